Source: an optimization exercise on an open RTL-to-GDS flow (aim: small area). Production flows keep margins and buffers that such runs may drop.
At most, simulation tests tie the RTL to the original design; equivalence was not proved.
Runs are listed by start time; runs that overlapped did not see each other's results, and the first one shown may already differ from the original design.
The series may have gaps, and a smaller design here may also do less where the tests do not look.
The RTL of runs 5 and 6 was laid out without a check of its function.
Power is estimated from default activity; no workload was simulated.

[design/flow/run.sh]
#!/bin/bash
# synth_recipe.tcl (not shown) runs the flow's synth.tcl, then flattens the netlist and writes it again
# the make line also repeats each setting of config.mk as NAME=value (left out here)
make -C /OpenROAD-flow-scripts/flow DESIGN_CONFIG=/design/flow/config.mk WORK_HOME=/design/flow/orfs CLKGATE_MAP_FILE= SYNTH_SCRIPT=/design/flow/synth_recipe.tcl finish
[design/flow/config.mk]
export PLATFORM = sky130hd
export DESIGN_NAME = uart
export DESIGN_NICKNAME = uart
export VERILOG_FILES = /design/flow/design.v
export SDC_FILE = /design/flow/constraint.sdc
export NUM_CORES = 4
export LEC_CHECK = 0
export CAP_MARGIN = 20
export CORE_MARGIN = 2
export CORE_UTILIZATION = 40
export PLACE_DENSITY = 0.6
export SLEW_MARGIN = 20
[design/flow/constraint.sdc]
create_clock -name core_clock -period 10.0 [get_ports {clk}]
set_input_delay 2.0000 -clock core_clock [delete_from_list [all_inputs] [get_ports {clk}]]
set_output_delay 2.0000 -clock core_clock [all_outputs]
set_load 0.01 [all_outputs]
[design/flow/design.v]
module Divide_By_N_Counter (clk, enable, reset, OUT, COUNT);
    parameter N = 16;
    input clk, enable, reset;
    output reg [3:0] COUNT;
    output reg OUT;
    always @ (posedge clk or posedge reset) begin
        if (reset)
        begin
            COUNT <= 4'b0;
            OUT   <= 1'b0;
        end
        else if (enable)
        begin
            if (COUNT == N-2) begin
                OUT <= 1'b1;
                COUNT <= N-1;
            end
            else if (COUNT == N-1) begin
                OUT <= 1'b0;
                COUNT <= 4'b0;
            end
            else begin
                OUT <= 1'b0;
                COUNT <= COUNT + 1'b1;
            end
        end
    end
endmodule
module ClockGenNM(clock, enable, reset, N, Nout);
    input clock, enable, reset;
    input [31:0] N;
    output reg Nout;
    reg [31:0] count;
    reg [31:0] target;
    always @ (posedge clock, posedge reset)
    begin
        if (reset)
        begin
            Nout   <= 1'b0;
            count  <= 32'b0;
            target <= 32'b0;
        end
        else if (enable)
        begin
            count <= count + 8'b10000000;
            if (count[31:7] == target[31:7])
            begin
                target <= target + N;
                Nout <= ~Nout;
            end
        end
    end
endmodule
module BAUD_GEN(clk, enable, BRD, reset, Nout);
    input clk, reset, enable;
    input [31:0] BRD;
    output Nout;
    ClockGenNM baudGen
    (
        .clock  (clk),
        .enable (enable),
        .reset  (reset),
        .N      (BRD),
        .Nout   (Nout)
    );
endmodule
module FIFO(
        output reg [8:0] DataOut,
        output     [8:0] Head,
        input      [8:0] DataIn,
        input            read, write, clk, reset, ClearOV,
        output     [2:0] states
        );
        reg [3:0] ReadPtr, WritePtr;
        reg [4:0] PtrDiff;            
        reg       OV;
        reg [8:0] Stack [15:0];       
        wire Empty = (PtrDiff == 5'd0);
        wire Full  = (PtrDiff == 5'd16);
        assign states = {Empty, Full, OV};
        assign Head = Stack[ReadPtr];
        wire do_read  = read && !Empty;
        wire do_write = write && !Full;
        always @ (posedge clk)
        begin
            if (do_write)
                Stack[WritePtr] <= DataIn;
        end
        always @ (posedge clk, posedge reset)
        begin
            if (reset) begin
                DataOut  <= 9'b0;
                ReadPtr  <= 4'b0;
                WritePtr <= 4'b0;
                PtrDiff  <= 5'b0;
                OV       <= 1'b0;
            end
            else begin
                if (do_read) begin
                    DataOut <= Stack[ReadPtr];
                    ReadPtr <= ReadPtr + 1'b1;
                end
                if (do_write)
                    WritePtr <= WritePtr + 1'b1;
                if (do_read && !do_write)
                    PtrDiff <= PtrDiff - 1'b1;
                else if (do_write && !do_read)
                    PtrDiff <= PtrDiff + 1'b1;
                if (write && Full)
                    OV <= 1'b1;
                else if (ClearOV)
                    OV <= 1'b0;
            end
        end
endmodule
module transmitter (
    input       clk,
    input       reset,
    input       tx_clk_enable,     
    input       tx_request,        
    input [8:0] tx_data,           
    input [1:0] parityMode,        
    input       wordSize,          
    output reg  tx_Ack,            
    output reg  tx_out             
    );
    parameter START = 4'd0,    
              A     = 4'd1,    
              B     = 4'd2,    
              C     = 4'd3,    
              D     = 4'd4,    
              E     = 4'd5,    
              F     = 4'd6,    
              G     = 4'd7,    
              H     = 4'd8,    
              I     = 4'd9,    
              J     = 4'd10,   
              IDLE  = 4'd11;   
    reg [3:0] state;
    reg [3:0] nextstate;
    reg [8:0] latch_data;
    reg tx_enable_perBRD;
    wire clk_enableDiv16In;
    wire clk_enable;
    always @ (posedge clk or posedge reset)
    begin
        if (reset)
            tx_enable_perBRD <= 1'b0;
        else
            tx_enable_perBRD <= tx_clk_enable;
    end
    assign clk_enableDiv16In = tx_clk_enable & !tx_enable_perBRD;
    Divide_By_N_Counter div16
    (
        .clk    (clk),
        .enable (clk_enableDiv16In),
        .reset  (reset),
        .OUT    (clk_enable),
        .COUNT  ()
    );
    always @ (posedge clk or posedge reset)
    begin
        if (reset)
        begin
            state      <= IDLE;
            nextstate  <= IDLE;
            latch_data <= 9'b0;
            tx_Ack     <= 1'b0;
            tx_out     <= 1'b1;
        end
        else if (clk_enable)
        begin
            state <= nextstate;
        end
        else
        begin
            case (state)
                IDLE:
                begin
                    if (!tx_request)
                    begin
                        nextstate <= START;
                        tx_Ack <= 1'b1;
                    end
                end
                START:
                begin
                    tx_out <= 1'b0;
                    latch_data <= tx_data;                                   
                    nextstate <= A;
                end
                A: begin tx_out <= latch_data[0]; nextstate <= B; end       
                B: begin tx_out <= latch_data[1]; nextstate <= C; end       
                C: begin tx_out <= latch_data[2]; nextstate <= D; end       
                D: begin tx_out <= latch_data[3]; nextstate <= E; end       
                E: begin tx_out <= latch_data[4]; nextstate <= F; end       
                F: begin tx_out <= latch_data[5]; nextstate <= G; end       
                G: begin
                    tx_out <= latch_data[6];                                 
                    if (wordSize)                                           
                        nextstate <= H;
                    else if (parityMode != 2'b0)
                        nextstate <= I;                                      
                    else
                        nextstate <= J;                                      
                end
                H:
                begin
                    tx_out <= latch_data[7];                                 
                    if (parityMode != 2'b0)
                        nextstate <= I;                                      
                    else
                        nextstate <= J;                                      
                end
                I: begin tx_out <= latch_data[8]; nextstate <= J; end       
                J: begin tx_out <= 1'b1; nextstate <= IDLE; tx_Ack <= 1'b0; end  
                default: nextstate <= IDLE;
            endcase
        end
    end
endmodule
module reciever (
    input       clk,
    input       reset,
    input       rx_clk_enable,     
    input [1:0] parityMode,        
    input       wordSize,          
    output      PE,                
    output reg  FE,                
    input       clearPE,
    input       clearFE,
    input       rxIn_pin,          
    output reg  rxwr_request,      
    output reg [8:0] rx_data       
    );
    parameter FINDFALLINGEDGE  = 4'd0,          
                 VERIFYSTART         = 4'd1,          
                 B0                   = 4'd2,          
                 B1                    = 4'd3,          
                 B2                    = 4'd4,         
                 B3                    = 4'd5,          
                 B4                    = 4'd6,          
                 B5                    = 4'd7,          
                 B6                    = 4'd8,          
                 B7                    = 4'd9,          
                 BP                    = 4'd10,      
                 STOP                 = 4'd11,      
                 IDLE                    = 4'd12;         
    reg [3:0] state;
    reg [3:0] nextstate;
    assign PE = 1'b0;
    reg rx_enable_perBRD;
    wire clk_enable;
    always @ (posedge clk or posedge reset)
    begin
        if (reset)
            rx_enable_perBRD <= 1'b0;
        else
            rx_enable_perBRD <= rx_clk_enable;
    end
    assign clk_enable = rx_clk_enable & !rx_enable_perBRD;
    reg [3:0] phase;
    reg bit7;
    reg bit8;
    reg bit9;
    reg FE_set;
    always @ (posedge clk or posedge reset)
    begin
        if (reset)
            FE <= 1'b0;
        else if (clk_enable && FE_set)
            FE <= 1'b1;
        else if (clearFE)
            FE <= 1'b0;
    end
    always @ (*)
    begin
        FE_set = 1'b0;
        if (state == STOP && phase == 4'd15 && !((bit7 & bit8) | (bit8 & bit9) | (bit9 & bit7)))
            FE_set = 1'b1;
    end
    always @ (posedge clk or posedge reset)
    begin
        if (reset)
        begin
            state        <= IDLE;
            nextstate    <= IDLE;
            phase        <= 4'b0;
            rx_data      <= 9'b0;
            rxwr_request <= 1'b0;
            bit7         <= 1'b0;
            bit8         <= 1'b0;
            bit9         <= 1'b0;
        end
        else if (clk_enable)
        begin
            state <= nextstate;
            case(state)
                IDLE:
                begin
                    if(rxIn_pin)
                        phase <= phase + 1'b1;
                    else
                        phase <= 1'b0;
                    if(phase >= 4'd8)
                        nextstate <= FINDFALLINGEDGE;
                end
                FINDFALLINGEDGE:
                begin
                    rxwr_request <= 1'b0;
                    if(rxIn_pin == 0)
                    begin
                        nextstate <= VERIFYSTART;
                        phase <= 1'b0;
                    end
                end
                VERIFYSTART: 
                begin 
                    phase <= phase + 1'b1;
                    if(phase == 4'd7)
                        bit7 <= rxIn_pin;
                    if(phase == 4'd8)
                        bit8 <= rxIn_pin;
                    if(phase == 4'd9)
                        bit9 <= rxIn_pin;
                    if(phase == 4'd15)
                    begin
                        if( !((bit7 & bit8) | (bit8 & bit9) | (bit9 & bit7)))
                        begin
                            nextstate <= B0;                                       
                            phase <= 4'd0;
                        end
                        else
                            nextstate <= IDLE;                                     
                    end
                end 
                B0:    
                begin    
                    phase <= phase + 1'b1;
                    if(phase == 4'd7)
                        bit7 <= rxIn_pin;
                    if(phase == 4'd8)
                        bit8 <= rxIn_pin;
                    if(phase == 4'd9)
                        bit9 <= rxIn_pin;                    
                    if(phase == 4'd15)
                    begin
                        if( ((bit7 & bit8) | (bit8 & bit9) | (bit9 & bit7)))
                            rx_data[0] <= 1'b1;                           
                        else
                            rx_data[0] <= 1'b0;                           
                        nextstate <= B1;    
                        phase <= 4'd0;
                    end
                end
                B1: 
                begin    
                    phase <= phase + 1'b1;
                    if(phase == 4'd7)
                        bit7 <= rxIn_pin;
                    if(phase == 4'd8)
                        bit8 <= rxIn_pin;
                    if(phase == 4'd9)
                        bit9 <= rxIn_pin;                    
                    if(phase == 4'd15)
                    begin
                        if( ((bit7 & bit8) | (bit8 & bit9) | (bit9 & bit7)))
                            rx_data[1] <= 1'b1;                           
                        else
                            rx_data[1] <= 1'b0;                           
                        nextstate <= B2;    
                        phase <= 4'd0;
                    end
                end
                B2: 
                begin    
                    phase <= phase + 1'b1;
                    if(phase == 4'd7)
                        bit7 <= rxIn_pin;
                    if(phase == 4'd8)
                        bit8 <= rxIn_pin;
                    if(phase == 4'd9)
                        bit9 <= rxIn_pin;                    
                    if(phase == 4'd15)
                    begin
                        if( ((bit7 & bit8) | (bit8 & bit9) | (bit9 & bit7)))
                            rx_data[2] <= 1'b1;                           
                        else
                            rx_data[2] <= 1'b0;                           
                        nextstate <= B3;    
                        phase <= 4'd0;
                    end
                end
                B3:  
                begin    
                    phase <= phase + 1'b1;
                    if(phase == 4'd7)
                        bit7 <= rxIn_pin;
                    if(phase == 4'd8)
                        bit8 <= rxIn_pin;
                    if(phase == 4'd9)
                        bit9 <= rxIn_pin;                    
                    if(phase == 4'd15)
                    begin
                        if( ((bit7 & bit8) | (bit8 & bit9) | (bit9 & bit7)))
                            rx_data[3] <= 1'b1;                           
                        else
                            rx_data[3] <= 1'b0;                           
                        nextstate <= B4;    
                        phase <= 4'd0;
                    end
                end
                B4:  
                begin    
                    phase <= phase + 1'b1;
                    if(phase == 4'd7)
                        bit7 <= rxIn_pin;
                    if(phase == 4'd8)
                        bit8 <= rxIn_pin;
                    if(phase == 4'd9)
                        bit9 <= rxIn_pin;                    
                    if(phase == 4'd15)
                    begin
                        if( ((bit7 & bit8) | (bit8 & bit9) | (bit9 & bit7)))
                            rx_data[4] <= 1'b1;                           
                        else
                            rx_data[4] <= 1'b0;                           
                        nextstate <= B5;    
                        phase <= 4'd0;
                    end
                end
                B5: 
                begin    
                    phase <= phase + 1'b1;
                    if(phase == 4'd7)
                        bit7 <= rxIn_pin;
                    if(phase == 4'd8)
                        bit8 <= rxIn_pin;
                    if(phase == 4'd9)
                        bit9 <= rxIn_pin;                    
                    if(phase == 4'd15)
                    begin
                        if( ((bit7 & bit8) | (bit8 & bit9) | (bit9 & bit7)))
                            rx_data[5] <= 1'b1;                           
                        else
                            rx_data[5] <= 1'b0;                           
                        nextstate <= B6;    
                        phase <= 4'd0;
                    end
                end
                B6:  
                begin    
                    phase <= phase + 1'b1;
                    if(phase == 4'd7)
                        bit7 <= rxIn_pin;
                    if(phase == 4'd8)
                        bit8 <= rxIn_pin;
                    if(phase == 4'd9)
                        bit9 <= rxIn_pin;    
                    if(phase == 4'd15)
                    begin
                        if( ((bit7 & bit8) | (bit8 & bit9) | (bit9 & bit7)))
                        begin
                            rx_data[6] <= 1'b1;                           
                        end
                        else
                        begin
                            rx_data[6] <= 1'b0;                           
                        end
                        phase <= 4'd0;
                        if((wordSize  == 0) && (parityMode == 0))   
                        begin 
                            rx_data[7] <= 1'b0;                             
                            rx_data[8] <= 1'b0;                             
                            nextstate <= STOP;                                 
                        end
                        else if(wordSize)
                        begin
                            nextstate <= B7; 
                        end
                        else if(parityMode)
                        begin
                            nextstate <= BP; 
                        end
                    end
                end
                B7:  
                begin    
                    phase <= phase + 1'b1;
                    if(phase == 4'd7)
                        bit7 <= rxIn_pin;
                    if(phase == 4'd8)
                        bit8 <= rxIn_pin;
                    if(phase == 4'd9)
                        bit9 <= rxIn_pin;                    
                    if(phase == 4'd15)
                    begin
                        if( ((bit7 & bit8) | (bit8 & bit9) | (bit9 & bit7)))
                        begin
                            rx_data[7] <= 1'b1;                              
                            phase <= 4'd0;
                            if(parityMode) 
                            begin
                                nextstate <= BP;                               
                            end
                            else
                            begin
                                rx_data[8] <= 1'b0;                           
                                nextstate <= STOP;                                
                            end    
                        end
                        else
                        begin
                            rx_data[7] <= 1'b0;                              
                            phase <= 4'd0;    
                            if(parityMode) 
                            begin
                                nextstate <= BP;                               
                            end
                            else
                            begin
                                rx_data[8] <= 1'b0;                           
                                nextstate <= STOP;                                
                            end
                        end                    
                    end
                end             
                BP:  
                begin    
                    phase <= phase + 1'b1;
                    if(phase == 4'd7)
                        bit7 <= rxIn_pin;
                    if(phase == 4'd8)
                        bit8 <= rxIn_pin;
                    if(phase == 4'd9)
                        bit9 <= rxIn_pin;                    
                    if(phase == 4'd15)
                    begin
                        if( ((bit7 & bit8) | (bit8 & bit9) | (bit9 & bit7)))
                            rx_data[8] <= 1'b1;                           
                        else
                            rx_data[8] <= 1'b0;                           
                        nextstate <= STOP;    
                        phase <= 4'd0;
                    end
                end                
                STOP:   
                begin    
                    phase <= phase + 1'b1;
                    if(phase == 4'd7)
                        bit7 <= rxIn_pin;
                    if(phase == 4'd8)
                        bit8 <= rxIn_pin;
                    if(phase == 4'd9)
                        bit9 <= rxIn_pin;                    
                    if(phase == 4'd15)
                    begin
                        nextstate <= IDLE;    
                        phase <= 4'd0;
                        rxwr_request <= 1'b1;                     
                    end
                end        
                default: nextstate <= IDLE;
            endcase
        end
    end
endmodule
module uart (
    clk,
    reset,
    address,
    chipselect,
    writedata,
    readdata,
    write,
    read,
    uart_clk_out,
    uart_rx,
    uart_tx
);
    input   clk, reset;
    input            read, write, chipselect;
    input [2:0]      address;
    input [31:0]     writedata;
    output reg [31:0] readdata;
    input        uart_rx;
    output       uart_clk_out;
    output       uart_tx;
    reg [31:0] latch_data;
    reg [7:0]  STATUS;
    reg [7:0]  RXFO_TXFO_FE_PE_clear_request;
    reg [31:0] CONTROL;
    reg [31:0] BRD;
    wire [8:0] transmitter_data;
    wire       clk_enable;
    reg last_write;
    reg last_read;
    reg wrFIFO;
    reg rdFIFO;
    wire [8:0] rx_head;
    wire [2:0] states_txfifo;
    wire [2:0] states_rxfifo;
    parameter DATA_REG    = 3'b000;
    parameter STATUS_REG  = 3'b001;
    parameter CONTROL_REG = 3'b010;
    parameter BRD_REG     = 3'b011;
    always @ (posedge clk or posedge reset)
    begin
        if (reset)
        begin
            last_write <= 1'b0;
            last_read  <= 1'b0;
        end
        else
        begin
            last_write <= write;
            last_read  <= read;
        end
    end
    always @ (posedge clk or posedge reset)
    begin
        if (reset)
        begin
            readdata <= 32'b0;
            rdFIFO   <= 1'b0;
        end
        else
        begin
            if (read && chipselect && (address == DATA_REG) && (!last_read))
            begin
                rdFIFO <= 1'b1;
            end
            else if (rdFIFO == 1'b1)
            begin
                readdata <= states_rxfifo[2] ? 32'b0 : {23'b0, rx_head};
                rdFIFO   <= 1'b0;
            end
            if (read && chipselect && (address == STATUS_REG))
                readdata <= {24'b0, STATUS};
            if (read && chipselect && (address == CONTROL_REG))
                readdata <= CONTROL;
            if (read && chipselect && (address == BRD_REG))
                readdata <= BRD;
        end
    end
    wire PE;
    wire FE;
    always @ (posedge clk or posedge reset)
    begin
        if (reset)
            STATUS <= 8'b0010_0100;
        else if (RXFO_TXFO_FE_PE_clear_request != 8'b0)
            STATUS <= STATUS & ~RXFO_TXFO_FE_PE_clear_request;
        else
            STATUS <= {PE, FE, states_txfifo, states_rxfifo};
    end
    reg W1C_STROBE;
    always @ (posedge clk or posedge reset)
    begin
        if (reset)
        begin
            latch_data <= 32'b0;
            wrFIFO     <= 1'b0;
            CONTROL    <= 32'd0;
            BRD        <= 32'b0;
            RXFO_TXFO_FE_PE_clear_request <= 8'b0;
            W1C_STROBE <= 1'b0;
        end
        else
        begin
            if (write && chipselect && (address == DATA_REG) && (!last_write))    
            begin
                latch_data <= writedata;
                wrFIFO <= 1'b1;
            end
            else
                wrFIFO <= 1'b0;
            if (write && chipselect && (address == STATUS_REG) && (!W1C_STROBE))  
            begin
                if (writedata[0] || writedata[3] || writedata[6] || writedata[7])
                begin
                    RXFO_TXFO_FE_PE_clear_request <= writedata[7:0] & 8'b1100_1001;
                    W1C_STROBE <= 1'b1;
                end
            end
            else
            begin
                RXFO_TXFO_FE_PE_clear_request <= 8'b0;
                W1C_STROBE <= 1'b0;
            end
            if (write && chipselect && (address == CONTROL_REG))                  
                CONTROL <= writedata;
            else
                CONTROL[4] <= uart_clk_out;
            if (write && chipselect && (address == BRD_REG))                      
                BRD <= writedata;
        end
    end
    BAUD_GEN baudGen
    (
        .clk    (clk),
        .enable (CONTROL[3]),
        .reset  (reset),
        .BRD    (BRD),
        .Nout   (clk_enable)
    );
    assign uart_clk_out = clk_enable;
    wire tx_read_Ack;        
    reg  rd_tx_fifo;         
    reg  last_tx_read_Ack;   
    always @ (posedge clk or posedge reset)
    begin
        if (reset)
        begin
            last_tx_read_Ack <= 1'b0;
            rd_tx_fifo       <= 1'b0;
        end
        else
        begin
            last_tx_read_Ack <= tx_read_Ack;
            rd_tx_fifo       <= tx_read_Ack & !last_tx_read_Ack;
        end
    end
    wire rx_write_Ack;       
    reg  rd_rx_fifo;         
    reg  last_rx_write_Ack;  
    always @ (posedge clk or posedge reset)
    begin
        if (reset)
        begin
            last_rx_write_Ack <= 1'b0;
            rd_rx_fifo        <= 1'b0;
        end
        else
        begin
            last_rx_write_Ack <= rx_write_Ack;
            rd_rx_fifo        <= rx_write_Ack & !last_rx_write_Ack;
        end
    end
    transmitter tx
    (
        .clk           (clk),
        .reset         (reset),
        .tx_clk_enable (clk_enable),
        .tx_request    (STATUS[5]),
        .tx_data       (transmitter_data),
        .parityMode    (CONTROL[2:1]),
        .wordSize      (CONTROL[0]),
        .tx_Ack        (tx_read_Ack),
        .tx_out        (uart_tx)
    );
    FIFO txfifo
    (
        .DataIn   (latch_data[8:0]),
        .DataOut  (transmitter_data),
        .Head     (),
        .write    (wrFIFO),
        .read     (rd_tx_fifo),
        .clk      (clk),
        .reset    (reset),
        .states   (states_txfifo),
        .ClearOV  (RXFO_TXFO_FE_PE_clear_request[3])
    );
    wire [8:0] received;
    reciever rx
    (
        .clk           (clk),
        .reset         (reset),
        .rx_clk_enable (clk_enable),
        .parityMode    (CONTROL[2:1]),
        .wordSize      (CONTROL[0]),
        .PE            (PE),
        .FE            (FE),
        .clearFE       (RXFO_TXFO_FE_PE_clear_request[6]),
        .clearPE       (RXFO_TXFO_FE_PE_clear_request[7]),
        .rxIn_pin      (uart_rx),
        .rxwr_request  (rx_write_Ack),
        .rx_data       (received)
    );
    FIFO rxfifo
    (
        .DataIn   (received),        
        .DataOut  (),
        .Head     (rx_head),         
        .write    (rd_rx_fifo),      
        .read     (rdFIFO),          
        .clk      (clk),
        .reset    (reset),
        .states   (states_rxfifo),
        .ClearOV  (RXFO_TXFO_FE_PE_clear_request[0])
    );
endmodule
==> results of run 1 <==
==> state kept, by name (all words and copies together) (netlist names), 5 cells and up <==
| name | cells |
|---|---|
| BRD | 32 |
| CONTROL | 32 |
| STATUS | 8 |
| baudGen.baudGen.count | 25 |
| baudGen.baudGen.target | 32 |
| latch_data | 9 |
| readdata | 32 |
| rx.rx_data | 9 |
| rxfifo.PtrDiff | 5 |
| rxfifo.Stack | 144 |
| tx.latch_data | 9 |
| txfifo.DataOut | 9 |
| txfifo.PtrDiff | 5 |
| txfifo.Stack | 144 |
==> cell type report <==
| type | count | area, sq um | area share |
|---|---|---|---|
| clock inverters | 32 | 357.8 | 0.01268 |
| flip-flops and latches | 560 | 15470 | 0.5483 |
| diodes | 1 | 2.502 | 0.00008867 |
| repair buffers | 88 | 853.3 | 0.03024 |
| multi-input cells | 1090 | 8748 | 0.3100 |
| clock buffers | 79 | 1643 | 0.05821 |
| inverters | 39 | 153.9 | 0.005453 |
| well taps | 790 | 988.4 | 0.03503 |
==> metrics by stage <==
step | utilization | worst slack, ps
finish | 0.4598 | 6200
floorplan | - | 526.1
global route | 0.4598 | 6099
global placement | 0.4271 | 5480
CTS | 0.4597 | 6009
detailed placement | 0.4271 | 5343
==> report_power, final <==
| group | internal (mW) | switching [mW] |
|---|---|---|
| Combinational | 0.424 | 0.491 |
| Sequential | 2.65 | 0.263 |
| Clock | 1.31 | 0.914 |
==> logic make-up (layout without fill, tap and decap cells) <==
kind of cell | after synthesis | count (layout) | synth area share
xor+xnor | 105 | 105 | 0.03731
buf+inv | 123 | 238 | 0.01914
fa+ha+maj | 57 | 57 | 0.02913
mux | 212 | 212 | 0.1360
other cells | 0 | 1 | 0
simple gates | 440 | 440 | 0.08248
flops | 560 | 560 | 0.6276
compound gates | 276 | 276 | 0.06837
==> worst min path at each step <==
stage / startpoint / to / slack, ps / depth (start not counted)
2_1_floorplan: tx.tx_Ack / last_tx_read_Ack / 370 / 0
3_3_place_gp: last_tx_read_Ack / rd_tx_fifo / 390 / 1
3_5_place_dp: last_rx_write_Ack / rd_rx_fifo / 390 / 1
4_1_cts: last_rx_write_Ack / rd_rx_fifo / 400 / 1
5_1_grt: last_rx_write_Ack / rd_rx_fifo / 400 / 1
6_report: last_rx_write_Ack / rd_rx_fifo / 390 / 1
==> layer usage <==
metal	global-route usage	vias to the layer above	wire, um	part of all wire
met5	0	-	35	0.00063
met4	0.05224	6	1426	0.026
met3	0.03018	96	2620	0.047
met2	0.2791	310	25770	0.46
met1	0.2541	7331	25640	0.46
li1	-	6726	-	-
==> layout by cell type (no fill, tap or decap), types with 60 or more instances in the layout <==
cell,instances
mux4_2,89
clkbuf_16,60
nand2_1,219
o21ai_0,110
a21oi_1,61
edfxtp_1,288
clkdlybuf4s50_1,73
dfrtp_1,257
nor2_1,71
mux2_2,93
==> impl_metrics.json, run 1 <==
{
  "cp.depth": 1,
  "max_slew.worst_pin.slew_ps": 1076,
  "cts.reportedPaths.clkPinSlew_ps": 60,
  "ctsLongestPathBuffers": 3,
  "rr_startpoint": "txfifo.PtrDiff[1]",
  "synth-edff-count": 288,
  "worstSetupEndpoint": "uart_clk_out",
  "fill_cells": 5351,
  "hp-class": "reg2reg",
  "ir_drop_uv": 169.4,
  "r2r-end": "txfifo.PtrDiff[4]",
  "cts_buffers": 59,
  "p_leak_nw": 10.90,
  "pwr_density_cell_nw_per_um2": 214.4,
  "numPortBuffers": 74,
  "vias": 14470,
  "slew_violations": 0,
  "wl_per_cell_um": 20.71,
  "syn_inst": 1773,
  "yosys-top-cells-count": "edfxtp_1, dfrtp_1, nand2_1",
  "ys_types": 64,
  "period_share": 0.3800,
  "num_rows": 91,
  "max_stage_delay_ps": 620,
  "ys_seq_area_frac": 0.6276,
  "ys_ff_latch": 560,
  "post_dp_cell_area_sq_um": 26210,
  "antenna_found_initial": 4,
  "yosysTopAreaCell": "edfxtp_1",
  "holdWs_ps": 393.6,
  "cp.required_ps": 8000,
  "r2r_cells": 13,
  "yosysMostFrequentCell": "edfxtp_1",
  "path_class": "reg2out",
  "total_power_mw": 6.049,
  "synth_nets": 1870,
  "hold_viol_final": 0,
  "drive_above_1_share": 0.1711,
  "tritoncts": "built",
  "clk_latency_ps": 620,
  "path_cells": "clkdlybuf4s50_1",
  "setup_viol": 0,
  "synth.area.top_cells": "edfxtp_1, dfrtp_1, mux4_2",
  "grt_first_pass_wirelength_um": 86820,
  "status": "no timing/DRC/antenna violations",
  "drc": 0,
  "cts_root_buf": "clkbuf_16",
  "relSlewSlack": 0.2798,
  "dieArea_sq_um": 63630,
  "setup_tns_ps": 0,
  "slowest_stage": "clkdlybuf4s50_1",
  "cp_top_family": "buffers and inverters",
  "ys_warn_count": 6,
  "gp_congestion": 0.8722,
  "syn_area_per_cell_sq_um": 13.90,
  "grt_setup_unrepaired": "false",
  "dpl.hpwl_um": 37490,
  "cts_setup_buffers": 0,
  "core_area_sq_um": 61370,
  "worst_ep_arrival_time_ps": 1800,
  "cts_resized": 0,
  "path_buf_inv": 1,
  "die_w_um": 252.3,
  "grt.total_usage": 0.1775,
  "wl_um": 55490,
  "layoutNonFillerInstCount": 2679,
  "cap_violations": 0,
  "first_pass_iters": 5,
  "post-route-cell-area_sq_um": 28220,
  "htreeDepth": 2,
  "crit_start": "baudGen.baudGen.Nout",
  "async_reset_ff_frac": 0.4857,
  "end_kind": "primary output",
  "area_growth_pct": 14.48,
  "fmax_mhz": 263.1,
  "detail-route-antenna-nets": 0,
  "fin_nets": 1935,
  "dr.first_iter.drc_count": 1188,
  "synth_top_area_share": 0.3508,
  "die_h_um": 252.3,
  "crit_fanout": 6,
  "finClkSkew_ps": 23.96,
  "numClockSinks": 560,
  "viasPerCell": 5.401,
  "dp.cells": 2567,
  "grt_max_degree": 176,
  "netlist_area_sq_um": 24650,
  "reg2reg_slack_ps": 6520,
  "synth_flop_cell": "edfxtp_1",
  "grt_pass1_vias": 14560,
  "initial_core_util": 0.4017,
  "start_kind": "register",
  "fin_crit_ps": 3800,
  "overflow": 0,
  "io_pins": 75,
  "hold_buffers": 0
}
==> run 2, diff against run 1 <==
==> design/flow/design.v (replaced) <==
module Divide_By_N_Counter (clk, enable, reset, OUT, COUNT);
    input clk, enable, reset;
    output reg [3:0] COUNT;
    output OUT;
    assign OUT = &COUNT;
    always @ (posedge clk or posedge reset) begin
        if (reset)
            COUNT <= 4'b0;
        else if (enable)
            COUNT <= COUNT + 1'b1;
    end
endmodule
module ClockGenNM(clock, enable, reset, N, Nout);
    input clock, enable, reset;
    input [31:0] N;
    output reg Nout;
    reg [31:0] d;
    wire hit = (d[31:7] == 25'd0);
    wire [31:0] base = hit ? N + {25'd0, d[6:0]} : d;
    always @ (posedge clock, posedge reset)
    begin
        if (reset)
        begin
            Nout <= 1'b0;
            d    <= 32'b0;
        end
        else if (enable)
        begin
            d <= {base[31:7] - 1'b1, base[6:0]};
            if (hit)
                Nout <= ~Nout;
        end
    end
endmodule
module BAUD_GEN(clk, enable, BRD, reset, Nout);
    input clk, reset, enable;
    input [31:0] BRD;
    output Nout;
    ClockGenNM baudGen
    (
        .clock  (clk),
        .enable (enable),
        .reset  (reset),
        .N      (BRD),
        .Nout   (Nout)
    );
endmodule
module FIFO(
        output reg [8:0] DataOut,
        output     [8:0] Head,
        input      [8:0] DataIn,
        input            read, write, clk, reset, ClearOV,
        output     [2:0] states
        );
        reg [4:0] top;
        reg       OV;
        reg [143:0] Stack;            
        wire Empty = top[4];
        wire Full  = (top == 5'd15);
        assign states = {Empty, Full, OV};
        assign Head = Stack[9*top[3:0] +: 9];
        wire do_read  = read && !Empty;
        wire do_write = write && !Full;
        always @ (posedge clk)
        begin
            if (do_write)
                Stack <= {Stack[134:0], DataIn};
        end
        always @ (posedge clk, posedge reset)
        begin
            if (reset) begin
                DataOut <= 9'b0;
                top     <= 5'b11111;
                OV      <= 1'b0;
            end
            else begin
                if (do_read)
                    DataOut <= Head;
                if (do_read && !do_write)
                    top <= top - 1'b1;
                else if (do_write && !do_read)
                    top <= top + 1'b1;
                if (write && Full)
                    OV <= 1'b1;
                else if (ClearOV)
                    OV <= 1'b0;
            end
        end
endmodule
module transmitter (
    input       clk,
    input       reset,
    input       tx_tick,           
    input       tx_request,        
    input [8:0] tx_data,           
    input [1:0] parityMode,        
    input       wordSize,          
    output      tx_Ack,            
    output reg  tx_out             
    );
    parameter START = 4'd0,    
              A     = 4'd1,    
              B     = 4'd2,    
              C     = 4'd3,    
              D     = 4'd4,    
              E     = 4'd5,    
              F     = 4'd6,    
              G     = 4'd7,    
              H     = 4'd8,    
              I     = 4'd9,    
              J     = 4'd10,   
              IDLE  = 4'd11;   
    reg [3:0] state;
    reg [3:0] nextstate;
    wire clk_enable;
    assign tx_Ack = (nextstate != IDLE);
    Divide_By_N_Counter div16
    (
        .clk    (clk),
        .enable (tx_tick),
        .reset  (reset),
        .OUT    (clk_enable),
        .COUNT  ()
    );
    always @ (posedge clk or posedge reset)
    begin
        if (reset)
        begin
            state      <= IDLE;
            nextstate  <= IDLE;
            tx_out     <= 1'b1;
        end
        else if (clk_enable)
        begin
            state <= nextstate;
        end
        else
        begin
            case (state)
                IDLE: if (!tx_request) nextstate <= START;
                START: begin tx_out <= 1'b0; nextstate <= A; end
                A: begin tx_out <= tx_data[0]; nextstate <= B; end
                B: begin tx_out <= tx_data[1]; nextstate <= C; end
                C: begin tx_out <= tx_data[2]; nextstate <= D; end
                D: begin tx_out <= tx_data[3]; nextstate <= E; end
                E: begin tx_out <= tx_data[4]; nextstate <= F; end
                F: begin tx_out <= tx_data[5]; nextstate <= G; end
                G: begin
                    tx_out <= tx_data[6];
                    if (wordSize)
                        nextstate <= H;
                    else if (parityMode != 2'b0)
                        nextstate <= I;
                    else
                        nextstate <= J;
                end
                H:
                begin
                    tx_out <= tx_data[7];
                    if (parityMode != 2'b0)
                        nextstate <= I;
                    else
                        nextstate <= J;
                end
                I: begin tx_out <= tx_data[8]; nextstate <= J; end
                J: begin tx_out <= 1'b1; nextstate <= IDLE; end
                default: nextstate <= IDLE;
            endcase
        end
    end
endmodule
module reciever (
    input       clk,
    input       reset,
    input       rx_tick,           
    input [1:0] parityMode,        
    input       wordSize,          
    output reg  FE,                
    input       clearFE,
    input       rxIn_pin,          
    output      rx_done,           
    output reg [8:0] rx_data       
    );
    parameter FINDFALLINGEDGE = 4'd0,
              VERIFYSTART     = 4'd1,
              B0              = 4'd2,
              B6              = 4'd8,
              B7              = 4'd9,
              BP              = 4'd10,
              STOP            = 4'd11,
              IDLE            = 4'd12;
    reg [3:0] state;
    reg [3:0] nextstate;
    reg [3:0] phase;
    reg bit7, bit8, bit9;
    wire maj = (bit7 & bit8) | (bit8 & bit9) | (bit9 & bit7);
    wire last_phase = (phase == 4'd15);
    wire in_bit = (state >= VERIFYSTART) && (state <= STOP);
    assign rx_done = rx_tick && (state == STOP) && last_phase;
    always @ (posedge clk or posedge reset)
    begin
        if (reset)
            FE <= 1'b0;
        else if (rx_done && !maj)
            FE <= 1'b1;
        else if (clearFE)
            FE <= 1'b0;
    end
    always @ (posedge clk or posedge reset)
    begin
        if (reset)
        begin
            state     <= IDLE;
            nextstate <= IDLE;
            phase     <= 4'b0;
            rx_data   <= 9'b0;
            bit7      <= 1'b0;
            bit8      <= 1'b0;
            bit9      <= 1'b0;
        end
        else if (rx_tick)
        begin
            state <= nextstate;
            if (state == IDLE)
            begin
                if (rxIn_pin)
                    phase <= phase + 1'b1;
                else
                    phase <= 4'd0;
                if (phase >= 4'd8)
                    nextstate <= FINDFALLINGEDGE;
            end
            else if (state == FINDFALLINGEDGE)
            begin
                if (!rxIn_pin)
                begin
                    nextstate <= VERIFYSTART;
                    phase <= 4'd0;
                end
            end
            else if (in_bit)
            begin
                phase <= phase + 1'b1;
                if (phase == 4'd7)
                    bit7 <= rxIn_pin;
                if (phase == 4'd8)
                    bit8 <= rxIn_pin;
                if (phase == 4'd9)
                    bit9 <= rxIn_pin;
                if (last_phase)
                begin
                    if (state == VERIFYSTART)
                        nextstate <= maj ? IDLE : B0;
                    else if (state < B6)
                    begin
                        rx_data[state - B0] <= maj;
                        nextstate <= state + 1'b1;
                    end
                    else if (state == B6)
                    begin
                        rx_data[6] <= maj;
                        if (!wordSize && parityMode == 2'b0)
                        begin
                            rx_data[8:7] <= 2'b00;
                            nextstate <= STOP;
                        end
                        else if (wordSize)
                            nextstate <= B7;
                        else
                            nextstate <= BP;
                    end
                    else if (state == B7)
                    begin
                        rx_data[7] <= maj;
                        if (parityMode != 2'b0)
                            nextstate <= BP;
                        else
                        begin
                            rx_data[8] <= 1'b0;
                            nextstate <= STOP;
                        end
                    end
                    else if (state == BP)
                    begin
                        rx_data[8] <= maj;
                        nextstate <= STOP;
                    end
                    else
                        nextstate <= IDLE;
                end
            end
            else
                nextstate <= IDLE;
        end
    end
endmodule
module uart (
    clk,
    reset,
    address,
    chipselect,
    writedata,
    readdata,
    write,
    read,
    uart_clk_out,
    uart_rx,
    uart_tx
);
    input   clk, reset;
    input            read, write, chipselect;
    input [2:0]      address;
    input [31:0]     writedata;
    output reg [31:0] readdata;
    input        uart_rx;
    output       uart_clk_out;
    output       uart_tx;
    reg [8:0]  latch_data;
    reg [6:0]  STATUS;
    reg [31:0] CONTROL;
    reg [31:0] BRD;
    reg last_write;
    reg last_read;
    reg wrFIFO;
    reg rdFIFO;
    reg W1C_STROBE;
    reg clr_rxo, clr_txo, clr_fe;
    wire [8:0] rx_head;
    wire [8:0] tx_word;
    wire [2:0] states_txfifo;
    wire [2:0] states_rxfifo;
    wire       FE;
    wire sel = chipselect;
    wire wr_data = write && sel && (address == 3'd0) && !last_write;
    wire wr_stat = write && sel && (address == 3'd1) && !W1C_STROBE;
    wire wr_ctrl = write && sel && (address == 3'd2);
    wire wr_brd  = write && sel && (address == 3'd3);
    wire rd_data = read && sel && (address == 3'd0) && !last_read;
    always @ (posedge clk or posedge reset)
    begin
        if (reset)
        begin
            last_write <= 1'b0;
            last_read  <= 1'b0;
        end
        else
        begin
            last_write <= write;
            last_read  <= read;
        end
    end
    always @ (posedge clk or posedge reset)
    begin
        if (reset)
        begin
            readdata <= 32'b0;
            rdFIFO   <= 1'b0;
        end
        else
        begin
            rdFIFO <= rd_data;
            if (read && sel && (address == 3'd1))
                readdata <= {25'b0, STATUS};
            else if (read && sel && (address == 3'd2))
                readdata <= CONTROL;
            else if (read && sel && (address == 3'd3))
                readdata <= BRD;
            else if (rdFIFO)
                readdata <= {23'b0, states_rxfifo[2] ? 9'b0 : rx_head};
        end
    end
    always @ (posedge clk or posedge reset)
    begin
        if (reset)
            STATUS <= 7'b010_0100;
        else if (W1C_STROBE)
            STATUS <= STATUS & ~{clr_fe, 2'b00, clr_txo, 2'b00, clr_rxo};
        else
            STATUS <= {FE, states_txfifo, states_rxfifo};
    end
    always @ (posedge clk or posedge reset)
    begin
        if (reset)
        begin
            latch_data <= 9'b0;
            wrFIFO     <= 1'b0;
            CONTROL    <= 32'd0;
            BRD        <= 32'b0;
            W1C_STROBE <= 1'b0;
            clr_rxo    <= 1'b0;
            clr_txo    <= 1'b0;
            clr_fe     <= 1'b0;
        end
        else
        begin
            if (wr_data)
                latch_data <= writedata[8:0];
            wrFIFO <= wr_data;
            W1C_STROBE <= wr_stat && (writedata[0] || writedata[3] || writedata[6] || writedata[7]);
            clr_rxo    <= wr_stat && writedata[0];
            clr_txo    <= wr_stat && writedata[3];
            clr_fe     <= wr_stat && writedata[6];
            if (wr_ctrl)
                CONTROL <= writedata;
            else
                CONTROL[4] <= uart_clk_out;
            if (wr_brd)
                BRD <= writedata;
        end
    end
    wire baud;
    reg  baud_q;
    BAUD_GEN baudGen
    (
        .clk    (clk),
        .enable (CONTROL[3]),
        .reset  (reset),
        .BRD    (BRD),
        .Nout   (baud)
    );
    assign uart_clk_out = baud;
    always @ (posedge clk or posedge reset)
    begin
        if (reset)
            baud_q <= 1'b0;
        else
            baud_q <= baud;
    end
    wire tick = baud && !baud_q;
    wire tx_Ack;
    reg  last_tx_Ack;
    reg  rd_tx_fifo;
    wire rx_done;
    reg  rx_done_q;
    reg  wr_rx_fifo;
    always @ (posedge clk or posedge reset)
    begin
        if (reset)
        begin
            last_tx_Ack <= 1'b0;
            rd_tx_fifo  <= 1'b0;
            rx_done_q   <= 1'b0;
            wr_rx_fifo  <= 1'b0;
        end
        else
        begin
            last_tx_Ack <= tx_Ack;
            rd_tx_fifo  <= tx_Ack & !last_tx_Ack;
            rx_done_q   <= rx_done;
            wr_rx_fifo  <= rx_done_q;
        end
    end
    transmitter tx
    (
        .clk        (clk),
        .reset      (reset),
        .tx_tick    (tick),
        .tx_request (STATUS[5]),
        .tx_data    (tx_word),
        .parityMode (CONTROL[2:1]),
        .wordSize   (CONTROL[0]),
        .tx_Ack     (tx_Ack),
        .tx_out     (uart_tx)
    );
    FIFO txfifo
    (
        .DataIn   (latch_data),
        .DataOut  (tx_word),
        .Head     (),
        .write    (wrFIFO),
        .read     (rd_tx_fifo),
        .clk      (clk),
        .reset    (reset),
        .states   (states_txfifo),
        .ClearOV  (clr_txo)
    );
    wire [8:0] received;
    reciever rx
    (
        .clk        (clk),
        .reset      (reset),
        .rx_tick    (tick),
        .parityMode (CONTROL[2:1]),
        .wordSize   (CONTROL[0]),
        .FE         (FE),
        .clearFE    (clr_fe),
        .rxIn_pin   (uart_rx),
        .rx_done    (rx_done),
        .rx_data    (received)
    );
    FIFO rxfifo
    (
        .DataIn   (received),
        .DataOut  (),
        .Head     (rx_head),
        .write    (wr_rx_fifo),
        .read     (rdFIFO),
        .clk      (clk),
        .reset    (reset),
        .states   (states_rxfifo),
        .ClearOV  (clr_rxo)
    );
endmodule
==> impl_metrics.json, run 2 <==
{
  "status": "no timing/DRC/antenna violations",
  "end_kind": "register",
  "tritoncts": "built",
  "cap_violations": 0,
  "cts_setup_buffers": 0,
  "grt_max_degree": 141,
  "clk_latency_ps": 610,
  "first_pass_iters": 6,
  "grt.total_usage": 0.1699,
  "detail-route-antenna-nets": 0,
  "ys_types": 77,
  "register_area_sq_um": 14110,
  "start_kind": "register",
  "gp_congestion": 0.8786,
  "overflow": 0,
  "setup_tns_ps": 0,
  "p_leak_nw": 9.311,
  "dpl.hpwl_um": 30270,
  "initial_core_util": 0.4025,
  "hp-class": "reg2reg",
  "fill_cells": 4771,
  "ctsLongestPathBuffers": 3,
  "viasPerCell": 5.723,
  "crit_start": "BRD[0]",
  "wl_per_cell_um": 20.80,
  "wl_um": 48150,
  "core_area_sq_um": 54880,
  "ys_warn_count": 6,
  "area_growth_pct": 14.91,
  "die_w_um": 239,
  "netlist_area_sq_um": 22090,
  "numPortBuffers": 74,
  "yosysMostFrequentCell": "edfxtp_1",
  "fmax_mhz": 220.7,
  "synth-edff-count": 288,
  "multiInputGateArea_sq_um": 7465,
  "cts_resized": 0,
  "vias": 13250,
  "synth_top_area_share": 0.3915,
  "ir_drop_uv": 126.1,
  "fin_nets": 1639,
  "antenna_cells": 0,
  "hold_viol_final": 0,
  "yosysTopAreaCell": "edfxtp_1",
  "ys_ff_latch": 505,
  "worst_ep_arrival_time_ps": 5070,
  "min_from": "rx_done_q",
  "setup_viol": 0,
  "timing.final.ws_setup_ps": 5468,
  "crit_fanout": 8,
  "synth_flop_cell": "edfxtp_1",
  "path_class": "reg2reg",
  "finClkSkew_ps": 28.72,
  "antenna_found_initial": 2,
  "async_reset_ff_frac": 0.4297,
  "dieArea_sq_um": 57120,
  "largestRegisters": "rxfifo.Stack (144), txfifo.Stack (144)",
  "num_rows": 86,
  "slew_violations": 0,
  "syn_area_per_cell_sq_um": 14.72,
  "grt_first_pass_wirelength_um": 75920,
  "drc": 0,
  "rr_startpoint": "BRD[0]",
  "grt_setup_unrepaired": "false",
  "die_h_um": 239,
  "synth.area.top_cells": "edfxtp_1, dfrtp_1, mux4_2",
  "drive_above_1_share": 0.2067,
  "syn_inst": 1501,
  "cts_buffers": 52,
  "max_slew.worst_pin.slew_ps": 1087,
  "dp_slack_ps": 5236,
  "synth_nets": 1573,
  "htreeDepth": 2,
  "relSlewSlack": 0.2752,
  "yosys-top-cells-count": "edfxtp_1, dfrtp_1, mux2_2",
  "grt_pass1_vias": 13060,
  "holdWs_ps": 348.5,
  "fin_crit_ps": 4532,
  "cts_root_buf": "clkbuf_16",
  "io_pins": 75,
  "ys_seq_area_frac": 0.6386,
  "cp.required_ps": 10530,
  "hold_buffers": 0,
  "cts.reportedPaths.clkPinSlew_ps": 60,
  "dr.first_iter.drc_count": 1180,
  "pwr_density_cell_nw_per_um2": 239.4,
  "layout_commonest_cell": "edfxtp_1",
  "numClockSinks": 505,
  "final_cell_mix": "edfxtp_1, dfrtp_1, mux2_2",
  "period_share": 0.4532
}
-- run 2: cell families after synthesis --
group                    Yosys count  synth area share
adder cells (fa/ha/maj)           32           0.01903
flip-flops                       505            0.6386
multiplexers                     196            0.1458
XOR/XNOR                          39           0.01546
buffers and inverters            147           0.02577
AO/OA/AOI/OAI                    270           0.08270
AND/OR/NAND/NOR                  312           0.07261
-- run 2: report_power, final --
part / switching, mW / internal, mW
sequential: 0.283 / 2.42
clock: 0.834 / 1.15
combinational: 0.679 / 0.708
-- run 2: final timing paths --
check	endpoint	slack, ps	cells after the start
worst max-delay path	baudGen.baudGen.d[31]	5470	18
worst min-delay path	wr_rx_fifo	350	0
worst max register to register	baudGen.baudGen.d[31]	5470	18
worst min register to register	wr_rx_fifo	350	0
max in group asynchronous	rx.state[2]	6630	5
min in group asynchronous	baudGen.baudGen.d[29]	1830	2
-- run 2: critical path, stage by stage, from the launching register on --
cell	delay [ps]
dfrtp_1	360
ha_1	220
inv_1	70
fa_1	400
nand2b_1	180
a21o_1	270
mux2i_1	170
nor3_1	230
nor2_1	90
nor2_1	160
ha_1	250
nand3b_1	100
a211oi_1	220
a211oi_1	130
nor4_2	370
o2111ai_1	340
nor3_1	550
and3_1	260
xnor2_1	110
-- run 2: cell type report --
cell class / instances / area share
repair buffers: 90 / 0.03598
inverters: 69 / 0.01070
clock inverters: 25 / 0.01129
flip-flops and latches: 505 / 0.5557
well taps: 704 / 0.03470
clock buffers: 73 / 0.05752
multi-input cells: 849 / 0.2941
-- run 2: metrics by stage --
| step | util | power (mW) | area [sq um] | std cells |
|---|---|---|---|---|
| floorplan | - | 3.681 | 22090 | 1501 |
| global placement | 0.4289 | 4.109 | 23540 | 2214 |
| detailed placement | 0.4295 | 4.125 | 23570 | 2215 |
| CTS | 0.4614 | 6.146 | 25320 | 2313 |
| global route | 0.4626 | 6.393 | 25380 | 2315 |
| finish | 0.4626 | 6.077 | 25380 | 2315 |
-- run 2: metal layers --
| metal | up-vias | global-route usage | part of all wire |
|---|---|---|---|
| li1 | 5945 | - | - |
| met1 | 6880 | 0.2561 | 0.48 |
| met2 | 349 | 0.2535 | 0.45 |
| met3 | 74 | 0.02517 | 0.049 |
| met4 | 0 | 0.05379 | 0.023 |
| met5 | - | 0 | 0 |
==> run 3, diff against run 2 <==
--- a/design/flow/config.mk
+++ b/design/flow/config.mk
@@ -6,7 +6,8 @@
 export NUM_CORES = 4
 export LEC_CHECK = 0
+export ABC_AREA = 1
 export CAP_MARGIN = 20
 export CORE_MARGIN = 2
-export CORE_UTILIZATION = 40
-export PLACE_DENSITY = 0.6
+export CORE_UTILIZATION = 65
+export PLACE_DENSITY = 0.75
 export SLEW_MARGIN = 20
==> impl_metrics.json, run 3 <==
{
  "pwr_density_cell_nw_per_um2": 239.2,
  "numClockSinks": 505,
  "vias": 17310,
  "numPortBuffers": 74,
  "status": "no timing/DRC/antenna violations",
  "slew_violations": 0,
  "cts.reportedPaths.clkPinSlew_ps": 60,
  "grt_max_degree": 143,
  "area_growth_pct": 12.28,
  "fill_cells": 2400,
  "ys_ff_latch": 505,
  "hp-class": "reg2reg",
  "cap_violations": 0,
  "grt_pass1_vias": 16710,
  "synth-edff-count": 288,
  "wl_per_cell_um": 18.90,
  "gp_congestion": 0.9249,
  "min_from": "rx_done_q",
  "dieArea_sq_um": 37010,
  "dpl.hpwl_um": 36110,
  "path_class": "in2reg",
  "p_leak_nw": 10.53,
  "crit_fanout": 22,
  "setup_tns_ps": 0,
  "synth_flop_cell": "edfxtp_1",
  "synth_nets": 2426,
  "synth_top_area_share": 0.3750,
  "wl_um": 54800,
  "final_cell_mix": "nand2_1, o21ai_0, edfxtp_1",
  "tritoncts": "built",
  "ctsLongestPathBuffers": 3,
  "die_w_um": 192.4,
  "initial_core_util": 0.6644,
  "layout_commonest_cell": "nand2_1",
  "synth.area.top_cells": "edfxtp_1, dfrtp_1, nand2_1",
  "ys_types": 55,
  "max_slew.worst_pin.slew_ps": 1063,
  "grt_setup_unrepaired": "false",
  "ir_drop_uv": 186.7,
  "relSlewSlack": 0.2916,
  "worst_ep_arrival_time_ps": 4960,
  "viasPerCell": 5.970,
  "clk_latency_ps": 590,
  "ys_warn_count": 6,
  "drive_above_1_share": 0.08429,
  "num_rows": 68,
  "core_area_sq_um": 34710,
  "setup_viol": 0,
  "fin_crit_ps": 4426,
  "die_h_um": 192.4,
  "multiInputGateArea_sq_um": 7774,
  "ys_seq_area_frac": 0.6116,
  "period_share": 0.4426,
  "dr.first_iter.drc_count": 1740,
  "detail-route-antenna-nets": 0,
  "overflow": 0,
  "final_util": 0.7460,
  "largestRegisters": "rxfifo.Stack (144), txfifo.Stack (144)",
  "htreeDepth": 2,
  "antenna_found_initial": 0,
  "crit_start": "address[1]",
  "end_kind": "register",
  "fmax_mhz": 226.0,
  "yosys-top-cells-count": "nand2_1, o21ai_0, edfxtp_1",
  "io_pins": 75,
  "hold_viol_final": 0,
  "cts_resized": 0,
  "fin_nets": 2477,
  "start_kind": "input pin",
  "rr_startpoint": "txfifo.top[1]",
  "first_pass_iters": 6,
  "cts_buffers": 50,
  "yosysMostFrequentCell": "nand2_1",
  "syn_area_per_cell_sq_um": 9.798,
  "syn_inst": 2354,
  "async_reset_ff_frac": 0.4297,
  "drc": 0,
  "finClkSkew_ps": 13.27,
  "grt.total_usage": 0.3035,
  "yosysTopAreaCell": "edfxtp_1",
  "cts_setup_buffers": 0,
  "hold_buffers": 0,
  "grt_first_pass_wirelength_um": 87350,
  "cts_root_buf": "clkbuf_16",
  "cp.required_ps": 10530,
  "register_area_sq_um": 14110,
  "antenna_cells": 0,
  "netlist_area_sq_um": 23060
}
-- run 3: changes by cell type after synthesis, sizes merged, moves of 25 or more --
cell / delta
o22ai: +32
inv: +144
mux2: -95
mux4: -91
nand2: +418
o21ai: +243
nor2: +238
nand3: +113
clkbuf: +25
o221ai: +38
a21oi: -27
-- run 3: final timing paths --
check                                        end  slack (ps)  cells past startpoint
min in group asynchronous      tx.div16.COUNT[1]        1950                      2
max in group asynchronous  baudGen.baudGen.d[28]        6370                      3
min reg2reg                           wr_rx_fifo         350                      0
max                                  readdata[8]        5570                     11
max reg2reg                        txfifo.top[4]        5610                     15
min                                   wr_rx_fifo         350                      0
-- run 3: layer usage --
layer  part of all wire  wire (um)  vias up  GRT usage
li1                   -          -     8147          -
met1               0.43      23550     8305     0.4358
met2               0.47      25590      739     0.4779
met3              0.075       4088      115    0.04746
met4              0.029       1576        0     0.1036
met5                  0          0        -          0
-- run 3: area by class of cell --
cell class,instances,share of cell area
Clock buffer,63,0.05136
Clock inverter,28,0.01459
Inverter,221,0.03232
Multi-Input combinational cell,1536,0.3002
Sequential cell,505,0.5448
Tap cell,455,0.02198
Timing Repair Buffer,91,0.03479
-- run 3: logic make-up (layout without fill, tap and decap cells) --
logic type      after synthesis  in the layout  share of synthesized area
mux                           2              2                  0.0009222
flops                       505            505                     0.6116
buf+inv                     313            403                    0.05257
simple gates                995            995                     0.1881
compound gates              483            483                     0.1195
xor+xnor                     25             25                   0.009493
fa+ha+maj                    31             31                    0.01779
-- run 3: per-stage QoR --
stage	power (mW)	instance area, sq um	hold WS, ps	worst slack, ps	std cells
final	6.194	25900	345.5	5574	2899
after global routing	6.516	25900	348.1	5224	2899
after CTS	6.213	25880	345.3	5658	2898
after detailed placement	4.243	24170	336.4	5038	2807
after global placement	4.180	24140	333.6	5158	2806
after floorplan	3.716	23060	331.2	1119	2354
-- run 3: worst max-delay path, cell delays in order --
cell and delay (ps):
clkdlybuf4s50_1 540, inv_1 70, nor3_1 270, nand2_1 600, inv_1 600, nor4_2 90
nor2_1 120, clkinv_1 250, a31oi_1 220, o21ai_0 100, nand2_1 70
-- run 3: power by group --
part           total [mW]  switching (mW)  leakage (nW)  internal, mW
clock                1.96           0.802         0.827          1.15
sequential           2.64           0.237          5.29          2.41
combinational        1.59            1.06          4.41         0.534
total                6.19            2.10          10.5          4.09
==> run 4, diff against run 3 <==
--- a/design/flow/config.mk
+++ b/design/flow/config.mk
@@ -9,5 +9,5 @@
 export CAP_MARGIN = 20
 export CORE_MARGIN = 2
-export CORE_UTILIZATION = 65
-export PLACE_DENSITY = 0.75
+export CORE_UTILIZATION = 40
+export PLACE_DENSITY = 0.6
 export SLEW_MARGIN = 20
==> impl_metrics.json, run 4 <==
{
  "status": "no timing/DRC/antenna violations",
  "ys_seq_area_frac": 0.6116,
  "worst_ep_arrival_time_ps": 5130,
  "grt_first_pass_wirelength_um": 92170,
  "num_rows": 88,
  "clk_latency_ps": 600,
  "syn_area_per_cell_sq_um": 9.798,
  "wl_um": 57080,
  "grt_max_degree": 136,
  "final_cell_mix": "nand2_1, o21ai_0, edfxtp_1",
  "initial_core_util": 0.4021,
  "pwr_density_cell_nw_per_um2": 238.9,
  "gp_congestion": 0.8714,
  "ys_types": 55,
  "cts_resized": 0,
  "grt.total_usage": 0.1939,
  "ys_warn_count": 6,
  "dpl.hpwl_um": 37910,
  "fin_crit_ps": 4608,
  "setup_viol": 0,
  "setup_tns_ps": 0,
  "end_kind": "register",
  "drive_above_1_share": 0.08883,
  "period_share": 0.4608,
  "antenna_found_initial": 2,
  "tritoncts": "built",
  "final_util": 0.4602,
  "overflow": 0,
  "slew_violations": 0,
  "dieArea_sq_um": 59600,
  "io_pins": 75,
  "start_kind": "input pin",
  "fin_nets": 2483,
  "total_power_mw": 6.306,
  "detail-route-antenna-nets": 0,
  "synth.area.top_cells": "edfxtp_1, dfrtp_1, nand2_1",
  "drc": 0,
  "relSlewSlack": 0.3083,
  "max_slew.worst_pin.slew_ps": 1038,
  "ir_drop_uv": 139.8,
  "vias": 16920,
  "synth_nets": 2426,
  "ys_ff_latch": 505,
  "yosysTopAreaCell": "edfxtp_1",
  "yosysMostFrequentCell": "nand2_1",
  "crit_fanout": 22,
  "cts_root_buf": "clkbuf_16",
  "yosys-top-cells-count": "nand2_1, o21ai_0, edfxtp_1",
  "path_class": "in2reg",
  "die_h_um": 244.1,
  "finClkSkew_ps": 19.45,
  "area_growth_pct": 14.46,
  "cap_violations": 0,
  "hold_viol_final": 0,
  "cts_setup_buffers": 0,
  "hp-class": "reg2reg",
  "synth_flop_cell": "edfxtp_1",
  "netlist_area_sq_um": 23060,
  "synth-edff-count": 288,
  "numPortBuffers": 74,
  "post-route-cell-area_sq_um": 26400,
  "layout_commonest_cell": "nand2_1",
  "htreeDepth": 2,
  "viasPerCell": 5.256,
  "antenna_cells": 0,
  "p_leak_nw": 10.61,
  "largestRegisters": "rxfifo.Stack (144), txfifo.Stack (144)",
  "cts.reportedPaths.clkPinSlew_ps": 60,
  "async_reset_ff_frac": 0.4297,
  "numClockSinks": 505,
  "die_w_um": 244.1,
  "cp.required_ps": 10530,
  "synth_top_area_share": 0.3750,
  "grt_setup_unrepaired": "false",
  "post_dp_cell_area_sq_um": 24560,
  "cts_buffers": 54,
  "fmax_mhz": 217.0,
  "ctsLongestPathBuffers": 3,
  "hold_buffers": 0,
  "first_pass_iters": 5,
  "syn_inst": 2354,
  "grt_pass1_vias": 16610,
  "wl_per_cell_um": 17.73,
  "dr.first_iter.drc_count": 1477,
  "core_area_sq_um": 57370
}
run 4: cell counts after synthesis:
Identical to the previous run, type by type.
run 4: layout make-up:
| class | instances | area [sq um] |
|---|---|---|
| Fill cell | 5326 | 30970 |
| Tap cell | 765 | 957.2 |
| Timing Repair Buffer | 93 | 887.1 |
| Sequential cell | 505 | 14110 |
| Multi-Input combinational cell | 1536 | 7781 |
| Inverter | 221 | 837.1 |
| Clock inverter | 29 | 336.6 |
| Clock buffer | 70 | 1493 |
run 4: critical path: stages:
cell	delay [ps]
clkdlybuf4s50_1	550
inv_1	80
nor3_1	350
nand2_1	660
inv_1	630
nor4_2	80
nor2_1	110
clkinv_1	260
a31oi_1	210
o21ai_0	100
nand2_1	80
run 4: final timing paths:
path / depth (start not counted) / end / slack, ps / start
max: 11 / readdata[8] / 5390 / address[1]
min: 0 / wr_rx_fifo / 350 / rx_done_q
max reg2reg: 14 / txfifo.top[4] / 6190 / txfifo.top[0]
min reg2reg: 0 / wr_rx_fifo / 350 / rx_done_q
max in group asynchronous: 3 / CONTROL[28] / 6580 / reset
min in group asynchronous: 2 / rx.state[0] / 1970 / reset
run 4: cells by family (layout without fill, tap and decap cells):
kind of cell / Yosys count / count (layout) / synth area share
AOI/OAI and AO/OA: 483 / 483 / 0.1195
xor gates and xnor gates: 25 / 25 / 0.009493
adders and majority gates: 31 / 31 / 0.01779
buffers and inverters: 313 / 413 / 0.05257
DFF: 505 / 505 / 0.6116
muxes: 2 / 2 / 0.0009222
and+or+nand+nor: 995 / 995 / 0.1881
run 4: report_power, final:
part / switching, mW / internal, mW
clock network: 0.832 / 1.23
registers: 0.220 / 2.41
logic: 1.08 / 0.536
run 4: stage by stage:
| stage | hold WS, ps | std cells | worst slack (ps) |
|---|---|---|---|
| CTS | 354.6 | 3219 | 5589 |
| detailed placement | 341.8 | 3120 | 4961 |
| global placement | 336.5 | 3120 | 5023 |
| finish | 349.9 | 3219 | 5392 |
| global route | 364.9 | 3219 | 5142 |
| floorplan | 331.2 | 2354 | 1119 |
run 4: layer usage:
| metal | vias up | GRT usage | part of all wire |
|---|---|---|---|
| met5 | - | 0 | 0 |
| li1 | 8161 | - | - |
| met1 | 8190 | 0.2739 | 0.47 |
| met4 | 0 | 0.06923 | 0.035 |
| met3 | 103 | 0.03830 | 0.056 |
| met2 | 464 | 0.2975 | 0.44 |
==> run 5, diff against run 4 <==
--- a/design/flow/design.v
+++ b/design/flow/design.v
@@ -88,4 +88,50 @@
         end
 endmodule
+module TXFIFO(
+        output reg [8:0] DataOut,
+        input      [8:0] DataIn,
+        input            read, wreq, clk, reset, ClearOV,
+        output     [2:0] states
+        );
+        reg [4:0] top;                
+        reg       pend;
+        reg       ovset;
+        reg       OV;
+        reg [143:0] Stack;            
+        wire Empty = pend ? (top == 5'd0) : top[4];
+        wire Full  = !pend && (top == 5'd15);
+        assign states = {Empty, Full, OV};
+        wire do_read = read && !Empty;
+        wire shift   = wreq && !((top == 5'd15) && !do_read);
+        always @ (posedge clk)
+        begin
+            if (shift)
+                Stack <= {Stack[134:0], DataIn};
+        end
+        always @ (posedge clk, posedge reset)
+        begin
+            if (reset) begin
+                DataOut <= 9'b0;
+                top     <= 5'b11111;
+                pend    <= 1'b0;
+                ovset   <= 1'b0;
+                OV      <= 1'b0;
+            end
+            else begin
+                pend  <= shift;
+                ovset <= wreq && !shift;
+                if (do_read)
+                    DataOut <= Stack[9*top[3:0] +: 9];
+                if (do_read && !shift)
+                    top <= top - 1'b1;
+                else if (shift && !do_read)
+                    top <= top + 1'b1;
+                if (ovset)
+                    OV <= 1'b1;
+                else if (ClearOV)
+                    OV <= 1'b0;
+            end
+        end
+endmodule
 module transmitter (
     input       clk,
@@ -316,5 +362,4 @@
     output       uart_clk_out;
     output       uart_tx;
-    reg [8:0]  latch_data;
     reg [6:0]  STATUS;
     reg [31:0] CONTROL;
@@ -322,5 +367,4 @@
     reg last_write;
     reg last_read;
-    reg wrFIFO;
     reg rdFIFO;
     reg W1C_STROBE;
@@ -383,6 +427,4 @@
         if (reset)
         begin
-            latch_data <= 9'b0;
-            wrFIFO     <= 1'b0;
             CONTROL    <= 32'd0;
             BRD        <= 32'b0;
@@ -394,7 +436,4 @@
         else
         begin
-            if (wr_data)
-                latch_data <= writedata[8:0];
-            wrFIFO <= wr_data;
             W1C_STROBE <= wr_stat && (writedata[0] || writedata[3] || writedata[6] || writedata[7]);
             clr_rxo    <= wr_stat && writedata[0];
@@ -463,10 +502,9 @@
         .tx_out     (uart_tx)
     );
-    FIFO txfifo
+    TXFIFO txfifo
     (
-        .DataIn   (latch_data),
+        .DataIn   (writedata[8:0]),
         .DataOut  (tx_word),
-        .Head     (),
-        .write    (wrFIFO),
+        .wreq     (wr_data),
         .read     (rd_tx_fifo),
         .clk      (clk),
--- a/design/flow/config.mk
+++ b/design/flow/config.mk
@@ -6,8 +6,8 @@
 export NUM_CORES = 4
 export LEC_CHECK = 0
-export ABC_AREA = 1
 export CAP_MARGIN = 20
 export CORE_MARGIN = 2
-export CORE_UTILIZATION = 40
-export PLACE_DENSITY = 0.6
+export CORE_UTILIZATION = 65
+export CTS_BUF_LIST = sky130_fd_sc_hd__clkbuf_4
+export PLACE_DENSITY = 0.75
 export SLEW_MARGIN = 20
==> impl_metrics.json, run 5 <==
{
  "status": "no timing/DRC/antenna violations",
  "highest_layer": "met5",
  "slew_violations": 0,
  "pwr_density_cell_nw_per_um2": 228.5,
  "final_cell_mix": "edfxtp_1, clkbuf_4, dfrtp_1",
  "vias": 13550,
  "fmax_mhz": 208.1,
  "area_growth_pct": 12.39,
  "intPower_mw": 3.944,
  "end_kind": "register",
  "wl_met2_um": 20790,
  "ys_ff_latch": 497,
  "initial_core_util": 0.6593,
  "yosysTopAreaCell": "edfxtp_1",
  "drive_above_1_share": 0.2600,
  "p_leak_nw": 9.174,
  "synth-edff-count": 288,
  "synth.area.top_cells": "edfxtp_1, dfrtp_1, mux4_2",
  "grt_setup_unrepaired": "false",
  "netlist_area_sq_um": 22050,
  "async_reset_ff_frac": 0.4205,
  "numClockSinks": 497,
  "worst_ep_arrival_time_ps": 5490,
  "die_h_um": 188.2,
  "ys_warn_count": 7,
  "drc": 0,
  "worstSetupEndpoint": "baudGen.baudGen.d[31]",
  "synth_nets": 1576,
  "dieArea_sq_um": 35420,
  "synth_flop_cell": "edfxtp_1",
  "die_w_um": 188.2,
  "p_switching_mw": 1.719,
  "holdWs_ps": 353.4,
  "r2r_cells": 16,
  "numPortBuffers": 74,
  "grt_max_degree": 105,
  "ir_drop_uv": 165.1,
  "relSlewSlack": 0.3005,
  "viasPerCell": 6.184,
  "yosysMostFrequentCell": "edfxtp_1",
  "hp-class": "reg2reg",
  "netSwitchingFraction": 0.3036,
  "cts_root_buf": "clkbuf_4",
  "tritoncts": "built",
  "period_share": 0.4804,
  "gp_congestion": 0.8689,
  "cts.reportedPaths.clkPinSlew_ps": 70,
  "grt.total_usage": 0.2706,
  "cts_setup_buffers": 0,
  "ys_seq_area_frac": 0.6306,
  "clkPwrFrac": 0.305,
  "first_pass_iters": 6,
  "layout_commonest_cell": "edfxtp_1",
  "cts_resized": 0,
  "r2r-end": "baudGen.baudGen.d[31]",
  "clk_latency_ps": 840,
  "grt_first_pass_wirelength_um": 74380,
  "cp.required_ps": 10690,
  "max_slew.worst_pin.slew_ps": 1049,
  "cts_buffers": 121,
  "wl_met1_um": 20280,
  "dr.first_iter.drc_count": 1195,
  "num_rows": 67,
  "synth_top_area_share": 0.3922,
  "antenna_found_initial": 4,
  "wl_um": 45210,
  "cap_violations": 0,
  "detail-route-antenna-nets": 0,
  "hold_viol_final": 0,
  "crit_fanout": 11,
  "reg2reg_slack_ps": 5200,
  "ctsLongestPathBuffers": 3,
  "wl_per_cell_um": 20.64,
  "setup_viol": 0,
  "core_area_sq_um": 33450,
  "setup_tns_ps": 0,
  "fill_cells": 2115,
  "ys_types": 82,
  "fin_crit_ps": 4804,
  "syn_inst": 1504,
  "crit_start": "BRD[0]",
  "largestRegisters": "rxfifo.Stack (144), txfifo.Stack (144)",
  "wl_met3_um": 3269,
  "path_class": "reg2reg",
  "syn_area_per_cell_sq_um": 14.66,
  "p_comb_frac": 0.232,
  "p_seq_frac": 0.463,
  "finClkSkew_ps": 42.39,
  "grt_pass1_vias": 13460,
  "hold_buffers": 0,
  "yosys-top-cells-count": "edfxtp_1, dfrtp_1, nand2_1",
  "rr_startpoint": "BRD[0]",
  "fin_nets": 1708,
  "start_kind": "register",
  "htreeDepth": 3,
  "dpl.hpwl_um": 28770,
  "overflow": 0,
  "io_pins": 75
}
==> run 5: cell count changes in the layout (fill, tap and decap cells not counted), moves of 96 or more <==
cell,change
o21ai_0,-224
inv_1,-156
nand3_1,-101
mux2_2,+96
nand2_1,-377
nor2_1,-205
clkbuf_4,+189
==> run 5: critical path: stages, from the launching register on <==
cell	delay, ps
dfrtp_1	390
ha_1	250
fa_1	470
a211o_1	350
a21boi_2	430
nor2_1	250
nand2_1	150
xnor2_1	70
a21oi_1	180
ha_1	200
nor2b_1	230
nand3_1	120
a211oi_2	330
nand3_1	340
nor3_1	540
nand4_1	180
xor2_1	180
==> run 5: per-stage QoR <==
| stage | std cells | setup slack (ps) | cell area, sq um | util | power [mW] |
|---|---|---|---|---|---|
| 2_1_floorplan | 1504 | 2329 | 22050 | - | 3.579 |
| 3_3_place_gp | 1961 | 4976 | 23140 | 0.6917 | 3.940 |
| 3_5_place_dp | 1961 | 4882 | 23140 | 0.6917 | 3.973 |
| 4_1_cts | 2190 | 5335 | 24780 | 0.7408 | 5.721 |
| 5_1_grt | 2191 | 4774 | 24790 | 0.7410 | 5.990 |
| 6_report | 2191 | 5196 | 24790 | 0.7410 | 5.662 |
==> run 5: kinds of logic after synthesis <==
group	share of synthesized area
xor+xnor	0.01906
buf+inv	0.02304
flops	0.6306
simple gates	0.07750
mux	0.1597
compound gates	0.07098
fa+ha+maj	0.01906
==> run 5: metal layers <==
metal	track usage	up-vias
li1	-	6119
met1	0.4068	6851
met2	0.3968	495
met3	0.06947	79
met4	0.08056	6
met5	0	-
==> run 5: worst min-delay path by stage <==
stage | slack (ps) | end | cells past startpoint | startpoint
2_1_floorplan | 330 | wr_rx_fifo | 0 | rx_done_q
3_3_place_gp | 330 | wr_rx_fifo | 0 | rx_done_q
3_5_place_dp | 340 | wr_rx_fifo | 0 | rx_done_q
4_1_cts | 350 | wr_rx_fifo | 0 | rx_done_q
5_1_grt | 380 | wr_rx_fifo | 0 | rx_done_q
6_report | 350 | wr_rx_fifo | 0 | rx_done_q
==> run 5: area by class of cell <==
| cell class | instances | area (sq um) | area share |
|---|---|---|---|
| diodes | 1 | 2.502 | 0.0001010 |
| clock buffers | 189 | 1419 | 0.05725 |
| clock inverters | 40 | 224.0 | 0.009036 |
| inverters | 44 | 177.7 | 0.007168 |
| multi-input cells | 883 | 7642 | 0.3083 |
| flip-flops and latches | 497 | 13910 | 0.5611 |
| well taps | 448 | 560.5 | 0.02262 |
| repair buffers | 89 | 852.1 | 0.03438 |
==> run 5: power by group through the flow <==
stage	Sequential [mW]	Clock [mW]	Combinational (mW)
2_1_floorplan	2.52	0	1.06
3_3_place_gp	2.65	0	1.29
3_5_place_dp	2.66	0	1.31
4_1_cts	2.62	1.78	1.32
5_1_grt	2.66	1.88	1.45
6_report	2.62	1.73	1.31
==> run 6, diff against run 5 <==
--- a/design/flow/config.mk
+++ b/design/flow/config.mk
@@ -9,5 +9,6 @@
 export CORE_MARGIN = 2
 export CORE_UTILIZATION = 65
-export CTS_BUF_LIST = sky130_fd_sc_hd__clkbuf_4
+export CTS_BUF_LIST = sky130_fd_sc_hd__clkbuf_2
+export CTS_CLUSTER_SIZE = 10
 export PLACE_DENSITY = 0.75
 export SLEW_MARGIN = 20
==> impl_metrics.json, run 6 <==
{
  "status": "no timing/DRC/antenna violations",
  "drive_above_1_share": 0.2556,
  "antenna_found_initial": 4,
  "drc": 0,
  "dr.first_iter.drc_count": 1269,
  "ys_ff_latch": 497,
  "wl_met1_um": 20110,
  "grt_first_pass_wirelength_um": 73270,
  "layout_commonest_cell": "edfxtp_1",
  "largestRegisters": "rxfifo.Stack (144), txfifo.Stack (144)",
  "htreeDepth": 3,
  "synth_nets": 1576,
  "core_area_sq_um": 33450,
  "p_leak_nw": 9.047,
  "period_share": 0.4767,
  "worst_ep_arrival_time_ps": 5680,
  "timing.final.ws_setup_ps": 5233,
  "cap_violations": 0,
  "path_class": "reg2reg",
  "yosys-top-cells-count": "edfxtp_1, dfrtp_1, nand2_1",
  "fin_crit_ps": 4767,
  "detail-route-antenna-nets": 0,
  "highest_layer": "met5",
  "async_reset_ff_frac": 0.4205,
  "fin_nets": 1706,
  "final_cell_mix": "edfxtp_1, dfrtp_1, clkbuf_2",
  "fill_cells": 2206,
  "grt.total_usage": 0.2656,
  "dieArea_sq_um": 35420,
  "syn_inst": 1504,
  "finClkSkew_ps": 45.85,
  "start_kind": "register",
  "crit_fanout": 11,
  "yosysMostFrequentCell": "edfxtp_1",
  "die_h_um": 188.2,
  "fmax_mhz": 209.8,
  "numClockSinks": 497,
  "num_rows": 67,
  "initial_core_util": 0.6593,
  "synth_flop_cell": "edfxtp_1",
  "cp.required_ps": 10910,
  "netlist_area_sq_um": 22050,
  "synth-edff-count": 288,
  "cts.reportedPaths.clkPinSlew_ps": 120,
  "grt_max_degree": 105,
  "syn_area_per_cell_sq_um": 14.66,
  "wl_met2_um": 20570,
  "synth.area.top_cells": "edfxtp_1, dfrtp_1, mux4_2",
  "overflow": 0,
  "hp-class": "reg2reg",
  "clk_latency_ps": 1040,
  "ys_seq_area_frac": 0.6306,
  "numPortBuffers": 74,
  "ys_types": 82,
  "dpl.hpwl_um": 28770,
  "dp_slack_ps": 4882,
  "cts_setup_buffers": 0,
  "area_growth_pct": 9.980,
  "ctsLongestPathBuffers": 3,
  "cts_resized": 0,
  "io_pins": 75,
  "total_power_mw": 5.241,
  "die_w_um": 188.2,
  "wl_um": 44670,
  "cts_buffers": 119,
  "gp_congestion": 0.8689,
  "viasPerCell": 6.137,
  "relSlewSlack": 0.3184,
  "first_pass_iters": 5,
  "pwr_density_cell_nw_per_um2": 216.1,
  "grt_setup_unrepaired": "false",
  "hold_buffers": 0,
  "synth_top_area_share": 0.3922,
  "max_slew.worst_pin.slew_ps": 1022,
  "slew_violations": 0,
  "setup_viol": 0,
  "vias": 13420,
  "cts_root_buf": "clkbuf_2",
  "ys_warn_count": 7,
  "tritoncts": "built",
  "end_kind": "register",
  "wl_per_cell_um": 20.43,
  "hold_viol_final": 0,
  "grt_pass1_vias": 13400,
  "yosysTopAreaCell": "edfxtp_1",
  "setup_tns_ps": 0,
  "ir_drop_uv": 133.7,
  "wl_met3_um": 3193
}
==> run 6: where the power goes <==
| part | switching (mW) | internal [mW] |
|---|---|---|
| Sequential | 0.268 | 2.35 |
| Clock | 0.798 | 0.513 |
| Combinational | 0.636 | 0.674 |
==> run 6: cell families after synthesis <==
| family | synth area share |
|---|---|
| XOR/XNOR | 0.01906 |
| buffers and inverters | 0.02304 |
| flip-flops | 0.6306 |
| multiplexers | 0.1597 |
| AND/OR/NAND/NOR | 0.07750 |
| adder cells (fa/ha/maj) | 0.01906 |
| AO/OA/AOI/OAI | 0.07098 |
==> run 6: worst paths after layout <==
kind / to / slack (ps) / cells past startpoint / start
setup / recovery: baudGen.baudGen.d[31] / 5230 / 16 / BRD[0]
hold / removal: wr_rx_fifo / 360 / 0 / rx_done_q
setup reg to reg: baudGen.baudGen.d[31] / 5230 / 16 / BRD[0]
hold reg to reg: wr_rx_fifo / 360 / 0 / rx_done_q
max in group asynchronous: BRD[8] / 6640 / 4 / reset
min in group asynchronous: rx.rx_data[6] / 1480 / 2 / reset
==> run 6: cell type report <==
cell class                 instances  area [sq um]  area share
clock buffer                     181         905.9     0.03735
clock inverter                    43         205.2    0.008461
multi-input combinational        883          7642      0.3151
sequential                       497         13910      0.5734
timing repair buffer              89         852.1     0.03513
tap                              448         560.5     0.02311
antenna                            1         2.502   0.0001032
inverter                          44         177.7    0.007326
==> run 6: per-layer routing <==
layer  global-route usage  vias up
met4              0.07238        6
met3              0.07152       68
li1                     -     6113
met2               0.3920      440
met5                    0        -
met1               0.3975     6788
==> run 6: metrics by stage <==
step / cell area [sq um] / hold slack, ps / instances / utilization
after CTS: 24250 / 362.2 / 2185 / 0.7249
after global placement: 23140 / 331.2 / 1961 / 0.6917
final: 24250 / 363.6 / 2186 / 0.7251
after floorplan: 22050 / 331.2 / 1504 / -
after detailed placement: 23140 / 339.7 / 1961 / 0.6917
after global routing: 24250 / 390.9 / 2186 / 0.7251
==> run 6: critical path, stage by stage (launching register included) <==
cell	delay, ps
dfrtp_1	410
ha_1	250
fa_1	480
a211o_1	350
a21boi_2	440
nor2_1	250
nand2_1	150
xnor2_1	70
a21oi_1	180
ha_1	190
nor2b_1	220
nand3_1	110
a211oi_2	340
nand3_1	350
nor3_1	500
nand4_1	180
xor2_1	170
==> run 7, diff against run 6 <==
--- a/design/flow/design.v
+++ b/design/flow/design.v
@@ -16,6 +16,9 @@
     output reg Nout;
     reg [31:0] d;
-    wire hit = (d[31:7] == 25'd0);
-    wire [31:0] base = hit ? N + {25'd0, d[6:0]} : d;
+    wire        hit  = ~|d[31:7];
+    wire [7:0]  slo  = {1'b0, N[6:0]} + {1'b0, d[6:0]};
+    wire [24:0] hi   = hit ? N[31:7] : d[31:7];
+    wire [24:0] hi_n = (hit && slo[7]) ? N[31:7] : hi - 1'b1;
+    wire [6:0]  lo_n = hit ? slo[6:0] : d[6:0];
     always @ (posedge clock, posedge reset)
     begin
@@ -27,5 +30,5 @@
         else if (enable)
         begin
-            d <= {base[31:7] - 1'b1, base[6:0]};
+            d <= {hi_n, lo_n};
             if (hit)
                 Nout <= ~Nout;
--- a/design/flow/config.mk
+++ b/design/flow/config.mk
@@ -9,6 +9,5 @@
 export CORE_MARGIN = 2
 export CORE_UTILIZATION = 65
-export CTS_BUF_LIST = sky130_fd_sc_hd__clkbuf_2
-export CTS_CLUSTER_SIZE = 10
+export CTS_BUF_LIST = sky130_fd_sc_hd__clkbuf_4
 export PLACE_DENSITY = 0.75
 export SLEW_MARGIN = 20
==> impl_metrics.json, run 7 <==
{
  "cts_root_buf": "clkbuf_4",
  "die_w_um": 187.5,
  "numClockSinks": 497,
  "cts_resized": 0,
  "slew_violations": 0,
  "hp-class": "reg2reg",
  "numPortBuffers": 74,
  "dpl.hpwl_um": 28310,
  "max_stage_delay_ps": 890,
  "dp.cells": 1951,
  "tritoncts": "built",
  "ys_ff_latch": 497,
  "core_area_sq_um": 33360,
  "grt_setup_unrepaired": "false",
  "grt_max_degree": 136,
  "setup_tns_ps": 0,
  "period_share": 0.4912,
  "fin_nets": 1700,
  "grt_pass1_vias": 13770,
  "detail-route-antenna-nets": 0,
  "synth-edff-count": 288,
  "overflow": 0,
  "path_cells": "clkdlybuf4s50_1 -> nor2b_1 -> nand2_1 -> or4_1 -> nand2b_1 -> inv_4 -> buf_4",
  "ir_drop_uv": 153.7,
  "multiInputGateArea_sq_um": 7523,
  "initial_core_util": 0.6562,
  "dr.first_iter.drc_count": 1108,
  "slowest_stage": "buf_4",
  "max_slew.worst_pin.slew_ps": 1011,
  "first_pass_iters": 8,
  "drive_above_1_share": 0.2612,
  "syn_inst": 1488,
  "ys_warn_count": 7,
  "hold_buffers": 0,
  "io_pins": 75,
  "setup_viol": 0,
  "register_area_sq_um": 13910,
  "netlist_area_sq_um": 21890,
  "area_growth_pct": 12.77,
  "reg2reg_slack_ps": 5820,
  "final_cell_mix": "edfxtp_1, clkbuf_4, dfrtp_1",
  "path_class": "in2reg",
  "finClkSkew_ps": 37.57,
  "min_to": "wr_rx_fifo",
  "cts.reportedPaths.clkPinSlew_ps": 70,
  "cts_setup_buffers": 0,
  "ctsLongestPathBuffers": 3,
  "wl_um": 45080,
  "num_rows": 67,
  "hold_depth": 0,
  "min_from": "rx_done_q",
  "layout_commonest_cell": "edfxtp_1",
  "status": "no timing/DRC/antenna violations",
  "fmax_mhz": 203.6,
  "largestRegisters": "rxfifo.Stack (144), txfifo.Stack (144)",
  "synth_top_area_share": 0.3950,
  "yosys-top-cells-count": "edfxtp_1, dfrtp_1, nand2_1",
  "start_kind": "input pin",
  "pwr_density_cell_nw_per_um2": 221.7,
  "ys_seq_area_frac": 0.6353,
  "cts_buffers": 121,
  "cap_violations": 0,
  "viasPerCell": 6.185,
  "drc": 0,
  "async_reset_ff_frac": 0.4205,
  "r2r-end": "txfifo.Stack[125]",
  "ys_types": 88,
  "hold_viol_final": 0,
  "worst_ep_arrival_time_ps": 5310,
  "final_util": 0.7399,
  "htreeDepth": 3,
  "fill_cells": 2205,
  "layoutNonFillerInstCount": 2184,
  "die_h_um": 187.5,
  "rr_startpoint": "txfifo.top[1]",
  "grt.total_usage": 0.2648,
  "grt_first_pass_wirelength_um": 72770,
  "end_kind": "register",
  "synth_nets": 1560,
  "crit_fanout": 82,
  "clk_latency_ps": 800,
  "r2r_cells": 7,
  "syn_area_per_cell_sq_um": 14.71,
  "yosysMostFrequentCell": "edfxtp_1",
  "synth_flop_cell": "edfxtp_1",
  "synth.area.top_cells": "edfxtp_1, dfrtp_1, mux4_2",
  "gp_congestion": 0.8891,
  "p_leak_nw": 8.848,
  "dieArea_sq_um": 35160,
  "yosysTopAreaCell": "edfxtp_1",
  "fin_crit_ps": 4912,
  "cp.required_ps": 10400,
  "relSlewSlack": 0.3258,
  "antenna_found_initial": 2,
  "wl_per_cell_um": 20.64,
  "vias": 13510
}
==> run 7: cells by family after synthesis <==
logic type	synth area share
DFF	0.6353
AOI/OAI and AO/OA	0.08396
and+or+nand+nor	0.07573
xor gates and xnor gates	0.009602
adders and majority gates	0.01875
muxes	0.1547
buffers and inverters	0.02200
==> run 7: critical path, delay by kind of cell <==
kind                   cells  cell delay, ps
and+or+nand+nor            4            1340
buffers and inverters      3            1910
==> run 7: worst max-delay path by stage <==
stage                     from           endpoint  slack (ps)
CTS                 chipselect   txfifo.Stack[99]        5210
detailed placement  chipselect   txfifo.Stack[17]        4310
floorplan                reset             BRD[0]        2330
global placement    chipselect  txfifo.Stack[116]        4390
finish              chipselect  txfifo.Stack[125]        5090
global route        chipselect   txfifo.Stack[88]        4910
==> run 7: where the power goes <==
group / internal [mW] / total (mW) / switching, mW
Sequential: 2.34 / 2.60 / 0.266
Clock: 0.943 / 1.74 / 0.798
Combinational: 0.587 / 1.13 / 0.540
Total: 3.87 / 5.47 / 1.60
==> run 7: layout make-up <==
type / count / share of cell area
Sequential cell: 497 / 0.5633
Multi-Input combinational cell: 883 / 0.3047
Clock buffer: 191 / 0.05808
Timing Repair Buffer: 88 / 0.03568
Tap cell: 448 / 0.02271
Clock inverter: 38 / 0.009123
Inverter: 37 / 0.006132
Antenna cell: 2 / 0.0002027
==> run 7: per-stage QoR <==
| step | setup WS [ps] | hold slack (ps) | total power, mW | area (sq um) |
|---|---|---|---|---|
| floorplan | 2329 | 331.2 | 3.429 | 21890 |
| global placement | 4390 | 336.3 | 3.739 | 22970 |
| detailed placement | 4313 | 353.0 | 3.772 | 22970 |
| CTS | 5212 | 403.8 | 5.529 | 24630 |
| global route | 4910 | 405.0 | 5.777 | 24690 |
| finish | 5088 | 385.9 | 5.474 | 24690 |
==> run 7: routing by layer <==
| layer | global-route usage | share of wire |
|---|---|---|
| met5 | 0 | 0 |
| met3 | 0.05970 | 0.064 |
| met1 | 0.3887 | 0.45 |
| met2 | 0.3900 | 0.46 |
| met4 | 0.1124 | 0.028 |
==> run 8, diff against run 7 <==
--- a/design/flow/config.mk
+++ b/design/flow/config.mk
@@ -9,5 +9,7 @@
 export CORE_MARGIN = 2
 export CORE_UTILIZATION = 65
-export CTS_BUF_LIST = sky130_fd_sc_hd__clkbuf_4
+export CTS_BUF_LIST = sky130_fd_sc_hd__clkbuf_8
+export CTS_CLUSTER_DIAMETER = 50
+export CTS_CLUSTER_SIZE = 14
 export PLACE_DENSITY = 0.75
 export SLEW_MARGIN = 20
==> impl_metrics.json, run 8 <==
{
  "finClkSkew_ps": 27.83,
  "async_reset_ff_frac": 0.4205,
  "drive_above_1_share": 0.2028,
  "ys_seq_area_frac": 0.6353,
  "grt_setup_unrepaired": "false",
  "dr.first_iter.drc_count": 1203,
  "syn_area_per_cell_sq_um": 14.71,
  "die_w_um": 187.5,
  "post-route-cell-area_sq_um": 24070,
  "grt_max_degree": 136,
  "total_power_mw": 5.074,
  "io_pins": 75,
  "slew_violations": 0,
  "min_from": "rx_done_q",
  "clk_latency_ps": 630,
  "vias": 13020,
  "min_to": "wr_rx_fifo",
  "pwr_density_cell_nw_per_um2": 210.8,
  "yosysTopAreaCell": "edfxtp_1",
  "ir_drop_uv": 176.4,
  "wl_per_cell_um": 21.66,
  "area_growth_pct": 9.939,
  "setup_viol": 0,
  "rr_startpoint": "txfifo.top[1]",
  "numPortBuffers": 74,
  "cts_buffers": 47,
  "start_kind": "input pin",
  "post_dp_cell_area_sq_um": 22970,
  "end_kind": "register",
  "synth.area.top_cells": "edfxtp_1, dfrtp_1, mux4_2",
  "cts_resized": 0,
  "worst_ep_arrival_time_ps": 5350,
  "slowest_stage": "buf_4",
  "antenna_cells": 0,
  "hold_buffers": 0,
  "core_area_sq_um": 33360,
  "numClockSinks": 497,
  "htreeDepth": 2,
  "max_slew.worst_pin.slew_ps": 1049,
  "synth-edff-count": 288,
  "cts.reportedPaths.clkPinSlew_ps": 90,
  "cap_violations": 0,
  "num_rows": 67,
  "netlist_area_sq_um": 21890,
  "fin_nets": 1626,
  "grt_first_pass_wirelength_um": 71210,
  "cts_root_buf": "clkbuf_8",
  "dieArea_sq_um": 35160,
  "fill_cells": 2221,
  "dpl.hpwl_um": 28310,
  "largestRegisters": "rxfifo.Stack (144), txfifo.Stack (144)",
  "layout_commonest_cell": "edfxtp_1",
  "syn_inst": 1488,
  "final_cell_mix": "edfxtp_1, dfrtp_1, nand2_1",
  "yosys-top-cells-count": "edfxtp_1, dfrtp_1, nand2_1",
  "antenna_found_initial": 0,
  "cp_top_family": "buffers and inverters",
  "crit_fanout": 82,
  "hold_viol_final": 0,
  "drc": 0,
  "r2r_cells": 7,
  "cts_setup_buffers": 0,
  "ys_warn_count": 7,
  "r2r-end": "txfifo.Stack[43]",
  "tritoncts": "built",
  "yosysMostFrequentCell": "edfxtp_1",
  "ys_types": 88,
  "hp-class": "reg2reg",
  "setup_tns_ps": 0,
  "first_pass_iters": 6,
  "p_leak_nw": 8.452,
  "ys_ff_latch": 497,
  "status": "no timing/DRC/antenna violations",
  "detail-route-antenna-nets": 0,
  "path_buf_inv": 3,
  "synth_top_area_share": 0.3950,
  "cp.required_ps": 10240,
  "synth_flop_cell": "edfxtp_1",
  "die_h_um": 187.5,
  "timing.final.ws_setup_ps": 4884,
  "grt.total_usage": 0.2577,
  "gp_congestion": 0.8891,
  "initial_core_util": 0.6562,
  "fmax_mhz": 195.5,
  "reg2reg_slack_ps": 5760,
  "period_share": 0.5116,
  "ctsLongestPathBuffers": 3,
  "path_class": "in2reg",
  "dp_slack_ps": 4313,
  "overflow": 0,
  "max_stage_delay_ps": 870,
  "viasPerCell": 6.380,
  "wl_um": 44210,
  "relSlewSlack": 0.3009,
  "grt_pass1_vias": 12990,
  "synth_nets": 1560,
  "holdWs_ps": 371.7,
  "fin_crit_ps": 5116,
  "path_cells": "clkdlybuf4s50_1 -> nor2b_1 -> nand2_1 -> or4_1 -> nand2b_1 -> inv_4 -> buf_4",
  "hold_depth": 0
}
## run 8: cell count changes in the layout (fill, tap and decap cells not counted), sizes merged
cell	before	now
bufinv	3	6
clkbuf	191	51
diode	2	0
clkinvlp	0	2
clkinv	33	8
inv	39	58
## run 8: logic make-up (layout without fill, tap and decap cells)
kind of cell,Yosys count,count (layout),synth area share
adder cells (fa/ha/maj),31,31,0.01875
AO/OA/AOI/OAI,286,286,0.08396
multiplexers,214,214,0.1547
XOR/XNOR,24,24,0.009602
flip-flops,497,497,0.6353
AND/OR/NAND/NOR,328,328,0.07573
buffers and inverters,108,213,0.02200
## run 8: area by class of cell
cell class / count / area, sq um / area share
clock buffer: 51 / 701.9 / 0.02916
clock inverter: 37 / 342.8 / 0.01424
inverter: 37 / 151.4 / 0.006290
multi-input combinational: 883 / 7523 / 0.3126
sequential: 497 / 13910 / 0.5778
tap: 448 / 560.5 / 0.02329
timing repair buffer: 88 / 880.8 / 0.03660
## run 8: how the worst max path moves through the flow
stage / startpoint / to / slack [ps] / cells after the start
2_1_floorplan: reset / BRD[0] / 2330 / 1
3_3_place_gp: chipselect / txfifo.Stack[116] / 4390 / 7
3_5_place_dp: chipselect / txfifo.Stack[17] / 4310 / 7
4_1_cts: chipselect / txfifo.Stack[125] / 5000 / 7
5_1_grt: chipselect / txfifo.Stack[89] / 4710 / 7
6_report: chipselect / txfifo.Stack[43] / 4880 / 7
## run 8: stage by stage
step           instances    util
2_1_floorplan       1488       -
3_3_place_gp        1951  0.6884
3_5_place_dp        1951  0.6884
4_1_cts             2039  0.7197
5_1_grt             2041  0.7214
6_report            2041  0.7214
## run 8: where the power goes
group | leakage [nW] | switching [mW] | internal, mW
registers | 4.82 | 0.266 | 2.34
logic | 3.03 | 0.541 | 0.588
clock network | 0.595 | 0.703 | 0.641
total | 8.45 | 1.51 | 3.56
## run 8: metal layers
metal  track usage  up-vias  routed length (um)
li1              -     5864                   -
met1        0.3971     6614               19720
met2        0.3890      460               20500
met3       0.03706       83                2863
met4       0.08056        0                1135
met5             0        -                   0
==> run 9, diff against run 8 <==
--- a/design/flow/design.v
+++ b/design/flow/design.v
@@ -145,75 +145,60 @@
     input [1:0] parityMode,        
     input       wordSize,          
-    output      tx_Ack,            
+    output      tx_take,           
     output reg  tx_out             
     );
-    parameter START = 4'd0,    
-              A     = 4'd1,    
-              B     = 4'd2,    
-              C     = 4'd3,    
-              D     = 4'd4,    
-              E     = 4'd5,    
-              F     = 4'd6,    
-              G     = 4'd7,    
-              H     = 4'd8,    
-              I     = 4'd9,    
-              J     = 4'd10,   
-              IDLE  = 4'd11;   
+    parameter START    = 4'd0,    
+              A        = 4'd1,    
+              G        = 4'd7,    
+              H        = 4'd8,    
+              I        = 4'd9,    
+              J        = 4'd10,   
+              IDLE     = 4'd11,   
+              IDLE_REQ = 4'd12;   
     reg [3:0] state;
-    reg [3:0] nextstate;
-    wire clk_enable;
-    assign tx_Ack = (nextstate != IDLE);
-    Divide_By_N_Counter div16
-    (
-        .clk    (clk),
-        .enable (tx_tick),
-        .reset  (reset),
-        .OUT    (clk_enable),
-        .COUNT  ()
-    );
+    reg [3:0] COUNT;
+    wire pulse  = &COUNT;                        
+    wire commit = tx_tick && (COUNT == 4'd14);   
+    wire parity = (parityMode != 2'b0);
+    assign tx_take = !pulse && (state == IDLE) && !tx_request;
+    always @ (posedge clk or posedge reset)
+    begin
+        if (reset)
+            COUNT <= 4'b0;
+        else if (tx_tick)
+            COUNT <= COUNT + 1'b1;
+    end
     always @ (posedge clk or posedge reset)
     begin
         if (reset)
         begin
-            state      <= IDLE;
-            nextstate  <= IDLE;
-            tx_out     <= 1'b1;
-        end
-        else if (clk_enable)
-        begin
-            state <= nextstate;
+            state  <= IDLE;
+            tx_out <= 1'b1;
         end
-        else
+        else if (!pulse)
         begin
-            case (state)
-                IDLE: if (!tx_request) nextstate <= START;
-                START: begin tx_out <= 1'b0; nextstate <= A; end
-                A: begin tx_out <= tx_data[0]; nextstate <= B; end
-                B: begin tx_out <= tx_data[1]; nextstate <= C; end
-                C: begin tx_out <= tx_data[2]; nextstate <= D; end
-                D: begin tx_out <= tx_data[3]; nextstate <= E; end
-                E: begin tx_out <= tx_data[4]; nextstate <= F; end
-                F: begin tx_out <= tx_data[5]; nextstate <= G; end
-                G: begin
-                    tx_out <= tx_data[6];
-                    if (wordSize)
-                        nextstate <= H;
-                    else if (parityMode != 2'b0)
-                        nextstate <= I;
-                    else
-                        nextstate <= J;
-                end
-                H:
-                begin
-                    tx_out <= tx_data[7];
-                    if (parityMode != 2'b0)
-                        nextstate <= I;
-                    else
-                        nextstate <= J;
-                end
-                I: begin tx_out <= tx_data[8]; nextstate <= J; end
-                J: begin tx_out <= 1'b1; nextstate <= IDLE; end
-                default: nextstate <= IDLE;
-            endcase
+            if (state == START)
+                tx_out <= 1'b0;
+            else if (state == J)
+                tx_out <= 1'b1;
+            else if (state <= I)
+                tx_out <= tx_data[state - A];
+            if (commit)
+            begin
+                if (state == IDLE)
+                    state <= tx_request ? IDLE : START;
+                else if (state == IDLE_REQ)
+                    state <= START;
+                else if (state == G)
+                    state <= wordSize ? H : (parity ? I : J);
+                else if (state == H)
+                    state <= parity ? I : J;
+                else if (state == J)
+                    state <= IDLE;
+                else
+                    state <= state + 1'b1;
+            end
+            else if (tx_take)
+                state <= IDLE_REQ;
         end
     end
@@ -240,11 +225,12 @@
               IDLE            = 4'd12;
     reg [3:0] state;
-    reg [3:0] nextstate;
+    reg       lag;
     reg [3:0] phase;
-    reg bit7, bit8, bit9;
-    wire maj = (bit7 & bit8) | (bit8 & bit9) | (bit9 & bit7);
+    reg       maj;         
+    reg       same;        
     wire last_phase = (phase == 4'd15);
-    wire in_bit = (state >= VERIFYSTART) && (state <= STOP);
-    assign rx_done = rx_tick && (state == STOP) && last_phase;
+    wire decide = rx_tick && !lag && last_phase &&
+                  (state != IDLE) && (state != FINDFALLINGEDGE);
+    assign rx_done = decide && (state == STOP);
     always @ (posedge clk or posedge reset)
     begin
@@ -260,23 +246,27 @@
         if (reset)
         begin
-            state     <= IDLE;
-            nextstate <= IDLE;
-            phase     <= 4'b0;
-            rx_data   <= 9'b0;
-            bit7      <= 1'b0;
-            bit8      <= 1'b0;
-            bit9      <= 1'b0;
+            state   <= IDLE;
+            lag     <= 1'b0;
+            phase   <= 4'b0;
+            rx_data <= 9'b0;
+            maj     <= 1'b0;
+            same    <= 1'b0;
         end
         else if (rx_tick)
         begin
-            state <= nextstate;
-            if (state == IDLE)
+            if (lag)
             begin
-                if (rxIn_pin)
+                lag <= 1'b0;
+                if (state != VERIFYSTART)
                     phase <= phase + 1'b1;
-                else
-                    phase <= 4'd0;
+            end
+            else if (state == IDLE)
+            begin
+                phase <= rxIn_pin ? phase + 1'b1 : 4'd0;
                 if (phase >= 4'd8)
-                    nextstate <= FINDFALLINGEDGE;
+                begin
+                    state <= FINDFALLINGEDGE;
+                    lag   <= 1'b1;
+                end
             end
             else if (state == FINDFALLINGEDGE)
@@ -284,25 +274,27 @@
                 if (!rxIn_pin)
                 begin
-                    nextstate <= VERIFYSTART;
+                    state <= VERIFYSTART;
+                    lag   <= 1'b1;
                     phase <= 4'd0;
                 end
             end
-            else if (in_bit)
+            else
             begin
                 phase <= phase + 1'b1;
                 if (phase == 4'd7)
-                    bit7 <= rxIn_pin;
+                    maj <= rxIn_pin;
                 if (phase == 4'd8)
-                    bit8 <= rxIn_pin;
-                if (phase == 4'd9)
-                    bit9 <= rxIn_pin;
+                    same <= (rxIn_pin == maj);
+                if (phase == 4'd9 && !same)
+                    maj <= rxIn_pin;
                 if (last_phase)
                 begin
+                    lag <= 1'b1;
                     if (state == VERIFYSTART)
-                        nextstate <= maj ? IDLE : B0;
+                        state <= maj ? IDLE : B0;
                     else if (state < B6)
                     begin
                         rx_data[state - B0] <= maj;
-                        nextstate <= state + 1'b1;
+                        state <= state + 1'b1;
                     end
                     else if (state == B6)
@@ -312,10 +304,10 @@
                         begin
                             rx_data[8:7] <= 2'b00;
-                            nextstate <= STOP;
+                            state <= STOP;
                         end
                         else if (wordSize)
-                            nextstate <= B7;
+                            state <= B7;
                         else
-                            nextstate <= BP;
+                            state <= BP;
                     end
                     else if (state == B7)
@@ -323,9 +315,9 @@
                         rx_data[7] <= maj;
                         if (parityMode != 2'b0)
-                            nextstate <= BP;
+                            state <= BP;
                         else
                         begin
                             rx_data[8] <= 1'b0;
-                            nextstate <= STOP;
+                            state <= STOP;
                         end
                     end
@@ -333,12 +325,10 @@
                     begin
                         rx_data[8] <= maj;
-                        nextstate <= STOP;
+                        state <= STOP;
                     end
                     else
-                        nextstate <= IDLE;
+                        state <= IDLE;
                 end
             end
-            else
-                nextstate <= IDLE;
         end
     end
@@ -470,6 +460,6 @@
     end
     wire tick = baud && !baud_q;
-    wire tx_Ack;
-    reg  last_tx_Ack;
+    wire tx_take;
+    reg  tx_take_q;
     reg  rd_tx_fifo;
     wire rx_done;
@@ -480,5 +470,5 @@
         if (reset)
         begin
-            last_tx_Ack <= 1'b0;
+            tx_take_q   <= 1'b0;
             rd_tx_fifo  <= 1'b0;
             rx_done_q   <= 1'b0;
@@ -487,6 +477,6 @@
         else
         begin
-            last_tx_Ack <= tx_Ack;
-            rd_tx_fifo  <= tx_Ack & !last_tx_Ack;
+            tx_take_q   <= tx_take;
+            rd_tx_fifo  <= tx_take_q;
             rx_done_q   <= rx_done;
             wr_rx_fifo  <= rx_done_q;
@@ -502,5 +492,5 @@
         .parityMode (CONTROL[2:1]),
         .wordSize   (CONTROL[0]),
-        .tx_Ack     (tx_Ack),
+        .tx_take    (tx_take),
         .tx_out     (uart_tx)
     );
==> impl_metrics.json, run 9 <==
{
  "status": "no timing/DRC/antenna violations",
  "numPortBuffers": 74,
  "crit_start": "txfifo.top[1]",
  "ctsLongestPathBuffers": 3,
  "r2r_cells": 7,
  "viasPerCell": 6.466,
  "max_slew.worst_pin.slew_ps": 1157,
  "cp_top_family": "buffers and inverters",
  "max_stage_delay_ps": 1230,
  "async_reset_ff_frac": 0.4110,
  "synth_top_area_share": 0.3966,
  "synth_flop_cell": "edfxtp_1",
  "hp-class": "reg2reg",
  "reg2reg_slack_ps": 5230,
  "slowest_stage": "dfstp_2",
  "ys_warn_count": 6,
  "path_class": "reg2reg",
  "path_buf_inv": 2,
  "worst_ep_arrival_time_ps": 5000,
  "fill_cells": 2218,
  "total_power_mw": 4.478,
  "cp.depth": 7,
  "initial_core_util": 0.6552,
  "grt.total_usage": 0.2634,
  "numClockSinks": 489,
  "crit_fanout": 86,
  "hold_buffers": 0,
  "cap_violations": 0,
  "p_comb_frac": 0.181,
  "cts_buffers": 46,
  "drive_above_1_share": 0.1912,
  "setup_viol": 0,
  "dpl.hpwl_um": 28990,
  "p_leak_nw": 8.296,
  "post_dp_cell_area_sq_um": 22840,
  "die_h_um": 187.2,
  "timing.final.ws_setup_ps": 5231,
  "dp.cells": 1950,
  "cts_root_buf": "clkbuf_8",
  "intPower_mw": 3.242,
  "hold_viol_final": 0,
  "period_share": 0.4769,
  "wl_per_cell_um": 22.01,
  "worstSetupEndpoint": "txfifo.Stack[22]",
  "io_pins": 75,
  "synth.area.top_cells": "edfxtp_1, dfrtp_1, mux4_2",
  "antenna_found_initial": 1,
  "cts_setup_buffers": 0,
  "gp_congestion": 0.8911,
  "area_growth_pct": 8.968,
  "cpMostUsedCell": "nand2_1",
  "cts_resized": 0,
  "fin_nets": 1628,
  "p_seq_frac": 0.547,
  "first_pass_iters": 6,
  "tritoncts": "built",
  "cp.required_ps": 10230,
  "largestRegisters": "rxfifo.Stack (144), txfifo.Stack (144)",
  "p_switching_mw": 1.236,
  "dr.first_iter.drc_count": 1307,
  "slew_violations": 0,
  "yosysMostFrequentCell": "edfxtp_1",
  "netlist_area_sq_um": 21810,
  "final_cell_mix": "edfxtp_1, dfrtp_1, o21ai_0",
  "finClkSkew_ps": 22.14,
  "synth-edff-count": 288,
  "htreeDepth": 2,
  "netSwitchingFraction": 0.2761,
  "clk_latency_ps": 610,
  "syn_area_per_cell_sq_um": 14.55,
  "syn_inst": 1499,
  "start_kind": "register",
  "dp_slack_ps": 4729,
  "wl_um": 44770,
  "holdWs_ps": 354.1,
  "ys_ff_latch": 489,
  "pwr_density_cell_nw_per_um2": 188.5,
  "post-route-cell-area_sq_um": 23760,
  "grt_pass1_vias": 12890,
  "vias": 13150,
  "fin_crit_ps": 4769,
  "core_area_sq_um": 33280,
  "grt_setup_unrepaired": "false",
  "r2r-end": "txfifo.Stack[22]",
  "final_util": 0.7140,
  "layoutNonFillerInstCount": 2034,
  "dieArea_sq_um": 35030,
  "overflow": 0,
  "cts.reportedPaths.clkPinSlew_ps": 90,
  "rr_startpoint": "txfifo.top[1]",
  "grt_first_pass_wirelength_um": 72550,
  "layout_commonest_cell": "edfxtp_1",
  "yosys-top-cells-count": "edfxtp_1, dfrtp_1, o21ai_0",
  "relSlewSlack": 0.2268,
  "setup_tns_ps": 0,
  "num_rows": 67,
  "ys_types": 89,
  "drc": 0,
  "grt_max_degree": 126,
  "fmax_mhz": 209.7,
  "ys_seq_area_frac": 0.6283,
  "yosysTopAreaCell": "edfxtp_1",
  "detail-route-antenna-nets": 0,
  "die_w_um": 187.2,
  "clkPwrFrac": 0.272,
  "ir_drop_uv": 131.2,
  "synth_nets": 1577,
  "path_cells": "nor4_1 -> a31oi_1 -> nand2_1 -> nand2_1 -> nand3_1 -> inv_4 -> buf_4",
  "end_kind": "register"
}
## run 9: changes by cell type in the layout (fill, tap and decap cells not counted), sizes merged, moves of 8 or more
| cell | previous run | this run |
|---|---|---|
| nand2 | 122 | 106 |
| a21o | 19 | 8 |
| nor2b | 9 | 19 |
| a211oi | 6 | 15 |
| nor3 | 31 | 22 |
| o21ai | 99 | 108 |
| o31ai | 12 | 3 |
| a21oi | 54 | 46 |
| nand2b | 14 | 6 |
## run 9: cell type report
type | count | area, sq um | area share
Multi-Input combinational cell | 890 | 7606 | 0.3201
Timing Repair Buffer | 85 | 818.3 | 0.03444
Sequential cell | 489 | 13700 | 0.5766
Inverter | 38 | 155.1 | 0.006529
Tap cell | 448 | 560.5 | 0.02359
Clock buffer | 48 | 660.6 | 0.02780
Antenna cell | 1 | 2.502 | 0.0001053
Clock inverter | 35 | 257.7 | 0.01085
## run 9: how the worst min path moves through the flow
stage                     startpoint          to  cells past startpoint
after floorplan            tx_take_q  rd_tx_fifo                      0
after global placement     rx_done_q  wr_rx_fifo                      0
after detailed placement   rx_done_q  wr_rx_fifo                      0
after CTS                  rx_done_q  wr_rx_fifo                      0
after global routing       rx_done_q  wr_rx_fifo                      0
final                      rx_done_q  wr_rx_fifo                      0
## run 9: power groups by stage
stage | Clock [mW] | Combinational [mW] | Sequential, mW
2_1_floorplan | 0 | 0.622 | 2.41
3_3_place_gp | 0 | 0.799 | 2.49
3_5_place_dp | 0 | 0.819 | 2.49
4_1_cts | 1.25 | 0.824 | 2.45
5_1_grt | 1.32 | 0.893 | 2.47
6_report | 1.22 | 0.812 | 2.45
## run 9: cells by family (layout without fill, tap and decap cells)
| kind of cell | count (synthesis) | count (layout) | share of synthesized area |
|---|---|---|---|
| DFF | 489 | 489 | 0.6283 |
| and+or+nand+nor | 336 | 336 | 0.07798 |
| AOI/OAI and AO/OA | 281 | 281 | 0.08263 |
| muxes | 208 | 208 | 0.1529 |
| buffers and inverters | 120 | 206 | 0.02404 |
| adders and majority gates | 37 | 37 | 0.02226 |
| xor gates and xnor gates | 28 | 28 | 0.01188 |
| other | 0 | 1 | 0 |
## run 9: per-layer routing
| layer | wire [um] | track usage | vias to the layer above | part of all wire |
|---|---|---|---|---|
| li1 | - | - | 5842 | - |
| met1 | 20680 | 0.4218 | 6734 | 0.46 |
| met2 | 19940 | 0.3782 | 508 | 0.45 |
| met3 | 3178 | 0.04765 | 67 | 0.071 |
| met4 | 965 | 0.07112 | 0 | 0.022 |
| met5 | 0 | 0 | - | 0 |
## run 9: worst register-to-register path, stage by stage, from the launching register on
cell     delay [ps]
dfstp_2        1230
nor4_1          150
a31oi_1         290
nand2_1         370
nand2_1         370
nand3_1         360
inv_4           640
buf_4           910
==> run 10, diff against run 9 <==
--- a/design/flow/config.mk
+++ b/design/flow/config.mk
@@ -10,6 +10,6 @@
 export CORE_UTILIZATION = 65
 export CTS_BUF_LIST = sky130_fd_sc_hd__clkbuf_8
-export CTS_CLUSTER_DIAMETER = 50
-export CTS_CLUSTER_SIZE = 14
+export CTS_CLUSTER_DIAMETER = 55
+export CTS_CLUSTER_SIZE = 17
 export PLACE_DENSITY = 0.75
 export SLEW_MARGIN = 20
==> impl_metrics.json, run 10 <==
{
  "status": "no timing/DRC/antenna violations",
  "cts_resized": 0,
  "path_class": "in2reg",
  "netSwitchingFraction": 0.2773,
  "ctsLongestPathBuffers": 3,
  "dpl.hpwl_um": 28990,
  "area_growth_pct": 8.469,
  "hold_viol_final": 0,
  "fin_nets": 1622,
  "synth.area.top_cells": "edfxtp_1, dfrtp_1, mux4_2",
  "hold_buffers": 0,
  "hold_depth": 0,
  "slew_violations": 0,
  "ys_types": 89,
  "syn_inst": 1499,
  "htreeDepth": 2,
  "layout_commonest_cell": "edfxtp_1",
  "period_share": 0.4691,
  "yosysMostFrequentCell": "edfxtp_1",
  "relSlewSlack": 0.2429,
  "drc": 0,
  "cp.required_ps": 10180,
  "numPortBuffers": 74,
  "dieArea_sq_um": 35030,
  "worst_ep_arrival_time_ps": 4870,
  "synth_flop_cell": "edfxtp_1",
  "cts.reportedPaths.clkPinSlew_ps": 100,
  "overflow": 0,
  "grt_max_degree": 126,
  "max_slew.worst_pin.slew_ps": 1133,
  "total_power_mw": 4.392,
  "start_kind": "input pin",
  "drive_above_1_share": 0.1896,
  "yosys-top-cells-count": "edfxtp_1, dfrtp_1, o21ai_0",
  "wl_um": 44420,
  "dr.first_iter.drc_count": 1329,
  "first_pass_iters": 5,
  "r2r_cells": 7,
  "antenna_cells": 0,
  "io_pins": 75,
  "intPower_mw": 3.174,
  "viasPerCell": 6.463,
  "cts_setup_buffers": 0,
  "syn_area_per_cell_sq_um": 14.55,
  "p_leak_nw": 8.211,
  "clk_latency_ps": 580,
  "crit_fanout": 86,
  "die_h_um": 187.2,
  "grt_first_pass_wirelength_um": 72300,
  "gp_congestion": 0.8911,
  "ys_ff_latch": 489,
  "min_from": "rx_done_q",
  "fin_crit_ps": 4691,
  "grt.total_usage": 0.2612,
  "async_reset_ff_frac": 0.4110,
  "antenna_found_initial": 0,
  "reg2reg_slack_ps": 5320,
  "r2r-end": "txfifo.Stack[128]",
  "largestRegisters": "rxfifo.Stack (144), txfifo.Stack (144)",
  "grt_pass1_vias": 12850,
  "core_area_sq_um": 33280,
  "fmax_mhz": 213.2,
  "yosysTopAreaCell": "edfxtp_1",
  "ir_drop_uv": 128.3,
  "p_comb_frac": 0.185,
  "die_w_um": 187.2,
  "synth_top_area_share": 0.3966,
  "setup_viol": 0,
  "cts_root_buf": "clkbuf_8",
  "register_area_sq_um": 13700,
  "ys_seq_area_frac": 0.6283,
  "end_kind": "register",
  "synth-edff-count": 288,
  "pwr_density_cell_nw_per_um2": 185.7,
  "final_util": 0.7107,
  "fill_cells": 2216,
  "initial_core_util": 0.6552,
  "ys_warn_count": 6,
  "final_cell_mix": "edfxtp_1, dfrtp_1, o21ai_0",
  "wl_per_cell_um": 21.99,
  "netlist_area_sq_um": 21810,
  "setup_tns_ps": 0,
  "finClkSkew_ps": 27.45,
  "rr_startpoint": "txfifo.top[1]",
  "synth_nets": 1577,
  "num_rows": 67,
  "cts_buffers": 40,
  "tritoncts": "built",
  "hp-class": "reg2reg",
  "cap_violations": 0,
  "grt_setup_unrepaired": "false",
  "clkPwrFrac": 0.257,
  "multiInputGateArea_sq_um": 7606,
  "min_to": "wr_rx_fifo",
  "numClockSinks": 489,
  "p_seq_frac": 0.558,
  "p_switching_mw": 1.218,
  "detail-route-antenna-nets": 0,
  "vias": 13060
}
==> run 10: layout make-up <==
| cell class | count | share of cell area |
|---|---|---|
| tap | 448 | 0.02370 |
| timing repair buffer | 85 | 0.03460 |
| multi-input combinational | 890 | 0.3216 |
| inverter | 38 | 0.006559 |
| sequential | 489 | 0.5792 |
| clock inverter | 27 | 0.009310 |
| clock buffer | 43 | 0.02502 |
==> run 10: logic make-up after synthesis <==
kind of cell,synth area share
buffers and inverters,0.02404
xor gates and xnor gates,0.01188
AOI/OAI and AO/OA,0.08263
adders and majority gates,0.02226
muxes,0.1529
and+or+nand+nor,0.07798
DFF,0.6283
==> run 10: worst max-delay path by stage <==
stage / depth (start not counted) / slack (ps) / start / endpoint
3_3_place_gp: 6 / 4850 / chipselect / txfifo.Stack[1]
3_5_place_dp: 6 / 4730 / chipselect / txfifo.Stack[73]
5_1_grt: 7 / 4990 / txfifo.top[1] / txfifo.Stack[91]
6_report: 6 / 5310 / chipselect / txfifo.Stack[128]
4_1_cts: 6 / 5380 / chipselect / txfifo.Stack[109]
2_1_floorplan: 1 / 2550 / reset / BRD[0]
==> run 10: routing by layer <==
layer / up-vias / global-route usage / wire (um)
li1: 5837 / - / -
met1: 6656 / 0.4210 / 20410
met2: 497 / 0.3775 / 19880
met3: 66 / 0.04296 / 3231
met4: 0 / 0.06624 / 896
met5: - / 0 / 0
==> run 10: worst max-delay path: stages <==
cell,delay [ps]
clkdlybuf4s50_1,440
nor2b_1,250
and2_1,250
nand3_1,300
inv_4,630
buf_4,900
==> run 10: per-stage QoR <==
stage | setup slack, ps | instance area, sq um | hold slack, ps | cells
2_1_floorplan | 2547 | 21810 | 331.2 | 1499
4_1_cts | 5379 | 23650 | 366.8 | 2020
6_report | 5309 | 23650 | 359.3 | 2020
3_5_place_dp | 4729 | 22840 | 341.8 | 1950
5_1_grt | 4989 | 23650 | 373.0 | 2020
3_3_place_gp | 4846 | 22840 | 335.1 | 1950
==> run 10: power by group through the flow <==
stage	clock network, mW	logic, mW	registers, mW
5_1_grt	1.23	0.893	2.47
3_5_place_dp	0	0.819	2.49
6_report	1.13	0.812	2.45
3_3_place_gp	0	0.799	2.49
4_1_cts	1.17	0.824	2.45
2_1_floorplan	0	0.622	2.41
==> run 11, diff against run 10 <==
--- a/design/flow/design.v
+++ b/design/flow/design.v
@@ -16,9 +16,8 @@
     output reg Nout;
     reg [31:0] d;
-    wire        hit  = ~|d[31:7];
-    wire [7:0]  slo  = {1'b0, N[6:0]} + {1'b0, d[6:0]};
-    wire [24:0] hi   = hit ? N[31:7] : d[31:7];
-    wire [24:0] hi_n = (hit && slo[7]) ? N[31:7] : hi - 1'b1;
-    wire [6:0]  lo_n = hit ? slo[6:0] : d[6:0];
+    wire        hit    = enable && ~|d[31:7];
+    wire [7:0]  slo    = {1'b0, N[6:0]} + {1'b0, d[6:0]};
+    wire [24:0] hi     = hit ? N[31:7] : d[31:7];
+    wire        borrow = enable && !(hit && slo[7]);
     always @ (posedge clock, posedge reset)
     begin
@@ -28,9 +27,12 @@
             d    <= 32'b0;
         end
-        else if (enable)
+        else
         begin
-            d <= {hi_n, lo_n};
+            d[31:7] <= hi - borrow;
             if (hit)
-                Nout <= ~Nout;
+            begin
+                d[6:0] <= slo[6:0];
+                Nout   <= ~Nout;
+            end
         end
     end
==> design/flow/flow/run.sh (new file) <==
#!/bin/bash
# Own layout flow: the standard ORFS flow (standard.sh, unchanged
# synthesis) with two placement/CTS arguments changed:
#  - port buffers use the smallest buffer (buf_1) instead of clkdlybuf4s50_1;
#  - clock tree: clkbuf_8 leaf buffers, 14-sink clusters, no dummy loads.
set -euo pipefail
export BUFFER_PORTS_ARGS="-buffer_cell sky130_fd_sc_hd__buf_1"
export CTS_ARGS="-sink_clustering_enable -repair_clock_nets -dont_use_dummy_load -buf_list sky130_fd_sc_hd__clkbuf_8 -sink_clustering_size 14 -sink_clustering_max_diameter 50"
bash standard.sh > standard_flow.log 2>&1
==> design/flow/standard.sh (new file) <==
#!/bin/bash
# synth_recipe.tcl (not shown) runs the flow's synth.tcl, then flattens the netlist and writes it again
# the make line also repeats each setting of config.mk as NAME=value (left out here)
make -C /OpenROAD-flow-scripts/flow DESIGN_CONFIG=/design/flow/config.mk WORK_HOME=/design/flow/orfs CLKGATE_MAP_FILE= SYNTH_SCRIPT=/design/flow/synth_recipe.tcl "${@:-finish}"
--- a/design/flow/config.mk
+++ b/design/flow/config.mk
@@ -9,7 +9,4 @@
 export CORE_MARGIN = 2
 export CORE_UTILIZATION = 65
-export CTS_BUF_LIST = sky130_fd_sc_hd__clkbuf_8
-export CTS_CLUSTER_DIAMETER = 55
-export CTS_CLUSTER_SIZE = 17
 export PLACE_DENSITY = 0.75
 export SLEW_MARGIN = 20
removed: design/flow/run.sh
==> impl_metrics.json, run 11 <==
{
  "status": "no timing/DRC/antenna violations",
  "area_growth_pct": 6.343,
  "dp_slack_ps": 5106,
  "dpl.hpwl_um": 26100,
  "ys_seq_area_frac": 0.6485,
  "crit_start": "address[0]",
  "async_reset_ff_frac": 0.4110,
  "ys_warn_count": 6,
  "cp_top_family": "buffers and inverters",
  "fin_crit_ps": 4313,
  "cts_resized": 0,
  "r2r_cells": 7,
  "grt_pass1_vias": 12000,
  "overflow": 0,
  "vias": 11930,
  "slowest_stage": "buf_4",
  "detail-route-antenna-nets": 0,
  "yosysTopAreaCell": "edfxtp_1",
  "slew_violations": 0,
  "worst_ep_arrival_time_ps": 4510,
  "crit_fanout": 75,
  "pwr_density_cell_nw_per_um2": 197.7,
  "antenna_found_initial": 1,
  "syn_inst": 1393,
  "numClockSinks": 489,
  "dieArea_sq_um": 33960,
  "gp_congestion": 0.9052,
  "grt_setup_unrepaired": "false",
  "drc": 0,
  "final_cell_mix": "edfxtp_1, dfrtp_1, nand2_1",
  "max_stage_delay_ps": 810,
  "cts_setup_buffers": 0,
  "core_area_sq_um": 32290,
  "cp.required_ps": 10190,
  "ctsLongestPathBuffers": 3,
  "fill_cells": 2222,
  "setup_tns_ps": 0,
  "cts.reportedPaths.clkPinSlew_ps": 90,
  "max_slew.worst_pin.slew_ps": 1079,
  "hold_buffers": 0,
  "largestRegisters": "rxfifo.Stack (144), txfifo.Stack (144)",
  "cts_buffers": 44,
  "path_buf_inv": 4,
  "r2r-end": "txfifo.Stack[86]",
  "ys_ff_latch": 489,
  "finClkSkew_ps": 59.97,
  "io_pins": 75,
  "die_w_um": 184.3,
  "htreeDepth": 2,
  "path_class": "in2reg",
  "clk_latency_ps": 610,
  "netlist_area_sq_um": 21130,
  "hold_viol_final": 0,
  "numPortBuffers": 74,
  "dr.first_iter.drc_count": 943,
  "reg2reg_slack_ps": 5750,
  "antenna_cells": 0,
  "setup_viol": 0,
  "synth.area.top_cells": "edfxtp_1, dfrtp_1, mux4_2",
  "cpMostUsedCell": "buf_4",
  "ys_types": 73,
  "synth_nets": 1472,
  "relSlewSlack": 0.2788,
  "viasPerCell": 6.255,
  "wl_um": 40330,
  "fin_nets": 1546,
  "layout_commonest_cell": "edfxtp_1",
  "ir_drop_uv": 137.8,
  "rr_startpoint": "txfifo.top[1]",
  "post_dp_cell_area_sq_um": 21860,
  "holdWs_ps": 332.4,
  "worstSetupEndpoint": "txfifo.Stack[86]",
  "synth-edff-count": 288,
  "post-route-cell-area_sq_um": 22470,
  "path_cells": "clkbuf_2 -> buf_4 -> nor3_1 -> nand3_1 -> inv_4 -> buf_4",
  "wl_per_cell_um": 21.15,
  "end_kind": "register",
  "yosysMostFrequentCell": "edfxtp_1",
  "cts_root_buf": "clkbuf_8",
  "first_pass_iters": 7,
  "die_h_um": 184.3,
  "synth_top_area_share": 0.4093,
  "p_leak_nw": 7.998,
  "grt_first_pass_wirelength_um": 65070,
  "tritoncts": "built",
  "cp.depth": 6,
  "fmax_mhz": 231.9,
  "synth_flop_cell": "edfxtp_1",
  "syn_area_per_cell_sq_um": 15.17,
  "timing.final.ws_setup_ps": 5687,
  "yosys-top-cells-count": "edfxtp_1, dfrtp_1, nand2_1",
  "initial_core_util": 0.6543,
  "start_kind": "input pin",
  "num_rows": 66,
  "grt.total_usage": 0.2464,
  "drive_above_1_share": 0.1843,
  "cap_violations": 0,
  "hp-class": "reg2reg",
  "period_share": 0.4313,
  "grt_max_degree": 132
}
## run 11: cell count changes after synthesis, sizes merged, moves of 7 or more
| cell | delta |
|---|---|
| clkbuf | -17 |
| a21o | +7 |
| o21ai | -31 |
| a21oi | -8 |
| nand2 | -7 |
| nor3 | +7 |
| a211oi | -10 |
| a31oi | -7 |
| a221oi | +8 |
| nor2 | -10 |
| a22oi | -7 |
## run 11: final cells by class
type	count	area (sq um)	area share
Sequential cell	489	13700	0.6098
Timing Repair Buffer	87	376.6	0.01676
Tap cell	442	553.0	0.02461
Clock buffer	44	605.6	0.02695
Inverter	45	181.4	0.008075
Multi-Input combinational cell	800	7051	0.3138
## run 11: report_power, final
| group | leakage (nW) | internal (mW) | switching [mW] |
|---|---|---|---|
| Clock | 0.316 | 0.393 | 0.604 |
| Combinational | 2.79 | 0.473 | 0.446 |
| Sequential | 4.89 | 2.30 | 0.224 |
## run 11: cell families after synthesis
group | synth area share
mux | 0.1593
flops | 0.6485
fa+ha+maj | 0.02357
compound gates | 0.06201
buf+inv | 0.01854
simple gates | 0.07255
xor+xnor | 0.01557
## run 11: how the worst min path moves through the flow
stage	from	endpoint	slack (ps)	cells past startpoint
global placement	rx_done_q	wr_rx_fifo	330	0
floorplan	tx_take_q	rd_tx_fifo	330	0
global route	rx_done_q	wr_rx_fifo	340	0
CTS	rx_done_q	wr_rx_fifo	340	0
detailed placement	rx_done_q	wr_rx_fifo	340	0
finish	rx_done_q	wr_rx_fifo	330	0
## run 11: metrics by stage
step	total power [mW]	utilization	std cells
2_1_floorplan	3.219	-	1393
3_3_place_gp	3.456	0.6770	1863
3_5_place_dp	3.490	0.6770	1863
4_1_cts	4.485	0.6958	1907
5_1_grt	4.669	0.6958	1907
6_report	4.442	0.6958	1907
## run 11: routing by layer
metal / global-route usage / wire, um
met1: 0.3678 / 18300
met2: 0.3754 / 18590
met3: 0.04762 / 2401
met4: 0.07552 / 1016
met5: 0 / 13
## run 11: worst register-to-register path, cell delays in order (launching register included)
cell,delay [ps]
dfstp_2,1210
nor4_1,130
a31oi_1,240
nand2_1,350
nand2_1,210
nand3_1,170
inv_4,690
buf_4,850
==> run 12, diff against run 11 <==
==> design/flow/flow/run.sh (replaced) <==
#!/bin/bash
# Own layout flow: the standard ORFS flow (standard.sh, the standard flow's synthesis
# script) with these changes:
#  - Yosys's ABC step maps for area (flow/abc_area.script in place of ORFS's
#    abc_speed.script; the registers are mapped before ABC and do not change);
#  - port buffers use the smallest buffer (buf_1) instead of clkdlybuf4s50_1;
#  - clock tree: clkbuf_8 leaf buffers, 14-sink clusters, no dummy loads.
set -euo pipefail
here=$(pwd)
rm -rf "$here/scripts"
cp -r "$FLOW_HOME/scripts" "$here/scripts"
cp "$here/flow/abc_area.script" "$here/scripts/abc_speed.script"
export SCRIPTS_DIR="$here/scripts"
export BUFFER_PORTS_ARGS="-buffer_cell sky130_fd_sc_hd__buf_1"
export CTS_ARGS="-sink_clustering_enable -repair_clock_nets -dont_use_dummy_load -buf_list sky130_fd_sc_hd__clkbuf_8 -sink_clustering_size 14 -sink_clustering_max_diameter 50"
bash standard.sh > standard_flow.log 2>&1
==> design/flow/flow/abc_area.script (new file) <==
&get -n
&st
&dch
&nf -R 1000
&put
==> impl_metrics.json, run 12 <==
{
  "status": "no timing/DRC/antenna violations",
  "viasPerCell": 6.287,
  "dpl.hpwl_um": 23820,
  "async_reset_ff_frac": 0.4110,
  "end_kind": "register",
  "grt.total_usage": 0.2356,
  "dp.cells": 1757,
  "finClkSkew_ps": 31.07,
  "synth-edff-count": 288,
  "cp.required_ps": 10180,
  "grt_pass1_vias": 11410,
  "worst_ep_arrival_time_ps": 4620,
  "r2r_cells": 8,
  "htreeDepth": 2,
  "fin_nets": 1487,
  "pwr_density_cell_nw_per_um2": 209.2,
  "ctsLongestPathBuffers": 3,
  "ys_types": 52,
  "cap_violations": 0,
  "p_leak_nw": 7.852,
  "min_to": "wr_rx_fifo",
  "numPortBuffers": 74,
  "setup_viol": 0,
  "yosysMostFrequentCell": "edfxtp_1",
  "crit_fanout": 96,
  "die_h_um": 179.5,
  "hold_viol_final": 0,
  "die_w_um": 179.5,
  "antenna_found_initial": 0,
  "synth_nets": 1352,
  "overflow": 0,
  "ys_seq_area_frac": 0.6843,
  "relSlewSlack": 0.2521,
  "max_stage_delay_ps": 800,
  "syn_area_per_cell_sq_um": 15.73,
  "vias": 11330,
  "area_growth_pct": 7.724,
  "rr_startpoint": "txfifo.top[2]",
  "cts.reportedPaths.clkPinSlew_ps": 90,
  "final_cell_mix": "edfxtp_1, dfrtp_1, nand2_1",
  "netlist_area_sq_um": 20020,
  "total_power_mw": 4.512,
  "layout_commonest_cell": "edfxtp_1",
  "post_dp_cell_area_sq_um": 20940,
  "cts_resized": 0,
  "hold_buffers": 0,
  "layoutNonFillerInstCount": 1802,
  "yosysTopAreaCell": "edfxtp_1",
  "max_slew.worst_pin.slew_ps": 1119,
  "wl_per_cell_um": 20.77,
  "period_share": 0.4449,
  "slew_violations": 0,
  "detail-route-antenna-nets": 0,
  "synth.area.top_cells": "edfxtp_1, dfrtp_1, mux4_2",
  "ys_ff_latch": 489,
  "grt_first_pass_wirelength_um": 60980,
  "numClockSinks": 489,
  "path_cells": "nor2_1 -> buf_4 -> a41oi_1 -> and2_0 -> nor2_1 -> or4_1 -> inv_4 -> buf_6",
  "dieArea_sq_um": 32220,
  "dr.first_iter.drc_count": 946,
  "fmax_mhz": 224.8,
  "num_rows": 64,
  "r2r-end": "txfifo.Stack[37]",
  "hold_depth": 0,
  "synth_top_area_share": 0.4319,
  "holdWs_ps": 345.7,
  "clk_latency_ps": 570,
  "largestRegisters": "rxfifo.Stack (144), txfifo.Stack (144)",
  "setup_tns_ps": 0,
  "initial_core_util": 0.6580,
  "syn_inst": 1273,
  "tritoncts": "built",
  "post-route-cell-area_sq_um": 21570,
  "io_pins": 75,
  "antenna_cells": 0,
  "drive_above_1_share": 0.1138,
  "cpMostUsedCell": "nor2_1",
  "first_pass_iters": 6,
  "fin_crit_ps": 4449,
  "reg2reg_slack_ps": 5550,
  "slowest_stage": "dfstp_2",
  "core_area_sq_um": 30430,
  "synth_flop_cell": "edfxtp_1",
  "grt_setup_unrepaired": "false",
  "wl_um": 37420,
  "yosys-top-cells-count": "edfxtp_1, dfrtp_1, nand2_1",
  "path_class": "reg2reg",
  "cts_setup_buffers": 0,
  "ir_drop_uv": 178.1,
  "hp-class": "reg2reg",
  "grt_max_degree": 122,
  "drc": 0,
  "gp_congestion": 0.8754,
  "start_kind": "register",
  "ys_warn_count": 6,
  "cts_root_buf": "clkbuf_8",
  "min_from": "rx_done_q",
  "cts_buffers": 45
}
-- run 12: stage by stage --
stage / setup slack [ps] / utilization
after floorplan: 3755 / -
after global placement: 5046 / 0.6882
after detailed placement: 4959 / 0.6882
after CTS: 5259 / 0.7086
after global routing: 5245 / 0.7088
final: 5551 / 0.7088
-- run 12: final cells by class --
type	count	area, sq um
clock buffer	45	619.3
fill	2026	8861
inverter	57	226.5
multi-input combinational	727	6136
sequential	489	13700
tap	396	495.5
timing repair buffer	88	390.4
-- run 12: worst max path at each step --
stage	start	end	slack [ps]
after floorplan	write	txfifo.Stack[0]	3760
after global placement	address[0]	txfifo.Stack[137]	5050
after detailed placement	address[0]	txfifo.Stack[119]	4960
after CTS	txfifo.top[2]	txfifo.Stack[65]	5260
after global routing	txfifo.top[2]	txfifo.Stack[37]	5240
final	txfifo.top[2]	txfifo.Stack[37]	5550
-- run 12: logic make-up (layout without fill, tap and decap cells) --
logic type	after synthesis	in the layout	synth area share
AO/OA/AOI/OAI	222	222	0.07205
adder cells (fa/ha/maj)	38	38	0.02487
flip-flops	489	489	0.6843
multiplexers	150	150	0.1260
buffers and inverters	57	190	0.01069
AND/OR/NAND/NOR	269	269	0.06112
XOR/XNOR	48	48	0.02100
-- run 12: power by group --
part | switching, mW | internal (mW) | total (mW)
sequential | 0.155 | 2.32 | 2.47
combinational | 0.558 | 0.485 | 1.04
clock | 0.593 | 0.402 | 0.995
-- run 12: worst max-delay path, delay by kind of cell (launching register included) --
family,cells,cell delay [ps]
flip-flops,1,800
AO/OA/AOI/OAI,1,250
buffers and inverters,3,1390
AND/OR/NAND/NOR,4,1530
-- run 12: routing by layer --
layer,share of wire,vias to the layer above,GRT usage
met2,0.48,321,0.3710
met1,0.45,5780,0.3542
met5,0,-,0
met3,0.050,57,0.03100
li1,-,5171,-
met4,0.023,0,0.06829
==> run 13, diff against run 12 <==
==> design/flow/flow/abc_area.script (replaced) <==
&get -n
&st
&dch
&nf -R 1000
&put
buffer -c
topo
stime -c
dnsize -c
==> impl_metrics.json, run 13 <==
{
  "synth.area.mux_share": 0.1246,
  "fin_crit_ps": 4312,
  "core_area_sq_um": 30590,
  "largestRegisters": "rxfifo.Stack (144), txfifo.Stack (144)",
  "setup_viol": 0,
  "ys_seq_area_frac": 0.6770,
  "initial_core_util": 0.6616,
  "synth-simple-area-share": 0.06046,
  "tritoncts": "built",
  "synth_top_area_share": 0.4273,
  "wl_met2_um": 17940,
  "cp.required_ps": 10180,
  "async_reset_ff_frac": 0.4110,
  "hold_viol_final": 0,
  "cts_root_buf": "clkbuf_8",
  "yosysMostFrequentCell": "edfxtp_1",
  "antenna_found_initial": 0,
  "numPortBuffers": 74,
  "yosys-top-cells-count": "edfxtp_1, dfrtp_1, nand2_1",
  "wl_met1_um": 16800,
  "hp-class": "reg2reg",
  "cts.reportedPaths.clkPinSlew_ps": 100,
  "intPower_mw": 3.212,
  "start_kind": "register",
  "synth-edff-count": 288,
  "end_kind": "register",
  "highest_layer": "met4",
  "synth_flop_cell": "edfxtp_1",
  "htreeDepth": 2,
  "drc": 0,
  "die_w_um": 180.5,
  "grt_max_degree": 123,
  "antenna_cells": 0,
  "num_rows": 64,
  "total_power_mw": 4.518,
  "fin_nets": 1484,
  "p_switching_mw": 1.306,
  "setup_tns_ps": 0,
  "pwr_density_cell_nw_per_um2": 209.9,
  "clkPwrFrac": 0.219,
  "synthAdderAreaFrac": 0.02461,
  "gp_congestion": 0.8594,
  "fmax_mhz": 231.9,
  "slew_violations": 0,
  "grt.total_usage": 0.2337,
  "max_slew.worst_pin.slew_ps": 1060,
  "grt_pass1_vias": 11310,
  "final_cell_mix": "edfxtp_1, dfrtp_1, nand2_1",
  "wl_met3_um": 1856,
  "numClockSinks": 489,
  "ctsLongestPathBuffers": 3,
  "p_comb_frac": 0.233,
  "io_pins": 75,
  "crit_fanout": 97,
  "fill_cells": 2070,
  "cts_resized": 0,
  "synthXorXnorAreaFrac": 0.02077,
  "finClkSkew_ps": 45.16,
  "syn_area_per_cell_sq_um": 15.23,
  "dpl.hpwl_um": 23880,
  "clk_latency_ps": 570,
  "p_leak_nw": 8.015,
  "syn_inst": 1329,
  "ys_types": 57,
  "layout_commonest_cell": "edfxtp_1",
  "synth_compound_area_frac": 0.07128,
  "grt_first_pass_wirelength_um": 60920,
  "grt_setup_unrepaired": "false",
  "p_seq_frac": 0.548,
  "ys_warn_count": 6,
  "dp.cells": 1755,
  "viasPerCell": 6.305,
  "hold_buffers": 0,
  "area_growth_pct": 6.386,
  "drive_above_1_share": 0.1682,
  "yosysTopAreaCell": "edfxtp_1",
  "period_share": 0.4312,
  "wl_per_cell_um": 20.76,
  "vias": 11340,
  "post_dp_cell_area_sq_um": 20920,
  "wl_um": 37340,
  "die_h_um": 180.5,
  "worst_ep_arrival_time_ps": 4490,
  "cts_setup_buffers": 0,
  "ir_drop_uv": 130.2,
  "netSwitchingFraction": 0.2891,
  "relSlewSlack": 0.2918,
  "first_pass_iters": 6,
  "status": "no timing/DRC/antenna violations",
  "post-route-cell-area_sq_um": 21530,
  "netlist_area_sq_um": 20240,
  "ys_ff_latch": 489,
  "cap_violations": 0,
  "dieArea_sq_um": 32560,
  "layoutNonFillerInstCount": 1799,
  "synth.area.top_cells": "edfxtp_1, dfrtp_1, mux4_2",
  "overflow": 0,
  "path_class": "reg2reg",
  "detail-route-antenna-nets": 0,
  "dr.first_iter.drc_count": 1026,
  "synth_top_family_by_area": "multiplexers",
  "synth_nets": 1408,
  "cts_buffers": 44
}
## run 13: changes by cell type in the layout (fill, tap and decap cells not counted), sizes merged
cell    delta
buf        -2
clkbuf     -1
clkinv    -53
inv       +53
## run 13: cell type report
class | instances | area [sq um] | share of cell area
clock buffers | 44 | 605.6 | 0.02813
well taps | 396 | 495.5 | 0.02301
repair buffers | 86 | 371.6 | 0.01726
inverters | 57 | 226.5 | 0.01052
multi-input cells | 727 | 6131 | 0.2848
flip-flops and latches | 489 | 13700 | 0.6363
## run 13: worst max-delay path, stage by stage (launching register included)
cell and delay (ps):
dfstp_2 790, nor2_1 280, a41oi_1 290, and2_1 640, nor2_1 120, or4_1 500
inv_4 480, buf_6 710
## run 13: routing by layer
| metal | global-route usage | up-vias |
|---|---|---|
| li1 | - | 5162 |
| met1 | 0.3525 | 5803 |
| met3 | 0.03537 | 61 |
| met4 | 0.05935 | 0 |
| met2 | 0.3667 | 316 |
| met5 | 0 | - |
## run 13: path summary, 6_finish.rpt
path | start | end | slack [ps] | cells after the start
max reg2reg | txfifo.top[2] | txfifo.Stack[9] | 5690 | 7
min reg2reg | rx_done_q | wr_rx_fifo | 360 | 0
max in group asynchronous | reset | rx.rx_data[0] | 6850 | 3
max | txfifo.top[2] | txfifo.Stack[9] | 5690 | 7
min in group asynchronous | reset | last_write | 1600 | 2
min | rx_done_q | wr_rx_fifo | 360 | 0
## run 13: stage by stage
step           utilization  setup WS (ps)  hold slack, ps
3_3_place_gp        0.6839           5066           338.9
6_report            0.7039           5688           363.1
4_1_cts             0.7037           5405           367.0
5_1_grt             0.7039           5316           386.3
2_1_floorplan            -           2547           331.2
3_5_place_dp        0.6839           4971           344.9
## run 13: power groups by stage
stage	combinational, mW	clock, mW	sequential, mW
floorplan	0.822	0	2.48
global placement	1.05	0	2.51
detailed placement	1.07	0	2.52
CTS	1.07	1.02	2.47
global route	1.18	1.09	2.50
finish	1.05	0.988	2.48
## run 13: logic make-up after synthesis
kind of cell / Yosys count
buffers and inverters: 113
AO/OA/AOI/OAI: 222
adder cells (fa/ha/maj): 38
XOR/XNOR: 48
flip-flops: 489
multiplexers: 150
AND/OR/NAND/NOR: 269
==> run 14, diff against run 13 <==
--- a/design/flow/flow/run.sh
+++ b/design/flow/flow/run.sh
@@ -13,4 +13,4 @@
 export SCRIPTS_DIR="$here/scripts"
 export BUFFER_PORTS_ARGS="-buffer_cell sky130_fd_sc_hd__buf_1"
-export CTS_ARGS="-sink_clustering_enable -repair_clock_nets -dont_use_dummy_load -buf_list sky130_fd_sc_hd__clkbuf_8 -sink_clustering_size 14 -sink_clustering_max_diameter 50"
+export CTS_ARGS="-sink_clustering_enable -repair_clock_nets -dont_use_dummy_load -buf_list sky130_fd_sc_hd__clkbuf_8 -sink_clustering_size 18 -sink_clustering_max_diameter 60"
 bash standard.sh > standard_flow.log 2>&1
==> design/flow/flow/abc_area.script (replaced) <==
&get -n
&st
&dch
&nf -R 1000
&put
==> impl_metrics.json, run 14 <==
{
  "status": "no timing/DRC/antenna violations",
  "numPortBuffers": 74,
  "core_area_sq_um": 30430,
  "hold_buffers": 0,
  "worst_ep_arrival_time_ps": 4610,
  "dr.first_iter.drc_count": 1076,
  "ir_drop_uv": 133.0,
  "viasPerCell": 6.289,
  "setup_viol": 0,
  "start_kind": "register",
  "io_pins": 75,
  "relSlewSlack": 0.2885,
  "dpl.hpwl_um": 23820,
  "layout_commonest_cell": "edfxtp_1",
  "p_leak_nw": 7.791,
  "numClockSinks": 489,
  "wl_per_cell_um": 20.73,
  "grt_setup_unrepaired": "false",
  "grt.total_usage": 0.2345,
  "cts.reportedPaths.clkPinSlew_ps": 100,
  "max_slew.worst_pin.slew_ps": 1065,
  "clk_latency_ps": 580,
  "path_cells": "nor2_1 -> buf_4 -> a41oi_1 -> and2_0 -> nor2_1 -> or4_1 -> inv_4 -> buf_6",
  "die_h_um": 179.5,
  "largestRegisters": "rxfifo.Stack (144), txfifo.Stack (144)",
  "cts_root_buf": "clkbuf_8",
  "gp_congestion": 0.8754,
  "crit_fanout": 96,
  "yosysMostFrequentCell": "edfxtp_1",
  "ctsLongestPathBuffers": 3,
  "area_growth_pct": 7.174,
  "fill_cells": 2043,
  "end_kind": "register",
  "hp-class": "reg2reg",
  "cts_buffers": 35,
  "synth_top_area_share": 0.4319,
  "wl_um": 37160,
  "netSwitchingFraction": 0.2913,
  "synth_nets": 1352,
  "die_w_um": 179.5,
  "num_rows": 64,
  "setup_tns_ps": 0,
  "p_comb_frac": 0.236,
  "yosys-top-cells-count": "edfxtp_1, dfrtp_1, nand2_1",
  "path_class": "reg2reg",
  "drc": 0,
  "max_stage_delay_ps": 810,
  "p_switching_mw": 1.283,
  "syn_area_per_cell_sq_um": 15.73,
  "dieArea_sq_um": 32220,
  "htreeDepth": 2,
  "drive_above_1_share": 0.1081,
  "grt_first_pass_wirelength_um": 60670,
  "yosysTopAreaCell": "edfxtp_1",
  "cp.required_ps": 10170,
  "post-route-cell-area_sq_um": 21460,
  "pwr_density_cell_nw_per_um2": 205.2,
  "slowest_stage": "and2_0",
  "slew_violations": 0,
  "clkPwrFrac": 0.202,
  "ys_seq_area_frac": 0.6843,
  "total_power_mw": 4.404,
  "cts_setup_buffers": 0,
  "ys_types": 52,
  "grt_pass1_vias": 11270,
  "synth.area.top_cells": "edfxtp_1, dfrtp_1, mux4_2",
  "fin_crit_ps": 4439,
  "cpMostUsedCell": "nor2_1",
  "ys_ff_latch": 489,
  "intPower_mw": 3.121,
  "hold_viol_final": 0,
  "synth_flop_cell": "edfxtp_1",
  "initial_core_util": 0.6580,
  "final_cell_mix": "edfxtp_1, dfrtp_1, nand2_1",
  "detail-route-antenna-nets": 0,
  "async_reset_ff_frac": 0.4110,
  "grt_max_degree": 122,
  "fmax_mhz": 225.3,
  "vias": 11280,
  "cap_violations": 0,
  "antenna_cells": 0,
  "timing.final.ws_setup_ps": 5561,
  "ys_warn_count": 6,
  "antenna_found_initial": 0,
  "p_seq_frac": 0.561,
  "synth-edff-count": 288,
  "finClkSkew_ps": 46.00,
  "fin_nets": 1478,
  "dp_slack_ps": 4959,
  "cts_resized": 0,
  "netlist_area_sq_um": 20020,
  "syn_inst": 1273,
  "post_dp_cell_area_sq_um": 20940,
  "overflow": 0,
  "first_pass_iters": 6,
  "period_share": 0.4439,
  "tritoncts": "built"
}
run 14: cell types whose count changed in the layout (fill, tap and decap cells not counted), moves of 9 or more:
cell      change
clkbuf_8      -9
and2_0        +9
mux2_2       -76
and2_1        -9
inv_1        -53
clkinv_1     +53
mux2_1       +76
run 14: cells by family after synthesis:
kind of cell	Yosys count	synth area share
simple gates	269	0.06112
flops	489	0.6843
mux	150	0.1260
buf+inv	57	0.01069
xor+xnor	48	0.02100
compound gates	222	0.07205
fa+ha+maj	38	0.02487
run 14: power groups by stage:
stage                     combinational, mW  sequential (mW)  clock (mW)
after floorplan                       0.700             2.58           0
after global placement                 1.04             2.51           0
after detailed placement               1.06             2.52           0
after CTS                              1.06             2.47       0.918
after global routing                   1.16             2.50       0.989
final                                  1.04             2.47       0.890
run 14: path summary, 6_finish.rpt:
path / to / slack [ps] / cells after the start / startpoint
max in group asynchronous: BRD[1] / 7160 / 3 / reset
setup / recovery: txfifo.Stack[142] / 5560 / 8 / txfifo.top[2]
min in group asynchronous: CONTROL[17] / 1570 / 2 / reset
hold / removal: rd_tx_fifo / 370 / 0 / tx_take_q
hold reg to reg: rd_tx_fifo / 370 / 0 / tx_take_q
setup reg to reg: txfifo.Stack[142] / 5560 / 8 / txfifo.top[2]
run 14: critical path, delay by kind of cell (launching register included):
kind / cells / cell delay, ps
AOI/OAI and AO/OA: 1 / 250
buffers and inverters: 3 / 1380
and+or+nand+nor: 4 / 1540
DFF: 1 / 800
run 14: cell type report:
cell class              instances  area, sq um  area share
well taps                     396        495.5     0.02309
multi-input cells             727         6136      0.2859
repair buffers                 89        417.9     0.01948
clock buffers                  35        481.7     0.02245
inverters                      57        226.5     0.01055
flip-flops and latches        489        13700      0.6385
run 14: routing by layer:
layer / share of wire / track usage / vias to the layer above
li1: - / - / 5146
met1: 0.45 / 0.3540 / 5772
met2: 0.48 / 0.3690 / 300
met3: 0.048 / 0.03424 / 58
met4: 0.024 / 0.05984 / 0
met5: 0 / 0 / -
run 14: per-stage QoR:
stage / std cells / util / hold WS (ps)
floorplan: 1273 / - / 331.2
global placement: 1757 / 0.6882 / 338.9
detailed placement: 1757 / 0.6882 / 350.9
CTS: 1792 / 0.7040 / 376.4
global route: 1793 / 0.7052 / 380.1
finish: 1793 / 0.7052 / 369.8
==> run 15, diff against run 14 <==
--- a/design/flow/flow/run.sh
+++ b/design/flow/flow/run.sh
@@ -13,4 +13,4 @@
 export SCRIPTS_DIR="$here/scripts"
 export BUFFER_PORTS_ARGS="-buffer_cell sky130_fd_sc_hd__buf_1"
-export CTS_ARGS="-sink_clustering_enable -repair_clock_nets -dont_use_dummy_load -buf_list sky130_fd_sc_hd__clkbuf_8 -sink_clustering_size 18 -sink_clustering_max_diameter 60"
+export CTS_ARGS="-sink_clustering_enable -repair_clock_nets -dont_use_dummy_load -buf_list sky130_fd_sc_hd__clkbuf_8 -sink_clustering_size 14 -sink_clustering_max_diameter 50"
 bash standard.sh > standard_flow.log 2>&1
==> design/flow/flow/abc_area.script (replaced) <==
strash
dch -f
amap
==> impl_metrics.json, run 15 <==
{
  "crit_start": "baudGen.baudGen.d[9]",
  "yosysTopAreaCell": "edfxtp_1",
  "dp.cells": 1992,
  "cpMostUsedCell": "or4_1",
  "layoutNonFillerInstCount": 2038,
  "synth_top_family_by_area": "compound AO/OA/AOI/OAI gates",
  "wl_um": 42130,
  "start_kind": "register",
  "synth_top_area_share": 0.4342,
  "hold_buffers": 0,
  "fill_cells": 2095,
  "numClockSinks": 489,
  "syn_inst": 1502,
  "area_growth_pct": 7.946,
  "detail-route-antenna-nets": 0,
  "synthXorXnorAreaFrac": 0,
  "setup_tns_ps": 0,
  "clk_latency_ps": 570,
  "viasPerCell": 6.571,
  "grt_max_degree": 138,
  "ys_warn_count": 6,
  "drc": 0,
  "fin_nets": 1722,
  "numPortBuffers": 74,
  "htreeDepth": 2,
  "core_area_sq_um": 30350,
  "grt_first_pass_wirelength_um": 68120,
  "max_stage_delay_ps": 550,
  "rr_startpoint": "baudGen.baudGen.d[9]",
  "hold_viol_final": 0,
  "die_h_um": 179.1,
  "synth_compound_area_frac": 0.1996,
  "antenna_found_initial": 1,
  "path_cells": "or4_1 -> or4_1 -> nor4_2 -> clkinv_1 -> o22ai_1 -> ha_1 -> nand3_1 -> nor3_1 -> clkinv_1 -> or4_1 -> or4_1 -> nor2_1 -> clkinv_1 -> nor3_1 -> nor2_1 -> a21oi_1",
  "async_reset_ff_frac": 0.4110,
  "wl_per_cell_um": 20.67,
  "end_kind": "register",
  "hp-class": "reg2reg",
  "synth-simple-area-share": 0.06024,
  "cts_setup_buffers": 0,
  "synth_nets": 1581,
  "grt.total_usage": 0.2692,
  "fin_crit_ps": 4985,
  "cts.reportedPaths.clkPinSlew_ps": 90,
  "gr-usage-met3": 0.03499,
  "fmax_mhz": 200.6,
  "gr-usage-met1": 0.4157,
  "initial_core_util": 0.6563,
  "pwr_density_cell_nw_per_um2": 225.7,
  "crit_fanout": 18,
  "min_from": "rx_done_q",
  "grt_pass1_vias": 12880,
  "ys_ff_latch": 489,
  "period_share": 0.4985,
  "largestRegisters": "rxfifo.Stack (144), txfifo.Stack (144)",
  "final_cell_mix": "edfxtp_1, dfrtp_1, clkinv_1",
  "gp_congestion": 0.8912,
  "relSlewSlack": 0.3050,
  "path_class": "reg2reg",
  "ctsLongestPathBuffers": 3,
  "layout_commonest_cell": "edfxtp_1",
  "cts_root_buf": "clkbuf_8",
  "cts_buffers": 45,
  "drive_above_1_share": 0.05606,
  "slowest_stage": "or4_1",
  "io_pins": 75,
  "finClkSkew_ps": 49.89,
  "syn_area_per_cell_sq_um": 13.26,
  "overflow": 0,
  "synthAdderAreaFrac": 0.02500,
  "top_usage_layer": "met1",
  "first_pass_iters": 5,
  "synth_flop_cell": "edfxtp_1",
  "ys_types": 41,
  "cap_violations": 0,
  "ys_seq_area_frac": 0.6879,
  "synth.area.mux_share": 0,
  "slew_violations": 0,
  "cp.required_ps": 10490,
  "post-route-cell-area_sq_um": 21500,
  "yosysMostFrequentCell": "edfxtp_1",
  "yosys-top-cells-count": "edfxtp_1, dfrtp_1, clkinv_1",
  "grtUsageMet2": 0.4079,
  "status": "no timing/DRC/antenna violations",
  "max_slew.worst_pin.slew_ps": 1036,
  "ir_drop_uv": 213.1,
  "dieArea_sq_um": 32060,
  "worst_ep_arrival_time_ps": 5480,
  "grt_setup_unrepaired": "false",
  "p_leak_nw": 7.526,
  "post_dp_cell_area_sq_um": 20880,
  "die_w_um": 179.1,
  "cts_resized": 0,
  "dpl.hpwl_um": 26480,
  "vias": 13390,
  "synth.area.top_cells": "edfxtp_1, dfrtp_1, a22oi_1",
  "setup_viol": 0,
  "dr.first_iter.drc_count": 1408,
  "tritoncts": "built",
  "num_rows": 64,
  "synth-edff-count": 288,
  "netlist_area_sq_um": 19920
}
## run 15: cell count changes in the layout (fill, tap and decap cells not counted), sizes merged, moves of 32 or more
cell    delta
a22oi     +85
o22a      +59
mux4      -74
o22ai     +74
o21ai     +49
nand2     -32
clkinv    +88
mux2      -76
## run 15: final cells by class
| cell class | instances | area, sq um | area share |
|---|---|---|---|
| flip-flops and latches | 489 | 13700 | 0.6372 |
| multi-input cells | 868 | 5700 | 0.2651 |
| clock buffers | 45 | 619.3 | 0.02881 |
| well taps | 396 | 495.5 | 0.02304 |
| diodes | 1 | 2.502 | 0.0001164 |
| repair buffers | 94 | 427.9 | 0.01990 |
| inverters | 145 | 554.3 | 0.02578 |
## run 15: metal layers
layer	up-vias	part of all wire
met5	-	0
met4	0	0.023
met3	74	0.061
met2	470	0.46
met1	6627	0.45
li1	6220	-
## run 15: worst paths after layout
| path | end | slack (ps) | cells past startpoint |
|---|---|---|---|
| hold / removal | wr_rx_fifo | 340 | 0 |
| hold reg to reg | wr_rx_fifo | 340 | 0 |
| setup reg to reg | baudGen.baudGen.d[24] | 5010 | 16 |
| min in group asynchronous | tx.COUNT[1] | 1680 | 2 |
| setup / recovery | baudGen.baudGen.d[24] | 5010 | 16 |
| max in group asynchronous | BRD[4] | 6900 | 3 |
## run 15: cell families after synthesis
logic type | count (synthesis)
buffers and inverters | 145
adder cells (fa/ha/maj) | 38
flip-flops | 489
AND/OR/NAND/NOR | 266
AO/OA/AOI/OAI | 564
## run 15: worst max-delay path: cells and delay by family, from the launching register on
family | cells | cell delay [ps]
compound gates | 2 | 410
fa+ha+maj | 1 | 210
simple gates | 10 | 3100
flops | 1 | 390
buf+inv | 3 | 810
## run 15: metrics by stage
stage / utilization / power (mW) / setup slack, ps / hold WS [ps]
after CTS: 0.7084 / 4.870 / 5039 / 349.5
after global routing: 0.7084 / 5.139 / 4518 / 365.7
final: 0.7084 / 4.852 / 5015 / 344.8
after floorplan: - / 3.445 / 458.3 / 331.2
after global placement: 0.6880 / 3.841 / 4531 / 333.7
after detailed placement: 0.6880 / 3.879 / 4442 / 339.6
## run 15: power by group
group | switching, mW | total, mW | internal (mW)
clock network | 0.600 | 1.00 | 0.402
registers | 0.204 | 2.55 | 2.35
logic | 0.810 | 1.30 | 0.487
total | 1.61 | 4.85 | 3.24
==> run 16, diff against run 15 <==
--- a/design/flow/design.v
+++ b/design/flow/design.v
@@ -293,14 +293,12 @@
                 begin
                     lag <= 1'b1;
+                    if (state >= B0 && state <= B6)
+                        rx_data[6:0] <= {maj, rx_data[6:1]};
                     if (state == VERIFYSTART)
                         state <= maj ? IDLE : B0;
                     else if (state < B6)
-                    begin
-                        rx_data[state - B0] <= maj;
                         state <= state + 1'b1;
-                    end
                     else if (state == B6)
                     begin
-                        rx_data[6] <= maj;
                         if (!wordSize && parityMode == 2'b0)
                         begin
==> design/flow/flow/run.sh (replaced) <==
#!/bin/bash
# Own layout flow: the standard ORFS flow (standard.sh, the standard flow's synthesis
# script) with these changes:
#  - Yosys's ABC step maps for area (flow/abc_area.script in place of ORFS's
#    abc_speed.script; the registers are mapped before ABC and do not change);
#  - port buffers use the smallest buffer (buf_1) instead of clkdlybuf4s50_1;
#  - clock tree: clkbuf_8 leaf buffers, 18-sink clusters, no dummy loads.
set -euo pipefail
here=$(pwd)
rm -rf "$here/scripts"
cp -r "$FLOW_HOME/scripts" "$here/scripts"
cp "$here/flow/abc_area.script" "$here/scripts/abc_speed.script"
export SCRIPTS_DIR="$here/scripts"
export BUFFER_PORTS_ARGS="-buffer_cell sky130_fd_sc_hd__buf_1"
export CTS_ARGS="-sink_clustering_enable -repair_clock_nets -dont_use_dummy_load -buf_list sky130_fd_sc_hd__clkbuf_8 -sink_clustering_size 18 -sink_clustering_max_diameter 60"
bash standard.sh > standard_flow.log 2>&1
==> impl_metrics.json, run 16 <==
{
  "antenna_cells": 0,
  "clk_latency_ps": 570,
  "max_slew.worst_pin.slew_ps": 951.9,
  "final_cell_mix": "edfxtp_1, dfrtp_1, clkinv_1",
  "post_dp_cell_area_sq_um": 20570,
  "gp_congestion": 0.8999,
  "num_rows": 63,
  "viasPerCell": 6.778,
  "p_leak_nw": 7.205,
  "wl_um": 41340,
  "holdWs_ps": 354.2,
  "yosysTopAreaCell": "edfxtp_1",
  "crit_fanout": 34,
  "hold_buffers": 0,
  "grt_max_degree": 134,
  "cts_setup_buffers": 0,
  "cpMostUsedCell": "clkinv_1",
  "antenna_found_initial": 0,
  "yosys-top-cells-count": "edfxtp_1, dfrtp_1, clkinv_1",
  "period_share": 0.5823,
  "hold_depth": 0,
  "ys_types": 43,
  "layout_commonest_cell": "edfxtp_1",
  "tritoncts": "built",
  "path_cells": "clkinv_1 -> or4_1 -> or4b_1 -> or4b_1 -> nor4_2 -> clkinv_1 -> o22ai_1 -> ha_1 -> ha_1 -> and3_1 -> nand3_1 -> or2_0 -> or3_1 -> nor4b_1 -> clkinv_1 -> nor3_1 -> nor2_1 -> a21oi_1",
  "cp_top_family": "simple AND/OR/NAND/NOR gates",
  "cts_root_buf": "clkbuf_8",
  "ys_warn_count": 6,
  "area_growth_pct": 7.626,
  "htreeDepth": 2,
  "fill_cells": 2065,
  "hold_viol_final": 0,
  "setup_viol": 0,
  "r2r_cells": 18,
  "slowest_stage": "clkinv_1",
  "initial_core_util": 0.6615,
  "cts.reportedPaths.clkPinSlew_ps": 100,
  "finClkSkew_ps": 54.27,
  "wl_per_cell_um": 21.44,
  "fin_crit_ps": 5823,
  "syn_inst": 1406,
  "worst_ep_arrival_time_ps": 6320,
  "die_w_um": 177.7,
  "rr_startpoint": "CONTROL[3]",
  "post-route-cell-area_sq_um": 21100,
  "vias": 13070,
  "timing.final.ws_setup_ps": 4177,
  "detail-route-antenna-nets": 0,
  "crit_start": "CONTROL[3]",
  "synth_top_area_share": 0.4411,
  "async_reset_ff_frac": 0.4110,
  "netlist_area_sq_um": 19610,
  "path_class": "reg2reg",
  "grt_setup_unrepaired": "false",
  "slew_violations": 0,
  "min_from": "rx_done_q",
  "synth.area.top_cells": "edfxtp_1, dfrtp_1, o22a_1",
  "max_stage_delay_ps": 800,
  "dp_slack_ps": 4211,
  "die_h_um": 177.7,
  "cp.depth": 18,
  "yosysMostFrequentCell": "edfxtp_1",
  "cts_buffers": 35,
  "end_kind": "register",
  "largestRegisters": "rxfifo.Stack (144), txfifo.Stack (144)",
  "status": "no timing/DRC/antenna violations",
  "ys_ff_latch": 489,
  "cp.required_ps": 10500,
  "drive_above_1_share": 0.05592,
  "synth_nets": 1481,
  "final_util": 0.7119,
  "path_buf_inv": 3,
  "numPortBuffers": 74,
  "pwr_density_cell_nw_per_um2": 201.5,
  "relSlewSlack": 0.3654,
  "first_pass_iters": 5,
  "io_pins": 75,
  "fin_nets": 1615,
  "drc": 0,
  "start_kind": "register",
  "fmax_mhz": 171.7,
  "dr.first_iter.drc_count": 1611,
  "cts_resized": 0,
  "numClockSinks": 489,
  "cap_violations": 0,
  "dpl.hpwl_um": 25700,
  "overflow": 0,
  "syn_area_per_cell_sq_um": 13.94,
  "hp-class": "reg2reg",
  "setup_tns_ps": 0,
  "synth-edff-count": 288,
  "dieArea_sq_um": 31570,
  "ctsLongestPathBuffers": 3,
  "synth_flop_cell": "edfxtp_1",
  "grt.total_usage": 0.2660,
  "core_area_sq_um": 29640,
  "grt_pass1_vias": 12520,
  "ys_seq_area_frac": 0.6988,
  "grt_first_pass_wirelength_um": 66360,
  "ir_drop_uv": 141.3
}
## run 16: changes by cell type after synthesis, moves of 5 or more
cell,before,now
a21oi_1,68,48
o22a_1,60,85
o21ai_0,109,79
clkinv_1,145,108
nor2_1,115,86
o22ai_1,80,93
nor3_1,28,22
a211oi_1,16,11
## run 16: through the flow
step / cells / total power, mW
final: 1928 / 4.252
after global routing: 1928 / 4.458
after CTS: 1926 / 4.274
after detailed placement: 1891 / 3.393
after global placement: 1891 / 3.362
after floorplan: 1406 / 3.076
## run 16: worst paths after layout
kind / endpoint / slack, ps
max: baudGen.baudGen.d[31] / 4180
min: wr_rx_fifo / 350
max reg2reg: baudGen.baudGen.d[31] / 4180
min reg2reg: wr_rx_fifo / 350
max in group asynchronous: BRD[28] / 6910
min in group asynchronous: rx.phase[0] / 1580
## run 16: cell type report
type / instances / area (sq um) / area share
multi-input combinational: 809 / 5529 / 0.2620
sequential: 489 / 13700 / 0.6493
inverter: 108 / 415.4 / 0.01969
clock buffer: 35 / 481.7 / 0.02283
timing repair buffer: 97 / 485.5 / 0.02301
tap: 390 / 488.0 / 0.02313
## run 16: per-layer routing
metal,track usage,share of wire,vias to the layer above
li1,-,-,5951
met1,0.4027,0.45,6562
met2,0.3994,0.46,482
met3,0.04520,0.066,73
met4,0.08607,0.028,0
met5,0,0,-
## run 16: where the power goes
part           leakage, nW  switching [mW]  internal, mW
Clock                0.252           0.575         0.317
Sequential            4.92           0.162          2.30
Combinational         2.03           0.543         0.359
Total                 7.21            1.28          2.97
## run 16: cell families (layout without fill, tap and decap cells)
family          count (synthesis)  after routing  synth area share
simple gates                  226            226           0.05348
xor+xnor                        4              4          0.001787
flops                         489            489            0.6988
buf+inv                       108            240           0.02068
fa+ha+maj                      34             34           0.02285
compound gates                545            545            0.2024
==> run 17, diff against run 16 <==
--- a/design/flow/design.v
+++ b/design/flow/design.v
@@ -113,9 +113,10 @@
             if (shift)
                 Stack <= {Stack[134:0], DataIn};
+            if (do_read)
+                DataOut <= Stack[9*top[3:0] +: 9];
         end
         always @ (posedge clk, posedge reset)
         begin
             if (reset) begin
-                DataOut <= 9'b0;
                 top     <= 5'b11111;
                 pend    <= 1'b0;
@@ -126,6 +127,4 @@
                 pend  <= shift;
                 ovset <= wreq && !shift;
-                if (do_read)
-                    DataOut <= Stack[9*top[3:0] +: 9];
                 if (do_read && !shift)
                     top <= top - 1'b1;
@@ -150,10 +149,10 @@
     output reg  tx_out             
     );
-    parameter START    = 4'd0,    
-              A        = 4'd1,    
-              G        = 4'd7,    
-              H        = 4'd8,    
-              I        = 4'd9,    
-              J        = 4'd10,   
+    parameter A        = 4'd0,    
+              G        = 4'd6,    
+              H        = 4'd7,    
+              I        = 4'd8,    
+              J        = 4'd9,    
+              START    = 4'd10,   
               IDLE     = 4'd11,   
               IDLE_REQ = 4'd12;   
@@ -185,5 +184,5 @@
                 tx_out <= 1'b1;
             else if (state <= I)
-                tx_out <= tx_data[state - A];
+                tx_out <= tx_data[state];
             if (commit)
             begin
@@ -198,4 +197,6 @@
                 else if (state == J)
                     state <= IDLE;
+                else if (state == START)
+                    state <= A;
                 else
                     state <= state + 1'b1;
@@ -232,6 +233,8 @@
     reg       same;        
     wire last_phase = (phase == 4'd15);
-    wire decide = rx_tick && !lag && last_phase &&
+    wire in_bit = rx_tick && !lag &&
                   (state != IDLE) && (state != FINDFALLINGEDGE);
+    wire decide = in_bit && last_phase;
+    wire parity = (parityMode != 2'b0);
     assign rx_done = decide && (state == STOP);
     always @ (posedge clk or posedge reset)
@@ -244,4 +247,38 @@
             FE <= 1'b0;
     end
+    always @ (posedge clk)
+    begin
+        if (in_bit)
+        begin
+            if (phase == 4'd7)
+                maj <= rxIn_pin;
+            if (phase == 4'd8)
+                same <= (rxIn_pin == maj);
+            if (phase == 4'd9 && !same)
+                maj <= rxIn_pin;
+        end
+        if (decide)
+        begin
+            if (state >= B0 && state <= B6)
+                rx_data[6:0] <= {maj, rx_data[6:1]};
+            if ((state == B6 && !wordSize && !parity) ||
+                (state == B7 && !parity))
+                rx_data[8] <= 1'b0;
+            if (state == BP)
+                rx_data[8] <= maj;
+        end
+    end
+    always @ (posedge clk or posedge reset)
+    begin
+        if (reset)
+            rx_data[7] <= 1'b0;
+        else if (decide)
+        begin
+            if (state == B6 && !wordSize && !parity)
+                rx_data[7] <= 1'b0;
+            if (state == B7)
+                rx_data[7] <= maj;
+        end
+    end
     always @ (posedge clk or posedge reset)
     begin
@@ -251,7 +288,4 @@
             lag     <= 1'b0;
             phase   <= 4'b0;
-            rx_data <= 9'b0;
-            maj     <= 1'b0;
-            same    <= 1'b0;
         end
         else if (rx_tick)
@@ -284,15 +318,7 @@
             begin
                 phase <= phase + 1'b1;
-                if (phase == 4'd7)
-                    maj <= rxIn_pin;
-                if (phase == 4'd8)
-                    same <= (rxIn_pin == maj);
-                if (phase == 4'd9 && !same)
-                    maj <= rxIn_pin;
                 if (last_phase)
                 begin
                     lag <= 1'b1;
-                    if (state >= B0 && state <= B6)
-                        rx_data[6:0] <= {maj, rx_data[6:1]};
                     if (state == VERIFYSTART)
                         state <= maj ? IDLE : B0;
@@ -300,31 +326,10 @@
                         state <= state + 1'b1;
                     else if (state == B6)
-                    begin
-                        if (!wordSize && parityMode == 2'b0)
-                        begin
-                            rx_data[8:7] <= 2'b00;
-                            state <= STOP;
-                        end
-                        else if (wordSize)
-                            state <= B7;
-                        else
-                            state <= BP;
-                    end
+                        state <= (!wordSize && !parity) ? STOP :
+                                 (wordSize ? B7 : BP);
                     else if (state == B7)
-                    begin
-                        rx_data[7] <= maj;
-                        if (parityMode != 2'b0)
-                            state <= BP;
-                        else
-                        begin
-                            rx_data[8] <= 1'b0;
-                            state <= STOP;
-                        end
-                    end
+                        state <= parity ? BP : STOP;
                     else if (state == BP)
-                    begin
-                        rx_data[8] <= maj;
                         state <= STOP;
-                    end
                     else
                         state <= IDLE;
--- a/design/flow/config.mk
+++ b/design/flow/config.mk
@@ -6,7 +6,7 @@
 export NUM_CORES = 4
 export LEC_CHECK = 0
-export CAP_MARGIN = 20
+export CAP_MARGIN = 0
 export CORE_MARGIN = 2
 export CORE_UTILIZATION = 65
 export PLACE_DENSITY = 0.75
-export SLEW_MARGIN = 20
+export SLEW_MARGIN = 0
==> impl_metrics.json, run 17 <==
{
  "max_stage_delay_ps": 1170,
  "antenna_found_initial": 4,
  "register_area_sq_um": 13800,
  "synth_flop_cell": "edfxtp_1",
  "yosysTopAreaCell": "edfxtp_1",
  "post_dp_cell_area_sq_um": 20370,
  "syn_area_per_cell_sq_um": 13.95,
  "layout_commonest_cell": "edfxtp_1",
  "gp_congestion": 0.8600,
  "cts_buffers": 36,
  "dr.first_iter.drc_count": 1413,
  "synth_top_family_by_area": "compound AO/OA/AOI/OAI gates",
  "wl_um": 40710,
  "path_class": "reg2reg",
  "largestRegisters": "rxfifo.Stack (144), txfifo.Stack (144)",
  "fmax_mhz": 197.2,
  "end_kind": "register",
  "grt_max_degree": 117,
  "die_w_um": 176.9,
  "detail-route-antenna-nets": 0,
  "fin_nets": 1592,
  "grt.total_usage": 0.2629,
  "cts_resized": 0,
  "timing.final.ws_setup_ps": 4929,
  "synth_compound_area_frac": 0.1940,
  "crit_fanout": 51,
  "layoutNonFillerInstCount": 1913,
  "hp-class": "reg2reg",
  "start_kind": "register",
  "slew_violations": 0,
  "synth_top_area_share": 0.4743,
  "yosys-top-cells-count": "edfxtp_1, dfrtp_1, clkinv_1",
  "tritoncts": "built",
  "cp.required_ps": 10490,
  "io_pins": 75,
  "ys_types": 45,
  "area_growth_pct": 7.377,
  "final_cell_mix": "edfxtp_1, dfrtp_1, clkinv_1",
  "synthXorXnorAreaFrac": 0.0009012,
  "pwr_density_cell_nw_per_um2": 201.3,
  "fin_crit_ps": 5072,
  "worst_ep_arrival_time_ps": 5560,
  "gr-usage-met1": 0.3920,
  "dpl.hpwl_um": 25650,
  "first_pass_iters": 6,
  "core_area_sq_um": 29560,
  "cts.reportedPaths.clkPinSlew_ps": 100,
  "drc": 0,
  "status": "no timing/DRC/antenna violations",
  "drive_above_1_share": 0.05329,
  "hold_viol_final": 0,
  "cts_root_buf": "clkbuf_8",
  "ctsLongestPathBuffers": 3,
  "p_leak_nw": 7.024,
  "dieArea_sq_um": 31300,
  "path_cells": "clkinv_1 -> a41oi_1 -> a21oi_1 -> nor2b_1 -> nor2_1 -> nor2_4 -> buf_4 -> clkinv_1 -> ha_1 -> fa_1 -> nand2_1 -> nand2b_1 -> a21oi_1 -> a21oi_1 -> o21ai_0 -> nand2_1 -> o21ai_0",
  "vias": 12750,
  "numClockSinks": 489,
  "ys_seq_area_frac": 0.7098,
  "cts_setup_buffers": 0,
  "max_slew.worst_pin.slew_ps": 1148,
  "num_rows": 63,
  "ys_ff_latch": 489,
  "relSlewSlack": 0.2347,
  "ys_warn_count": 6,
  "die_h_um": 176.9,
  "synth_nets": 1463,
  "fill_cells": 2074,
  "ir_drop_uv": 118.5,
  "viasPerCell": 6.664,
  "grt_pass1_vias": 12200,
  "wl_per_cell_um": 21.28,
  "initial_core_util": 0.6576,
  "hold_buffers": 0,
  "grt_first_pass_wirelength_um": 65180,
  "cpMostUsedCell": "a21oi_1",
  "post-route-cell-area_sq_um": 20870,
  "slowest_stage": "dfstp_2",
  "dp.cells": 1874,
  "setup_tns_ps": 0,
  "clk_latency_ps": 570,
  "async_reset_ff_frac": 0.3722,
  "cap_violations": 0,
  "period_share": 0.5072,
  "htreeDepth": 2,
  "finClkSkew_ps": 39.81,
  "synth.area.top_cells": "edfxtp_1, dfrtp_1, o22a_1",
  "setup_viol": 0,
  "numPortBuffers": 74,
  "synth-edff-count": 307,
  "gr-usage-met3": 0.04489,
  "multiInputGateArea_sq_um": 5184,
  "top_usage_layer": "met2",
  "grtUsageMet2": 0.4056,
  "synth-simple-area-share": 0.05040,
  "synth.area.mux_share": 0,
  "synthAdderAreaFrac": 0.01983,
  "yosysMostFrequentCell": "edfxtp_1",
  "syn_inst": 1393,
  "overflow": 0,
  "grt_setup_unrepaired": "false",
  "netlist_area_sq_um": 19440,
  "dp_slack_ps": 4601
}
-- run 17: changes by cell type in the layout (fill, tap and decap cells not counted), sizes merged, moves of 6 or more --
| cell | previous run | this run |
|---|---|---|
| o32a | 9 | 1 |
| clkinv | 105 | 127 |
| buf | 97 | 91 |
| nand2 | 52 | 60 |
| a21oi | 48 | 68 |
| edfxtp | 288 | 307 |
| o22ai | 93 | 71 |
| a22oi | 95 | 82 |
| a221o | 0 | 7 |
| dfrtp | 183 | 164 |
| o221a | 10 | 0 |
| nor4 | 6 | 14 |
-- run 17: final timing paths --
check | to | from | slack (ps) | depth (start not counted)
setup / recovery | txfifo.top[4] | txfifo.top[1] | 4930 | 17
hold / removal | wr_rx_fifo | rx_done_q | 330 | 0
setup reg to reg | txfifo.top[4] | txfifo.top[1] | 4930 | 17
hold reg to reg | wr_rx_fifo | rx_done_q | 330 | 0
max in group asynchronous | CONTROL[2] | reset | 6870 | 3
min in group asynchronous | readdata[9] | reset | 1690 | 2
-- run 17: per-layer routing --
| metal | up-vias | part of all wire | wire length [um] |
|---|---|---|---|
| li1 | 5817 | - | - |
| met1 | 6450 | 0.44 | 17890 |
| met2 | 413 | 0.48 | 19360 |
| met3 | 67 | 0.061 | 2493 |
| met4 | 2 | 0.023 | 954 |
| met5 | - | 0.00032 | 13 |
-- run 17: worst max-delay path, delay by kind of cell (launching register included) --
family                     cells  cell delay (ps)
and+or+nand+nor                6             1340
DFF                            1             1170
buffers and inverters          3              900
AOI/OAI and AO/OA              6              790
adders and majority gates      2              770
-- run 17: area by class of cell --
class / count / area share
multi-input cells: 774 / 0.2484
diodes: 3 / 0.0003597
well taps: 390 / 0.02338
clock buffers: 36 / 0.02374
flip-flops and latches: 489 / 0.6610
inverters: 130 / 0.02374
repair buffers: 91 / 0.01942
-- run 17: power breakdown --
| part | switching (mW) | internal [mW] |
|---|---|---|
| logic | 0.499 | 0.326 |
| registers | 0.173 | 2.30 |
| clock network | 0.577 | 0.326 |
-- run 17: logic make-up after synthesis --
kind of cell,after synthesis
AO/OA/AOI/OAI,525
XOR/XNOR,2
adder cells (fa/ha/maj),29
buffers and inverters,130
flip-flops,489
AND/OR/NAND/NOR,218
-- run 17: per-stage QoR --
step                power (mW)  utilization  hold WS [ps]
floorplan                3.028            -         331.2
global placement         3.309       0.6891         334.0
detailed placement       3.337       0.6891         334.7
CTS                      4.224       0.7058         336.0
global route             4.405       0.7059         351.9
finish                   4.201       0.7061         334.7
==> run 18, diff against run 17 <==
--- a/design/flow/config.mk
+++ b/design/flow/config.mk
@@ -6,7 +6,7 @@
 export NUM_CORES = 4
 export LEC_CHECK = 0
-export CAP_MARGIN = 0
+export CAP_MARGIN = 20
 export CORE_MARGIN = 2
 export CORE_UTILIZATION = 65
 export PLACE_DENSITY = 0.75
-export SLEW_MARGIN = 0
+export SLEW_MARGIN = 20
==> impl_metrics.json, run 18 <==
{
  "synth-edff-count": 307,
  "path_class": "reg2reg",
  "async_reset_ff_frac": 0.3722,
  "area_growth_pct": 7.550,
  "p_switching_mw": 1.249,
  "start_kind": "register",
  "fmax_mhz": 197.3,
  "overflow": 0,
  "hold_depth": 0,
  "largestRegisters": "rxfifo.Stack (144), txfifo.Stack (144)",
  "netlist_area_sq_um": 19440,
  "relSlewSlack": 0.3435,
  "layoutNonFillerInstCount": 1914,
  "die_w_um": 176.9,
  "pwr_density_cell_nw_per_um2": 201.0,
  "io_pins": 75,
  "finClkSkew_ps": 41.31,
  "dpl.hpwl_um": 25650,
  "p_comb_frac": 0.196,
  "synth_flop_cell": "edfxtp_1",
  "p_seq_frac": 0.588,
  "ctsLongestPathBuffers": 3,
  "cap_violations": 0,
  "dr.first_iter.drc_count": 1576,
  "numPortBuffers": 74,
  "wl_per_cell_um": 21.25,
  "vias": 12770,
  "synth_nets": 1463,
  "dp.cells": 1874,
  "worst_ep_arrival_time_ps": 5550,
  "rr_startpoint": "txfifo.top[1]",
  "final_cell_mix": "edfxtp_1, dfrtp_1, clkinv_1",
  "hold_buffers": 0,
  "intPower_mw": 2.952,
  "r2r_cells": 17,
  "synth_compound_area_frac": 0.1940,
  "grt_setup_unrepaired": "false",
  "grtUsageMet2": 0.4056,
  "antenna_found_initial": 4,
  "cp.required_ps": 10480,
  "drc": 0,
  "wl_um": 40680,
  "cts.reportedPaths.clkPinSlew_ps": 100,
  "hp-class": "reg2reg",
  "r2r-end": "txfifo.top[4]",
  "ys_ff_latch": 489,
  "core_area_sq_um": 29560,
  "setup_tns_ps": 0,
  "cts_resized": 0,
  "ir_drop_uv": 119.0,
  "top_usage_layer": "met2",
  "numClockSinks": 489,
  "gr-usage-met3": 0.04489,
  "cts_root_buf": "clkbuf_8",
  "synth-simple-area-share": 0.05040,
  "synthAdderAreaFrac": 0.01983,
  "end_kind": "register",
  "max_slew.worst_pin.slew_ps": 982.7,
  "netSwitchingFraction": 0.2972,
  "grt_pass1_vias": 12200,
  "yosysTopAreaCell": "edfxtp_1",
  "crit_fanout": 51,
  "slew_violations": 0,
  "tritoncts": "built",
  "cts_buffers": 36,
  "ys_types": 45,
  "clkPwrFrac": 0.215,
  "syn_inst": 1393,
  "drive_above_1_share": 0.05391,
  "period_share": 0.5069,
  "cts_setup_buffers": 0,
  "p_leak_nw": 7.040,
  "layout_commonest_cell": "edfxtp_1",
  "htreeDepth": 2,
  "synthXorXnorAreaFrac": 0.0009012,
  "clk_latency_ps": 570,
  "grt_first_pass_wirelength_um": 65180,
  "gr-usage-met1": 0.3920,
  "reg2reg_slack_ps": 4930,
  "fin_crit_ps": 5069,
  "setup_viol": 0,
  "synth_top_family_by_area": "compound AO/OA/AOI/OAI gates",
  "synth.area.top_cells": "edfxtp_1, dfrtp_1, o22a_1",
  "gp_congestion": 0.8600,
  "fin_nets": 1593,
  "detail-route-antenna-nets": 0,
  "min_from": "rx_done_q",
  "first_pass_iters": 6,
  "initial_core_util": 0.6576,
  "status": "no timing/DRC/antenna violations",
  "synth.area.mux_share": 0,
  "fill_cells": 2068,
  "ys_seq_area_frac": 0.7098,
  "grt_max_degree": 117,
  "synth_top_area_share": 0.4743,
  "ys_warn_count": 6,
  "dieArea_sq_um": 31300,
  "viasPerCell": 6.669,
  "hold_viol_final": 0,
  "num_rows": 63,
  "yosysMostFrequentCell": "edfxtp_1",
  "syn_area_per_cell_sq_um": 13.95,
  "grt.total_usage": 0.2629,
  "min_to": "wr_rx_fifo",
  "die_h_um": 176.9,
  "crit_start": "txfifo.top[1]",
  "yosys-top-cells-count": "edfxtp_1, dfrtp_1, clkinv_1"
}
[run 18: how the worst max path moves through the flow]
stage	slack, ps	end
after floorplan	800	txfifo.top[4]
after global placement	4790	txfifo.top[4]
after detailed placement	4600	txfifo.top[4]
after CTS	4980	txfifo.top[4]
after global routing	4510	txfifo.top[4]
final	4930	txfifo.top[4]
[run 18: critical path: stages, from the launching register on]
cell,delay (ps)
dfstp_2,1150
clkinv_1,220
a41oi_1,230
a21oi_1,80
nor2b_1,770
nor2_1,180
nor2_4,110
buf_4,520
clkinv_1,170
ha_1,320
fa_1,450
nand2_1,100
nand2b_1,70
a21oi_1,180
a21oi_1,80
o21ai_0,130
nand2_1,120
o21ai_0,90
[run 18: power by group through the flow]
stage | Sequential (mW) | Combinational, mW | Clock [mW]
after detailed placement | 2.51 | 0.827 | 0
after CTS | 2.47 | 0.829 | 0.927
after floorplan | 2.49 | 0.533 | 0
after global placement | 2.51 | 0.804 | 0
final | 2.47 | 0.825 | 0.904
after global routing | 2.49 | 0.915 | 0.997
[run 18: per-layer routing]
metal,vias to the layer above,wire [um]
met1,6423,17760
met5,-,13
met2,452,19330
met4,2,1000
met3,70,2566
li1,5818,-
[run 18: stage by stage]
step                instance area [sq um]  utilization  power (mW)  hold WS, ps  worst slack, ps
floorplan                           19440            -       3.028        331.2            797.5
global placement                    20370       0.6891       3.309        334.0             4790
detailed placement                  20370       0.6891       3.337        334.7             4601
CTS                                 20860       0.7058       4.224        336.0             4976
global route                        20900       0.7070       4.406        351.9             4505
finish                              20910       0.7072       4.201        334.8             4931
[run 18: cells by family (layout without fill, tap and decap cells)]
kind of cell	Yosys count	in the layout
simple gates	218	218
buf+inv	130	258
flops	489	489
xor+xnor	2	2
fa+ha+maj	29	29
compound gates	525	525
other cells	0	3
[run 18: final cells by class]
type                       count  area, sq um  area share
sequential                   489        13800      0.6599
tap                          390        488.0     0.02334
antenna                        3        7.507   0.0003591
inverter                     130        498.0     0.02382
timing repair buffer          92        436.7     0.02089
clock buffer                  36        495.5     0.02370
multi-input combinational    774         5184      0.2480
==> run 19, diff against run 18 <==
--- a/design/flow/config.mk
+++ b/design/flow/config.mk
@@ -8,5 +8,5 @@
 export CAP_MARGIN = 20
 export CORE_MARGIN = 2
-export CORE_UTILIZATION = 65
-export PLACE_DENSITY = 0.75
+export CORE_UTILIZATION = 80
+export PLACE_DENSITY = 0.88
 export SLEW_MARGIN = 20
==> impl_metrics.json, run 19 <==
{
  "io_pins": 75,
  "synth.area.top_cells": "edfxtp_1, dfrtp_1, o22a_1",
  "period_share": 0.4848,
  "status": "no timing/DRC/antenna violations",
  "first_pass_iters": 7,
  "grt_first_pass_wirelength_um": 68220,
  "yosysMostFrequentCell": "edfxtp_1",
  "tritoncts": "built",
  "die_h_um": 159.9,
  "synth-edff-count": 307,
  "finClkSkew_ps": 41.10,
  "post-route-cell-area_sq_um": 20780,
  "viasPerCell": 7.215,
  "crit_fanout": 75,
  "synth-simple-area-share": 0.05040,
  "synth_compound_area_frac": 0.1940,
  "synth_top_area_share": 0.4743,
  "vias": 13310,
  "drc": 0,
  "post_dp_cell_area_sq_um": 20290,
  "synthXorXnorAreaFrac": 0.0009012,
  "synth_flop_cell": "edfxtp_1",
  "ir_drop_uv": 170.2,
  "dpl.hpwl_um": 27310,
  "largestRegisters": "rxfifo.Stack (144), txfifo.Stack (144)",
  "dr.first_iter.drc_count": 1935,
  "grt_max_degree": 98,
  "num_rows": 57,
  "slew_violations": 0,
  "core_area_sq_um": 24110,
  "dieArea_sq_um": 25560,
  "gp_congestion": 0.9232,
  "syn_inst": 1393,
  "die_w_um": 159.9,
  "final_cell_mix": "edfxtp_1, dfrtp_1, clkinv_1",
  "ys_types": 45,
  "end_kind": "register",
  "ys_ff_latch": 489,
  "max_slew.worst_pin.slew_ps": 1030,
  "fill_cells": 1134,
  "syn_area_per_cell_sq_um": 13.95,
  "fin_nets": 1591,
  "cts_resized": 0,
  "ctsLongestPathBuffers": 3,
  "async_reset_ff_frac": 0.3722,
  "setup_tns_ps": 0,
  "pwr_density_cell_nw_per_um2": 203.5,
  "hold_buffers": 0,
  "netlist_area_sq_um": 19440,
  "numPortBuffers": 74,
  "slowest_stage": "dfstp_2",
  "synthAdderAreaFrac": 0.01983,
  "max_stage_delay_ps": 1140,
  "relSlewSlack": 0.3093,
  "area_growth_pct": 6.888,
  "ys_warn_count": 6,
  "detail-route-antenna-nets": 0,
  "grt_setup_unrepaired": "false",
  "path_cells": "clkinv_1 -> a41oi_1 -> a21oi_1 -> nor2b_1 -> nor2_1 -> nor2_4 -> buf_4 -> buf_4",
  "synth_nets": 1463,
  "cap_violations": 0,
  "ys_seq_area_frac": 0.7098,
  "hold_viol_final": 0,
  "yosysTopAreaCell": "edfxtp_1",
  "numClockSinks": 489,
  "cts_setup_buffers": 0,
  "drive_above_1_share": 0.05267,
  "p_leak_nw": 7.018,
  "cts_root_buf": "clkbuf_8",
  "synth.area.mux_share": 0,
  "cts.reportedPaths.clkPinSlew_ps": 100,
  "clk_latency_ps": 570,
  "antenna_found_initial": 3,
  "htreeDepth": 2,
  "grt_pass1_vias": 12860,
  "cpMostUsedCell": "buf_4",
  "fmax_mhz": 206.3,
  "worst_ep_arrival_time_ps": 5040,
  "wl_per_cell_um": 23.16,
  "hp-class": "reg2reg",
  "overflow": 0,
  "fin_crit_ps": 4848,
  "yosys-top-cells-count": "edfxtp_1, dfrtp_1, clkinv_1",
  "wl_um": 42730,
  "start_kind": "register",
  "path_class": "reg2reg",
  "grt.total_usage": 0.3386,
  "initial_core_util": 0.8063,
  "setup_viol": 0,
  "layout_commonest_cell": "edfxtp_1",
  "synth_top_family_by_area": "compound AO/OA/AOI/OAI gates",
  "cp.required_ps": 10190,
  "cts_buffers": 35
}
run 19: power by group:
group          internal (mW)  total, mW  switching (mW)  leakage (nW)
registers               2.30       2.48           0.179          4.88
logic                  0.328      0.852           0.524          1.89
clock network          0.317      0.896           0.579         0.252
run 19: worst paths after layout:
path | slack (ps) | endpoint | depth (start not counted) | startpoint
worst min register to register | 350 | rd_tx_fifo | 0 | tx_take_q
worst min-delay path | 350 | rd_tx_fifo | 0 | tx_take_q
min in group asynchronous | 1580 | readdata[10] | 2 | reset
worst max-delay path | 5150 | txfifo.Stack[141] | 8 | txfifo.top[1]
worst max register to register | 5150 | txfifo.Stack[141] | 8 | txfifo.top[1]
max in group asynchronous | 7120 | readdata[0] | 3 | reset
run 19: cells by family (layout without fill, tap and decap cells):
| logic type | Yosys count | count (layout) |
|---|---|---|
| AND/OR/NAND/NOR | 218 | 218 |
| AO/OA/AOI/OAI | 525 | 525 |
| XOR/XNOR | 2 | 2 |
| flip-flops | 489 | 489 |
| other | 0 | 2 |
| buffers and inverters | 130 | 256 |
| adder cells (fa/ha/maj) | 29 | 29 |
run 19: metal layers:
metal | share of wire | track usage | wire length (um) | up-vias
met5 | 0.00035 | 0 | 15 | -
met4 | 0.039 | 0.1314 | 1647 | 2
met3 | 0.086 | 0.04935 | 3663 | 118
met2 | 0.49 | 0.5431 | 20860 | 790
met1 | 0.39 | 0.4865 | 16550 | 6567
li1 | - | - | - | 5835
run 19: final cells by class:
| type | count | area, sq um | area share |
|---|---|---|---|
| sequential | 489 | 13800 | 0.6640 |
| tap | 324 | 405.4 | 0.01951 |
| timing repair buffer | 91 | 409.1 | 0.01969 |
| inverter | 130 | 495.5 | 0.02385 |
| antenna | 2 | 5.005 | 0.0002409 |
| clock buffer | 35 | 481.7 | 0.02319 |
| multi-input combinational | 774 | 5184 | 0.2495 |
run 19: metrics by stage:
step	cells	util	hold WS [ps]	power (mW)	worst slack, ps
floorplan	1393	-	331.2	3.028	797.5
global placement	1808	0.8415	336.3	3.298	5016
detailed placement	1808	0.8415	334.7	3.348	4917
CTS	1843	0.8615	354.7	4.211	5165
global route	1844	0.8618	365.9	4.399	4786
finish	1845	0.8619	352.0	4.227	5152
run 19: worst max-delay path, delay by kind of cell, from the launching register on:
kind                   cells  cell delay, ps
AOI/OAI and AO/OA          2             320
buffers and inverters      3            1780
DFF                        1            1140
and+or+nand+nor            3            1190
==> run 20, diff against run 19 <==
--- a/design/flow/design.v
+++ b/design/flow/design.v
@@ -138,4 +138,61 @@
         end
 endmodule
+module RXFIFO(
+        output     [8:0] Head,
+        input      [8:0] DataIn,
+        input            read, write, clk, reset, ClearOV,
+        output     [2:0] states
+        );
+        reg [143:0] Ring;             
+        reg [3:0] hp;                 
+        reg [4:0] count;              
+        reg       pend;               
+        reg [3:0] wp;                 
+        reg       OV;
+        wire Empty = (count == 5'd0);
+        wire Full  = count[4];
+        assign states = {Empty, Full, OV};
+        wire do_read  = read && !Empty;
+        wire do_write = write && !Full;
+        wire [3:0] tail = hp + count[3:0];       
+        wire put = do_write ? (tail == 4'd15) : (pend && wp == 4'd15);
+        assign Head = (pend && wp == hp) ? DataIn : Ring[9*hp +: 9];
+        always @ (posedge clk)
+        begin
+            Ring <= {Ring[134:0], put ? DataIn : Ring[143:135]};
+        end
+        always @ (posedge clk, posedge reset)
+        begin
+            if (reset) begin
+                hp    <= 4'd0;
+                count <= 5'd0;
+                pend  <= 1'b0;
+                wp    <= 4'd0;
+                OV    <= 1'b0;
+            end
+            else begin
+                hp <= hp + 1'b1 + do_read;
+                if (do_read && !do_write)
+                    count <= count - 1'b1;
+                else if (do_write && !do_read)
+                    count <= count + 1'b1;
+                if (do_write)
+                begin
+                    pend <= (tail != 4'd15);
+                    wp   <= tail + 1'b1;
+                end
+                else
+                begin
+                    if (wp == 4'd15)
+                        pend <= 1'b0;
+                    wp <= wp + 1'b1;
+                end
+                if (write && Full)
+                    OV <= 1'b1;
+                else if (ClearOV)
+                    OV <= 1'b0;
+            end
+        end
+endmodule
 module transmitter (
     input       clk,
@@ -525,8 +582,7 @@
         .rx_data    (received)
     );
-    FIFO rxfifo
+    RXFIFO rxfifo
     (
         .DataIn   (received),
-        .DataOut  (),
         .Head     (rx_head),
         .write    (wr_rx_fifo),
--- a/design/flow/config.mk
+++ b/design/flow/config.mk
@@ -8,5 +8,5 @@
 export CAP_MARGIN = 20
 export CORE_MARGIN = 2
-export CORE_UTILIZATION = 80
-export PLACE_DENSITY = 0.88
+export CORE_UTILIZATION = 65
+export PLACE_DENSITY = 0.75
 export SLEW_MARGIN = 20
==> impl_metrics.json, run 20 <==
{
  "grt_first_pass_wirelength_um": 65450,
  "grt_setup_unrepaired": "false",
  "first_pass_iters": 6,
  "ir_drop_uv": 171.0,
  "dpl.hpwl_um": 25310,
  "ys_warn_count": 6,
  "holdWs_ps": 334.1,
  "netlist_area_sq_um": 18720,
  "cp.required_ps": 10480,
  "hold_viol_final": 0,
  "htreeDepth": 2,
  "num_rows": 62,
  "cts_buffers": 36,
  "antenna_cells": 0,
  "grt.total_usage": 0.2666,
  "ys_seq_area_frac": 0.6718,
  "ys_types": 48,
  "path_class": "in2reg",
  "wl_um": 40330,
  "async_reset_ff_frac": 0.3835,
  "synth_top_area_share": 0.2615,
  "final_util": 0.7060,
  "syn_area_per_cell_sq_um": 12.85,
  "tritoncts": "built",
  "drc": 0,
  "vias": 12880,
  "fmax_mhz": 192.0,
  "relSlewSlack": 0.3299,
  "area_growth_pct": 7.688,
  "p_leak_nw": 7.220,
  "numClockSinks": 498,
  "ctsLongestPathBuffers": 3,
  "slowest_stage": "buf_4",
  "yosysMostFrequentCell": "dfrtp_1",
  "core_area_sq_um": 28550,
  "cts_setup_buffers": 0,
  "worst_ep_arrival_time_ps": 5690,
  "grt_pass1_vias": 12600,
  "detail-route-antenna-nets": 0,
  "max_stage_delay_ps": 650,
  "hold_buffers": 0,
  "fin_nets": 1664,
  "cts_resized": 0,
  "initial_core_util": 0.6556,
  "cts_root_buf": "clkbuf_8",
  "period_share": 0.5210,
  "fin_crit_ps": 5210,
  "slew_violations": 0,
  "synth-edff-count": 163,
  "crit_start": "address[0]",
  "path_cells": "buf_1 -> or3_1 -> or3_1 -> nor2_4 -> buf_4 -> clkinv_1 -> ha_1 -> fa_1 -> nor2b_1 -> o21a_1 -> o21a_1 -> nor3_1 -> nor2_1 -> a21oi_1",
  "min_from": "rxfifo.Ring[79]",
  "wl_per_cell_um": 20.48,
  "finClkSkew_ps": 42.07,
  "numPortBuffers": 74,
  "max_slew.worst_pin.slew_ps": 998.9,
  "dr.first_iter.drc_count": 1339,
  "dp_slack_ps": 4233,
  "viasPerCell": 6.542,
  "crit_fanout": 67,
  "yosys-top-cells-count": "dfrtp_1, edfxtp_1, dfxtp_1",
  "final_cell_mix": "dfrtp_1, edfxtp_1, dfxtp_1",
  "largestRegisters": "rxfifo.Ring (144), txfifo.Stack (144)",
  "drive_above_1_share": 0.04984,
  "synth.area.top_cells": "edfxtp_1, dfrtp_1, dfxtp_1",
  "hp-class": "reg2reg",
  "cap_violations": 0,
  "total_power_mw": 4.036,
  "die_w_um": 173.7,
  "status": "no timing/DRC/antenna violations",
  "grt_max_degree": 113,
  "setup_tns_ps": 0,
  "start_kind": "input pin",
  "timing.final.ws_setup_ps": 4790,
  "pwr_density_cell_nw_per_um2": 200.3,
  "die_h_um": 173.7,
  "cts.reportedPaths.clkPinSlew_ps": 100,
  "end_kind": "register",
  "syn_inst": 1456,
  "ys_ff_latch": 498,
  "dieArea_sq_um": 30170,
  "rr_startpoint": "baudGen.baudGen.d[30]",
  "gp_congestion": 0.8634,
  "clk_latency_ps": 570,
  "io_pins": 75,
  "yosysTopAreaCell": "edfxtp_1",
  "setup_viol": 0,
  "overflow": 0,
  "antenna_found_initial": 0,
  "synth_nets": 1533,
  "synth_flop_cell": "dfrtp_1",
  "layout_commonest_cell": "dfrtp_1"
}
[run 20: cell count changes after synthesis, sizes merged, moves of 14 or more]
| cell | change |
|---|---|
| a221oi | -18 |
| o21ai | -30 |
| dfxtp | +144 |
| o22a | +27 |
| nor2 | +23 |
| nand2 | -17 |
| edfxtp | -144 |
| dfrtp | +14 |
[run 20: cell families (layout without fill, tap and decap cells)]
family / Yosys count / in the layout / synth area share
compound gates: 547 / 547 / 0.2157
fa+ha+maj: 36 / 36 / 0.02567
flops: 498 / 498 / 0.6718
xor+xnor: 4 / 4 / 0.001872
buf+inv: 131 / 260 / 0.02627
simple gates: 240 / 240 / 0.05870
[run 20: path summary, 6_finish.rpt]
| check | endpoint | slack, ps | depth (start not counted) |
|---|---|---|---|
| worst max-delay path | txfifo.top[4] | 4790 | 14 |
| worst min-delay path | rxfifo.Ring[88] | 330 | 0 |
| worst max register to register | baudGen.baudGen.d[30] | 4980 | 16 |
| worst min register to register | rxfifo.Ring[88] | 330 | 0 |
| max in group asynchronous | rx.lag | 7200 | 3 |
| min in group asynchronous | rxfifo.hp[1] | 1560 | 2 |
[run 20: where the power goes]
group          switching, mW  internal, mW  total [mW]  leakage [nW]
logic                  0.419         0.296       0.715          2.01
registers              0.154          2.26        2.41          4.95
clock network          0.584         0.326       0.909         0.259
[run 20: layer usage]
layer / track usage / routed length, um / vias up
met2: 0.4080 / 18270 / 452
met3: 0.04298 / 2659 / 64
li1: - / - / 5988
met4: 0.07248 / 907 / 0
met5: 0 / 0 / -
met1: 0.4030 / 18490 / 6377
[run 20: metrics by stage]
step / area (sq um) / cells
after global routing: 20150 / 1969
after CTS: 20150 / 1969
final: 20150 / 1969
after detailed placement: 19660 / 1933
after floorplan: 18720 / 1456
after global placement: 19660 / 1933
[run 20: worst max-delay path: cells and delay by family]
kind | cells | cell delay [ps]
buf+inv | 3 | 960
compound gates | 3 | 490
simple gates | 6 | 1430
fa+ha+maj | 2 | 800
[run 20: final cells by class]
type,instances,area (sq um)
Tap cell,384,480.5
Fill cell,2085,8393
Timing Repair Buffer,93,424.2
Clock buffer,36,495.5
Inverter,131,499.2
Multi-Input combinational cell,827,5680
Sequential cell,498,12570
==> run 21, diff against run 20 <==
--- a/design/flow/design.v
+++ b/design/flow/design.v
@@ -148,5 +148,4 @@
         reg [4:0] count;              
         reg       pend;               
-        reg [3:0] wp;                 
         reg       OV;
         wire Empty = (count == 5'd0);
@@ -155,7 +154,7 @@
         wire do_read  = read && !Empty;
         wire do_write = write && !Full;
-        wire [3:0] tail = hp + count[3:0];       
-        wire put = do_write ? (tail == 4'd15) : (pend && wp == 4'd15);
-        assign Head = (pend && wp == hp) ? DataIn : Ring[9*hp +: 9];
+        wire [3:0] tail = hp + count[3:0];
+        wire put = do_write ? (tail == 4'd15) : (pend && tail == 4'd0);
+        assign Head = (pend && count == 5'd1) ? DataIn : Ring[9*hp +: 9];
         always @ (posedge clk)
         begin
@@ -168,5 +167,4 @@
                 count <= 5'd0;
                 pend  <= 1'b0;
-                wp    <= 4'd0;
                 OV    <= 1'b0;
             end
@@ -178,14 +176,7 @@
                     count <= count + 1'b1;
                 if (do_write)
-                begin
                     pend <= (tail != 4'd15);
-                    wp   <= tail + 1'b1;
-                end
-                else
-                begin
-                    if (wp == 4'd15)
-                        pend <= 1'b0;
-                    wp <= wp + 1'b1;
-                end
+                else if (tail == 4'd0)
+                    pend <= 1'b0;
                 if (write && Full)
                     OV <= 1'b1;
==> impl_metrics.json, run 21 <==
{
  "wl_met3_um": 2492,
  "reg2reg_slack_ps": 5340,
  "slowest_stage": "buf_4",
  "synth.area.top_cells": "edfxtp_1, dfrtp_1, dfxtp_1",
  "die_w_um": 172.2,
  "yosysTopAreaCell": "edfxtp_1",
  "vias": 12680,
  "max_stage_delay_ps": 550,
  "area_growth_pct": 8.050,
  "io_pins": 75,
  "dp.cells": 1900,
  "grt_pass1_vias": 12400,
  "ctsLongestPathBuffers": 3,
  "ys_seq_area_frac": 0.6783,
  "multiInputGateArea_sq_um": 5520,
  "drc": 0,
  "setup_tns_ps": 0,
  "drive_above_1_share": 0.05192,
  "ys_types": 41,
  "max_slew.worst_pin.slew_ps": 989.5,
  "ys_warn_count": 6,
  "post_dp_cell_area_sq_um": 19330,
  "ys_ff_latch": 494,
  "relSlewSlack": 0.3403,
  "p_leak_nw": 7.095,
  "num_rows": 61,
  "grt_first_pass_wirelength_um": 64780,
  "syn_inst": 1428,
  "fin_crit_ps": 5057,
  "path_cells": "buf_1 -> or3_1 -> or3_1 -> nor2_4 -> buf_4 -> clkinv_1 -> ha_1 -> fa_1 -> nor2b_1 -> o21a_1 -> o21a_1 -> nor3_1 -> nor2_1 -> a21oi_1",
  "synth-edff-count": 163,
  "syn_area_per_cell_sq_um": 12.88,
  "wl_um": 40500,
  "wl_met2_um": 18870,
  "cts_root_buf": "clkbuf_8",
  "htreeDepth": 2,
  "clk_latency_ps": 580,
  "viasPerCell": 6.544,
  "overflow": 0,
  "register_area_sq_um": 12470,
  "finClkSkew_ps": 58.30,
  "crit_fanout": 55,
  "wl_met1_um": 17960,
  "yosys-top-cells-count": "dfrtp_1, edfxtp_1, dfxtp_1",
  "antenna_found_initial": 0,
  "initial_core_util": 0.6619,
  "post-route-cell-area_sq_um": 19870,
  "final_util": 0.7151,
  "cp.required_ps": 10460,
  "tritoncts": "built",
  "cap_violations": 0,
  "numClockSinks": 494,
  "dpl.hpwl_um": 25270,
  "end_kind": "register",
  "worst_ep_arrival_time_ps": 5520,
  "fmax_mhz": 197.8,
  "hp-class": "reg2reg",
  "pwr_density_cell_nw_per_um2": 205.7,
  "gp_congestion": 0.9022,
  "fin_nets": 1637,
  "wl_per_cell_um": 20.90,
  "synth_flop_cell": "dfrtp_1",
  "cts_buffers": 37,
  "start_kind": "input pin",
  "path_class": "in2reg",
  "async_reset_ff_frac": 0.3785,
  "numPortBuffers": 74,
  "slew_violations": 0,
  "netlist_area_sq_um": 18390,
  "cts_resized": 0,
  "first_pass_iters": 5,
  "hold_viol_final": 0,
  "synth_nets": 1503,
  "final_cell_mix": "dfrtp_1, edfxtp_1, dfxtp_1",
  "dieArea_sq_um": 29650,
  "status": "no timing/DRC/antenna violations",
  "layout_commonest_cell": "dfrtp_1",
  "r2r_cells": 15,
  "hold_buffers": 0,
  "die_h_um": 172.2,
  "hold_depth": 0,
  "grt_max_degree": 122,
  "setup_viol": 0,
  "yosysMostFrequentCell": "dfrtp_1",
  "grt.total_usage": 0.2779,
  "antenna_cells": 0,
  "period_share": 0.5057,
  "largestRegisters": "rxfifo.Ring (144), txfifo.Stack (144)",
  "cts_setup_buffers": 0,
  "core_area_sq_um": 27780,
  "layoutNonFillerInstCount": 1938,
  "detail-route-antenna-nets": 0,
  "grt_setup_unrepaired": "false",
  "synth_top_area_share": 0.2662,
  "ir_drop_uv": 136.0,
  "cts.reportedPaths.clkPinSlew_ps": 110,
  "highest_layer": "met4",
  "fill_cells": 2009,
  "dr.first_iter.drc_count": 1337
}
## run 21: stage by stage
stage	power [mW]	worst slack [ps]	hold slack, ps
6_report	4.087	4943	333.8
5_1_grt	4.288	4645	347.8
4_1_cts	4.105	4947	334.8
3_5_place_dp	3.216	4377	337.0
3_3_place_gp	3.192	4514	332.2
2_1_floorplan	2.953	796.7	331.0
## run 21: routing by layer
metal,vias to the layer above,track usage
met5,-,0
met1,6280,0.3983
met2,434,0.4412
met4,0,0.09390
met3,71,0.04211
li1,5898,-
## run 21: worst max-delay path: cells and delay by family
kind                     cells  cell delay [ps]
AND/OR/NAND/NOR              6             1430
buffers and inverters        3              810
adder cells (fa/ha/maj)      2              790
AO/OA/AOI/OAI                3              480
## run 21: final timing paths
kind,startpoint,end
worst max register to register,baudGen.baudGen.d[30],baudGen.baudGen.d[29]
worst min register to register,rxfifo.Ring[30],rxfifo.Ring[39]
worst min-delay path,rxfifo.Ring[30],rxfifo.Ring[39]
min in group asynchronous,reset,BRD[30]
max in group asynchronous,reset,CONTROL[13]
worst max-delay path,address[0],txfifo.top[4]
## run 21: where the power goes
part / leakage [nW] / internal, mW / switching (mW)
logic: 1.94 / 0.315 / 0.440
clock network: 0.266 / 0.334 / 0.575
registers: 4.89 / 2.25 / 0.174
## run 21: layout make-up
| class | count | area share |
|---|---|---|
| Clock buffer | 37 | 0.02563 |
| Inverter | 113 | 0.02173 |
| Multi-Input combinational cell | 821 | 0.2779 |
| Sequential cell | 494 | 0.6279 |
| Tap cell | 378 | 0.02381 |
| Timing Repair Buffer | 95 | 0.02311 |
## run 21: cells by family (layout without fill, tap and decap cells)
group                    count (synthesis)  in the layout  synth area share
adder cells (fa/ha/maj)                 34             34           0.02436
buffers and inverters                  113            245           0.02307
flip-flops                             494            494            0.6783
AO/OA/AOI/OAI                          529            529            0.2099
AND/OR/NAND/NOR                        256            256           0.06342
XOR/XNOR                                 2              2         0.0009528
==> run 22, diff against run 21 <==
--- a/design/flow/design.v
+++ b/design/flow/design.v
@@ -186,4 +186,64 @@
         end
 endmodule
+module TXRING(
+        output reg [8:0] DataOut,
+        input      [8:0] DataIn,
+        input            read, wreq, clk, reset, ClearOV,
+        output     [2:0] states
+        );
+        reg [143:0] Ring;             
+        reg [8:0] held;               
+        reg [3:0] hp;                 
+        reg [4:0] count;              
+        reg       inc;                
+        reg       late;               
+        reg       ovset;
+        reg       OV;
+        wire Empty = (count == 5'd0);
+        wire Full  = count[4];
+        assign states = {Empty, Full, OV};
+        wire do_read = read && !Empty;
+        wire take    = wreq && !(Full && !do_read);
+        wire [3:0] tail = hp + count[3:0];
+        wire       put  = (take && tail[0]) || late;
+        wire [8:0] word = late ? held : DataIn;
+        wire [2:0] pq   = tail[3:1] + 1'b1;       
+        integer q;
+        always @ (posedge clk)
+        begin
+            held <= DataIn;
+            Ring <= {Ring[134:0], Ring[143:135]};
+            for (q = 0; q < 8; q = q + 1)
+                if (put && pq == q)
+                    Ring[18*q +: 9] <= word;
+            if (do_read)
+                DataOut <= Ring[9*hp +: 9];
+        end
+        always @ (posedge clk, posedge reset)
+        begin
+            if (reset) begin
+                hp    <= 4'd0;
+                count <= 5'd0;
+                inc   <= 1'b0;
+                late  <= 1'b0;
+                ovset <= 1'b0;
+                OV    <= 1'b0;
+            end
+            else begin
+                inc   <= take;
+                late  <= take && !tail[0];
+                ovset <= wreq && !take;
+                hp    <= hp + 1'b1 + do_read;
+                if (do_read && !inc)
+                    count <= count - 1'b1;
+                else if (inc && !do_read)
+                    count <= count + 1'b1;
+                if (ovset)
+                    OV <= 1'b1;
+                else if (ClearOV)
+                    OV <= 1'b0;
+            end
+        end
+endmodule
 module transmitter (
     input       clk,
@@ -548,5 +608,5 @@
         .tx_out     (uart_tx)
     );
-    TXFIFO txfifo
+    TXRING txfifo
     (
         .DataIn   (writedata[8:0]),
==> impl_metrics.json, run 22 <==
{
  "status": "no timing/DRC/antenna violations",
  "dr.first_iter.drc_count": 1520,
  "dp_slack_ps": 4686,
  "min_from": "rx_done_q",
  "yosysMostFrequentCell": "dfxtp_1",
  "first_pass_iters": 6,
  "syn_area_per_cell_sq_um": 11.53,
  "async_reset_ff_frac": 0.3780,
  "pwr_density_cell_nw_per_um2": 199.6,
  "multiInputGateArea_sq_um": 6332,
  "yosysTopAreaCell": "dfxtp_1",
  "ys_seq_area_frac": 0.6219,
  "start_kind": "register",
  "core_area_sq_um": 27710,
  "fin_nets": 1798,
  "numClockSinks": 508,
  "ctsLongestPathBuffers": 3,
  "die_w_um": 171.4,
  "die_h_um": 171.4,
  "ir_drop_uv": 134.9,
  "crit_fanout": 33,
  "path_class": "reg2reg",
  "clkPwrFrac": 0.237,
  "tritoncts": "built",
  "rr_startpoint": "baudGen.baudGen.d[18]",
  "dpl.hpwl_um": 28830,
  "yosys-top-cells-count": "dfxtp_1, dfrtp_1, clkinv_1",
  "cap_violations": 0,
  "grt.total_usage": 0.2989,
  "layout_commonest_cell": "dfxtp_1",
  "cts_setup_buffers": 0,
  "synth_top_area_share": 0.3264,
  "synth.area.top_cells": "dfxtp_1, dfrtp_1, o22a_1",
  "num_rows": 61,
  "fill_cells": 2082,
  "ys_ff_latch": 508,
  "synth-edff-count": 19,
  "drive_above_1_share": 0.04606,
  "dieArea_sq_um": 29380,
  "viasPerCell": 6.628,
  "ys_warn_count": 6,
  "numPortBuffers": 74,
  "intPower_mw": 2.854,
  "cts.reportedPaths.clkPinSlew_ps": 110,
  "post_dp_cell_area_sq_um": 19200,
  "hold_buffers": 0,
  "antenna_found_initial": 0,
  "netlist_area_sq_um": 18220,
  "crit_start": "baudGen.baudGen.d[18]",
  "r2r-end": "baudGen.baudGen.d[31]",
  "grt_max_degree": 131,
  "p_seq_frac": 0.612,
  "synth_flop_cell": "dfxtp_1",
  "largestRegisters": "rxfifo.Ring (144), txfifo.Ring (144)",
  "wl_per_cell_um": 21.22,
  "grt_pass1_vias": 13050,
  "worstSetupEndpoint": "baudGen.baudGen.d[31]",
  "clk_latency_ps": 580,
  "p_comb_frac": 0.151,
  "fin_crit_ps": 5435,
  "final_cell_mix": "dfxtp_1, dfrtp_1, clkinv_1",
  "cts_root_buf": "clkbuf_8",
  "final_util": 0.7121,
  "wl_um": 44440,
  "reg2reg_slack_ps": 4560,
  "max_slew.worst_pin.slew_ps": 1211,
  "period_share": 0.5435,
  "netSwitchingFraction": 0.2752,
  "io_pins": 75,
  "setup_viol": 0,
  "setup_tns_ps": 0,
  "post-route-cell-area_sq_um": 19730,
  "syn_inst": 1580,
  "vias": 13880,
  "register_area_sq_um": 11330,
  "htreeDepth": 2,
  "end_kind": "register",
  "grt_first_pass_wirelength_um": 69060,
  "relSlewSlack": 0.1928,
  "detail-route-antenna-nets": 0,
  "hold_viol_final": 0,
  "hold_depth": 0,
  "cts_resized": 0,
  "p_switching_mw": 1.083,
  "synth_nets": 1661,
  "overflow": 0,
  "finClkSkew_ps": 62.71,
  "fmax_mhz": 184.0,
  "drc": 0,
  "grt_setup_unrepaired": "false",
  "worst_ep_arrival_time_ps": 5900,
  "cts_buffers": 36,
  "ys_types": 44,
  "cp.required_ps": 10470,
  "area_growth_pct": 8.283,
  "r2r_cells": 21,
  "hp-class": "reg2reg",
  "p_leak_nw": 7.491,
  "timing.final.ws_setup_ps": 4565,
  "gp_congestion": 0.8934,
  "slew_violations": 0,
  "initial_core_util": 0.6576
}
run 22: cell count changes after synthesis, moves of 17 or more:
cell,previous run,this run
dfxtp_1,144,297
edfxtp_1,163,19
o22a_1,89,142
a22oi_1,70,25
clkinv_1,113,155
a221oi_1,7,40
o21ai_0,65,82
run 22: area by class of cell:
cell class                 instances  area share
antenna                            1   0.0001268
clock buffer                      36     0.02512
inverter                         155     0.02987
multi-input combinational        917      0.3210
sequential                       508      0.5744
tap                              378     0.02397
timing repair buffer              99     0.02550
run 22: how the worst min path moves through the flow:
stage,endpoint,slack (ps)
after floorplan,txfifo.Ring[83],330
after CTS,wr_rx_fifo,290
final,wr_rx_fifo,300
after detailed placement,rxfifo.Ring[47],340
after global placement,txfifo.Ring[17],330
after global routing,wr_rx_fifo,310
run 22: cells by family (layout without fill, tap and decap cells):
group,Yosys count,after routing,share of synthesized area
buffers and inverters,155,290,0.03193
and+or+nand+nor,261,261,0.06517
other,0,1,0
DFF,508,508,0.6219
xor gates and xnor gates,5,5,0.002404
adders and majority gates,40,40,0.02912
AOI/OAI and AO/OA,611,611,0.2494
run 22: power groups by stage:
stage / Clock (mW) / Combinational, mW / Sequential (mW)
finish: 0.932 / 0.596 / 2.41
CTS: 0.946 / 0.598 / 2.41
floorplan: 0 / 0.441 / 2.42
global placement: 0 / 0.574 / 2.44
global route: 1.01 / 0.675 / 2.43
detailed placement: 0 / 0.595 / 2.45
run 22: metal layers:
layer / up-vias / wire (um) / track usage
li1: 6385 / - / -
met1: 6869 / 19510 / 0.4269
met2: 537 / 20510 / 0.4709
met3: 88 / 3133 / 0.04648
met4: 0 / 1283 / 0.09838
met5: - / 0 / 0
run 22: stage by stage:
stage          total power, mW  instances  hold slack [ps]
6_report                 3.937       2094            295.9
5_1_grt                  4.117       2093            309.7
3_3_place_gp             3.014       2055            333.2
3_5_place_dp             3.044       2056            336.6
4_1_cts                  3.950       2092            294.7
2_1_floorplan            2.857       1580            330.8
run 22: critical path, cell delays in order, from the launching register on:
cell and delay (ps):
dfrtp_1 390, or4_1 540, nor4_1 190, nand4_1 140, nor4_2 220, clkinv_1 820
o22ai_1 400, ha_1 220, ha_1 190, nand3_1 110, clkinv_1 90, nand3_1 90
clkinv_1 90, nand3_1 110, nor2_1 250, clkinv_1 120, nor4_1 350, nand3_1 200
nor4_1 320, clkinv_1 140, nor3_1 190, xor2_1 160
==> run 23, diff against run 22 <==
--- a/design/flow/flow/run.sh
+++ b/design/flow/flow/run.sh
@@ -13,4 +13,4 @@
 export SCRIPTS_DIR="$here/scripts"
 export BUFFER_PORTS_ARGS="-buffer_cell sky130_fd_sc_hd__buf_1"
-export CTS_ARGS="-sink_clustering_enable -repair_clock_nets -dont_use_dummy_load -buf_list sky130_fd_sc_hd__clkbuf_8 -sink_clustering_size 18 -sink_clustering_max_diameter 60"
+export CTS_ARGS="-sink_clustering_enable -repair_clock_nets -dont_use_dummy_load -buf_list sky130_fd_sc_hd__clkbuf_8 -sink_clustering_size 20 -sink_clustering_max_diameter 50"
 bash standard.sh > standard_flow.log 2>&1
==> impl_metrics.json, run 23 <==
{
  "status": "no timing/DRC/antenna violations",
  "overflow": 0,
  "drive_above_1_share": 0.04718,
  "final_cell_mix": "dfxtp_1, dfrtp_1, clkinv_1",
  "grt_max_degree": 131,
  "area_growth_pct": 8.434,
  "rr_startpoint": "baudGen.baudGen.d[18]",
  "cts_root_buf": "clkbuf_8",
  "first_pass_iters": 6,
  "cap_violations": 0,
  "numPortBuffers": 74,
  "hold_depth": 0,
  "min_to": "rxfifo.Ring[74]",
  "ys_ff_latch": 508,
  "largestRegisters": "rxfifo.Ring (144), txfifo.Ring (144)",
  "num_rows": 61,
  "r2r_cells": 21,
  "antenna_found_initial": 0,
  "dpl.hpwl_um": 28830,
  "max_slew.worst_pin.slew_ps": 1200,
  "start_kind": "register",
  "ctsLongestPathBuffers": 3,
  "cts_resized": 0,
  "cts_setup_buffers": 0,
  "tritoncts": "built",
  "worst_ep_arrival_time_ps": 5870,
  "dp_slack_ps": 4686,
  "cts_buffers": 38,
  "wl_met2_um": 20630,
  "setup_tns_ps": 0,
  "hold_viol_final": 0,
  "synth-edff-count": 19,
  "synth_flop_cell": "dfxtp_1",
  "timing.final.ws_setup_ps": 4609,
  "clk_latency_ps": 590,
  "gp_congestion": 0.8934,
  "yosys-top-cells-count": "dfxtp_1, dfrtp_1, clkinv_1",
  "r2r-end": "baudGen.baudGen.d[31]",
  "cp.required_ps": 10480,
  "finClkSkew_ps": 66.78,
  "viasPerCell": 6.665,
  "vias": 13970,
  "ys_seq_area_frac": 0.6219,
  "register_area_sq_um": 11330,
  "synth_nets": 1661,
  "ys_types": 44,
  "die_h_um": 171.4,
  "syn_inst": 1580,
  "yosysMostFrequentCell": "dfxtp_1",
  "crit_fanout": 33,
  "initial_core_util": 0.6576,
  "hold_buffers": 0,
  "wl_met3_um": 3176,
  "cts.reportedPaths.clkPinSlew_ps": 120,
  "path_class": "reg2reg",
  "highest_layer": "met4",
  "p_leak_nw": 7.505,
  "reg2reg_slack_ps": 4610,
  "fin_crit_ps": 5391,
  "wl_per_cell_um": 21.33,
  "synth.area.top_cells": "dfxtp_1, dfrtp_1, o22a_1",
  "setup_viol": 0,
  "ys_warn_count": 6,
  "multiInputGateArea_sq_um": 6332,
  "async_reset_ff_frac": 0.3780,
  "core_area_sq_um": 27710,
  "synth_top_area_share": 0.3264,
  "wl_um": 44710,
  "yosysTopAreaCell": "dfxtp_1",
  "dr.first_iter.drc_count": 1430,
  "wl_met1_um": 19600,
  "grt.total_usage": 0.2994,
  "min_from": "rxfifo.Ring[65]",
  "grt_setup_unrepaired": "false",
  "pwr_density_cell_nw_per_um2": 200.4,
  "grt_pass1_vias": 13120,
  "hp-class": "reg2reg",
  "ir_drop_uv": 129.6,
  "relSlewSlack": 0.2003,
  "slew_violations": 0,
  "fmax_mhz": 185.5,
  "fill_cells": 2083,
  "end_kind": "register",
  "detail-route-antenna-nets": 0,
  "fin_nets": 1800,
  "syn_area_per_cell_sq_um": 11.53,
  "dieArea_sq_um": 29380,
  "layout_commonest_cell": "dfxtp_1",
  "period_share": 0.5391,
  "io_pins": 75,
  "htreeDepth": 2,
  "netlist_area_sq_um": 18220,
  "drc": 0,
  "numClockSinks": 508,
  "grt_first_pass_wirelength_um": 69150,
  "die_w_um": 171.4
}
run 23: cell counts after synthesis:
Identical to the previous run, type by type.
run 23: worst max-delay path, stage by stage, from the launching register on:
cell and delay [ps]:
dfrtp_1 390, or4_1 540, nor4_1 180, nand4_1 140, nor4_2 220, clkinv_1 810, o22ai_1 390, ha_1 220
ha_1 190, nand3_1 110, clkinv_1 90, nand3_1 90, clkinv_1 90, nand3_1 110, nor2_1 250, clkinv_1 120
nor4_1 350, nand3_1 200, nor4_1 320, clkinv_1 140, nor3_1 190, xor2_1 160
run 23: area by class of cell:
type                    count  area share
inverters                 155     0.02983
flip-flops and latches    508      0.5736
diodes                      1   0.0001267
multi-input cells         917      0.3205
well taps                 378     0.02394
clock buffers              38     0.02647
repair buffers             99     0.02546
run 23: cell families after synthesis:
family	share of synthesized area
adder cells (fa/ha/maj)	0.02912
flip-flops	0.6219
buffers and inverters	0.03193
AO/OA/AOI/OAI	0.2494
XOR/XNOR	0.002404
AND/OR/NAND/NOR	0.06517
run 23: worst max-delay path by stage:
stage	to	slack, ps	startpoint
finish	baudGen.baudGen.d[31]	4610	baudGen.baudGen.d[18]
global route	baudGen.baudGen.d[31]	3900	baudGen.baudGen.d[18]
CTS	baudGen.baudGen.d[31]	4650	baudGen.baudGen.d[18]
detailed placement	baudGen.baudGen.d[31]	4690	baudGen.baudGen.d[18]
global placement	txfifo.Ring[129]	4850	address[0]
floorplan	baudGen.baudGen.d[31]	2110	baudGen.baudGen.d[18]
run 23: report_power, final:
group | internal [mW] | switching, mW
logic | 0.268 | 0.328
registers | 2.26 | 0.150
clock network | 0.343 | 0.609
run 23: metal layers:
layer	vias to the layer above	global-route usage
li1	6380	-
met1	6914	0.4284
met3	94	0.04556
met5	-	0
met2	581	0.4669
met4	0	0.1087
run 23: through the flow:
stage | hold slack [ps] | area (sq um) | cells | utilization | power (mW)
floorplan | 330.8 | 18220 | 1580 | - | 2.857
global placement | 333.2 | 19170 | 2055 | 0.6920 | 3.014
detailed placement | 336.6 | 19200 | 2056 | 0.6930 | 3.044
CTS | 305.7 | 19720 | 2094 | 0.7119 | 3.975
global route | 301.0 | 19750 | 2095 | 0.7130 | 4.141
finish | 311.9 | 19760 | 2096 | 0.7130 | 3.958
==> run 24, diff against run 23 <==
--- a/design/flow/design.v
+++ b/design/flow/design.v
@@ -246,4 +246,72 @@
         end
 endmodule
+module TXRING17(
+        output reg [8:0] DataOut,
+        input      [8:0] DataIn,
+        input            read, wreq, clk, reset, ClearOV,
+        output     [2:0] states
+        );
+        reg [152:0] Ring;             
+        reg [8:0] held;               
+        reg [4:0] hp;                 
+        reg [4:0] count;              
+        reg       inc;                
+        reg       late;               
+        reg       ovset;
+        reg       cp;                 
+        reg       OV;
+        wire Empty = (count == 5'd0);
+        wire Full  = count[4];
+        assign states = {Empty, Full, OV};
+        wire do_read = read && !Empty;
+        wire take    = wreq && !(Full && !do_read);
+        wire [5:0] tsum = hp + count;
+        wire [4:0] tail = (tsum >= 6'd17) ? tsum - 6'd17 : tsum[4:0];
+        wire       odd  = tail[0] || (tail == 5'd16);
+        wire       put  = (take && odd) || late;
+        wire [8:0] word = late ? held : DataIn;
+        wire [4:0] pq   = (tail == 5'd16) ? 5'd0 : tail + 1'b1;
+        wire [5:0] hsum = hp + 1'b1 + do_read;
+        wire [4:0] hp_n = (hsum >= 6'd17) ? hsum - 6'd17 : hsum[4:0];
+        wire grab = (do_read && hp == 5'd16) || (cp && hp == 5'd0);
+        integer q;
+        always @ (posedge clk)
+        begin
+            held <= DataIn;
+            Ring <= {Ring[143:0], Ring[152:144]};
+            for (q = 0; q <= 16; q = q + 2)
+                if (put && pq == q)
+                    Ring[9*q +: 9] <= word;
+            if (grab)
+                DataOut <= Ring[152:144];
+        end
+        always @ (posedge clk, posedge reset)
+        begin
+            if (reset) begin
+                hp    <= 5'd0;
+                count <= 5'd0;
+                inc   <= 1'b0;
+                late  <= 1'b0;
+                ovset <= 1'b0;
+                cp    <= 1'b0;
+                OV    <= 1'b0;
+            end
+            else begin
+                inc   <= take;
+                late  <= take && !odd;
+                ovset <= wreq && !take;
+                hp    <= hp_n;
+                cp    <= (do_read && hp != 5'd16) || (cp && hp != 5'd0);
+                if (do_read && !inc)
+                    count <= count - 1'b1;
+                else if (inc && !do_read)
+                    count <= count + 1'b1;
+                if (ovset)
+                    OV <= 1'b1;
+                else if (ClearOV)
+                    OV <= 1'b0;
+            end
+        end
+endmodule
 module transmitter (
     input       clk,
@@ -608,5 +676,5 @@
         .tx_out     (uart_tx)
     );
-    TXRING txfifo
+    TXRING17 txfifo
     (
         .DataIn   (writedata[8:0]),
--- a/design/flow/flow/run.sh
+++ b/design/flow/flow/run.sh
@@ -13,4 +13,4 @@
 export SCRIPTS_DIR="$here/scripts"
 export BUFFER_PORTS_ARGS="-buffer_cell sky130_fd_sc_hd__buf_1"
-export CTS_ARGS="-sink_clustering_enable -repair_clock_nets -dont_use_dummy_load -buf_list sky130_fd_sc_hd__clkbuf_8 -sink_clustering_size 20 -sink_clustering_max_diameter 50"
+export CTS_ARGS="-sink_clustering_enable -repair_clock_nets -dont_use_dummy_load -buf_list sky130_fd_sc_hd__clkbuf_8 -sink_clustering_size 18 -sink_clustering_max_diameter 60"
 bash standard.sh > standard_flow.log 2>&1
==> impl_metrics.json, run 24 <==
{
  "first_pass_iters": 5,
  "drc": 0,
  "dieArea_sq_um": 28990,
  "detail-route-antenna-nets": 0,
  "synth_top_area_share": 0.3409,
  "min_from": "rxfifo.Ring[51]",
  "tritoncts": "built",
  "core_area_sq_um": 27030,
  "layout_commonest_cell": "dfxtp_1",
  "dp_slack_ps": 4225,
  "num_rows": 60,
  "worst_ep_arrival_time_ps": 6340,
  "grt_first_pass_wirelength_um": 62770,
  "rr_startpoint": "baudGen.baudGen.d[26]",
  "cp.required_ps": 10460,
  "cts_setup_buffers": 0,
  "holdWs_ps": 321.5,
  "ys_seq_area_frac": 0.6434,
  "antenna_found_initial": 2,
  "fin_nets": 1761,
  "drive_above_1_share": 0.04246,
  "setup_viol": 0,
  "initial_core_util": 0.6649,
  "max_slew.worst_pin.slew_ps": 1109,
  "grt_max_degree": 115,
  "io_pins": 75,
  "crit_start": "baudGen.baudGen.d[26]",
  "vias": 12750,
  "relSlewSlack": 0.2608,
  "dr.first_iter.drc_count": 1040,
  "finClkSkew_ps": 74.34,
  "netlist_area_sq_um": 17970,
  "path_class": "reg2reg",
  "area_growth_pct": 7.785,
  "wl_per_cell_um": 19.40,
  "p_leak_nw": 7.419,
  "hp-class": "reg2reg",
  "largest_reg_flops": 153,
  "setup_tns_ps": 0,
  "yosys-top-cells-count": "dfxtp_1, dfrtp_1, o22a_1",
  "gp_congestion": 0.8646,
  "largestRegisters": "txfifo.Ring (153), rxfifo.Ring (144)",
  "syn_inst": 1545,
  "final_cell_mix": "dfxtp_1, dfrtp_1, o22a_1",
  "pwr_density_cell_nw_per_um2": 196.8,
  "htreeDepth": 2,
  "synth_flop_cell": "dfxtp_1",
  "status": "no timing/DRC/antenna violations",
  "viasPerCell": 6.331,
  "cts_root_buf": "clkbuf_8",
  "start_kind": "register",
  "die_w_um": 170.3,
  "wl_um": 39080,
  "ys_ff_latch": 519,
  "synth_nets": 1632,
  "slew_violations": 0,
  "synth-edff-count": 19,
  "grt.total_usage": 0.2720,
  "grt_setup_unrepaired": "false",
  "cts_buffers": 38,
  "numPortBuffers": 74,
  "cts.reportedPaths.clkPinSlew_ps": 110,
  "hold_buffers": 0,
  "cap_violations": 0,
  "regMostFlops": "txfifo.Ring",
  "fin_crit_ps": 5880,
  "total_power_mw": 3.812,
  "grt_pass1_vias": 12210,
  "period_share": 0.5880,
  "syn_area_per_cell_sq_um": 11.63,
  "ys_warn_count": 6,
  "synth.area.top_cells": "dfxtp_1, dfrtp_1, o22a_1",
  "overflow": 0,
  "crit_fanout": 33,
  "end_kind": "register",
  "cts_resized": 0,
  "post-route-cell-area_sq_um": 19370,
  "numClockSinks": 519,
  "ys_types": 47,
  "clk_latency_ps": 580,
  "hold_viol_final": 0,
  "ir_drop_uv": 138.9,
  "timing.final.ws_setup_ps": 4120,
  "async_reset_ff_frac": 0.3738,
  "ctsLongestPathBuffers": 3,
  "yosysMostFrequentCell": "dfxtp_1",
  "dpl.hpwl_um": 25630,
  "post_dp_cell_area_sq_um": 18810,
  "fmax_mhz": 170.1,
  "die_h_um": 170.3,
  "yosysTopAreaCell": "dfxtp_1"
}
[run 24: cell families after synthesis]
| group | Yosys count | synth area share |
|---|---|---|
| xor gates and xnor gates | 5 | 0.002437 |
| AOI/OAI and AO/OA | 512 | 0.2106 |
| adders and majority gates | 46 | 0.03370 |
| DFF | 519 | 0.6434 |
| buffers and inverters | 154 | 0.03217 |
| and+or+nand+nor | 309 | 0.07771 |
[run 24: final cells by class]
cell class	count	area (sq um)
well taps	341	426.7
inverters	154	585.6
clock buffers	38	523.0
multi-input cells	872	5857
repair buffers	89	410.4
diodes	1	2.502
fillers	1971	7659
flip-flops and latches	519	11560
[run 24: per-layer routing]
layer  routed length [um]  part of all wire  vias up  track usage
met4                  805             0.021        2      0.07098
met3                 2184             0.056       74      0.03860
met1                17810              0.46     6270       0.3858
met2                18270              0.47      379       0.4443
met5                   13           0.00033        -            0
li1                     -                 -     6026            -
[run 24: metrics by stage]
step,cells,util
after floorplan,1545,-
after global placement,1973,0.6957
after detailed placement,1974,0.6960
after CTS,2012,0.7153
after global routing,2014,0.7166
final,2014,0.7166
[run 24: final timing paths]
check,to,depth (start not counted),slack (ps)
worst max register to register,baudGen.baudGen.d[31],21,4120
max in group asynchronous,baudGen.baudGen.d[29],3,6860
worst min-delay path,rxfifo.Ring[60],0,320
worst min register to register,rxfifo.Ring[60],0,320
worst max-delay path,baudGen.baudGen.d[31],21,4120
min in group asynchronous,CONTROL[24],2,1570
[run 24: worst max-delay path, stage by stage, from the launching register on]
cell      delay (ps)
dfrtp_1          390
or4_1            500
or4_1            390
or4_1            420
nor4_2           210
clkinv_1         790
o22ai_1          390
ha_1             230
ha_1             160
nand2_1           60
nor2_1           130
nand2_1          110
nor3_1           230
clkinv_1         130
nor2_1           160
clkinv_1         130
nor3_1           240
nand3_1          170
nor2_1           220
nand3_1          150
nor4b_1          430
xor2_1           180
[run 24: report_power, final]
| part | internal [mW] | total, mW | switching (mW) |
|---|---|---|---|
| Combinational | 0.205 | 0.476 | 0.271 |
| Sequential | 2.27 | 2.39 | 0.119 |
| Clock | 0.343 | 0.946 | 0.603 |
==> run 25, diff against run 24 <==
--- a/design/flow/config.mk
+++ b/design/flow/config.mk
@@ -6,7 +6,7 @@
 export NUM_CORES = 4
 export LEC_CHECK = 0
-export CAP_MARGIN = 20
+export CAP_MARGIN = 0
 export CORE_MARGIN = 2
 export CORE_UTILIZATION = 65
 export PLACE_DENSITY = 0.75
-export SLEW_MARGIN = 20
+export SLEW_MARGIN = 0
==> impl_metrics.json, run 25 <==
{
  "status": "no timing/DRC/antenna violations",
  "synth.area.mux_share": 0,
  "hold_viol_final": 0,
  "synth-simple-area-share": 0.07771,
  "ys_types": 47,
  "crit_fanout": 33,
  "cts.reportedPaths.clkPinSlew_ps": 110,
  "clk_latency_ps": 570,
  "register_area_sq_um": 11560,
  "vias": 12700,
  "detail-route-antenna-nets": 0,
  "setup_tns_ps": 0,
  "fill_cells": 1982,
  "multiInputGateArea_sq_um": 5852,
  "total_power_mw": 3.787,
  "final_cell_mix": "dfxtp_1, dfrtp_1, o22a_1",
  "hold_buffers": 0,
  "grt_pass1_vias": 12140,
  "drc": 0,
  "tritoncts": "built",
  "syn_inst": 1545,
  "initial_core_util": 0.6649,
  "finClkSkew_ps": 56.82,
  "worst_ep_arrival_time_ps": 6330,
  "dieArea_sq_um": 28990,
  "end_kind": "register",
  "post-route-cell-area_sq_um": 19300,
  "slew_violations": 0,
  "fin_crit_ps": 5864,
  "viasPerCell": 6.320,
  "die_h_um": 170.3,
  "cts_setup_buffers": 0,
  "yosysTopAreaCell": "dfxtp_1",
  "synth_compound_area_frac": 0.2106,
  "first_pass_iters": 6,
  "dr.first_iter.drc_count": 1020,
  "async_reset_ff_frac": 0.3738,
  "post_dp_cell_area_sq_um": 18800,
  "numClockSinks": 519,
  "area_growth_pct": 7.409,
  "drive_above_1_share": 0.03957,
  "fin_nets": 1757,
  "num_rows": 60,
  "dpl.hpwl_um": 25510,
  "synthXorXnorAreaFrac": 0.002437,
  "yosysMostFrequentCell": "dfxtp_1",
  "overflow": 0,
  "cts_root_buf": "clkbuf_8",
  "pwr_density_cell_nw_per_um2": 196.2,
  "gp_congestion": 0.8646,
  "cts_buffers": 36,
  "ctsLongestPathBuffers": 3,
  "synth-edff-count": 19,
  "cts_resized": 0,
  "layoutNonFillerInstCount": 2010,
  "largestRegisters": "txfifo.Ring (153), rxfifo.Ring (144)",
  "path_class": "reg2reg",
  "io_pins": 75,
  "yosys-top-cells-count": "dfxtp_1, dfrtp_1, o22a_1",
  "synthAdderAreaFrac": 0.03370,
  "grt.total_usage": 0.2728,
  "dp.cells": 1973,
  "reg2reg_slack_ps": 4140,
  "wl_um": 38740,
  "setup_viol": 0,
  "htreeDepth": 2,
  "slowest_stage": "clkinv_1",
  "synth_top_family_by_area": "compound AO/OA/AOI/OAI gates",
  "layout_commonest_cell": "dfxtp_1",
  "synth_top_area_share": 0.3409,
  "relSlewSlack": 0.1979,
  "antenna_found_initial": 2,
  "wl_per_cell_um": 19.28,
  "syn_area_per_cell_sq_um": 11.63,
  "hp-class": "reg2reg",
  "synth_nets": 1632,
  "core_area_sq_um": 27030,
  "netlist_area_sq_um": 17970,
  "ys_warn_count": 6,
  "numPortBuffers": 74,
  "max_stage_delay_ps": 800,
  "cp.required_ps": 10470,
  "path_cells": "or4_1 -> or4_1 -> or4_1 -> nor4_2 -> clkinv_1 -> o22ai_1 -> ha_1 -> ha_1 -> nand2_1 -> nor2_1 -> nand2_1 -> nor3_1 -> clkinv_1 -> nor2_1 -> clkinv_1 -> nor3_1 -> nand3_1 -> nor2_1 -> nand3_1 -> nor4b_1 -> xor2_1",
  "period_share": 0.5864,
  "p_leak_nw": 7.386,
  "synth_flop_cell": "dfxtp_1",
  "ir_drop_uv": 139.0,
  "grt_first_pass_wirelength_um": 63030,
  "grt_setup_unrepaired": "false",
  "synth.area.top_cells": "dfxtp_1, dfrtp_1, o22a_1",
  "fmax_mhz": 170.5,
  "start_kind": "register",
  "regMostFlops": "txfifo.Ring",
  "die_w_um": 170.3,
  "cap_violations": 0,
  "ys_ff_latch": 519,
  "grt_max_degree": 115,
  "ys_seq_area_frac": 0.6434,
  "largest_reg_flops": 153,
  "holdWs_ps": 314.3,
  "max_slew.worst_pin.slew_ps": 1203
}
## run 25: changes by cell type in the layout (fill, tap and decap cells not counted)
cell	delta
buf_16	-1
buf_4	-1
clkbuf_8	-2
nor3_1	+1
nor3_2	-1
## run 25: per-stage QoR
stage,util,setup WS (ps)
3_5_place_dp,0.6957,4254
3_3_place_gp,0.6957,4333
2_1_floorplan,-,1570
6_report,0.7141,4136
4_1_cts,0.7140,4198
5_1_grt,0.7141,3565
## run 25: cell families (layout without fill, tap and decap cells)
family,after synthesis,in the layout
other cells,0,1
compound gates,512,512
simple gates,309,309
buf+inv,154,277
flops,519,519
fa+ha+maj,46,46
xor+xnor,5,5
## run 25: per-layer routing
| metal | track usage | share of wire | up-vias |
|---|---|---|---|
| li1 | - | - | 6021 |
| met1 | 0.3911 | 0.46 | 6259 |
| met2 | 0.4415 | 0.47 | 363 |
| met3 | 0.03953 | 0.055 | 59 |
| met4 | 0.06912 | 0.020 | 2 |
| met5 | 0 | 0.00031 | - |
## run 25: critical path, delay by kind of cell (launching register included)
kind	cells	cell delay (ps)
compound gates	1	400
xor+xnor	1	170
fa+ha+maj	2	390
buf+inv	3	1040
flops	1	390
simple gates	14	3410
## run 25: final cells by class
class | count | area share
flip-flops and latches | 519 | 0.5991
multi-input cells | 872 | 0.3032
inverters | 154 | 0.03034
clock buffers | 36 | 0.02567
well taps | 341 | 0.02211
repair buffers | 87 | 0.01945
diodes | 1 | 0.0001297
## run 25: path summary, 6_finish.rpt
check                                           start               endpoint  cells after the start
worst max-delay path            baudGen.baudGen.d[26]  baudGen.baudGen.d[31]                     21
worst min-delay path                  rxfifo.Ring[59]        rxfifo.Ring[68]                      0
worst max register to register  baudGen.baudGen.d[26]  baudGen.baudGen.d[31]                     21
worst min register to register        rxfifo.Ring[59]        rxfifo.Ring[68]                      0
max in group asynchronous                       reset                BRD[18]                      3
min in group asynchronous                       reset           readdata[24]                      2
## run 25: power by group
part	internal, mW	total (mW)	leakage (nW)	switching (mW)
sequential	2.27	2.39	5.02	0.119
clock	0.326	0.924	0.259	0.598
combinational	0.204	0.473	2.11	0.269
==> run 26, diff against run 25 <==
==> design/flow/config.mk (replaced) <==
export PLATFORM = sky130hd
export DESIGN_NAME = uart
export DESIGN_NICKNAME = uart
export VERILOG_FILES = /design/flow/design.v
export SDC_FILE = /design/flow/constraint.sdc
export NUM_CORES = 4
export LEC_CHECK = 0
export CAP_MARGIN = 20
export CORE_MARGIN = 2
export CORE_UTILIZATION = 72
export PLACE_DENSITY = 0.8
export SLEW_MARGIN = 20
==> impl_metrics.json, run 26 <==
{
  "ys_types": 47,
  "viasPerCell": 6.450,
  "slew_violations": 0,
  "grt_first_pass_wirelength_um": 63890,
  "grt_pass1_vias": 12500,
  "wl_per_cell_um": 19.84,
  "numPortBuffers": 74,
  "syn_inst": 1545,
  "clkPwrFrac": 0.244,
  "num_rows": 57,
  "start_kind": "register",
  "multiInputGateArea_sq_um": 5856,
  "syn_area_per_cell_sq_um": 11.63,
  "core_area_sq_um": 24390,
  "synth_compound_area_frac": 0.2106,
  "synthXorXnorAreaFrac": 0.002437,
  "synth-simple-area-share": 0.07771,
  "hp-class": "reg2reg",
  "synthAdderAreaFrac": 0.03370,
  "yosysTopAreaCell": "dfxtp_1",
  "antenna_found_initial": 0,
  "grt.total_usage": 0.3035,
  "fin_crit_ps": 6003,
  "worst_ep_arrival_time_ps": 6460,
  "register_area_sq_um": 11560,
  "yosysMostFrequentCell": "dfxtp_1",
  "htreeDepth": 2,
  "async_reset_ff_frac": 0.3738,
  "final_cell_mix": "dfxtp_1, dfrtp_1, o22a_1",
  "setup_viol": 0,
  "hold_buffers": 0,
  "regMostFlops": "txfifo.Ring",
  "synth-edff-count": 19,
  "relSlewSlack": 0.2870,
  "cp.required_ps": 10460,
  "grt_setup_unrepaired": "false",
  "setup_tns_ps": 0,
  "synth_top_area_share": 0.3409,
  "yosys-top-cells-count": "dfxtp_1, dfrtp_1, o22a_1",
  "netlist_area_sq_um": 17970,
  "fill_cells": 1593,
  "first_pass_iters": 5,
  "dieArea_sq_um": 26240,
  "die_w_um": 162.0,
  "cp_top_family": "simple AND/OR/NAND/NOR gates",
  "io_pins": 75,
  "timing.final.ws_setup_ps": 3997,
  "fmax_mhz": 166.6,
  "max_slew.worst_pin.slew_ps": 1063,
  "post_dp_cell_area_sq_um": 18790,
  "dr.first_iter.drc_count": 1247,
  "clk_latency_ps": 570,
  "status": "no timing/DRC/antenna violations",
  "crit_fanout": 33,
  "slowest_stage": "clkinv_1",
  "largestRegisters": "txfifo.Ring (153), rxfifo.Ring (144)",
  "dp_slack_ps": 4124,
  "numClockSinks": 519,
  "drc": 0,
  "max_stage_delay_ps": 810,
  "synth.area.mux_share": 0,
  "intPower_mw": 2.803,
  "cts_setup_buffers": 0,
  "hold_viol_final": 0,
  "cts_buffers": 36,
  "drive_above_1_share": 0.04074,
  "synth_nets": 1632,
  "cts_resized": 0,
  "p_comb_frac": 0.126,
  "p_leak_nw": 7.392,
  "netSwitchingFraction": 0.2633,
  "cts_root_buf": "clkbuf_8",
  "wl_um": 39550,
  "cts.reportedPaths.clkPinSlew_ps": 100,
  "ctsLongestPathBuffers": 3,
  "fin_nets": 1758,
  "path_class": "reg2reg",
  "ys_ff_latch": 519,
  "path_buf_inv": 3,
  "area_growth_pct": 7.339,
  "finClkSkew_ps": 42.09,
  "pwr_density_cell_nw_per_um2": 197.3,
  "ys_warn_count": 6,
  "grt_max_degree": 133,
  "ys_seq_area_frac": 0.6434,
  "detail-route-antenna-nets": 0,
  "end_kind": "register",
  "dpl.hpwl_um": 25790,
  "gp_congestion": 0.8964,
  "synth_top_family_by_area": "compound AO/OA/AOI/OAI gates",
  "layout_commonest_cell": "dfxtp_1",
  "synth.area.top_cells": "dfxtp_1, dfrtp_1, o22a_1",
  "period_share": 0.6003,
  "initial_core_util": 0.7367,
  "vias": 12860,
  "antenna_cells": 0,
  "total_power_mw": 3.805,
  "largest_reg_flops": 153,
  "p_seq_frac": 0.630,
  "path_cells": "or4_1 -> or4_1 -> or4_1 -> nor4_2 -> clkinv_1 -> o22ai_1 -> ha_1 -> ha_1 -> nand2_1 -> nor2_1 -> nand2_1 -> nor3_1 -> clkinv_1 -> nor2_1 -> clkinv_1 -> nor3_1 -> nand3_1 -> nor2_1 -> nand3_1 -> nor4b_1 -> xor2_1",
  "ir_drop_uv": 170.2,
  "post-route-cell-area_sq_um": 19290,
  "p_switching_mw": 1.002,
  "tritoncts": "built",
  "synth_flop_cell": "dfxtp_1",
  "cap_violations": 0,
  "die_h_um": 162.0,
  "overflow": 0
}
run 26: cell count changes in the layout (fill, tap and decap cells not counted):
cell     change
buf_4        +1
a21oi_2      +1
a21oi_1      -1
diode_2      -1
run 26: metal layers:
metal / up-vias / wire, um / global-route usage
met5: - / 0 / 0
met4: 0 / 990 / 0.09212
met3: 70 / 2424 / 0.04111
met2: 458 / 18510 / 0.4882
met1: 6300 / 17630 / 0.4374
li1: 6027 / - / -
run 26: final timing paths:
check | startpoint | endpoint | slack [ps] | cells past startpoint
min reg2reg | txfifo.Ring[127] | txfifo.Ring[136] | 320 | 0
max reg2reg | baudGen.baudGen.d[26] | baudGen.baudGen.d[31] | 4000 | 21
min | txfifo.Ring[127] | txfifo.Ring[136] | 320 | 0
max in group asynchronous | reset | rxfifo.count[3] | 6970 | 3
max | baudGen.baudGen.d[26] | baudGen.baudGen.d[31] | 4000 | 21
min in group asynchronous | reset | CONTROL[25] | 1620 | 2
run 26: power groups by stage:
| stage | Sequential, mW | Clock, mW | Combinational [mW] |
|---|---|---|---|
| 2_1_floorplan | 2.40 | 0 | 0.349 |
| 3_3_place_gp | 2.43 | 0 | 0.452 |
| 3_5_place_dp | 2.44 | 0 | 0.478 |
| 4_1_cts | 2.39 | 0.939 | 0.481 |
| 5_1_grt | 2.41 | 1.01 | 0.544 |
| 6_report | 2.40 | 0.928 | 0.481 |
run 26: kinds of logic after synthesis:
group | after synthesis
fa+ha+maj | 46
compound gates | 512
flops | 519
xor+xnor | 5
simple gates | 309
buf+inv | 154
run 26: cell type report:
cell class	instances	area share
Tap cell	324	0.02102
Sequential cell	519	0.5995
Inverter	154	0.03036
Clock buffer	36	0.02569
Timing Repair Buffer	88	0.01985
Multi-Input combinational cell	872	0.3036
run 26: metrics by stage:
step           hold slack (ps)  utilization  cells
6_report                 323.9       0.7908   1993
5_1_grt                  332.6       0.7908   1993
4_1_cts                  320.3       0.7906   1993
3_5_place_dp             312.1       0.7703   1957
3_3_place_gp             310.1       0.7703   1957
2_1_floorplan            309.6            -   1545
==> run 27, diff against run 26 <==
--- a/design/flow/config.mk
+++ b/design/flow/config.mk
@@ -8,5 +8,7 @@
 export CAP_MARGIN = 20
 export CORE_MARGIN = 2
-export CORE_UTILIZATION = 72
-export PLACE_DENSITY = 0.8
+export CORE_UTILIZATION = 65
+export GPL_ROUTABILITY_DRIVEN = 0
+export GPL_TIMING_DRIVEN = 0
+export PLACE_DENSITY = 0.75
 export SLEW_MARGIN = 20
==> impl_metrics.json, run 27 <==
{
  "grt_max_degree": 75,
  "cts_setup_buffers": 0,
  "final_util": 0.7220,
  "overflow": 0,
  "cts_resized": 0,
  "hold_viol_final": 0,
  "drc": 0,
  "fill_cells": 1953,
  "cts.reportedPaths.clkPinSlew_ps": 110,
  "drive_above_1_share": 0.04540,
  "r2r_cells": 22,
  "cp.required_ps": 10470,
  "start_kind": "register",
  "r2r-end": "baudGen.baudGen.d[31]",
  "die_h_um": 170.3,
  "ir_drop_uv": 153.5,
  "post-route-cell-area_sq_um": 19510,
  "area_growth_pct": 8.600,
  "rr_startpoint": "baudGen.baudGen.d[26]",
  "io_pins": 75,
  "synth-edff-count": 19,
  "die_w_um": 170.3,
  "async_reset_ff_frac": 0.3738,
  "wl_um": 39080,
  "ys_warn_count": 6,
  "yosys-top-cells-count": "dfxtp_1, dfrtp_1, o22a_1",
  "worst_ep_arrival_time_ps": 7060,
  "dpl.hpwl_um": 26770,
  "synth_nets": 1632,
  "final_cell_mix": "dfxtp_1, dfrtp_1, o22a_1",
  "grt_setup_unrepaired": "false",
  "numPortBuffers": 74,
  "min_to": "rxfifo.Ring[69]",
  "cap_violations": 0,
  "ys_seq_area_frac": 0.6434,
  "gr-usage-met1": 0.3829,
  "cts_root_buf": "clkbuf_8",
  "p_leak_nw": 7.459,
  "fin_nets": 1763,
  "path_class": "reg2reg",
  "yosysTopAreaCell": "dfxtp_1",
  "hold_depth": 0,
  "synth_top_area_share": 0.3409,
  "grtUsageMet2": 0.4479,
  "ys_types": 47,
  "synth.area.top_cells": "dfxtp_1, dfrtp_1, o22a_1",
  "relSlewSlack": 0.2841,
  "multiInputGateArea_sq_um": 5877,
  "initial_core_util": 0.6649,
  "max_slew.worst_pin.slew_ps": 1069,
  "top_usage_layer": "met2",
  "grt_first_pass_wirelength_um": 63160,
  "dr.first_iter.drc_count": 1277,
  "fmax_mhz": 151.7,
  "hp-class": "reg2reg",
  "num_rows": 60,
  "syn_inst": 1545,
  "setup_viol": 0,
  "register_area_sq_um": 11570,
  "syn_area_per_cell_sq_um": 11.63,
  "period_share": 0.6594,
  "post_dp_cell_area_sq_um": 18990,
  "htreeDepth": 2,
  "reg2reg_slack_ps": 3410,
  "dieArea_sq_um": 28990,
  "hold_buffers": 0,
  "clk_latency_ps": 570,
  "first_pass_iters": 6,
  "antenna_found_initial": 3,
  "viasPerCell": 6.311,
  "end_kind": "register",
  "min_from": "rxfifo.Ring[60]",
  "gr-usage-met3": 0.03814,
  "crit_fanout": 33,
  "detail-route-antenna-nets": 0,
  "yosysMostFrequentCell": "dfxtp_1",
  "layout_commonest_cell": "dfxtp_1",
  "fin_crit_ps": 6594,
  "pwr_density_cell_nw_per_um2": 194.7,
  "regMostFlops": "txfifo.Ring",
  "largest_reg_flops": 153,
  "status": "no timing/DRC/antenna violations",
  "core_area_sq_um": 27030,
  "finClkSkew_ps": 78.90,
  "slew_violations": 0,
  "vias": 12730,
  "synth_flop_cell": "dfxtp_1",
  "grt_pass1_vias": 12390,
  "netlist_area_sq_um": 17970,
  "numClockSinks": 519,
  "cts_buffers": 37,
  "wl_per_cell_um": 19.38,
  "tritoncts": "built",
  "ys_ff_latch": 519,
  "grt.total_usage": 0.2735,
  "ctsLongestPathBuffers": 3,
  "largestRegisters": "txfifo.Ring (153), rxfifo.Ring (144)"
}
run 27: cell counts after synthesis:
No cell type changed its count.
run 27: worst max-delay path by stage:
stage	startpoint	end	slack, ps	cells after the start
2_1_floorplan	baudGen.baudGen.d[26]	baudGen.baudGen.d[31]	1570	21
3_3_place_gp	baudGen.baudGen.d[26]	baudGen.baudGen.d[31]	-1410	21
3_5_place_dp	baudGen.baudGen.d[26]	baudGen.baudGen.d[31]	3440	22
4_1_cts	baudGen.baudGen.d[26]	baudGen.baudGen.d[31]	3390	22
5_1_grt	baudGen.baudGen.d[26]	baudGen.baudGen.d[31]	2780	22
6_report	baudGen.baudGen.d[26]	baudGen.baudGen.d[31]	3410	22
run 27: cells by family after synthesis:
| family | after synthesis | synth area share |
|---|---|---|
| XOR/XNOR | 5 | 0.002437 |
| adder cells (fa/ha/maj) | 46 | 0.03370 |
| AND/OR/NAND/NOR | 309 | 0.07771 |
| AO/OA/AOI/OAI | 512 | 0.2106 |
| buffers and inverters | 154 | 0.03217 |
| flip-flops | 519 | 0.6434 |
run 27: per-stage QoR:
step                      setup TNS [ps]  power (mW)  worst slack, ps  instances  hold slack (ps)
after floorplan                        0       2.754             1570       1545            309.6
after global placement             -9673       2.879            -1411       1960            309.8
after detailed placement               0       2.911             3442       1978            312.1
after CTS                              0       3.821             3391       2015            320.1
after global routing                   0       3.976             2778       2016            314.8
final                                  0       3.800             3406       2017            323.7
run 27: report_power, final:
part           internal, mW  switching (mW)  total, mW
clock                 0.334           0.598      0.932
sequential             2.27           0.116       2.39
combinational         0.209           0.272      0.481
total                  2.81           0.986       3.80
run 27: critical path: stages, from the launching register on:
cell and delay, ps:
dfrtp_1 380, or4_1 540, or4_1 400, or4_1 460
nor4_2 380, buf_2 310, clkinv_1 780, o22ai_1 380
ha_1 230, ha_1 170, nand2_1 60, nor2_1 150
nand2_1 130, nor3_1 250, clkinv_1 130, nor2_1 150
clkinv_1 130, nor3_1 280, nand3_1 170, nor2_1 240
nand3_1 160, nor4b_1 460, xor2_1 180
run 27: cell type report:
type,instances,area share
inverters,154,0.03001
diodes,2,0.0002565
multi-input cells,872,0.3012
repair buffers,92,0.02789
flip-flops and latches,519,0.5927
clock buffers,37,0.02610
well taps,341,0.02186
run 27: routing by layer:
layer  share of wire  vias up
met2            0.47      370
met5         0.00033        -
met4           0.024        2
met1            0.45     6246
met3           0.054       65
li1                -     6046
==> run 28, diff against run 27 <==
--- a/design/flow/design.v
+++ b/design/flow/design.v
@@ -156,5 +156,9 @@
         wire [3:0] tail = hp + count[3:0];
         wire put = do_write ? (tail == 4'd15) : (pend && tail == 4'd0);
-        assign Head = (pend && count == 5'd1) ? DataIn : Ring[9*hp +: 9];
+        wire [8:0] even = Ring[18*hp[3:1] +: 9];
+        reg  [8:0] even_q;
+        always @ (posedge clk)
+            even_q <= even;
+        assign Head = (pend && count == 5'd1) ? DataIn : (hp[0] ? even_q : even);
         always @ (posedge clk)
         begin
--- a/design/flow/config.mk
+++ b/design/flow/config.mk
@@ -9,6 +9,4 @@
 export CORE_MARGIN = 2
 export CORE_UTILIZATION = 65
-export GPL_ROUTABILITY_DRIVEN = 0
-export GPL_TIMING_DRIVEN = 0
 export PLACE_DENSITY = 0.75
 export SLEW_MARGIN = 20
==> impl_metrics.json, run 28 <==
{
  "status": "no timing/DRC/antenna violations",
  "cts_buffers": 39,
  "initial_core_util": 0.6612,
  "hp-class": "reg2reg",
  "relSlewSlack": 0.2324,
  "dieArea_sq_um": 28760,
  "post_dp_cell_area_sq_um": 18640,
  "viasPerCell": 6.151,
  "ctsLongestPathBuffers": 3,
  "vias": 12110,
  "yosysMostFrequentCell": "dfxtp_1",
  "syn_inst": 1502,
  "yosysTopAreaCell": "dfxtp_1",
  "cp.required_ps": 10480,
  "die_h_um": 169.6,
  "final_cell_mix": "dfxtp_1, dfrtp_1, clkinv_1",
  "ys_seq_area_frac": 0.6589,
  "layoutNonFillerInstCount": 1969,
  "drive_above_1_share": 0.04057,
  "grt.total_usage": 0.2659,
  "core_area_sq_um": 26950,
  "ys_ff_latch": 528,
  "ys_types": 45,
  "drc": 0,
  "detail-route-antenna-nets": 0,
  "path_class": "reg2reg",
  "fmax_mhz": 192.2,
  "cap_violations": 0,
  "grt_first_pass_wirelength_um": 60950,
  "p_leak_nw": 7.434,
  "gp_congestion": 0.8831,
  "yosys-top-cells-count": "dfxtp_1, dfrtp_1, clkinv_1",
  "cts_setup_buffers": 0,
  "io_pins": 75,
  "largestRegisters": "txfifo.Ring (153), rxfifo.Ring (144)",
  "grt_setup_unrepaired": "false",
  "synth_flop_cell": "dfxtp_1",
  "synth_nets": 1589,
  "final_util": 0.7125,
  "cts.reportedPaths.clkPinSlew_ps": 100,
  "wl_um": 37790,
  "numClockSinks": 528,
  "holdWs_ps": 302.8,
  "start_kind": "register",
  "tritoncts": "built",
  "end_kind": "register",
  "grt_pass1_vias": 11690,
  "pwr_density_cell_nw_per_um2": 202.1,
  "wl_per_cell_um": 19.19,
  "synth-edff-count": 19,
  "fin_crit_ps": 5203,
  "timing.final.ws_setup_ps": 4797,
  "cts_resized": 0,
  "overflow": 0,
  "setup_viol": 0,
  "cts_root_buf": "clkbuf_8",
  "post-route-cell-area_sq_um": 19200,
  "dr.first_iter.drc_count": 1054,
  "area_growth_pct": 7.766,
  "clk_latency_ps": 590,
  "ys_warn_count": 6,
  "async_reset_ff_frac": 0.3674,
  "syn_area_per_cell_sq_um": 11.86,
  "numPortBuffers": 74,
  "worst_ep_arrival_time_ps": 5680,
  "hold_buffers": 0,
  "htreeDepth": 2,
  "period_share": 0.5203,
  "crit_fanout": 10,
  "netlist_area_sq_um": 17820,
  "num_rows": 60,
  "synth_top_area_share": 0.3539,
  "max_slew.worst_pin.slew_ps": 1151,
  "largest_reg_flops": 153,
  "slew_violations": 0,
  "dpl.hpwl_um": 25180,
  "first_pass_iters": 5,
  "grt_max_degree": 123,
  "total_power_mw": 3.881,
  "setup_tns_ps": 0,
  "finClkSkew_ps": 96.09,
  "dp.cells": 1928,
  "fin_nets": 1716,
  "antenna_found_initial": 1,
  "ir_drop_uv": 160.4,
  "hold_viol_final": 0,
  "synth.area.top_cells": "dfxtp_1, dfrtp_1, o22a_1",
  "layout_commonest_cell": "dfxtp_1",
  "die_w_um": 169.6,
  "dp_slack_ps": 4732,
  "regMostFlops": "txfifo.Ring"
}
==> run 28: layer usage <==
metal,vias to the layer above,global-route usage,share of wire
li1,5760,-,-
met1,5957,0.3802,0.46
met2,346,0.4231,0.46
met3,48,0.04688,0.055
met4,0,0.07321,0.020
met5,-,0,0
==> run 28: cells by family (layout without fill, tap and decap cells) <==
family,Yosys count,in the layout,synth area share
fa+ha+maj,46,46,0.03398
other cells,0,1,0
buf+inv,172,297,0.03623
flops,528,528,0.6589
simple gates,294,294,0.07401
compound gates,456,456,0.1939
xor+xnor,6,6,0.002949
==> run 28: worst paths after layout <==
kind	cells after the start	slack [ps]	start	endpoint
worst max-delay path	20	4800	txfifo.count[2]	txfifo.Ring[36]
worst min-delay path	0	300	rxfifo.Ring[89]	rxfifo.Ring[98]
worst max register to register	20	4800	txfifo.count[2]	txfifo.Ring[36]
worst min register to register	0	300	rxfifo.Ring[89]	rxfifo.Ring[98]
max in group asynchronous	3	6780	reset	txfifo.hp[2]
min in group asynchronous	2	1560	reset	readdata[17]
==> run 28: power breakdown <==
part / switching [mW] / internal (mW)
registers: 0.119 / 2.31
logic: 0.278 / 0.210
clock network: 0.612 / 0.351
==> run 28: critical path: stages, from the launching register on <==
cell	delay, ps
dfrtp_1	420
ha_1	360
clkinv_1	80
nor2_1	50
a221oi_1	330
nor2_1	90
a21oi_1	230
nor3_1	120
nand2b_1	80
a21oi_1	60
o21ai_0	140
clkinv_1	220
nor4_1	290
a21oi_1	200
nor4_1	430
or2_0	220
a21oi_1	160
or3_1	360
nor2_1	550
clkinv_1	440
o22a_1	320
==> run 28: layout make-up <==
| cell class | instances | area, sq um |
|---|---|---|
| Multi-Input combinational cell | 802 | 5455 |
| Tap cell | 341 | 426.7 |
| Antenna cell | 1 | 2.502 |
| Inverter | 172 | 653.1 |
| Sequential cell | 528 | 11740 |
| Timing Repair Buffer | 86 | 387.9 |
| Clock buffer | 39 | 536.8 |
| Fill cell | 1973 | 7747 |
==> run 29, diff against run 28 <==
--- a/design/flow/config.mk
+++ b/design/flow/config.mk
@@ -8,5 +8,5 @@
 export CAP_MARGIN = 20
 export CORE_MARGIN = 2
-export CORE_UTILIZATION = 65
-export PLACE_DENSITY = 0.75
+export CORE_UTILIZATION = 72
+export PLACE_DENSITY = 0.8
 export SLEW_MARGIN = 20
==> impl_metrics.json, run 29 <==
{
  "status": "no timing/DRC/antenna violations",
  "layout_commonest_cell": "dfxtp_1",
  "tritoncts": "built",
  "cp.required_ps": 10460,
  "yosys-top-cells-count": "dfxtp_1, dfrtp_1, clkinv_1",
  "fin_crit_ps": 5371,
  "initial_core_util": 0.7327,
  "cts_root_buf": "clkbuf_8",
  "synth_flop_cell": "dfxtp_1",
  "setup_viol": 0,
  "drc": 0,
  "layoutNonFillerInstCount": 1950,
  "core_area_sq_um": 24320,
  "async_reset_ff_frac": 0.3674,
  "num_rows": 57,
  "numPortBuffers": 74,
  "ys_warn_count": 6,
  "drive_above_1_share": 0.03998,
  "dieArea_sq_um": 26020,
  "ys_types": 45,
  "cts.reportedPaths.clkPinSlew_ps": 100,
  "gp_congestion": 0.9551,
  "yosysTopAreaCell": "dfxtp_1",
  "grt_first_pass_wirelength_um": 62540,
  "grt_max_degree": 123,
  "slew_violations": 0,
  "dr.first_iter.drc_count": 1262,
  "intPower_mw": 2.864,
  "start_kind": "register",
  "ctsLongestPathBuffers": 3,
  "regMostFlops": "txfifo.Ring",
  "synth_nets": 1589,
  "clk_latency_ps": 580,
  "multiInputGateArea_sq_um": 5455,
  "clkPwrFrac": 0.244,
  "cts_resized": 0,
  "overflow": 0,
  "p_switching_mw": 1.002,
  "netSwitchingFraction": 0.2592,
  "ys_ff_latch": 528,
  "max_slew.worst_pin.slew_ps": 1143,
  "grt.total_usage": 0.3010,
  "final_cell_mix": "dfxtp_1, dfrtp_1, clkinv_1",
  "hold_viol_final": 0,
  "relSlewSlack": 0.2380,
  "register_area_sq_um": 11740,
  "synth-edff-count": 19,
  "antenna_cells": 0,
  "path_class": "reg2reg",
  "finClkSkew_ps": 66.05,
  "cap_violations": 0,
  "syn_area_per_cell_sq_um": 11.86,
  "grt_setup_unrepaired": "false",
  "die_h_um": 161.3,
  "wl_per_cell_um": 19.56,
  "crit_fanout": 10,
  "setup_tns_ps": 0,
  "netlist_area_sq_um": 17820,
  "viasPerCell": 6.273,
  "ys_seq_area_frac": 0.6589,
  "largest_reg_flops": 153,
  "hp-class": "reg2reg",
  "end_kind": "register",
  "fill_cells": 1553,
  "area_growth_pct": 7.485,
  "antenna_found_initial": 0,
  "io_pins": 75,
  "cts_buffers": 38,
  "period_share": 0.5371,
  "synth.area.top_cells": "dfxtp_1, dfrtp_1, o22a_1",
  "cts_setup_buffers": 0,
  "detail-route-antenna-nets": 0,
  "wl_um": 38140,
  "hold_buffers": 0,
  "first_pass_iters": 6,
  "pwr_density_cell_nw_per_um2": 201.9,
  "htreeDepth": 2,
  "dpl.hpwl_um": 25590,
  "p_comb_frac": 0.126,
  "dp.cells": 1911,
  "worst_ep_arrival_time_ps": 5830,
  "holdWs_ps": 322.3,
  "grt_pass1_vias": 12160,
  "yosysMostFrequentCell": "dfxtp_1",
  "fmax_mhz": 186.2,
  "syn_inst": 1502,
  "final_util": 0.7876,
  "p_seq_frac": 0.629,
  "synth_top_area_share": 0.3539,
  "numClockSinks": 528,
  "vias": 12230,
  "largestRegisters": "txfifo.Ring (153), rxfifo.Ring (144)",
  "ir_drop_uv": 183.5,
  "die_w_um": 161.3,
  "fin_nets": 1715,
  "p_leak_nw": 7.421
}
-- run 29: changes by cell type in the layout (fill, tap and decap cells not counted), sizes merged --
cell	previous run	this run
diode	1	0
clkbuf	39	38
-- run 29: through the flow --
| step | total power [mW] | cell area [sq um] | setup slack [ps] |
|---|---|---|---|
| floorplan | 2.802 | 17820 | 2452 |
| global placement | 2.932 | 18610 | 4945 |
| detailed placement | 2.959 | 18620 | 4762 |
| CTS | 3.882 | 19150 | 4756 |
| global route | 4.041 | 19150 | 4009 |
| finish | 3.866 | 19150 | 4629 |
-- run 29: final timing paths --
kind	slack (ps)	from	depth (start not counted)	end
setup / recovery	4630	txfifo.count[2]	20	txfifo.Ring[108]
min in group asynchronous	1590	reset	2	CONTROL[26]
hold reg to reg	320	txfifo.Ring[108]	0	txfifo.Ring[117]
max in group asynchronous	6850	reset	3	rx.lag
setup reg to reg	4630	txfifo.count[2]	20	txfifo.Ring[108]
hold / removal	320	txfifo.Ring[108]	0	txfifo.Ring[117]
-- run 29: layer usage --
| layer | share of wire | vias to the layer above | GRT usage |
|---|---|---|---|
| met1 | 0.44 | 6009 | 0.4305 |
| met3 | 0.059 | 79 | 0.04263 |
| met2 | 0.47 | 389 | 0.4825 |
| met5 | 0 | - | 0 |
| met4 | 0.028 | 0 | 0.09943 |
| li1 | - | 5756 | - |
-- run 29: cells by family (layout without fill, tap and decap cells) --
family                     after synthesis  after routing  synth area share
DFF                                    528            528            0.6589
AOI/OAI and AO/OA                      456            456            0.1939
and+or+nand+nor                        294            294           0.07401
buffers and inverters                  172            296           0.03623
adders and majority gates               46             46           0.03398
xor gates and xnor gates                 6              6          0.002949
-- run 29: worst max-delay path, cell delays in order, from the launching register on --
cell,delay [ps]
dfrtp_1,430
ha_1,360
clkinv_1,80
nor2_1,40
a221oi_1,340
nor2_1,110
a21oi_1,240
nor3_1,120
nand2b_1,90
a21oi_1,60
o21ai_0,140
clkinv_1,230
nor4_1,340
a21oi_1,180
nor4_1,460
or2_0,200
a21oi_1,130
or3_1,360
nor2_1,580
clkinv_1,460
o22a_1,330
-- run 29: cell type report --
class,instances,area share
inverters,172,0.03410
multi-input cells,802,0.2848
clock buffers,38,0.02731
flip-flops and latches,528,0.6130
well taps,324,0.02117
repair buffers,86,0.01960
-- run 29: power groups by stage --
stage	Sequential (mW)	Clock (mW)	Combinational, mW
5_1_grt	2.45	1.04	0.553
4_1_cts	2.43	0.964	0.488
3_3_place_gp	2.47	0	0.465
2_1_floorplan	2.45	0	0.356
6_report	2.43	0.945	0.488
3_5_place_dp	2.47	0	0.485
==> run 30, diff against run 29 <==
--- a/design/flow/design.v
+++ b/design/flow/design.v
@@ -318,4 +318,74 @@
         end
 endmodule
+module TXRING16(
+        output reg [8:0] DataOut,
+        input      [8:0] DataIn,
+        input            read, wreq, clk, reset, ClearOV,
+        output     [2:0] states
+        );
+        reg [143:0] Ring;             
+        reg [8:0] held;               
+        reg [3:0] hp;                 
+        reg [4:0] count;              
+        reg       inc;                
+        reg       late;               
+        reg       wait_cp;            
+        reg       ovset;
+        reg       cp;                 
+        reg       OV;
+        wire Empty = (count == 5'd0);
+        wire Full  = count[4];
+        assign states = {Empty, Full, OV};
+        wire do_read = read && !Empty;
+        wire take    = wreq && !(Full && !do_read);
+        wire [3:0] tail = hp + count[3:0];
+        wire grab  = (do_read && hp == 4'd15) || (cp && hp == 4'd0);
+        wire clash = (do_read || cp) && !grab && (tail == hp + do_read - 1'b1);
+        wire put_now  = take && tail[0] && !clash;
+        wire put_held = late || (wait_cp && grab);
+        wire [8:0] word = put_held ? held : DataIn;
+        wire [2:0] pq   = put_held && !late ? 3'd0 : tail[3:1] + 1'b1;
+        integer q;
+        always @ (posedge clk)
+        begin
+            if (take)
+                held <= DataIn;
+            Ring <= {Ring[134:0], Ring[143:135]};
+            for (q = 0; q < 8; q = q + 1)
+                if ((put_now || put_held) && pq == q)
+                    Ring[18*q +: 9] <= word;
+            if (grab)
+                DataOut <= Ring[143:135];
+        end
+        always @ (posedge clk, posedge reset)
+        begin
+            if (reset) begin
+                hp      <= 4'd0;
+                count   <= 5'd0;
+                inc     <= 1'b0;
+                late    <= 1'b0;
+                wait_cp <= 1'b0;
+                ovset   <= 1'b0;
+                cp      <= 1'b0;
+                OV      <= 1'b0;
+            end
+            else begin
+                inc     <= take;
+                late    <= take && !tail[0] && !clash;
+                wait_cp <= (take && clash) || (wait_cp && !grab);
+                ovset   <= wreq && !take;
+                hp      <= hp + 1'b1 + do_read;
+                cp      <= (do_read && hp != 4'd15) || (cp && hp != 4'd0);
+                if (do_read && !inc)
+                    count <= count - 1'b1;
+                else if (inc && !do_read)
+                    count <= count + 1'b1;
+                if (ovset)
+                    OV <= 1'b1;
+                else if (ClearOV)
+                    OV <= 1'b0;
+            end
+        end
+endmodule
 module transmitter (
     input       clk,
@@ -680,5 +750,5 @@
         .tx_out     (uart_tx)
     );
-    TXRING17 txfifo
+    TXRING16 txfifo
     (
         .DataIn   (writedata[8:0]),
--- a/design/flow/config.mk
+++ b/design/flow/config.mk
@@ -8,5 +8,5 @@
 export CAP_MARGIN = 20
 export CORE_MARGIN = 2
-export CORE_UTILIZATION = 72
-export PLACE_DENSITY = 0.8
+export CORE_UTILIZATION = 65
+export PLACE_DENSITY = 0.75
 export SLEW_MARGIN = 20
==> impl_metrics.json, run 30 <==
{
  "vias": 11810,
  "synth.area.top_cells": "dfxtp_1, dfrtp_1, o22a_1",
  "slowest_stage": "clkinv_1",
  "r2r_cells": 22,
  "cp.required_ps": 10450,
  "pwr_density_cell_nw_per_um2": 210.9,
  "num_rows": 59,
  "path_buf_inv": 5,
  "gp_congestion": 0.8672,
  "grt_setup_unrepaired": "false",
  "ir_drop_uv": 169.5,
  "hold_buffers": 0,
  "syn_inst": 1450,
  "cp.depth": 22,
  "max_slew.worst_pin.slew_ps": 1080,
  "yosys-top-cells-count": "dfxtp_1, dfrtp_1, clkinv_1",
  "yosysTopAreaCell": "dfxtp_1",
  "grt.total_usage": 0.2676,
  "ys_ff_latch": 519,
  "area_growth_pct": 7.807,
  "cp_top_family": "simple AND/OR/NAND/NOR gates",
  "die_w_um": 167.8,
  "dieArea_sq_um": 28150,
  "synth_flop_cell": "dfxtp_1",
  "end_kind": "register",
  "first_pass_iters": 9,
  "drc": 0,
  "total_power_mw": 3.965,
  "dr.first_iter.drc_count": 1000,
  "antenna_found_initial": 2,
  "wl_per_cell_um": 19.40,
  "cpMostUsedCell": "clkinv_1",
  "status": "no timing/DRC/antenna violations",
  "core_area_sq_um": 26210,
  "grt_first_pass_wirelength_um": 60380,
  "drive_above_1_share": 0.04196,
  "numPortBuffers": 74,
  "relSlewSlack": 0.2797,
  "finClkSkew_ps": 87.53,
  "path_class": "reg2reg",
  "cap_violations": 0,
  "cts_resized": 0,
  "period_share": 0.5039,
  "holdWs_ps": 307.5,
  "htreeDepth": 2,
  "cts_setup_buffers": 0,
  "clk_latency_ps": 590,
  "synth_top_area_share": 0.3410,
  "setup_tns_ps": 0,
  "rr_startpoint": "CONTROL[3]",
  "async_reset_ff_frac": 0.3738,
  "fin_nets": 1659,
  "worst_ep_arrival_time_ps": 5490,
  "fmax_mhz": 198.5,
  "io_pins": 75,
  "setup_viol": 0,
  "ys_warn_count": 6,
  "viasPerCell": 6.183,
  "largestRegisters": "rxfifo.Ring (144), txfifo.Ring (144)",
  "multiInputGateArea_sq_um": 5185,
  "min_from": "rxfifo.Ring[12]",
  "yosysMostFrequentCell": "dfxtp_1",
  "grt_max_degree": 120,
  "hp-class": "reg2reg",
  "fin_crit_ps": 5039,
  "final_cell_mix": "dfxtp_1, dfrtp_1, clkinv_1",
  "crit_fanout": 31,
  "timing.final.ws_setup_ps": 4961,
  "overflow": 0,
  "grt_pass1_vias": 11470,
  "reg2reg_slack_ps": 4960,
  "r2r-end": "baudGen.baudGen.d[31]",
  "ys_types": 46,
  "start_kind": "register",
  "p_leak_nw": 7.358,
  "synth-edff-count": 28,
  "register_area_sq_um": 11650,
  "final_util": 0.7173,
  "dpl.hpwl_um": 24540,
  "numClockSinks": 519,
  "min_to": "rxfifo.Ring[21]",
  "cts_root_buf": "clkbuf_8",
  "hold_viol_final": 0,
  "cts_buffers": 38,
  "hold_depth": 0,
  "initial_core_util": 0.6654,
  "detail-route-antenna-nets": 0,
  "path_cells": "or4b_1 -> nor3_1 -> nand3_1 -> clkinv_1 -> o22ai_1 -> ha_1 -> ha_1 -> and3_1 -> nand2_1 -> nor2_1 -> nand3_1 -> nor2_1 -> clkinv_1 -> nor3_1 -> clkinv_1 -> nor3_1 -> clkinv_1 -> nor2_1 -> clkinv_1 -> nor4_1 -> nor2_1 -> a21oi_1",
  "cts.reportedPaths.clkPinSlew_ps": 100,
  "fill_cells": 1876,
  "wl_um": 37050,
  "layout_commonest_cell": "dfxtp_1",
  "tritoncts": "built",
  "slew_violations": 0,
  "ys_seq_area_frac": 0.6682,
  "syn_area_per_cell_sq_um": 12.03,
  "max_stage_delay_ps": 710,
  "synth_nets": 1534,
  "ctsLongestPathBuffers": 3,
  "die_h_um": 167.8,
  "netlist_area_sq_um": 17440,
  "dp_slack_ps": 4449
}
run 30: changes by cell type after synthesis, sizes merged, moves of 5 or more:
cell / change
a211oi: -7
a21oi: +8
clkinv: -5
dfxtp: -18
edfxtp: +9
nor2: -9
nor2b: -5
o22a: -13
run 30: logic make-up after synthesis:
logic type               synth area share
AO/OA/AOI/OAI                      0.1925
AND/OR/NAND/NOR                   0.06975
buffers and inverters             0.03595
flip-flops                         0.6682
XOR/XNOR                         0.001005
adder cells (fa/ha/maj)           0.03258
run 30: per-layer routing:
metal | vias to the layer above | routed length, um | global-route usage
met2 | 320 | 16980 | 0.4215
met1 | 5853 | 17410 | 0.3984
met4 | 0 | 786 | 0.07259
li1 | 5572 | - | -
met5 | - | 0 | 0
met3 | 64 | 1866 | 0.03315
run 30: through the flow:
step                area, sq um  std cells
CTS                       18760       1907
floorplan                 17440       1450
global placement          18230       1869
global route              18800       1910
detailed placement        18230       1869
finish                    18800       1910
run 30: worst max path at each step:
| stage | startpoint | to | slack, ps |
|---|---|---|---|
| floorplan | address[1] | readdata[1] | 4040 |
| CTS | CONTROL[3] | baudGen.baudGen.d[31] | 4970 |
| detailed placement | address[0] | txfifo.Ring[77] | 4450 |
| finish | CONTROL[3] | baudGen.baudGen.d[31] | 4960 |
| global placement | address[0] | txfifo.Ring[75] | 4670 |
| global route | CONTROL[3] | baudGen.baudGen.d[31] | 4440 |
run 30: layout make-up:
type                    count  share of cell area
flip-flops and latches    519              0.6198
inverters                 167             0.03375
clock buffers              38             0.02782
well taps                 335             0.02230
repair buffers             85             0.02023
diodes                      2           0.0002662
multi-input cells         764              0.2758
run 30: where the power goes:
group	switching (mW)	internal [mW]	leakage [nW]
Clock	0.600	0.343	0.273
Sequential	0.144	2.32	5.07
Combinational	0.306	0.250	2.01
Total	1.05	2.92	7.36
==> run 31, diff against run 30 <==
--- a/design/flow/design.v
+++ b/design/flow/design.v
@@ -51,91 +51,4 @@
     );
 endmodule
-module FIFO(
-        output reg [8:0] DataOut,
-        output     [8:0] Head,
-        input      [8:0] DataIn,
-        input            read, write, clk, reset, ClearOV,
-        output     [2:0] states
-        );
-        reg [4:0] top;
-        reg       OV;
-        reg [143:0] Stack;            
-        wire Empty = top[4];
-        wire Full  = (top == 5'd15);
-        assign states = {Empty, Full, OV};
-        assign Head = Stack[9*top[3:0] +: 9];
-        wire do_read  = read && !Empty;
-        wire do_write = write && !Full;
-        always @ (posedge clk)
-        begin
-            if (do_write)
-                Stack <= {Stack[134:0], DataIn};
-        end
-        always @ (posedge clk, posedge reset)
-        begin
-            if (reset) begin
-                DataOut <= 9'b0;
-                top     <= 5'b11111;
-                OV      <= 1'b0;
-            end
-            else begin
-                if (do_read)
-                    DataOut <= Head;
-                if (do_read && !do_write)
-                    top <= top - 1'b1;
-                else if (do_write && !do_read)
-                    top <= top + 1'b1;
-                if (write && Full)
-                    OV <= 1'b1;
-                else if (ClearOV)
-                    OV <= 1'b0;
-            end
-        end
-endmodule
-module TXFIFO(
-        output reg [8:0] DataOut,
-        input      [8:0] DataIn,
-        input            read, wreq, clk, reset, ClearOV,
-        output     [2:0] states
-        );
-        reg [4:0] top;                
-        reg       pend;
-        reg       ovset;
-        reg       OV;
-        reg [143:0] Stack;            
-        wire Empty = pend ? (top == 5'd0) : top[4];
-        wire Full  = !pend && (top == 5'd15);
-        assign states = {Empty, Full, OV};
-        wire do_read = read && !Empty;
-        wire shift   = wreq && !((top == 5'd15) && !do_read);
-        always @ (posedge clk)
-        begin
-            if (shift)
-                Stack <= {Stack[134:0], DataIn};
-            if (do_read)
-                DataOut <= Stack[9*top[3:0] +: 9];
-        end
-        always @ (posedge clk, posedge reset)
-        begin
-            if (reset) begin
-                top     <= 5'b11111;
-                pend    <= 1'b0;
-                ovset   <= 1'b0;
-                OV      <= 1'b0;
-            end
-            else begin
-                pend  <= shift;
-                ovset <= wreq && !shift;
-                if (do_read && !shift)
-                    top <= top - 1'b1;
-                else if (shift && !do_read)
-                    top <= top + 1'b1;
-                if (ovset)
-                    OV <= 1'b1;
-                else if (ClearOV)
-                    OV <= 1'b0;
-            end
-        end
-endmodule
 module RXFIFO(
         output     [8:0] Head,
@@ -190,132 +103,4 @@
         end
 endmodule
-module TXRING(
-        output reg [8:0] DataOut,
-        input      [8:0] DataIn,
-        input            read, wreq, clk, reset, ClearOV,
-        output     [2:0] states
-        );
-        reg [143:0] Ring;             
-        reg [8:0] held;               
-        reg [3:0] hp;                 
-        reg [4:0] count;              
-        reg       inc;                
-        reg       late;               
-        reg       ovset;
-        reg       OV;
-        wire Empty = (count == 5'd0);
-        wire Full  = count[4];
-        assign states = {Empty, Full, OV};
-        wire do_read = read && !Empty;
-        wire take    = wreq && !(Full && !do_read);
-        wire [3:0] tail = hp + count[3:0];
-        wire       put  = (take && tail[0]) || late;
-        wire [8:0] word = late ? held : DataIn;
-        wire [2:0] pq   = tail[3:1] + 1'b1;       
-        integer q;
-        always @ (posedge clk)
-        begin
-            held <= DataIn;
-            Ring <= {Ring[134:0], Ring[143:135]};
-            for (q = 0; q < 8; q = q + 1)
-                if (put && pq == q)
-                    Ring[18*q +: 9] <= word;
-            if (do_read)
-                DataOut <= Ring[9*hp +: 9];
-        end
-        always @ (posedge clk, posedge reset)
-        begin
-            if (reset) begin
-                hp    <= 4'd0;
-                count <= 5'd0;
-                inc   <= 1'b0;
-                late  <= 1'b0;
-                ovset <= 1'b0;
-                OV    <= 1'b0;
-            end
-            else begin
-                inc   <= take;
-                late  <= take && !tail[0];
-                ovset <= wreq && !take;
-                hp    <= hp + 1'b1 + do_read;
-                if (do_read && !inc)
-                    count <= count - 1'b1;
-                else if (inc && !do_read)
-                    count <= count + 1'b1;
-                if (ovset)
-                    OV <= 1'b1;
-                else if (ClearOV)
-                    OV <= 1'b0;
-            end
-        end
-endmodule
-module TXRING17(
-        output reg [8:0] DataOut,
-        input      [8:0] DataIn,
-        input            read, wreq, clk, reset, ClearOV,
-        output     [2:0] states
-        );
-        reg [152:0] Ring;             
-        reg [8:0] held;               
-        reg [4:0] hp;                 
-        reg [4:0] count;              
-        reg       inc;                
-        reg       late;               
-        reg       ovset;
-        reg       cp;                 
-        reg       OV;
-        wire Empty = (count == 5'd0);
-        wire Full  = count[4];
-        assign states = {Empty, Full, OV};
-        wire do_read = read && !Empty;
-        wire take    = wreq && !(Full && !do_read);
-        wire [5:0] tsum = hp + count;
-        wire [4:0] tail = (tsum >= 6'd17) ? tsum - 6'd17 : tsum[4:0];
-        wire       odd  = tail[0] || (tail == 5'd16);
-        wire       put  = (take && odd) || late;
-        wire [8:0] word = late ? held : DataIn;
-        wire [4:0] pq   = (tail == 5'd16) ? 5'd0 : tail + 1'b1;
-        wire [5:0] hsum = hp + 1'b1 + do_read;
-        wire [4:0] hp_n = (hsum >= 6'd17) ? hsum - 6'd17 : hsum[4:0];
-        wire grab = (do_read && hp == 5'd16) || (cp && hp == 5'd0);
-        integer q;
-        always @ (posedge clk)
-        begin
-            held <= DataIn;
-            Ring <= {Ring[143:0], Ring[152:144]};
-            for (q = 0; q <= 16; q = q + 2)
-                if (put && pq == q)
-                    Ring[9*q +: 9] <= word;
-            if (grab)
-                DataOut <= Ring[152:144];
-        end
-        always @ (posedge clk, posedge reset)
-        begin
-            if (reset) begin
-                hp    <= 5'd0;
-                count <= 5'd0;
-                inc   <= 1'b0;
-                late  <= 1'b0;
-                ovset <= 1'b0;
-                cp    <= 1'b0;
-                OV    <= 1'b0;
-            end
-            else begin
-                inc   <= take;
-                late  <= take && !odd;
-                ovset <= wreq && !take;
-                hp    <= hp_n;
-                cp    <= (do_read && hp != 5'd16) || (cp && hp != 5'd0);
-                if (do_read && !inc)
-                    count <= count - 1'b1;
-                else if (inc && !do_read)
-                    count <= count + 1'b1;
-                if (ovset)
-                    OV <= 1'b1;
-                else if (ClearOV)
-                    OV <= 1'b0;
-            end
-        end
-endmodule
 module TXRING16(
         output reg [8:0] DataOut,
@@ -353,5 +138,5 @@
             Ring <= {Ring[134:0], Ring[143:135]};
             for (q = 0; q < 8; q = q + 1)
-                if ((put_now || put_held) && pq == q)
+                if ((put_now || put_held) && pq == q[2:0])
                     Ring[18*q +: 9] <= word;
             if (grab)
@@ -467,6 +252,10 @@
     input       rxIn_pin,          
     output      rx_done,           
-    output reg [8:0] rx_data       
+    output     [8:0] rx_data       
     );
+    reg [6:0] rx_lo;       
+    reg       rx_b7;       
+    reg       rx_b8;       
+    assign rx_data = {rx_b8, rx_b7, rx_lo};
     parameter FINDFALLINGEDGE = 4'd0,
               VERIFYSTART     = 4'd1,
@@ -511,10 +300,10 @@
         begin
             if (state >= B0 && state <= B6)
-                rx_data[6:0] <= {maj, rx_data[6:1]};
+                rx_lo <= {maj, rx_lo[6:1]};
             if ((state == B6 && !wordSize && !parity) ||
                 (state == B7 && !parity))
-                rx_data[8] <= 1'b0;
+                rx_b8 <= 1'b0;
             if (state == BP)
-                rx_data[8] <= maj;
+                rx_b8 <= maj;
         end
     end
@@ -522,11 +311,11 @@
     begin
         if (reset)
-            rx_data[7] <= 1'b0;
+            rx_b7 <= 1'b0;
         else if (decide)
         begin
             if (state == B6 && !wordSize && !parity)
-                rx_data[7] <= 1'b0;
+                rx_b7 <= 1'b0;
             if (state == B7)
-                rx_data[7] <= maj;
+                rx_b7 <= maj;
         end
     end
==> impl_metrics.json, run 31 <==
{
  "status": "no timing/DRC/antenna violations",
  "cts_buffers": 37,
  "num_rows": 59,
  "ys_ff_latch": 519,
  "wl_per_cell_um": 19.16,
  "relSlewSlack": 0.2976,
  "clk_latency_ps": 570,
  "fill_cells": 1888,
  "layout_commonest_cell": "dfxtp_1",
  "p_switching_mw": 1.045,
  "slew_violations": 0,
  "grt_setup_unrepaired": "false",
  "core_area_sq_um": 26210,
  "grt_pass1_vias": 11360,
  "ys_warn_count": 6,
  "die_w_um": 167.8,
  "hold_buffers": 0,
  "cts_setup_buffers": 0,
  "gp_congestion": 0.8540,
  "dp.cells": 1870,
  "p_comb_frac": 0.142,
  "worst_ep_arrival_time_ps": 5550,
  "cts_resized": 0,
  "largestRegisters": "rxfifo.Ring (144), txfifo.Ring (144)",
  "yosysTopAreaCell": "dfxtp_1",
  "post-route-cell-area_sq_um": 18790,
  "ys_seq_area_frac": 0.6682,
  "drive_above_1_share": 0.04066,
  "setup_tns_ps": 0,
  "yosys-top-cells-count": "dfxtp_1, dfrtp_1, clkinv_1",
  "grt_max_degree": 124,
  "min_from": "rxfifo.Ring[89]",
  "dieArea_sq_um": 28150,
  "die_h_um": 167.8,
  "overflow": 0,
  "rr_startpoint": "baudGen.baudGen.d[25]",
  "post_dp_cell_area_sq_um": 18240,
  "path_cells": "or4_1 -> nor3_1 -> nand3_1 -> buf_4 -> o22ai_1 -> ha_1 -> ha_1 -> and3_1 -> nand2_1 -> nor2_1 -> nand3_1 -> nor2_1 -> clkinv_1 -> nor3_1 -> clkinv_1 -> nor3_1 -> clkinv_1 -> nor2_1 -> clkinv_1 -> nor4_1 -> nor2_1 -> a21oi_1",
  "fmax_mhz": 196.6,
  "layoutNonFillerInstCount": 1910,
  "setup_viol": 0,
  "ys_types": 46,
  "cap_violations": 0,
  "max_stage_delay_ps": 550,
  "drc": 0,
  "synth.area.top_cells": "dfxtp_1, dfrtp_1, o22a_1",
  "register_area_sq_um": 11650,
  "numPortBuffers": 74,
  "finClkSkew_ps": 86.37,
  "clkPwrFrac": 0.234,
  "grt_first_pass_wirelength_um": 59200,
  "initial_core_util": 0.6654,
  "yosysMostFrequentCell": "dfxtp_1",
  "htreeDepth": 2,
  "intPower_mw": 2.906,
  "final_cell_mix": "dfxtp_1, dfrtp_1, clkinv_1",
  "syn_area_per_cell_sq_um": 12.03,
  "syn_inst": 1450,
  "total_power_mw": 3.951,
  "io_pins": 75,
  "cts_root_buf": "clkbuf_8",
  "dr.first_iter.drc_count": 987,
  "synth_flop_cell": "dfxtp_1",
  "dpl.hpwl_um": 24490,
  "start_kind": "register",
  "fin_nets": 1660,
  "synth_nets": 1534,
  "ctsLongestPathBuffers": 3,
  "crit_start": "baudGen.baudGen.d[25]",
  "detail-route-antenna-nets": 0,
  "area_growth_pct": 7.786,
  "antenna_found_initial": 2,
  "vias": 11750,
  "end_kind": "register",
  "grt.total_usage": 0.2613,
  "viasPerCell": 6.151,
  "netlist_area_sq_um": 17440,
  "numClockSinks": 519,
  "synth-edff-count": 28,
  "hp-class": "reg2reg",
  "p_leak_nw": 7.362,
  "fin_crit_ps": 5088,
  "hold_viol_final": 0,
  "crit_fanout": 26,
  "p_seq_frac": 0.624,
  "netSwitchingFraction": 0.2644,
  "path_class": "reg2reg",
  "wl_um": 36600,
  "max_slew.worst_pin.slew_ps": 1049,
  "slowest_stage": "or4_1",
  "synth_top_area_share": 0.3410,
  "tritoncts": "built",
  "async_reset_ff_frac": 0.3738,
  "pwr_density_cell_nw_per_um2": 210.2,
  "ir_drop_uv": 166.9,
  "cts.reportedPaths.clkPinSlew_ps": 110,
  "first_pass_iters": 6,
  "multiInputGateArea_sq_um": 5175,
  "cp.required_ps": 10460,
  "period_share": 0.5088
}
-- run 31: changes by cell type in the layout (fill, tap and decap cells not counted), sizes merged --
cell	previous run	this run
clkinv	165	166
clkbuf	38	37
inv	2	1
buf	85	87
diode	2	1
-- run 31: power by group through the flow --
stage               registers, mW  clock network, mW  logic, mW
floorplan                    2.47                  0      0.414
global placement             2.50                  0      0.534
detailed placement           2.51                  0      0.558
CTS                          2.46              0.947      0.561
global route                 2.49               1.02      0.634
finish                       2.47              0.926      0.560
-- run 31: logic make-up (layout without fill, tap and decap cells) --
logic type | count (synthesis) | in the layout | share of synthesized area
adder cells (fa/ha/maj) | 43 | 43 | 0.03258
AO/OA/AOI/OAI | 446 | 446 | 0.1925
XOR/XNOR | 2 | 2 | 0.001005
flip-flops | 519 | 519 | 0.6682
other | 0 | 1 | 0
buffers and inverters | 167 | 291 | 0.03595
AND/OR/NAND/NOR | 273 | 273 | 0.06975
-- run 31: critical path: cells and delay by family (launching register included) --
kind                     cells  cell delay [ps]
adder cells (fa/ha/maj)      2              400
AO/OA/AOI/OAI                2              300
flip-flops                   1              390
buffers and inverters        5              880
AND/OR/NAND/NOR             13             3040
-- run 31: through the flow --
step / hold slack [ps] / utilization / setup slack [ps]
finish: 307.4 / 0.7172 / 4912
global route: 309.4 / 0.7172 / 4341
CTS: 304.3 / 0.7154 / 5023
detailed placement: 312.1 / 0.6960 / 4490
global placement: 310.0 / 0.6960 / 4641
floorplan: 309.6 / - / 4039
-- run 31: final cells by class --
cell class / count / share of cell area
antenna: 1 / 0.0001331
clock buffer: 37 / 0.02710
inverter: 167 / 0.03375
multi-input combinational: 764 / 0.2753
sequential: 519 / 0.6199
tap: 335 / 0.02230
timing repair buffer: 87 / 0.02144
-- run 31: worst paths after layout --
kind	endpoint	slack (ps)	cells past startpoint
min in group asynchronous	CONTROL[24]	1570	2
max in group asynchronous	rx.rx_b7	6820	3
worst max-delay path	baudGen.baudGen.d[31]	4910	22
worst min-delay path	rxfifo.Ring[98]	310	0
worst min register to register	rxfifo.Ring[98]	310	0
worst max register to register	baudGen.baudGen.d[31]	4910	22
-- run 31: layer usage --
layer	up-vias	global-route usage	part of all wire	wire length, um
met5	-	0	0.00044	16
met2	363	0.4095	0.45	16620
met3	59	0.04090	0.062	2273
met4	2	0.06389	0.016	603
met1	5737	0.3880	0.47	17090
li1	5587	-	-	-
==> run 32, diff against run 31 <==
==> design/flow/flow/abc_area.script (replaced) <==
strash
dch -f
amap -A 10 -F 3
==> impl_metrics.json, run 32 <==
{
  "post_dp_cell_area_sq_um": 18140,
  "cts_root_buf": "clkbuf_8",
  "ir_drop_uv": 152.9,
  "synth_compound_area_frac": 0.1900,
  "cap_violations": 0,
  "fin_crit_ps": 4915,
  "dieArea_sq_um": 27990,
  "crit_fanout": 3,
  "pwr_density_cell_nw_per_um2": 203.9,
  "end_kind": "register",
  "grt_pass1_vias": 11210,
  "r2r_cells": 27,
  "max_slew.worst_pin.slew_ps": 1126,
  "slew_violations": 0,
  "dpl.hpwl_um": 24480,
  "final_util": 0.7150,
  "hold_depth": 0,
  "cts_setup_buffers": 0,
  "io_pins": 75,
  "status": "no timing/DRC/antenna violations",
  "die_w_um": 167.3,
  "hp-class": "reg2reg",
  "min_to": "rxfifo.Ring[70]",
  "vias": 11500,
  "wl_um": 36280,
  "synth_flop_cell": "dfxtp_1",
  "r2r-end": "baudGen.baudGen.d[31]",
  "worst_ep_arrival_time_ps": 5400,
  "ctsLongestPathBuffers": 3,
  "path_class": "reg2reg",
  "drc": 0,
  "highest_layer": "met5",
  "period_share": 0.4915,
  "gp_congestion": 0.8831,
  "min_from": "rxfifo.Ring[61]",
  "final_cell_mix": "dfxtp_1, dfrtp_1, clkinv_1",
  "grt.total_usage": 0.2611,
  "fmax_mhz": 203.4,
  "synthAdderAreaFrac": 0.03277,
  "synth_top_area_share": 0.3430,
  "first_pass_iters": 16,
  "synth-edff-count": 28,
  "fill_cells": 1904,
  "hold_buffers": 0,
  "syn_inst": 1436,
  "yosysTopAreaCell": "dfxtp_1",
  "reg2reg_slack_ps": 5080,
  "rr_startpoint": "baudGen.baudGen.d[1]",
  "ys_types": 41,
  "syn_area_per_cell_sq_um": 12.07,
  "grt_setup_unrepaired": "false",
  "wl_met2_um": 16410,
  "grt_max_degree": 133,
  "yosysMostFrequentCell": "dfxtp_1",
  "p_leak_nw": 7.263,
  "num_rows": 59,
  "dr.first_iter.drc_count": 999,
  "tritoncts": "built",
  "setup_viol": 0,
  "largestRegisters": "rxfifo.Ring (144), txfifo.Ring (144)",
  "numPortBuffers": 74,
  "htreeDepth": 2,
  "numClockSinks": 519,
  "synthXorXnorAreaFrac": 0.001516,
  "hold_viol_final": 0,
  "cts.reportedPaths.clkPinSlew_ps": 110,
  "post-route-cell-area_sq_um": 18690,
  "ys_ff_latch": 519,
  "synth.area.top_cells": "dfxtp_1, dfrtp_1, o22a_1",
  "drive_above_1_share": 0.04233,
  "cp_top_family": "simple AND/OR/NAND/NOR gates",
  "cpMostUsedCell": "nor2_1",
  "cts_buffers": 37,
  "initial_core_util": 0.6634,
  "die_h_um": 167.3,
  "start_kind": "register",
  "slowest_stage": "dfrtp_1",
  "synth-simple-area-share": 0.07044,
  "setup_tns_ps": 0,
  "synth.area.mux_share": 0,
  "detail-route-antenna-nets": 0,
  "layout_commonest_cell": "dfxtp_1",
  "fin_nets": 1645,
  "grt_first_pass_wirelength_um": 58510,
  "viasPerCell": 6.071,
  "overflow": 0,
  "path_buf_inv": 3,
  "clk_latency_ps": 580,
  "cp.required_ps": 10490,
  "area_growth_pct": 7.788,
  "antenna_cells": 0,
  "synth_nets": 1520,
  "ys_seq_area_frac": 0.6721,
  "yosys-top-cells-count": "dfxtp_1, dfrtp_1, clkinv_1",
  "cts_resized": 0,
  "finClkSkew_ps": 68.83,
  "wl_met3_um": 1861,
  "core_area_sq_um": 26130,
  "antenna_found_initial": 1,
  "synth_top_family_by_area": "compound AO/OA/AOI/OAI gates",
  "wl_per_cell_um": 19.16,
  "relSlewSlack": 0.2491,
  "async_reset_ff_frac": 0.3738,
  "ys_warn_count": 6,
  "max_stage_delay_ps": 430,
  "wl_met1_um": 17150,
  "netlist_area_sq_um": 17340
}
## run 32: cell count changes after synthesis, moves of 14 or more
cell / previous run / this run
o21ai_0: 35 / 50
o22ai_1: 59 / 37
a22oi_1: 17 / 3
a21oi_1: 69 / 95
clkinv_1: 167 / 153
## run 32: cells by family (layout without fill, tap and decap cells)
kind of cell | after synthesis | count (layout)
xor gates and xnor gates | 3 | 3
adders and majority gates | 43 | 43
AOI/OAI and AO/OA | 449 | 449
and+or+nand+nor | 269 | 269
DFF | 519 | 519
buffers and inverters | 153 | 276
## run 32: worst register-to-register path, delay by kind of cell (launching register included)
family	cells	cell delay [ps]
adder cells (fa/ha/maj)	3	680
buffers and inverters	3	390
AO/OA/AOI/OAI	5	770
AND/OR/NAND/NOR	16	2550
flip-flops	1	430
## run 32: stage by stage
step                cells  hold slack, ps  total power, mW  setup slack, ps
global placement     1856           309.7            2.893             4584
global route         1894           296.1            3.979             4621
detailed placement   1856           312.1            2.919             4319
CTS                  1893           293.2            3.824             4925
finish               1894           297.4            3.810             5085
floorplan            1436           309.6            2.756             4052
## run 32: worst max path at each step
| stage | startpoint | end | slack, ps | depth (start not counted) |
|---|---|---|---|---|
| after floorplan | address[1] | readdata[0] | 4050 | 7 |
| after global placement | address[0] | txfifo.Ring[75] | 4580 | 10 |
| after detailed placement | address[0] | txfifo.Ring[74] | 4320 | 10 |
| after CTS | address[0] | txfifo.Ring[74] | 4930 | 10 |
| after global routing | baudGen.baudGen.d[1] | baudGen.baudGen.d[31] | 4620 | 27 |
| final | baudGen.baudGen.d[1] | baudGen.baudGen.d[31] | 5080 | 27 |
## run 32: layout make-up
cell class / count / area [sq um] / area share
Clock buffer: 37 / 509.2 / 0.02725
Inverter: 153 / 581.8 / 0.03114
Multi-Input combinational cell: 764 / 5136 / 0.2749
Sequential cell: 519 / 11650 / 0.6235
Tap cell: 335 / 419.2 / 0.02243
Timing Repair Buffer: 86 / 387.9 / 0.02076
## run 32: layer usage
metal | global-route usage | vias to the layer above
met5 | 0 | -
met4 | 0.07750 | 2
met3 | 0.04183 | 65
met2 | 0.4099 | 316
met1 | 0.3809 | 5599
li1 | - | 5517
## run 32: power by group
group          internal [mW]  leakage (nW)  switching, mW  total, mW
registers               2.30          4.98          0.131       2.43
clock network          0.334         0.266          0.598      0.932
logic                  0.199          2.02          0.251      0.450
total                   2.83          7.26          0.980       3.81
==> run 33, diff against run 32 <==
--- a/design/flow/config.mk
+++ b/design/flow/config.mk
@@ -8,5 +8,5 @@
 export CAP_MARGIN = 20
 export CORE_MARGIN = 2
-export CORE_UTILIZATION = 65
-export PLACE_DENSITY = 0.75
+export CORE_UTILIZATION = 72
+export PLACE_DENSITY = 0.8
 export SLEW_MARGIN = 20
==> impl_metrics.json, run 33 <==
{
  "status": "no timing/DRC/antenna violations",
  "grt.total_usage": 0.2970,
  "dr.first_iter.drc_count": 1183,
  "start_kind": "register",
  "synth.area.mux_share": 0,
  "ys_types": 41,
  "period_share": 0.4954,
  "drc": 0,
  "p_leak_nw": 7.269,
  "hold_depth": 0,
  "initial_core_util": 0.7363,
  "wl_um": 37230,
  "cts.reportedPaths.clkPinSlew_ps": 110,
  "first_pass_iters": 6,
  "worst_ep_arrival_time_ps": 5450,
  "pwr_density_cell_nw_per_um2": 204.2,
  "cap_violations": 0,
  "vias": 11810,
  "finClkSkew_ps": 38.50,
  "numPortBuffers": 74,
  "dp.cells": 1841,
  "drive_above_1_share": 0.04295,
  "path_class": "reg2reg",
  "slew_violations": 0,
  "cts_root_buf": "clkbuf_8",
  "fmax_mhz": 201.9,
  "numClockSinks": 519,
  "tritoncts": "built",
  "io_pins": 75,
  "syn_area_per_cell_sq_um": 12.07,
  "async_reset_ff_frac": 0.3738,
  "slowest_stage": "dfrtp_1",
  "synth-edff-count": 28,
  "synth_compound_area_frac": 0.1900,
  "final_cell_mix": "dfxtp_1, dfrtp_1, clkinv_1",
  "htreeDepth": 2,
  "setup_viol": 0,
  "viasPerCell": 6.280,
  "die_h_um": 159.2,
  "synth-simple-area-share": 0.07044,
  "max_slew.worst_pin.slew_ps": 1147,
  "hp-class": "reg2reg",
  "cp_top_family": "simple AND/OR/NAND/NOR gates",
  "grt_pass1_vias": 11830,
  "synth.area.top_cells": "dfxtp_1, dfrtp_1, o22a_1",
  "r2r-end": "baudGen.baudGen.d[31]",
  "grt_setup_unrepaired": "false",
  "synth_top_area_share": 0.3430,
  "grt_max_degree": 114,
  "wl_per_cell_um": 19.79,
  "clk_latency_ps": 560,
  "relSlewSlack": 0.2351,
  "yosys-top-cells-count": "dfxtp_1, dfrtp_1, clkinv_1",
  "cp.required_ps": 10490,
  "hold_buffers": 0,
  "cts_setup_buffers": 0,
  "grt_first_pass_wirelength_um": 60900,
  "rr_startpoint": "BRD[1]",
  "crit_fanout": 3,
  "synth_flop_cell": "dfxtp_1",
  "dpl.hpwl_um": 24510,
  "ys_seq_area_frac": 0.6721,
  "die_w_um": 159.2,
  "end_kind": "register",
  "num_rows": 56,
  "ctsLongestPathBuffers": 3,
  "ir_drop_uv": 176.8,
  "netlist_area_sq_um": 17340,
  "synthXorXnorAreaFrac": 0.001516,
  "setup_tns_ps": 0,
  "syn_inst": 1436,
  "yosysTopAreaCell": "dfxtp_1",
  "overflow": 0,
  "path_buf_inv": 3,
  "hold_viol_final": 0,
  "r2r_cells": 27,
  "min_from": "txfifo.Ring[72]",
  "reg2reg_slack_ps": 5050,
  "timing.final.ws_setup_ps": 5046,
  "synth_nets": 1520,
  "antenna_found_initial": 2,
  "layout_commonest_cell": "dfxtp_1",
  "dieArea_sq_um": 25330,
  "cts_buffers": 37,
  "synth_top_family_by_area": "compound AO/OA/AOI/OAI gates",
  "core_area_sq_um": 23540,
  "cpMostUsedCell": "nor2_1",
  "max_stage_delay_ps": 440,
  "largestRegisters": "rxfifo.Ring (144), txfifo.Ring (144)",
  "ys_ff_latch": 519,
  "detail-route-antenna-nets": 0,
  "ys_warn_count": 6,
  "cts_resized": 0,
  "area_growth_pct": 7.766,
  "dp_slack_ps": 4417,
  "fin_nets": 1646,
  "synthAdderAreaFrac": 0.03277,
  "gp_congestion": 0.8684,
  "yosysMostFrequentCell": "dfxtp_1",
  "min_to": "txfifo.Ring[81]",
  "fin_crit_ps": 4954,
  "layoutNonFillerInstCount": 1881
}
-- run 33: changes by cell type in the layout (fill, tap and decap cells not counted), sizes merged --
cell and change:
diode +2, buf +1
-- run 33: worst max-delay path by stage --
stage                          start                    end  slack (ps)  cells after the start
after floorplan           address[1]            readdata[0]        4050                      7
after global placement    address[0]        txfifo.Ring[75]        4620                     10
after detailed placement  address[0]        txfifo.Ring[74]        4420                     10
after CTS                 address[0]        txfifo.Ring[72]        4890                     10
after global routing          BRD[1]  baudGen.baudGen.d[31]        4500                     27
final                         BRD[1]  baudGen.baudGen.d[31]        5050                     27
-- run 33: layer usage --
| layer | wire length [um] | up-vias | GRT usage |
|---|---|---|---|
| met5 | 0 | - | 0 |
| met4 | 1148 | 0 | 0.1021 |
| met3 | 2373 | 84 | 0.05626 |
| met2 | 17470 | 399 | 0.4800 |
| met1 | 16230 | 5811 | 0.4106 |
| li1 | - | 5519 | - |
-- run 33: cell type report --
type / count / area (sq um)
diodes: 2 / 5.005
clock buffers: 37 / 509.2
fillers: 1503 / 4861
inverters: 153 / 581.8
multi-input cells: 764 / 5136
flip-flops and latches: 519 / 11650
well taps: 319 / 399.1
repair buffers: 87 / 399.1
-- run 33: worst register-to-register path: cells and delay by family, from the launching register on --
family	cells	cell delay, ps
AO/OA/AOI/OAI	5	790
adder cells (fa/ha/maj)	3	700
buffers and inverters	3	410
flip-flops	1	440
AND/OR/NAND/NOR	16	2560
-- run 33: per-stage QoR --
| stage | util | cell area [sq um] | total power [mW] | hold slack, ps |
|---|---|---|---|---|
| finish | 0.7935 | 18680 | 3.814 | 309.4 |
| global route | 0.7934 | 18680 | 3.979 | 308.3 |
| CTS | 0.7918 | 18640 | 3.821 | 311.4 |
| detailed placement | 0.7701 | 18130 | 2.914 | 312.1 |
| global placement | 0.7701 | 18130 | 2.886 | 310.6 |
| floorplan | - | 17340 | 2.756 | 309.6 |
-- run 33: where the power goes --
group	internal, mW	leakage, nW	switching, mW
logic	0.199	2.02	0.251
registers	2.30	4.98	0.132
clock network	0.335	0.266	0.600
total	2.83	7.27	0.983
-- run 33: logic make-up (layout without fill, tap and decap cells) --
kind of cell,Yosys count,in the layout
flip-flops,519,519
adder cells (fa/ha/maj),43,43
XOR/XNOR,3,3
AND/OR/NAND/NOR,269,269
other,0,2
buffers and inverters,153,277
AO/OA/AOI/OAI,449,449

## afterwards: timing with drivers on the ports
In the flow no input, the clock included, has a driving cell. The finished layouts below were timed again as built, in two steps.
Step 1, drivers: a clkbuf_16 drives clk and a buf_2 each remaining input, both assumed.
Step 2 times the ports against the registers' clock, not the clock port: input delays grow and output delays shrink by t, the midpoint of the rising clock arrivals with the driver on.
Slacks: no drivers / after step 1 / after step 2; pairs: no drivers / after step 1.
run | t, ns | setup slack, ns | worst register clock-pin slew, ns | worst slew at a driven data input, ns
run 1 | 0.665 | 6.200 / 6.141 / 5.642 | 0.07 / 0.07 | 0.10
run 2 | 0.660 | 5.468 / 5.468 / 5.468 | 0.07 / 0.07 | 0.09
run 3 | 0.643 | 5.574 / 5.607 / 4.964 | 0.07 / 0.07 | 0.04
run 4 | 0.648 | 5.392 / 5.430 / 4.782 | 0.07 / 0.07 | 0.04
run 5 | 0.867 | 5.196 / 5.196 / 5.089 | 0.08 / 0.08 | 0.07
run 6 | 1.054 | 5.233 / 5.233 / 5.068 | 0.13 / 0.13 | 0.07
run 7 | 0.832 | 5.088 / 5.113 / 4.281 | 0.08 / 0.08 | 0.10
run 8 | 0.667 | 4.884 / 4.908 / 4.241 | 0.09 / 0.09 | 0.07
run 9 | 0.647 | 5.231 / 5.231 / 4.703 | 0.09 / 0.09 | 0.08
run 10 | 0.621 | 5.309 / 5.317 / 4.715 | 0.10 / 0.10 | 0.07
run 11 | 0.631 | 5.687 / 5.717 / 5.086 | 0.09 / 0.09 | 0.07
run 12 | 0.597 | 5.551 / 5.551 / 5.240 | 0.09 / 0.09 | 0.07
run 13 | 0.605 | 5.688 / 5.688 / 5.244 | 0.10 / 0.10 | 0.06
run 14 | 0.609 | 5.561 / 5.561 / 5.230 | 0.11 / 0.11 | 0.07
run 15 | 0.600 | 5.015 / 5.015 / 4.474 | 0.09 / 0.09 | 0.08
run 16 | 0.592 | 4.177 / 4.177 / 4.177 | 0.11 / 0.11 | 0.04
run 17 | 0.597 | 4.929 / 4.929 / 4.601 | 0.11 / 0.11 | 0.08
run 18 | 0.599 | 4.931 / 4.931 / 4.589 | 0.11 / 0.11 | 0.08
run 19 | 0.599 | 5.152 / 5.152 / 4.914 | 0.12 / 0.12 | 0.09
run 20 | 0.603 | 4.790 / 4.820 / 4.217 | 0.11 / 0.11 | 0.04
run 21 | 0.597 | 4.943 / 4.973 / 4.377 | 0.11 / 0.11 | 0.07
run 22 | 0.602 | 4.565 / 4.565 / 4.565 | 0.11 / 0.11 | 0.08
run 23 | 0.605 | 4.609 / 4.609 / 4.609 | 0.12 / 0.12 | 0.07
run 24 | 0.592 | 4.120 / 4.120 / 4.120 | 0.11 / 0.11 | 0.09
run 25 | 0.590 | 4.136 / 4.136 / 4.136 | 0.11 / 0.11 | 0.09
run 26 | 0.593 | 3.997 / 3.997 / 3.997 | 0.11 / 0.11 | 0.08
run 27 | 0.578 | 3.406 / 3.406 / 3.406 | 0.11 / 0.11 | 0.08
run 28 | 0.586 | 4.797 / 4.797 / 4.707 | 0.11 / 0.11 | 0.08
run 29 | 0.588 | 4.629 / 4.629 / 4.629 | 0.11 / 0.11 | 0.06
run 30 | 0.587 | 4.961 / 4.961 / 4.478 | 0.11 / 0.11 | 0.09
run 31 | 0.574 | 4.912 / 4.912 / 4.510 | 0.11 / 0.11 | 0.07
run 32 | 0.594 | 5.085 / 5.085 / 4.658 | 0.11 / 0.11 | 0.06
run 33 | 0.589 | 5.046 / 5.046 / 4.653 | 0.11 / 0.11 | 0.08
After both steps every run listed still meets setup and hold. For run 7, which loses most, drivers alone change the setup slack by +0.025 ns; drivers and shift together by -0.807 ns.
